What follows belongs to an exercise in optimizing a design on an open flow for small area and a short achievable clock period; a production flow would make more cautious choices.
Where RTL was checked, it was by simulation tests only, not by an equivalence proof against the original.
The runs stand in the order in which they began. Some may have run side by side, so a run need not build on the results above it, and the first need not be the original design.
The series may have gaps, and a smaller design here may also do less where the tests do not look.
For runs 2 to 4, 7, 8, 15 and 23, only the layout was checked, not whether the RTL still works.
No activity file was given, so power comes from the tool's default toggle rates.

$ cat design/flow/config.mk
export PLATFORM = sky130hd
export DESIGN_NAME = arctos32_top
export DESIGN_NICKNAME = arctos32_top
export VERILOG_FILES = /design/flow/design.v
export SDC_FILE = /design/flow/constraint.sdc
export NUM_CORES = 8
export LEC_CHECK = 0
export CAP_MARGIN = 20
export CORE_MARGIN = 2
export CORE_UTILIZATION = 40
export SLEW_MARGIN = 20
$ cat design/flow/constraint.sdc
create_clock -name core_clock -period 25.0 [get_ports {clock}]
set_input_delay 5.0000 -clock core_clock [delete_from_list [all_inputs] [get_ports {clock}]]
set_output_delay 5.0000 -clock core_clock [all_outputs]
set_load 0.01 [all_outputs]
$ cat design/flow/design.v
module ALU(
    input [3:0] alu_opcode, 
    input [31:0] A_data_in, 
    input [31:0] B_data_in, 
    input alu_src_sel,
    input [31:0] shift_amt,
    input [31:0] alu_immediate_in,
    output reg z_flag, 
    output reg carry_flag,  
    output reg [63:0] data_out 
    );
parameter ADD  =  4'b0000,
          SUB  =  4'b0001,
          MUL  =  4'b0010,
          AND  =  4'b0011,
          OR   =  4'b0100,
          NOT  =  4'b0101,
          NOR  =  4'b0110,
          NAND =  4'b0111,
          XOR  =  4'b1000,
          XNOR =  4'b1001,
          INC  =  4'b1010,
          DEC  =  4'b1011,
          SHL  =  4'b1100,
          SHR  =  4'b1101;
always@(*)   
begin
    case(alu_opcode)
        ADD     :     begin if(alu_src_sel == 1'b0)
                            data_out = A_data_in + B_data_in;
                      else data_out = A_data_in + alu_immediate_in;
                      end
        SUB     :     begin if(alu_src_sel == 1'b0)
                            data_out = (A_data_in - B_data_in);
                      else data_out = A_data_in - alu_immediate_in;
                      end
        MUL     :     begin if(alu_src_sel == 1'b0)
                            data_out = A_data_in * B_data_in;
                      else data_out = A_data_in * alu_immediate_in;
                      end
        AND     :     begin if(alu_src_sel == 1'b0)
                            data_out = A_data_in & B_data_in;
                      else data_out = A_data_in & alu_immediate_in;
                      end
        OR      :     begin if(alu_src_sel == 1'b0)
                            data_out = A_data_in | B_data_in;
                      else data_out = A_data_in | alu_immediate_in;
                      end
        NOT     :        data_out = {32'd0,~A_data_in};
        NOR     :     begin if(alu_src_sel == 1'b0)
                            data_out = {32'd0,~(A_data_in | B_data_in)};
                      else data_out = {32'd0,~(A_data_in | alu_immediate_in)};
                      end
        NAND    :     begin if(alu_src_sel == 1'b0)
                            data_out = {32'd0,~(A_data_in & B_data_in)};
                      else data_out = {32'd0,~(A_data_in & alu_immediate_in)};
                      end
        XOR     :     begin if(alu_src_sel == 1'b0)
                            data_out = (A_data_in ^ B_data_in);
                      else data_out = (A_data_in ^ alu_immediate_in);
                      end
        XNOR    :     begin if(alu_src_sel == 1'b0)
                            data_out = {32'd0,~(A_data_in ^ B_data_in)};
                      else data_out = {32'd0,~(A_data_in ^ alu_immediate_in)};
                      end
        SHL     :     data_out = A_data_in << shift_amt;
        SHR     :     data_out = A_data_in >> shift_amt;
        INC     :     data_out = A_data_in + 1;
        DEC     :     data_out = A_data_in - 1;
                default : data_out = 64'b0;
    endcase
end            
  always@(*) z_flag = (data_out == 64'd0) ? 1'b1 : 1'b0;
  always@(*)
  begin
     carry_flag = 1'b0;
  if(alu_opcode == ADD)
     carry_flag = (data_out[32] == 1'b1) ? 1'b1 : 1'b0;
  else if(alu_opcode == SUB)
     carry_flag = (A_data_in >= B_data_in) ? 1'b1 : 1'b0;
  end
endmodule   
module if_id_reg(
    input reset,
    input [31:0] inst_in,
    output reg [31:0] inst_out
);
always@(*)
begin
    if(!reset)
        inst_out = 32'd0;
    else inst_out = inst_in;
end
endmodule
module flash_memory (
    input [26:0] pc_addr,
    input read,
    input clock,
    input reset,
    input [31:0] imem_rdata,
    output [26:0] imem_addr,
    output imem_en,
    output reg [31:0] inst_out
    );
assign imem_addr = pc_addr;
assign imem_en   = read;
always@(posedge clock or negedge reset)
begin
    if(!reset)
        inst_out <= 32'd0;
    else if(read)
         inst_out <= imem_rdata;
end
endmodule
module instr_decoder(
    input reset,
    input [31:0] instr,
    output [2:0] opcode,
    output reg [31:0] imm_value,
    output reg [4:0] rd_sel,
    output reg [4:0] rs1_sel,
    output reg [4:0] rs2_sel,
    output reg [3:0] alu_func, 
    output reg [31:0] alu_imm,
    output reg mem_rw,
    output reg [22:0] mem_addr,    
    output reg [1:0] branch_type,
    output reg [26:0] inst_addr
);
localparam [2:0] RR = 3'b000;
localparam [2:0] IMM = 3'b001;
localparam [2:0] LOADIMM = 3'b010;
localparam [2:0] MEM = 3'b011;
localparam [2:0] BRANCH = 3'b100;
assign opcode = instr[31:29];
always@(*)
begin
    if(!reset)
    begin
        alu_func    = 4'd0;
        rd_sel      = 5'd0;
        rs1_sel     = 5'd0;
        rs2_sel     = 5'd0;
        alu_imm     = 32'd0;
        mem_rw      = 1'b0;
        mem_addr    = 23'd0;
        branch_type = 2'd0;
        inst_addr   = 27'd0;
        imm_value   = 32'd0;
    end
    else
    begin
        alu_func    = 4'd0;
        rd_sel      = 5'd0;
        rs1_sel     = 5'd0;
        rs2_sel     = 5'd0;
        alu_imm     = 32'd0;
        mem_rw      = 1'b0;
        mem_addr    = 23'd0;
        branch_type = 2'd0;
        inst_addr   = 27'd0;
        imm_value   = 32'd0;
        case (opcode)
        RR           :       begin
                                alu_func = instr[28:25];
                                rd_sel = instr[24:20];
                                rs1_sel = instr[19:15];
                                rs2_sel = instr[14:10];
                             end
        IMM          :       begin
                                alu_func = instr[28:25];
                                rd_sel = instr[24:20];
                                rs1_sel = instr[19:15];
                                alu_imm[14:0] = instr[14:0];
                                    if(instr[14])
                                        alu_imm[31:15] = 17'b11111111111111111;
                                    else alu_imm[31:15] = 17'd0;
                             end
        LOADIMM      :       begin
                                rd_sel = instr[28:24];                                
                                imm_value[23:0] = instr[23:0]; 
                                if(instr[23])
                                    imm_value[31:24] = 8'b11111111;
                                else imm_value[31:24] = 8'd0;           
                             end 
        MEM          :       begin
                                mem_rw = instr[28];
                                if(instr[28])
                                    rs1_sel = instr[27:23];
                                else rd_sel = instr[27:23];
                                mem_addr = instr[22:0];
                             end
        BRANCH       :       begin
                                branch_type = instr[28:27];
                                inst_addr = instr[26:0];
                             end
        endcase
    end
end
endmodule
module control_unit(
    input reset,
    input [2:0] opcode,
    input z_flag, 
    input carry_flag,
    input [1:0] branch_type,
    input mem_rw,
    output reg pc_load,
    output reg pc_inc,
    output reg alu_src_sel,
    output reg reg_write,
    output reg flash_read,
    output reg wr_en_A,
    output reg wr_en_B,
    output reg mem_rw_out,
    output reg [2:0] reg_src_sel
);
    localparam RR       = 3'd0;
    localparam IMM      = 3'd1;
    localparam LOADIMM  = 3'd2;
    localparam MEM      = 3'd3;
    localparam BRANCH   = 3'd4;
    localparam UNB      = 2'd0;
    localparam BIZ      = 2'd1;
    localparam BINZ     = 2'd2;
    localparam BIC      = 2'd3;
always@(*)
begin
    if(!reset)
    begin
            pc_load     = 1'b0;
            pc_inc      = 1'b0;
            alu_src_sel = 1'b0;
            reg_src_sel = 3'd0;
            reg_write   = 1'b0;
            flash_read  = 1'b0;
            wr_en_A     = 1'b0;
            wr_en_B     = 1'b0;
            mem_rw_out  = 1'b0;
    end
    else begin
            pc_load     = 1'b0;
            pc_inc      = 1'b0;
            alu_src_sel = 1'b0;
            reg_src_sel = 3'd0;
            reg_write   = 1'b0;
            flash_read  = 1'b0;
            wr_en_A     = 1'b0;
            wr_en_B     = 1'b0;
            mem_rw_out  = 1'b0;
        case(opcode)
                RR          :       begin
                                        alu_src_sel = 1'b0;
                                        reg_src_sel = 3'd0;
                                        flash_read  = 1'b1;
                                        pc_inc      = 1'b1;
                                        reg_write   = 1'b1;                                        
                                    end
                IMM         :       begin
                                        alu_src_sel = 1'b1;
                                        reg_src_sel = 3'b0;
                                        flash_read  = 1'b1;
                                        pc_inc      = 1'b1;
                                        reg_write   = 1'b1;                    
                                    end 
                LOADIMM     :       begin
                                        reg_write   = 1'b1;
                                        reg_src_sel = 3'd2;
                                        pc_inc      = 1'b1;
                                        flash_read  = 1'b1;                    
                                    end
                MEM         :       begin
                                        mem_rw_out = mem_rw;
                                        if(mem_rw)                                       
                                            reg_write = 1'b0;
                                        else 
                                        begin
                                            reg_src_sel = 3'd1;                                       
                                            reg_write = 1'b1;
                                        end
                                        flash_read  = 1'b1;
                                        pc_inc      = 1'b1;
                                    end
                BRANCH      :       begin
                                        case(branch_type)
                                            UNB     :   pc_load = 1'b1;
                                            BIZ     :   pc_load = z_flag;
                                            BINZ    :   pc_load = ~z_flag;
                                            BIC     :   pc_load = carry_flag;
                                                default : pc_load = 1'b0;
                                        endcase
                                        pc_inc = ~pc_load;
                                        flash_read = 1'b1;
                                    end
        endcase
    end
end
endmodule
module program_counter(
    input clock,
    input reset,
    input pc_load,
    input [26:0] pc_addr_in,
    input pc_inc,
    output reg [26:0] pc_addr_out
    );
always@(posedge clock or negedge reset)
begin
    if(!reset)
        pc_addr_out <= 27'd0;
    else if(pc_load)
        pc_addr_out <= pc_addr_in;
    else if(pc_inc)
        pc_addr_out <= pc_addr_out + 1'b1;
end
endmodule
module control_path(
    input reset,
    input clock,
    input z_flag,
    input carry_flag,
    input [31:0] imem_rdata,
    output [26:0] imem_addr,
    output imem_en,
    output mem_rw,
    output alu_src_sel,
    output reg_write,
    output [31:0] imm_value,
    output [4:0] rd_sel,
    output [4:0] rs1_sel,
    output [4:0] rs2_sel,
    output [3:0] alu_func,
    output [31:0] alu_imm,
    output [22:0] mem_addr,
    output [2:0] reg_src_sel
);
wire [31:0] inst_fm_id_in, inst_ifid_id;
wire [2:0] opcode_w;
wire [1:0] branch_type_w;
wire mem_rw_w, pc_load_w, pc_inc_w, flash_read_w;
wire [26:0] inst_addr_w, pc_addr_out_w;
flash_memory FM (.clock(clock), .pc_addr(pc_addr_out_w), .read(flash_read_w), .reset(reset), .imem_rdata(imem_rdata),
                  .imem_addr(imem_addr), .imem_en(imem_en), .inst_out(inst_fm_id_in));
if_id_reg IFIDreg (.reset(reset), .inst_in(inst_fm_id_in), .inst_out(inst_ifid_id));
instr_decoder ID (.reset(reset), .instr(inst_ifid_id), .opcode(opcode_w), .mem_rw(mem_rw_w),
                  .branch_type(branch_type_w), .inst_addr(inst_addr_w), .imm_value(imm_value),
                  .rs1_sel(rs1_sel), .rs2_sel(rs2_sel), .rd_sel(rd_sel), .mem_addr(mem_addr),
                  .alu_func(alu_func), .alu_imm(alu_imm));
control_unit CU (.reset(reset), .opcode(opcode_w), .mem_rw(mem_rw_w), .branch_type(branch_type_w), .z_flag(z_flag), .carry_flag(carry_flag),
                 .pc_load(pc_load_w), .pc_inc(pc_inc_w), .alu_src_sel(alu_src_sel), .reg_write(reg_write), .flash_read(flash_read_w), .wr_en_A(), .wr_en_B(),
                 .mem_rw_out(mem_rw), .reg_src_sel(reg_src_sel));
program_counter PC (.clock(clock), .reset(reset), .pc_addr_in(inst_addr_w), .pc_inc(pc_inc_w), .pc_load(pc_load_w), .pc_addr_out(pc_addr_out_w));
endmodule
module register_bank(
    input clock, 
    input reset, 
    input reg_write, 
    input [4:0] rd_sel,
    input [4:0] rs1_sel, 
    input [4:0] rs2_sel, 
    input [31:0] write_data, 
    output [31:0] rs1_data,
    output [31:0] rs2_data  
    );
    reg [31:0] buffer [0:31];
    integer i;
    always@(posedge clock or negedge reset)
    begin
        if(!reset)
        begin
            for (i = 0; i < 32; i = i + 1) begin
                buffer[i] <= 32'd0;
            end
        end
   else if(reg_write)
        begin
            if(rd_sel)
                buffer[rd_sel] <= write_data;         
        end
    end
    assign rs1_data = buffer[rs1_sel];
    assign rs2_data = buffer[rs2_sel];  
endmodule
module write_back_mux(
    input [31:0] alu_data_in,
    input [31:0] mem_data_in,
    input [31:0] imm_data_in,
    input [2:0] reg_src_sel,
    output reg [31:0] write_data
    );
    always@(*)
    begin
        case(reg_src_sel)
            3'b000 :  write_data = alu_data_in;
            3'b001 :  write_data = mem_data_in;
            3'b010 :  write_data = imm_data_in;
                default : write_data = 32'd0;    
        endcase
    end
endmodule
module arctos32_top (
    input         clock,
    input         reset,
    output [26:0] imem_addr,
    output        imem_en,
    input  [31:0] imem_rdata,
    output [22:0] dmem_addr,
    output [31:0] dmem_wdata,
    output        dmem_we,
    output        dmem_re,
    input  [31:0] dmem_rdata
);
wire        z_w, carry_w;
reg         z_flag_q, carry_flag_q;
wire        mem_rw_w, alu_src_sel_w, reg_write_w;
wire [31:0] imm_value_w, alu_imm_w;
wire [4:0]  rd_sel_w, rs1_sel_w, rs2_sel_w;
wire [3:0]  alu_func_w;
wire [22:0] mem_addr_w;
wire [2:0]  reg_src_sel_w;
wire [31:0] rs1_data_w, rs2_data_w, write_data_w;
wire [63:0] alu_out_w;
wire [31:0] shift_amt_w;
control_path CP (.reset(reset), .clock(clock), .z_flag(z_flag_q), .carry_flag(carry_flag_q),
                 .imem_rdata(imem_rdata), .imem_addr(imem_addr), .imem_en(imem_en),
                 .mem_rw(mem_rw_w), .alu_src_sel(alu_src_sel_w), .reg_write(reg_write_w),
                 .imm_value(imm_value_w), .rd_sel(rd_sel_w), .rs1_sel(rs1_sel_w), .rs2_sel(rs2_sel_w),
                 .alu_func(alu_func_w), .alu_imm(alu_imm_w), .mem_addr(mem_addr_w), .reg_src_sel(reg_src_sel_w));
register_bank RB (.clock(clock), .reset(reset), .reg_write(reg_write_w), .rd_sel(rd_sel_w),
                  .rs1_sel(rs1_sel_w), .rs2_sel(rs2_sel_w), .write_data(write_data_w),
                  .rs1_data(rs1_data_w), .rs2_data(rs2_data_w));
assign shift_amt_w = alu_src_sel_w ? alu_imm_w : rs2_data_w;
ALU ALU0 (.alu_opcode(alu_func_w), .A_data_in(rs1_data_w), .B_data_in(rs2_data_w), .alu_src_sel(alu_src_sel_w),
          .shift_amt(shift_amt_w), .alu_immediate_in(alu_imm_w), .z_flag(z_w), .carry_flag(carry_w),
          .data_out(alu_out_w));
write_back_mux WB (.alu_data_in(alu_out_w[31:0]), .mem_data_in(dmem_rdata), .imm_data_in(imm_value_w),
                   .reg_src_sel(reg_src_sel_w), .write_data(write_data_w));
always@(posedge clock or negedge reset)
begin
    if(!reset)
    begin
        z_flag_q     <= 1'b0;
        carry_flag_q <= 1'b0;
    end
    else if(reg_write_w && (reg_src_sel_w == 3'd0))
    begin
        z_flag_q     <= z_w;
        carry_flag_q <= carry_w;
    end
end
assign dmem_addr  = mem_addr_w;
assign dmem_wdata = rs1_data_w;
assign dmem_we    = mem_rw_w;
assign dmem_re    = reg_write_w && (reg_src_sel_w == 3'd1);
endmodule
$ cat design/flow/run.sh
#!/bin/bash
# synth_recipe.tcl (not shown) runs the flow's synth.tcl, then flattens the netlist and writes it again
# the make line also repeats each setting of config.mk as NAME=value (left out here)
make -C /OpenROAD-flow-scripts/flow DESIGN_CONFIG=/design/flow/config.mk WORK_HOME=/design/flow/orfs CLKGATE_MAP_FILE= SYNTH_SCRIPT=/design/flow/synth_recipe.tcl finish
==> flow_results.xml, run 1 <==
<?xml version="1.0" encoding="UTF-8"?>
<metrics>
  <group name="outcome">
    <metric name="outcome" unit="">complete, no violations</metric>
  </group>
  <group name="critical_path">
    <metric name="critPathTopFamily" unit="">compound AO/OA/AOI/OAI gates</metric>
    <metric name="crit_path_buf_inv_count" unit="">13</metric>
    <metric name="critical_path.max_stage_delay" unit="ns">0.99</metric>
    <metric name="critPathArrivalTime" unit="ns">22.11</metric>
    <metric name="crit_type" unit="">input pin to flop</metric>
    <metric name="critical_path_required" unit="ns">25.73</metric>
    <metric name="timing.critical_path.fanout_max" unit="">76</metric>
    <metric name="cpMaxStageDelayCell" unit="">sky130_fd_sc_hd__o21ai_1</metric>
    <metric name="timing.critical_path.to_type" unit="">flop</metric>
    <metric name="setup.worst_path.start_class" unit="">input pin</metric>
  </group>
  <group name="drt">
    <metric name="drt-wirelength-per-cell" unit="microns">41.7</metric>
    <metric name="finalWirelength" unit="mm">813</metric>
    <metric name="vias_per_cell" unit="">6.76</metric>
    <metric name="antenna_left" unit="">0</metric>
    <metric name="drc" unit="">0</metric>
    <metric name="drt_first_iter_violations" unit="">18987</metric>
    <metric name="drt_first_pass_iters" unit="">9</metric>
    <metric name="via_count_of_the_routed_design" unit="">131801</metric>
  </group>
  <group name="final_layout">
    <metric name="design.final.nets" unit="">17367</metric>
    <metric name="final_util" unit="%">44.2</metric>
    <metric name="synthToLayoutAreaGrowth" unit="%">9.92</metric>
    <metric name="share_of_post_route_cells_with_drive_strength_above_1" unit="%">8.03</metric>
    <metric name="final_cells" unit="">19497</metric>
    <metric name="commonest_cells_after_routing_fill_and_taps_aside" unit="">sky130_fd_sc_hd__nand2_1, sky130_fd_sc_hd__nor2_1, sky130_fd_sc_hd__inv_1</metric>
    <metric name="layout_commonest_cell" unit="">sky130_fd_sc_hd__nand2_1</metric>
    <metric name="post-route-cell-area" unit="sq mm">0.142</metric>
  </group>
  <group name="timing">
    <metric name="max_clock_freq" unit="GHz">0.0468</metric>
    <metric name="clock_skew" unit="ns">0.0536</metric>
    <metric name="slew_viol_final" unit="">0</metric>
    <metric name="setup_viol" unit="">0</metric>
    <metric name="worstMarginPinSlew" unit="ns">1.37</metric>
    <metric name="period_needed" unit="ns">21.38</metric>
    <metric name="final.setup.tns" unit="ns">0</metric>
    <metric name="slew-limit-headroom" unit="%">8.04</metric>
    <metric name="rsz0062_at_grt" unit="">no</metric>
    <metric name="fin_crit_sh" unit="%">85.5</metric>
    <metric name="report.final.hold_viol_count" unit="">0</metric>
  </group>
  <group name="cts">
    <metric name="ctsRootBufferMaster" unit="">sky130_fd_sc_hd__clkbuf_16</metric>
    <metric name="tritoncts.num_buffers" unit="">112</metric>
    <metric name="clk_pin_slew_worst_paths" unit="ns">0.07</metric>
    <metric name="clock_sink_count" unit="">1085</metric>
    <metric name="tritoncts" unit="">done</metric>
    <metric name="postCtsSetupBuffers" unit="">0</metric>
    <metric name="cts_resized" unit="">0</metric>
    <metric name="ctsHoldBuffers" unit="">0</metric>
    <metric name="clock_latency_of_the_later_clocked_register_in_the_worst_skew_pair" unit="ns">0.83</metric>
    <metric name="htree_levels" unit="">3</metric>
    <metric name="cts_max_path_buffers" unit="">3</metric>
  </group>
  <group name="die">
    <metric name="start_util" unit="%">40.2</metric>
    <metric name="die_height" unit="microns">572</metric>
    <metric name="std_cell_rows" unit="">208</metric>
    <metric name="die_area" unit="sq mm">0.327</metric>
    <metric name="fp.dieW" unit="microns">572</metric>
    <metric name="core_area" unit="sq mm">0.321</metric>
    <metric name="top_level_ports" unit="">151</metric>
  </group>
  <group name="grt">
    <metric name="antenna_found_initial" unit="">114</metric>
    <metric name="global_route_wire_length_before_repair" unit="mm">1100</metric>
    <metric name="grt_pass1_vias" unit="">127194</metric>
    <metric name="grt_usage" unit="%">49.2</metric>
    <metric name="grt_start_max_net_pins" unit="">140</metric>
    <metric name="grt.overflow.total" unit="">0</metric>
  </group>
  <group name="place">
    <metric name="dp_hpwl" unit="mm">587</metric>
    <metric name="dp.cells" unit="">19166</metric>
    <metric name="io_buffers" unit="">150</metric>
    <metric name="dpl-instance-area" unit="sq mm">0.137</metric>
    <metric name="routabilityCongestion" unit="">1.09</metric>
  </group>
  <group name="yosys">
    <metric name="synth.distinct_cells" unit="">110</metric>
    <metric name="postSynthRegisterBits" unit="">1085</metric>
    <metric name="number_of_synthesized_flops_with_an_enable_pin" unit="">0</metric>
    <metric name="synth_flop_cell" unit="">sky130_fd_sc_hd__dfrtp_1</metric>
    <metric name="synth_top_cell_by_area" unit="">sky130_fd_sc_hd__fa_1</metric>
    <metric name="syn-instance-count" unit="">15311</metric>
    <metric name="synth_area" unit="sq mm">0.129</metric>
    <metric name="yosysWarnings" unit="">10</metric>
    <metric name="synth.area.top_cells" unit="">sky130_fd_sc_hd__fa_1, sky130_fd_sc_hd__dfrtp_1, sky130_fd_sc_hd__ha_1</metric>
    <metric name="synth_top_area_share" unit="%">24.2</metric>
    <metric name="synthArstFlopShare" unit="%">100</metric>
    <metric name="syn-mean-instance-area" unit="sq um">8.42</metric>
    <metric name="yosysSeqAreaShare" unit="%">21.1</metric>
  </group>
  <group name="pwr">
    <metric name="total_leakage_power" unit="nW">60.2</metric>
    <metric name="pwr_density_cell" unit="mW/mm^2">116</metric>
    <metric name="worst_ir_drop_vdd" unit="mV">0.127</metric>
  </group>
  <group name="run">
    <metric name="maxCapViolations" unit="">0</metric>
  </group>
  <group name="hold_path">
    <metric name="type_of_the_most_critical_hold_path" unit="">flop to flop</metric>
  </group>
</metrics>
-- registers in the layout, indices dropped and copies added, names as in the netlist --
| register | flops |
|---|---|
| RB.buffer | 1024 |
| carry_flag_q | 1 |
| z_flag_q | 1 |
| CP.PC.pc_addr_out | 27 |
| CP.FM.inst_out | 32 |
-- cell type report --
cell class	count	area, sq um
clock inverters	58	694
flip-flops and latches	1085	27200
well taps	4305	5390
inverters	1636	6140
fillers	32295	179000
multi-input cells	11394	92600
clock buffers	150	3220
repair buffers	750	6220
diodes	119	298
-- per-stage QoR --
step / worst slack [ns] / power [W] / hold WS [ns]
floorplan: 6.78 / 0.00802 / 0.429
global placement: 2.98 / 0.0138 / 0.369
detailed placement: 3.31 / 0.0137 / 0.376
CTS: 4.07 / 0.0156 / 0.392
global route: 3.48 / 0.0165 / 0.407
finish: 3.62 / 0.0164 / 0.396
-- path summary, 6_finish.rpt --
path / start / cells past startpoint / endpoint / slack (ns)
worst max-delay path: reset / 47 / z_flag_q$_DFFE_PN0P_ / 3.62
worst min-delay path: RB.buffer[0][13]$_DFFE_PN0P_ / 0 / RB.buffer[0][13]$_DFFE_PN0P_ / 0.40
min in group asynchronous: reset / 1 / RB.buffer[15][16]$_DFFE_PN0P_ / 4.08
worst min register to register: RB.buffer[0][13]$_DFFE_PN0P_ / 0 / RB.buffer[0][13]$_DFFE_PN0P_ / 0.40
worst max register to register: CP.FM.inst_out[14]$_DFFE_PN0P_ / 45 / z_flag_q$_DFFE_PN0P_ / 7.63
max in group asynchronous: reset / 4 / RB.buffer[6][25]$_DFFE_PN0P_ / 18.29
-- cell families (layout without fill, tap and decap cells) --
logic type | count (synthesis) | in the layout | synth area share, %
simple gates | 4934 | 4934 | 16.7
compound gates | 3557 | 3557 | 17.7
buf+inv | 2832 | 2594 | 8.61
fa+ha+maj | 2324 | 2324 | 31.6
flops | 1085 | 1085 | 21.1
mux | 354 | 354 | 2.82
xor+xnor | 225 | 225 | 1.53
other cells | 0 | 119 | 0
-- per-layer routing --
| metal | global-route usage (%) | routed length [microns] | vias up |
|---|---|---|---|
| met3 | 18.0 | 98900 | 4101 |
| li1 | - | - | 51036 |
| met2 | 70.9 | 337000 | 10947 |
| met4 | 49.5 | 101000 | 54 |
| met5 | 0.926 | 569 | - |
| met1 | 55.1 | 276000 | 65663 |
-- synthesized netlist by cell type, types with 38 or more instances --
library cell,count
sky130_fd_sc_hd__buf_2,172
sky130_fd_sc_hd__mux2_2,67
sky130_fd_sc_hd__o21a_1,41
sky130_fd_sc_hd__nand2_1,1808
sky130_fd_sc_hd__a31oi_1,99
sky130_fd_sc_hd__nor2b_1,45
sky130_fd_sc_hd__o21ai_0,874
sky130_fd_sc_hd__a32oi_1,67
sky130_fd_sc_hd__ha_1,765
sky130_fd_sc_hd__and3_1,133
sky130_fd_sc_hd__o22ai_1,91
sky130_fd_sc_hd__a211oi_1,94
sky130_fd_sc_hd__a21oi_1,1023
sky130_fd_sc_hd__nand3_1,385
sky130_fd_sc_hd__a21o_1,99
sky130_fd_sc_hd__nor4_1,77
sky130_fd_sc_hd__o21ai_1,49
sky130_fd_sc_hd__fa_1,1557
sky130_fd_sc_hd__nand4_1,175
sky130_fd_sc_hd__buf_1,166
sky130_fd_sc_hd__nor2_1,1809
sky130_fd_sc_hd__nand2b_1,48
sky130_fd_sc_hd__clkbuf_1,812
sky130_fd_sc_hd__o21bai_1,38
sky130_fd_sc_hd__inv_1,1595
sky130_fd_sc_hd__xnor2_1,155
sky130_fd_sc_hd__dfrtp_1,1085
sky130_fd_sc_hd__a22oi_1,268
sky130_fd_sc_hd__a2111oi_0,56
sky130_fd_sc_hd__mux2i_1,285
sky130_fd_sc_hd__nor3_1,205
sky130_fd_sc_hd__a221oi_1,89
sky130_fd_sc_hd__a22o_1,151
sky130_fd_sc_hd__xor2_1,70
sky130_fd_sc_hd__o211ai_1,73
-- power by group --
| group | internal (W) | switching, W |
|---|---|---|
| logic | 0.00297 | 0.00902 |
| registers | 0.00207 | 0.000457 |
| clock network | 0.00104 | 0.000843 |
| total | 0.00608 | 0.0103 |
==> run 2, diff against run 1 <==
==> design/flow/design.v (replaced) <==
module mul32lo (input [31:0] a, input [31:0] b, output [31:0] p);
wire neg0, one0, two0, pp0_0, pp0_1, pp0_2, pp0_3, pp0_4, pp0_5, pp0_6, pp0_7, pp0_8, pp0_9, pp0_10, pp0_11, pp0_12;
wire pp0_13, pp0_14, pp0_15, pp0_16, pp0_17, pp0_18, pp0_19, pp0_20, pp0_21, pp0_22, pp0_23, pp0_24, pp0_25, pp0_26, pp0_27, pp0_28;
wire pp0_29, pp0_30, pp0_31, neg1, one1, two1, pp1_0, pp1_1, pp1_2, pp1_3, pp1_4, pp1_5, pp1_6, pp1_7, pp1_8, pp1_9;
wire pp1_10, pp1_11, pp1_12, pp1_13, pp1_14, pp1_15, pp1_16, pp1_17, pp1_18, pp1_19, pp1_20, pp1_21, pp1_22, pp1_23, pp1_24, pp1_25;
wire pp1_26, pp1_27, pp1_28, pp1_29, neg2, one2, two2, pp2_0, pp2_1, pp2_2, pp2_3, pp2_4, pp2_5, pp2_6, pp2_7, pp2_8;
wire pp2_9, pp2_10, pp2_11, pp2_12, pp2_13, pp2_14, pp2_15, pp2_16, pp2_17, pp2_18, pp2_19, pp2_20, pp2_21, pp2_22, pp2_23, pp2_24;
wire pp2_25, pp2_26, pp2_27, neg3, one3, two3, pp3_0, pp3_1, pp3_2, pp3_3, pp3_4, pp3_5, pp3_6, pp3_7, pp3_8, pp3_9;
wire pp3_10, pp3_11, pp3_12, pp3_13, pp3_14, pp3_15, pp3_16, pp3_17, pp3_18, pp3_19, pp3_20, pp3_21, pp3_22, pp3_23, pp3_24, pp3_25;
wire neg4, one4, two4, pp4_0, pp4_1, pp4_2, pp4_3, pp4_4, pp4_5, pp4_6, pp4_7, pp4_8, pp4_9, pp4_10, pp4_11, pp4_12;
wire pp4_13, pp4_14, pp4_15, pp4_16, pp4_17, pp4_18, pp4_19, pp4_20, pp4_21, pp4_22, pp4_23, neg5, one5, two5, pp5_0, pp5_1;
wire pp5_2, pp5_3, pp5_4, pp5_5, pp5_6, pp5_7, pp5_8, pp5_9, pp5_10, pp5_11, pp5_12, pp5_13, pp5_14, pp5_15, pp5_16, pp5_17;
wire pp5_18, pp5_19, pp5_20, pp5_21, neg6, one6, two6, pp6_0, pp6_1, pp6_2, pp6_3, pp6_4, pp6_5, pp6_6, pp6_7, pp6_8;
wire pp6_9, pp6_10, pp6_11, pp6_12, pp6_13, pp6_14, pp6_15, pp6_16, pp6_17, pp6_18, pp6_19, neg7, one7, two7, pp7_0, pp7_1;
wire pp7_2, pp7_3, pp7_4, pp7_5, pp7_6, pp7_7, pp7_8, pp7_9, pp7_10, pp7_11, pp7_12, pp7_13, pp7_14, pp7_15, pp7_16, pp7_17;
wire neg8, one8, two8, pp8_0, pp8_1, pp8_2, pp8_3, pp8_4, pp8_5, pp8_6, pp8_7, pp8_8, pp8_9, pp8_10, pp8_11, pp8_12;
wire pp8_13, pp8_14, pp8_15, neg9, one9, two9, pp9_0, pp9_1, pp9_2, pp9_3, pp9_4, pp9_5, pp9_6, pp9_7, pp9_8, pp9_9;
wire pp9_10, pp9_11, pp9_12, pp9_13, neg10, one10, two10, pp10_0, pp10_1, pp10_2, pp10_3, pp10_4, pp10_5, pp10_6, pp10_7, pp10_8;
wire pp10_9, pp10_10, pp10_11, neg11, one11, two11, pp11_0, pp11_1, pp11_2, pp11_3, pp11_4, pp11_5, pp11_6, pp11_7, pp11_8, pp11_9;
wire neg12, one12, two12, pp12_0, pp12_1, pp12_2, pp12_3, pp12_4, pp12_5, pp12_6, pp12_7, neg13, one13, two13, pp13_0, pp13_1;
wire pp13_2, pp13_3, pp13_4, pp13_5, neg14, one14, two14, pp14_0, pp14_1, pp14_2, pp14_3, neg15, one15, two15, pp15_0, pp15_1;
wire s0, k0, s1, k1, s2, k2, s3, k3, s4, k4, s5, k5, s6, k6, s7, k7;
wire s8, k8, s9, k9, s10, k10, s11, k11, s12, k12, s13, k13, s14, k14, s15, k15;
wire s16, k16, s17, k17, s18, k18, s19, k19, s20, k20, s21, k21, s22, k22, s23, k23;
wire s24, k24, s25, k25, s26, k26, s27, k27, s28, k28, s29, k29, s30, k30, s31, k31;
wire s32, k32, s33, k33, s34, k34, s35, k35, s36, k36, s37, k37, s38, k38, s39, k39;
wire s40, k40, s41, k41, s42, k42, s43, k43, s44, k44, s45, k45, s46, k46, s47, k47;
wire s48, k48, s49, k49, s50, k50, s51, k51, s52, k52, s53, k53, s54, k54, s55, k55;
wire s56, k56, s57, k57, s58, k58, s59, k59, s60, k60, s61, k61, s62, k62, s63, k63;
wire s64, k64, s65, k65, s66, k66, s67, k67, s68, k68, s69, k69, s70, k70, s71, k71;
wire s72, k72, s73, k73, s74, k74, s75, k75, s76, k76, s77, k77, s78, k78, s79, k79;
wire s80, k80, s81, k81, s82, k82, s83, k83, s84, k84, s85, k85, s86, k86, s87, k87;
wire s88, k88, s89, k89, s90, k90, s91, k91, s92, k92, s93, k93, s94, k94, s95, k95;
wire s96, k96, s97, k97, s98, k98, s99, k99, s100, k100, s101, k101, s102, k102, s103, k103;
wire s104, k104, s105, k105, s106, k106, s107, k107, s108, k108, s109, k109, s110, k110, s111, k111;
wire s112, k112, s113, k113, s114, k114, s115, k115, s116, k116, s117, k117, s118, k118, s119, k119;
wire s120, k120, s121, k121, s122, k122, s123, k123, s124, k124, s125, k125, s126, k126, s127, k127;
wire s128, k128, s129, k129, s130, k130, s131, k131, s132, k132, s133, k133, s134, k134, s135, k135;
wire s136, k136, s137, k137, s138, k138, s139, k139, s140, k140, s141, k141, s142, k142, s143, k143;
wire s144, k144, s145, k145, s146, k146, s147, k147, s148, k148, s149, k149, s150, k150, s151, k151;
wire s152, k152, s153, k153, s154, k154, s155, k155, s156, k156, s157, k157, s158, k158, s159, k159;
wire s160, k160, s161, k161, s162, k162, s163, k163, s164, k164, s165, k165, s166, k166, s167, k167;
wire s168, k168, s169, k169, s170, k170, s171, k171, s172, k172, s173, k173, s174, k174, s175, k175;
wire s176, k176, s177, k177, s178, k178, s179, k179, s180, k180, s181, k181, s182, k182, s183, k183;
wire s184, k184, s185, k185, s186, k186, s187, k187, s188, k188, s189, k189, s190, k190, s191, k191;
wire s192, k192, s193, k193, s194, k194, s195, k195, s196, k196, s197, k197, s198, k198, s199, k199;
wire s200, k200, s201, k201, s202, k202, s203, k203, s204, k204, s205, k205, s206, k206, s207, k207;
wire s208, k208, s209, k209, s210, k210, s211, k211, s212, k212, s213, k213, s214, k214, s215, k215;
wire s216, k216, s217, k217, s218, k218, s219, k219, s220, k220, s221, k221, s222, k222, s223, k223;
wire s224, k224, s225, k225, s226, k226, s227, k227, s228, k228, s229, k229, s230, k230, s231, k231;
wire s232, k232, s233, k233, s234, k234, s235, k235, s236, k236, s237, k237, s238, k238, s239, k239;
assign neg0 = b[1];
assign one0 = b[0] ^ 1'b0;
assign two0 = (b[1] & ~b[0] & ~1'b0) | (~b[1] & b[0] & 1'b0);
assign pp0_0 = (one0 & a[0]) ^ neg0;
assign pp0_1 = ((one0 & a[1]) | (two0 & a[0])) ^ neg0;
assign pp0_2 = ((one0 & a[2]) | (two0 & a[1])) ^ neg0;
assign pp0_3 = ((one0 & a[3]) | (two0 & a[2])) ^ neg0;
assign pp0_4 = ((one0 & a[4]) | (two0 & a[3])) ^ neg0;
assign pp0_5 = ((one0 & a[5]) | (two0 & a[4])) ^ neg0;
assign pp0_6 = ((one0 & a[6]) | (two0 & a[5])) ^ neg0;
assign pp0_7 = ((one0 & a[7]) | (two0 & a[6])) ^ neg0;
assign pp0_8 = ((one0 & a[8]) | (two0 & a[7])) ^ neg0;
assign pp0_9 = ((one0 & a[9]) | (two0 & a[8])) ^ neg0;
assign pp0_10 = ((one0 & a[10]) | (two0 & a[9])) ^ neg0;
assign pp0_11 = ((one0 & a[11]) | (two0 & a[10])) ^ neg0;
assign pp0_12 = ((one0 & a[12]) | (two0 & a[11])) ^ neg0;
assign pp0_13 = ((one0 & a[13]) | (two0 & a[12])) ^ neg0;
assign pp0_14 = ((one0 & a[14]) | (two0 & a[13])) ^ neg0;
assign pp0_15 = ((one0 & a[15]) | (two0 & a[14])) ^ neg0;
assign pp0_16 = ((one0 & a[16]) | (two0 & a[15])) ^ neg0;
assign pp0_17 = ((one0 & a[17]) | (two0 & a[16])) ^ neg0;
assign pp0_18 = ((one0 & a[18]) | (two0 & a[17])) ^ neg0;
assign pp0_19 = ((one0 & a[19]) | (two0 & a[18])) ^ neg0;
assign pp0_20 = ((one0 & a[20]) | (two0 & a[19])) ^ neg0;
assign pp0_21 = ((one0 & a[21]) | (two0 & a[20])) ^ neg0;
assign pp0_22 = ((one0 & a[22]) | (two0 & a[21])) ^ neg0;
assign pp0_23 = ((one0 & a[23]) | (two0 & a[22])) ^ neg0;
assign pp0_24 = ((one0 & a[24]) | (two0 & a[23])) ^ neg0;
assign pp0_25 = ((one0 & a[25]) | (two0 & a[24])) ^ neg0;
assign pp0_26 = ((one0 & a[26]) | (two0 & a[25])) ^ neg0;
assign pp0_27 = ((one0 & a[27]) | (two0 & a[26])) ^ neg0;
assign pp0_28 = ((one0 & a[28]) | (two0 & a[27])) ^ neg0;
assign pp0_29 = ((one0 & a[29]) | (two0 & a[28])) ^ neg0;
assign pp0_30 = ((one0 & a[30]) | (two0 & a[29])) ^ neg0;
assign pp0_31 = ((one0 & a[31]) | (two0 & a[30])) ^ neg0;
assign neg1 = b[3];
assign one1 = b[2] ^ b[1];
assign two1 = (b[3] & ~b[2] & ~b[1]) | (~b[3] & b[2] & b[1]);
assign pp1_0 = (one1 & a[0]) ^ neg1;
assign pp1_1 = ((one1 & a[1]) | (two1 & a[0])) ^ neg1;
assign pp1_2 = ((one1 & a[2]) | (two1 & a[1])) ^ neg1;
assign pp1_3 = ((one1 & a[3]) | (two1 & a[2])) ^ neg1;
assign pp1_4 = ((one1 & a[4]) | (two1 & a[3])) ^ neg1;
assign pp1_5 = ((one1 & a[5]) | (two1 & a[4])) ^ neg1;
assign pp1_6 = ((one1 & a[6]) | (two1 & a[5])) ^ neg1;
assign pp1_7 = ((one1 & a[7]) | (two1 & a[6])) ^ neg1;
assign pp1_8 = ((one1 & a[8]) | (two1 & a[7])) ^ neg1;
assign pp1_9 = ((one1 & a[9]) | (two1 & a[8])) ^ neg1;
assign pp1_10 = ((one1 & a[10]) | (two1 & a[9])) ^ neg1;
assign pp1_11 = ((one1 & a[11]) | (two1 & a[10])) ^ neg1;
assign pp1_12 = ((one1 & a[12]) | (two1 & a[11])) ^ neg1;
assign pp1_13 = ((one1 & a[13]) | (two1 & a[12])) ^ neg1;
assign pp1_14 = ((one1 & a[14]) | (two1 & a[13])) ^ neg1;
assign pp1_15 = ((one1 & a[15]) | (two1 & a[14])) ^ neg1;
assign pp1_16 = ((one1 & a[16]) | (two1 & a[15])) ^ neg1;
assign pp1_17 = ((one1 & a[17]) | (two1 & a[16])) ^ neg1;
assign pp1_18 = ((one1 & a[18]) | (two1 & a[17])) ^ neg1;
assign pp1_19 = ((one1 & a[19]) | (two1 & a[18])) ^ neg1;
assign pp1_20 = ((one1 & a[20]) | (two1 & a[19])) ^ neg1;
assign pp1_21 = ((one1 & a[21]) | (two1 & a[20])) ^ neg1;
assign pp1_22 = ((one1 & a[22]) | (two1 & a[21])) ^ neg1;
assign pp1_23 = ((one1 & a[23]) | (two1 & a[22])) ^ neg1;
assign pp1_24 = ((one1 & a[24]) | (two1 & a[23])) ^ neg1;
assign pp1_25 = ((one1 & a[25]) | (two1 & a[24])) ^ neg1;
assign pp1_26 = ((one1 & a[26]) | (two1 & a[25])) ^ neg1;
assign pp1_27 = ((one1 & a[27]) | (two1 & a[26])) ^ neg1;
assign pp1_28 = ((one1 & a[28]) | (two1 & a[27])) ^ neg1;
assign pp1_29 = ((one1 & a[29]) | (two1 & a[28])) ^ neg1;
assign neg2 = b[5];
assign one2 = b[4] ^ b[3];
assign two2 = (b[5] & ~b[4] & ~b[3]) | (~b[5] & b[4] & b[3]);
assign pp2_0 = (one2 & a[0]) ^ neg2;
assign pp2_1 = ((one2 & a[1]) | (two2 & a[0])) ^ neg2;
assign pp2_2 = ((one2 & a[2]) | (two2 & a[1])) ^ neg2;
assign pp2_3 = ((one2 & a[3]) | (two2 & a[2])) ^ neg2;
assign pp2_4 = ((one2 & a[4]) | (two2 & a[3])) ^ neg2;
assign pp2_5 = ((one2 & a[5]) | (two2 & a[4])) ^ neg2;
assign pp2_6 = ((one2 & a[6]) | (two2 & a[5])) ^ neg2;
assign pp2_7 = ((one2 & a[7]) | (two2 & a[6])) ^ neg2;
assign pp2_8 = ((one2 & a[8]) | (two2 & a[7])) ^ neg2;
assign pp2_9 = ((one2 & a[9]) | (two2 & a[8])) ^ neg2;
assign pp2_10 = ((one2 & a[10]) | (two2 & a[9])) ^ neg2;
assign pp2_11 = ((one2 & a[11]) | (two2 & a[10])) ^ neg2;
assign pp2_12 = ((one2 & a[12]) | (two2 & a[11])) ^ neg2;
assign pp2_13 = ((one2 & a[13]) | (two2 & a[12])) ^ neg2;
assign pp2_14 = ((one2 & a[14]) | (two2 & a[13])) ^ neg2;
assign pp2_15 = ((one2 & a[15]) | (two2 & a[14])) ^ neg2;
assign pp2_16 = ((one2 & a[16]) | (two2 & a[15])) ^ neg2;
assign pp2_17 = ((one2 & a[17]) | (two2 & a[16])) ^ neg2;
assign pp2_18 = ((one2 & a[18]) | (two2 & a[17])) ^ neg2;
assign pp2_19 = ((one2 & a[19]) | (two2 & a[18])) ^ neg2;
assign pp2_20 = ((one2 & a[20]) | (two2 & a[19])) ^ neg2;
assign pp2_21 = ((one2 & a[21]) | (two2 & a[20])) ^ neg2;
assign pp2_22 = ((one2 & a[22]) | (two2 & a[21])) ^ neg2;
assign pp2_23 = ((one2 & a[23]) | (two2 & a[22])) ^ neg2;
assign pp2_24 = ((one2 & a[24]) | (two2 & a[23])) ^ neg2;
assign pp2_25 = ((one2 & a[25]) | (two2 & a[24])) ^ neg2;
assign pp2_26 = ((one2 & a[26]) | (two2 & a[25])) ^ neg2;
assign pp2_27 = ((one2 & a[27]) | (two2 & a[26])) ^ neg2;
assign neg3 = b[7];
assign one3 = b[6] ^ b[5];
assign two3 = (b[7] & ~b[6] & ~b[5]) | (~b[7] & b[6] & b[5]);
assign pp3_0 = (one3 & a[0]) ^ neg3;
assign pp3_1 = ((one3 & a[1]) | (two3 & a[0])) ^ neg3;
assign pp3_2 = ((one3 & a[2]) | (two3 & a[1])) ^ neg3;
assign pp3_3 = ((one3 & a[3]) | (two3 & a[2])) ^ neg3;
assign pp3_4 = ((one3 & a[4]) | (two3 & a[3])) ^ neg3;
assign pp3_5 = ((one3 & a[5]) | (two3 & a[4])) ^ neg3;
assign pp3_6 = ((one3 & a[6]) | (two3 & a[5])) ^ neg3;
assign pp3_7 = ((one3 & a[7]) | (two3 & a[6])) ^ neg3;
assign pp3_8 = ((one3 & a[8]) | (two3 & a[7])) ^ neg3;
assign pp3_9 = ((one3 & a[9]) | (two3 & a[8])) ^ neg3;
assign pp3_10 = ((one3 & a[10]) | (two3 & a[9])) ^ neg3;
assign pp3_11 = ((one3 & a[11]) | (two3 & a[10])) ^ neg3;
assign pp3_12 = ((one3 & a[12]) | (two3 & a[11])) ^ neg3;
assign pp3_13 = ((one3 & a[13]) | (two3 & a[12])) ^ neg3;
assign pp3_14 = ((one3 & a[14]) | (two3 & a[13])) ^ neg3;
assign pp3_15 = ((one3 & a[15]) | (two3 & a[14])) ^ neg3;
assign pp3_16 = ((one3 & a[16]) | (two3 & a[15])) ^ neg3;
assign pp3_17 = ((one3 & a[17]) | (two3 & a[16])) ^ neg3;
assign pp3_18 = ((one3 & a[18]) | (two3 & a[17])) ^ neg3;
assign pp3_19 = ((one3 & a[19]) | (two3 & a[18])) ^ neg3;
assign pp3_20 = ((one3 & a[20]) | (two3 & a[19])) ^ neg3;
assign pp3_21 = ((one3 & a[21]) | (two3 & a[20])) ^ neg3;
assign pp3_22 = ((one3 & a[22]) | (two3 & a[21])) ^ neg3;
assign pp3_23 = ((one3 & a[23]) | (two3 & a[22])) ^ neg3;
assign pp3_24 = ((one3 & a[24]) | (two3 & a[23])) ^ neg3;
assign pp3_25 = ((one3 & a[25]) | (two3 & a[24])) ^ neg3;
assign neg4 = b[9];
assign one4 = b[8] ^ b[7];
assign two4 = (b[9] & ~b[8] & ~b[7]) | (~b[9] & b[8] & b[7]);
assign pp4_0 = (one4 & a[0]) ^ neg4;
assign pp4_1 = ((one4 & a[1]) | (two4 & a[0])) ^ neg4;
assign pp4_2 = ((one4 & a[2]) | (two4 & a[1])) ^ neg4;
assign pp4_3 = ((one4 & a[3]) | (two4 & a[2])) ^ neg4;
assign pp4_4 = ((one4 & a[4]) | (two4 & a[3])) ^ neg4;
assign pp4_5 = ((one4 & a[5]) | (two4 & a[4])) ^ neg4;
assign pp4_6 = ((one4 & a[6]) | (two4 & a[5])) ^ neg4;
assign pp4_7 = ((one4 & a[7]) | (two4 & a[6])) ^ neg4;
assign pp4_8 = ((one4 & a[8]) | (two4 & a[7])) ^ neg4;
assign pp4_9 = ((one4 & a[9]) | (two4 & a[8])) ^ neg4;
assign pp4_10 = ((one4 & a[10]) | (two4 & a[9])) ^ neg4;
assign pp4_11 = ((one4 & a[11]) | (two4 & a[10])) ^ neg4;
assign pp4_12 = ((one4 & a[12]) | (two4 & a[11])) ^ neg4;
assign pp4_13 = ((one4 & a[13]) | (two4 & a[12])) ^ neg4;
assign pp4_14 = ((one4 & a[14]) | (two4 & a[13])) ^ neg4;
assign pp4_15 = ((one4 & a[15]) | (two4 & a[14])) ^ neg4;
assign pp4_16 = ((one4 & a[16]) | (two4 & a[15])) ^ neg4;
assign pp4_17 = ((one4 & a[17]) | (two4 & a[16])) ^ neg4;
assign pp4_18 = ((one4 & a[18]) | (two4 & a[17])) ^ neg4;
assign pp4_19 = ((one4 & a[19]) | (two4 & a[18])) ^ neg4;
assign pp4_20 = ((one4 & a[20]) | (two4 & a[19])) ^ neg4;
assign pp4_21 = ((one4 & a[21]) | (two4 & a[20])) ^ neg4;
assign pp4_22 = ((one4 & a[22]) | (two4 & a[21])) ^ neg4;
assign pp4_23 = ((one4 & a[23]) | (two4 & a[22])) ^ neg4;
assign neg5 = b[11];
assign one5 = b[10] ^ b[9];
assign two5 = (b[11] & ~b[10] & ~b[9]) | (~b[11] & b[10] & b[9]);
assign pp5_0 = (one5 & a[0]) ^ neg5;
assign pp5_1 = ((one5 & a[1]) | (two5 & a[0])) ^ neg5;
assign pp5_2 = ((one5 & a[2]) | (two5 & a[1])) ^ neg5;
assign pp5_3 = ((one5 & a[3]) | (two5 & a[2])) ^ neg5;
assign pp5_4 = ((one5 & a[4]) | (two5 & a[3])) ^ neg5;
assign pp5_5 = ((one5 & a[5]) | (two5 & a[4])) ^ neg5;
assign pp5_6 = ((one5 & a[6]) | (two5 & a[5])) ^ neg5;
assign pp5_7 = ((one5 & a[7]) | (two5 & a[6])) ^ neg5;
assign pp5_8 = ((one5 & a[8]) | (two5 & a[7])) ^ neg5;
assign pp5_9 = ((one5 & a[9]) | (two5 & a[8])) ^ neg5;
assign pp5_10 = ((one5 & a[10]) | (two5 & a[9])) ^ neg5;
assign pp5_11 = ((one5 & a[11]) | (two5 & a[10])) ^ neg5;
assign pp5_12 = ((one5 & a[12]) | (two5 & a[11])) ^ neg5;
assign pp5_13 = ((one5 & a[13]) | (two5 & a[12])) ^ neg5;
assign pp5_14 = ((one5 & a[14]) | (two5 & a[13])) ^ neg5;
assign pp5_15 = ((one5 & a[15]) | (two5 & a[14])) ^ neg5;
assign pp5_16 = ((one5 & a[16]) | (two5 & a[15])) ^ neg5;
assign pp5_17 = ((one5 & a[17]) | (two5 & a[16])) ^ neg5;
assign pp5_18 = ((one5 & a[18]) | (two5 & a[17])) ^ neg5;
assign pp5_19 = ((one5 & a[19]) | (two5 & a[18])) ^ neg5;
assign pp5_20 = ((one5 & a[20]) | (two5 & a[19])) ^ neg5;
assign pp5_21 = ((one5 & a[21]) | (two5 & a[20])) ^ neg5;
assign neg6 = b[13];
assign one6 = b[12] ^ b[11];
assign two6 = (b[13] & ~b[12] & ~b[11]) | (~b[13] & b[12] & b[11]);
assign pp6_0 = (one6 & a[0]) ^ neg6;
assign pp6_1 = ((one6 & a[1]) | (two6 & a[0])) ^ neg6;
assign pp6_2 = ((one6 & a[2]) | (two6 & a[1])) ^ neg6;
assign pp6_3 = ((one6 & a[3]) | (two6 & a[2])) ^ neg6;
assign pp6_4 = ((one6 & a[4]) | (two6 & a[3])) ^ neg6;
assign pp6_5 = ((one6 & a[5]) | (two6 & a[4])) ^ neg6;
assign pp6_6 = ((one6 & a[6]) | (two6 & a[5])) ^ neg6;
assign pp6_7 = ((one6 & a[7]) | (two6 & a[6])) ^ neg6;
assign pp6_8 = ((one6 & a[8]) | (two6 & a[7])) ^ neg6;
assign pp6_9 = ((one6 & a[9]) | (two6 & a[8])) ^ neg6;
assign pp6_10 = ((one6 & a[10]) | (two6 & a[9])) ^ neg6;
assign pp6_11 = ((one6 & a[11]) | (two6 & a[10])) ^ neg6;
assign pp6_12 = ((one6 & a[12]) | (two6 & a[11])) ^ neg6;
assign pp6_13 = ((one6 & a[13]) | (two6 & a[12])) ^ neg6;
assign pp6_14 = ((one6 & a[14]) | (two6 & a[13])) ^ neg6;
assign pp6_15 = ((one6 & a[15]) | (two6 & a[14])) ^ neg6;
assign pp6_16 = ((one6 & a[16]) | (two6 & a[15])) ^ neg6;
assign pp6_17 = ((one6 & a[17]) | (two6 & a[16])) ^ neg6;
assign pp6_18 = ((one6 & a[18]) | (two6 & a[17])) ^ neg6;
assign pp6_19 = ((one6 & a[19]) | (two6 & a[18])) ^ neg6;
assign neg7 = b[15];
assign one7 = b[14] ^ b[13];
assign two7 = (b[15] & ~b[14] & ~b[13]) | (~b[15] & b[14] & b[13]);
assign pp7_0 = (one7 & a[0]) ^ neg7;
assign pp7_1 = ((one7 & a[1]) | (two7 & a[0])) ^ neg7;
assign pp7_2 = ((one7 & a[2]) | (two7 & a[1])) ^ neg7;
assign pp7_3 = ((one7 & a[3]) | (two7 & a[2])) ^ neg7;
assign pp7_4 = ((one7 & a[4]) | (two7 & a[3])) ^ neg7;
assign pp7_5 = ((one7 & a[5]) | (two7 & a[4])) ^ neg7;
assign pp7_6 = ((one7 & a[6]) | (two7 & a[5])) ^ neg7;
assign pp7_7 = ((one7 & a[7]) | (two7 & a[6])) ^ neg7;
assign pp7_8 = ((one7 & a[8]) | (two7 & a[7])) ^ neg7;
assign pp7_9 = ((one7 & a[9]) | (two7 & a[8])) ^ neg7;
assign pp7_10 = ((one7 & a[10]) | (two7 & a[9])) ^ neg7;
assign pp7_11 = ((one7 & a[11]) | (two7 & a[10])) ^ neg7;
assign pp7_12 = ((one7 & a[12]) | (two7 & a[11])) ^ neg7;
assign pp7_13 = ((one7 & a[13]) | (two7 & a[12])) ^ neg7;
assign pp7_14 = ((one7 & a[14]) | (two7 & a[13])) ^ neg7;
assign pp7_15 = ((one7 & a[15]) | (two7 & a[14])) ^ neg7;
assign pp7_16 = ((one7 & a[16]) | (two7 & a[15])) ^ neg7;
assign pp7_17 = ((one7 & a[17]) | (two7 & a[16])) ^ neg7;
assign neg8 = b[17];
assign one8 = b[16] ^ b[15];
assign two8 = (b[17] & ~b[16] & ~b[15]) | (~b[17] & b[16] & b[15]);
assign pp8_0 = (one8 & a[0]) ^ neg8;
assign pp8_1 = ((one8 & a[1]) | (two8 & a[0])) ^ neg8;
assign pp8_2 = ((one8 & a[2]) | (two8 & a[1])) ^ neg8;
assign pp8_3 = ((one8 & a[3]) | (two8 & a[2])) ^ neg8;
assign pp8_4 = ((one8 & a[4]) | (two8 & a[3])) ^ neg8;
assign pp8_5 = ((one8 & a[5]) | (two8 & a[4])) ^ neg8;
assign pp8_6 = ((one8 & a[6]) | (two8 & a[5])) ^ neg8;
assign pp8_7 = ((one8 & a[7]) | (two8 & a[6])) ^ neg8;
assign pp8_8 = ((one8 & a[8]) | (two8 & a[7])) ^ neg8;
assign pp8_9 = ((one8 & a[9]) | (two8 & a[8])) ^ neg8;
assign pp8_10 = ((one8 & a[10]) | (two8 & a[9])) ^ neg8;
assign pp8_11 = ((one8 & a[11]) | (two8 & a[10])) ^ neg8;
assign pp8_12 = ((one8 & a[12]) | (two8 & a[11])) ^ neg8;
assign pp8_13 = ((one8 & a[13]) | (two8 & a[12])) ^ neg8;
assign pp8_14 = ((one8 & a[14]) | (two8 & a[13])) ^ neg8;
assign pp8_15 = ((one8 & a[15]) | (two8 & a[14])) ^ neg8;
assign neg9 = b[19];
assign one9 = b[18] ^ b[17];
assign two9 = (b[19] & ~b[18] & ~b[17]) | (~b[19] & b[18] & b[17]);
assign pp9_0 = (one9 & a[0]) ^ neg9;
assign pp9_1 = ((one9 & a[1]) | (two9 & a[0])) ^ neg9;
assign pp9_2 = ((one9 & a[2]) | (two9 & a[1])) ^ neg9;
assign pp9_3 = ((one9 & a[3]) | (two9 & a[2])) ^ neg9;
assign pp9_4 = ((one9 & a[4]) | (two9 & a[3])) ^ neg9;
assign pp9_5 = ((one9 & a[5]) | (two9 & a[4])) ^ neg9;
assign pp9_6 = ((one9 & a[6]) | (two9 & a[5])) ^ neg9;
assign pp9_7 = ((one9 & a[7]) | (two9 & a[6])) ^ neg9;
assign pp9_8 = ((one9 & a[8]) | (two9 & a[7])) ^ neg9;
assign pp9_9 = ((one9 & a[9]) | (two9 & a[8])) ^ neg9;
assign pp9_10 = ((one9 & a[10]) | (two9 & a[9])) ^ neg9;
assign pp9_11 = ((one9 & a[11]) | (two9 & a[10])) ^ neg9;
assign pp9_12 = ((one9 & a[12]) | (two9 & a[11])) ^ neg9;
assign pp9_13 = ((one9 & a[13]) | (two9 & a[12])) ^ neg9;
assign neg10 = b[21];
assign one10 = b[20] ^ b[19];
assign two10 = (b[21] & ~b[20] & ~b[19]) | (~b[21] & b[20] & b[19]);
assign pp10_0 = (one10 & a[0]) ^ neg10;
assign pp10_1 = ((one10 & a[1]) | (two10 & a[0])) ^ neg10;
assign pp10_2 = ((one10 & a[2]) | (two10 & a[1])) ^ neg10;
assign pp10_3 = ((one10 & a[3]) | (two10 & a[2])) ^ neg10;
assign pp10_4 = ((one10 & a[4]) | (two10 & a[3])) ^ neg10;
assign pp10_5 = ((one10 & a[5]) | (two10 & a[4])) ^ neg10;
assign pp10_6 = ((one10 & a[6]) | (two10 & a[5])) ^ neg10;
assign pp10_7 = ((one10 & a[7]) | (two10 & a[6])) ^ neg10;
assign pp10_8 = ((one10 & a[8]) | (two10 & a[7])) ^ neg10;
assign pp10_9 = ((one10 & a[9]) | (two10 & a[8])) ^ neg10;
assign pp10_10 = ((one10 & a[10]) | (two10 & a[9])) ^ neg10;
assign pp10_11 = ((one10 & a[11]) | (two10 & a[10])) ^ neg10;
assign neg11 = b[23];
assign one11 = b[22] ^ b[21];
assign two11 = (b[23] & ~b[22] & ~b[21]) | (~b[23] & b[22] & b[21]);
assign pp11_0 = (one11 & a[0]) ^ neg11;
assign pp11_1 = ((one11 & a[1]) | (two11 & a[0])) ^ neg11;
assign pp11_2 = ((one11 & a[2]) | (two11 & a[1])) ^ neg11;
assign pp11_3 = ((one11 & a[3]) | (two11 & a[2])) ^ neg11;
assign pp11_4 = ((one11 & a[4]) | (two11 & a[3])) ^ neg11;
assign pp11_5 = ((one11 & a[5]) | (two11 & a[4])) ^ neg11;
assign pp11_6 = ((one11 & a[6]) | (two11 & a[5])) ^ neg11;
assign pp11_7 = ((one11 & a[7]) | (two11 & a[6])) ^ neg11;
assign pp11_8 = ((one11 & a[8]) | (two11 & a[7])) ^ neg11;
assign pp11_9 = ((one11 & a[9]) | (two11 & a[8])) ^ neg11;
assign neg12 = b[25];
assign one12 = b[24] ^ b[23];
assign two12 = (b[25] & ~b[24] & ~b[23]) | (~b[25] & b[24] & b[23]);
assign pp12_0 = (one12 & a[0]) ^ neg12;
assign pp12_1 = ((one12 & a[1]) | (two12 & a[0])) ^ neg12;
assign pp12_2 = ((one12 & a[2]) | (two12 & a[1])) ^ neg12;
assign pp12_3 = ((one12 & a[3]) | (two12 & a[2])) ^ neg12;
assign pp12_4 = ((one12 & a[4]) | (two12 & a[3])) ^ neg12;
assign pp12_5 = ((one12 & a[5]) | (two12 & a[4])) ^ neg12;
assign pp12_6 = ((one12 & a[6]) | (two12 & a[5])) ^ neg12;
assign pp12_7 = ((one12 & a[7]) | (two12 & a[6])) ^ neg12;
assign neg13 = b[27];
assign one13 = b[26] ^ b[25];
assign two13 = (b[27] & ~b[26] & ~b[25]) | (~b[27] & b[26] & b[25]);
assign pp13_0 = (one13 & a[0]) ^ neg13;
assign pp13_1 = ((one13 & a[1]) | (two13 & a[0])) ^ neg13;
assign pp13_2 = ((one13 & a[2]) | (two13 & a[1])) ^ neg13;
assign pp13_3 = ((one13 & a[3]) | (two13 & a[2])) ^ neg13;
assign pp13_4 = ((one13 & a[4]) | (two13 & a[3])) ^ neg13;
assign pp13_5 = ((one13 & a[5]) | (two13 & a[4])) ^ neg13;
assign neg14 = b[29];
assign one14 = b[28] ^ b[27];
assign two14 = (b[29] & ~b[28] & ~b[27]) | (~b[29] & b[28] & b[27]);
assign pp14_0 = (one14 & a[0]) ^ neg14;
assign pp14_1 = ((one14 & a[1]) | (two14 & a[0])) ^ neg14;
assign pp14_2 = ((one14 & a[2]) | (two14 & a[1])) ^ neg14;
assign pp14_3 = ((one14 & a[3]) | (two14 & a[2])) ^ neg14;
assign neg15 = b[31];
assign one15 = b[30] ^ b[29];
assign two15 = (b[31] & ~b[30] & ~b[29]) | (~b[31] & b[30] & b[29]);
assign pp15_0 = (one15 & a[0]) ^ neg15;
assign pp15_1 = ((one15 & a[1]) | (two15 & a[0])) ^ neg15;
assign s0 = neg12 ^ pp0_24;
assign k0 = neg12 & pp0_24;
assign s1 = pp0_25 ^ pp10_5;
assign k1 = pp0_25 & pp10_5;
assign s2 = neg13 ^ pp0_26 ^ pp10_6;
assign k2 = (neg13 & pp0_26) | (pp10_6 & (neg13 ^ pp0_26));
assign s3 = pp11_4 ^ pp12_2;
assign k3 = pp11_4 & pp12_2;
assign s4 = pp0_27 ^ pp10_7 ^ pp11_5;
assign k4 = (pp0_27 & pp10_7) | (pp11_5 & (pp0_27 ^ pp10_7));
assign s5 = pp12_3 ^ pp13_1;
assign k5 = pp12_3 & pp13_1;
assign s6 = neg14 ^ pp0_28 ^ pp10_8;
assign k6 = (neg14 & pp0_28) | (pp10_8 & (neg14 ^ pp0_28));
assign s7 = pp11_6 ^ pp12_4 ^ pp13_2;
assign k7 = (pp11_6 & pp12_4) | (pp13_2 & (pp11_6 ^ pp12_4));
assign s8 = pp14_0 ^ pp1_26;
assign k8 = pp14_0 & pp1_26;
assign s9 = pp0_29 ^ pp10_9 ^ pp11_7;
assign k9 = (pp0_29 & pp10_9) | (pp11_7 & (pp0_29 ^ pp10_9));
assign s10 = pp12_5 ^ pp13_3 ^ pp14_1;
assign k10 = (pp12_5 & pp13_3) | (pp14_1 & (pp12_5 ^ pp13_3));
assign s11 = pp1_27 ^ pp2_25;
assign k11 = pp1_27 & pp2_25;
assign s12 = neg15 ^ pp0_30 ^ pp10_10;
assign k12 = (neg15 & pp0_30) | (pp10_10 & (neg15 ^ pp0_30));
assign s13 = pp11_8 ^ pp12_6 ^ pp13_4;
assign k13 = (pp11_8 & pp12_6) | (pp13_4 & (pp11_8 ^ pp12_6));
assign s14 = pp14_2 ^ pp15_0 ^ pp1_28;
assign k14 = (pp14_2 & pp15_0) | (pp1_28 & (pp14_2 ^ pp15_0));
assign s15 = pp2_26 ^ pp3_24;
assign k15 = pp2_26 & pp3_24;
assign s16 = pp0_31 ^ pp10_11 ^ pp11_9;
assign k16 = (pp0_31 & pp10_11) | (pp11_9 & (pp0_31 ^ pp10_11));
assign s17 = pp12_7 ^ pp13_5 ^ pp14_3;
assign k17 = (pp12_7 & pp13_5) | (pp14_3 & (pp12_7 ^ pp13_5));
assign s18 = pp15_1 ^ pp1_29 ^ pp2_27;
assign k18 = (pp15_1 & pp1_29) | (pp2_27 & (pp15_1 ^ pp1_29));
assign s19 = pp3_25 ^ pp4_23;
assign k19 = pp3_25 & pp4_23;
assign s20 = neg8 ^ pp0_16;
assign k20 = neg8 & pp0_16;
assign s21 = pp0_17 ^ pp1_15;
assign k21 = pp0_17 & pp1_15;
assign s22 = neg9 ^ pp0_18 ^ pp1_16;
assign k22 = (neg9 & pp0_18) | (pp1_16 & (neg9 ^ pp0_18));
assign s23 = pp2_14 ^ pp3_12;
assign k23 = pp2_14 & pp3_12;
assign s24 = pp0_19 ^ pp1_17 ^ pp2_15;
assign k24 = (pp0_19 & pp1_17) | (pp2_15 & (pp0_19 ^ pp1_17));
assign s25 = pp3_13 ^ pp4_11;
assign k25 = pp3_13 & pp4_11;
assign s26 = neg10 ^ pp0_20 ^ pp10_0;
assign k26 = (neg10 & pp0_20) | (pp10_0 & (neg10 ^ pp0_20));
assign s27 = pp1_18 ^ pp2_16 ^ pp3_14;
assign k27 = (pp1_18 & pp2_16) | (pp3_14 & (pp1_18 ^ pp2_16));
assign s28 = pp4_12 ^ pp5_10;
assign k28 = pp4_12 & pp5_10;
assign s29 = pp0_21 ^ pp10_1 ^ pp1_19;
assign k29 = (pp0_21 & pp10_1) | (pp1_19 & (pp0_21 ^ pp10_1));
assign s30 = pp2_17 ^ pp3_15 ^ pp4_13;
assign k30 = (pp2_17 & pp3_15) | (pp4_13 & (pp2_17 ^ pp3_15));
assign s31 = pp5_11 ^ pp6_9;
assign k31 = pp5_11 & pp6_9;
assign s32 = neg11 ^ pp0_22 ^ pp10_2;
assign k32 = (neg11 & pp0_22) | (pp10_2 & (neg11 ^ pp0_22));
assign s33 = pp11_0 ^ pp1_20 ^ pp2_18;
assign k33 = (pp11_0 & pp1_20) | (pp2_18 & (pp11_0 ^ pp1_20));
assign s34 = pp3_16 ^ pp4_14 ^ pp5_12;
assign k34 = (pp3_16 & pp4_14) | (pp5_12 & (pp3_16 ^ pp4_14));
assign s35 = pp6_10 ^ pp7_8;
assign k35 = pp6_10 & pp7_8;
assign s36 = pp0_23 ^ pp10_3 ^ pp11_1;
assign k36 = (pp0_23 & pp10_3) | (pp11_1 & (pp0_23 ^ pp10_3));
assign s37 = pp1_21 ^ pp2_19 ^ pp3_17;
assign k37 = (pp1_21 & pp2_19) | (pp3_17 & (pp1_21 ^ pp2_19));
assign s38 = pp4_15 ^ pp5_13 ^ pp6_11;
assign k38 = (pp4_15 & pp5_13) | (pp6_11 & (pp4_15 ^ pp5_13));
assign s39 = pp7_9 ^ pp8_7;
assign k39 = pp7_9 & pp8_7;
assign s40 = pp10_4 ^ pp11_2 ^ pp12_0;
assign k40 = (pp10_4 & pp11_2) | (pp12_0 & (pp10_4 ^ pp11_2));
assign s41 = pp1_22 ^ pp2_20 ^ pp3_18;
assign k41 = (pp1_22 & pp2_20) | (pp3_18 & (pp1_22 ^ pp2_20));
assign s42 = pp4_16 ^ pp5_14 ^ pp6_12;
assign k42 = (pp4_16 & pp5_14) | (pp6_12 & (pp4_16 ^ pp5_14));
assign s43 = pp7_10 ^ pp8_8 ^ pp9_6;
assign k43 = (pp7_10 & pp8_8) | (pp9_6 & (pp7_10 ^ pp8_8));
assign s44 = pp11_3 ^ pp12_1 ^ pp1_23;
assign k44 = (pp11_3 & pp12_1) | (pp1_23 & (pp11_3 ^ pp12_1));
assign s45 = pp2_21 ^ pp3_19 ^ pp4_17;
assign k45 = (pp2_21 & pp3_19) | (pp4_17 & (pp2_21 ^ pp3_19));
assign s46 = pp5_15 ^ pp6_13 ^ pp7_11;
assign k46 = (pp5_15 & pp6_13) | (pp7_11 & (pp5_15 ^ pp6_13));
assign s47 = pp8_9 ^ pp9_7 ^ k0;
assign k47 = (pp8_9 & pp9_7) | (k0 & (pp8_9 ^ pp9_7));
assign s48 = pp13_0 ^ pp1_24 ^ pp2_22;
assign k48 = (pp13_0 & pp1_24) | (pp2_22 & (pp13_0 ^ pp1_24));
assign s49 = pp3_20 ^ pp4_18 ^ pp5_16;
assign k49 = (pp3_20 & pp4_18) | (pp5_16 & (pp3_20 ^ pp4_18));
assign s50 = pp6_14 ^ pp7_12 ^ pp8_10;
assign k50 = (pp6_14 & pp7_12) | (pp8_10 & (pp6_14 ^ pp7_12));
assign s51 = pp9_8 ^ k1 ^ s3;
assign k51 = (pp9_8 & k1) | (s3 & (pp9_8 ^ k1));
assign s52 = pp1_25 ^ pp2_23 ^ pp3_21;
assign k52 = (pp1_25 & pp2_23) | (pp3_21 & (pp1_25 ^ pp2_23));
assign s53 = pp4_19 ^ pp5_17 ^ pp6_15;
assign k53 = (pp4_19 & pp5_17) | (pp6_15 & (pp4_19 ^ pp5_17));
assign s54 = pp7_13 ^ pp8_11 ^ pp9_9;
assign k54 = (pp7_13 & pp8_11) | (pp9_9 & (pp7_13 ^ pp8_11));
assign s55 = k3 ^ s5 ^ k2;
assign k55 = (k3 & s5) | (k2 & (k3 ^ s5));
assign s56 = pp2_24 ^ pp3_22 ^ pp4_20;
assign k56 = (pp2_24 & pp3_22) | (pp4_20 & (pp2_24 ^ pp3_22));
assign s57 = pp5_18 ^ pp6_16 ^ pp7_14;
assign k57 = (pp5_18 & pp6_16) | (pp7_14 & (pp5_18 ^ pp6_16));
assign s58 = pp8_12 ^ pp9_10 ^ k5;
assign k58 = (pp8_12 & pp9_10) | (k5 & (pp8_12 ^ pp9_10));
assign s59 = s8 ^ k4 ^ s6;
assign k59 = (s8 & k4) | (s6 & (s8 ^ k4));
assign s60 = pp3_23 ^ pp4_21 ^ pp5_19;
assign k60 = (pp3_23 & pp4_21) | (pp5_19 & (pp3_23 ^ pp4_21));
assign s61 = pp6_17 ^ pp7_15 ^ pp8_13;
assign k61 = (pp6_17 & pp7_15) | (pp8_13 & (pp6_17 ^ pp7_15));
assign s62 = pp9_11 ^ k8 ^ s11;
assign k62 = (pp9_11 & k8) | (s11 & (pp9_11 ^ k8));
assign s63 = k6 ^ k7 ^ s10;
assign k63 = (k6 & k7) | (s10 & (k6 ^ k7));
assign s64 = pp4_22 ^ pp5_20 ^ pp6_18;
assign k64 = (pp4_22 & pp5_20) | (pp6_18 & (pp4_22 ^ pp5_20));
assign s65 = pp7_16 ^ pp8_14 ^ pp9_12;
assign k65 = (pp7_16 & pp8_14) | (pp9_12 & (pp7_16 ^ pp8_14));
assign s66 = k11 ^ s15 ^ k10;
assign k66 = (k11 & s15) | (k10 & (k11 ^ s15));
assign s67 = k9 ^ s12 ^ s13;
assign k67 = (k9 & s12) | (s13 & (k9 ^ s12));
assign s68 = pp5_21 ^ pp6_19 ^ pp7_17;
assign k68 = (pp5_21 & pp6_19) | (pp7_17 & (pp5_21 ^ pp6_19));
assign s69 = pp8_15 ^ pp9_13 ^ k15;
assign k69 = (pp8_15 & pp9_13) | (k15 & (pp8_15 ^ pp9_13));
assign s70 = s19 ^ k12 ^ k13;
assign k70 = (s19 & k12) | (k13 & (s19 ^ k12));
assign s71 = k14 ^ s16 ^ s17;
assign k71 = (k14 & s16) | (s17 & (k14 ^ s16));
assign s72 = neg5 ^ pp0_10;
assign k72 = neg5 & pp0_10;
assign s73 = pp0_11 ^ pp1_9;
assign k73 = pp0_11 & pp1_9;
assign s74 = neg6 ^ pp0_12 ^ pp1_10;
assign k74 = (neg6 & pp0_12) | (pp1_10 & (neg6 ^ pp0_12));
assign s75 = pp2_8 ^ pp3_6;
assign k75 = pp2_8 & pp3_6;
assign s76 = pp0_13 ^ pp1_11 ^ pp2_9;
assign k76 = (pp0_13 & pp1_11) | (pp2_9 & (pp0_13 ^ pp1_11));
assign s77 = pp3_7 ^ pp4_5;
assign k77 = pp3_7 & pp4_5;
assign s78 = neg7 ^ pp0_14 ^ pp1_12;
assign k78 = (neg7 & pp0_14) | (pp1_12 & (neg7 ^ pp0_14));
assign s79 = pp2_10 ^ pp3_8 ^ pp4_6;
assign k79 = (pp2_10 & pp3_8) | (pp4_6 & (pp2_10 ^ pp3_8));
assign s80 = pp5_4 ^ pp6_2;
assign k80 = pp5_4 & pp6_2;
assign s81 = pp0_15 ^ pp1_13 ^ pp2_11;
assign k81 = (pp0_15 & pp1_13) | (pp2_11 & (pp0_15 ^ pp1_13));
assign s82 = pp3_9 ^ pp4_7 ^ pp5_5;
assign k82 = (pp3_9 & pp4_7) | (pp5_5 & (pp3_9 ^ pp4_7));
assign s83 = pp6_3 ^ pp7_1;
assign k83 = pp6_3 & pp7_1;
assign s84 = pp1_14 ^ pp2_12 ^ pp3_10;
assign k84 = (pp1_14 & pp2_12) | (pp3_10 & (pp1_14 ^ pp2_12));
assign s85 = pp4_8 ^ pp5_6 ^ pp6_4;
assign k85 = (pp4_8 & pp5_6) | (pp6_4 & (pp4_8 ^ pp5_6));
assign s86 = pp7_2 ^ pp8_0 ^ s20;
assign k86 = (pp7_2 & pp8_0) | (s20 & (pp7_2 ^ pp8_0));
assign s87 = pp2_13 ^ pp3_11 ^ pp4_9;
assign k87 = (pp2_13 & pp3_11) | (pp4_9 & (pp2_13 ^ pp3_11));
assign s88 = pp5_7 ^ pp6_5 ^ pp7_3;
assign k88 = (pp5_7 & pp6_5) | (pp7_3 & (pp5_7 ^ pp6_5));
assign s89 = pp8_1 ^ k20 ^ s21;
assign k89 = (pp8_1 & k20) | (s21 & (pp8_1 ^ k20));
assign s90 = pp4_10 ^ pp5_8 ^ pp6_6;
assign k90 = (pp4_10 & pp5_8) | (pp6_6 & (pp4_10 ^ pp5_8));
assign s91 = pp7_4 ^ pp8_2 ^ pp9_0;
assign k91 = (pp7_4 & pp8_2) | (pp9_0 & (pp7_4 ^ pp8_2));
assign s92 = k21 ^ s23 ^ s22;
assign k92 = (k21 & s23) | (s22 & (k21 ^ s23));
assign s93 = pp5_9 ^ pp6_7 ^ pp7_5;
assign k93 = (pp5_9 & pp6_7) | (pp7_5 & (pp5_9 ^ pp6_7));
assign s94 = pp8_3 ^ pp9_1 ^ k23;
assign k94 = (pp8_3 & pp9_1) | (k23 & (pp8_3 ^ pp9_1));
assign s95 = s25 ^ k22 ^ s24;
assign k95 = (s25 & k22) | (s24 & (s25 ^ k22));
assign s96 = pp6_8 ^ pp7_6 ^ pp8_4;
assign k96 = (pp6_8 & pp7_6) | (pp8_4 & (pp6_8 ^ pp7_6));
assign s97 = pp9_2 ^ k25 ^ s28;
assign k97 = (pp9_2 & k25) | (s28 & (pp9_2 ^ k25));
assign s98 = k24 ^ s26 ^ s27;
assign k98 = (k24 & s26) | (s27 & (k24 ^ s26));
assign s99 = pp7_7 ^ pp8_5 ^ pp9_3;
assign k99 = (pp7_7 & pp8_5) | (pp9_3 & (pp7_7 ^ pp8_5));
assign s100 = k28 ^ s31 ^ k26;
assign k100 = (k28 & s31) | (k26 & (k28 ^ s31));
assign s101 = k27 ^ s29 ^ s30;
assign k101 = (k27 & s29) | (s30 & (k27 ^ s29));
assign s102 = pp8_6 ^ pp9_4 ^ k31;
assign k102 = (pp8_6 & pp9_4) | (k31 & (pp8_6 ^ pp9_4));
assign s103 = s35 ^ k29 ^ k30;
assign k103 = (s35 & k29) | (k30 & (s35 ^ k29));
assign s104 = s32 ^ s33 ^ s34;
assign k104 = (s32 & s33) | (s34 & (s32 ^ s33));
assign s105 = pp9_5 ^ k35 ^ s39;
assign k105 = (pp9_5 & k35) | (s39 & (pp9_5 ^ k35));
assign s106 = k32 ^ k33 ^ k34;
assign k106 = (k32 & k33) | (k34 & (k32 ^ k33));
assign s107 = s36 ^ s37 ^ s38;
assign k107 = (s36 & s37) | (s38 & (s36 ^ s37));
assign s108 = k39 ^ s0 ^ k36;
assign k108 = (k39 & s0) | (k36 & (k39 ^ s0));
assign s109 = k37 ^ k38 ^ s40;
assign k109 = (k37 & k38) | (s40 & (k37 ^ k38));
assign s110 = s41 ^ s42 ^ s43;
assign k110 = (s41 & s42) | (s43 & (s41 ^ s42));
assign s111 = s1 ^ k40 ^ k41;
assign k111 = (s1 & k40) | (k41 & (s1 ^ k40));
assign s112 = k42 ^ k43 ^ s44;
assign k112 = (k42 & k43) | (s44 & (k42 ^ k43));
assign s113 = s45 ^ s46 ^ s47;
assign k113 = (s45 & s46) | (s47 & (s45 ^ s46));
assign s114 = k44 ^ k45 ^ k46;
assign k114 = (k44 & k45) | (k46 & (k44 ^ k45));
assign s115 = s2 ^ s48 ^ s49;
assign k115 = (s2 & s48) | (s49 & (s2 ^ s48));
assign s116 = s50 ^ k47 ^ s51;
assign k116 = (s50 & k47) | (s51 & (s50 ^ k47));
assign s117 = k48 ^ k49 ^ k50;
assign k117 = (k48 & k49) | (k50 & (k48 ^ k49));
assign s118 = s4 ^ s52 ^ s53;
assign k118 = (s4 & s52) | (s53 & (s4 ^ s52));
assign s119 = s54 ^ k51 ^ s55;
assign k119 = (s54 & k51) | (s55 & (s54 ^ k51));
assign s120 = k52 ^ k53 ^ k54;
assign k120 = (k52 & k53) | (k54 & (k52 ^ k53));
assign s121 = s56 ^ s57 ^ s7;
assign k121 = (s56 & s57) | (s7 & (s56 ^ s57));
assign s122 = s58 ^ k55 ^ s59;
assign k122 = (s58 & k55) | (s59 & (s58 ^ k55));
assign s123 = k56 ^ k57 ^ s60;
assign k123 = (k56 & k57) | (s60 & (k56 ^ k57));
assign s124 = s61 ^ s9 ^ k58;
assign k124 = (s61 & s9) | (k58 & (s61 ^ s9));
assign s125 = s62 ^ k59 ^ s63;
assign k125 = (s62 & k59) | (s63 & (s62 ^ k59));
assign s126 = k60 ^ k61 ^ s14;
assign k126 = (k60 & k61) | (s14 & (k60 ^ k61));
assign s127 = s64 ^ s65 ^ k62;
assign k127 = (s64 & s65) | (k62 & (s64 ^ s65));
assign s128 = k63 ^ s66 ^ s67;
assign k128 = (k63 & s66) | (s67 & (k63 ^ s66));
assign s129 = k64 ^ k65 ^ s18;
assign k129 = (k64 & k65) | (s18 & (k64 ^ k65));
assign s130 = s68 ^ s69 ^ k66;
assign k130 = (s68 & s69) | (k66 & (s68 ^ s69));
assign s131 = k67 ^ s70 ^ s71;
assign k131 = (k67 & s70) | (s71 & (k67 ^ s70));
assign s132 = neg3 ^ pp0_6;
assign k132 = neg3 & pp0_6;
assign s133 = pp0_7 ^ pp1_5;
assign k133 = pp0_7 & pp1_5;
assign s134 = neg4 ^ pp0_8 ^ pp1_6;
assign k134 = (neg4 & pp0_8) | (pp1_6 & (neg4 ^ pp0_8));
assign s135 = pp2_4 ^ pp3_2;
assign k135 = pp2_4 & pp3_2;
assign s136 = pp0_9 ^ pp1_7 ^ pp2_5;
assign k136 = (pp0_9 & pp1_7) | (pp2_5 & (pp0_9 ^ pp1_7));
assign s137 = pp3_3 ^ pp4_1;
assign k137 = pp3_3 & pp4_1;
assign s138 = pp1_8 ^ pp2_6 ^ pp3_4;
assign k138 = (pp1_8 & pp2_6) | (pp3_4 & (pp1_8 ^ pp2_6));
assign s139 = pp4_2 ^ pp5_0 ^ s72;
assign k139 = (pp4_2 & pp5_0) | (s72 & (pp4_2 ^ pp5_0));
assign s140 = pp2_7 ^ pp3_5 ^ pp4_3;
assign k140 = (pp2_7 & pp3_5) | (pp4_3 & (pp2_7 ^ pp3_5));
assign s141 = pp5_1 ^ k72 ^ s73;
assign k141 = (pp5_1 & k72) | (s73 & (pp5_1 ^ k72));
assign s142 = pp4_4 ^ pp5_2 ^ pp6_0;
assign k142 = (pp4_4 & pp5_2) | (pp6_0 & (pp4_4 ^ pp5_2));
assign s143 = k73 ^ s75 ^ s74;
assign k143 = (k73 & s75) | (s74 & (k73 ^ s75));
assign s144 = pp5_3 ^ pp6_1 ^ k75;
assign k144 = (pp5_3 & pp6_1) | (k75 & (pp5_3 ^ pp6_1));
assign s145 = s77 ^ k74 ^ s76;
assign k145 = (s77 & k74) | (s76 & (s77 ^ k74));
assign s146 = pp7_0 ^ k77 ^ s80;
assign k146 = (pp7_0 & k77) | (s80 & (pp7_0 ^ k77));
assign s147 = k76 ^ s78 ^ s79;
assign k147 = (k76 & s78) | (s79 & (k76 ^ s78));
assign s148 = k80 ^ s83 ^ k78;
assign k148 = (k80 & s83) | (k78 & (k80 ^ s83));
assign s149 = k79 ^ s81 ^ s82;
assign k149 = (k79 & s81) | (s82 & (k79 ^ s81));
assign s150 = k83 ^ k81 ^ k82;
assign k150 = (k83 & k81) | (k82 & (k83 ^ k81));
assign s151 = s84 ^ s85 ^ s86;
assign k151 = (s84 & s85) | (s86 & (s84 ^ s85));
assign s152 = k84 ^ k85 ^ s87;
assign k152 = (k84 & k85) | (s87 & (k84 ^ k85));
assign s153 = s88 ^ k86 ^ s89;
assign k153 = (s88 & k86) | (s89 & (s88 ^ k86));
assign s154 = k87 ^ k88 ^ s90;
assign k154 = (k87 & k88) | (s90 & (k87 ^ k88));
assign s155 = s91 ^ k89 ^ s92;
assign k155 = (s91 & k89) | (s92 & (s91 ^ k89));
assign s156 = k90 ^ k91 ^ s93;
assign k156 = (k90 & k91) | (s93 & (k90 ^ k91));
assign s157 = s94 ^ k92 ^ s95;
assign k157 = (s94 & k92) | (s95 & (s94 ^ k92));
assign s158 = k93 ^ s96 ^ k94;
assign k158 = (k93 & s96) | (k94 & (k93 ^ s96));
assign s159 = s97 ^ k95 ^ s98;
assign k159 = (s97 & k95) | (s98 & (s97 ^ k95));
assign s160 = k96 ^ s99 ^ k97;
assign k160 = (k96 & s99) | (k97 & (k96 ^ s99));
assign s161 = k98 ^ s100 ^ s101;
assign k161 = (k98 & s100) | (s101 & (k98 ^ s100));
assign s162 = k99 ^ s102 ^ k100;
assign k162 = (k99 & s102) | (k100 & (k99 ^ s102));
assign s163 = k101 ^ s103 ^ s104;
assign k163 = (k101 & s103) | (s104 & (k101 ^ s103));
assign s164 = k102 ^ k103 ^ s105;
assign k164 = (k102 & k103) | (s105 & (k102 ^ k103));
assign s165 = k104 ^ s106 ^ s107;
assign k165 = (k104 & s106) | (s107 & (k104 ^ s106));
assign s166 = k105 ^ k106 ^ k107;
assign k166 = (k105 & k106) | (k107 & (k105 ^ k106));
assign s167 = s108 ^ s109 ^ s110;
assign k167 = (s108 & s109) | (s110 & (s108 ^ s109));
assign s168 = k108 ^ k109 ^ k110;
assign k168 = (k108 & k109) | (k110 & (k108 ^ k109));
assign s169 = s111 ^ s112 ^ s113;
assign k169 = (s111 & s112) | (s113 & (s111 ^ s112));
assign s170 = k111 ^ k112 ^ s114;
assign k170 = (k111 & k112) | (s114 & (k111 ^ k112));
assign s171 = s115 ^ k113 ^ s116;
assign k171 = (s115 & k113) | (s116 & (s115 ^ k113));
assign s172 = k114 ^ k115 ^ s117;
assign k172 = (k114 & k115) | (s117 & (k114 ^ k115));
assign s173 = s118 ^ k116 ^ s119;
assign k173 = (s118 & k116) | (s119 & (s118 ^ k116));
assign s174 = k117 ^ k118 ^ s120;
assign k174 = (k117 & k118) | (s120 & (k117 ^ k118));
assign s175 = s121 ^ k119 ^ s122;
assign k175 = (s121 & k119) | (s122 & (s121 ^ k119));
assign s176 = k120 ^ k121 ^ s123;
assign k176 = (k120 & k121) | (s123 & (k120 ^ k121));
assign s177 = s124 ^ k122 ^ s125;
assign k177 = (s124 & k122) | (s125 & (s124 ^ k122));
assign s178 = k123 ^ k124 ^ s126;
assign k178 = (k123 & k124) | (s126 & (k123 ^ k124));
assign s179 = s127 ^ k125 ^ s128;
assign k179 = (s127 & k125) | (s128 & (s127 ^ k125));
assign s180 = k126 ^ s129 ^ k127;
assign k180 = (k126 & s129) | (k127 & (k126 ^ s129));
assign s181 = s130 ^ k128 ^ s131;
assign k181 = (s130 & k128) | (s131 & (s130 ^ k128));
assign s182 = neg2 ^ pp0_4;
assign k182 = neg2 & pp0_4;
assign s183 = pp0_5 ^ pp1_3;
assign k183 = pp0_5 & pp1_3;
assign s184 = pp1_4 ^ pp2_2 ^ pp3_0;
assign k184 = (pp1_4 & pp2_2) | (pp3_0 & (pp1_4 ^ pp2_2));
assign s185 = pp2_3 ^ pp3_1 ^ k132;
assign k185 = (pp2_3 & pp3_1) | (k132 & (pp2_3 ^ pp3_1));
assign s186 = pp4_0 ^ k133 ^ s135;
assign k186 = (pp4_0 & k133) | (s135 & (pp4_0 ^ k133));
assign s187 = k135 ^ s137 ^ k134;
assign k187 = (k135 & s137) | (k134 & (k135 ^ s137));
assign s188 = k137 ^ k136 ^ s138;
assign k188 = (k137 & k136) | (s138 & (k137 ^ k136));
assign s189 = k138 ^ s140 ^ k139;
assign k189 = (k138 & s140) | (k139 & (k138 ^ s140));
assign s190 = k140 ^ s142 ^ k141;
assign k190 = (k140 & s142) | (k141 & (k140 ^ s142));
assign s191 = k142 ^ s144 ^ k143;
assign k191 = (k142 & s144) | (k143 & (k142 ^ s144));
assign s192 = k144 ^ s146 ^ k145;
assign k192 = (k144 & s146) | (k145 & (k144 ^ s146));
assign s193 = k146 ^ k147 ^ s148;
assign k193 = (k146 & k147) | (s148 & (k146 ^ k147));
assign s194 = k148 ^ k149 ^ s150;
assign k194 = (k148 & k149) | (s150 & (k148 ^ k149));
assign s195 = k150 ^ s152 ^ k151;
assign k195 = (k150 & s152) | (k151 & (k150 ^ s152));
assign s196 = k152 ^ s154 ^ k153;
assign k196 = (k152 & s154) | (k153 & (k152 ^ s154));
assign s197 = k154 ^ s156 ^ k155;
assign k197 = (k154 & s156) | (k155 & (k154 ^ s156));
assign s198 = k156 ^ s158 ^ k157;
assign k198 = (k156 & s158) | (k157 & (k156 ^ s158));
assign s199 = k158 ^ s160 ^ k159;
assign k199 = (k158 & s160) | (k159 & (k158 ^ s160));
assign s200 = k160 ^ s162 ^ k161;
assign k200 = (k160 & s162) | (k161 & (k160 ^ s162));
assign s201 = k162 ^ s164 ^ k163;
assign k201 = (k162 & s164) | (k163 & (k162 ^ s164));
assign s202 = k164 ^ k165 ^ s166;
assign k202 = (k164 & k165) | (s166 & (k164 ^ k165));
assign s203 = k166 ^ k167 ^ s168;
assign k203 = (k166 & k167) | (s168 & (k166 ^ k167));
assign s204 = k168 ^ s170 ^ k169;
assign k204 = (k168 & s170) | (k169 & (k168 ^ s170));
assign s205 = k170 ^ s172 ^ k171;
assign k205 = (k170 & s172) | (k171 & (k170 ^ s172));
assign s206 = k172 ^ s174 ^ k173;
assign k206 = (k172 & s174) | (k173 & (k172 ^ s174));
assign s207 = k174 ^ s176 ^ k175;
assign k207 = (k174 & s176) | (k175 & (k174 ^ s176));
assign s208 = k176 ^ s178 ^ k177;
assign k208 = (k176 & s178) | (k177 & (k176 ^ s178));
assign s209 = k178 ^ s180 ^ k179;
assign k209 = (k178 & s180) | (k179 & (k178 ^ s180));
assign s210 = neg1 ^ pp0_2;
assign k210 = neg1 & pp0_2;
assign s211 = pp0_3 ^ pp1_1;
assign k211 = pp0_3 & pp1_1;
assign s212 = pp1_2 ^ pp2_0 ^ s182;
assign k212 = (pp1_2 & pp2_0) | (s182 & (pp1_2 ^ pp2_0));
assign s213 = pp2_1 ^ k182 ^ s183;
assign k213 = (pp2_1 & k182) | (s183 & (pp2_1 ^ k182));
assign s214 = k183 ^ s132 ^ s184;
assign k214 = (k183 & s132) | (s184 & (k183 ^ s132));
assign s215 = s133 ^ k184 ^ s185;
assign k215 = (s133 & k184) | (s185 & (s133 ^ k184));
assign s216 = s134 ^ k185 ^ s186;
assign k216 = (s134 & k185) | (s186 & (s134 ^ k185));
assign s217 = s136 ^ k186 ^ s187;
assign k217 = (s136 & k186) | (s187 & (s136 ^ k186));
assign s218 = k187 ^ s139 ^ s188;
assign k218 = (k187 & s139) | (s188 & (k187 ^ s139));
assign s219 = s141 ^ k188 ^ s189;
assign k219 = (s141 & k188) | (s189 & (s141 ^ k188));
assign s220 = s143 ^ k189 ^ s190;
assign k220 = (s143 & k189) | (s190 & (s143 ^ k189));
assign s221 = s145 ^ k190 ^ s191;
assign k221 = (s145 & k190) | (s191 & (s145 ^ k190));
assign s222 = s147 ^ k191 ^ s192;
assign k222 = (s147 & k191) | (s192 & (s147 ^ k191));
assign s223 = s149 ^ k192 ^ s193;
assign k223 = (s149 & k192) | (s193 & (s149 ^ k192));
assign s224 = k193 ^ s151 ^ s194;
assign k224 = (k193 & s151) | (s194 & (k193 ^ s151));
assign s225 = k194 ^ s153 ^ s195;
assign k225 = (k194 & s153) | (s195 & (k194 ^ s153));
assign s226 = s155 ^ k195 ^ s196;
assign k226 = (s155 & k195) | (s196 & (s155 ^ k195));
assign s227 = s157 ^ k196 ^ s197;
assign k227 = (s157 & k196) | (s197 & (s157 ^ k196));
assign s228 = s159 ^ k197 ^ s198;
assign k228 = (s159 & k197) | (s198 & (s159 ^ k197));
assign s229 = s161 ^ k198 ^ s199;
assign k229 = (s161 & k198) | (s199 & (s161 ^ k198));
assign s230 = s163 ^ k199 ^ s200;
assign k230 = (s163 & k199) | (s200 & (s163 ^ k199));
assign s231 = s165 ^ k200 ^ s201;
assign k231 = (s165 & k200) | (s201 & (s165 ^ k200));
assign s232 = s167 ^ k201 ^ s202;
assign k232 = (s167 & k201) | (s202 & (s167 ^ k201));
assign s233 = s169 ^ k202 ^ s203;
assign k233 = (s169 & k202) | (s203 & (s169 ^ k202));
assign s234 = k203 ^ s171 ^ s204;
assign k234 = (k203 & s171) | (s204 & (k203 ^ s171));
assign s235 = s173 ^ k204 ^ s205;
assign k235 = (s173 & k204) | (s205 & (s173 ^ k204));
assign s236 = s175 ^ k205 ^ s206;
assign k236 = (s175 & k205) | (s206 & (s175 ^ k205));
assign s237 = s177 ^ k206 ^ s207;
assign k237 = (s177 & k206) | (s207 & (s177 ^ k206));
assign s238 = s179 ^ k207 ^ s208;
assign k238 = (s179 & k207) | (s208 & (s179 ^ k207));
assign s239 = s181 ^ k208 ^ s209;
assign k239 = (s181 & k208) | (s209 & (s181 ^ k208));
wire [31:0] rx = {k238, k237, k236, k235, k234, k233, k232, k231, k230, k229, k228, k227, k226, k225, k224, k223, k222, k221, k220, k219, k218, k217, k216, k215, k214, k213, k212, k211, k210, pp1_0, pp0_1, neg0};
wire [31:0] ry = {s239, s238, s237, s236, s235, s234, s233, s232, s231, s230, s229, s228, s227, s226, s225, s224, s223, s222, s221, s220, s219, s218, s217, s216, s215, s214, s213, s212, s211, s210, 1'b0, pp0_0};
assign p = rx + ry;
endmodule
module register_bank (
    input         clock,
    input         reset,
    input         we,        
    input  [4:0]  wa,
    input  [31:0] wd,
    input  [4:0]  ra,
    input  [4:0]  rb,
    input         rb_en,     
    output [31:0] qa,
    output [31:0] qb
);
reg  [31:1] valid;
wire [31:1] wsel;
wire [31:0] ta [0:31];
wire [31:0] tb [0:31];
assign ta[0] = 32'd0;
assign tb[0] = 32'd0;
genvar k;
generate
    for (k = 1; k < 32; k = k + 1) begin : r
        reg [31:0] q;
        assign wsel[k] = we & (wa == k);
        always @(posedge clock)
            if (wsel[k])
                q <= wd;
        wire sa = valid[k] & (ra == k);
        wire sb = valid[k] & rb_en & (rb == k);
        assign ta[k] = ta[k-1] | ({32{sa}} & q);
        assign tb[k] = tb[k-1] | ({32{sb}} & q);
    end
endgenerate
always @(posedge clock or negedge reset)
    if (!reset)
        valid <= 31'd0;
    else
        valid <= valid | wsel;
assign qa = ta[31];
assign qb = tb[31];
endmodule
module arctos32_top (
    input         clock,
    input         reset,
    output [26:0] imem_addr,
    output        imem_en,
    input  [31:0] imem_rdata,
    output [22:0] dmem_addr,
    output [31:0] dmem_wdata,
    output        dmem_we,
    output        dmem_re,
    input  [31:0] dmem_rdata
);
reg  [31:0] ir;         
reg  [4:0]  ra_q;       
reg  [26:0] pc;
reg         zf, cf;
wire [2:0] op     = ir[31:29];
wire       is_rr  = (op == 3'd0);
wire       is_imm = (op == 3'd1);
wire       is_li  = (op == 3'd2);
wire       is_mem = (op == 3'd3);
wire       is_br  = (op == 3'd4);
wire       stop   = ir[31] & (ir[30] | ir[29]);    
wire       is_alu = is_rr | is_imm;
wire [3:0] f      = ir[28:25];
always @(posedge clock or negedge reset)
    if (!reset) begin
        ir   <= 32'd0;
        ra_q <= 5'd0;
    end else begin
        ir   <= {imem_rdata[31:29] | {3{stop}}, imem_rdata[28:0]};
        ra_q <= (imem_rdata[31:29] == 3'd3) ? imem_rdata[27:23] : imem_rdata[19:15];
    end
wire take = is_br & ((ir[28:27] == 2'd0) | ((ir[28:27] == 2'd1) &  zf) |
                     ((ir[28:27] == 2'd2) & ~zf) | ((ir[28:27] == 2'd3) & cf));
always @(posedge clock or negedge reset)
    if (!reset)
        pc <= 27'd0;
    else if (!stop)
        pc <= take ? ir[26:0] : pc + 27'd1;
assign imem_addr = pc;
assign imem_en   = ~stop;
wire [31:0] a, rb_q, wd;
wire        we = is_alu | is_li | (is_mem & ~ir[28]);
wire [4:0]  wa = is_li ? ir[28:24] : (is_mem ? ir[27:23] : ir[24:20]);
register_bank RB (.clock(clock), .reset(reset), .we(we), .wa(wa), .wd(wd),
                  .ra(ra_q), .rb(ir[14:10]), .rb_en(~ir[29]), .qa(a), .qb(rb_q));
wire [31:0] b = rb_q | ({32{ir[29]}} & {{17{ir[14]}}, ir[14:0]});
wire        f_add = (f == 4'd0), f_sub = (f == 4'd1), f_mul = (f == 4'd2);
wire        f_inc = (f == 4'd10), f_dec = (f == 4'd11);
wire        f_shl = (f == 4'd12), f_shr = (f == 4'd13);
wire        use_b = f_add | f_sub;
wire        inv_b = f_sub | f_dec;
wire        cin   = f_sub | f_inc;
wire [31:0] bx    = ({32{use_b}} & b) ^ {32{inv_b}};
wire [33:0] sum34 = {1'b0, a, 1'b1} + {1'b0, bx, cin};
wire [31:0] sum   = sum34[32:1];
wire        cout  = sum34[33];
wire        sh_small = ~|b[31:5];
wire [31:0] shl_raw  = a << b[4:0];
wire [31:0] shr_raw  = a >> b[4:0];
reg  [31:0] fast;
always @* begin
    case (f)
        4'd0, 4'd1, 4'd10, 4'd11: fast = sum;
        4'd3:  fast = a & b;
        4'd4:  fast = a | b;
        4'd5:  fast = ~a;
        4'd6:  fast = ~(a | b);
        4'd7:  fast = ~(a & b);
        4'd8:  fast = a ^ b;
        4'd9:  fast = ~(a ^ b);
        4'd12: fast = sh_small ? shl_raw : 32'd0;
        4'd13: fast = sh_small ? shr_raw : 32'd0;
        default: fast = 32'd0;
    endcase
end
wire [31:0] prod;
mul32lo MUL (.a(a), .b(b), .p(prod));
wire za = ~|a, zb = ~|b;
wire zfast = ~|fast;
wire zshl  = ~sh_small & (|b[31:6] | ~|shl_raw) | (sh_small & za);
wire z_new = f_mul ? (za | zb) :
             f_shl ? zshl :
             (zfast & ~(cout & (f_add | f_inc)));
wire c_new = (f_add & cout) | (f_sub & (cout | ir[29]));
always @(posedge clock or negedge reset)
    if (!reset) begin
        zf <= 1'b0;
        cf <= 1'b0;
    end else if (is_alu) begin
        zf <= z_new;
        cf <= c_new;
    end
wire [31:0] limm  = {{8{ir[23]}}, ir[23:0]};
wire [31:0] other = is_alu ? fast : (is_li ? limm : dmem_rdata);
assign wd = (is_alu & f_mul) ? prod : other;
assign dmem_addr  = ir[22:0];
assign dmem_wdata = a;
assign dmem_we    = is_mem & ir[28];
assign dmem_re    = is_mem & ~ir[28];
endmodule
==> run 2 against run 1 <==
Net effect: combinational power fell by 78%; clock skew fell by 0.0047 ns; critical path depth fell by 11; via count fell by 40%; clock-buffer cell count did not move; register-to-register slack improved by 5.3 ns; setup slack improved by 9.3 ns; flip-flop and latch count rose by 4; total power fell by 61%; critical path type is now flop to flop; largest cell class unchanged.
==> flow_results.xml, run 2 <==
<?xml version="1.0" encoding="UTF-8"?>
<metrics>
  <group name="outcome">
    <metric name="outcome" unit="">complete, no violations</metric>
  </group>
  <group name="drt">
    <metric name="finalWirelength" unit="mm">468</metric>
    <metric name="met2_wirelength" unit="mm">188</metric>
    <metric name="drt-met1-wl" unit="mm">158</metric>
    <metric name="antenna_left" unit="">0</metric>
    <metric name="drt-wirelength-per-cell" unit="microns">44.3</metric>
    <metric name="drt_first_iter_violations" unit="">16119</metric>
    <metric name="highest_layer" unit="">met5</metric>
    <metric name="drc" unit="">0</metric>
    <metric name="drt_first_pass_iters" unit="">9</metric>
    <metric name="via_count_of_the_routed_design" unit="">79535</metric>
    <metric name="vias_per_cell" unit="">7.53</metric>
    <metric name="met3_length" unit="mm">74.2</metric>
  </group>
  <group name="yosys">
    <metric name="syn-mean-instance-area" unit="sq um">9.31</metric>
    <metric name="synth_flop_cell" unit="">sky130_fd_sc_hd__edfxtp_1</metric>
    <metric name="post_synth_xor_xnor_area" unit="%">3.08</metric>
    <metric name="number_of_synthesized_flops_with_an_enable_pin" unit="">992</metric>
    <metric name="synth_most_common_cell" unit="">sky130_fd_sc_hd__edfxtp_1</metric>
    <metric name="synthArstFlopShare" unit="%">8.91</metric>
    <metric name="multiplexer_share_of_the_synthesized_area" unit="%">2.39</metric>
    <metric name="post_synth_and_or_nand_nor_area_fraction" unit="%">21.3</metric>
    <metric name="synth_top_cell_by_area" unit="">sky130_fd_sc_hd__edfxtp_1</metric>
    <metric name="main_combinational_cell_family_by_area_after_synthesis" unit="">simple AND/OR/NAND/NOR gates</metric>
    <metric name="synth.distinct_cells" unit="">108</metric>
    <metric name="syn-instance-count" unit="">8080</metric>
    <metric name="synth_area" unit="sq mm">0.0753</metric>
    <metric name="synth_compound_gate_area_share" unit="%">16.6</metric>
    <metric name="synth.area.top_cells" unit="">sky130_fd_sc_hd__edfxtp_1, sky130_fd_sc_hd__fa_1, sky130_fd_sc_hd__nand2_1</metric>
    <metric name="yosysWarnings" unit="">2</metric>
    <metric name="yosysSeqAreaShare" unit="%">42.8</metric>
    <metric name="postSynthRegisterBits" unit="">1089</metric>
    <metric name="synth_top_area_share" unit="%">39.6</metric>
    <metric name="post_synth_fa_ha_maj_area_fraction" unit="%">7.80</metric>
    <metric name="synth.top_cells.by_count" unit="">sky130_fd_sc_hd__edfxtp_1, sky130_fd_sc_hd__nand2_1, sky130_fd_sc_hd__nor3_1</metric>
  </group>
  <group name="final_layout">
    <metric name="commonest_cells_after_routing_fill_and_taps_aside" unit="">sky130_fd_sc_hd__edfxtp_1, sky130_fd_sc_hd__nand2_1, sky130_fd_sc_hd__nor3_1</metric>
    <metric name="final_cells" unit="">10563</metric>
    <metric name="design.final.nets" unit="">8347</metric>
    <metric name="registers_with_the_most_flip_flops" unit="">RB.r.q x992, ir x32, RB.valid x31</metric>
    <metric name="multi_input_logic_area" unit="sq mm">0.0393</metric>
    <metric name="nFillCells" unit="">17951</metric>
    <metric name="layout_commonest_cell" unit="">sky130_fd_sc_hd__edfxtp_1</metric>
    <metric name="share_of_post_route_cells_with_drive_strength_above_1" unit="%">10.5</metric>
    <metric name="registers.top_by_ff_count" unit="">RB.r.q</metric>
    <metric name="combined_flip_flop_and_latch_cell_area" unit="sq mm">0.0322</metric>
    <metric name="flip_flop_count_of_the_largest_register_all_copies_and_words_added" unit="">992</metric>
    <metric name="synthToLayoutAreaGrowth" unit="%">12.0</metric>
  </group>
  <group name="die">
    <metric name="core_area" unit="sq mm">0.187</metric>
    <metric name="top_level_ports" unit="">151</metric>
    <metric name="std_cell_rows" unit="">159</metric>
    <metric name="die_area" unit="sq mm">0.192</metric>
    <metric name="start_util" unit="%">40.2</metric>
    <metric name="die_height" unit="microns">438</metric>
    <metric name="fp.dieW" unit="microns">438</metric>
  </group>
  <group name="timing">
    <metric name="slew_viol_final" unit="">0</metric>
    <metric name="period_needed" unit="ns">12.10</metric>
    <metric name="worstMarginPinSlew" unit="ns">1.35</metric>
    <metric name="clock_skew" unit="ns">0.0490</metric>
    <metric name="fin_ws" unit="ns">12.90</metric>
    <metric name="report.final.hold_viol_count" unit="">0</metric>
    <metric name="rsz0062_at_grt" unit="">no</metric>
    <metric name="setup_viol" unit="">0</metric>
    <metric name="max_clock_freq" unit="GHz">0.0826</metric>
    <metric name="slew-limit-headroom" unit="%">10.0</metric>
    <metric name="fin_crit_sh" unit="%">48.4</metric>
    <metric name="final.setup.tns" unit="ns">0</metric>
  </group>
  <group name="grt">
    <metric name="grt.overflow.total" unit="">0</metric>
    <metric name="grt_usage" unit="%">47.2</metric>
    <metric name="grt_start_max_net_pins" unit="">142</metric>
    <metric name="grt_pass1_vias" unit="">73032</metric>
    <metric name="antenna_found_initial" unit="">34</metric>
    <metric name="global_route_wire_length_before_repair" unit="mm">626</metric>
  </group>
  <group name="pwr">
    <metric name="pwr_density_cell" unit="mW/mm^2">76.6</metric>
    <metric name="worst_ir_drop_vdd" unit="mV">0.247</metric>
    <metric name="total_leakage_power" unit="nW">27.9</metric>
  </group>
  <group name="place">
    <metric name="dp_worst_setup_slack" unit="ns">13.42</metric>
    <metric name="dp_hpwl" unit="mm">302</metric>
    <metric name="io_buffers" unit="">150</metric>
    <metric name="routabilityCongestion" unit="">1.06</metric>
    <metric name="dp.cells" unit="">10302</metric>
  </group>
  <group name="critical_path">
    <metric name="r2r_setup_slack" unit="ns">12.90</metric>
    <metric name="crit_path_buf_inv_count" unit="">8</metric>
    <metric name="critical_path_required" unit="ns">25.54</metric>
    <metric name="crit_type" unit="">flop to flop</metric>
    <metric name="critical_path.max_stage_delay" unit="ns">0.68</metric>
    <metric name="cpMaxStageDelayCell" unit="">sky130_fd_sc_hd__nor2_1</metric>
    <metric name="timing.critical_path.to_type" unit="">flop</metric>
    <metric name="setup.worst_path.start_class" unit="">flop</metric>
    <metric name="critPathTopFamily" unit="">simple AND/OR/NAND/NOR gates</metric>
    <metric name="timing.critical_path.fanout_max" unit="">36</metric>
    <metric name="critPathArrivalTime" unit="ns">12.64</metric>
    <metric name="timing.critical_path.mode_cell" unit="">sky130_fd_sc_hd__buf_4</metric>
  </group>
  <group name="cts">
    <metric name="clock_latency_of_the_later_clocked_register_in_the_worst_skew_pair" unit="ns">0.84</metric>
    <metric name="clk_pin_slew_worst_paths" unit="ns">0.06</metric>
    <metric name="postCtsSetupBuffers" unit="">0</metric>
    <metric name="cts_max_path_buffers" unit="">3</metric>
    <metric name="tritoncts" unit="">done</metric>
    <metric name="htree_levels" unit="">3</metric>
    <metric name="ctsRootBufferMaster" unit="">sky130_fd_sc_hd__clkbuf_16</metric>
    <metric name="tritoncts.num_buffers" unit="">120</metric>
    <metric name="ctsHoldBuffers" unit="">0</metric>
    <metric name="clock_sink_count" unit="">1089</metric>
    <metric name="cts_resized" unit="">0</metric>
  </group>
  <group name="run">
    <metric name="maxCapViolations" unit="">0</metric>
  </group>
  <group name="hold_path">
    <metric name="type_of_the_most_critical_hold_path" unit="">flop to flop</metric>
  </group>
</metrics>
[run 2: final timing paths]
path | from | endpoint | cells past startpoint
setup / recovery | ir[14]$_DFF_PN0_ | RB.r[20].q[28]$_DFFE_PP_ | 36
hold / removal | cf$_DFFE_PN0N_ | cf$_DFFE_PN0N_ | 1
setup reg to reg | ir[14]$_DFF_PN0_ | RB.r[20].q[28]$_DFFE_PP_ | 36
hold reg to reg | cf$_DFFE_PN0N_ | cf$_DFFE_PN0N_ | 1
max in group asynchronous | reset | ir[22]$_DFF_PN0_ | 3
min in group asynchronous | reset | RB.valid[28]$_DFF_PN0_ | 1
[run 2: cell type report]
cell class,count,share of cell area (%)
antenna,34,0.101
clock buffer,150,3.83
clock inverter,74,0.996
inverter,273,1.23
multi-input combinational,5907,46.6
sequential,1089,38.2
tap,2495,3.70
timing repair buffer,541,5.33
[run 2: report_power, final]
group | internal [W] | switching, W | total [W]
combinational | 0.000842 | 0.00175 | 0.00259
clock | 0.00107 | 0.000801 | 0.00187
sequential | 0.00199 | 0.0000114 | 0.00200
[run 2: stage by stage]
| stage | utilization (%) | cell area (sq um) | hold WS [ns] | power [W] |
|---|---|---|---|---|
| after floorplan | - | 75300 | 0.443 | 0.00347 |
| after global placement | 42.7 | 80100 | 0.455 | 0.00458 |
| after detailed placement | 42.8 | 80100 | 0.464 | 0.00456 |
| after CTS | 44.9 | 84200 | 0.477 | 0.00640 |
| after global routing | 45.0 | 84300 | 0.518 | 0.00664 |
| final | 45.0 | 84300 | 0.482 | 0.00646 |
[run 2: cell families after synthesis]
| family | count (synthesis) |
|---|---|
| buf+inv | 1084 |
| flops | 1089 |
| xor+xnor | 263 |
| simple gates | 3217 |
| fa+ha+maj | 353 |
| compound gates | 1898 |
| mux | 176 |
[run 2: worst register-to-register path: cells and delay by family (launching register included)]
kind	cells	cell delay [ns]
AOI/OAI and AO/OA	12	2.85
buffers and inverters	8	2.25
adders and majority gates	5	2.16
DFF	1	0.47
xor gates and xnor gates	1	0.25
and+or+nand+nor	10	3.81
[run 2: layer usage]
metal | global-route usage (%) | vias up
li1 | - | 30225
met1 | 56.6 | 38357
met2 | 66.2 | 8403
met3 | 19.7 | 2522
met4 | 37.6 | 28
met5 | 0 | -
## Run 3: large edit since run 2, in outline
design/flow/design.v: 997 -> 1422 lines; modules unchanged: 0
  mul32lo: edited, 855 -> 1207 lines, shown in part
  c_a222oi: new, 3 lines
  c_a21oi: new, 3 lines
  c_o21ai: new, 3 lines
  c_o22ai: new, 3 lines
  c_nand2: new, 3 lines
  c_nand3: new, 3 lines
  c_nand4: new, 3 lines
  c_nor2: new, 3 lines
  c_inv: new, 3 lines
  c_xor2: new, 3 lines
  c_xnor2: new, 3 lines
  c_fa: new, 4 lines
  c_ha: new, 4 lines
  register_bank: edited, 40 -> 74 lines
  arctos32_top: edited, 102 -> 100 lines
==> module mul32lo as of run 3, first 15 of 1207 lines <==
module mul32lo (input [31:0] a_n, input [31:0] b, output [31:0] p);
wire sel1, pp3, sel5, pp7, sel9, pp11, sel13, pp15, sel17, pp19, sel21, pp23, sel25, pp27, sel29, pp31;
wire sel33, pp35, sel37, pp39, sel41, pp43, sel45, pp47, sel49, pp51, sel53, pp55, sel57, pp59, sel61, pp63;
wire sel65, pp67, sel69, pp71, sel73, pp75, sel77, pp79, sel81, pp83, sel85, pp87, sel89, pp91, sel93, pp95;
wire sel97, pp99, sel101, pp103, sel105, pp107, sel109, pp111, sel113, pp115, sel117, pp119, sel121, pp123, sel125, pp127;
wire sel129, pp131, sel133, pp135, sel137, pp139, sel141, pp143, sel145, pp147, sel149, pp151, sel153, pp155, sel157, pp159;
wire sel161, pp163, sel165, pp167, sel169, pp171, sel173, pp175, sel177, pp179, sel181, pp183, sel185, pp187, sel189, pp191;
wire sel193, pp195, sel197, pp199, sel201, pp203, sel205, pp207, sel209, pp211, sel213, pp215, sel217, pp219, sel221, pp223;
wire sel225, pp227, sel229, pp231, sel233, pp235, sel237, pp239, sel241, pp243, sel245, pp247, sel249, pp251, sel253, pp255;
wire sel257, pp259, sel261, pp263, sel265, pp267, sel269, pp271, sel273, pp275, sel277, pp279, sel281, pp283, sel285, pp287;
wire sel289, pp291, sel293, pp295, sel297, pp299, sel301, pp303, sel305, pp307, sel309, pp311, sel313, pp315, sel317, pp319;
wire sel321, pp323, sel325, pp327, sel329, pp331, sel333, pp335, sel337, pp339, sel341, pp343, sel345, pp347, sel349, pp351;
wire sel353, pp355, sel357, pp359, sel361, pp363, sel365, pp367, sel369, pp371, sel373, pp375, sel377, pp379, sel381, pp383;
wire sel385, pp387, sel389, pp391, sel393, pp395, sel397, pp399, sel401, pp403, sel405, pp407, sel409, pp411, sel413, pp415;
wire sel417, pp419, sel421, pp423, sel425, pp427, sel429, pp431, sel433, pp435, sel437, pp439, sel441, pp443, sel445, pp447;
==> module c_a222oi as of run 3 <==
module c_a222oi (output Y, input A1, A2, B1, B2, C1, C2);
    assign Y = ~((A1 & A2) | (B1 & B2) | (C1 & C2));
endmodule
==> module c_a21oi as of run 3 <==
module c_a21oi (output Y, input A1, A2, B1);
    assign Y = ~((A1 & A2) | B1);
endmodule
==> module c_o21ai as of run 3 <==
module c_o21ai (output Y, input A1, A2, B1);
    assign Y = ~((A1 | A2) & B1);
endmodule
==> module c_o22ai as of run 3 <==
module c_o22ai (output Y, input A1, A2, B1, B2);
    assign Y = ~((A1 | A2) & (B1 | B2));
endmodule
==> module c_nand2 as of run 3 <==
module c_nand2 (output Y, input A, B);
    assign Y = ~(A & B);
endmodule
==> module c_nand3 as of run 3 <==
module c_nand3 (output Y, input A, B, C);
    assign Y = ~(A & B & C);
endmodule
==> module c_nand4 as of run 3 <==
module c_nand4 (output Y, input A, B, C, D);
    assign Y = ~(A & B & C & D);
endmodule
==> module c_nor2 as of run 3 <==
module c_nor2 (output Y, input A, B);
    assign Y = ~(A | B);
endmodule
==> module c_inv as of run 3 <==
module c_inv (output Y, input A);
    assign Y = ~A;
endmodule
==> module c_xor2 as of run 3 <==
module c_xor2 (output Y, input A, B);
    assign Y = A ^ B;
endmodule
==> module c_xnor2 as of run 3 <==
module c_xnor2 (output Y, input A, B);
    assign Y = ~(A ^ B);
endmodule
==> module c_fa as of run 3 <==
module c_fa (output COUT, SUM, input A, B, CIN);
    assign SUM  = A ^ B ^ CIN;
    assign COUT = (A & B) | (A & CIN) | (B & CIN);
endmodule
==> module c_ha as of run 3 <==
module c_ha (output COUT, SUM, input A, B);
    assign SUM  = A ^ B;
    assign COUT = A & B;
endmodule
==> module register_bank as of run 3 <==
module register_bank (
    input         clock,
    input         reset,
    input         we,        
    input  [4:0]  wa,
    input  [31:0] wd,
    input  [4:0]  ra_nxt,    
    input  [4:0]  rb_nxt,    
    input         rb_en_nxt,
    input  [31:0] b_or,      
    output [31:0] qa,
    output [31:0] qa_n,      
    output [31:0] qb
);
reg  [31:1] valid;
wire [31:1] wsel;
wire [31:1] valid_nxt = valid | wsel;
reg  [31:1] sa, sb;          
wire [31:0] q [0:31];
assign q[0] = 32'd0;
genvar k, j;
generate
    for (k = 1; k < 32; k = k + 1) begin : r
        reg [31:0] d;
        assign wsel[k] = we & (wa == k);
        always @(posedge clock)
            if (wsel[k])
                d <= wd;
        assign q[k] = d;
    end
endgenerate
integer i;
always @(posedge clock or negedge reset)
    if (!reset) begin
        valid <= 31'd0;
        sa    <= 31'd0;
        sb    <= 31'd0;
    end else begin
        valid <= valid_nxt;
        for (i = 1; i < 32; i = i + 1) begin
            sa[i] <= valid_nxt[i] & (ra_nxt == i);
            sb[i] <= valid_nxt[i] & rb_en_nxt & (rb_nxt == i);
        end
    end
wire [31:0] s_a = {sa, 1'b0};
wire [31:0] s_b = {sb, 1'b0};
generate
    for (j = 0; j < 32; j = j + 1) begin : b
        wire [10:0] na, nb;      
        for (k = 0; k < 10; k = k + 1) begin : t
            c_a222oi ua (.Y(na[k]),
                .A1(s_a[3*k+1]), .A2(q[3*k+1][j]), .B1(s_a[3*k+2]), .B2(q[3*k+2][j]),
                .C1(s_a[3*k+3]), .C2(q[3*k+3][j]));
            c_a222oi ub (.Y(nb[k]),
                .A1(s_b[3*k+1]), .A2(q[3*k+1][j]), .B1(s_b[3*k+2]), .B2(q[3*k+2][j]),
                .C1(s_b[3*k+3]), .C2(q[3*k+3][j]));
        end
        c_nand2 la (.Y(na[10]), .A(s_a[31]), .B(q[31][j]));
        c_nand2 lb (.Y(nb[10]), .A(s_b[31]), .B(q[31][j]));
        wire im_n;
        c_inv ib (.Y(im_n), .A(b_or[j]));
        wire [2:0] oa, ob;
        c_nand4 a0 (.Y(oa[0]), .A(na[0]), .B(na[1]), .C(na[2]), .D(na[3]));
        c_nand4 a1 (.Y(oa[1]), .A(na[4]), .B(na[5]), .C(na[6]), .D(na[7]));
        c_nand3 a2 (.Y(oa[2]), .A(na[8]), .B(na[9]), .C(na[10]));
        c_nand4 b0 (.Y(ob[0]), .A(nb[0]), .B(nb[1]), .C(nb[2]), .D(nb[3]));
        c_nand4 b1 (.Y(ob[1]), .A(nb[4]), .B(nb[5]), .C(nb[6]), .D(nb[7]));
        c_nand4 b2 (.Y(ob[2]), .A(nb[8]), .B(nb[9]), .C(nb[10]), .D(im_n));
        assign qa[j]   = |oa;
        assign qa_n[j] = ~|oa;
        assign qb[j]   = |ob;
    end
endgenerate
endmodule
==> module arctos32_top, changes in run 3 <==
@@ -11,7 +11,6 @@
     input  [31:0] dmem_rdata
 );
 reg  [31:0] ir;         
-reg  [4:0]  ra_q;       
 reg  [26:0] pc;
 reg         zf, cf;
 wire [2:0] op     = ir[31:29];
@@ -24,13 +23,10 @@
 wire       is_alu = is_rr | is_imm;
 wire [3:0] f      = ir[28:25];
 always @(posedge clock or negedge reset)
-    if (!reset) begin
-        ir   <= 32'd0;
-        ra_q <= 5'd0;
-    end else begin
-        ir   <= {imem_rdata[31:29] | {3{stop}}, imem_rdata[28:0]};
-        ra_q <= (imem_rdata[31:29] == 3'd3) ? imem_rdata[27:23] : imem_rdata[19:15];
-    end
+    if (!reset)
+        ir <= 32'd0;
+    else
+        ir <= {imem_rdata[31:29] | {3{stop}}, imem_rdata[28:0]};
 wire take = is_br & ((ir[28:27] == 2'd0) | ((ir[28:27] == 2'd1) &  zf) |
                      ((ir[28:27] == 2'd2) & ~zf) | ((ir[28:27] == 2'd3) & cf));
 always @(posedge clock or negedge reset)
@@ -40,12 +36,14 @@
         pc <= take ? ir[26:0] : pc + 27'd1;
 assign imem_addr = pc;
 assign imem_en   = ~stop;
-wire [31:0] a, rb_q, wd;
+wire [31:0] a, a_n, b, wd;
 wire        we = is_alu | is_li | (is_mem & ~ir[28]);
 wire [4:0]  wa = is_li ? ir[28:24] : (is_mem ? ir[27:23] : ir[24:20]);
+wire [4:0]  ra_nxt = (imem_rdata[31:29] == 3'd3) ? imem_rdata[27:23] : imem_rdata[19:15];
 register_bank RB (.clock(clock), .reset(reset), .we(we), .wa(wa), .wd(wd),
-                  .ra(ra_q), .rb(ir[14:10]), .rb_en(~ir[29]), .qa(a), .qb(rb_q));
-wire [31:0] b = rb_q | ({32{ir[29]}} & {{17{ir[14]}}, ir[14:0]});
+                  .ra_nxt(ra_nxt), .rb_nxt(imem_rdata[14:10]), .rb_en_nxt(~imem_rdata[29]),
+                  .b_or({32{ir[29]}} & {{17{ir[14]}}, ir[14:0]}),
+                  .qa(a), .qa_n(a_n), .qb(b));
 wire        f_add = (f == 4'd0), f_sub = (f == 4'd1), f_mul = (f == 4'd2);
 wire        f_inc = (f == 4'd10), f_dec = (f == 4'd11);
 wire        f_shl = (f == 4'd12), f_shr = (f == 4'd13);
@@ -76,7 +74,7 @@
     endcase
 end
 wire [31:0] prod;
-mul32lo MUL (.a(a), .b(b), .p(prod));
+mul32lo MUL (.a_n(a_n), .b(b), .p(prod));
 wire za = ~|a, zb = ~|b;
 wire zfast = ~|fast;
 wire zshl  = ~sh_small & (|b[31:6] | ~|shl_raw) | (sh_small & za);
removed: design/flow/run.sh
==> design/flow/flow/run.sh (new file) <==
#!/bin/bash
# Own flow: the standard layout (standard synthesis included), with
# repair_timing asked to reach a setup margin, so that the layout is optimised
# for a shorter period than the 25 ns constraint. The SDC is unchanged.
set -euo pipefail
MARGIN=$(cat flow/margin.txt)
bash standard.sh SETUP_SLACK_MARGIN=$MARGIN finish > standard_flow.log 2>&1
==> design/flow/flow/margin.txt (new file) <==
16.5
==> design/flow/standard.sh (new file) <==
#!/bin/bash
# synth_recipe.tcl (not shown) runs the flow's synth.tcl, then flattens the netlist and writes it again
# the make line also repeats each setting of config.mk as NAME=value (left out here)
make -C /OpenROAD-flow-scripts/flow DESIGN_CONFIG=/design/flow/config.mk WORK_HOME=/design/flow/orfs CLKGATE_MAP_FILE= SYNTH_SCRIPT=/design/flow/synth_recipe.tcl "${@:-finish}"
--- a/design/flow/config.mk
+++ b/design/flow/config.mk
@@ -9,3 +9,4 @@
 export CORE_MARGIN = 2
 export CORE_UTILIZATION = 40
 export SLEW_MARGIN = 20
+export SYNTH_HIERARCHICAL = 1
==> run 3 against run 2 <==
Net effect: synthesized area down 11%; clock skew down 0.0096 ns; synthesized cell count down 33%; die area down 11%; clock-buffer cell count down 24; utilization up 1.7 points; non-clock buffer count down 102; global-route usage down 13 points; register-to-register slack better by 3.5 ns; worst hold slack worse by 0.018 ns; clock power down 9.6%; critical path depth down 9; highest routed layer unchanged.
==> flow_results.xml, run 3 <==
<?xml version="1.0" encoding="UTF-8"?>
<metrics>
  <group name="drt">
    <metric name="drt_first_pass_iters" unit="">12</metric>
    <metric name="drc" unit="">0</metric>
    <metric name="antenna_left" unit="">0</metric>
    <metric name="drt-wirelength-per-cell" unit="microns">37.0</metric>
    <metric name="via_count_of_the_routed_design" unit="">57587</metric>
    <metric name="vias_per_cell" unit="">7.20</metric>
    <metric name="finalWirelength" unit="mm">296</metric>
    <metric name="drt_first_iter_violations" unit="">11588</metric>
  </group>
  <group name="yosys">
    <metric name="postSynthRegisterBits" unit="">1146</metric>
    <metric name="syn-instance-count" unit="">5395</metric>
    <metric name="synth_top_cell_by_area" unit="">sky130_fd_sc_hd__edfxtp_1</metric>
    <metric name="synth_most_common_cell" unit="">sky130_fd_sc_hd__edfxtp_1</metric>
    <metric name="synth_area" unit="sq mm">0.0667</metric>
    <metric name="synthArstFlopShare" unit="%">13.4</metric>
    <metric name="synth_top_area_share" unit="%">44.6</metric>
    <metric name="synth.area.top_cells" unit="">sky130_fd_sc_hd__edfxtp_1, sky130_fd_sc_hd__a222oi_1, sky130_fd_sc_hd__fa_1</metric>
    <metric name="syn-mean-instance-area" unit="sq um">12.4</metric>
    <metric name="number_of_synthesized_flops_with_an_enable_pin" unit="">992</metric>
    <metric name="yosysSeqAreaShare" unit="%">50.4</metric>
    <metric name="yosysWarnings" unit="">8</metric>
    <metric name="synth_flop_cell" unit="">sky130_fd_sc_hd__edfxtp_1</metric>
    <metric name="synth.top_cells.by_count" unit="">sky130_fd_sc_hd__edfxtp_1, sky130_fd_sc_hd__a222oi_1, sky130_fd_sc_hd__nand2_1</metric>
    <metric name="synth.distinct_cells" unit="">99</metric>
  </group>
  <group name="critical_path">
    <metric name="timing.critical_path.to_type" unit="">flop</metric>
    <metric name="cpMaxStageDelayCell" unit="">sky130_fd_sc_hd__fa_1</metric>
    <metric name="critPathArrivalTime" unit="ns">9.06</metric>
    <metric name="critical_path_required" unit="ns">25.47</metric>
    <metric name="crit_type" unit="">flop to flop</metric>
    <metric name="crit_path_buf_inv_count" unit="">6</metric>
    <metric name="critPathTopFamily" unit="">adder cells</metric>
    <metric name="timing.critical_path.mode_cell" unit="">sky130_fd_sc_hd__fa_1</metric>
    <metric name="setup.worst_path.start_class" unit="">flop</metric>
    <metric name="critical_path.max_stage_delay" unit="ns">0.58</metric>
    <metric name="timing.critical_path.fanout_max" unit="">32</metric>
  </group>
  <group name="cts">
    <metric name="clk_pin_slew_worst_paths" unit="ns">0.06</metric>
    <metric name="tritoncts.num_buffers" unit="">109</metric>
    <metric name="cts_max_path_buffers" unit="">3</metric>
    <metric name="ctsHoldBuffers" unit="">0</metric>
    <metric name="clock_latency_of_the_later_clocked_register_in_the_worst_skew_pair" unit="ns">0.75</metric>
    <metric name="htree_levels" unit="">3</metric>
    <metric name="clock_sink_count" unit="">1146</metric>
    <metric name="tritoncts" unit="">done</metric>
    <metric name="ctsRootBufferMaster" unit="">sky130_fd_sc_hd__clkbuf_16</metric>
  </group>
  <group name="die">
    <metric name="top_level_ports" unit="">151</metric>
    <metric name="core_area" unit="sq mm">0.165</metric>
    <metric name="std_cell_rows" unit="">149</metric>
    <metric name="die_height" unit="microns">412</metric>
    <metric name="start_util" unit="%">40.4</metric>
    <metric name="fp.dieW" unit="microns">412</metric>
    <metric name="die_area" unit="sq mm">0.170</metric>
  </group>
  <group name="hold_path">
    <metric name="type_of_the_most_critical_hold_path" unit="">flop to flop</metric>
  </group>
  <group name="timing">
    <metric name="rsz0062_at_grt" unit="">yes</metric>
    <metric name="max_clock_freq" unit="GHz">0.116</metric>
    <metric name="final.setup.tns" unit="ns">0</metric>
    <metric name="setup_viol" unit="">0</metric>
    <metric name="report.final.hold_viol_count" unit="">0</metric>
    <metric name="clock_skew" unit="ns">0.0394</metric>
    <metric name="slew-limit-headroom" unit="%">18.6</metric>
    <metric name="fin_ws" unit="ns">16.40</metric>
    <metric name="slew_viol_final" unit="">0</metric>
    <metric name="fin_crit_sh" unit="%">34.4</metric>
    <metric name="period_needed" unit="ns">8.60</metric>
    <metric name="worstMarginPinSlew" unit="ns">1.22</metric>
  </group>
  <group name="final_layout">
    <metric name="post-route-cell-area" unit="sq mm">0.0771</metric>
    <metric name="registers.top_by_ff_count" unit="">RB.r.d</metric>
    <metric name="layout_commonest_cell" unit="">sky130_fd_sc_hd__edfxtp_1</metric>
    <metric name="flip_flop_count_of_the_largest_register_all_copies_and_words_added" unit="">992</metric>
    <metric name="final_cells" unit="">8001</metric>
    <metric name="registers_with_the_most_flip_flops" unit="">RB.r.d x992, ir x32</metric>
    <metric name="commonest_cells_after_routing_fill_and_taps_aside" unit="">sky130_fd_sc_hd__edfxtp_1, sky130_fd_sc_hd__a222oi_1, sky130_fd_sc_hd__nand2_1</metric>
    <metric name="synthToLayoutAreaGrowth" unit="%">15.6</metric>
    <metric name="design.final.nets" unit="">6141</metric>
    <metric name="share_of_post_route_cells_with_drive_strength_above_1" unit="%">13.7</metric>
  </group>
  <group name="place">
    <metric name="io_buffers" unit="">150</metric>
    <metric name="dp_worst_setup_slack" unit="ns">15.66</metric>
    <metric name="dp_hpwl" unit="mm">199</metric>
    <metric name="routabilityCongestion" unit="">1.06</metric>
    <metric name="dpl-instance-area" unit="sq mm">0.0720</metric>
    <metric name="dp.cells" unit="">7725</metric>
  </group>
  <group name="grt">
    <metric name="global_route_wire_length_before_repair" unit="mm">414</metric>
    <metric name="grt_usage" unit="%">33.7</metric>
    <metric name="grt.overflow.total" unit="">0</metric>
    <metric name="grt_pass1_vias" unit="">55224</metric>
    <metric name="antenna_found_initial" unit="">37</metric>
    <metric name="grt_start_max_net_pins" unit="">79</metric>
  </group>
  <group name="outcome">
    <metric name="outcome" unit="">complete, no violations</metric>
  </group>
  <group name="pwr">
    <metric name="total_leakage_power" unit="nW">27.1</metric>
    <metric name="pwr_density_cell" unit="mW/mm^2">79.8</metric>
    <metric name="worst_ir_drop_vdd" unit="mV">0.106</metric>
  </group>
  <group name="run">
    <metric name="maxCapViolations" unit="">0</metric>
  </group>
</metrics>
==> run 3: cell count changes in the layout (fill, tap and decap cells not counted), sizes merged, moves of 117 or more <==
cell    previous run  this run
a222oi             4       640
nand2            964       343
nor3             662        83
xor2              40       321
nand3            357        88
xnor2            222        52
o21ai            329       170
nor4             186        37
a22oi            194        72
nor2             352       232
a21oi            409       292
==> run 3: where the power goes <==
group	leakage [nW]	total, W	switching, W	internal (W)
combinational	14.4	0.00237	0.00157	0.000805
sequential	11.0	0.00209	0.00000843	0.00208
clock	1.78	0.00169	0.000747	0.000946
==> run 3: cell families after synthesis <==
logic type	Yosys count	share of synthesized area [%]
adders and majority gates	371	9.33
DFF	1146	50.4
muxes	136	3.00
xor gates and xnor gates	373	4.90
AOI/OAI and AO/OA	1731	20.3
other	1	0.00562
and+or+nand+nor	1207	9.11
buffers and inverters	430	2.91
==> run 3: metal layers <==
layer | share of wire, % | up-vias | wire (microns) | GRT usage (%)
met5 | 0.029 | - | 86 | 0
met4 | 6.2 | 12 | 18300 | 16.6
met3 | 13 | 949 | 37800 | 7.92
met2 | 45 | 4635 | 135000 | 53.7
met1 | 36 | 28846 | 105000 | 43.0
li1 | - | 23145 | - | -
==> run 3: path summary, 6_finish.rpt <==
| check | startpoint | to | slack [ns] | cells after the start |
|---|---|---|---|---|
| max in group asynchronous | reset | RB.sa[19]$_DFF_PN0_ | 19.44 | 2 |
| worst max register to register | RB.sb[1]$_DFF_PN0_ | RB.r[23].d[26]$_DFFE_PP_ | 16.40 | 27 |
| min in group asynchronous | reset | ir[5]$_DFF_PN0_ | 4.31 | 1 |
| worst min register to register | RB.valid[4]$_DFF_PN0_ | RB.valid[4]$_DFF_PN0_ | 0.46 | 2 |
| worst min-delay path | RB.valid[4]$_DFF_PN0_ | RB.valid[4]$_DFF_PN0_ | 0.46 | 2 |
| worst max-delay path | RB.sb[1]$_DFF_PN0_ | RB.r[23].d[26]$_DFFE_PP_ | 16.40 | 27 |
==> run 3: worst min-delay path, delay by kind of cell, from the launching register on <==
family / cells / cell delay (ns)
buffers and inverters: 1 / 0.05
DFF: 1 / 0.34
AOI/OAI and AO/OA: 1 / 0.05
==> run 3: cell type report <==
cell class	count	area (sq um)
timing repair buffer	439	4270
antenna	14	35.0
tap	2189	2740
clock inverter	79	763
clock buffer	126	2850
multi-input combinational	3824	32100
inverter	184	709
sequential	1146	33600
fill	14823	88200
==> run 3: timing repair <==
item / CTS / global route
resized for setup: 99 / 117
setup endpoints to repair: 488 / 478
pin swaps: 57 / 104
gates cloned: 7 / 7
buffers inserted: 20 / 23
==> run 3: through the flow <==
step | hold WS (ns) | total power [W] | utilization, %
final | 0.464 | 0.00615 | 46.7
after global routing | 0.475 | 0.00636 | 46.6
after CTS | 0.467 | 0.00599 | 46.1
after detailed placement | 0.451 | 0.00426 | 43.5
after global placement | 0.447 | 0.00428 | 43.5
after floorplan | 0.425 | 0.00379 | -
==> run 3: modules after synthesis (local to each module, per instance), a selection <==
module | cells inside | flops+latches
arctos32_top | 1890 | 61
c_a21oi | 1 | 0
c_fa | 1 | 0
c_o21ai | 1 | 0
c_nand4 | 1 | 0
c_a222oi | 1 | 0
c_ha | 1 | 0
register_bank | 1410 | 1085
c_xor2 | 1 | 0
c_xnor2 | 1 | 0
mul32lo | 95 | 0
c_nand3 | 1 | 0
c_nand2 | 1 | 0
c_inv | 1 | 0
==> run 4, diff against run 3 <==
==> design/flow/flow/margin.txt (replaced) <==
17.5
==> run 4 against run 3 <==
Net effect: clock skew grew 0.0055 ns; largest cell class is now multi-input gates; sequential power is essentially flat; fmax up 1.5%; largest power group unchanged; sequential share of layout area fell by 3.6 points; register-to-register slack improved by 0.13 ns; critical endpoint is now RB.r[5].d[21]$_DFFE_PP_.
==> flow_results.xml, run 4 <==
<?xml version="1.0" encoding="UTF-8"?>
<metrics>
  <group name="critical_path">
    <metric name="timing.critical_path.fanout_max" unit="">37</metric>
    <metric name="crit_type" unit="">flop to flop</metric>
    <metric name="critical_path_required" unit="ns">25.46</metric>
    <metric name="timing.critical_path.to_type" unit="">flop</metric>
    <metric name="setup.worst_path.start_class" unit="">flop</metric>
    <metric name="critPathArrivalTime" unit="ns">8.93</metric>
  </group>
  <group name="grt">
    <metric name="grt.overflow.total" unit="">0</metric>
    <metric name="global_route_wire_length_before_repair" unit="mm">460</metric>
    <metric name="antenna_found_initial" unit="">35</metric>
    <metric name="grt_start_max_net_pins" unit="">112</metric>
    <metric name="grt_usage" unit="%">38.5</metric>
    <metric name="grt_pass1_vias" unit="">57704</metric>
  </group>
  <group name="timing">
    <metric name="report.final.hold_viol_count" unit="">0</metric>
    <metric name="clock_skew" unit="ns">0.0449</metric>
    <metric name="fin_crit_sh" unit="%">33.9</metric>
    <metric name="setup_viol" unit="">0</metric>
    <metric name="max_clock_freq" unit="GHz">0.118</metric>
    <metric name="slew_viol_final" unit="">0</metric>
    <metric name="period_needed" unit="ns">8.47</metric>
    <metric name="slew-limit-headroom" unit="%">9.58</metric>
    <metric name="fin_ws" unit="ns">16.53</metric>
    <metric name="worstMarginPinSlew" unit="ns">1.35</metric>
    <metric name="final.setup.tns" unit="ns">0</metric>
    <metric name="rsz0062_at_grt" unit="">yes</metric>
  </group>
  <group name="cts">
    <metric name="clock_latency_of_the_later_clocked_register_in_the_worst_skew_pair" unit="ns">0.74</metric>
    <metric name="clock_sink_count" unit="">1146</metric>
    <metric name="ctsRootBufferMaster" unit="">sky130_fd_sc_hd__clkbuf_16</metric>
    <metric name="tritoncts" unit="">done</metric>
    <metric name="clk_pin_slew_worst_paths" unit="ns">0.06</metric>
    <metric name="cts_max_path_buffers" unit="">3</metric>
    <metric name="tritoncts.num_buffers" unit="">109</metric>
    <metric name="ctsHoldBuffers" unit="">0</metric>
    <metric name="htree_levels" unit="">3</metric>
  </group>
  <group name="yosys">
    <metric name="synth_area" unit="sq mm">0.0667</metric>
    <metric name="synth.area.top_cells" unit="">sky130_fd_sc_hd__edfxtp_1, sky130_fd_sc_hd__a222oi_1, sky130_fd_sc_hd__fa_1</metric>
    <metric name="synth_most_common_cell" unit="">sky130_fd_sc_hd__edfxtp_1</metric>
    <metric name="synth.top_cells.by_count" unit="">sky130_fd_sc_hd__edfxtp_1, sky130_fd_sc_hd__a222oi_1, sky130_fd_sc_hd__nand2_1</metric>
    <metric name="syn-mean-instance-area" unit="sq um">12.4</metric>
    <metric name="postSynthRegisterBits" unit="">1146</metric>
    <metric name="synth.distinct_cells" unit="">99</metric>
    <metric name="synth_top_cell_by_area" unit="">sky130_fd_sc_hd__edfxtp_1</metric>
    <metric name="yosysSeqAreaShare" unit="%">50.4</metric>
    <metric name="yosysWarnings" unit="">8</metric>
    <metric name="synth_flop_cell" unit="">sky130_fd_sc_hd__edfxtp_1</metric>
    <metric name="number_of_synthesized_flops_with_an_enable_pin" unit="">992</metric>
    <metric name="syn-instance-count" unit="">5395</metric>
    <metric name="synthArstFlopShare" unit="%">13.4</metric>
    <metric name="synth_top_area_share" unit="%">44.6</metric>
  </group>
  <group name="place">
    <metric name="dp_worst_setup_slack" unit="ns">15.47</metric>
    <metric name="io_buffers" unit="">150</metric>
    <metric name="routabilityCongestion" unit="">1.04</metric>
    <metric name="dp_hpwl" unit="mm">196</metric>
  </group>
  <group name="outcome">
    <metric name="outcome" unit="">complete, no violations</metric>
  </group>
  <group name="final_layout">
    <metric name="flip_flop_count_of_the_largest_register_all_copies_and_words_added" unit="">992</metric>
    <metric name="final_util" unit="%">50.9</metric>
    <metric name="share_of_post_route_cells_with_drive_strength_above_1" unit="%">22.9</metric>
    <metric name="registers_with_the_most_flip_flops" unit="">RB.r.d x992, ir x32</metric>
    <metric name="commonest_cells_after_routing_fill_and_taps_aside" unit="">sky130_fd_sc_hd__edfxtp_1, sky130_fd_sc_hd__a222oi_1, sky130_fd_sc_hd__buf_4</metric>
    <metric name="layout_commonest_cell" unit="">sky130_fd_sc_hd__edfxtp_1</metric>
    <metric name="registers.top_by_ff_count" unit="">RB.r.d</metric>
    <metric name="synthToLayoutAreaGrowth" unit="%">26.1</metric>
    <metric name="design.final.nets" unit="">6461</metric>
  </group>
  <group name="pwr">
    <metric name="net-switching-power" unit="W">0.00276</metric>
    <metric name="seq_power_share" unit="%">28.4</metric>
    <metric name="worst_ir_drop_vdd" unit="mV">0.187</metric>
    <metric name="pwr_density_cell" unit="mW/mm^2">87.5</metric>
    <metric name="total_leakage_power" unit="nW">29.7</metric>
    <metric name="swShare" unit="%">37.5</metric>
    <metric name="p_int" unit="W">0.00460</metric>
    <metric name="pwr-share-clk" unit="%">23.9</metric>
    <metric name="power_frac_comb" unit="%">47.8</metric>
  </group>
  <group name="drt">
    <metric name="drt_first_pass_iters" unit="">14</metric>
    <metric name="drt-wirelength-per-cell" unit="microns">41.4</metric>
    <metric name="vias_per_cell" unit="">7.48</metric>
    <metric name="antenna_left" unit="">0</metric>
    <metric name="drt_first_iter_violations" unit="">14610</metric>
    <metric name="via_count_of_the_routed_design" unit="">62319</metric>
    <metric name="finalWirelength" unit="mm">345</metric>
    <metric name="drc" unit="">0</metric>
  </group>
  <group name="die">
    <metric name="top_level_ports" unit="">151</metric>
    <metric name="die_area" unit="sq mm">0.170</metric>
    <metric name="die_height" unit="microns">412</metric>
    <metric name="core_area" unit="sq mm">0.165</metric>
    <metric name="start_util" unit="%">40.4</metric>
    <metric name="std_cell_rows" unit="">149</metric>
    <metric name="fp.dieW" unit="microns">412</metric>
  </group>
  <group name="run">
    <metric name="maxCapViolations" unit="">0</metric>
  </group>
  <group name="hold_path">
    <metric name="type_of_the_most_critical_hold_path" unit="">flop to flop</metric>
  </group>
</metrics>
==> run 4: power groups by stage <==
stage | sequential [W] | combinational (W) | clock, W
global placement | 0.00213 | 0.00205 | 0
finish | 0.00209 | 0.00351 | 0.00176
CTS | 0.00209 | 0.00274 | 0.00176
detailed placement | 0.00213 | 0.00200 | 0
floorplan | 0.00212 | 0.00167 | 0
global route | 0.00209 | 0.00362 | 0.00183
==> run 4: worst paths after layout <==
path / from / end / slack (ns) / depth (start not counted)
worst min-delay path: RB.valid[2]$_DFF_PN0_ / RB.valid[2]$_DFF_PN0_ / 0.46 / 2
min in group asynchronous: reset / ir[8]$_DFF_PN0_ / 4.43 / 1
worst max-delay path: RB.sb[16]$_DFF_PN0_ / RB.r[5].d[21]$_DFFE_PP_ / 16.53 / 22
worst max register to register: RB.sb[16]$_DFF_PN0_ / RB.r[5].d[21]$_DFFE_PP_ / 16.53 / 22
worst min register to register: RB.valid[2]$_DFF_PN0_ / RB.valid[2]$_DFF_PN0_ / 0.46 / 2
max in group asynchronous: reset / RB.sb[4]$_DFF_PN0_ / 19.26 / 2
==> run 4: area by class of cell <==
cell class | count | area [sq um]
fillers | 14046 | 81200
multi-input cells | 3846 | 34200
flip-flops and latches | 1146 | 33700
repair buffers | 736 | 8950
clock buffers | 139 | 3030
well taps | 2189 | 2740
clock inverters | 66 | 751
inverters | 184 | 751
diodes | 25 | 62.6
repair inverters | 1 | 5.00
==> run 4: cell families (layout without fill, tap and decap cells) <==
family	after synthesis	count (layout)	share of synthesized area, %
XOR/XNOR	373	378	4.90
adder cells (fa/ha/maj)	371	371	9.33
buffers and inverters	430	1126	2.91
AND/OR/NAND/NOR	1207	1216	9.11
flip-flops	1146	1146	50.4
AO/OA/AOI/OAI	1731	1743	20.3
multiplexers	136	136	3.00
other	1	27	0.00562
==> run 4: critical path: stages, from the launching register on <==
cell and delay (ns):
sky130_fd_sc_hd__dfrtp_2 0.42, sky130_fd_sc_hd__buf_12 0.18, sky130_fd_sc_hd__a222oi_1 0.42, sky130_fd_sc_hd__nand4_1 0.80, sky130_fd_sc_hd__or3_4 0.65, sky130_fd_sc_hd__buf_8 0.22
sky130_fd_sc_hd__xnor2_2 0.81, sky130_fd_sc_hd__o22ai_1 0.21, sky130_fd_sc_hd__xor2_1 0.20, sky130_fd_sc_hd__fa_1 0.59, sky130_fd_sc_hd__fa_1 0.43, sky130_fd_sc_hd__fa_1 0.54
sky130_fd_sc_hd__fa_1 0.46, sky130_fd_sc_hd__ha_4 0.35, sky130_fd_sc_hd__nand2_2 0.13, sky130_fd_sc_hd__nor2_4 0.16, sky130_fd_sc_hd__buf_4 0.14, sky130_fd_sc_hd__nand2_4 0.08
sky130_fd_sc_hd__o21ai_4 0.16, sky130_fd_sc_hd__a21oi_4 0.07, sky130_fd_sc_hd__xnor2_4 0.17, sky130_fd_sc_hd__a221o_4 0.59, sky130_fd_sc_hd__buf_16 0.23
==> run 4: per-stage QoR <==
| step | hold slack (ns) | std cells | power [W] | instance area, sq um |
|---|---|---|---|---|
| finish | 0.456 | 8332 | 0.00736 | 84100 |
| global route | 0.478 | 8313 | 0.00754 | 84100 |
| CTS | 0.459 | 8178 | 0.00659 | 81400 |
| detailed placement | 0.444 | 7710 | 0.00413 | 72000 |
| global placement | 0.440 | 7710 | 0.00418 | 72000 |
| floorplan | 0.425 | 5396 | 0.00379 | 67000 |
==> run 4: Yosys stat by module (local to each module, per instance), excerpt <==
module,times used,cells,area (sq um),flip-flops and latches
c_fa,210,1,20.0,0
c_o22ai,256,1,6.26,0
c_ha,61,1,12.5,0
c_a21oi,72,1,8.76,0
c_xnor2,20,1,8.76,0
c_inv,40,1,3.75,0
arctos32_top,1,1890,13800,61
mul32lo,1,95,648,0
c_a222oi,640,1,10.0,0
register_bank,1,1410,33800,1085
c_nor2,58,1,3.75,0
c_o21ai,52,1,5.00,0
c_nand4,160,1,6.26,0
c_nand3,32,1,5.00,0
c_nand2,116,1,3.75,0
==> run 4: per-layer routing <==
metal	track usage, %	share of wire, %	up-vias
met1	46.5	32	30651
met5	0.339	0.095	-
met2	54.8	40	6192
met3	16.2	17	1582
li1	-	-	23866
met4	28.3	10	28
==> run 4: what timing repair did <==
item / 4_1_cts / 5_1_grt
endpoints found under the setup margin: 748 / 746
gates resized for setup: 689 / 279
setup buffers: 208 / 97
cloned: 55 / 27
pin swaps: 257 / 168
==> run 5, diff against run 4 <==
--- a/design/flow/design.v
+++ b/design/flow/design.v
@@ -1,4 +1,4 @@
-module mul32lo (input [31:0] a_n, input [31:0] b, output [31:0] p);
+module mul32lo (input [31:0] a_n, input [31:0] b_n, output [31:0] p);
 wire sel1, pp3, sel5, pp7, sel9, pp11, sel13, pp15, sel17, pp19, sel21, pp23, sel25, pp27, sel29, pp31;
 wire sel33, pp35, sel37, pp39, sel41, pp43, sel45, pp47, sel49, pp51, sel53, pp55, sel57, pp59, sel61, pp63;
 wire sel65, pp67, sel69, pp71, sel73, pp75, sel77, pp79, sel81, pp83, sel85, pp87, sel89, pp91, sel93, pp95;
@@ -63,29 +63,30 @@
 wire s1737, k1738, s1740, k1741, s1743, k1744, s1746, k1747, s1749, k1750, s1752, k1753, s1755, k1756, s1758, k1759;
 wire s1761, k1762, s1764, k1765, s1767, k1768, s1770, k1771, s1773, k1774, s1776, k1777, s1779, k1780, s1782, k1783;
 wire s1785, k1786, s1788, k1789, s1791, k1792, s1794, k1795, s1797, k1798, s1800, k1801, s1803, k1804, s1806, k1807;
-wire p1809, g1810, p1812, g1813, p1815, g1816, p1818, g1819, p1821, g1822, p1824, g1825, p1827, g1828, p1830, g1831;
-wire p1833, g1834, p1836, g1837, p1839, g1840, p1842, g1843, p1845, g1846, p1848, g1849, p1851, g1852, p1854, g1855;
-wire p1857, g1858, p1860, g1861, p1863, g1864, p1866, g1867, p1869, g1870, p1872, g1873, p1875, g1876, p1878, g1879;
-wire p1881, g1882, p1884, g1885, p1887, g1888, p1890, g1891, p1893, g1894, p1896, g1897, p1899, g1900, sum1902, G1904;
-wire sum1906, G1908, P1910, G1912, n1913, sum1916, G1918, P1920, G1922, sum1924, G1926, P1928, G1930, P1932, G1934, sum1936;
-wire G1938, P1940, G1942, P1944, G1946, n1947, sum1950, G1952, P1954, G1956, P1958, G1960, sum1962, G1964, P1966, G1968;
-wire P1970, G1972, sum1974, G1976, P1978, G1980, P1982, G1984, P1986, G1988, sum1990, G1992, P1994, G1996, P1998, G2000;
-wire P2002, G2004, sum2006, G2008, P2010, G2012, P2014, G2016, P2018, G2020, n2021, sum2024, G2026, P2028, G2030, P2032;
-wire G2034, P2036, G2038, n2039, sum2042, G2044, P2046, G2048, P2050, G2052, P2054, G2056, sum2058, G2060, P2062, G2064;
-wire P2066, G2068, P2070, G2072, sum2074, G2076, P2078, G2080, P2082, G2084, P2086, G2088, sum2090, G2092, P2094, G2096;
-wire P2098, G2100, P2102, G2104, sum2106, G2108, P2110, G2112, P2114, G2116, P2118, G2120, P2122, G2124, sum2126, G2128;
-wire P2130, G2132, P2134, G2136, P2138, G2140, P2142, G2144, sum2146, G2148, P2150, G2152, P2154, G2156, P2158, G2160;
-wire P2162, G2164, sum2166, G2168, P2170, G2172, P2174, G2176, P2178, G2180, P2182, G2184, sum2186, G2188, P2190, G2192;
-wire P2194, G2196, P2198, G2200, P2202, G2204, n2205, sum2208, G2210, P2212, G2214, P2216, G2218, P2220, G2222, P2224;
-wire G2226, n2227, sum2230, G2232, P2234, G2236, P2238, G2240, P2242, G2244, P2246, G2248, n2249, sum2252, G2254, P2256;
-wire G2258, P2260, G2262, P2264, G2266, P2268, G2270, n2271, sum2274, G2276, P2278, G2280, P2282, G2284, P2286, G2288;
-wire P2290, G2292, sum2294, G2296, P2298, G2300, P2302, G2304, P2306, G2308, P2310, G2312, sum2314, G2316, P2318, G2320;
-wire P2322, G2324, P2326, G2328, P2330, G2332, sum2334, G2336, P2338, G2340, P2342, G2344, P2346, G2348, P2350, G2352;
-wire sum2354, G2356, P2358, G2360, P2362, G2364, P2366, G2368, P2370, G2372, sum2374, G2376, P2378, G2380, P2382, G2384;
-wire P2386, G2388, P2390, G2392, sum2394, G2396, P2398, G2400, P2402, G2404, P2406, G2408, P2410, G2412, sum2414;
-wire one_n0 = ~(b[0] ^ 1'b0);
-wire two_n0 = ~((b[1] & ~b[0] & ~1'b0) | (~b[1] & b[0] & 1'b0));
-wire neg0 = b[1];
+wire p1809, g1810, p1813, g1814, p1817, g1818, p1821, g1822, p1825, g1826, p1829, g1830, p1833, g1834, p1837, g1838;
+wire p1841, g1842, p1845, g1846, p1849, g1850, p1853, g1854, p1857, g1858, p1861, g1862, p1865, g1866, p1869, g1870;
+wire p1873, g1874, p1877, g1878, p1881, g1882, p1885, g1886, p1889, g1890, p1893, g1894, p1897, g1898, p1901, g1902;
+wire p1905, g1906, p1909, g1910, p1913, g1914, p1917, g1918, p1921, g1922, p1925, g1926, p1929, g1930, n1933, sum1935;
+wire G1937, n1938, sum1941, P1943, G1945, n1946, sum1949, G1951, P1953, G1955, sum1957, G1959, P1961, G1963, n1964, P1967;
+wire G1969, sum1971, G1973, P1975, G1977, P1979, G1981, n1982, sum1985, G1987, P1989, G1991, P1993, G1995, n1996, sum1999;
+wire G2001, P2003, G2005, P2007, G2009, sum2011, G2013, P2015, G2017, P2019, G2021, P2023, G2025, n2026, sum2029, G2031;
+wire P2033, G2035, P2037, G2039, P2041, G2043, sum2045, G2047, P2049, G2051, P2053, G2055, P2057, G2059, sum2061, G2063;
+wire P2065, G2067, P2069, G2071, P2073, G2075, n2076, sum2079, G2081, P2083, G2085, P2087, G2089, P2091, G2093, sum2095;
+wire G2097, P2099, G2101, P2103, G2105, P2107, G2109, sum2111, G2113, P2115, G2117, P2119, G2121, P2123, G2125, sum2127;
+wire G2129, P2131, G2133, P2135, G2137, P2139, G2141, sum2143, G2145, P2147, G2149, P2151, G2153, P2155, G2157, P2159;
+wire G2161, sum2163, G2165, P2167, G2169, P2171, G2173, P2175, G2177, P2179, G2181, sum2183, G2185, P2187, G2189, P2191;
+wire G2193, P2195, G2197, P2199, G2201, sum2203, G2205, P2207, G2209, P2211, G2213, P2215, G2217, P2219, G2221, sum2223;
+wire G2225, P2227, G2229, P2231, G2233, P2235, G2237, P2239, G2241, n2242, sum2245, G2247, P2249, G2251, P2253, G2255;
+wire P2257, G2259, P2261, G2263, n2264, sum2267, G2269, P2271, G2273, P2275, G2277, P2279, G2281, P2283, G2285, n2286;
+wire sum2289, G2291, P2293, G2295, P2297, G2299, P2301, G2303, P2305, G2307, n2308, sum2311, G2313, P2315, G2317, P2319;
+wire G2321, P2323, G2325, P2327, G2329, sum2331, G2333, P2335, G2337, P2339, G2341, P2343, G2345, P2347, G2349, sum2351;
+wire G2353, P2355, G2357, P2359, G2361, P2363, G2365, P2367, G2369, sum2371, G2373, P2375, G2377, P2379, G2381, P2383;
+wire G2385, P2387, G2389, sum2391, G2393, P2395, G2397, P2399, G2401, P2403, G2405, P2407, G2409, sum2411, G2413, P2415;
+wire G2417, P2419, G2421, P2423, G2425, P2427, G2429, sum2431, G2433, P2435, G2437, P2439, G2441, P2443, G2445, P2447;
+wire G2449, sum2451;
+wire one_n0 = ~(~b_n[0] ^ 1'b0);
+wire two_n0 = ~((~b_n[1] & b_n[0] & ~1'b0) | (b_n[1] & ~b_n[0] & 1'b0));
+wire neg0 = ~b_n[1];
 c_nor2 u2 (.Y(sel1), .A(one_n0), .B(a_n[0]));
 c_xor2 u4 (.Y(pp3), .A(sel1), .B(neg0));
 c_o22ai u6 (.Y(sel5), .A1(one_n0), .A2(a_n[1]), .B1(two_n0), .B2(a_n[0]));
@@ -150,9 +151,9 @@
 c_xor2 u124 (.Y(pp123), .A(sel121), .B(neg0));
 c_o22ai u126 (.Y(sel125), .A1(one_n0), .A2(a_n[31]), .B1(two_n0), .B2(a_n[30]));
 c_xor2 u128 (.Y(pp127), .A(sel125), .B(neg0));
-wire one_n1 = ~(b[2] ^ b[1]);
-wire two_n1 = ~((b[3] & ~b[2] & ~b[1]) | (~b[3] & b[2] & b[1]));
-wire neg1 = b[3];
+wire one_n1 = ~(~b_n[2] ^ (~b_n[1]));
+wire two_n1 = ~((~b_n[3] & b_n[2] & ~(~b_n[1])) | (b_n[3] & ~b_n[2] & (~b_n[1])));
+wire neg1 = ~b_n[3];
 c_nor2 u130 (.Y(sel129), .A(one_n1), .B(a_n[0]));
 c_xor2 u132 (.Y(pp131), .A(sel129), .B(neg1));
 c_o22ai u134 (.Y(sel133), .A1(one_n1), .A2(a_n[1]), .B1(two_n1), .B2(a_n[0]));
@@ -213,9 +214,9 @@
 c_xor2 u244 (.Y(pp243), .A(sel241), .B(neg1));
 c_o22ai u246 (.Y(sel245), .A1(one_n1), .A2(a_n[29]), .B1(two_n1), .B2(a_n[28]));
 c_xor2 u248 (.Y(pp247), .A(sel245), .B(neg1));
-wire one_n2 = ~(b[4] ^ b[3]);
-wire two_n2 = ~((b[5] & ~b[4] & ~b[3]) | (~b[5] & b[4] & b[3]));
-wire neg2 = b[5];
+wire one_n2 = ~(~b_n[4] ^ (~b_n[3]));
+wire two_n2 = ~((~b_n[5] & b_n[4] & ~(~b_n[3])) | (b_n[5] & ~b_n[4] & (~b_n[3])));
+wire neg2 = ~b_n[5];
 c_nor2 u250 (.Y(sel249), .A(one_n2), .B(a_n[0]));
 c_xor2 u252 (.Y(pp251), .A(sel249), .B(neg2));
 c_o22ai u254 (.Y(sel253), .A1(one_n2), .A2(a_n[1]), .B1(two_n2), .B2(a_n[0]));
@@ -272,9 +273,9 @@
 c_xor2 u356 (.Y(pp355), .A(sel353), .B(neg2));
 c_o22ai u358 (.Y(sel357), .A1(one_n2), .A2(a_n[27]), .B1(two_n2), .B2(a_n[26]));
 c_xor2 u360 (.Y(pp359), .A(sel357), .B(neg2));
-wire one_n3 = ~(b[6] ^ b[5]);
-wire two_n3 = ~((b[7] & ~b[6] & ~b[5]) | (~b[7] & b[6] & b[5]));
-wire neg3 = b[7];
+wire one_n3 = ~(~b_n[6] ^ (~b_n[5]));
+wire two_n3 = ~((~b_n[7] & b_n[6] & ~(~b_n[5])) | (b_n[7] & ~b_n[6] & (~b_n[5])));
+wire neg3 = ~b_n[7];
 c_nor2 u362 (.Y(sel361), .A(one_n3), .B(a_n[0]));
 c_xor2 u364 (.Y(pp363), .A(sel361), .B(neg3));
 c_o22ai u366 (.Y(sel365), .A1(one_n3), .A2(a_n[1]), .B1(two_n3), .B2(a_n[0]));
@@ -327,9 +328,9 @@
 c_xor2 u460 (.Y(pp459), .A(sel457), .B(neg3));
 c_o22ai u462 (.Y(sel461), .A1(one_n3), .A2(a_n[25]), .B1(two_n3), .B2(a_n[24]));
 c_xor2 u464 (.Y(pp463), .A(sel461), .B(neg3));
-wire one_n4 = ~(b[8] ^ b[7]);
-wire two_n4 = ~((b[9] & ~b[8] & ~b[7]) | (~b[9] & b[8] & b[7]));
-wire neg4 = b[9];
+wire one_n4 = ~(~b_n[8] ^ (~b_n[7]));
+wire two_n4 = ~((~b_n[9] & b_n[8] & ~(~b_n[7])) | (b_n[9] & ~b_n[8] & (~b_n[7])));
+wire neg4 = ~b_n[9];
 c_nor2 u466 (.Y(sel465), .A(one_n4), .B(a_n[0]));
 c_xor2 u468 (.Y(pp467), .A(sel465), .B(neg4));
 c_o22ai u470 (.Y(sel469), .A1(one_n4), .A2(a_n[1]), .B1(two_n4), .B2(a_n[0]));
@@ -378,9 +379,9 @@
 c_xor2 u556 (.Y(pp555), .A(sel553), .B(neg4));
 c_o22ai u558 (.Y(sel557), .A1(one_n4), .A2(a_n[23]), .B1(two_n4), .B2(a_n[22]));
 c_xor2 u560 (.Y(pp559), .A(sel557), .B(neg4));
-wire one_n5 = ~(b[10] ^ b[9]);
-wire two_n5 = ~((b[11] & ~b[10] & ~b[9]) | (~b[11] & b[10] & b[9]));
-wire neg5 = b[11];
+wire one_n5 = ~(~b_n[10] ^ (~b_n[9]));
+wire two_n5 = ~((~b_n[11] & b_n[10] & ~(~b_n[9])) | (b_n[11] & ~b_n[10] & (~b_n[9])));
+wire neg5 = ~b_n[11];
 c_nor2 u562 (.Y(sel561), .A(one_n5), .B(a_n[0]));
 c_xor2 u564 (.Y(pp563), .A(sel561), .B(neg5));
 c_o22ai u566 (.Y(sel565), .A1(one_n5), .A2(a_n[1]), .B1(two_n5), .B2(a_n[0]));
@@ -425,9 +426,9 @@
 c_xor2 u644 (.Y(pp643), .A(sel641), .B(neg5));
 c_o22ai u646 (.Y(sel645), .A1(one_n5), .A2(a_n[21]), .B1(two_n5), .B2(a_n[20]));
 c_xor2 u648 (.Y(pp647), .A(sel645), .B(neg5));
-wire one_n6 = ~(b[12] ^ b[11]);
-wire two_n6 = ~((b[13] & ~b[12] & ~b[11]) | (~b[13] & b[12] & b[11]));
-wire neg6 = b[13];
+wire one_n6 = ~(~b_n[12] ^ (~b_n[11]));
+wire two_n6 = ~((~b_n[13] & b_n[12] & ~(~b_n[11])) | (b_n[13] & ~b_n[12] & (~b_n[11])));
+wire neg6 = ~b_n[13];
 c_nor2 u650 (.Y(sel649), .A(one_n6), .B(a_n[0]));
 c_xor2 u652 (.Y(pp651), .A(sel649), .B(neg6));
 c_o22ai u654 (.Y(sel653), .A1(one_n6), .A2(a_n[1]), .B1(two_n6), .B2(a_n[0]));
@@ -468,9 +469,9 @@
 c_xor2 u724 (.Y(pp723), .A(sel721), .B(neg6));
 c_o22ai u726 (.Y(sel725), .A1(one_n6), .A2(a_n[19]), .B1(two_n6), .B2(a_n[18]));
 c_xor2 u728 (.Y(pp727), .A(sel725), .B(neg6));
-wire one_n7 = ~(b[14] ^ b[13]);
-wire two_n7 = ~((b[15] & ~b[14] & ~b[13]) | (~b[15] & b[14] & b[13]));
-wire neg7 = b[15];
+wire one_n7 = ~(~b_n[14] ^ (~b_n[13]));
+wire two_n7 = ~((~b_n[15] & b_n[14] & ~(~b_n[13])) | (b_n[15] & ~b_n[14] & (~b_n[13])));
+wire neg7 = ~b_n[15];
 c_nor2 u730 (.Y(sel729), .A(one_n7), .B(a_n[0]));
 c_xor2 u732 (.Y(pp731), .A(sel729), .B(neg7));
 c_o22ai u734 (.Y(sel733), .A1(one_n7), .A2(a_n[1]), .B1(two_n7), .B2(a_n[0]));
@@ -507,9 +508,9 @@
 c_xor2 u796 (.Y(pp795), .A(sel793), .B(neg7));
 c_o22ai u798 (.Y(sel797), .A1(one_n7), .A2(a_n[17]), .B1(two_n7), .B2(a_n[16]));
 c_xor2 u800 (.Y(pp799), .A(sel797), .B(neg7));
-wire one_n8 = ~(b[16] ^ b[15]);
-wire two_n8 = ~((b[17] & ~b[16] & ~b[15]) | (~b[17] & b[16] & b[15]));
-wire neg8 = b[17];
+wire one_n8 = ~(~b_n[16] ^ (~b_n[15]));
+wire two_n8 = ~((~b_n[17] & b_n[16] & ~(~b_n[15])) | (b_n[17] & ~b_n[16] & (~b_n[15])));
+wire neg8 = ~b_n[17];
 c_nor2 u802 (.Y(sel801), .A(one_n8), .B(a_n[0]));
 c_xor2 u804 (.Y(pp803), .A(sel801), .B(neg8));
 c_o22ai u806 (.Y(sel805), .A1(one_n8), .A2(a_n[1]), .B1(two_n8), .B2(a_n[0]));
@@ -542,9 +543,9 @@
 c_xor2 u860 (.Y(pp859), .A(sel857), .B(neg8));
 c_o22ai u862 (.Y(sel861), .A1(one_n8), .A2(a_n[15]), .B1(two_n8), .B2(a_n[14]));
 c_xor2 u864 (.Y(pp863), .A(sel861), .B(neg8));
-wire one_n9 = ~(b[18] ^ b[17]);
-wire two_n9 = ~((b[19] & ~b[18] & ~b[17]) | (~b[19] & b[18] & b[17]));
-wire neg9 = b[19];
+wire one_n9 = ~(~b_n[18] ^ (~b_n[17]));
+wire two_n9 = ~((~b_n[19] & b_n[18] & ~(~b_n[17])) | (b_n[19] & ~b_n[18] & (~b_n[17])));
+wire neg9 = ~b_n[19];
 c_nor2 u866 (.Y(sel865), .A(one_n9), .B(a_n[0]));
 c_xor2 u868 (.Y(pp867), .A(sel865), .B(neg9));
 c_o22ai u870 (.Y(sel869), .A1(one_n9), .A2(a_n[1]), .B1(two_n9), .B2(a_n[0]));
@@ -573,9 +574,9 @@
 c_xor2 u916 (.Y(pp915), .A(sel913), .B(neg9));
 c_o22ai u918 (.Y(sel917), .A1(one_n9), .A2(a_n[13]), .B1(two_n9), .B2(a_n[12]));
 c_xor2 u920 (.Y(pp919), .A(sel917), .B(neg9));
-wire one_n10 = ~(b[20] ^ b[19]);
-wire two_n10 = ~((b[21] & ~b[20] & ~b[19]) | (~b[21] & b[20] & b[19]));
-wire neg10 = b[21];
+wire one_n10 = ~(~b_n[20] ^ (~b_n[19]));
+wire two_n10 = ~((~b_n[21] & b_n[20] & ~(~b_n[19])) | (b_n[21] & ~b_n[20] & (~b_n[19])));
+wire neg10 = ~b_n[21];
 c_nor2 u922 (.Y(sel921), .A(one_n10), .B(a_n[0]));
 c_xor2 u924 (.Y(pp923), .A(sel921), .B(neg10));
 c_o22ai u926 (.Y(sel925), .A1(one_n10), .A2(a_n[1]), .B1(two_n10), .B2(a_n[0]));
@@ -600,9 +601,9 @@
 c_xor2 u964 (.Y(pp963), .A(sel961), .B(neg10));
 c_o22ai u966 (.Y(sel965), .A1(one_n10), .A2(a_n[11]), .B1(two_n10), .B2(a_n[10]));
 c_xor2 u968 (.Y(pp967), .A(sel965), .B(neg10));
-wire one_n11 = ~(b[22] ^ b[21]);
-wire two_n11 = ~((b[23] & ~b[22] & ~b[21]) | (~b[23] & b[22] & b[21]));
-wire neg11 = b[23];
+wire one_n11 = ~(~b_n[22] ^ (~b_n[21]));
+wire two_n11 = ~((~b_n[23] & b_n[22] & ~(~b_n[21])) | (b_n[23] & ~b_n[22] & (~b_n[21])));
+wire neg11 = ~b_n[23];
 c_nor2 u970 (.Y(sel969), .A(one_n11), .B(a_n[0]));
 c_xor2 u972 (.Y(pp971), .A(sel969), .B(neg11));
 c_o22ai u974 (.Y(sel973), .A1(one_n11), .A2(a_n[1]), .B1(two_n11), .B2(a_n[0]));
@@ -623,9 +624,9 @@
 c_xor2 u1004 (.Y(pp1003), .A(sel1001), .B(neg11));
 c_o22ai u1006 (.Y(sel1005), .A1(one_n11), .A2(a_n[9]), .B1(two_n11), .B2(a_n[8]));
 c_xor2 u1008 (.Y(pp1007), .A(sel1005), .B(neg11));
-wire one_n12 = ~(b[24] ^ b[23]);
-wire two_n12 = ~((b[25] & ~b[24] & ~b[23]) | (~b[25] & b[24] & b[23]));
-wire neg12 = b[25];
+wire one_n12 = ~(~b_n[24] ^ (~b_n[23]));
+wire two_n12 = ~((~b_n[25] & b_n[24] & ~(~b_n[23])) | (b_n[25] & ~b_n[24] & (~b_n[23])));
+wire neg12 = ~b_n[25];
 c_nor2 u1010 (.Y(sel1009), .A(one_n12), .B(a_n[0]));
 c_xor2 u1012 (.Y(pp1011), .A(sel1009), .B(neg12));
 c_o22ai u1014 (.Y(sel1013), .A1(one_n12), .A2(a_n[1]), .B1(two_n12), .B2(a_n[0]));
@@ -642,9 +643,9 @@
 c_xor2 u1036 (.Y(pp1035), .A(sel1033), .B(neg12));
 c_o22ai u1038 (.Y(sel1037), .A1(one_n12), .A2(a_n[7]), .B1(two_n12), .B2(a_n[6]));
 c_xor2 u1040 (.Y(pp1039), .A(sel1037), .B(neg12));
-wire one_n13 = ~(b[26] ^ b[25]);
-wire two_n13 = ~((b[27] & ~b[26] & ~b[25]) | (~b[27] & b[26] & b[25]));
-wire neg13 = b[27];
+wire one_n13 = ~(~b_n[26] ^ (~b_n[25]));
+wire two_n13 = ~((~b_n[27] & b_n[26] & ~(~b_n[25])) | (b_n[27] & ~b_n[26] & (~b_n[25])));
+wire neg13 = ~b_n[27];
 c_nor2 u1042 (.Y(sel1041), .A(one_n13), .B(a_n[0]));
 c_xor2 u1044 (.Y(pp1043), .A(sel1041), .B(neg13));
 c_o22ai u1046 (.Y(sel1045), .A1(one_n13), .A2(a_n[1]), .B1(two_n13), .B2(a_n[0]));
@@ -657,9 +658,9 @@
 c_xor2 u1060 (.Y(pp1059), .A(sel1057), .B(neg13));
 c_o22ai u1062 (.Y(sel1061), .A1(one_n13), .A2(a_n[5]), .B1(two_n13), .B2(a_n[4]));
 c_xor2 u1064 (.Y(pp1063), .A(sel1061), .B(neg13));
-wire one_n14 = ~(b[28] ^ b[27]);
-wire two_n14 = ~((b[29] & ~b[28] & ~b[27]) | (~b[29] & b[28] & b[27]));
-wire neg14 = b[29];
+wire one_n14 = ~(~b_n[28] ^ (~b_n[27]));
+wire two_n14 = ~((~b_n[29] & b_n[28] & ~(~b_n[27])) | (b_n[29] & ~b_n[28] & (~b_n[27])));
+wire neg14 = ~b_n[29];
 c_nor2 u1066 (.Y(sel1065), .A(one_n14), .B(a_n[0]));
 c_xor2 u1068 (.Y(pp1067), .A(sel1065), .B(neg14));
 c_o22ai u1070 (.Y(sel1069), .A1(one_n14), .A2(a_n[1]), .B1(two_n14), .B2(a_n[0]));
@@ -668,9 +669,9 @@
 c_xor2 u1076 (.Y(pp1075), .A(sel1073), .B(neg14));
 c_o22ai u1078 (.Y(sel1077), .A1(one_n14), .A2(a_n[3]), .B1(two_n14), .B2(a_n[2]));
 c_xor2 u1080 (.Y(pp1079), .A(sel1077), .B(neg14));
-wire one_n15 = ~(b[30] ^ b[29]);
-wire two_n15 = ~((b[31] & ~b[30] & ~b[29]) | (~b[31] & b[30] & b[29]));
-wire neg15 = b[31];
+wire one_n15 = ~(~b_n[30] ^ (~b_n[29]));
+wire two_n15 = ~((~b_n[31] & b_n[30] & ~(~b_n[29])) | (b_n[31] & ~b_n[30] & (~b_n[29])));
+wire neg15 = ~b_n[31];
 c_nor2 u1082 (.Y(sel1081), .A(one_n15), .B(a_n[0]));
 c_xor2 u1084 (.Y(pp1083), .A(sel1081), .B(neg15));
 c_o22ai u1086 (.Y(sel1085), .A1(one_n15), .A2(a_n[1]), .B1(two_n15), .B2(a_n[0]));
@@ -915,295 +916,329 @@
 c_fa u1802 (.SUM(s1800), .COUT(k1801), .A(s1620), .B(k1708), .CIN(s1710));
 c_fa u1805 (.SUM(s1803), .COUT(k1804), .A(s1626), .B(k1711), .CIN(s1713));
 c_fa u1808 (.SUM(s1806), .COUT(k1807), .A(s1632), .B(k1714), .CIN(s1716));
-c_ha u1811 (.SUM(p1809), .COUT(g1810), .A(neg0), .B(pp3));
-c_ha u1814 (.SUM(p1812), .COUT(g1813), .A(pp131), .B(s1719));
-c_ha u1817 (.SUM(p1815), .COUT(g1816), .A(k1720), .B(s1722));
-c_ha u1820 (.SUM(p1818), .COUT(g1819), .A(k1723), .B(s1725));
-c_ha u1823 (.SUM(p1821), .COUT(g1822), .A(k1726), .B(s1728));
-c_ha u1826 (.SUM(p1824), .COUT(g1825), .A(k1729), .B(s1731));
-c_ha u1829 (.SUM(p1827), .COUT(g1828), .A(k1732), .B(s1734));
-c_ha u1832 (.SUM(p1830), .COUT(g1831), .A(k1735), .B(s1737));
-c_ha u1835 (.SUM(p1833), .COUT(g1834), .A(k1738), .B(s1740));
-c_ha u1838 (.SUM(p1836), .COUT(g1837), .A(k1741), .B(s1743));
-c_ha u1841 (.SUM(p1839), .COUT(g1840), .A(k1744), .B(s1746));
-c_ha u1844 (.SUM(p1842), .COUT(g1843), .A(k1747), .B(s1749));
-c_ha u1847 (.SUM(p1845), .COUT(g1846), .A(k1750), .B(s1752));
-c_ha u1850 (.SUM(p1848), .COUT(g1849), .A(k1753), .B(s1755));
-c_ha u1853 (.SUM(p1851), .COUT(g1852), .A(k1756), .B(s1758));
-c_ha u1856 (.SUM(p1854), .COUT(g1855), .A(k1759), .B(s1761));
-c_ha u1859 (.SUM(p1857), .COUT(g1858), .A(k1762), .B(s1764));
-c_ha u1862 (.SUM(p1860), .COUT(g1861), .A(k1765), .B(s1767));
-c_ha u1865 (.SUM(p1863), .COUT(g1864), .A(k1768), .B(s1770));
-c_ha u1868 (.SUM(p1866), .COUT(g1867), .A(k1771), .B(s1773));
-c_ha u1871 (.SUM(p1869), .COUT(g1870), .A(k1774), .B(s1776));
-c_ha u1874 (.SUM(p1872), .COUT(g1873), .A(k1777), .B(s1779));
-c_ha u1877 (.SUM(p1875), .COUT(g1876), .A(k1780), .B(s1782));
-c_ha u1880 (.SUM(p1878), .COUT(g1879), .A(k1783), .B(s1785));
-c_ha u1883 (.SUM(p1881), .COUT(g1882), .A(k1786), .B(s1788));
-c_ha u1886 (.SUM(p1884), .COUT(g1885), .A(k1789), .B(s1791));
-c_ha u1889 (.SUM(p1887), .COUT(g1888), .A(k1792), .B(s1794));
-c_ha u1892 (.SUM(p1890), .COUT(g1891), .A(k1795), .B(s1797));
-c_ha u1895 (.SUM(p1893), .COUT(g1894), .A(k1798), .B(s1800));
-c_ha u1898 (.SUM(p1896), .COUT(g1897), .A(k1801), .B(s1803));
-c_ha u1901 (.SUM(p1899), .COUT(g1900), .A(k1804), .B(s1806));
-c_xor2 u1903 (.Y(sum1902), .A(pp7), .B(g1810));
-c_a21oi u1905 (.Y(G1904), .A1(pp7), .A2(g1810), .B1(1'b0));
-c_xnor2 u1907 (.Y(sum1906), .A(p1812), .B(G1904));
-c_a21oi u1909 (.Y(G1908), .A1(p1812), .A2(1'b0), .B1(g1813));
-c_nand2 u1911 (.Y(P1910), .A(p1812), .B(pp7));
-c_inv u1914 (.Y(n1913), .A(g1810));
-c_o21ai u1915 (.Y(G1912), .A1(P1910), .A2(n1913), .B1(G1908));
-c_xor2 u1917 (.Y(sum1916), .A(p1815), .B(G1912));
-c_a21oi u1919 (.Y(G1918), .A1(p1815), .A2(g1813), .B1(g1816));
-c_nand2 u1921 (.Y(P1920), .A(p1815), .B(p1812));
-c_o21ai u1923 (.Y(G1922), .A1(P1920), .A2(G1904), .B1(G1918));
-c_xor2 u1925 (.Y(sum1924), .A(p1818), .B(G1922));
-c_a21oi u1927 (.Y(G1926), .A1(p1818), .A2(g1816), .B1(g1819));
-c_nand2 u1929 (.Y(P1928), .A(p1818), .B(p1815));
-c_o21ai u1931 (.Y(G1930), .A1(P1928), .A2(G1908), .B1(G1926));
-c_nor2 u1933 (.Y(P1932), .A(P1928), .B(P1910));
-c_a21oi u1935 (.Y(G1934), .A1(P1932), .A2(g1810), .B1(G1930));
-c_xnor2 u1937 (.Y(sum1936), .A(p1821), .B(G1934));
-c_a21oi u1939 (.Y(G1938), .A1(p1821), .A2(g1819), .B1(g1822));
-c_nand2 u1941 (.Y(P1940), .A(p1821), .B(p1818));
-c_o21ai u1943 (.Y(G1942), .A1(P1940), .A2(G1918), .B1(G1938));
-c_nor2 u1945 (.Y(P1944), .A(P1940), .B(P1920));
-c_inv u1948 (.Y(n1947), .A(G1904));
-c_a21oi u1949 (.Y(G1946), .A1(P1944), .A2(n1947), .B1(G1942));
-c_xnor2 u1951 (.Y(sum1950), .A(p1824), .B(G1946));
-c_a21oi u1953 (.Y(G1952), .A1(p1824), .A2(g1822), .B1(g1825));
-c_nand2 u1955 (.Y(P1954), .A(p1824), .B(p1821));
-c_o21ai u1957 (.Y(G1956), .A1(P1954), .A2(G1926), .B1(G1952));
-c_nor2 u1959 (.Y(P1958), .A(P1954), .B(P1928));
-c_a21oi u1961 (.Y(G1960), .A1(P1958), .A2(G1912), .B1(G1956));
-c_xnor2 u1963 (.Y(sum1962), .A(p1827), .B(G1960));
-c_a21oi u1965 (.Y(G1964), .A1(p1827), .A2(g1825), .B1(g1828));
-c_nand2 u1967 (.Y(P1966), .A(p1827), .B(p1824));
-c_o21ai u1969 (.Y(G1968), .A1(P1966), .A2(G1938), .B1(G1964));
-c_nor2 u1971 (.Y(P1970), .A(P1966), .B(P1940));
-c_a21oi u1973 (.Y(G1972), .A1(P1970), .A2(G1922), .B1(G1968));
-c_xnor2 u1975 (.Y(sum1974), .A(p1830), .B(G1972));
-c_a21oi u1977 (.Y(G1976), .A1(p1830), .A2(g1828), .B1(g1831));
-c_nand2 u1979 (.Y(P1978), .A(p1830), .B(p1827));
-c_o21ai u1981 (.Y(G1980), .A1(P1978), .A2(G1952), .B1(G1976));
-c_nor2 u1983 (.Y(P1982), .A(P1978), .B(P1954));
-c_a21oi u1985 (.Y(G1984), .A1(P1982), .A2(G1930), .B1(G1980));
-c_nand2 u1987 (.Y(P1986), .A(P1982), .B(P1932));
-c_o21ai u1989 (.Y(G1988), .A1(P1986), .A2(n1913), .B1(G1984));
-c_xor2 u1991 (.Y(sum1990), .A(p1833), .B(G1988));
-c_a21oi u1993 (.Y(G1992), .A1(p1833), .A2(g1831), .B1(g1834));
-c_nand2 u1995 (.Y(P1994), .A(p1833), .B(p1830));
-c_o21ai u1997 (.Y(G1996), .A1(P1994), .A2(G1964), .B1(G1992));
-c_nor2 u1999 (.Y(P1998), .A(P1994), .B(P1966));
-c_a21oi u2001 (.Y(G2000), .A1(P1998), .A2(G1942), .B1(G1996));
-c_nand2 u2003 (.Y(P2002), .A(P1998), .B(P1944));
-c_o21ai u2005 (.Y(G2004), .A1(P2002), .A2(G1904), .B1(G2000));
-c_xor2 u2007 (.Y(sum2006), .A(p1836), .B(G2004));
-c_a21oi u2009 (.Y(G2008), .A1(p1836), .A2(g1834), .B1(g1837));
-c_nand2 u2011 (.Y(P2010), .A(p1836), .B(p1833));
-c_o21ai u2013 (.Y(G2012), .A1(P2010), .A2(G1976), .B1(G2008));
-c_nor2 u2015 (.Y(P2014), .A(P2010), .B(P1978));
-c_a21oi u2017 (.Y(G2016), .A1(P2014), .A2(G1956), .B1(G2012));
-c_nand2 u2019 (.Y(P2018), .A(P2014), .B(P1958));
-c_inv u2022 (.Y(n2021), .A(G1912));
-c_o21ai u2023 (.Y(G2020), .A1(P2018), .A2(n2021), .B1(G2016));
-c_xor2 u2025 (.Y(sum2024), .A(p1839), .B(G2020));
-c_a21oi u2027 (.Y(G2026), .A1(p1839), .A2(g1837), .B1(g1840));
-c_nand2 u2029 (.Y(P2028), .A(p1839), .B(p1836));
-c_o21ai u2031 (.Y(G2030), .A1(P2028), .A2(G1992), .B1(G2026));
-c_nor2 u2033 (.Y(P2032), .A(P2028), .B(P1994));
-c_a21oi u2035 (.Y(G2034), .A1(P2032), .A2(G1968), .B1(G2030));
-c_nand2 u2037 (.Y(P2036), .A(P2032), .B(P1970));
-c_inv u2040 (.Y(n2039), .A(G1922));
-c_o21ai u2041 (.Y(G2038), .A1(P2036), .A2(n2039), .B1(G2034));
-c_xor2 u2043 (.Y(sum2042), .A(p1842), .B(G2038));
-c_a21oi u2045 (.Y(G2044), .A1(p1842), .A2(g1840), .B1(g1843));
-c_nand2 u2047 (.Y(P2046), .A(p1842), .B(p1839));
-c_o21ai u2049 (.Y(G2048), .A1(P2046), .A2(G2008), .B1(G2044));
-c_nor2 u2051 (.Y(P2050), .A(P2046), .B(P2010));
-c_a21oi u2053 (.Y(G2052), .A1(P2050), .A2(G1980), .B1(G2048));
-c_nand2 u2055 (.Y(P2054), .A(P2050), .B(P1982));
-c_o21ai u2057 (.Y(G2056), .A1(P2054), .A2(G1934), .B1(G2052));
-c_xor2 u2059 (.Y(sum2058), .A(p1845), .B(G2056));
-c_a21oi u2061 (.Y(G2060), .A1(p1845), .A2(g1843), .B1(g1846));
-c_nand2 u2063 (.Y(P2062), .A(p1845), .B(p1842));
-c_o21ai u2065 (.Y(G2064), .A1(P2062), .A2(G2026), .B1(G2060));
-c_nor2 u2067 (.Y(P2066), .A(P2062), .B(P2028));
-c_a21oi u2069 (.Y(G2068), .A1(P2066), .A2(G1996), .B1(G2064));
-c_nand2 u2071 (.Y(P2070), .A(P2066), .B(P1998));
-c_o21ai u2073 (.Y(G2072), .A1(P2070), .A2(G1946), .B1(G2068));
-c_xor2 u2075 (.Y(sum2074), .A(p1848), .B(G2072));
-c_a21oi u2077 (.Y(G2076), .A1(p1848), .A2(g1846), .B1(g1849));
-c_nand2 u2079 (.Y(P2078), .A(p1848), .B(p1845));
-c_o21ai u2081 (.Y(G2080), .A1(P2078), .A2(G2044), .B1(G2076));
-c_nor2 u2083 (.Y(P2082), .A(P2078), .B(P2046));
-c_a21oi u2085 (.Y(G2084), .A1(P2082), .A2(G2012), .B1(G2080));
-c_nand2 u2087 (.Y(P2086), .A(P2082), .B(P2014));
-c_o21ai u2089 (.Y(G2088), .A1(P2086), .A2(G1960), .B1(G2084));
-c_xor2 u2091 (.Y(sum2090), .A(p1851), .B(G2088));
-c_a21oi u2093 (.Y(G2092), .A1(p1851), .A2(g1849), .B1(g1852));
-c_nand2 u2095 (.Y(P2094), .A(p1851), .B(p1848));
-c_o21ai u2097 (.Y(G2096), .A1(P2094), .A2(G2060), .B1(G2092));
-c_nor2 u2099 (.Y(P2098), .A(P2094), .B(P2062));
-c_a21oi u2101 (.Y(G2100), .A1(P2098), .A2(G2030), .B1(G2096));
-c_nand2 u2103 (.Y(P2102), .A(P2098), .B(P2032));
-c_o21ai u2105 (.Y(G2104), .A1(P2102), .A2(G1972), .B1(G2100));
-c_xor2 u2107 (.Y(sum2106), .A(p1854), .B(G2104));
-c_a21oi u2109 (.Y(G2108), .A1(p1854), .A2(g1852), .B1(g1855));
-c_nand2 u2111 (.Y(P2110), .A(p1854), .B(p1851));
-c_o21ai u2113 (.Y(G2112), .A1(P2110), .A2(G2076), .B1(G2108));
-c_nor2 u2115 (.Y(P2114), .A(P2110), .B(P2078));
-c_a21oi u2117 (.Y(G2116), .A1(P2114), .A2(G2048), .B1(G2112));
-c_nand2 u2119 (.Y(P2118), .A(P2114), .B(P2050));
-c_o21ai u2121 (.Y(G2120), .A1(P2118), .A2(G1984), .B1(G2116));
-c_nor2 u2123 (.Y(P2122), .A(P2118), .B(P1986));
-c_a21oi u2125 (.Y(G2124), .A1(P2122), .A2(g1810), .B1(G2120));
-c_xnor2 u2127 (.Y(sum2126), .A(p1857), .B(G2124));
-c_a21oi u2129 (.Y(G2128), .A1(p1857), .A2(g1855), .B1(g1858));
-c_nand2 u2131 (.Y(P2130), .A(p1857), .B(p1854));
-c_o21ai u2133 (.Y(G2132), .A1(P2130), .A2(G2092), .B1(G2128));
-c_nor2 u2135 (.Y(P2134), .A(P2130), .B(P2094));
-c_a21oi u2137 (.Y(G2136), .A1(P2134), .A2(G2064), .B1(G2132));
-c_nand2 u2139 (.Y(P2138), .A(P2134), .B(P2066));
-c_o21ai u2141 (.Y(G2140), .A1(P2138), .A2(G2000), .B1(G2136));
-c_nor2 u2143 (.Y(P2142), .A(P2138), .B(P2002));
-c_a21oi u2145 (.Y(G2144), .A1(P2142), .A2(n1947), .B1(G2140));
-c_xnor2 u2147 (.Y(sum2146), .A(p1860), .B(G2144));
-c_a21oi u2149 (.Y(G2148), .A1(p1860), .A2(g1858), .B1(g1861));
-c_nand2 u2151 (.Y(P2150), .A(p1860), .B(p1857));
-c_o21ai u2153 (.Y(G2152), .A1(P2150), .A2(G2108), .B1(G2148));
-c_nor2 u2155 (.Y(P2154), .A(P2150), .B(P2110));
-c_a21oi u2157 (.Y(G2156), .A1(P2154), .A2(G2080), .B1(G2152));
-c_nand2 u2159 (.Y(P2158), .A(P2154), .B(P2082));
-c_o21ai u2161 (.Y(G2160), .A1(P2158), .A2(G2016), .B1(G2156));
-c_nor2 u2163 (.Y(P2162), .A(P2158), .B(P2018));
-c_a21oi u2165 (.Y(G2164), .A1(P2162), .A2(G1912), .B1(G2160));
-c_xnor2 u2167 (.Y(sum2166), .A(p1863), .B(G2164));
-c_a21oi u2169 (.Y(G2168), .A1(p1863), .A2(g1861), .B1(g1864));
-c_nand2 u2171 (.Y(P2170), .A(p1863), .B(p1860));
-c_o21ai u2173 (.Y(G2172), .A1(P2170), .A2(G2128), .B1(G2168));
-c_nor2 u2175 (.Y(P2174), .A(P2170), .B(P2130));
-c_a21oi u2177 (.Y(G2176), .A1(P2174), .A2(G2096), .B1(G2172));
-c_nand2 u2179 (.Y(P2178), .A(P2174), .B(P2098));
-c_o21ai u2181 (.Y(G2180), .A1(P2178), .A2(G2034), .B1(G2176));
-c_nor2 u2183 (.Y(P2182), .A(P2178), .B(P2036));
-c_a21oi u2185 (.Y(G2184), .A1(P2182), .A2(G1922), .B1(G2180));
-c_xnor2 u2187 (.Y(sum2186), .A(p1866), .B(G2184));
-c_a21oi u2189 (.Y(G2188), .A1(p1866), .A2(g1864), .B1(g1867));
-c_nand2 u2191 (.Y(P2190), .A(p1866), .B(p1863));
-c_o21ai u2193 (.Y(G2192), .A1(P2190), .A2(G2148), .B1(G2188));
-c_nor2 u2195 (.Y(P2194), .A(P2190), .B(P2150));
-c_a21oi u2197 (.Y(G2196), .A1(P2194), .A2(G2112), .B1(G2192));
-c_nand2 u2199 (.Y(P2198), .A(P2194), .B(P2114));
-c_o21ai u2201 (.Y(G2200), .A1(P2198), .A2(G2052), .B1(G2196));
-c_nor2 u2203 (.Y(P2202), .A(P2198), .B(P2054));
-c_inv u2206 (.Y(n2205), .A(G1934));
-c_a21oi u2207 (.Y(G2204), .A1(P2202), .A2(n2205), .B1(G2200));
-c_xnor2 u2209 (.Y(sum2208), .A(p1869), .B(G2204));
-c_a21oi u2211 (.Y(G2210), .A1(p1869), .A2(g1867), .B1(g1870));
-c_nand2 u2213 (.Y(P2212), .A(p1869), .B(p1866));
-c_o21ai u2215 (.Y(G2214), .A1(P2212), .A2(G2168), .B1(G2210));
-c_nor2 u2217 (.Y(P2216), .A(P2212), .B(P2170));
-c_a21oi u2219 (.Y(G2218), .A1(P2216), .A2(G2132), .B1(G2214));
-c_nand2 u2221 (.Y(P2220), .A(P2216), .B(P2134));
-c_o21ai u2223 (.Y(G2222), .A1(P2220), .A2(G2068), .B1(G2218));
-c_nor2 u2225 (.Y(P2224), .A(P2220), .B(P2070));
-c_inv u2228 (.Y(n2227), .A(G1946));
-c_a21oi u2229 (.Y(G2226), .A1(P2224), .A2(n2227), .B1(G2222));
-c_xnor2 u2231 (.Y(sum2230), .A(p1872), .B(G2226));
-c_a21oi u2233 (.Y(G2232), .A1(p1872), .A2(g1870), .B1(g1873));
-c_nand2 u2235 (.Y(P2234), .A(p1872), .B(p1869));
-c_o21ai u2237 (.Y(G2236), .A1(P2234), .A2(G2188), .B1(G2232));
-c_nor2 u2239 (.Y(P2238), .A(P2234), .B(P2190));
-c_a21oi u2241 (.Y(G2240), .A1(P2238), .A2(G2152), .B1(G2236));
-c_nand2 u2243 (.Y(P2242), .A(P2238), .B(P2154));
-c_o21ai u2245 (.Y(G2244), .A1(P2242), .A2(G2084), .B1(G2240));
-c_nor2 u2247 (.Y(P2246), .A(P2242), .B(P2086));
-c_inv u2250 (.Y(n2249), .A(G1960));
-c_a21oi u2251 (.Y(G2248), .A1(P2246), .A2(n2249), .B1(G2244));
-c_xnor2 u2253 (.Y(sum2252), .A(p1875), .B(G2248));
-c_a21oi u2255 (.Y(G2254), .A1(p1875), .A2(g1873), .B1(g1876));
-c_nand2 u2257 (.Y(P2256), .A(p1875), .B(p1872));
-c_o21ai u2259 (.Y(G2258), .A1(P2256), .A2(G2210), .B1(G2254));
-c_nor2 u2261 (.Y(P2260), .A(P2256), .B(P2212));
-c_a21oi u2263 (.Y(G2262), .A1(P2260), .A2(G2172), .B1(G2258));
-c_nand2 u2265 (.Y(P2264), .A(P2260), .B(P2174));
-c_o21ai u2267 (.Y(G2266), .A1(P2264), .A2(G2100), .B1(G2262));
-c_nor2 u2269 (.Y(P2268), .A(P2264), .B(P2102));
-c_inv u2272 (.Y(n2271), .A(G1972));
-c_a21oi u2273 (.Y(G2270), .A1(P2268), .A2(n2271), .B1(G2266));
-c_xnor2 u2275 (.Y(sum2274), .A(p1878), .B(G2270));
-c_a21oi u2277 (.Y(G2276), .A1(p1878), .A2(g1876), .B1(g1879));
-c_nand2 u2279 (.Y(P2278), .A(p1878), .B(p1875));
-c_o21ai u2281 (.Y(G2280), .A1(P2278), .A2(G2232), .B1(G2276));
-c_nor2 u2283 (.Y(P2282), .A(P2278), .B(P2234));
-c_a21oi u2285 (.Y(G2284), .A1(P2282), .A2(G2192), .B1(G2280));
-c_nand2 u2287 (.Y(P2286), .A(P2282), .B(P2194));
-c_o21ai u2289 (.Y(G2288), .A1(P2286), .A2(G2116), .B1(G2284));
-c_nor2 u2291 (.Y(P2290), .A(P2286), .B(P2118));
-c_a21oi u2293 (.Y(G2292), .A1(P2290), .A2(G1988), .B1(G2288));
-c_xnor2 u2295 (.Y(sum2294), .A(p1881), .B(G2292));
-c_a21oi u2297 (.Y(G2296), .A1(p1881), .A2(g1879), .B1(g1882));
-c_nand2 u2299 (.Y(P2298), .A(p1881), .B(p1878));
-c_o21ai u2301 (.Y(G2300), .A1(P2298), .A2(G2254), .B1(G2296));
-c_nor2 u2303 (.Y(P2302), .A(P2298), .B(P2256));
-c_a21oi u2305 (.Y(G2304), .A1(P2302), .A2(G2214), .B1(G2300));
-c_nand2 u2307 (.Y(P2306), .A(P2302), .B(P2216));
-c_o21ai u2309 (.Y(G2308), .A1(P2306), .A2(G2136), .B1(G2304));
-c_nor2 u2311 (.Y(P2310), .A(P2306), .B(P2138));
-c_a21oi u2313 (.Y(G2312), .A1(P2310), .A2(G2004), .B1(G2308));
-c_xnor2 u2315 (.Y(sum2314), .A(p1884), .B(G2312));
-c_a21oi u2317 (.Y(G2316), .A1(p1884), .A2(g1882), .B1(g1885));
-c_nand2 u2319 (.Y(P2318), .A(p1884), .B(p1881));
-c_o21ai u2321 (.Y(G2320), .A1(P2318), .A2(G2276), .B1(G2316));
-c_nor2 u2323 (.Y(P2322), .A(P2318), .B(P2278));
-c_a21oi u2325 (.Y(G2324), .A1(P2322), .A2(G2236), .B1(G2320));
-c_nand2 u2327 (.Y(P2326), .A(P2322), .B(P2238));
-c_o21ai u2329 (.Y(G2328), .A1(P2326), .A2(G2156), .B1(G2324));
-c_nor2 u2331 (.Y(P2330), .A(P2326), .B(P2158));
-c_a21oi u2333 (.Y(G2332), .A1(P2330), .A2(G2020), .B1(G2328));
-c_xnor2 u2335 (.Y(sum2334), .A(p1887), .B(G2332));
-c_a21oi u2337 (.Y(G2336), .A1(p1887), .A2(g1885), .B1(g1888));
-c_nand2 u2339 (.Y(P2338), .A(p1887), .B(p1884));
-c_o21ai u2341 (.Y(G2340), .A1(P2338), .A2(G2296), .B1(G2336));
-c_nor2 u2343 (.Y(P2342), .A(P2338), .B(P2298));
-c_a21oi u2345 (.Y(G2344), .A1(P2342), .A2(G2258), .B1(G2340));
-c_nand2 u2347 (.Y(P2346), .A(P2342), .B(P2260));
-c_o21ai u2349 (.Y(G2348), .A1(P2346), .A2(G2176), .B1(G2344));
-c_nor2 u2351 (.Y(P2350), .A(P2346), .B(P2178));
-c_a21oi u2353 (.Y(G2352), .A1(P2350), .A2(G2038), .B1(G2348));
-c_xnor2 u2355 (.Y(sum2354), .A(p1890), .B(G2352));
-c_a21oi u2357 (.Y(G2356), .A1(p1890), .A2(g1888), .B1(g1891));
-c_nand2 u2359 (.Y(P2358), .A(p1890), .B(p1887));
-c_o21ai u2361 (.Y(G2360), .A1(P2358), .A2(G2316), .B1(G2356));
-c_nor2 u2363 (.Y(P2362), .A(P2358), .B(P2318));
-c_a21oi u2365 (.Y(G2364), .A1(P2362), .A2(G2280), .B1(G2360));
-c_nand2 u2367 (.Y(P2366), .A(P2362), .B(P2282));
-c_o21ai u2369 (.Y(G2368), .A1(P2366), .A2(G2196), .B1(G2364));
-c_nor2 u2371 (.Y(P2370), .A(P2366), .B(P2198));
-c_a21oi u2373 (.Y(G2372), .A1(P2370), .A2(G2056), .B1(G2368));
-c_xnor2 u2375 (.Y(sum2374), .A(p1893), .B(G2372));
-c_a21oi u2377 (.Y(G2376), .A1(p1893), .A2(g1891), .B1(g1894));
-c_nand2 u2379 (.Y(P2378), .A(p1893), .B(p1890));
-c_o21ai u2381 (.Y(G2380), .A1(P2378), .A2(G2336), .B1(G2376));
-c_nor2 u2383 (.Y(P2382), .A(P2378), .B(P2338));
-c_a21oi u2385 (.Y(G2384), .A1(P2382), .A2(G2300), .B1(G2380));
-c_nand2 u2387 (.Y(P2386), .A(P2382), .B(P2302));
-c_o21ai u2389 (.Y(G2388), .A1(P2386), .A2(G2218), .B1(G2384));
-c_nor2 u2391 (.Y(P2390), .A(P2386), .B(P2220));
-c_a21oi u2393 (.Y(G2392), .A1(P2390), .A2(G2072), .B1(G2388));
-c_xnor2 u2395 (.Y(sum2394), .A(p1896), .B(G2392));
-c_a21oi u2397 (.Y(G2396), .A1(p1896), .A2(g1894), .B1(g1897));
-c_nand2 u2399 (.Y(P2398), .A(p1896), .B(p1893));
-c_o21ai u2401 (.Y(G2400), .A1(P2398), .A2(G2356), .B1(G2396));
-c_nor2 u2403 (.Y(P2402), .A(P2398), .B(P2358));
-c_a21oi u2405 (.Y(G2404), .A1(P2402), .A2(G2320), .B1(G2400));
-c_nand2 u2407 (.Y(P2406), .A(P2402), .B(P2322));
-c_o21ai u2409 (.Y(G2408), .A1(P2406), .A2(G2240), .B1(G2404));
-c_nor2 u2411 (.Y(P2410), .A(P2406), .B(P2242));
-c_a21oi u2413 (.Y(G2412), .A1(P2410), .A2(G2088), .B1(G2408));
-c_xnor2 u2415 (.Y(sum2414), .A(p1899), .B(G2412));
-assign p = {sum2414, sum2394, sum2374, sum2354, sum2334, sum2314, sum2294, sum2274, sum2252, sum2230, sum2208, sum2186, sum2166, sum2146, sum2126, sum2106, sum2090, sum2074, sum2058, sum2042, sum2024, sum2006, sum1990, sum1974, sum1962, sum1950, sum1936, sum1924, sum1916, sum1906, sum1902, p1809};
+c_xnor2 u1811 (.Y(p1809), .A(neg0), .B(pp3));
+c_nand2 u1812 (.Y(g1810), .A(neg0), .B(pp3));
+c_xnor2 u1815 (.Y(p1813), .A(pp131), .B(s1719));
+c_nand2 u1816 (.Y(g1814), .A(pp131), .B(s1719));
+c_xnor2 u1819 (.Y(p1817), .A(k1720), .B(s1722));
+c_nand2 u1820 (.Y(g1818), .A(k1720), .B(s1722));
+c_xnor2 u1823 (.Y(p1821), .A(k1723), .B(s1725));
+c_nand2 u1824 (.Y(g1822), .A(k1723), .B(s1725));
+c_xnor2 u1827 (.Y(p1825), .A(k1726), .B(s1728));
+c_nand2 u1828 (.Y(g1826), .A(k1726), .B(s1728));
+c_xnor2 u1831 (.Y(p1829), .A(k1729), .B(s1731));
+c_nand2 u1832 (.Y(g1830), .A(k1729), .B(s1731));
+c_xnor2 u1835 (.Y(p1833), .A(k1732), .B(s1734));
+c_nand2 u1836 (.Y(g1834), .A(k1732), .B(s1734));
+c_xnor2 u1839 (.Y(p1837), .A(k1735), .B(s1737));
+c_nand2 u1840 (.Y(g1838), .A(k1735), .B(s1737));
+c_xnor2 u1843 (.Y(p1841), .A(k1738), .B(s1740));
+c_nand2 u1844 (.Y(g1842), .A(k1738), .B(s1740));
+c_xnor2 u1847 (.Y(p1845), .A(k1741), .B(s1743));
+c_nand2 u1848 (.Y(g1846), .A(k1741), .B(s1743));
+c_xnor2 u1851 (.Y(p1849), .A(k1744), .B(s1746));
+c_nand2 u1852 (.Y(g1850), .A(k1744), .B(s1746));
+c_xnor2 u1855 (.Y(p1853), .A(k1747), .B(s1749));
+c_nand2 u1856 (.Y(g1854), .A(k1747), .B(s1749));
+c_xnor2 u1859 (.Y(p1857), .A(k1750), .B(s1752));
+c_nand2 u1860 (.Y(g1858), .A(k1750), .B(s1752));
+c_xnor2 u1863 (.Y(p1861), .A(k1753), .B(s1755));
+c_nand2 u1864 (.Y(g1862), .A(k1753), .B(s1755));
+c_xnor2 u1867 (.Y(p1865), .A(k1756), .B(s1758));
+c_nand2 u1868 (.Y(g1866), .A(k1756), .B(s1758));
+c_xnor2 u1871 (.Y(p1869), .A(k1759), .B(s1761));
+c_nand2 u1872 (.Y(g1870), .A(k1759), .B(s1761));
+c_xnor2 u1875 (.Y(p1873), .A(k1762), .B(s1764));
+c_nand2 u1876 (.Y(g1874), .A(k1762), .B(s1764));
+c_xnor2 u1879 (.Y(p1877), .A(k1765), .B(s1767));
+c_nand2 u1880 (.Y(g1878), .A(k1765), .B(s1767));
+c_xnor2 u1883 (.Y(p1881), .A(k1768), .B(s1770));
+c_nand2 u1884 (.Y(g1882), .A(k1768), .B(s1770));
+c_xnor2 u1887 (.Y(p1885), .A(k1771), .B(s1773));
+c_nand2 u1888 (.Y(g1886), .A(k1771), .B(s1773));
+c_xnor2 u1891 (.Y(p1889), .A(k1774), .B(s1776));
+c_nand2 u1892 (.Y(g1890), .A(k1774), .B(s1776));
+c_xnor2 u1895 (.Y(p1893), .A(k1777), .B(s1779));
+c_nand2 u1896 (.Y(g1894), .A(k1777), .B(s1779));
+c_xnor2 u1899 (.Y(p1897), .A(k1780), .B(s1782));
+c_nand2 u1900 (.Y(g1898), .A(k1780), .B(s1782));
+c_xnor2 u1903 (.Y(p1901), .A(k1783), .B(s1785));
+c_nand2 u1904 (.Y(g1902), .A(k1783), .B(s1785));
+c_xnor2 u1907 (.Y(p1905), .A(k1786), .B(s1788));
+c_nand2 u1908 (.Y(g1906), .A(k1786), .B(s1788));
+c_xnor2 u1911 (.Y(p1909), .A(k1789), .B(s1791));
+c_nand2 u1912 (.Y(g1910), .A(k1789), .B(s1791));
+c_xnor2 u1915 (.Y(p1913), .A(k1792), .B(s1794));
+c_nand2 u1916 (.Y(g1914), .A(k1792), .B(s1794));
+c_xnor2 u1919 (.Y(p1917), .A(k1795), .B(s1797));
+c_nand2 u1920 (.Y(g1918), .A(k1795), .B(s1797));
+c_xnor2 u1923 (.Y(p1921), .A(k1798), .B(s1800));
+c_nand2 u1924 (.Y(g1922), .A(k1798), .B(s1800));
+c_xnor2 u1927 (.Y(p1925), .A(k1801), .B(s1803));
+c_nand2 u1928 (.Y(g1926), .A(k1801), .B(s1803));
+c_xnor2 u1931 (.Y(p1929), .A(k1804), .B(s1806));
+c_nand2 u1932 (.Y(g1930), .A(k1804), .B(s1806));
+c_inv u1934 (.Y(n1933), .A(p1809));
+c_xnor2 u1936 (.Y(sum1935), .A(pp7), .B(g1810));
+c_inv u1939 (.Y(n1938), .A(pp7));
+c_nor2 u1940 (.Y(G1937), .A(n1938), .B(g1810));
+c_xnor2 u1942 (.Y(sum1941), .A(p1813), .B(G1937));
+c_nor2 u1944 (.Y(P1943), .A(p1813), .B(n1938));
+c_inv u1947 (.Y(n1946), .A(P1943));
+c_o21ai u1948 (.Y(G1945), .A1(n1946), .A2(g1810), .B1(g1814));
+c_xnor2 u1950 (.Y(sum1949), .A(p1817), .B(G1945));
+c_o21ai u1952 (.Y(G1951), .A1(p1817), .A2(g1814), .B1(g1818));
+c_nor2 u1954 (.Y(P1953), .A(p1817), .B(p1813));
+c_a21oi u1956 (.Y(G1955), .A1(P1953), .A2(G1937), .B1(G1951));
+c_xor2 u1958 (.Y(sum1957), .A(p1821), .B(G1955));
+c_o21ai u1960 (.Y(G1959), .A1(p1821), .A2(g1818), .B1(g1822));
+c_nor2 u1962 (.Y(P1961), .A(p1821), .B(p1817));
+c_inv u1965 (.Y(n1964), .A(g1814));
+c_a21oi u1966 (.Y(G1963), .A1(P1961), .A2(n1964), .B1(G1959));
+c_nand2 u1968 (.Y(P1967), .A(P1961), .B(P1943));
+c_o21ai u1970 (.Y(G1969), .A1(P1967), .A2(g1810), .B1(G1963));
+c_xnor2 u1972 (.Y(sum1971), .A(p1825), .B(G1969));
+c_o21ai u1974 (.Y(G1973), .A1(p1825), .A2(g1822), .B1(g1826));
+c_nor2 u1976 (.Y(P1975), .A(p1825), .B(p1821));
+c_a21oi u1978 (.Y(G1977), .A1(P1975), .A2(G1951), .B1(G1973));
+c_nand2 u1980 (.Y(P1979), .A(P1975), .B(P1953));
+c_inv u1983 (.Y(n1982), .A(G1937));
+c_o21ai u1984 (.Y(G1981), .A1(P1979), .A2(n1982), .B1(G1977));
+c_xnor2 u1986 (.Y(sum1985), .A(p1829), .B(G1981));
+c_o21ai u1988 (.Y(G1987), .A1(p1829), .A2(g1826), .B1(g1830));
+c_nor2 u1990 (.Y(P1989), .A(p1829), .B(p1825));
+c_a21oi u1992 (.Y(G1991), .A1(P1989), .A2(G1959), .B1(G1987));
+c_nand2 u1994 (.Y(P1993), .A(P1989), .B(P1961));
+c_inv u1997 (.Y(n1996), .A(G1945));
+c_o21ai u1998 (.Y(G1995), .A1(P1993), .A2(n1996), .B1(G1991));
+c_xnor2 u2000 (.Y(sum1999), .A(p1833), .B(G1995));
+c_o21ai u2002 (.Y(G2001), .A1(p1833), .A2(g1830), .B1(g1834));
+c_nor2 u2004 (.Y(P2003), .A(p1833), .B(p1829));
+c_a21oi u2006 (.Y(G2005), .A1(P2003), .A2(G1973), .B1(G2001));
+c_nand2 u2008 (.Y(P2007), .A(P2003), .B(P1975));
+c_o21ai u2010 (.Y(G2009), .A1(P2007), .A2(G1955), .B1(G2005));
+c_xnor2 u2012 (.Y(sum2011), .A(p1837), .B(G2009));
+c_o21ai u2014 (.Y(G2013), .A1(p1837), .A2(g1834), .B1(g1838));
+c_nor2 u2016 (.Y(P2015), .A(p1837), .B(p1833));
+c_a21oi u2018 (.Y(G2017), .A1(P2015), .A2(G1987), .B1(G2013));
+c_nand2 u2020 (.Y(P2019), .A(P2015), .B(P1989));
+c_o21ai u2022 (.Y(G2021), .A1(P2019), .A2(G1963), .B1(G2017));
+c_nor2 u2024 (.Y(P2023), .A(P2019), .B(P1967));
+c_inv u2027 (.Y(n2026), .A(g1810));
+c_a21oi u2028 (.Y(G2025), .A1(P2023), .A2(n2026), .B1(G2021));
+c_xor2 u2030 (.Y(sum2029), .A(p1841), .B(G2025));
+c_o21ai u2032 (.Y(G2031), .A1(p1841), .A2(g1838), .B1(g1842));
+c_nor2 u2034 (.Y(P2033), .A(p1841), .B(p1837));
+c_a21oi u2036 (.Y(G2035), .A1(P2033), .A2(G2001), .B1(G2031));
+c_nand2 u2038 (.Y(P2037), .A(P2033), .B(P2003));
+c_o21ai u2040 (.Y(G2039), .A1(P2037), .A2(G1977), .B1(G2035));
+c_nor2 u2042 (.Y(P2041), .A(P2037), .B(P1979));
+c_a21oi u2044 (.Y(G2043), .A1(P2041), .A2(G1937), .B1(G2039));
+c_xor2 u2046 (.Y(sum2045), .A(p1845), .B(G2043));
+c_o21ai u2048 (.Y(G2047), .A1(p1845), .A2(g1842), .B1(g1846));
+c_nor2 u2050 (.Y(P2049), .A(p1845), .B(p1841));
+c_a21oi u2052 (.Y(G2051), .A1(P2049), .A2(G2013), .B1(G2047));
+c_nand2 u2054 (.Y(P2053), .A(P2049), .B(P2015));
+c_o21ai u2056 (.Y(G2055), .A1(P2053), .A2(G1991), .B1(G2051));
+c_nor2 u2058 (.Y(P2057), .A(P2053), .B(P1993));
+c_a21oi u2060 (.Y(G2059), .A1(P2057), .A2(G1945), .B1(G2055));
+c_xor2 u2062 (.Y(sum2061), .A(p1849), .B(G2059));
+c_o21ai u2064 (.Y(G2063), .A1(p1849), .A2(g1846), .B1(g1850));
+c_nor2 u2066 (.Y(P2065), .A(p1849), .B(p1845));
+c_a21oi u2068 (.Y(G2067), .A1(P2065), .A2(G2031), .B1(G2063));
+c_nand2 u2070 (.Y(P2069), .A(P2065), .B(P2033));
+c_o21ai u2072 (.Y(G2071), .A1(P2069), .A2(G2005), .B1(G2067));
+c_nor2 u2074 (.Y(P2073), .A(P2069), .B(P2007));
+c_inv u2077 (.Y(n2076), .A(G1955));
+c_a21oi u2078 (.Y(G2075), .A1(P2073), .A2(n2076), .B1(G2071));
+c_xor2 u2080 (.Y(sum2079), .A(p1853), .B(G2075));
+c_o21ai u2082 (.Y(G2081), .A1(p1853), .A2(g1850), .B1(g1854));
+c_nor2 u2084 (.Y(P2083), .A(p1853), .B(p1849));
+c_a21oi u2086 (.Y(G2085), .A1(P2083), .A2(G2047), .B1(G2081));
+c_nand2 u2088 (.Y(P2087), .A(P2083), .B(P2049));
+c_o21ai u2090 (.Y(G2089), .A1(P2087), .A2(G2017), .B1(G2085));
+c_nor2 u2092 (.Y(P2091), .A(P2087), .B(P2019));
+c_a21oi u2094 (.Y(G2093), .A1(P2091), .A2(G1969), .B1(G2089));
+c_xor2 u2096 (.Y(sum2095), .A(p1857), .B(G2093));
+c_o21ai u2098 (.Y(G2097), .A1(p1857), .A2(g1854), .B1(g1858));
+c_nor2 u2100 (.Y(P2099), .A(p1857), .B(p1853));
+c_a21oi u2102 (.Y(G2101), .A1(P2099), .A2(G2063), .B1(G2097));
+c_nand2 u2104 (.Y(P2103), .A(P2099), .B(P2065));
+c_o21ai u2106 (.Y(G2105), .A1(P2103), .A2(G2035), .B1(G2101));
+c_nor2 u2108 (.Y(P2107), .A(P2103), .B(P2037));
+c_a21oi u2110 (.Y(G2109), .A1(P2107), .A2(G1981), .B1(G2105));
+c_xor2 u2112 (.Y(sum2111), .A(p1861), .B(G2109));
+c_o21ai u2114 (.Y(G2113), .A1(p1861), .A2(g1858), .B1(g1862));
+c_nor2 u2116 (.Y(P2115), .A(p1861), .B(p1857));
+c_a21oi u2118 (.Y(G2117), .A1(P2115), .A2(G2081), .B1(G2113));
+c_nand2 u2120 (.Y(P2119), .A(P2115), .B(P2083));
+c_o21ai u2122 (.Y(G2121), .A1(P2119), .A2(G2051), .B1(G2117));
+c_nor2 u2124 (.Y(P2123), .A(P2119), .B(P2053));
+c_a21oi u2126 (.Y(G2125), .A1(P2123), .A2(G1995), .B1(G2121));
+c_xor2 u2128 (.Y(sum2127), .A(p1865), .B(G2125));
+c_o21ai u2130 (.Y(G2129), .A1(p1865), .A2(g1862), .B1(g1866));
+c_nor2 u2132 (.Y(P2131), .A(p1865), .B(p1861));
+c_a21oi u2134 (.Y(G2133), .A1(P2131), .A2(G2097), .B1(G2129));
+c_nand2 u2136 (.Y(P2135), .A(P2131), .B(P2099));
+c_o21ai u2138 (.Y(G2137), .A1(P2135), .A2(G2067), .B1(G2133));
+c_nor2 u2140 (.Y(P2139), .A(P2135), .B(P2069));
+c_a21oi u2142 (.Y(G2141), .A1(P2139), .A2(G2009), .B1(G2137));
+c_xor2 u2144 (.Y(sum2143), .A(p1869), .B(G2141));
+c_o21ai u2146 (.Y(G2145), .A1(p1869), .A2(g1866), .B1(g1870));
+c_nor2 u2148 (.Y(P2147), .A(p1869), .B(p1865));
+c_a21oi u2150 (.Y(G2149), .A1(P2147), .A2(G2113), .B1(G2145));
+c_nand2 u2152 (.Y(P2151), .A(P2147), .B(P2115));
+c_o21ai u2154 (.Y(G2153), .A1(P2151), .A2(G2085), .B1(G2149));
+c_nor2 u2156 (.Y(P2155), .A(P2151), .B(P2087));
+c_a21oi u2158 (.Y(G2157), .A1(P2155), .A2(G2021), .B1(G2153));
+c_nand2 u2160 (.Y(P2159), .A(P2155), .B(P2023));
+c_o21ai u2162 (.Y(G2161), .A1(P2159), .A2(g1810), .B1(G2157));
+c_xnor2 u2164 (.Y(sum2163), .A(p1873), .B(G2161));
+c_o21ai u2166 (.Y(G2165), .A1(p1873), .A2(g1870), .B1(g1874));
+c_nor2 u2168 (.Y(P2167), .A(p1873), .B(p1869));
+c_a21oi u2170 (.Y(G2169), .A1(P2167), .A2(G2129), .B1(G2165));
+c_nand2 u2172 (.Y(P2171), .A(P2167), .B(P2131));
+c_o21ai u2174 (.Y(G2173), .A1(P2171), .A2(G2101), .B1(G2169));
+c_nor2 u2176 (.Y(P2175), .A(P2171), .B(P2103));
+c_a21oi u2178 (.Y(G2177), .A1(P2175), .A2(G2039), .B1(G2173));
+c_nand2 u2180 (.Y(P2179), .A(P2175), .B(P2041));
+c_o21ai u2182 (.Y(G2181), .A1(P2179), .A2(n1982), .B1(G2177));
+c_xnor2 u2184 (.Y(sum2183), .A(p1877), .B(G2181));
+c_o21ai u2186 (.Y(G2185), .A1(p1877), .A2(g1874), .B1(g1878));
+c_nor2 u2188 (.Y(P2187), .A(p1877), .B(p1873));
+c_a21oi u2190 (.Y(G2189), .A1(P2187), .A2(G2145), .B1(G2185));
+c_nand2 u2192 (.Y(P2191), .A(P2187), .B(P2147));
+c_o21ai u2194 (.Y(G2193), .A1(P2191), .A2(G2117), .B1(G2189));
+c_nor2 u2196 (.Y(P2195), .A(P2191), .B(P2119));
+c_a21oi u2198 (.Y(G2197), .A1(P2195), .A2(G2055), .B1(G2193));
+c_nand2 u2200 (.Y(P2199), .A(P2195), .B(P2057));
+c_o21ai u2202 (.Y(G2201), .A1(P2199), .A2(n1996), .B1(G2197));
+c_xnor2 u2204 (.Y(sum2203), .A(p1881), .B(G2201));
+c_o21ai u2206 (.Y(G2205), .A1(p1881), .A2(g1878), .B1(g1882));
+c_nor2 u2208 (.Y(P2207), .A(p1881), .B(p1877));
+c_a21oi u2210 (.Y(G2209), .A1(P2207), .A2(G2165), .B1(G2205));
+c_nand2 u2212 (.Y(P2211), .A(P2207), .B(P2167));
+c_o21ai u2214 (.Y(G2213), .A1(P2211), .A2(G2133), .B1(G2209));
+c_nor2 u2216 (.Y(P2215), .A(P2211), .B(P2135));
+c_a21oi u2218 (.Y(G2217), .A1(P2215), .A2(G2071), .B1(G2213));
+c_nand2 u2220 (.Y(P2219), .A(P2215), .B(P2073));
+c_o21ai u2222 (.Y(G2221), .A1(P2219), .A2(G1955), .B1(G2217));
+c_xnor2 u2224 (.Y(sum2223), .A(p1885), .B(G2221));
+c_o21ai u2226 (.Y(G2225), .A1(p1885), .A2(g1882), .B1(g1886));
+c_nor2 u2228 (.Y(P2227), .A(p1885), .B(p1881));
+c_a21oi u2230 (.Y(G2229), .A1(P2227), .A2(G2185), .B1(G2225));
+c_nand2 u2232 (.Y(P2231), .A(P2227), .B(P2187));
+c_o21ai u2234 (.Y(G2233), .A1(P2231), .A2(G2149), .B1(G2229));
+c_nor2 u2236 (.Y(P2235), .A(P2231), .B(P2151));
+c_a21oi u2238 (.Y(G2237), .A1(P2235), .A2(G2089), .B1(G2233));
+c_nand2 u2240 (.Y(P2239), .A(P2235), .B(P2091));
+c_inv u2243 (.Y(n2242), .A(G1969));
+c_o21ai u2244 (.Y(G2241), .A1(P2239), .A2(n2242), .B1(G2237));
+c_xnor2 u2246 (.Y(sum2245), .A(p1889), .B(G2241));
+c_o21ai u2248 (.Y(G2247), .A1(p1889), .A2(g1886), .B1(g1890));
+c_nor2 u2250 (.Y(P2249), .A(p1889), .B(p1885));
+c_a21oi u2252 (.Y(G2251), .A1(P2249), .A2(G2205), .B1(G2247));
+c_nand2 u2254 (.Y(P2253), .A(P2249), .B(P2207));
+c_o21ai u2256 (.Y(G2255), .A1(P2253), .A2(G2169), .B1(G2251));
+c_nor2 u2258 (.Y(P2257), .A(P2253), .B(P2171));
+c_a21oi u2260 (.Y(G2259), .A1(P2257), .A2(G2105), .B1(G2255));
+c_nand2 u2262 (.Y(P2261), .A(P2257), .B(P2107));
+c_inv u2265 (.Y(n2264), .A(G1981));
+c_o21ai u2266 (.Y(G2263), .A1(P2261), .A2(n2264), .B1(G2259));
+c_xnor2 u2268 (.Y(sum2267), .A(p1893), .B(G2263));
+c_o21ai u2270 (.Y(G2269), .A1(p1893), .A2(g1890), .B1(g1894));
+c_nor2 u2272 (.Y(P2271), .A(p1893), .B(p1889));
+c_a21oi u2274 (.Y(G2273), .A1(P2271), .A2(G2225), .B1(G2269));
+c_nand2 u2276 (.Y(P2275), .A(P2271), .B(P2227));
+c_o21ai u2278 (.Y(G2277), .A1(P2275), .A2(G2189), .B1(G2273));
+c_nor2 u2280 (.Y(P2279), .A(P2275), .B(P2191));
+c_a21oi u2282 (.Y(G2281), .A1(P2279), .A2(G2121), .B1(G2277));
+c_nand2 u2284 (.Y(P2283), .A(P2279), .B(P2123));
+c_inv u2287 (.Y(n2286), .A(G1995));
+c_o21ai u2288 (.Y(G2285), .A1(P2283), .A2(n2286), .B1(G2281));
+c_xnor2 u2290 (.Y(sum2289), .A(p1897), .B(G2285));
+c_o21ai u2292 (.Y(G2291), .A1(p1897), .A2(g1894), .B1(g1898));
+c_nor2 u2294 (.Y(P2293), .A(p1897), .B(p1893));
+c_a21oi u2296 (.Y(G2295), .A1(P2293), .A2(G2247), .B1(G2291));
+c_nand2 u2298 (.Y(P2297), .A(P2293), .B(P2249));
+c_o21ai u2300 (.Y(G2299), .A1(P2297), .A2(G2209), .B1(G2295));
+c_nor2 u2302 (.Y(P2301), .A(P2297), .B(P2211));
+c_a21oi u2304 (.Y(G2303), .A1(P2301), .A2(G2137), .B1(G2299));
+c_nand2 u2306 (.Y(P2305), .A(P2301), .B(P2139));
+c_inv u2309 (.Y(n2308), .A(G2009));
+c_o21ai u2310 (.Y(G2307), .A1(P2305), .A2(n2308), .B1(G2303));
+c_xnor2 u2312 (.Y(sum2311), .A(p1901), .B(G2307));
+c_o21ai u2314 (.Y(G2313), .A1(p1901), .A2(g1898), .B1(g1902));
+c_nor2 u2316 (.Y(P2315), .A(p1901), .B(p1897));
+c_a21oi u2318 (.Y(G2317), .A1(P2315), .A2(G2269), .B1(G2313));
+c_nand2 u2320 (.Y(P2319), .A(P2315), .B(P2271));
+c_o21ai u2322 (.Y(G2321), .A1(P2319), .A2(G2229), .B1(G2317));
+c_nor2 u2324 (.Y(P2323), .A(P2319), .B(P2231));
+c_a21oi u2326 (.Y(G2325), .A1(P2323), .A2(G2153), .B1(G2321));
+c_nand2 u2328 (.Y(P2327), .A(P2323), .B(P2155));
+c_o21ai u2330 (.Y(G2329), .A1(P2327), .A2(G2025), .B1(G2325));
+c_xnor2 u2332 (.Y(sum2331), .A(p1905), .B(G2329));
+c_o21ai u2334 (.Y(G2333), .A1(p1905), .A2(g1902), .B1(g1906));
+c_nor2 u2336 (.Y(P2335), .A(p1905), .B(p1901));
+c_a21oi u2338 (.Y(G2337), .A1(P2335), .A2(G2291), .B1(G2333));
+c_nand2 u2340 (.Y(P2339), .A(P2335), .B(P2293));
+c_o21ai u2342 (.Y(G2341), .A1(P2339), .A2(G2251), .B1(G2337));
+c_nor2 u2344 (.Y(P2343), .A(P2339), .B(P2253));
+c_a21oi u2346 (.Y(G2345), .A1(P2343), .A2(G2173), .B1(G2341));
+c_nand2 u2348 (.Y(P2347), .A(P2343), .B(P2175));
+c_o21ai u2350 (.Y(G2349), .A1(P2347), .A2(G2043), .B1(G2345));
+c_xnor2 u2352 (.Y(sum2351), .A(p1909), .B(G2349));
+c_o21ai u2354 (.Y(G2353), .A1(p1909), .A2(g1906), .B1(g1910));
+c_nor2 u2356 (.Y(P2355), .A(p1909), .B(p1905));
+c_a21oi u2358 (.Y(G2357), .A1(P2355), .A2(G2313), .B1(G2353));
+c_nand2 u2360 (.Y(P2359), .A(P2355), .B(P2315));
+c_o21ai u2362 (.Y(G2361), .A1(P2359), .A2(G2273), .B1(G2357));
+c_nor2 u2364 (.Y(P2363), .A(P2359), .B(P2275));
+c_a21oi u2366 (.Y(G2365), .A1(P2363), .A2(G2193), .B1(G2361));
+c_nand2 u2368 (.Y(P2367), .A(P2363), .B(P2195));
+c_o21ai u2370 (.Y(G2369), .A1(P2367), .A2(G2059), .B1(G2365));
+c_xnor2 u2372 (.Y(sum2371), .A(p1913), .B(G2369));
+c_o21ai u2374 (.Y(G2373), .A1(p1913), .A2(g1910), .B1(g1914));
+c_nor2 u2376 (.Y(P2375), .A(p1913), .B(p1909));
+c_a21oi u2378 (.Y(G2377), .A1(P2375), .A2(G2333), .B1(G2373));
+c_nand2 u2380 (.Y(P2379), .A(P2375), .B(P2335));
+c_o21ai u2382 (.Y(G2381), .A1(P2379), .A2(G2295), .B1(G2377));
+c_nor2 u2384 (.Y(P2383), .A(P2379), .B(P2297));
+c_a21oi u2386 (.Y(G2385), .A1(P2383), .A2(G2213), .B1(G2381));
+c_nand2 u2388 (.Y(P2387), .A(P2383), .B(P2215));
+c_o21ai u2390 (.Y(G2389), .A1(P2387), .A2(G2075), .B1(G2385));
+c_xnor2 u2392 (.Y(sum2391), .A(p1917), .B(G2389));
+c_o21ai u2394 (.Y(G2393), .A1(p1917), .A2(g1914), .B1(g1918));
+c_nor2 u2396 (.Y(P2395), .A(p1917), .B(p1913));
+c_a21oi u2398 (.Y(G2397), .A1(P2395), .A2(G2353), .B1(G2393));
+c_nand2 u2400 (.Y(P2399), .A(P2395), .B(P2355));
+c_o21ai u2402 (.Y(G2401), .A1(P2399), .A2(G2317), .B1(G2397));
+c_nor2 u2404 (.Y(P2403), .A(P2399), .B(P2319));
+c_a21oi u2406 (.Y(G2405), .A1(P2403), .A2(G2233), .B1(G2401));
+c_nand2 u2408 (.Y(P2407), .A(P2403), .B(P2235));
+c_o21ai u2410 (.Y(G2409), .A1(P2407), .A2(G2093), .B1(G2405));
+c_xnor2 u2412 (.Y(sum2411), .A(p1921), .B(G2409));
+c_o21ai u2414 (.Y(G2413), .A1(p1921), .A2(g1918), .B1(g1922));
+c_nor2 u2416 (.Y(P2415), .A(p1921), .B(p1917));
+c_a21oi u2418 (.Y(G2417), .A1(P2415), .A2(G2373), .B1(G2413));
+c_nand2 u2420 (.Y(P2419), .A(P2415), .B(P2375));
+c_o21ai u2422 (.Y(G2421), .A1(P2419), .A2(G2337), .B1(G2417));
+c_nor2 u2424 (.Y(P2423), .A(P2419), .B(P2339));
+c_a21oi u2426 (.Y(G2425), .A1(P2423), .A2(G2255), .B1(G2421));
+c_nand2 u2428 (.Y(P2427), .A(P2423), .B(P2257));
+c_o21ai u2430 (.Y(G2429), .A1(P2427), .A2(G2109), .B1(G2425));
+c_xnor2 u2432 (.Y(sum2431), .A(p1925), .B(G2429));
+c_o21ai u2434 (.Y(G2433), .A1(p1925), .A2(g1922), .B1(g1926));
+c_nor2 u2436 (.Y(P2435), .A(p1925), .B(p1921));
+c_a21oi u2438 (.Y(G2437), .A1(P2435), .A2(G2393), .B1(G2433));
+c_nand2 u2440 (.Y(P2439), .A(P2435), .B(P2395));
+c_o21ai u2442 (.Y(G2441), .A1(P2439), .A2(G2357), .B1(G2437));
+c_nor2 u2444 (.Y(P2443), .A(P2439), .B(P2359));
+c_a21oi u2446 (.Y(G2445), .A1(P2443), .A2(G2277), .B1(G2441));
+c_nand2 u2448 (.Y(P2447), .A(P2443), .B(P2279));
+c_o21ai u2450 (.Y(G2449), .A1(P2447), .A2(G2125), .B1(G2445));
+c_xnor2 u2452 (.Y(sum2451), .A(p1929), .B(G2449));
+assign p = {sum2451, sum2431, sum2411, sum2391, sum2371, sum2351, sum2331, sum2311, sum2289, sum2267, sum2245, sum2223, sum2203, sum2183, sum2163, sum2143, sum2127, sum2111, sum2095, sum2079, sum2061, sum2045, sum2029, sum2011, sum1999, sum1985, sum1971, sum1957, sum1949, sum1941, sum1935, n1933};
 endmodule
 module c_a222oi (output Y, input A1, A2, B1, B2, C1, C2);
     assign Y = ~((A1 & A2) | (B1 & B2) | (C1 & C2));
@@ -1246,6 +1281,12 @@
     assign SUM  = A ^ B;
     assign COUT = A & B;
 endmodule
+module c_or3 (output X, input A, B, C);
+    assign X = A | B | C;
+endmodule
+module c_nor3 (output Y, input A, B, C);
+    assign Y = ~(A | B | C);
+endmodule
 module register_bank (
     input         clock,
     input         reset,
@@ -1257,8 +1298,10 @@
     input         rb_en_nxt,
     input  [31:0] b_or,      
     output [31:0] qa,
+    output [31:0] qa_w,      
     output [31:0] qa_n,      
-    output [31:0] qb
+    output [31:0] qb,
+    output [31:0] qb_n       
 );
 reg  [31:1] valid;
 wire [31:1] wsel;
@@ -1314,9 +1357,11 @@
         c_nand4 b0 (.Y(ob[0]), .A(nb[0]), .B(nb[1]), .C(nb[2]), .D(nb[3]));
         c_nand4 b1 (.Y(ob[1]), .A(nb[4]), .B(nb[5]), .C(nb[6]), .D(nb[7]));
         c_nand4 b2 (.Y(ob[2]), .A(nb[8]), .B(nb[9]), .C(nb[10]), .D(im_n));
-        assign qa[j]   = |oa;
-        assign qa_n[j] = ~|oa;
-        assign qb[j]   = |ob;
+        c_or3  oqa  (.X(qa[j]),   .A(oa[0]), .B(oa[1]), .C(oa[2]));
+        c_or3  oqaw (.X(qa_w[j]), .A(oa[0]), .B(oa[1]), .C(oa[2]));
+        c_nor3 oqan (.Y(qa_n[j]), .A(oa[0]), .B(oa[1]), .C(oa[2]));
+        c_or3  oqb  (.X(qb[j]),   .A(ob[0]), .B(ob[1]), .C(ob[2]));
+        c_nor3 oqbn (.Y(qb_n[j]), .A(ob[0]), .B(ob[1]), .C(ob[2]));
     end
 endgenerate
 endmodule
@@ -1358,14 +1403,14 @@
         pc <= take ? ir[26:0] : pc + 27'd1;
 assign imem_addr = pc;
 assign imem_en   = ~stop;
-wire [31:0] a, a_n, b, wd;
+wire [31:0] a, a_w, a_n, b, b_n, wd;
 wire        we = is_alu | is_li | (is_mem & ~ir[28]);
 wire [4:0]  wa = is_li ? ir[28:24] : (is_mem ? ir[27:23] : ir[24:20]);
 wire [4:0]  ra_nxt = (imem_rdata[31:29] == 3'd3) ? imem_rdata[27:23] : imem_rdata[19:15];
 register_bank RB (.clock(clock), .reset(reset), .we(we), .wa(wa), .wd(wd),
                   .ra_nxt(ra_nxt), .rb_nxt(imem_rdata[14:10]), .rb_en_nxt(~imem_rdata[29]),
                   .b_or({32{ir[29]}} & {{17{ir[14]}}, ir[14:0]}),
-                  .qa(a), .qa_n(a_n), .qb(b));
+                  .qa(a), .qa_w(a_w), .qa_n(a_n), .qb(b), .qb_n(b_n));
 wire        f_add = (f == 4'd0), f_sub = (f == 4'd1), f_mul = (f == 4'd2);
 wire        f_inc = (f == 4'd10), f_dec = (f == 4'd11);
 wire        f_shl = (f == 4'd12), f_shr = (f == 4'd13);
@@ -1396,7 +1441,7 @@
     endcase
 end
 wire [31:0] prod;
-mul32lo MUL (.a_n(a_n), .b(b), .p(prod));
+mul32lo MUL (.a_n(a_n), .b_n(b_n), .p(prod));
 wire za = ~|a, zb = ~|b;
 wire zfast = ~|fast;
 wire zshl  = ~sh_small & (|b[31:6] | ~|shl_raw) | (sh_small & za);
@@ -1413,10 +1458,18 @@
         cf <= c_new;
     end
 wire [31:0] limm  = {{8{ir[23]}}, ir[23:0]};
-wire [31:0] other = is_alu ? fast : (is_li ? limm : dmem_rdata);
-assign wd = (is_alu & f_mul) ? prod : other;
+wire        msel  = is_alu & f_mul;
+wire [31:0] other_n = ~(msel ? 32'd0 : (is_alu ? fast : (is_li ? limm : dmem_rdata)));
+genvar j;
+generate
+    for (j = 0; j < 32; j = j + 1) begin : w
+        wire t;
+        c_nand2 m0 (.Y(t), .A(prod[j]), .B(msel));
+        c_nand2 m1 (.Y(wd[j]), .A(t), .B(other_n[j]));
+    end
+endgenerate
 assign dmem_addr  = ir[22:0];
-assign dmem_wdata = a;
+assign dmem_wdata = a_w;
 assign dmem_we    = is_mem & ir[28];
 assign dmem_re    = is_mem & ~ir[28];
 endmodule
==> design/flow/flow/run.sh (replaced) <==
#!/bin/bash
# Own flow: the standard layout (standard synthesis included, unchanged),
# with repair_timing asked for a setup margin so that the layout is optimised
# for a shorter clock period than the 25 ns constraint. The SDC is unchanged;
# the margin only steers repair_timing. make's output goes to standard_flow.log
# and each ORFS step writes its own log under orfs/logs.
set -euo pipefail
bash standard.sh SETUP_SLACK_MARGIN=17.5 finish > standard_flow.log 2>&1
--- a/design/flow/config.mk
+++ b/design/flow/config.mk
@@ -7,6 +7,6 @@
 export LEC_CHECK = 0
 export CAP_MARGIN = 20
 export CORE_MARGIN = 2
-export CORE_UTILIZATION = 40
+export CORE_UTILIZATION = 60
 export SLEW_MARGIN = 20
 export SYNTH_HIERARCHICAL = 1
removed: design/flow/flow/margin.txt
==> run 5 against run 4 <==
Net effect: now fails the layout checks on capacitance limit, slew limit; non-clock buffer count shrank 114; final cell count shrank 9.2%; die area shrank 32%; total power shrank 15%; setup slack gained 0.60 ns.
==> flow_results.xml, run 5 <==
<?xml version="1.0" encoding="UTF-8"?>
<metrics>
  <group name="cts">
    <metric name="htree_levels" unit="">3</metric>
    <metric name="ctsRootBufferMaster" unit="">sky130_fd_sc_hd__clkbuf_16</metric>
    <metric name="clock_latency_of_the_later_clocked_register_in_the_worst_skew_pair" unit="ns">0.71</metric>
    <metric name="cts_max_path_buffers" unit="">3</metric>
    <metric name="tritoncts.num_buffers" unit="">105</metric>
    <metric name="tritoncts" unit="">done</metric>
    <metric name="clock_sink_count" unit="">1146</metric>
    <metric name="clk_pin_slew_worst_paths" unit="ns">0.07</metric>
  </group>
  <group name="yosys">
    <metric name="synth.distinct_cells" unit="">102</metric>
    <metric name="synth_top_cell_by_area" unit="">sky130_fd_sc_hd__edfxtp_1</metric>
    <metric name="yosysSeqAreaShare" unit="%">49.8</metric>
    <metric name="synth.top_cells.by_count" unit="">sky130_fd_sc_hd__edfxtp_1, sky130_fd_sc_hd__a222oi_1, sky130_fd_sc_hd__nand2_1</metric>
    <metric name="synth.area.top_cells" unit="">sky130_fd_sc_hd__edfxtp_1, sky130_fd_sc_hd__a222oi_1, sky130_fd_sc_hd__fa_1</metric>
    <metric name="synth_top_area_share" unit="%">44.1</metric>
    <metric name="synthArstFlopShare" unit="%">13.4</metric>
    <metric name="yosysWarnings" unit="">8</metric>
    <metric name="synth_area" unit="sq mm">0.0675</metric>
    <metric name="number_of_synthesized_flops_with_an_enable_pin" unit="">992</metric>
    <metric name="postSynthRegisterBits" unit="">1146</metric>
    <metric name="synth_most_common_cell" unit="">sky130_fd_sc_hd__edfxtp_1</metric>
    <metric name="syn-instance-count" unit="">5476</metric>
    <metric name="synth_flop_cell" unit="">sky130_fd_sc_hd__edfxtp_1</metric>
    <metric name="syn-mean-instance-area" unit="sq um">12.3</metric>
  </group>
  <group name="pwr">
    <metric name="total_leakage_power" unit="nW">28.5</metric>
    <metric name="p_int" unit="W">0.00404</metric>
    <metric name="pwr-share-clk" unit="%">25.9</metric>
    <metric name="net-switching-power" unit="W">0.00225</metric>
    <metric name="power_frac_comb" unit="%">40.9</metric>
    <metric name="worst_ir_drop_vdd" unit="mV">0.137</metric>
    <metric name="pwr_density_cell" unit="mW/mm^2">78.8</metric>
    <metric name="p_total" unit="W">0.00629</metric>
    <metric name="swShare" unit="%">35.8</metric>
    <metric name="seq_power_share" unit="%">33.2</metric>
  </group>
  <group name="critical_path">
    <metric name="timing.critical_path.fanout_max" unit="">8</metric>
    <metric name="critical_path.reg2reg.startpoint" unit="">ir[26]$_DFF_PN0_</metric>
    <metric name="critPathArrivalTime" unit="ns">2.87</metric>
    <metric name="worstPathCellList" unit="">buf_12, clkbuf_16, a222oi_1, nand4_1, buf_4, or3_4, buf_6</metric>
    <metric name="crit_type" unit="">flop to output port</metric>
    <metric name="critical_path.startpoint" unit="">RB.sa[19]$_DFF_PN0_</metric>
    <metric name="worst_r2r_path_depth" unit="">19</metric>
    <metric name="cpMaxStageDelayCell" unit="">sky130_fd_sc_hd__dfrtp_2</metric>
    <metric name="setup.worst_path.start_class" unit="">flop</metric>
    <metric name="critPathTopFamily" unit="">buffers and inverters</metric>
    <metric name="crit_path_buf_inv_count" unit="">4</metric>
    <metric name="timing.critical_path.to_type" unit="">output port</metric>
    <metric name="critical_path.max_stage_delay" unit="ns">0.45</metric>
    <metric name="critical_path_cell_count" unit="">7</metric>
    <metric name="critical_path_required" unit="ns">20.00</metric>
  </group>
  <group name="hold_path">
    <metric name="hold_path.startpoint" unit="">RB.valid[12]$_DFF_PN0_</metric>
    <metric name="type_of_the_most_critical_hold_path" unit="">flop to flop</metric>
    <metric name="hold_depth" unit="">2</metric>
  </group>
  <group name="drt">
    <metric name="drc" unit="">0</metric>
    <metric name="vias_per_cell" unit="">8.11</metric>
    <metric name="drt-wirelength-per-cell" unit="microns">40.1</metric>
    <metric name="drt_first_iter_violations" unit="">14228</metric>
    <metric name="finalWirelength" unit="mm">303</metric>
    <metric name="antenna_left" unit="">0</metric>
    <metric name="via_count_of_the_routed_design" unit="">61375</metric>
    <metric name="drt_first_pass_iters" unit="">15</metric>
  </group>
  <group name="timing">
    <metric name="slew-limit-headroom" unit="%">-8.12</metric>
    <metric name="fin_crit_sh" unit="%">31.5</metric>
    <metric name="setup_viol" unit="">0</metric>
    <metric name="final.setup.tns" unit="ns">0</metric>
    <metric name="report.final.hold_viol_count" unit="">0</metric>
    <metric name="slew_viol_final" unit="">10</metric>
    <metric name="period_needed" unit="ns">7.87</metric>
    <metric name="clock_skew" unit="ns">0.0442</metric>
    <metric name="max_clock_freq" unit="GHz">0.127</metric>
    <metric name="worstMarginPinSlew" unit="ns">1.62</metric>
    <metric name="rsz0062_at_grt" unit="">yes</metric>
  </group>
  <group name="die">
    <metric name="std_cell_rows" unit="">123</metric>
    <metric name="fp.dieW" unit="microns">339</metric>
    <metric name="top_level_ports" unit="">151</metric>
    <metric name="die_area" unit="sq mm">0.115</metric>
    <metric name="die_height" unit="microns">339</metric>
    <metric name="start_util" unit="%">60.3</metric>
    <metric name="core_area" unit="sq mm">0.112</metric>
  </group>
  <group name="final_layout">
    <metric name="design.final.nets" unit="">6383</metric>
    <metric name="layout_commonest_cell" unit="">sky130_fd_sc_hd__edfxtp_1</metric>
    <metric name="registers_with_the_most_flip_flops" unit="">RB.r.d x992, ir x32</metric>
    <metric name="flip_flop_count_of_the_largest_register_all_copies_and_words_added" unit="">992</metric>
    <metric name="commonest_cells_after_routing_fill_and_taps_aside" unit="">sky130_fd_sc_hd__edfxtp_1, sky130_fd_sc_hd__a222oi_1, sky130_fd_sc_hd__nand2_1</metric>
    <metric name="share_of_post_route_cells_with_drive_strength_above_1" unit="%">18.8</metric>
    <metric name="registers.top_by_ff_count" unit="">RB.r.d</metric>
    <metric name="synthToLayoutAreaGrowth" unit="%">18.2</metric>
  </group>
  <group name="run">
    <metric name="maxCapViolations" unit="">1</metric>
  </group>
  <group name="outcome">
    <metric name="outcome" unit="">complete, but fails checks</metric>
    <metric name="so.violations" unit="">capacitance limit, slew limit</metric>
  </group>
  <group name="grt">
    <metric name="antenna_found_initial" unit="">4</metric>
    <metric name="grt_pass1_vias" unit="">57940</metric>
    <metric name="global_route_wire_length_before_repair" unit="mm">411</metric>
    <metric name="grt_usage" unit="%">49.1</metric>
    <metric name="grt.overflow.total" unit="">0</metric>
    <metric name="grt_start_max_net_pins" unit="">82</metric>
  </group>
  <group name="place">
    <metric name="routabilityCongestion" unit="">1.02</metric>
    <metric name="io_buffers" unit="">150</metric>
    <metric name="dp_hpwl" unit="mm">184</metric>
  </group>
</metrics>
## run 5: final timing paths
path | slack [ns] | to
hold reg to reg | 0.46 | RB.valid[12]$_DFF_PN0_
setup reg to reg | 17.43 | zf$_DFFE_PN0N_
max in group asynchronous | 19.14 | ir[26]$_DFF_PN0_
min in group asynchronous | 4.33 | RB.sa[9]$_DFF_PN0_
hold / removal | 0.46 | RB.valid[12]$_DFF_PN0_
setup / recovery | 17.13 | dmem_wdata[4]
## run 5: per-module statistics from Yosys (local to each module, per instance), excerpt
module,area [sq um],cells inside
c_a21oi,8.76,1
c_or3,6.26,1
arctos32_top,13600,1796
c_fa,20.0,1
c_nor2,3.75,1
mul32lo,716,109
c_o22ai,6.26,1
c_a222oi,10.0,1
c_nand4,6.26,1
register_bank,33300,1314
c_inv,3.75,1
c_xor2,8.76,1
c_xnor2,8.76,1
## run 5: layer usage
metal,vias to the layer above,wire [microns],GRT usage (%),part of all wire [%]
li1,23798,-,-,-
met1,29471,96000,63.4,32
met2,6558,127000,71.8,42
met3,1544,52900,17.4,17
met4,4,27200,29.2,9.0
met5,-,212,0,0.070
## run 5: power by group through the flow
stage | Sequential (W) | Clock [W] | Combinational [W]
after floorplan | 0.00212 | 0 | 0.00167
after global placement | 0.00213 | 0 | 0.00185
after detailed placement | 0.00213 | 0 | 0.00184
after CTS | 0.00209 | 0.00161 | 0.00190
after global routing | 0.00208 | 0.00169 | 0.00273
final | 0.00209 | 0.00163 | 0.00257
## run 5: stage by stage
| stage | area, sq um | setup slack [ns] | hold slack, ns | cells | util (%) |
|---|---|---|---|---|---|
| after floorplan | 67500 | 17.50 | 0.425 | 5476 | - |
| after global placement | 71800 | 16.53 | 0.439 | 7103 | 64.1 |
| after detailed placement | 71800 | 16.34 | 0.440 | 7103 | 64.1 |
| after CTS | 77200 | 17.17 | 0.456 | 7438 | 68.9 |
| after global routing | 79800 | 17.09 | 0.477 | 7562 | 71.2 |
| final | 79800 | 17.13 | 0.458 | 7566 | 71.2 |
## run 5: layout make-up
| type | instances | area, sq um |
|---|---|---|
| inverter | 182 | 687 |
| clock buffer | 137 | 2840 |
| timing repair buffer | 622 | 6260 |
| antenna | 4 | 10.0 |
| fill | 7748 | 32200 |
| sequential | 1146 | 33700 |
| clock inverter | 55 | 618 |
| multi-input combinational | 3920 | 33900 |
| tap | 1500 | 1880 |
## run 5: logic make-up (layout without fill, tap and decap cells)
| group | Yosys count | after routing | share of synthesized area [%] |
|---|---|---|---|
| buffers and inverters | 421 | 996 | 2.85 |
| and+or+nand+nor | 1333 | 1343 | 10.4 |
| AOI/OAI and AO/OA | 1680 | 1681 | 19.4 |
| xor gates and xnor gates | 398 | 398 | 5.16 |
| adders and majority gates | 340 | 340 | 8.65 |
| other | 0 | 4 | 0 |
| DFF | 1146 | 1146 | 49.8 |
| muxes | 158 | 158 | 3.66 |
## run 5: tightest hold or removal path, cell delays in order (launching register included)
cell and delay [ns]:
sky130_fd_sc_hd__dfrtp_1 0.34, sky130_fd_sc_hd__a21oi_2 0.05, sky130_fd_sc_hd__inv_1 0.04
## run 5: timing repair
action	4_1_cts	5_1_grt
pin swaps	177	193
hold buffers	0	0
buffers inserted	136	92
cloned	7	30
gates resized for setup	298	256
setup endpoints to repair	717	687
==> run 6, diff against run 5 <==
--- a/design/flow/design.v
+++ b/design/flow/design.v
@@ -1,4 +1,7 @@
-module mul32lo (input [31:0] a_n, input [31:0] b_n, output [31:0] p);
+module mul32lo (input [31:0] a, input [31:0] b, output [31:0] p);
+wire [31:0] a_n;
+genvar j;
+generate for (j = 0; j < 32; j = j + 1) begin : ia c_inv u (.Y(a_n[j]), .A(a[j])); end endgenerate
 wire sel1, pp3, sel5, pp7, sel9, pp11, sel13, pp15, sel17, pp19, sel21, pp23, sel25, pp27, sel29, pp31;
 wire sel33, pp35, sel37, pp39, sel41, pp43, sel45, pp47, sel49, pp51, sel53, pp55, sel57, pp59, sel61, pp63;
 wire sel65, pp67, sel69, pp71, sel73, pp75, sel77, pp79, sel81, pp83, sel85, pp87, sel89, pp91, sel93, pp95;
@@ -84,9 +87,9 @@
 wire G2385, P2387, G2389, sum2391, G2393, P2395, G2397, P2399, G2401, P2403, G2405, P2407, G2409, sum2411, G2413, P2415;
 wire G2417, P2419, G2421, P2423, G2425, P2427, G2429, sum2431, G2433, P2435, G2437, P2439, G2441, P2443, G2445, P2447;
 wire G2449, sum2451;
-wire one_n0 = ~(~b_n[0] ^ 1'b0);
-wire two_n0 = ~((~b_n[1] & b_n[0] & ~1'b0) | (b_n[1] & ~b_n[0] & 1'b0));
-wire neg0 = ~b_n[1];
+wire one_n0 = ~(b[0] ^ 1'b0);
+wire two_n0 = ~((b[1] & ~b[0] & ~1'b0) | (~b[1] & b[0] & 1'b0));
+wire neg0 = b[1];
 c_nor2 u2 (.Y(sel1), .A(one_n0), .B(a_n[0]));
 c_xor2 u4 (.Y(pp3), .A(sel1), .B(neg0));
 c_o22ai u6 (.Y(sel5), .A1(one_n0), .A2(a_n[1]), .B1(two_n0), .B2(a_n[0]));
@@ -151,9 +154,9 @@
 c_xor2 u124 (.Y(pp123), .A(sel121), .B(neg0));
 c_o22ai u126 (.Y(sel125), .A1(one_n0), .A2(a_n[31]), .B1(two_n0), .B2(a_n[30]));
 c_xor2 u128 (.Y(pp127), .A(sel125), .B(neg0));
-wire one_n1 = ~(~b_n[2] ^ (~b_n[1]));
-wire two_n1 = ~((~b_n[3] & b_n[2] & ~(~b_n[1])) | (b_n[3] & ~b_n[2] & (~b_n[1])));
-wire neg1 = ~b_n[3];
+wire one_n1 = ~(b[2] ^ b[1]);
+wire two_n1 = ~((b[3] & ~b[2] & ~b[1]) | (~b[3] & b[2] & b[1]));
+wire neg1 = b[3];
 c_nor2 u130 (.Y(sel129), .A(one_n1), .B(a_n[0]));
 c_xor2 u132 (.Y(pp131), .A(sel129), .B(neg1));
 c_o22ai u134 (.Y(sel133), .A1(one_n1), .A2(a_n[1]), .B1(two_n1), .B2(a_n[0]));
@@ -214,9 +217,9 @@
 c_xor2 u244 (.Y(pp243), .A(sel241), .B(neg1));
 c_o22ai u246 (.Y(sel245), .A1(one_n1), .A2(a_n[29]), .B1(two_n1), .B2(a_n[28]));
 c_xor2 u248 (.Y(pp247), .A(sel245), .B(neg1));
-wire one_n2 = ~(~b_n[4] ^ (~b_n[3]));
-wire two_n2 = ~((~b_n[5] & b_n[4] & ~(~b_n[3])) | (b_n[5] & ~b_n[4] & (~b_n[3])));
-wire neg2 = ~b_n[5];
+wire one_n2 = ~(b[4] ^ b[3]);
+wire two_n2 = ~((b[5] & ~b[4] & ~b[3]) | (~b[5] & b[4] & b[3]));
+wire neg2 = b[5];
 c_nor2 u250 (.Y(sel249), .A(one_n2), .B(a_n[0]));
 c_xor2 u252 (.Y(pp251), .A(sel249), .B(neg2));
 c_o22ai u254 (.Y(sel253), .A1(one_n2), .A2(a_n[1]), .B1(two_n2), .B2(a_n[0]));
@@ -273,9 +276,9 @@
 c_xor2 u356 (.Y(pp355), .A(sel353), .B(neg2));
 c_o22ai u358 (.Y(sel357), .A1(one_n2), .A2(a_n[27]), .B1(two_n2), .B2(a_n[26]));
 c_xor2 u360 (.Y(pp359), .A(sel357), .B(neg2));
-wire one_n3 = ~(~b_n[6] ^ (~b_n[5]));
-wire two_n3 = ~((~b_n[7] & b_n[6] & ~(~b_n[5])) | (b_n[7] & ~b_n[6] & (~b_n[5])));
-wire neg3 = ~b_n[7];
+wire one_n3 = ~(b[6] ^ b[5]);
+wire two_n3 = ~((b[7] & ~b[6] & ~b[5]) | (~b[7] & b[6] & b[5]));
+wire neg3 = b[7];
 c_nor2 u362 (.Y(sel361), .A(one_n3), .B(a_n[0]));
 c_xor2 u364 (.Y(pp363), .A(sel361), .B(neg3));
 c_o22ai u366 (.Y(sel365), .A1(one_n3), .A2(a_n[1]), .B1(two_n3), .B2(a_n[0]));
@@ -328,9 +331,9 @@
 c_xor2 u460 (.Y(pp459), .A(sel457), .B(neg3));
 c_o22ai u462 (.Y(sel461), .A1(one_n3), .A2(a_n[25]), .B1(two_n3), .B2(a_n[24]));
 c_xor2 u464 (.Y(pp463), .A(sel461), .B(neg3));
-wire one_n4 = ~(~b_n[8] ^ (~b_n[7]));
-wire two_n4 = ~((~b_n[9] & b_n[8] & ~(~b_n[7])) | (b_n[9] & ~b_n[8] & (~b_n[7])));
-wire neg4 = ~b_n[9];
+wire one_n4 = ~(b[8] ^ b[7]);
+wire two_n4 = ~((b[9] & ~b[8] & ~b[7]) | (~b[9] & b[8] & b[7]));
+wire neg4 = b[9];
 c_nor2 u466 (.Y(sel465), .A(one_n4), .B(a_n[0]));
 c_xor2 u468 (.Y(pp467), .A(sel465), .B(neg4));
 c_o22ai u470 (.Y(sel469), .A1(one_n4), .A2(a_n[1]), .B1(two_n4), .B2(a_n[0]));
@@ -379,9 +382,9 @@
 c_xor2 u556 (.Y(pp555), .A(sel553), .B(neg4));
 c_o22ai u558 (.Y(sel557), .A1(one_n4), .A2(a_n[23]), .B1(two_n4), .B2(a_n[22]));
 c_xor2 u560 (.Y(pp559), .A(sel557), .B(neg4));
-wire one_n5 = ~(~b_n[10] ^ (~b_n[9]));
-wire two_n5 = ~((~b_n[11] & b_n[10] & ~(~b_n[9])) | (b_n[11] & ~b_n[10] & (~b_n[9])));
-wire neg5 = ~b_n[11];
+wire one_n5 = ~(b[10] ^ b[9]);
+wire two_n5 = ~((b[11] & ~b[10] & ~b[9]) | (~b[11] & b[10] & b[9]));
+wire neg5 = b[11];
 c_nor2 u562 (.Y(sel561), .A(one_n5), .B(a_n[0]));
 c_xor2 u564 (.Y(pp563), .A(sel561), .B(neg5));
 c_o22ai u566 (.Y(sel565), .A1(one_n5), .A2(a_n[1]), .B1(two_n5), .B2(a_n[0]));
@@ -426,9 +429,9 @@
 c_xor2 u644 (.Y(pp643), .A(sel641), .B(neg5));
 c_o22ai u646 (.Y(sel645), .A1(one_n5), .A2(a_n[21]), .B1(two_n5), .B2(a_n[20]));
 c_xor2 u648 (.Y(pp647), .A(sel645), .B(neg5));
-wire one_n6 = ~(~b_n[12] ^ (~b_n[11]));
-wire two_n6 = ~((~b_n[13] & b_n[12] & ~(~b_n[11])) | (b_n[13] & ~b_n[12] & (~b_n[11])));
-wire neg6 = ~b_n[13];
+wire one_n6 = ~(b[12] ^ b[11]);
+wire two_n6 = ~((b[13] & ~b[12] & ~b[11]) | (~b[13] & b[12] & b[11]));
+wire neg6 = b[13];
 c_nor2 u650 (.Y(sel649), .A(one_n6), .B(a_n[0]));
 c_xor2 u652 (.Y(pp651), .A(sel649), .B(neg6));
 c_o22ai u654 (.Y(sel653), .A1(one_n6), .A2(a_n[1]), .B1(two_n6), .B2(a_n[0]));
@@ -469,9 +472,9 @@
 c_xor2 u724 (.Y(pp723), .A(sel721), .B(neg6));
 c_o22ai u726 (.Y(sel725), .A1(one_n6), .A2(a_n[19]), .B1(two_n6), .B2(a_n[18]));
 c_xor2 u728 (.Y(pp727), .A(sel725), .B(neg6));
-wire one_n7 = ~(~b_n[14] ^ (~b_n[13]));
-wire two_n7 = ~((~b_n[15] & b_n[14] & ~(~b_n[13])) | (b_n[15] & ~b_n[14] & (~b_n[13])));
-wire neg7 = ~b_n[15];
+wire one_n7 = ~(b[14] ^ b[13]);
+wire two_n7 = ~((b[15] & ~b[14] & ~b[13]) | (~b[15] & b[14] & b[13]));
+wire neg7 = b[15];
 c_nor2 u730 (.Y(sel729), .A(one_n7), .B(a_n[0]));
 c_xor2 u732 (.Y(pp731), .A(sel729), .B(neg7));
 c_o22ai u734 (.Y(sel733), .A1(one_n7), .A2(a_n[1]), .B1(two_n7), .B2(a_n[0]));
@@ -508,9 +511,9 @@
 c_xor2 u796 (.Y(pp795), .A(sel793), .B(neg7));
 c_o22ai u798 (.Y(sel797), .A1(one_n7), .A2(a_n[17]), .B1(two_n7), .B2(a_n[16]));
 c_xor2 u800 (.Y(pp799), .A(sel797), .B(neg7));
-wire one_n8 = ~(~b_n[16] ^ (~b_n[15]));
-wire two_n8 = ~((~b_n[17] & b_n[16] & ~(~b_n[15])) | (b_n[17] & ~b_n[16] & (~b_n[15])));
-wire neg8 = ~b_n[17];
+wire one_n8 = ~(b[16] ^ b[15]);
+wire two_n8 = ~((b[17] & ~b[16] & ~b[15]) | (~b[17] & b[16] & b[15]));
+wire neg8 = b[17];
 c_nor2 u802 (.Y(sel801), .A(one_n8), .B(a_n[0]));
 c_xor2 u804 (.Y(pp803), .A(sel801), .B(neg8));
 c_o22ai u806 (.Y(sel805), .A1(one_n8), .A2(a_n[1]), .B1(two_n8), .B2(a_n[0]));
@@ -543,9 +546,9 @@
 c_xor2 u860 (.Y(pp859), .A(sel857), .B(neg8));
 c_o22ai u862 (.Y(sel861), .A1(one_n8), .A2(a_n[15]), .B1(two_n8), .B2(a_n[14]));
 c_xor2 u864 (.Y(pp863), .A(sel861), .B(neg8));
-wire one_n9 = ~(~b_n[18] ^ (~b_n[17]));
-wire two_n9 = ~((~b_n[19] & b_n[18] & ~(~b_n[17])) | (b_n[19] & ~b_n[18] & (~b_n[17])));
-wire neg9 = ~b_n[19];
+wire one_n9 = ~(b[18] ^ b[17]);
+wire two_n9 = ~((b[19] & ~b[18] & ~b[17]) | (~b[19] & b[18] & b[17]));
+wire neg9 = b[19];
 c_nor2 u866 (.Y(sel865), .A(one_n9), .B(a_n[0]));
 c_xor2 u868 (.Y(pp867), .A(sel865), .B(neg9));
 c_o22ai u870 (.Y(sel869), .A1(one_n9), .A2(a_n[1]), .B1(two_n9), .B2(a_n[0]));
@@ -574,9 +577,9 @@
 c_xor2 u916 (.Y(pp915), .A(sel913), .B(neg9));
 c_o22ai u918 (.Y(sel917), .A1(one_n9), .A2(a_n[13]), .B1(two_n9), .B2(a_n[12]));
 c_xor2 u920 (.Y(pp919), .A(sel917), .B(neg9));
-wire one_n10 = ~(~b_n[20] ^ (~b_n[19]));
-wire two_n10 = ~((~b_n[21] & b_n[20] & ~(~b_n[19])) | (b_n[21] & ~b_n[20] & (~b_n[19])));
-wire neg10 = ~b_n[21];
+wire one_n10 = ~(b[20] ^ b[19]);
+wire two_n10 = ~((b[21] & ~b[20] & ~b[19]) | (~b[21] & b[20] & b[19]));
+wire neg10 = b[21];
 c_nor2 u922 (.Y(sel921), .A(one_n10), .B(a_n[0]));
 c_xor2 u924 (.Y(pp923), .A(sel921), .B(neg10));
 c_o22ai u926 (.Y(sel925), .A1(one_n10), .A2(a_n[1]), .B1(two_n10), .B2(a_n[0]));
@@ -601,9 +604,9 @@
 c_xor2 u964 (.Y(pp963), .A(sel961), .B(neg10));
 c_o22ai u966 (.Y(sel965), .A1(one_n10), .A2(a_n[11]), .B1(two_n10), .B2(a_n[10]));
 c_xor2 u968 (.Y(pp967), .A(sel965), .B(neg10));
-wire one_n11 = ~(~b_n[22] ^ (~b_n[21]));
-wire two_n11 = ~((~b_n[23] & b_n[22] & ~(~b_n[21])) | (b_n[23] & ~b_n[22] & (~b_n[21])));
-wire neg11 = ~b_n[23];
+wire one_n11 = ~(b[22] ^ b[21]);
+wire two_n11 = ~((b[23] & ~b[22] & ~b[21]) | (~b[23] & b[22] & b[21]));
+wire neg11 = b[23];
 c_nor2 u970 (.Y(sel969), .A(one_n11), .B(a_n[0]));
 c_xor2 u972 (.Y(pp971), .A(sel969), .B(neg11));
 c_o22ai u974 (.Y(sel973), .A1(one_n11), .A2(a_n[1]), .B1(two_n11), .B2(a_n[0]));
@@ -624,9 +627,9 @@
 c_xor2 u1004 (.Y(pp1003), .A(sel1001), .B(neg11));
 c_o22ai u1006 (.Y(sel1005), .A1(one_n11), .A2(a_n[9]), .B1(two_n11), .B2(a_n[8]));
 c_xor2 u1008 (.Y(pp1007), .A(sel1005), .B(neg11));
-wire one_n12 = ~(~b_n[24] ^ (~b_n[23]));
-wire two_n12 = ~((~b_n[25] & b_n[24] & ~(~b_n[23])) | (b_n[25] & ~b_n[24] & (~b_n[23])));
-wire neg12 = ~b_n[25];
+wire one_n12 = ~(b[24] ^ b[23]);
+wire two_n12 = ~((b[25] & ~b[24] & ~b[23]) | (~b[25] & b[24] & b[23]));
+wire neg12 = b[25];
 c_nor2 u1010 (.Y(sel1009), .A(one_n12), .B(a_n[0]));
 c_xor2 u1012 (.Y(pp1011), .A(sel1009), .B(neg12));
 c_o22ai u1014 (.Y(sel1013), .A1(one_n12), .A2(a_n[1]), .B1(two_n12), .B2(a_n[0]));
@@ -643,9 +646,9 @@
 c_xor2 u1036 (.Y(pp1035), .A(sel1033), .B(neg12));
 c_o22ai u1038 (.Y(sel1037), .A1(one_n12), .A2(a_n[7]), .B1(two_n12), .B2(a_n[6]));
 c_xor2 u1040 (.Y(pp1039), .A(sel1037), .B(neg12));
-wire one_n13 = ~(~b_n[26] ^ (~b_n[25]));
-wire two_n13 = ~((~b_n[27] & b_n[26] & ~(~b_n[25])) | (b_n[27] & ~b_n[26] & (~b_n[25])));
-wire neg13 = ~b_n[27];
+wire one_n13 = ~(b[26] ^ b[25]);
+wire two_n13 = ~((b[27] & ~b[26] & ~b[25]) | (~b[27] & b[26] & b[25]));
+wire neg13 = b[27];
 c_nor2 u1042 (.Y(sel1041), .A(one_n13), .B(a_n[0]));
 c_xor2 u1044 (.Y(pp1043), .A(sel1041), .B(neg13));
 c_o22ai u1046 (.Y(sel1045), .A1(one_n13), .A2(a_n[1]), .B1(two_n13), .B2(a_n[0]));
@@ -658,9 +661,9 @@
 c_xor2 u1060 (.Y(pp1059), .A(sel1057), .B(neg13));
 c_o22ai u1062 (.Y(sel1061), .A1(one_n13), .A2(a_n[5]), .B1(two_n13), .B2(a_n[4]));
 c_xor2 u1064 (.Y(pp1063), .A(sel1061), .B(neg13));
-wire one_n14 = ~(~b_n[28] ^ (~b_n[27]));
-wire two_n14 = ~((~b_n[29] & b_n[28] & ~(~b_n[27])) | (b_n[29] & ~b_n[28] & (~b_n[27])));
-wire neg14 = ~b_n[29];
+wire one_n14 = ~(b[28] ^ b[27]);
+wire two_n14 = ~((b[29] & ~b[28] & ~b[27]) | (~b[29] & b[28] & b[27]));
+wire neg14 = b[29];
 c_nor2 u1066 (.Y(sel1065), .A(one_n14), .B(a_n[0]));
 c_xor2 u1068 (.Y(pp1067), .A(sel1065), .B(neg14));
 c_o22ai u1070 (.Y(sel1069), .A1(one_n14), .A2(a_n[1]), .B1(two_n14), .B2(a_n[0]));
@@ -669,9 +672,9 @@
 c_xor2 u1076 (.Y(pp1075), .A(sel1073), .B(neg14));
 c_o22ai u1078 (.Y(sel1077), .A1(one_n14), .A2(a_n[3]), .B1(two_n14), .B2(a_n[2]));
 c_xor2 u1080 (.Y(pp1079), .A(sel1077), .B(neg14));
-wire one_n15 = ~(~b_n[30] ^ (~b_n[29]));
-wire two_n15 = ~((~b_n[31] & b_n[30] & ~(~b_n[29])) | (b_n[31] & ~b_n[30] & (~b_n[29])));
-wire neg15 = ~b_n[31];
+wire one_n15 = ~(b[30] ^ b[29]);
+wire two_n15 = ~((b[31] & ~b[30] & ~b[29]) | (~b[31] & b[30] & b[29]));
+wire neg15 = b[31];
 c_nor2 u1082 (.Y(sel1081), .A(one_n15), .B(a_n[0]));
 c_xor2 u1084 (.Y(pp1083), .A(sel1081), .B(neg15));
 c_o22ai u1086 (.Y(sel1085), .A1(one_n15), .A2(a_n[1]), .B1(two_n15), .B2(a_n[0]));
@@ -1287,26 +1290,28 @@
 module c_nor3 (output Y, input A, B, C);
     assign Y = ~(A | B | C);
 endmodule
+module c_o31ai (output Y, input A1, A2, A3, B1);
+    assign Y = ~((A1 | A2 | A3) & B1);
+endmodule
+module c_mux2 (output X, input S, A0, A1);
+    assign X = S ? A1 : A0;
+endmodule
 module register_bank (
     input         clock,
     input         reset,
     input         we,        
     input  [4:0]  wa,
     input  [31:0] wd,
-    input  [4:0]  ra_nxt,    
-    input  [4:0]  rb_nxt,    
-    input         rb_en_nxt,
-    input  [31:0] b_or,      
-    output [31:0] qa,
-    output [31:0] qa_w,      
+    input         ra_sel,    
+    input  [4:0]  ra0,
+    input  [4:0]  ra1,
+    input  [4:0]  rb,        
+    input         rb_en,     
     output [31:0] qa_n,      
-    output [31:0] qb,
     output [31:0] qb_n       
 );
 reg  [31:1] valid;
 wire [31:1] wsel;
-wire [31:1] valid_nxt = valid | wsel;
-reg  [31:1] sa, sb;          
 wire [31:0] q [0:31];
 assign q[0] = 32'd0;
 genvar k, j;
@@ -1320,21 +1325,42 @@
         assign q[k] = d;
     end
 endgenerate
-integer i;
 always @(posedge clock or negedge reset)
-    if (!reset) begin
+    if (!reset)
         valid <= 31'd0;
-        sa    <= 31'd0;
-        sb    <= 31'd0;
-    end else begin
-        valid <= valid_nxt;
-        for (i = 1; i < 32; i = i + 1) begin
-            sa[i] <= valid_nxt[i] & (ra_nxt == i);
-            sb[i] <= valid_nxt[i] & rb_en_nxt & (rb_nxt == i);
-        end
+    else
+        valid <= valid | wsel;
+wire [31:0] s_a, s_b;
+wire [4:0]  ra0_n, ra1_n, rb_n;
+wire        ra_sel_n;
+wire [7:0]  pa0_n, pa1_n, pb_n;      
+wire [31:1] rd_ok = valid & ~wsel;
+c_inv isel (.Y(ra_sel_n), .A(ra_sel));
+generate
+    for (k = 0; k < 5; k = k + 1) begin : li
+        c_inv ia0 (.Y(ra0_n[k]), .A(ra0[k]));
+        c_inv ia1 (.Y(ra1_n[k]), .A(ra1[k]));
+        c_inv ib  (.Y(rb_n[k]),  .A(rb[k]));
+    end
+    for (k = 0; k < 8; k = k + 1) begin : p
+        c_nand4 pa0 (.Y(pa0_n[k]), .A(k & 1 ? ra0[0] : ra0_n[0]), .B(k & 2 ? ra0[1] : ra0_n[1]),
+                     .C(k & 4 ? ra0[2] : ra0_n[2]), .D(ra_sel_n));
+        c_nand4 pa1 (.Y(pa1_n[k]), .A(k & 1 ? ra1[0] : ra1_n[0]), .B(k & 2 ? ra1[1] : ra1_n[1]),
+                     .C(k & 4 ? ra1[2] : ra1_n[2]), .D(ra_sel));
+        c_nand3 pb  (.Y(pb_n[k]),  .A(k & 1 ? rb[0] : rb_n[0]),   .B(k & 2 ? rb[1] : rb_n[1]),
+                     .C(k & 4 ? rb[2] : rb_n[2]));
+    end
+    for (k = 1; k < 32; k = k + 1) begin : s
+        wire ha0_n, ha1_n, hb_n;
+        c_nand3 ha0 (.Y(ha0_n), .A(rd_ok[k]), .B(k & 8 ? ra0[3] : ra0_n[3]), .C(k & 16 ? ra0[4] : ra0_n[4]));
+        c_nand3 ha1 (.Y(ha1_n), .A(rd_ok[k]), .B(k & 8 ? ra1[3] : ra1_n[3]), .C(k & 16 ? ra1[4] : ra1_n[4]));
+        c_nand3 hb  (.Y(hb_n),  .A(rd_ok[k]), .B(k & 8 ? rb[3] : rb_n[3]),   .C(k & 16 ? rb[4] : rb_n[4]));
+        c_o22ai sa (.Y(s_a[k]), .A1(pa0_n[k % 8]), .A2(ha0_n), .B1(pa1_n[k % 8]), .B2(ha1_n));
+        c_nor2  sb (.Y(s_b[k]), .A(pb_n[k % 8]), .B(hb_n));
     end
-wire [31:0] s_a = {sa, 1'b0};
-wire [31:0] s_b = {sb, 1'b0};
+endgenerate
+assign s_a[0] = 1'b0;
+assign s_b[0] = 1'b0;
 generate
     for (j = 0; j < 32; j = j + 1) begin : b
         wire [10:0] na, nb;      
@@ -1348,20 +1374,15 @@
         end
         c_nand2 la (.Y(na[10]), .A(s_a[31]), .B(q[31][j]));
         c_nand2 lb (.Y(nb[10]), .A(s_b[31]), .B(q[31][j]));
-        wire im_n;
-        c_inv ib (.Y(im_n), .A(b_or[j]));
         wire [2:0] oa, ob;
         c_nand4 a0 (.Y(oa[0]), .A(na[0]), .B(na[1]), .C(na[2]), .D(na[3]));
         c_nand4 a1 (.Y(oa[1]), .A(na[4]), .B(na[5]), .C(na[6]), .D(na[7]));
         c_nand3 a2 (.Y(oa[2]), .A(na[8]), .B(na[9]), .C(na[10]));
         c_nand4 b0 (.Y(ob[0]), .A(nb[0]), .B(nb[1]), .C(nb[2]), .D(nb[3]));
         c_nand4 b1 (.Y(ob[1]), .A(nb[4]), .B(nb[5]), .C(nb[6]), .D(nb[7]));
-        c_nand4 b2 (.Y(ob[2]), .A(nb[8]), .B(nb[9]), .C(nb[10]), .D(im_n));
-        c_or3  oqa  (.X(qa[j]),   .A(oa[0]), .B(oa[1]), .C(oa[2]));
-        c_or3  oqaw (.X(qa_w[j]), .A(oa[0]), .B(oa[1]), .C(oa[2]));
-        c_nor3 oqan (.Y(qa_n[j]), .A(oa[0]), .B(oa[1]), .C(oa[2]));
-        c_or3  oqb  (.X(qb[j]),   .A(ob[0]), .B(ob[1]), .C(ob[2]));
-        c_nor3 oqbn (.Y(qb_n[j]), .A(ob[0]), .B(ob[1]), .C(ob[2]));
+        c_nand3 b2 (.Y(ob[2]), .A(nb[8]), .B(nb[9]), .C(nb[10]));
+        c_nor3  oqa (.Y(qa_n[j]), .A(oa[0]), .B(oa[1]), .C(oa[2]));
+        c_o31ai oqb (.Y(qb_n[j]), .A1(ob[0]), .A2(ob[1]), .A3(ob[2]), .B1(rb_en));
     end
 endgenerate
 endmodule
@@ -1377,7 +1398,9 @@
     output        dmem_re,
     input  [31:0] dmem_rdata
 );
+genvar j;
 reg  [31:0] ir;         
+reg  [31:0] a, b;       
 reg  [26:0] pc;
 reg         zf, cf;
 wire [2:0] op     = ir[31:29];
@@ -1391,9 +1414,11 @@
 wire [3:0] f      = ir[28:25];
 always @(posedge clock or negedge reset)
     if (!reset)
-        ir <= 32'd0;
+        ir[31:24] <= 8'b010_00000;
     else
-        ir <= {imem_rdata[31:29] | {3{stop}}, imem_rdata[28:0]};
+        ir[31:24] <= {imem_rdata[31:29] | {3{stop}}, imem_rdata[28:24]};
+always @(posedge clock)
+    ir[23:0] <= imem_rdata[23:0];
 wire take = is_br & ((ir[28:27] == 2'd0) | ((ir[28:27] == 2'd1) &  zf) |
                      ((ir[28:27] == 2'd2) & ~zf) | ((ir[28:27] == 2'd3) & cf));
 always @(posedge clock or negedge reset)
@@ -1401,16 +1426,47 @@
         pc <= 27'd0;
     else if (!stop)
         pc <= take ? ir[26:0] : pc + 27'd1;
+wire [2:0] op_nxt = imem_rdata[31:29] | {3{stop}};
+reg        en_q, we_q, re_q;
+always @(posedge clock or negedge reset)
+    if (!reset) begin
+        en_q <= 1'b1;
+        we_q <= 1'b0;
+        re_q <= 1'b0;
+    end else begin
+        en_q <= ~(op_nxt[2] & (op_nxt[1] | op_nxt[0]));
+        we_q <= (op_nxt == 3'd3) &  imem_rdata[28];
+        re_q <= (op_nxt == 3'd3) & ~imem_rdata[28];
+    end
 assign imem_addr = pc;
-assign imem_en   = ~stop;
-wire [31:0] a, a_w, a_n, b, b_n, wd;
+assign imem_en   = en_q;
+wire [31:0] wd, wd_f;    
 wire        we = is_alu | is_li | (is_mem & ~ir[28]);
 wire [4:0]  wa = is_li ? ir[28:24] : (is_mem ? ir[27:23] : ir[24:20]);
-wire [4:0]  ra_nxt = (imem_rdata[31:29] == 3'd3) ? imem_rdata[27:23] : imem_rdata[19:15];
+wire [31:0] nx     = imem_rdata;
+wire [4:0]  ra_nxt = nx[30] ? nx[27:23] : nx[19:15];
+wire [4:0]  rb_nxt = nx[14:10];
+wire [31:0] qa_n, qb_n;
 register_bank RB (.clock(clock), .reset(reset), .we(we), .wa(wa), .wd(wd),
-                  .ra_nxt(ra_nxt), .rb_nxt(imem_rdata[14:10]), .rb_en_nxt(~imem_rdata[29]),
-                  .b_or({32{ir[29]}} & {{17{ir[14]}}, ir[14:0]}),
-                  .qa(a), .qa_w(a_w), .qa_n(a_n), .qb(b), .qb_n(b_n));
+                  .ra_sel(nx[30]), .ra0(nx[19:15]), .ra1(nx[27:23]), .rb(rb_nxt), .rb_en(~nx[29]),
+                  .qa_n(qa_n), .qb_n(qb_n));
+wire        fwd_a = we & (wa == ra_nxt) & (|ra_nxt);
+wire        fwd_b = we & ~nx[29] & (wa == rb_nxt) & (|rb_nxt);
+wire [31:0] a_d, b_d;
+wire [31:0] imm_n = ~({32{nx[29]}} & {{17{nx[14]}}, nx[14:0]});    
+generate
+    for (j = 0; j < 32; j = j + 1) begin : fw
+        wire ta, tb;
+        c_nand2 a0 (.Y(ta), .A(wd_f[j]), .B(fwd_a));
+        c_nand2 a2 (.Y(a_d[j]), .A(ta), .B(qa_n[j]));
+        c_nand2 b0 (.Y(tb), .A(wd_f[j]), .B(fwd_b));
+        c_nand3 b2 (.Y(b_d[j]), .A(tb), .B(qb_n[j]), .C(imm_n[j]));
+    end
+endgenerate
+always @(posedge clock) begin
+    a  <= a_d;
+    b  <= b_d;
+end
 wire        f_add = (f == 4'd0), f_sub = (f == 4'd1), f_mul = (f == 4'd2);
 wire        f_inc = (f == 4'd10), f_dec = (f == 4'd11);
 wire        f_shl = (f == 4'd12), f_shr = (f == 4'd13);
@@ -1422,8 +1478,14 @@
 wire [31:0] sum   = sum34[32:1];
 wire        cout  = sum34[33];
 wire        sh_small = ~|b[31:5];
-wire [31:0] shl_raw  = a << b[4:0];
-wire [31:0] shr_raw  = a >> b[4:0];
+function [31:0] rev32(input [31:0] x);
+    integer i;
+    for (i = 0; i < 32; i = i + 1)
+        rev32[i] = x[31-i];
+endfunction
+wire [31:0] sh_in    = f[0] ? rev32(a) : a;      
+wire [31:0] shl_raw  = sh_in << b[4:0];
+wire [31:0] shr_raw  = rev32(shl_raw);
 reg  [31:0] fast;
 always @* begin
     case (f)
@@ -1441,7 +1503,7 @@
     endcase
 end
 wire [31:0] prod;
-mul32lo MUL (.a_n(a_n), .b_n(b_n), .p(prod));
+mul32lo MUL (.a(a), .b(b), .p(prod));
 wire za = ~|a, zb = ~|b;
 wire zfast = ~|fast;
 wire zshl  = ~sh_small & (|b[31:6] | ~|shl_raw) | (sh_small & za);
@@ -1451,25 +1513,24 @@
 wire c_new = (f_add & cout) | (f_sub & (cout | ir[29]));
 always @(posedge clock or negedge reset)
     if (!reset) begin
-        zf <= 1'b0;
+        zf <= 1'b1;
         cf <= 1'b0;
     end else if (is_alu) begin
         zf <= z_new;
         cf <= c_new;
     end
-wire [31:0] limm  = {{8{ir[23]}}, ir[23:0]};
-wire        msel  = is_alu & f_mul;
-wire [31:0] other_n = ~(msel ? 32'd0 : (is_alu ? fast : (is_li ? limm : dmem_rdata)));
-genvar j;
+wire        msel    = is_alu & f_mul;
+wire [31:0] other_n = ~(msel ? 32'd0 : (is_alu ? fast : (is_li ? {{8{ir[23]}}, ir[23:0]} : dmem_rdata)));
 generate
     for (j = 0; j < 32; j = j + 1) begin : w
         wire t;
         c_nand2 m0 (.Y(t), .A(prod[j]), .B(msel));
         c_nand2 m1 (.Y(wd[j]), .A(t), .B(other_n[j]));
+        c_nand2 m2 (.Y(wd_f[j]), .A(t), .B(other_n[j]));
     end
 endgenerate
 assign dmem_addr  = ir[22:0];
-assign dmem_wdata = a_w;
-assign dmem_we    = is_mem & ir[28];
-assign dmem_re    = is_mem & ~ir[28];
+assign dmem_wdata = a;
+assign dmem_we    = we_q;     
+assign dmem_re    = re_q;     
 endmodule
==> design/flow/flow/run.sh (replaced) <==
#!/bin/bash
set -euo pipefail
MARGIN=$(cat flow/margin.txt)
bash standard.sh SETUP_SLACK_MARGIN=$MARGIN POST_GLOBAL_ROUTE_TCL=$PWD/flow/post_grt.tcl finish > standard_flow.log 2>&1
==> design/flow/flow/margin.txt (new file) <==
18.5
==> design/flow/flow/post_grt.tcl (new file) <==
# Sourced by ORFS's global_route.tcl (POST_GLOBAL_ROUTE_TCL) after its
# repair_timing: repair max slew and capacitance once more, with a wider
# margin, then legalise and re-route the changed nets incrementally.
puts "post_grt: repair_design after repair_timing"
estimate_parasitics -global_routing
repair_design -slew_margin 35 -cap_margin 35 -verbose
global_route -start_incremental
detailed_placement
global_route -end_incremental
estimate_parasitics -global_routing
report_check_types -max_slew -max_cap -violators
--- a/design/flow/config.mk
+++ b/design/flow/config.mk
@@ -7,6 +7,6 @@
 export LEC_CHECK = 0
 export CAP_MARGIN = 20
 export CORE_MARGIN = 2
-export CORE_UTILIZATION = 60
+export CORE_UTILIZATION = 50
 export SLEW_MARGIN = 20
 export SYNTH_HIERARCHICAL = 1
==> run 6 against run 5 <==
Net effect: now clean on timing, DRC and antenna; die area is 18% higher; flip-flop and latch count up 5; register-to-register slack gained 1.2 ns; synthesized area down 1.4%; critical path type is now input pin to flop; critical endpoint is now b[8]$_DFF_P_.
==> flow_results.xml, run 6 <==
<?xml version="1.0" encoding="UTF-8"?>
<metrics>
  <group name="outcome">
    <metric name="outcome" unit="">complete, no violations</metric>
  </group>
  <group name="pwr">
    <metric name="p_int" unit="W">0.00363</metric>
    <metric name="pwr_density_cell" unit="mW/mm^2">68.0</metric>
    <metric name="pwr-share-clk" unit="%">30.1</metric>
    <metric name="seq_power_share" unit="%">38.6</metric>
    <metric name="worst_ir_drop_vdd" unit="mV">0.0858</metric>
    <metric name="p_total" unit="W">0.00546</metric>
    <metric name="swShare" unit="%">33.5</metric>
    <metric name="total_leakage_power" unit="nW">28.7</metric>
    <metric name="net-switching-power" unit="W">0.00183</metric>
    <metric name="power_frac_comb" unit="%">31.4</metric>
  </group>
  <group name="grt">
    <metric name="grt.overflow.total" unit="">0</metric>
    <metric name="global_route_wire_length_before_repair" unit="mm">434</metric>
    <metric name="grt_start_max_net_pins" unit="">72</metric>
    <metric name="grt_pass1_vias" unit="">56806</metric>
    <metric name="antenna_found_initial" unit="">21</metric>
    <metric name="grt_usage" unit="%">45.1</metric>
  </group>
  <group name="cts">
    <metric name="ctsHoldBuffers" unit="">0</metric>
    <metric name="clock_sink_count" unit="">1151</metric>
    <metric name="clock_latency_of_the_later_clocked_register_in_the_worst_skew_pair" unit="ns">0.73</metric>
    <metric name="ctsRootBufferMaster" unit="">sky130_fd_sc_hd__clkbuf_16</metric>
    <metric name="clk_pin_slew_worst_paths" unit="ns">0.06</metric>
    <metric name="tritoncts.num_buffers" unit="">107</metric>
    <metric name="postCtsSetupBuffers" unit="">99</metric>
    <metric name="cts_max_path_buffers" unit="">3</metric>
    <metric name="tritoncts" unit="">done</metric>
    <metric name="cts_resized" unit="">584</metric>
    <metric name="htree_levels" unit="">3</metric>
  </group>
  <group name="timing">
    <metric name="worstMarginPinSlew" unit="ns">1.04</metric>
    <metric name="clock_skew" unit="ns">0.0233</metric>
    <metric name="setup_viol" unit="">0</metric>
    <metric name="period_needed" unit="ns">6.64</metric>
    <metric name="fin_crit_sh" unit="%">26.6</metric>
    <metric name="fin_ws" unit="ns">18.36</metric>
    <metric name="final.setup.tns" unit="ns">0</metric>
    <metric name="slew-limit-headroom" unit="%">30.5</metric>
    <metric name="slew_viol_final" unit="">0</metric>
    <metric name="max_clock_freq" unit="GHz">0.151</metric>
    <metric name="report.final.hold_viol_count" unit="">0</metric>
  </group>
  <group name="critical_path">
    <metric name="critical_path.startpoint" unit="">imem_rdata[13]</metric>
    <metric name="setup.worst_path.start_class" unit="">input pin</metric>
    <metric name="worstPathCellList" unit="">buf_8, buf_12, clkinvlp_4, buf_12, nand3_4, nor2_4, buf_12, buf_16, a222oi_1, nand4_1, o31ai_2, nand3_1</metric>
    <metric name="crit_type" unit="">input pin to flop</metric>
    <metric name="critPathArrivalTime" unit="ns">7.24</metric>
    <metric name="timing.critical_path.mode_cell" unit="">sky130_fd_sc_hd__buf_12</metric>
    <metric name="critical_path.reg2reg.startpoint" unit="">a[14]$_DFF_P_</metric>
    <metric name="timing.critical_path.to_type" unit="">flop</metric>
    <metric name="cpMaxStageDelayCell" unit="">sky130_fd_sc_hd__a222oi_1</metric>
    <metric name="critical_path_required" unit="ns">25.60</metric>
    <metric name="critical_path_cell_count" unit="">12</metric>
    <metric name="critPathTopFamily" unit="">buffers and inverters</metric>
    <metric name="critical_path.max_stage_delay" unit="ns">0.43</metric>
    <metric name="timing.critical_path.fanout_max" unit="">8</metric>
    <metric name="worst_r2r_path_depth" unit="">21</metric>
    <metric name="crit_path_buf_inv_count" unit="">6</metric>
  </group>
  <group name="yosys">
    <metric name="synth_top_area_share" unit="%">44.8</metric>
    <metric name="yosysSeqAreaShare" unit="%">50.1</metric>
    <metric name="postSynthRegisterBits" unit="">1151</metric>
    <metric name="synth.top_cells.by_count" unit="">sky130_fd_sc_hd__edfxtp_1, sky130_fd_sc_hd__a222oi_1, sky130_fd_sc_hd__nand2_1</metric>
    <metric name="synth.area.top_cells" unit="">sky130_fd_sc_hd__edfxtp_1, sky130_fd_sc_hd__a222oi_1, sky130_fd_sc_hd__fa_1</metric>
    <metric name="syn-mean-instance-area" unit="sq um">12.1</metric>
    <metric name="synth_flop_cell" unit="">sky130_fd_sc_hd__edfxtp_1</metric>
    <metric name="synth_top_cell_by_area" unit="">sky130_fd_sc_hd__edfxtp_1</metric>
    <metric name="synth.distinct_cells" unit="">91</metric>
    <metric name="yosysWarnings" unit="">8</metric>
    <metric name="synth_area" unit="sq mm">0.0666</metric>
    <metric name="synthArstFlopShare" unit="%">6.17</metric>
    <metric name="synth_most_common_cell" unit="">sky130_fd_sc_hd__edfxtp_1</metric>
    <metric name="syn-instance-count" unit="">5523</metric>
    <metric name="number_of_synthesized_flops_with_an_enable_pin" unit="">992</metric>
  </group>
  <group name="drt">
    <metric name="via_count_of_the_routed_design" unit="">62021</metric>
    <metric name="drt-wirelength-per-cell" unit="microns">41.3</metric>
    <metric name="drc" unit="">0</metric>
    <metric name="vias_per_cell" unit="">7.86</metric>
    <metric name="antenna_left" unit="">0</metric>
    <metric name="finalWirelength" unit="mm">326</metric>
    <metric name="drt_first_iter_violations" unit="">14847</metric>
    <metric name="drt_first_pass_iters" unit="">14</metric>
  </group>
  <group name="final_layout">
    <metric name="nFillCells" unit="">10536</metric>
    <metric name="commonest_cells_after_routing_fill_and_taps_aside" unit="">sky130_fd_sc_hd__edfxtp_1, sky130_fd_sc_hd__a222oi_1, sky130_fd_sc_hd__nand2_1</metric>
    <metric name="layout_commonest_cell" unit="">sky130_fd_sc_hd__edfxtp_1</metric>
    <metric name="share_of_post_route_cells_with_drive_strength_above_1" unit="%">19.0</metric>
    <metric name="final_util" unit="%">61.0</metric>
    <metric name="synthToLayoutAreaGrowth" unit="%">20.8</metric>
    <metric name="design.final.nets" unit="">6437</metric>
    <metric name="registers.top_by_ff_count" unit="">RB.r.d</metric>
    <metric name="flip_flop_count_of_the_largest_register_all_copies_and_words_added" unit="">992</metric>
  </group>
  <group name="die">
    <metric name="start_util" unit="%">50.5</metric>
    <metric name="core_area" unit="sq mm">0.132</metric>
    <metric name="std_cell_rows" unit="">133</metric>
    <metric name="top_level_ports" unit="">151</metric>
    <metric name="fp.dieW" unit="microns">369</metric>
    <metric name="die_area" unit="sq mm">0.136</metric>
    <metric name="die_height" unit="microns">369</metric>
  </group>
  <group name="run">
    <metric name="maxCapViolations" unit="">0</metric>
  </group>
  <group name="place">
    <metric name="io_buffers" unit="">150</metric>
    <metric name="dp_worst_setup_slack" unit="ns">16.37</metric>
    <metric name="dp_hpwl" unit="mm">184</metric>
    <metric name="routabilityCongestion" unit="">0.993</metric>
  </group>
  <group name="hold_path">
    <metric name="hold_depth" unit="">2</metric>
    <metric name="type_of_the_most_critical_hold_path" unit="">flop to flop</metric>
    <metric name="hold_path.startpoint" unit="">cf$_DFFE_PN0N_</metric>
  </group>
</metrics>
## run 6: logic make-up (layout without fill, tap and decap cells)
family / Yosys count / in the layout / synth area share (%)
flops: 1151 / 1151 / 50.1
xor+xnor: 414 / 414 / 5.45
other cells: 0 / 13 / 0
simple gates: 1427 / 1434 / 10.2
compound gates: 1710 / 1710 / 20.4
buf+inv: 358 / 951 / 2.43
mux: 124 / 124 / 2.71
fa+ha+maj: 339 / 339 / 8.75
## run 6: layer usage
layer  track usage (%)  wire length (microns)  up-vias
li1                  -                      -    23948
met1              60.0                 114000    30342
met2              61.3                 129000     6395
met3              19.8                  59900     1298
met4              24.4                  22800       38
met5              1.92                    530        -
## run 6: power groups by stage
stage	registers, W	clock network (W)	logic (W)
after detailed placement	0.00215	0	0.00148
final	0.00211	0.00164	0.00171
after global placement	0.00215	0	0.00148
after CTS	0.00211	0.00164	0.00158
after floorplan	0.00215	0	0.00126
## run 6: final timing paths
kind	to	slack [ns]
worst max-delay path	b[8]$_DFF_P_	18.36
worst min-delay path	cf$_DFFE_PN0N_	0.46
worst max register to register	b[21]$_DFF_P_	18.59
worst min register to register	cf$_DFFE_PN0N_	0.46
max in group asynchronous	ir[25]$_DFF_PN0_	20.16
min in group asynchronous	pc[22]$_DFFE_PN0N_	4.30
## run 6: through the flow
step | hold slack [ns] | cell area (sq um) | cells
after floorplan | 0.432 | 67300 | 5523
after global placement | 0.447 | 71900 | 7443
after detailed placement | 0.452 | 72000 | 7445
after CTS | 0.466 | 78200 | 7767
final | 0.461 | 80400 | 7891
## run 6: layout make-up
cell class | count | area, sq um | share of cell area, %
multi-input cells | 4021 | 33500 | 41.7
flip-flops and latches | 1151 | 33400 | 41.6
repair buffers | 602 | 7140 | 8.88
clock buffers | 127 | 2790 | 3.48
well taps | 1755 | 2200 | 2.73
clock inverters | 73 | 637 | 0.792
inverters | 148 | 612 | 0.761
diodes | 13 | 32.5 | 0.0405
repair inverters | 1 | 7.51 | 0.00934
## run 6: Yosys stat by module, one instance, submodules excluded, a selection
module         flip-flops and latches  copies in the design
c_fa                                0                   210
arctos32_top                      128                     1
c_nor3                              0                    32
c_a21oi                             0                    51
c_o31ai                             0                    32
c_a222oi                            0                   640
register_bank                    1023                     1
c_xnor2                             0                    53
c_o22ai                             0                   287
c_inv                               0                    60
c_o21ai                             0                    71
c_ha                                0                    30
## run 6: tightest hold or removal path, stage by stage (launching register included)
cell	delay [ns]
sky130_fd_sc_hd__dfrtp_1	0.34
sky130_fd_sc_hd__nand2_1	0.05
sky130_fd_sc_hd__nand2_1	0.05
==> run 7, diff against run 6 <==
--- a/design/flow/design.v
+++ b/design/flow/design.v
@@ -1296,6 +1296,9 @@
 module c_mux2 (output X, input S, A0, A1);
     assign X = S ? A1 : A0;
 endmodule
+module c_nand4b (output Y, input A_N, B, C, D);
+    assign Y = ~(~A_N & B & C & D);
+endmodule
 module register_bank (
     input         clock,
     input         reset,
@@ -1306,7 +1309,7 @@
     input  [4:0]  ra0,
     input  [4:0]  ra1,
     input  [4:0]  rb,        
-    input         rb_en,     
+    input         rb_off,    
     output [31:0] qa_n,      
     output [31:0] qb_n       
 );
@@ -1347,8 +1350,8 @@
                      .C(k & 4 ? ra0[2] : ra0_n[2]), .D(ra_sel_n));
         c_nand4 pa1 (.Y(pa1_n[k]), .A(k & 1 ? ra1[0] : ra1_n[0]), .B(k & 2 ? ra1[1] : ra1_n[1]),
                      .C(k & 4 ? ra1[2] : ra1_n[2]), .D(ra_sel));
-        c_nand3 pb  (.Y(pb_n[k]),  .A(k & 1 ? rb[0] : rb_n[0]),   .B(k & 2 ? rb[1] : rb_n[1]),
-                     .C(k & 4 ? rb[2] : rb_n[2]));
+        c_nand4b pb (.Y(pb_n[k]),  .A_N(rb_off), .B(k & 1 ? rb[0] : rb_n[0]),
+                     .C(k & 2 ? rb[1] : rb_n[1]), .D(k & 4 ? rb[2] : rb_n[2]));
     end
     for (k = 1; k < 32; k = k + 1) begin : s
         wire ha0_n, ha1_n, hb_n;
@@ -1382,7 +1385,7 @@
         c_nand4 b1 (.Y(ob[1]), .A(nb[4]), .B(nb[5]), .C(nb[6]), .D(nb[7]));
         c_nand3 b2 (.Y(ob[2]), .A(nb[8]), .B(nb[9]), .C(nb[10]));
         c_nor3  oqa (.Y(qa_n[j]), .A(oa[0]), .B(oa[1]), .C(oa[2]));
-        c_o31ai oqb (.Y(qb_n[j]), .A1(ob[0]), .A2(ob[1]), .A3(ob[2]), .B1(rb_en));
+        c_nor3  oqb (.Y(qb_n[j]), .A(ob[0]), .B(ob[1]), .C(ob[2]));
     end
 endgenerate
 endmodule
@@ -1401,6 +1404,7 @@
 genvar j;
 reg  [31:0] ir;         
 reg  [31:0] a, b;       
+reg  [31:0] wdata_n;    
 reg  [26:0] pc;
 reg         zf, cf;
 wire [2:0] op     = ir[31:29];
@@ -1448,7 +1452,7 @@
 wire [4:0]  rb_nxt = nx[14:10];
 wire [31:0] qa_n, qb_n;
 register_bank RB (.clock(clock), .reset(reset), .we(we), .wa(wa), .wd(wd),
-                  .ra_sel(nx[30]), .ra0(nx[19:15]), .ra1(nx[27:23]), .rb(rb_nxt), .rb_en(~nx[29]),
+                  .ra_sel(nx[30]), .ra0(nx[19:15]), .ra1(nx[27:23]), .rb(rb_nxt), .rb_off(nx[29]),
                   .qa_n(qa_n), .qb_n(qb_n));
 wire        fwd_a = we & (wa == ra_nxt) & (|ra_nxt);
 wire        fwd_b = we & ~nx[29] & (wa == rb_nxt) & (|rb_nxt);
@@ -1464,8 +1468,9 @@
     end
 endgenerate
 always @(posedge clock) begin
-    a  <= a_d;
-    b  <= b_d;
+    a       <= a_d;
+    b       <= b_d;
+    wdata_n <= ~a_d;
 end
 wire        f_add = (f == 4'd0), f_sub = (f == 4'd1), f_mul = (f == 4'd2);
 wire        f_inc = (f == 4'd10), f_dec = (f == 4'd11);
@@ -1530,7 +1535,7 @@
     end
 endgenerate
 assign dmem_addr  = ir[22:0];
-assign dmem_wdata = a;
+assign dmem_wdata = ~wdata_n;
 assign dmem_we    = we_q;     
 assign dmem_re    = re_q;     
 endmodule
==> design/flow/flow/run.sh (replaced) <==
#!/bin/bash
# Own flow: the standard layout (standard synthesis included, unchanged)
# with changes that only steer optimisation; the SDC is unchanged:
#  - repair_timing is asked for a setup margin (flow/margin.txt), so the
#    layout is optimised for a shorter period than the 25 ns constraint;
#  - the port buffers are buf_4 (buffer_ports would otherwise pick a slow
#    delay cell);
set -euo pipefail
MARGIN=$(cat flow/margin.txt)
bash standard.sh synth > standard_synth.log 2>&1
bash standard.sh SETUP_SLACK_MARGIN=$MARGIN POST_GLOBAL_ROUTE_TCL=$PWD/flow/post_grt.tcl \
    "BUFFER_PORTS_ARGS=-buffer_cell sky130_fd_sc_hd__buf_4" finish > standard_flow.log 2>&1
==> run 7 against run 6 <==
Net effect: final cell count is 0.19% higher; combinational power down 3%; largest power group unchanged; still clean; setup slack worse by 0.17 ns; clock power grew 16%; flip-flop and latch count up 32; critical endpoint is now a[16]$_DFF_P_; global-route usage is 0.47 points lower; highest routed layer unchanged.
==> flow_results.xml, run 7 <==
<?xml version="1.0" encoding="UTF-8"?>
<metrics>
  <group name="outcome">
    <metric name="outcome" unit="">complete, no violations</metric>
  </group>
  <group name="cts">
    <metric name="cts_max_path_buffers" unit="">3</metric>
    <metric name="ctsRootBufferMaster" unit="">sky130_fd_sc_hd__clkbuf_16</metric>
    <metric name="clock_latency_of_the_later_clocked_register_in_the_worst_skew_pair" unit="ns">0.76</metric>
    <metric name="tritoncts.num_buffers" unit="">119</metric>
    <metric name="clk_pin_slew_worst_paths" unit="ns">0.06</metric>
    <metric name="tritoncts" unit="">done</metric>
    <metric name="cts_resized" unit="">243</metric>
    <metric name="htree_levels" unit="">3</metric>
    <metric name="postCtsSetupBuffers" unit="">80</metric>
    <metric name="ctsHoldBuffers" unit="">0</metric>
    <metric name="clock_sink_count" unit="">1183</metric>
  </group>
  <group name="final_layout">
    <metric name="registers.top_by_ff_count" unit="">RB.r.d</metric>
    <metric name="nFillCells" unit="">10559</metric>
    <metric name="commonest_cells_after_routing_fill_and_taps_aside" unit="">sky130_fd_sc_hd__edfxtp_1, sky130_fd_sc_hd__a222oi_1, sky130_fd_sc_hd__nand2_1</metric>
    <metric name="design.final.nets" unit="">6438</metric>
    <metric name="flip_flop_count_of_the_largest_register_all_copies_and_words_added" unit="">992</metric>
    <metric name="synthToLayoutAreaGrowth" unit="%">20.7</metric>
    <metric name="layout_commonest_cell" unit="">sky130_fd_sc_hd__edfxtp_1</metric>
    <metric name="post-route-cell-area" unit="sq mm">0.0811</metric>
    <metric name="share_of_post_route_cells_with_drive_strength_above_1" unit="%">20.2</metric>
  </group>
  <group name="drt">
    <metric name="drt_first_pass_iters" unit="">14</metric>
    <metric name="drc" unit="">0</metric>
    <metric name="drt_first_iter_violations" unit="">14256</metric>
    <metric name="antenna_left" unit="">0</metric>
    <metric name="finalWirelength" unit="mm">328</metric>
    <metric name="via_count_of_the_routed_design" unit="">62071</metric>
    <metric name="vias_per_cell" unit="">7.85</metric>
    <metric name="drt-wirelength-per-cell" unit="microns">41.4</metric>
  </group>
  <group name="critical_path">
    <metric name="crit_type" unit="">input pin to flop</metric>
    <metric name="setup.worst_path.start_class" unit="">input pin</metric>
    <metric name="timing.critical_path.fanout_max" unit="">9</metric>
    <metric name="worst_r2r_path_depth" unit="">18</metric>
    <metric name="critPathArrivalTime" unit="ns">7.43</metric>
    <metric name="r2r_setup_slack" unit="ns">18.50</metric>
    <metric name="reg2reg_to" unit="">RB.r[2].d[17]$_DFFE_PP_</metric>
    <metric name="timing.critical_path.to_type" unit="">flop</metric>
    <metric name="critical_path_required" unit="ns">25.62</metric>
    <metric name="critical_path.reg2reg.startpoint" unit="">ir[28]$_DFF_PN0_</metric>
  </group>
  <group name="yosys">
    <metric name="synthArstFlopShare" unit="%">6.00</metric>
    <metric name="number_of_synthesized_flops_with_an_enable_pin" unit="">992</metric>
    <metric name="postSynthRegisterBits" unit="">1183</metric>
    <metric name="synth_most_common_cell" unit="">sky130_fd_sc_hd__edfxtp_1</metric>
    <metric name="synth_top_cell_by_area" unit="">sky130_fd_sc_hd__edfxtp_1</metric>
    <metric name="synth_area" unit="sq mm">0.0672</metric>
    <metric name="syn-mean-instance-area" unit="sq um">12.1</metric>
    <metric name="yosysSeqAreaShare" unit="%">50.5</metric>
    <metric name="synth_top_area_share" unit="%">44.3</metric>
    <metric name="synth.area.top_cells" unit="">sky130_fd_sc_hd__edfxtp_1, sky130_fd_sc_hd__a222oi_1, sky130_fd_sc_hd__fa_1</metric>
    <metric name="synth_flop_cell" unit="">sky130_fd_sc_hd__edfxtp_1</metric>
    <metric name="yosysWarnings" unit="">8</metric>
    <metric name="synth.top_cells.by_count" unit="">sky130_fd_sc_hd__edfxtp_1, sky130_fd_sc_hd__a222oi_1, sky130_fd_sc_hd__nand2_1</metric>
    <metric name="syn-instance-count" unit="">5533</metric>
    <metric name="synth.distinct_cells" unit="">95</metric>
  </group>
  <group name="die">
    <metric name="top_level_ports" unit="">151</metric>
    <metric name="die_height" unit="microns">371</metric>
    <metric name="std_cell_rows" unit="">134</metric>
    <metric name="die_area" unit="sq mm">0.137</metric>
    <metric name="core_area" unit="sq mm">0.133</metric>
    <metric name="fp.dieW" unit="microns">371</metric>
    <metric name="start_util" unit="%">50.4</metric>
  </group>
  <group name="timing">
    <metric name="report.final.hold_viol_count" unit="">0</metric>
    <metric name="period_needed" unit="ns">6.81</metric>
    <metric name="slew-limit-headroom" unit="%">27.6</metric>
    <metric name="final.setup.tns" unit="ns">0</metric>
    <metric name="max_clock_freq" unit="GHz">0.147</metric>
    <metric name="worstMarginPinSlew" unit="ns">1.09</metric>
    <metric name="slew_viol_final" unit="">0</metric>
    <metric name="clock_skew" unit="ns">0.0355</metric>
    <metric name="fin_crit_sh" unit="%">27.2</metric>
    <metric name="setup_viol" unit="">0</metric>
  </group>
  <group name="pwr">
    <metric name="worst_ir_drop_vdd" unit="mV">0.0997</metric>
    <metric name="p_int" unit="W">0.00385</metric>
    <metric name="pwr-share-clk" unit="%">33.2</metric>
    <metric name="pwr_density_cell" unit="mW/mm^2">70.6</metric>
    <metric name="seq_power_share" unit="%">37.7</metric>
    <metric name="total_leakage_power" unit="nW">29.2</metric>
    <metric name="swShare" unit="%">32.8</metric>
    <metric name="net-switching-power" unit="W">0.00188</metric>
    <metric name="power_frac_comb" unit="%">29.1</metric>
  </group>
  <group name="grt">
    <metric name="global_route_wire_length_before_repair" unit="mm">432</metric>
    <metric name="grt.overflow.total" unit="">0</metric>
    <metric name="grt_usage" unit="%">44.7</metric>
    <metric name="grt_start_max_net_pins" unit="">72</metric>
    <metric name="grt_pass1_vias" unit="">56517</metric>
    <metric name="antenna_found_initial" unit="">10</metric>
  </group>
  <group name="place">
    <metric name="routabilityCongestion" unit="">1.08</metric>
    <metric name="dp_hpwl" unit="mm">192</metric>
    <metric name="io_buffers" unit="">150</metric>
    <metric name="dpl-instance-area" unit="sq mm">0.0721</metric>
  </group>
  <group name="hold_path">
    <metric name="hold_depth" unit="">1</metric>
    <metric name="type_of_the_most_critical_hold_path" unit="">flop to flop</metric>
    <metric name="hold_path.startpoint" unit="">RB.valid[7]$_DFF_PN0_</metric>
    <metric name="hold_path_end" unit="">RB.valid[7]$_DFF_PN0_</metric>
  </group>
  <group name="run">
    <metric name="maxCapViolations" unit="">0</metric>
  </group>
</metrics>
## run 7: cell types whose count changed in the layout (fill, tap and decap cells not counted), sizes merged, moves of 35 or more
| cell | before | now |
|---|---|---|
| nor3 | 69 | 114 |
| o31ai | 42 | 7 |
| dlygate4sd2 | 50 | 0 |
| a21oi | 221 | 178 |
| nor2 | 273 | 238 |
| inv | 135 | 203 |
| buf | 442 | 534 |
| nand2 | 551 | 483 |
| clkdlybuf4s50 | 48 | 0 |
## run 7: worst max path at each step
stage,start,to,slack (ns),cells past startpoint
2_1_floorplan,imem_rdata[11],b[14]$_DFF_P_,18.08,7
3_3_place_gp,b[1]$_DFF_P_,RB.r[4].d[29]$_DFFE_PP_,16.86,19
3_5_place_dp,imem_rdata[30],a[18]$_DFF_P_,17.17,9
4_1_cts,imem_rdata[17],a[29]$_DFF_P_,18.47,11
6_report,imem_rdata[26],a[16]$_DFF_P_,18.19,11
## run 7: modules after synthesis (local to each module, per instance), a selection
module	cells	area [sq um]	copies in the design	flops+latches
mul32lo	94	644	1	0
c_a222oi	1	10.0	640	0
c_nor2	1	3.75	100	0
c_nand3	1	5.00	189	0
c_nand4	1	6.26	144	0
c_fa	1	20.0	210	0
c_nand4b	1	8.76	8	0
c_inv	1	3.75	60	0
c_o21ai	1	5.00	71	0
c_ha	1	12.5	30	0
register_bank	1146	31300	1	1023
c_o22ai	1	6.26	287	0
c_a21oi	1	8.76	51	0
c_xor2	1	8.76	281	0
c_nand2	1	3.75	328	0
## run 7: per-layer routing
| metal | share of wire (%) | wire, microns | up-vias | GRT usage [%] |
|---|---|---|---|---|
| met2 | 40 | 129000 | 6448 | 60.6 |
| met3 | 18 | 58800 | 1305 | 16.8 |
| met4 | 8.1 | 26500 | 6 | 28.4 |
| met5 | 0.014 | 46 | - | 0 |
| li1 | - | - | 23914 | - |
| met1 | 34 | 113000 | 30398 | 59.9 |
## run 7: per-stage QoR
stage          util (%)  power (W)  cells  worst slack [ns]  hold slack, ns
2_1_floorplan         -    0.00346   5533             18.08           0.444
3_3_place_gp       54.0    0.00370   7458             16.86           0.458
3_5_place_dp       54.1    0.00369   7458             17.17           0.462
4_1_cts            59.0    0.00562   7781             18.47           0.479
6_report           60.8    0.00572   7906             18.19           0.478
## run 7: critical path, cell delays in order
cell and delay, ns:
sky130_fd_sc_hd__buf_16 0.09, sky130_fd_sc_hd__clkinvlp_4 0.22, sky130_fd_sc_hd__buf_4 0.22, sky130_fd_sc_hd__nand3_2 0.07, sky130_fd_sc_hd__o22ai_4 0.15, sky130_fd_sc_hd__buf_12 0.20
sky130_fd_sc_hd__buf_8 0.17, sky130_fd_sc_hd__a222oi_1 0.45, sky130_fd_sc_hd__nand4_1 0.34, sky130_fd_sc_hd__nor3_4 0.38, sky130_fd_sc_hd__nand2_1 0.13
## run 7: kinds of logic (layout without fill, tap and decap cells)
| family | after synthesis | count (layout) | share of synthesized area [%] |
|---|---|---|---|
| mux | 117 | 117 | 2.53 |
| fa+ha+maj | 339 | 339 | 8.67 |
| xor+xnor | 416 | 417 | 5.42 |
| flops | 1183 | 1183 | 50.5 |
| simple gates | 1389 | 1390 | 10.3 |
| buf+inv | 408 | 1006 | 2.72 |
| other cells | 0 | 5 | 0 |
| compound gates | 1681 | 1681 | 19.8 |
## run 7: power by group through the flow
stage          clock network [W]  registers [W]  logic, W
3_3_place_gp                   0        0.00220   0.00150
2_1_floorplan                  0        0.00220   0.00126
6_report                 0.00190        0.00216   0.00166
3_5_place_dp                   0        0.00220   0.00149
4_1_cts                  0.00189        0.00216   0.00157
## run 7: final cells by class
cell class	instances	area, sq um	share of cell area, %
Tap cell	1768	2210	2.73
Timing Repair Buffer	565	6500	8.02
Antenna cell	5	12.5	0.0154
Clock inverter	66	838	1.03
Sequential cell	1183	34000	42.0
Multi-Input combinational cell	3944	33300	41.1
Inverter	216	857	1.06
Timing Repair inverter	4	30.0	0.0370
Clock buffer	155	3290	4.06
==> run 8, diff against run 7 <==
--- a/design/flow/design.v
+++ b/design/flow/design.v
@@ -1404,7 +1404,6 @@
 genvar j;
 reg  [31:0] ir;         
 reg  [31:0] a, b;       
-reg  [31:0] wdata_n;    
 reg  [26:0] pc;
 reg         zf, cf;
 wire [2:0] op     = ir[31:29];
@@ -1468,9 +1467,8 @@
     end
 endgenerate
 always @(posedge clock) begin
-    a       <= a_d;
-    b       <= b_d;
-    wdata_n <= ~a_d;
+    a <= a_d;
+    b <= b_d;
 end
 wire        f_add = (f == 4'd0), f_sub = (f == 4'd1), f_mul = (f == 4'd2);
 wire        f_inc = (f == 4'd10), f_dec = (f == 4'd11);
@@ -1479,34 +1477,38 @@
 wire        inv_b = f_sub | f_dec;
 wire        cin   = f_sub | f_inc;
 wire [31:0] bx    = ({32{use_b}} & b) ^ {32{inv_b}};
-wire [33:0] sum34 = {1'b0, a, 1'b1} + {1'b0, bx, cin};
-wire [31:0] sum   = sum34[32:1];
-wire        cout  = sum34[33];
-wire        sh_small = ~|b[31:5];
+wire [31:0] sum;
+wire        cout;
+alu_add ADD (.a(a), .b(bx), .cin(cin), .sum(sum), .cout(cout));
 function [31:0] rev32(input [31:0] x);
     integer i;
     for (i = 0; i < 32; i = i + 1)
         rev32[i] = x[31-i];
 endfunction
+wire        sh_small = ~|b[31:5];
 wire [31:0] sh_in    = f[0] ? rev32(a) : a;      
-wire [31:0] shl_raw  = sh_in << b[4:0];
+wire [31:0] shl_raw;
+alu_shl SHL (.x(sh_in), .s(b[4:0]), .y(shl_raw));
 wire [31:0] shr_raw  = rev32(shl_raw);
-reg  [31:0] fast;
+reg  [3:0]  tt;
 always @* begin
     case (f)
-        4'd0, 4'd1, 4'd10, 4'd11: fast = sum;
-        4'd3:  fast = a & b;
-        4'd4:  fast = a | b;
-        4'd5:  fast = ~a;
-        4'd6:  fast = ~(a | b);
-        4'd7:  fast = ~(a & b);
-        4'd8:  fast = a ^ b;
-        4'd9:  fast = ~(a ^ b);
-        4'd12: fast = sh_small ? shl_raw : 32'd0;
-        4'd13: fast = sh_small ? shr_raw : 32'd0;
-        default: fast = 32'd0;
+        4'd3:    tt = 4'b1000;    
+        4'd4:    tt = 4'b1110;    
+        4'd5:    tt = 4'b0011;    
+        4'd6:    tt = 4'b0001;    
+        4'd7:    tt = 4'b0111;    
+        4'd8:    tt = 4'b0110;    
+        4'd9:    tt = 4'b1001;    
+        default: tt = 4'b0000;
     endcase
 end
+wire [31:0] lgc;
+alu_logic LGC (.a(a), .b(b), .t(tt), .y(lgc));
+wire        s_sum = f_add | f_sub | f_inc | f_dec;
+wire        s_shl = f_shl & sh_small;
+wire        s_shr = f_shr & sh_small;
+wire [31:0] fast  = ({32{s_sum}} & sum) | lgc | ({32{s_shl}} & shl_raw) | ({32{s_shr}} & shr_raw);
 wire [31:0] prod;
 mul32lo MUL (.a(a), .b(b), .p(prod));
 wire za = ~|a, zb = ~|b;
@@ -1535,7 +1537,21 @@
     end
 endgenerate
 assign dmem_addr  = ir[22:0];
-assign dmem_wdata = ~wdata_n;
+assign dmem_wdata = a;
 assign dmem_we    = we_q;     
 assign dmem_re    = re_q;     
 endmodule
+module alu_add (input [31:0] a, input [31:0] b, input cin, output [31:0] sum, output cout);
+    assign {cout, sum} = a + b + cin;
+endmodule
+module alu_shl (input [31:0] x, input [4:0] s, output [31:0] y);
+    assign y = x << s;
+endmodule
+module alu_logic (input [31:0] a, input [31:0] b, input [3:0] t, output [31:0] y);
+    genvar j;
+    generate
+        for (j = 0; j < 32; j = j + 1) begin : g
+            assign y[j] = t[{a[j], b[j]}];
+        end
+    endgenerate
+endmodule
==> run 8 against run 7 <==
Net effect: still clean on timing, DRC and antenna; die area fell by 4.4%; final cell count fell by 6.1%; synthesized area fell by 4.5%; critical path type unchanged; critical endpoint is now a[0]$_DFF_P_; highest routed layer unchanged.
==> flow_results.xml, run 8 <==
<?xml version="1.0" encoding="UTF-8"?>
<metrics>
  <group name="yosys">
    <metric name="postSynthRegisterBits" unit="">1151</metric>
    <metric name="synth.top_cells.by_count" unit="">sky130_fd_sc_hd__edfxtp_1, sky130_fd_sc_hd__a222oi_1, sky130_fd_sc_hd__nand2_1</metric>
    <metric name="number_of_synthesized_flops_with_an_enable_pin" unit="">992</metric>
    <metric name="synth_most_common_cell" unit="">sky130_fd_sc_hd__edfxtp_1</metric>
    <metric name="synth_area" unit="sq mm">0.0642</metric>
    <metric name="synth_flop_cell" unit="">sky130_fd_sc_hd__edfxtp_1</metric>
    <metric name="synth_top_area_share" unit="%">46.4</metric>
    <metric name="synth_top_cell_by_area" unit="">sky130_fd_sc_hd__edfxtp_1</metric>
    <metric name="synthArstFlopShare" unit="%">6.17</metric>
    <metric name="syn-instance-count" unit="">5065</metric>
    <metric name="synth.distinct_cells" unit="">105</metric>
    <metric name="yosysWarnings" unit="">8</metric>
    <metric name="syn-mean-instance-area" unit="sq um">12.7</metric>
    <metric name="synth.area.top_cells" unit="">sky130_fd_sc_hd__edfxtp_1, sky130_fd_sc_hd__a222oi_1, sky130_fd_sc_hd__fa_1</metric>
    <metric name="yosysSeqAreaShare" unit="%">51.9</metric>
  </group>
  <group name="hold_path">
    <metric name="hold_path.startpoint" unit="">cf$_DFFE_PN0N_</metric>
    <metric name="type_of_the_most_critical_hold_path" unit="">flop to flop</metric>
    <metric name="hold_path_end" unit="">cf$_DFFE_PN0N_</metric>
    <metric name="hold_depth" unit="">2</metric>
  </group>
  <group name="final_layout">
    <metric name="layout_commonest_cell" unit="">sky130_fd_sc_hd__edfxtp_1</metric>
    <metric name="final_util" unit="%">61.5</metric>
    <metric name="commonest_cells_after_routing_fill_and_taps_aside" unit="">sky130_fd_sc_hd__edfxtp_1, sky130_fd_sc_hd__a222oi_1, sky130_fd_sc_hd__nand2_1</metric>
    <metric name="design.final.nets" unit="">5986</metric>
    <metric name="flip_flop_count_of_the_largest_register_all_copies_and_words_added" unit="">992</metric>
    <metric name="nFillCells" unit="">9864</metric>
    <metric name="registers.top_by_ff_count" unit="">RB.r.d</metric>
    <metric name="share_of_post_route_cells_with_drive_strength_above_1" unit="%">22.9</metric>
    <metric name="synthToLayoutAreaGrowth" unit="%">22.3</metric>
  </group>
  <group name="die">
    <metric name="core_area" unit="sq mm">0.128</metric>
    <metric name="start_util" unit="%">50.3</metric>
    <metric name="top_level_ports" unit="">151</metric>
    <metric name="die_area" unit="sq mm">0.131</metric>
    <metric name="fp.dieW" unit="microns">362</metric>
    <metric name="die_height" unit="microns">362</metric>
    <metric name="std_cell_rows" unit="">131</metric>
  </group>
  <group name="critical_path">
    <metric name="crit_type" unit="">input pin to flop</metric>
    <metric name="worstPathCellList" unit="">buf_12, clkinvlp_4, buf_4, nand3_1, o22ai_4, buf_8, a222oi_1, nand4_1, nor3_4, nand2_1</metric>
    <metric name="critical_path_required" unit="ns">25.60</metric>
    <metric name="critical_path.reg2reg.startpoint" unit="">a[7]$_DFF_P_</metric>
    <metric name="timing.critical_path.to_type" unit="">flop</metric>
    <metric name="r2r_setup_slack" unit="ns">18.59</metric>
    <metric name="cpMaxStageDelayCell" unit="">sky130_fd_sc_hd__nand4_1</metric>
    <metric name="critPathTopFamily" unit="">simple AND/OR/NAND/NOR gates</metric>
    <metric name="critPathArrivalTime" unit="ns">7.29</metric>
    <metric name="timing.critical_path.fanout_max" unit="">32</metric>
    <metric name="reg2reg_to" unit="">RB.r[25].d[15]$_DFFE_PP_</metric>
    <metric name="setup.worst_path.start_class" unit="">input pin</metric>
    <metric name="crit_path_buf_inv_count" unit="">4</metric>
    <metric name="critical_path.max_stage_delay" unit="ns">0.45</metric>
    <metric name="worst_r2r_path_depth" unit="">16</metric>
  </group>
  <group name="run">
    <metric name="maxCapViolations" unit="">0</metric>
  </group>
  <group name="timing">
    <metric name="slew-limit-headroom" unit="%">27.3</metric>
    <metric name="max_clock_freq" unit="GHz">0.149</metric>
    <metric name="clock_skew" unit="ns">0.0949</metric>
    <metric name="setup_viol" unit="">0</metric>
    <metric name="fin_crit_sh" unit="%">26.8</metric>
    <metric name="report.final.hold_viol_count" unit="">0</metric>
    <metric name="worstMarginPinSlew" unit="ns">1.08</metric>
    <metric name="final.setup.tns" unit="ns">0</metric>
    <metric name="slew_viol_final" unit="">0</metric>
    <metric name="period_needed" unit="ns">6.70</metric>
  </group>
  <group name="cts">
    <metric name="tritoncts.num_buffers" unit="">117</metric>
    <metric name="clock_sink_count" unit="">1151</metric>
    <metric name="clock_latency_of_the_later_clocked_register_in_the_worst_skew_pair" unit="ns">0.81</metric>
    <metric name="cts_resized" unit="">264</metric>
    <metric name="ctsHoldBuffers" unit="">0</metric>
    <metric name="htree_levels" unit="">3</metric>
    <metric name="postCtsSetupBuffers" unit="">127</metric>
    <metric name="ctsRootBufferMaster" unit="">sky130_fd_sc_hd__clkbuf_16</metric>
    <metric name="clk_pin_slew_worst_paths" unit="ns">0.06</metric>
    <metric name="tritoncts" unit="">done</metric>
    <metric name="cts_max_path_buffers" unit="">3</metric>
  </group>
  <group name="place">
    <metric name="io_buffers" unit="">150</metric>
    <metric name="routabilityCongestion" unit="">1.01</metric>
    <metric name="dp_hpwl" unit="mm">180</metric>
  </group>
  <group name="grt">
    <metric name="grt.overflow.total" unit="">0</metric>
    <metric name="grt_usage" unit="%">44.3</metric>
    <metric name="grt_start_max_net_pins" unit="">68</metric>
    <metric name="antenna_found_initial" unit="">7</metric>
    <metric name="grt_pass1_vias" unit="">53016</metric>
    <metric name="global_route_wire_length_before_repair" unit="mm">410</metric>
  </group>
  <group name="pwr">
    <metric name="worst_ir_drop_vdd" unit="mV">0.0984</metric>
    <metric name="p_total" unit="W">0.00559</metric>
    <metric name="total_leakage_power" unit="nW">28.1</metric>
    <metric name="pwr_density_cell" unit="mW/mm^2">71.3</metric>
  </group>
  <group name="drt">
    <metric name="drt_first_pass_iters" unit="">14</metric>
    <metric name="drc" unit="">0</metric>
    <metric name="vias_per_cell" unit="">7.87</metric>
    <metric name="drt-wirelength-per-cell" unit="microns">42.6</metric>
    <metric name="drt_first_iter_violations" unit="">13403</metric>
    <metric name="antenna_left" unit="">0</metric>
    <metric name="finalWirelength" unit="mm">316</metric>
    <metric name="via_count_of_the_routed_design" unit="">58383</metric>
  </group>
  <group name="outcome">
    <metric name="outcome" unit="">complete, no violations</metric>
  </group>
</metrics>
==> run 8: how the worst max path moves through the flow <==
stage	startpoint	to	slack (ns)	depth (start not counted)
after global placement	imem_rdata[30]	a[16]$_DFF_P_	17.13	9
after CTS	a[28]$_DFF_P_	dmem_wdata[28]	18.50	2
after detailed placement	imem_rdata[30]	a[16]$_DFF_P_	17.11	9
final	imem_rdata[26]	a[0]$_DFF_P_	18.30	10
after floorplan	imem_rdata[30]	a[10]$_DFF_P_	18.39	8
==> run 8: cell families (layout without fill, tap and decap cells) <==
logic type | count (synthesis) | after routing | share of synthesized area (%)
AO/OA/AOI/OAI | 1540 | 1540 | 19.1
XOR/XNOR | 389 | 389 | 5.31
other | 0 | 10 | 0
buffers and inverters | 252 | 936 | 1.96
AND/OR/NAND/NOR | 1325 | 1327 | 10.4
multiplexers | 134 | 134 | 3.50
flip-flops | 1151 | 1151 | 51.9
adder cells (fa/ha/maj) | 274 | 274 | 7.82
==> run 8: cell type report <==
cell class / instances / area (sq um) / share of cell area [%]
multi-input cells: 3664 / 31300 / 39.9
repair inverters: 4 / 27.5 / 0.0351
well taps: 1662 / 2080 / 2.65
repair buffers: 628 / 7200 / 9.17
clock inverters: 69 / 887 / 1.13
diodes: 10 / 25.0 / 0.0319
inverters: 80 / 340 / 0.434
clock buffers: 155 / 3240 / 4.13
flip-flops and latches: 1151 / 33400 / 42.6
==> run 8: worst reg2reg max path, cell delays in order, from the launching register on <==
cell                         delay (ns)
sky130_fd_sc_hd__dfxtp_1           0.33
sky130_fd_sc_hd__buf_6             0.27
sky130_fd_sc_hd__clkinvlp_2        0.83
sky130_fd_sc_hd__o22ai_1           0.39
sky130_fd_sc_hd__xor2_1            0.21
sky130_fd_sc_hd__fa_1              0.46
sky130_fd_sc_hd__fa_1              0.42
sky130_fd_sc_hd__fa_1              0.52
sky130_fd_sc_hd__fa_1              0.45
sky130_fd_sc_hd__xnor2_1           0.51
sky130_fd_sc_hd__nor2_1            0.18
sky130_fd_sc_hd__a21oi_2           0.21
sky130_fd_sc_hd__o21ai_1           0.15
sky130_fd_sc_hd__a21oi_2           0.20
sky130_fd_sc_hd__xor2_1            0.20
sky130_fd_sc_hd__nand2_1           0.18
sky130_fd_sc_hd__nand2_2           0.60
==> run 8: per-stage QoR <==
step | instances | instance area [sq um] | setup WS (ns) | hold WS (ns)
floorplan | 5065 | 64900 | 18.39 | 0.432
global placement | 6914 | 69100 | 17.13 | 0.453
detailed placement | 6914 | 69100 | 17.11 | 0.462
CTS | 7274 | 75800 | 18.50 | 0.475
finish | 7423 | 78500 | 18.30 | 0.477
==> run 8: modules after synthesis, one instance, submodules excluded, a selection <==
module        times used  flip-flops and latches  area [sq um]  cells inside
alu_add                1                       0          1790           250
arctos32_top           1                     128          7000           832
c_ha                  30                       0          12.5             1
c_nand3              189                       0          5.00             1
c_nand4b               8                       0          8.76             1
c_xor2               281                       0          8.76             1
==> run 8: per-layer routing <==
layer / vias up / GRT usage (%) / routed length, microns
met5: - / 0.777 / 322
met4: 8 / 28.8 / 29800
met1: 28699 / 56.5 / 105000
li1: 22571 / - / -
met3: 1382 / 16.2 / 51800
met2: 5723 / 63.5 / 130000
==> run 8: power breakdown <==
part           switching [W]  internal, W
clock network       0.000800      0.00108
registers          0.0000194      0.00209
logic                0.00101     0.000592
total                0.00183      0.00376
==> run 9, diff against run 8 <==
--- a/design/flow/design.v
+++ b/design/flow/design.v
@@ -1333,7 +1333,8 @@
         valid <= 31'd0;
     else
         valid <= valid | wsel;
-wire [31:0] s_a, s_b;
+wire [31:0] s_a, s_b;        
+wire [31:0] s_a2, s_b2;      
 wire [4:0]  ra0_n, ra1_n, rb_n;
 wire        ra_sel_n;
 wire [7:0]  pa0_n, pa1_n, pb_n;      
@@ -1358,25 +1359,31 @@
         c_nand3 ha0 (.Y(ha0_n), .A(rd_ok[k]), .B(k & 8 ? ra0[3] : ra0_n[3]), .C(k & 16 ? ra0[4] : ra0_n[4]));
         c_nand3 ha1 (.Y(ha1_n), .A(rd_ok[k]), .B(k & 8 ? ra1[3] : ra1_n[3]), .C(k & 16 ? ra1[4] : ra1_n[4]));
         c_nand3 hb  (.Y(hb_n),  .A(rd_ok[k]), .B(k & 8 ? rb[3] : rb_n[3]),   .C(k & 16 ? rb[4] : rb_n[4]));
-        c_o22ai sa (.Y(s_a[k]), .A1(pa0_n[k % 8]), .A2(ha0_n), .B1(pa1_n[k % 8]), .B2(ha1_n));
-        c_nor2  sb (.Y(s_b[k]), .A(pb_n[k % 8]), .B(hb_n));
+        c_o22ai sa  (.Y(s_a[k]),  .A1(pa0_n[k % 8]), .A2(ha0_n), .B1(pa1_n[k % 8]), .B2(ha1_n));
+        c_o22ai sa2 (.Y(s_a2[k]), .A1(pa0_n[k % 8]), .A2(ha0_n), .B1(pa1_n[k % 8]), .B2(ha1_n));
+        c_nor2  sb  (.Y(s_b[k]),  .A(pb_n[k % 8]), .B(hb_n));
+        c_nor2  sb2 (.Y(s_b2[k]), .A(pb_n[k % 8]), .B(hb_n));
     end
 endgenerate
-assign s_a[0] = 1'b0;
-assign s_b[0] = 1'b0;
+assign s_a[0]  = 1'b0;
+assign s_b[0]  = 1'b0;
+assign s_a2[0] = 1'b0;
+assign s_b2[0] = 1'b0;
 generate
     for (j = 0; j < 32; j = j + 1) begin : b
+        wire [31:0] sa = j < 16 ? s_a : s_a2;
+        wire [31:0] sb = j < 16 ? s_b : s_b2;
         wire [10:0] na, nb;      
         for (k = 0; k < 10; k = k + 1) begin : t
             c_a222oi ua (.Y(na[k]),
-                .A1(s_a[3*k+1]), .A2(q[3*k+1][j]), .B1(s_a[3*k+2]), .B2(q[3*k+2][j]),
-                .C1(s_a[3*k+3]), .C2(q[3*k+3][j]));
+                .A1(sa[3*k+1]), .A2(q[3*k+1][j]), .B1(sa[3*k+2]), .B2(q[3*k+2][j]),
+                .C1(sa[3*k+3]), .C2(q[3*k+3][j]));
             c_a222oi ub (.Y(nb[k]),
-                .A1(s_b[3*k+1]), .A2(q[3*k+1][j]), .B1(s_b[3*k+2]), .B2(q[3*k+2][j]),
-                .C1(s_b[3*k+3]), .C2(q[3*k+3][j]));
+                .A1(sb[3*k+1]), .A2(q[3*k+1][j]), .B1(sb[3*k+2]), .B2(q[3*k+2][j]),
+                .C1(sb[3*k+3]), .C2(q[3*k+3][j]));
         end
-        c_nand2 la (.Y(na[10]), .A(s_a[31]), .B(q[31][j]));
-        c_nand2 lb (.Y(nb[10]), .A(s_b[31]), .B(q[31][j]));
+        c_nand2 la (.Y(na[10]), .A(sa[31]), .B(q[31][j]));
+        c_nand2 lb (.Y(nb[10]), .A(sb[31]), .B(q[31][j]));
         wire [2:0] oa, ob;
         c_nand4 a0 (.Y(oa[0]), .A(na[0]), .B(na[1]), .C(na[2]), .D(na[3]));
         c_nand4 a1 (.Y(oa[1]), .A(na[4]), .B(na[5]), .C(na[6]), .D(na[7]));
==> run 9 against run 8 <==
Net effect: still clean; setup slack got worse by 0.051 ns; synthesized area increased by 0.48%; total power increased by 2.1%; design area decreased by 0.80%; worst hold slack got worse by 0.0038 ns; combinational power increased by about 10%; register-to-register slack got worse by 0.13 ns; non-clock buffer count increased by 54; clock skew increased by 0.00058 ns; sequential share of layout area increased by 0.35 points; utilization decreased by 0.65 points; die area increased by 0.48%; critical path type unchanged; critical endpoint is now a[20]$_DFF_P_; largest cell class unchanged.
==> flow_results.xml, run 9 <==
<?xml version="1.0" encoding="UTF-8"?>
<metrics>
  <group name="outcome">
    <metric name="outcome" unit="">complete, no violations</metric>
  </group>
  <group name="place">
    <metric name="dp_hpwl" unit="mm">196</metric>
    <metric name="dp.cells" unit="">7033</metric>
    <metric name="io_buffers" unit="">150</metric>
    <metric name="dpl-instance-area" unit="sq mm">0.0694</metric>
    <metric name="routabilityCongestion" unit="">1.05</metric>
  </group>
  <group name="pwr">
    <metric name="worst_ir_drop_vdd" unit="mV">0.0975</metric>
    <metric name="pwr-share-clk" unit="%">32.3</metric>
    <metric name="power_frac_comb" unit="%">30.8</metric>
    <metric name="p_total" unit="W">0.00571</metric>
    <metric name="p_int" unit="W">0.00378</metric>
    <metric name="seq_power_share" unit="%">36.9</metric>
    <metric name="net-switching-power" unit="W">0.00193</metric>
    <metric name="swShare" unit="%">33.8</metric>
    <metric name="total_leakage_power" unit="nW">27.9</metric>
    <metric name="pwr_density_cell" unit="mW/mm^2">73.3</metric>
  </group>
  <group name="grt">
    <metric name="grt_pass1_vias" unit="">54089</metric>
    <metric name="global_route_wire_length_before_repair" unit="mm">415</metric>
    <metric name="grt_usage" unit="%">44.8</metric>
    <metric name="grt_start_max_net_pins" unit="">64</metric>
    <metric name="grt.overflow.total" unit="">0</metric>
    <metric name="antenna_found_initial" unit="">12</metric>
  </group>
  <group name="cts">
    <metric name="clock_sink_count" unit="">1151</metric>
    <metric name="ctsHoldBuffers" unit="">0</metric>
    <metric name="clock_latency_of_the_later_clocked_register_in_the_worst_skew_pair" unit="ns">0.81</metric>
    <metric name="ctsRootBufferMaster" unit="">sky130_fd_sc_hd__clkbuf_16</metric>
    <metric name="htree_levels" unit="">3</metric>
    <metric name="clk_pin_slew_worst_paths" unit="ns">0.06</metric>
    <metric name="tritoncts" unit="">done</metric>
    <metric name="cts_resized" unit="">183</metric>
    <metric name="cts_max_path_buffers" unit="">3</metric>
    <metric name="tritoncts.num_buffers" unit="">115</metric>
    <metric name="postCtsSetupBuffers" unit="">99</metric>
  </group>
  <group name="timing">
    <metric name="setup_viol" unit="">0</metric>
    <metric name="report.final.hold_viol_count" unit="">0</metric>
    <metric name="slew-limit-headroom" unit="%">26.2</metric>
    <metric name="period_needed" unit="ns">6.75</metric>
    <metric name="final.setup.tns" unit="ns">0</metric>
    <metric name="worstMarginPinSlew" unit="ns">1.10</metric>
    <metric name="fin_crit_sh" unit="%">27.0</metric>
    <metric name="max_clock_freq" unit="GHz">0.148</metric>
    <metric name="clock_skew" unit="ns">0.0955</metric>
    <metric name="slew_viol_final" unit="">0</metric>
  </group>
  <group name="final_layout">
    <metric name="post-route-cell-area" unit="sq mm">0.0779</metric>
    <metric name="final_util" unit="%">60.9</metric>
    <metric name="share_of_post_route_cells_with_drive_strength_above_1" unit="%">23.4</metric>
    <metric name="commonest_cells_after_routing_fill_and_taps_aside" unit="">sky130_fd_sc_hd__edfxtp_1, sky130_fd_sc_hd__a222oi_1, sky130_fd_sc_hd__buf_4</metric>
    <metric name="flip_flop_count_of_the_largest_register_all_copies_and_words_added" unit="">992</metric>
    <metric name="registers.top_by_ff_count" unit="">RB.r.d</metric>
    <metric name="layout_commonest_cell" unit="">sky130_fd_sc_hd__edfxtp_1</metric>
    <metric name="design.final.nets" unit="">6097</metric>
    <metric name="synthToLayoutAreaGrowth" unit="%">20.7</metric>
    <metric name="final_cells" unit="">7521</metric>
    <metric name="nFillCells" unit="">10131</metric>
  </group>
  <group name="critical_path">
    <metric name="crit_type" unit="">input pin to flop</metric>
    <metric name="timing.critical_path.fanout_max" unit="">16</metric>
    <metric name="setup.worst_path.start_class" unit="">input pin</metric>
    <metric name="critPathArrivalTime" unit="ns">7.39</metric>
    <metric name="r2r_setup_slack" unit="ns">18.46</metric>
    <metric name="critical_path_required" unit="ns">25.64</metric>
    <metric name="timing.critical_path.to_type" unit="">flop</metric>
  </group>
  <group name="yosys">
    <metric name="synth.area.top_cells" unit="">sky130_fd_sc_hd__edfxtp_1, sky130_fd_sc_hd__a222oi_1, sky130_fd_sc_hd__fa_1</metric>
    <metric name="postSynthRegisterBits" unit="">1151</metric>
    <metric name="yosysSeqAreaShare" unit="%">51.7</metric>
    <metric name="synth.distinct_cells" unit="">105</metric>
    <metric name="synth.top_cells.by_count" unit="">sky130_fd_sc_hd__edfxtp_1, sky130_fd_sc_hd__a222oi_1, sky130_fd_sc_hd__nand2_1</metric>
    <metric name="synth_area" unit="sq mm">0.0645</metric>
    <metric name="synth_flop_cell" unit="">sky130_fd_sc_hd__edfxtp_1</metric>
    <metric name="syn-instance-count" unit="">5127</metric>
    <metric name="synth_top_area_share" unit="%">46.2</metric>
    <metric name="number_of_synthesized_flops_with_an_enable_pin" unit="">992</metric>
    <metric name="yosysWarnings" unit="">8</metric>
    <metric name="synthArstFlopShare" unit="%">6.17</metric>
    <metric name="syn-mean-instance-area" unit="sq um">12.6</metric>
    <metric name="synth_top_cell_by_area" unit="">sky130_fd_sc_hd__edfxtp_1</metric>
    <metric name="synth_most_common_cell" unit="">sky130_fd_sc_hd__edfxtp_1</metric>
  </group>
  <group name="die">
    <metric name="top_level_ports" unit="">151</metric>
    <metric name="die_height" unit="microns">363</metric>
    <metric name="die_area" unit="sq mm">0.132</metric>
    <metric name="std_cell_rows" unit="">131</metric>
    <metric name="core_area" unit="sq mm">0.128</metric>
    <metric name="fp.dieW" unit="microns">363</metric>
    <metric name="start_util" unit="%">50.5</metric>
  </group>
  <group name="drt">
    <metric name="vias_per_cell" unit="">7.83</metric>
    <metric name="drt-wirelength-per-cell" unit="microns">41.4</metric>
    <metric name="drc" unit="">0</metric>
    <metric name="antenna_left" unit="">0</metric>
    <metric name="via_count_of_the_routed_design" unit="">58878</metric>
    <metric name="finalWirelength" unit="mm">311</metric>
    <metric name="drt_first_iter_violations" unit="">13624</metric>
    <metric name="drt_first_pass_iters" unit="">14</metric>
  </group>
  <group name="run">
    <metric name="maxCapViolations" unit="">0</metric>
  </group>
  <group name="hold_path">
    <metric name="type_of_the_most_critical_hold_path" unit="">flop to flop</metric>
  </group>
</metrics>
-- run 9: cell count changes after synthesis, sizes merged --
cell   delta
nor2     +31
o22ai    +31
-- run 9: path summary, 6_finish.rpt --
| check | start | endpoint | depth (start not counted) |
|---|---|---|---|
| max in group asynchronous | reset | re_q$_DFF_PN0_ | 2 |
| max reg2reg | a[12]$_DFF_P_ | RB.r[1].d[19]$_DFFE_PP_ | 18 |
| min in group asynchronous | reset | RB.valid[9]$_DFF_PN0_ | 1 |
| min reg2reg | cf$_DFFE_PN0N_ | cf$_DFFE_PN0N_ | 2 |
| min | cf$_DFFE_PN0N_ | cf$_DFFE_PN0N_ | 2 |
| max | imem_rdata[30] | a[20]$_DFF_P_ | 10 |
-- run 9: layout make-up --
| cell class | count | area (sq um) | share of cell area [%] |
|---|---|---|---|
| clock buffer | 156 | 3080 | 3.96 |
| antenna | 3 | 7.51 | 0.00964 |
| inverter | 80 | 362 | 0.464 |
| tap | 1662 | 2080 | 2.67 |
| clock inverter | 60 | 923 | 1.19 |
| multi-input combinational | 3725 | 31500 | 40.4 |
| sequential | 1151 | 33400 | 42.9 |
| timing repair buffer | 682 | 6530 | 8.39 |
| timing repair inverter | 2 | 12.5 | 0.0161 |
-- run 9: logic make-up (layout without fill, tap and decap cells) --
kind of cell    count (synthesis)  after routing  synth area share (%)
simple gates                 1356           1356                  10.5
fa+ha+maj                     274            274                  7.78
compound gates               1571           1572                  19.3
mux                           134            134                  3.49
other cells                     0              3                     0
xor+xnor                      389            389                  5.28
flops                        1151           1151                  51.7
buf+inv                       252            980                  1.95
-- run 9: per-module statistics from Yosys, one instance, submodules excluded, a selection --
module        cells  cell area (sq um)  copies in the design  flops+latches
alu_add         250               1790                     1              0
alu_shl         183               1770                     1              0
arctos32_top    832               7000                     1            128
c_a21oi           1               8.76                    51              0
c_a222oi          1               10.0                   640              0
c_fa              1               20.0                   210              0
c_ha              1               12.5                    30              0
c_inv             1               3.75                    60              0
c_nand2           1               3.75                   328              0
c_nand4           1               6.26                   144              0
c_nand4b          1               8.76                     8              0
c_o21ai           1               5.00                    71              0
c_o22ai           1               6.26                   318              0
c_xnor2           1               8.76                    53              0
c_xor2            1               8.76                   281              0
mul32lo          94                644                     1              0
-- run 9: worst max-delay path: stages --
cell	delay [ns]
sky130_fd_sc_hd__buf_16	0.10
sky130_fd_sc_hd__clkinvlp_4	0.16
sky130_fd_sc_hd__nand4_1	0.20
sky130_fd_sc_hd__buf_4	0.17
sky130_fd_sc_hd__o22ai_1	0.12
sky130_fd_sc_hd__buf_4	0.26
sky130_fd_sc_hd__a222oi_1	0.39
sky130_fd_sc_hd__nand4_1	0.56
sky130_fd_sc_hd__nor3_2	0.33
sky130_fd_sc_hd__nand2_1	0.07
-- run 9: power by group through the flow --
stage | logic [W] | registers (W) | clock network, W
floorplan | 0.00124 | 0.00215 | 0
global placement | 0.00153 | 0.00215 | 0
detailed placement | 0.00151 | 0.00215 | 0
CTS | 0.00159 | 0.00211 | 0.00185
finish | 0.00176 | 0.00211 | 0.00184
-- run 9: stage by stage --
stage / setup WS, ns / hold WS, ns
2_1_floorplan: 18.39 / 0.432
3_3_place_gp: 17.04 / 0.446
3_5_place_dp: 17.13 / 0.454
6_report: 18.25 / 0.473
4_1_cts: 18.40 / 0.468
-- run 9: layer usage --
layer | vias to the layer above | global-route usage (%) | part of all wire, %
met5 | - | 0 | 0.041
met4 | 14 | 26.7 | 7.9
met3 | 1369 | 17.9 | 18
met2 | 5831 | 63.6 | 41
met1 | 28763 | 57.6 | 34
li1 | 22901 | - | -
==> run 10, diff against run 9 <==
--- a/design/flow/flow/run.sh
+++ b/design/flow/flow/run.sh
@@ -5,8 +5,13 @@
 #    layout is optimised for a shorter period than the 25 ns constraint;
 #  - the port buffers are buf_4 (buffer_ports would otherwise pick a slow
 #    delay cell);
+#  - clock tree synthesis clusters the sinks more coarsely and adds no dummy
+#    loads (a smaller clock tree; every register still gets the clock
+#    through the same balanced tree);
 set -euo pipefail
 MARGIN=$(cat flow/margin.txt)
 bash standard.sh synth > standard_synth.log 2>&1
 bash standard.sh SETUP_SLACK_MARGIN=$MARGIN POST_GLOBAL_ROUTE_TCL=$PWD/flow/post_grt.tcl \
-    "BUFFER_PORTS_ARGS=-buffer_cell sky130_fd_sc_hd__buf_4" finish > standard_flow.log 2>&1
+    "BUFFER_PORTS_ARGS=-buffer_cell sky130_fd_sc_hd__buf_4" \
+    "CTS_ARGS=-sink_clustering_enable -repair_clock_nets -dont_use_dummy_load -sink_clustering_size 24 -sink_clustering_max_diameter 70" \
+    finish > standard_flow.log 2>&1
==> run 10 against run 9 <==
Net effect: still clean; global-route usage shrank 0.64 points; routed wire length shrank 1.1%; synthesized area is the same; critical path depth is the same; combinational power is essentially flat; non-clock buffer count shrank 7; setup slack lost 0.0092 ns; final cell count shrank 1.8%; largest cell class unchanged; largest power group unchanged; highest routed layer unchanged.
==> flow_results.xml, run 10 <==
<?xml version="1.0" encoding="UTF-8"?>
<metrics>
  <group name="timing">
    <metric name="final.setup.tns" unit="ns">0</metric>
    <metric name="slew_viol_final" unit="">0</metric>
    <metric name="worst_hold_slack" unit="ns">0.478</metric>
    <metric name="worstMarginPinSlew" unit="ns">1.18</metric>
    <metric name="fin_ws" unit="ns">18.24</metric>
    <metric name="fin_crit_sh" unit="%">27.0</metric>
    <metric name="period_needed" unit="ns">6.76</metric>
    <metric name="report.final.hold_viol_count" unit="">0</metric>
    <metric name="slew-limit-headroom" unit="%">20.3</metric>
    <metric name="clock_skew" unit="ns">0.141</metric>
    <metric name="setup_viol" unit="">0</metric>
    <metric name="max_clock_freq" unit="GHz">0.148</metric>
  </group>
  <group name="yosys">
    <metric name="syn-instance-count" unit="">5127</metric>
    <metric name="synth.distinct_cells" unit="">105</metric>
    <metric name="synth_flop_cell" unit="">sky130_fd_sc_hd__edfxtp_1</metric>
    <metric name="synthArstFlopShare" unit="%">6.17</metric>
    <metric name="yosysWarnings" unit="">8</metric>
    <metric name="synth_top_area_share" unit="%">46.2</metric>
    <metric name="synth_top_cell_by_area" unit="">sky130_fd_sc_hd__edfxtp_1</metric>
    <metric name="synth.area.top_cells" unit="">sky130_fd_sc_hd__edfxtp_1, sky130_fd_sc_hd__a222oi_1, sky130_fd_sc_hd__fa_1</metric>
    <metric name="synth.top_cells.by_count" unit="">sky130_fd_sc_hd__edfxtp_1, sky130_fd_sc_hd__a222oi_1, sky130_fd_sc_hd__nand2_1</metric>
    <metric name="synth_most_common_cell" unit="">sky130_fd_sc_hd__edfxtp_1</metric>
    <metric name="postSynthRegisterBits" unit="">1151</metric>
    <metric name="yosysSeqAreaShare" unit="%">51.7</metric>
    <metric name="synth_area" unit="sq mm">0.0645</metric>
    <metric name="syn-mean-instance-area" unit="sq um">12.6</metric>
    <metric name="number_of_synthesized_flops_with_an_enable_pin" unit="">992</metric>
  </group>
  <group name="cts">
    <metric name="tritoncts" unit="">done</metric>
    <metric name="ctsRootBufferMaster" unit="">sky130_fd_sc_hd__clkbuf_16</metric>
    <metric name="htree_levels" unit="">3</metric>
    <metric name="postCtsSetupBuffers" unit="">93</metric>
    <metric name="cts_max_path_buffers" unit="">3</metric>
    <metric name="cts_resized" unit="">154</metric>
    <metric name="clock_latency_of_the_later_clocked_register_in_the_worst_skew_pair" unit="ns">0.78</metric>
    <metric name="clk_pin_slew_worst_paths" unit="ns">0.08</metric>
    <metric name="ctsHoldBuffers" unit="">0</metric>
    <metric name="clock_sink_count" unit="">1151</metric>
    <metric name="tritoncts.num_buffers" unit="">77</metric>
  </group>
  <group name="hold_path">
    <metric name="type_of_the_most_critical_hold_path" unit="">flop to flop</metric>
  </group>
  <group name="place">
    <metric name="dp_worst_setup_slack" unit="ns">17.13</metric>
    <metric name="dp_hpwl" unit="mm">196</metric>
    <metric name="routabilityCongestion" unit="">1.05</metric>
    <metric name="dp.cells" unit="">7033</metric>
    <metric name="io_buffers" unit="">150</metric>
  </group>
  <group name="die">
    <metric name="start_util" unit="%">50.5</metric>
    <metric name="core_area" unit="sq mm">0.128</metric>
    <metric name="die_height" unit="microns">363</metric>
    <metric name="fp.dieW" unit="microns">363</metric>
    <metric name="std_cell_rows" unit="">131</metric>
    <metric name="top_level_ports" unit="">151</metric>
    <metric name="die_area" unit="sq mm">0.132</metric>
  </group>
  <group name="drt">
    <metric name="vias_per_cell" unit="">7.93</metric>
    <metric name="drt_first_pass_iters" unit="">12</metric>
    <metric name="drt-wirelength-per-cell" unit="microns">41.7</metric>
    <metric name="via_count_of_the_routed_design" unit="">58565</metric>
    <metric name="antenna_left" unit="">0</metric>
    <metric name="drt_first_iter_violations" unit="">14056</metric>
    <metric name="finalWirelength" unit="mm">308</metric>
    <metric name="drc" unit="">0</metric>
  </group>
  <group name="critical_path">
    <metric name="timing.critical_path.to_type" unit="">flop</metric>
    <metric name="critPathArrivalTime" unit="ns">7.32</metric>
    <metric name="critical_path_required" unit="ns">25.57</metric>
    <metric name="setup.worst_path.start_class" unit="">input pin</metric>
    <metric name="r2r_setup_slack" unit="ns">18.36</metric>
    <metric name="crit_type" unit="">input pin to flop</metric>
    <metric name="timing.critical_path.fanout_max" unit="">8</metric>
  </group>
  <group name="run">
    <metric name="maxCapViolations" unit="">0</metric>
  </group>
  <group name="final_layout">
    <metric name="share_of_post_route_cells_with_drive_strength_above_1" unit="%">22.3</metric>
    <metric name="final_cells" unit="">7385</metric>
    <metric name="registers.top_by_ff_count" unit="">RB.r.d</metric>
    <metric name="flip_flop_count_of_the_largest_register_all_copies_and_words_added" unit="">992</metric>
    <metric name="design.final.nets" unit="">6053</metric>
    <metric name="commonest_cells_after_routing_fill_and_taps_aside" unit="">sky130_fd_sc_hd__edfxtp_1, sky130_fd_sc_hd__a222oi_1, sky130_fd_sc_hd__buf_4</metric>
    <metric name="layout_commonest_cell" unit="">sky130_fd_sc_hd__edfxtp_1</metric>
    <metric name="synthToLayoutAreaGrowth" unit="%">17.7</metric>
  </group>
  <group name="grt">
    <metric name="global_route_wire_length_before_repair" unit="mm">410</metric>
    <metric name="grt_start_max_net_pins" unit="">64</metric>
    <metric name="grt_usage" unit="%">44.1</metric>
    <metric name="grt_pass1_vias" unit="">53498</metric>
    <metric name="antenna_found_initial" unit="">20</metric>
    <metric name="grt.overflow.total" unit="">0</metric>
  </group>
  <group name="pwr">
    <metric name="p_total" unit="W">0.00507</metric>
    <metric name="worst_ir_drop_vdd" unit="mV">0.100</metric>
    <metric name="pwr_density_cell" unit="mW/mm^2">66.8</metric>
    <metric name="total_leakage_power" unit="nW">27.0</metric>
  </group>
  <group name="outcome">
    <metric name="outcome" unit="">complete, no violations</metric>
  </group>
</metrics>
[run 10: area by class of cell]
cell class | instances | area, sq um
well taps | 1662 | 2080
fillers | 10228 | 51900
repair buffers | 675 | 6490
diodes | 12 | 30.0
repair inverters | 3 | 22.5
flip-flops and latches | 1151 | 33400
inverters | 80 | 340
clock buffers | 77 | 1930
multi-input cells | 3725 | 31700
[run 10: logic make-up (layout without fill, tap and decap cells)]
group | count (synthesis) | count (layout) | synth area share [%]
AND/OR/NAND/NOR | 1356 | 1356 | 10.5
XOR/XNOR | 389 | 389 | 5.28
adder cells (fa/ha/maj) | 274 | 274 | 7.78
flip-flops | 1151 | 1151 | 51.7
buffers and inverters | 252 | 835 | 1.95
multiplexers | 134 | 134 | 3.49
other | 0 | 12 | 0
AO/OA/AOI/OAI | 1571 | 1572 | 19.3
[run 10: metal layers]
layer	global-route usage, %	part of all wire, %
met5	0	0.14
met3	17.8	17
met1	56.9	34
met2	63.4	41
met4	24.3	7.6
[run 10: power by group]
part,leakage [nW],switching (W),internal (W),total (W)
Sequential,10.6,0.0000180,0.00209,0.00211
Clock,0.949,0.000633,0.000545,0.00118
Combinational,15.4,0.00114,0.000654,0.00179
Total,27.0,0.00179,0.00329,0.00507
[run 10: critical path, cell delays in order]
cell and delay [ns]:
sky130_fd_sc_hd__buf_16 0.10, sky130_fd_sc_hd__clkinvlp_4 0.15, sky130_fd_sc_hd__nand4_1 0.16, sky130_fd_sc_hd__buf_6 0.16, sky130_fd_sc_hd__o22ai_4 0.09, sky130_fd_sc_hd__buf_6 0.16
sky130_fd_sc_hd__a222oi_1 0.52, sky130_fd_sc_hd__nand4_1 0.57, sky130_fd_sc_hd__nor3_2 0.33, sky130_fd_sc_hd__nand2_1 0.08
[run 10: modules after synthesis (local to each module, per instance), excerpt]
module	area, sq um	flip-flops and latches	copies in the design	cells
c_fa	20.0	0	210	1
arctos32_top	7000	128	1	832
c_o22ai	6.26	0	318	1
c_nor2	3.75	0	131	1
c_a21oi	8.76	0	51	1
mul32lo	644	0	1	94
c_xnor2	8.76	0	53	1
c_nand3	5.00	0	189	1
c_ha	12.5	0	30	1
alu_shl	1770	0	1	183
[run 10: worst paths after layout]
check                                     from                      end  depth (start not counted)
worst min register to register  cf$_DFFE_PN0N_           cf$_DFFE_PN0N_                          2
worst max register to register   a[10]$_DFF_P_  RB.r[4].d[24]$_DFFE_PP_                         18
worst min-delay path            cf$_DFFE_PN0N_           cf$_DFFE_PN0N_                          2
min in group asynchronous                reset   RB.valid[14]$_DFF_PN0_                          1
worst max-delay path            imem_rdata[30]             a[8]$_DFF_P_                         10
max in group asynchronous                reset       pc[18]$_DFFE_PN0N_                          2
[run 10: through the flow]
stage               instance area, sq um  util, %
CTS                                72900     57.0
floorplan                          64600        -
global placement                   69300     54.2
detailed placement                 69400     54.3
finish                             75900     59.4
--- run 11: outline of the changes from run 10 ---
design/flow/design.v: 1564 -> 1569 lines; modules unchanged: 23
  mul32lo: edited, 1245 -> 1250 lines, shown in part
==> module mul32lo, changes in run 11, first 32 of 882 lines <==
@@ -1,7 +1,12 @@
 module mul32lo (input [31:0] a, input [31:0] b, output [31:0] p);
-wire [31:0] a_n;
+wire [31:0] a_n0, a_n1, a_n2, a_n3;
 genvar j;
-generate for (j = 0; j < 32; j = j + 1) begin : ia c_inv u (.Y(a_n[j]), .A(a[j])); end endgenerate
+generate for (j = 0; j < 32; j = j + 1) begin : ia
+    c_inv u0 (.Y(a_n0[j]), .A(a[j]));
+    c_inv u1 (.Y(a_n1[j]), .A(a[j]));
+    c_inv u2 (.Y(a_n2[j]), .A(a[j]));
+    c_inv u3 (.Y(a_n3[j]), .A(a[j]));
+end endgenerate
 wire sel1, pp3, sel5, pp7, sel9, pp11, sel13, pp15, sel17, pp19, sel21, pp23, sel25, pp27, sel29, pp31;
 wire sel33, pp35, sel37, pp39, sel41, pp43, sel45, pp47, sel49, pp51, sel53, pp55, sel57, pp59, sel61, pp63;
 wire sel65, pp67, sel69, pp71, sel73, pp75, sel77, pp79, sel81, pp83, sel85, pp87, sel89, pp91, sel93, pp95;
@@ -90,594 +95,594 @@
 wire one_n0 = ~(b[0] ^ 1'b0);
 wire two_n0 = ~((b[1] & ~b[0] & ~1'b0) | (~b[1] & b[0] & 1'b0));
 wire neg0 = b[1];
-c_nor2 u2 (.Y(sel1), .A(one_n0), .B(a_n[0]));
+c_nor2 u2 (.Y(sel1), .A(one_n0), .B(a_n0[0]));
 c_xor2 u4 (.Y(pp3), .A(sel1), .B(neg0));
-c_o22ai u6 (.Y(sel5), .A1(one_n0), .A2(a_n[1]), .B1(two_n0), .B2(a_n[0]));
+c_o22ai u6 (.Y(sel5), .A1(one_n0), .A2(a_n0[1]), .B1(two_n0), .B2(a_n0[0]));
 c_xor2 u8 (.Y(pp7), .A(sel5), .B(neg0));
-c_o22ai u10 (.Y(sel9), .A1(one_n0), .A2(a_n[2]), .B1(two_n0), .B2(a_n[1]));
+c_o22ai u10 (.Y(sel9), .A1(one_n0), .A2(a_n0[2]), .B1(two_n0), .B2(a_n0[1]));
 c_xor2 u12 (.Y(pp11), .A(sel9), .B(neg0));
-c_o22ai u14 (.Y(sel13), .A1(one_n0), .A2(a_n[3]), .B1(two_n0), .B2(a_n[2]));
+c_o22ai u14 (.Y(sel13), .A1(one_n0), .A2(a_n0[3]), .B1(two_n0), .B2(a_n0[2]));
 c_xor2 u16 (.Y(pp15), .A(sel13), .B(neg0));
-c_o22ai u18 (.Y(sel17), .A1(one_n0), .A2(a_n[4]), .B1(two_n0), .B2(a_n[3]));
==> design/flow/flow/run.sh (replaced) <==
#!/bin/bash
# Own flow: the standard layout (standard synthesis included, unchanged)
# with changes that only steer optimisation; the SDC is unchanged:
#  - repair_timing is asked for a setup margin, so the layout is optimised
#    for a shorter period than the 25 ns constraint: flow/margin.txt after
#    clock tree synthesis, flow/margin_grt.txt after global routing (a little
#    more, since detailed routing loses some of what it gains);
#  - the port buffers are buf_4 (buffer_ports would otherwise pick a slow
#    delay cell);
#  - clock tree synthesis clusters the sinks more coarsely and adds no dummy
#    loads (a smaller clock tree; every register still gets the clock
#    through the same balanced tree);
set -euo pipefail
MARGIN=$(cat flow/margin.txt)
MARGIN_GRT=$(cat flow/margin_grt.txt)
COMMON=("BUFFER_PORTS_ARGS=-buffer_cell sky130_fd_sc_hd__buf_4"
        "CTS_ARGS=-sink_clustering_enable -repair_clock_nets -dont_use_dummy_load -sink_clustering_size 24 -sink_clustering_max_diameter 70"
        "POST_GLOBAL_ROUTE_TCL=$PWD/flow/post_grt.tcl")
bash standard.sh synth > standard_synth.log 2>&1
bash standard.sh SETUP_SLACK_MARGIN=$MARGIN "${COMMON[@]}" cts > standard_cts.log 2>&1
bash standard.sh SETUP_SLACK_MARGIN=$MARGIN_GRT "${COMMON[@]}" finish > standard_flow.log 2>&1
==> design/flow/flow/margin_grt.txt (new file) <==
18.8
==> run 11 against run 10 <==
Net effect: clock skew is 0.038 ns lower; combinational power is 26% higher; largest cell class unchanged; still clean; register-to-register slack better by 0.43 ns; setup slack worse by 0.0039 ns; global-route usage is 3.8 points lower; via count is 0.55% lower; synthesized area is 0.28% higher; synthesized cell count is 0.94% higher; total power is 9.8% higher.
==> flow_results.xml, run 11 <==
<?xml version="1.0" encoding="UTF-8"?>
<metrics>
  <group name="yosys">
    <metric name="synth_top_cell_by_area" unit="">sky130_fd_sc_hd__edfxtp_1</metric>
    <metric name="synth_area" unit="sq mm">0.0647</metric>
    <metric name="synthArstFlopShare" unit="%">6.17</metric>
    <metric name="synth.area.top_cells" unit="">sky130_fd_sc_hd__edfxtp_1, sky130_fd_sc_hd__a222oi_1, sky130_fd_sc_hd__fa_1</metric>
    <metric name="yosysWarnings" unit="">8</metric>
    <metric name="synth.top_cells.by_count" unit="">sky130_fd_sc_hd__edfxtp_1, sky130_fd_sc_hd__a222oi_1, sky130_fd_sc_hd__nand2_1</metric>
    <metric name="yosysSeqAreaShare" unit="%">51.5</metric>
    <metric name="postSynthRegisterBits" unit="">1151</metric>
    <metric name="synth_top_area_share" unit="%">46.0</metric>
    <metric name="synth.distinct_cells" unit="">105</metric>
    <metric name="syn-instance-count" unit="">5175</metric>
    <metric name="number_of_synthesized_flops_with_an_enable_pin" unit="">992</metric>
    <metric name="syn-mean-instance-area" unit="sq um">12.5</metric>
    <metric name="synth_flop_cell" unit="">sky130_fd_sc_hd__edfxtp_1</metric>
    <metric name="synth_most_common_cell" unit="">sky130_fd_sc_hd__edfxtp_1</metric>
  </group>
  <group name="die">
    <metric name="die_area" unit="sq mm">0.132</metric>
    <metric name="start_util" unit="%">50.5</metric>
    <metric name="top_level_ports" unit="">151</metric>
    <metric name="core_area" unit="sq mm">0.128</metric>
    <metric name="std_cell_rows" unit="">131</metric>
    <metric name="fp.dieW" unit="microns">364</metric>
    <metric name="die_height" unit="microns">364</metric>
  </group>
  <group name="critical_path">
    <metric name="crit_path_end" unit="">a[5]$_DFF_P_</metric>
    <metric name="worst_r2r_path_depth" unit="">22</metric>
    <metric name="critical_path.reg2reg.startpoint" unit="">a[2]$_DFF_P_</metric>
    <metric name="timing.critical_path.fanout_max" unit="">7</metric>
    <metric name="timing.critical_path.to_type" unit="">flop</metric>
    <metric name="critical_path.max_stage_delay" unit="ns">0.55</metric>
    <metric name="critical_path.startpoint" unit="">imem_rdata[18]</metric>
    <metric name="critical_path_required" unit="ns">25.60</metric>
    <metric name="reg2reg_to" unit="">a[30]$_DFF_P_</metric>
    <metric name="timing.critical_path.mode_cell" unit="">sky130_fd_sc_hd__buf_12</metric>
    <metric name="r2r_setup_slack" unit="ns">18.79</metric>
    <metric name="critPathArrivalTime" unit="ns">7.35</metric>
    <metric name="crit_type" unit="">input pin to flop</metric>
    <metric name="cpMaxStageDelayCell" unit="">sky130_fd_sc_hd__nand4_1</metric>
    <metric name="worstPathCellList" unit="">buf_16, clkinvlp_4, buf_6, buf_12, nand3_4, o22ai_4, buf_12, a222oi_1, nand4_1, nor3_2, nand2_1</metric>
    <metric name="setup.worst_path.start_class" unit="">input pin</metric>
  </group>
  <group name="timing">
    <metric name="slew_viol_final" unit="">0</metric>
    <metric name="period_needed" unit="ns">6.76</metric>
    <metric name="clock_skew" unit="ns">0.103</metric>
    <metric name="worstMarginPinSlew" unit="ns">1.04</metric>
    <metric name="final.setup.tns" unit="ns">0</metric>
    <metric name="max_clock_freq" unit="GHz">0.148</metric>
    <metric name="fin_crit_sh" unit="%">27.0</metric>
    <metric name="slew-limit-headroom" unit="%">30.1</metric>
    <metric name="setup_viol" unit="">0</metric>
    <metric name="report.final.hold_viol_count" unit="">0</metric>
    <metric name="worst_hold_slack" unit="ns">0.476</metric>
  </group>
  <group name="pwr">
    <metric name="p_total" unit="W">0.00557</metric>
    <metric name="worst_ir_drop_vdd" unit="mV">0.116</metric>
    <metric name="pwr_density_cell" unit="mW/mm^2">69.9</metric>
    <metric name="total_leakage_power" unit="nW">28.4</metric>
  </group>
  <group name="grt">
    <metric name="grt_start_max_net_pins" unit="">67</metric>
    <metric name="grt_usage" unit="%">40.4</metric>
    <metric name="antenna_found_initial" unit="">11</metric>
    <metric name="global_route_wire_length_before_repair" unit="mm">383</metric>
    <metric name="grt.overflow.total" unit="">0</metric>
    <metric name="grt_pass1_vias" unit="">51963</metric>
  </group>
  <group name="drt">
    <metric name="vias_per_cell" unit="">7.61</metric>
    <metric name="drt_first_pass_iters" unit="">13</metric>
    <metric name="antenna_left" unit="">0</metric>
    <metric name="via_count_of_the_routed_design" unit="">58240</metric>
    <metric name="drt-wirelength-per-cell" unit="microns">38.7</metric>
    <metric name="finalWirelength" unit="mm">296</metric>
    <metric name="drt_first_iter_violations" unit="">12522</metric>
    <metric name="drc" unit="">0</metric>
  </group>
  <group name="final_layout">
    <metric name="registers.top_by_ff_count" unit="">RB.r.d</metric>
    <metric name="multi_input_logic_area" unit="sq mm">0.0327</metric>
    <metric name="design.final.nets" unit="">6264</metric>
    <metric name="commonest_cells_after_routing_fill_and_taps_aside" unit="">sky130_fd_sc_hd__edfxtp_1, sky130_fd_sc_hd__a222oi_1, sky130_fd_sc_hd__buf_4</metric>
    <metric name="synthToLayoutAreaGrowth" unit="%">23.2</metric>
    <metric name="share_of_post_route_cells_with_drive_strength_above_1" unit="%">26.7</metric>
    <metric name="combined_flip_flop_and_latch_cell_area" unit="sq mm">0.0335</metric>
    <metric name="nFillCells" unit="">9934</metric>
    <metric name="layout_commonest_cell" unit="">sky130_fd_sc_hd__edfxtp_1</metric>
    <metric name="flip_flop_count_of_the_largest_register_all_copies_and_words_added" unit="">992</metric>
    <metric name="final_util" unit="%">62.2</metric>
  </group>
  <group name="cts">
    <metric name="htree_levels" unit="">3</metric>
    <metric name="cts_resized" unit="">191</metric>
    <metric name="postCtsSetupBuffers" unit="">68</metric>
    <metric name="clock_sink_count" unit="">1151</metric>
    <metric name="ctsRootBufferMaster" unit="">sky130_fd_sc_hd__clkbuf_16</metric>
    <metric name="clock_latency_of_the_later_clocked_register_in_the_worst_skew_pair" unit="ns">0.74</metric>
    <metric name="ctsHoldBuffers" unit="">0</metric>
    <metric name="tritoncts" unit="">done</metric>
    <metric name="cts_max_path_buffers" unit="">3</metric>
    <metric name="clk_pin_slew_worst_paths" unit="ns">0.06</metric>
    <metric name="tritoncts.num_buffers" unit="">81</metric>
  </group>
  <group name="outcome">
    <metric name="outcome" unit="">complete, no violations</metric>
  </group>
  <group name="place">
    <metric name="io_buffers" unit="">150</metric>
    <metric name="routabilityCongestion" unit="">1.01</metric>
    <metric name="dp_hpwl" unit="mm">189</metric>
  </group>
  <group name="hold_path">
    <metric name="type_of_the_most_critical_hold_path" unit="">flop to flop</metric>
  </group>
  <group name="run">
    <metric name="maxCapViolations" unit="">0</metric>
  </group>
</metrics>
-- run 11: cell count changes in the layout (fill, tap and decap cells not counted), moves of 12 or more --
cell	previous run	this run
sky130_fd_sc_hd__clkbuf_16	86	99
sky130_fd_sc_hd__dfrtp_2	3	15
sky130_fd_sc_hd__nand2_1	439	427
sky130_fd_sc_hd__xnor2_1	72	60
sky130_fd_sc_hd__buf_12	42	94
sky130_fd_sc_hd__dfxtp_1	64	15
sky130_fd_sc_hd__dfrtp_1	65	52
sky130_fd_sc_hd__inv_1	64	110
sky130_fd_sc_hd__nand2_4	9	21
sky130_fd_sc_hd__nor2_1	208	193
sky130_fd_sc_hd__buf_6	101	186
sky130_fd_sc_hd__dfxtp_2	17	35
sky130_fd_sc_hd__o22ai_4	20	41
sky130_fd_sc_hd__dfxtp_4	7	38
-- run 11: per-layer routing --
| metal | part of all wire (%) | vias up | global-route usage (%) |
|---|---|---|---|
| li1 | - | 23146 | - |
| met5 | 0.020 | - | 0 |
| met3 | 16 | 1136 | 12.3 |
| met4 | 7.2 | 8 | 17.6 |
| met2 | 42 | 5416 | 60.1 |
| met1 | 35 | 28534 | 54.7 |
-- run 11: through the flow --
stage,instance area (sq um),std cells,worst slack [ns]
CTS,73000,7278,18.50
floorplan,64800,5175,18.39
finish,79700,7657,18.24
global placement,69400,7121,17.23
detailed placement,69400,7124,17.24
-- run 11: cell type report --
| cell class | instances | area share [%] |
|---|---|---|
| antenna | 6 | 0.0188 |
| clock buffer | 81 | 2.54 |
| inverter | 128 | 0.674 |
| multi-input combinational | 3737 | 41.0 |
| sequential | 1151 | 42.1 |
| tap | 1729 | 2.72 |
| timing repair buffer | 822 | 10.9 |
| timing repair inverter | 3 | 0.0251 |
-- run 11: power by group --
| part | internal [W] | total (W) | switching [W] |
|---|---|---|---|
| registers | 0.00208 | 0.00210 | 0.0000139 |
| clock network | 0.000571 | 0.00121 | 0.000635 |
| logic | 0.000877 | 0.00226 | 0.00139 |
| total | 0.00353 | 0.00557 | 0.00204 |
-- run 11: cell families (layout without fill, tap and decap cells) --
group | count (synthesis) | in the layout | synth area share, %
AO/OA/AOI/OAI | 1571 | 1578 | 19.2
AND/OR/NAND/NOR | 1356 | 1362 | 10.5
flip-flops | 1151 | 1151 | 51.5
XOR/XNOR | 389 | 389 | 5.27
buffers and inverters | 300 | 1034 | 2.23
adder cells (fa/ha/maj) | 274 | 274 | 7.76
multiplexers | 134 | 134 | 3.48
other | 0 | 6 | 0
-- run 11: worst min path at each step --
stage               slack, ns                      to  cells past startpoint                   start
floorplan                0.43          cf$_DFFE_PN0N_                      2          cf$_DFFE_PN0N_
global placement         0.46          cf$_DFFE_PN0N_                      2          cf$_DFFE_PN0N_
detailed placement       0.46  RB.valid[11]$_DFF_PN0_                      1  RB.valid[11]$_DFF_PN0_
CTS                      0.47  RB.valid[26]$_DFF_PN0_                      1  RB.valid[26]$_DFF_PN0_
finish                   0.48   RB.valid[1]$_DFF_PN0_                      1   RB.valid[1]$_DFF_PN0_
-- run 11: Yosys stat by module, one instance, submodules excluded, excerpt --
module / area (sq um) / flip-flops and latches
alu_shl: 1770 / 0
c_nor2: 3.75 / 0
c_nand4: 6.26 / 0
c_nor3: 10.0 / 0
c_nand3: 5.00 / 0
c_o22ai: 6.26 / 0
c_nand2: 3.75 / 0
c_ha: 12.5 / 0
c_inv: 3.75 / 0
c_o21ai: 5.00 / 0
-- run 11: critical path, delay by kind of cell --
kind	cells	cell delay, ns
and+or+nand+nor	4	1.06
buffers and inverters	5	0.77
AOI/OAI and AO/OA	2	0.51
==> run 12, diff against run 11 <==
==> design/flow/flow/run.sh (replaced) <==
#!/bin/bash
# Own flow: the standard layout (standard synthesis included, unchanged)
# with changes that only steer optimisation; the SDC is unchanged:
#  - repair_timing is asked for a setup margin (flow/margin.txt), so the
#    layout is optimised for a shorter period than the 25 ns constraint;
#  - the port buffers are buf_4 (buffer_ports would otherwise pick a slow
#    delay cell);
#  - clock tree synthesis clusters the sinks more coarsely and adds no dummy
#    loads (a smaller clock tree; every register still gets the clock
#    through the same balanced tree);
set -euo pipefail
MARGIN=$(cat flow/margin.txt)
bash standard.sh synth > standard_synth.log 2>&1
bash standard.sh SETUP_SLACK_MARGIN=$MARGIN POST_GLOBAL_ROUTE_TCL=$PWD/flow/post_grt.tcl \
    "BUFFER_PORTS_ARGS=-buffer_cell sky130_fd_sc_hd__buf_4" \
    "CTS_ARGS=-sink_clustering_enable -repair_clock_nets -dont_use_dummy_load -sink_clustering_size 24 -sink_clustering_max_diameter 70" \
    finish > standard_flow.log 2>&1
removed: design/flow/flow/margin_grt.txt
==> run 12 against run 11 <==
Net effect: critical path depth fell by 2; fmax is 2.2% higher; die area is the same; synthesized area is the same; sequential power barely moved; first-iteration DRC count down 6.1%; global-route usage did not move; setup slack gained 0.14 ns.
==> flow_results.xml, run 12 <==
<?xml version="1.0" encoding="UTF-8"?>
<metrics>
  <group name="cts">
    <metric name="clk_pin_slew_worst_paths" unit="ns">0.06</metric>
    <metric name="postCtsSetupBuffers" unit="">68</metric>
    <metric name="htree_levels" unit="">3</metric>
    <metric name="clock_sink_count" unit="">1151</metric>
    <metric name="ctsHoldBuffers" unit="">0</metric>
    <metric name="tritoncts.num_buffers" unit="">81</metric>
    <metric name="cts_resized" unit="">191</metric>
    <metric name="tritoncts" unit="">done</metric>
    <metric name="clock_latency_of_the_later_clocked_register_in_the_worst_skew_pair" unit="ns">0.74</metric>
    <metric name="ctsRootBufferMaster" unit="">sky130_fd_sc_hd__clkbuf_16</metric>
    <metric name="cts_max_path_buffers" unit="">3</metric>
  </group>
  <group name="yosys">
    <metric name="synth_area" unit="sq mm">0.0647</metric>
    <metric name="synth.distinct_cells" unit="">105</metric>
    <metric name="synthArstFlopShare" unit="%">6.17</metric>
    <metric name="synth_flop_cell" unit="">sky130_fd_sc_hd__edfxtp_1</metric>
    <metric name="synth.area.top_cells" unit="">sky130_fd_sc_hd__edfxtp_1, sky130_fd_sc_hd__a222oi_1, sky130_fd_sc_hd__fa_1</metric>
    <metric name="yosysWarnings" unit="">8</metric>
    <metric name="synth.top_cells.by_count" unit="">sky130_fd_sc_hd__edfxtp_1, sky130_fd_sc_hd__a222oi_1, sky130_fd_sc_hd__nand2_1</metric>
    <metric name="syn-instance-count" unit="">5175</metric>
    <metric name="number_of_synthesized_flops_with_an_enable_pin" unit="">992</metric>
    <metric name="synth_top_area_share" unit="%">46.0</metric>
    <metric name="syn-mean-instance-area" unit="sq um">12.5</metric>
    <metric name="synth_top_cell_by_area" unit="">sky130_fd_sc_hd__edfxtp_1</metric>
    <metric name="yosysSeqAreaShare" unit="%">51.5</metric>
    <metric name="postSynthRegisterBits" unit="">1151</metric>
    <metric name="synth_most_common_cell" unit="">sky130_fd_sc_hd__edfxtp_1</metric>
  </group>
  <group name="timing">
    <metric name="max_clock_freq" unit="GHz">0.151</metric>
    <metric name="setup_viol" unit="">0</metric>
    <metric name="slew_viol_final" unit="">0</metric>
    <metric name="worstMarginPinSlew" unit="ns">1.07</metric>
    <metric name="fin_crit_sh" unit="%">26.5</metric>
    <metric name="final.setup.tns" unit="ns">0</metric>
    <metric name="report.final.hold_viol_count" unit="">0</metric>
    <metric name="fin_ws" unit="ns">18.38</metric>
    <metric name="period_needed" unit="ns">6.62</metric>
    <metric name="clock_skew" unit="ns">0.103</metric>
    <metric name="slew-limit-headroom" unit="%">28.2</metric>
  </group>
  <group name="drt">
    <metric name="drt_first_iter_violations" unit="">11763</metric>
    <metric name="vias_per_cell" unit="">7.59</metric>
    <metric name="drc" unit="">0</metric>
    <metric name="drt_first_pass_iters" unit="">14</metric>
    <metric name="drt-wirelength-per-cell" unit="microns">38.0</metric>
    <metric name="finalWirelength" unit="mm">282</metric>
    <metric name="antenna_left" unit="">0</metric>
    <metric name="via_count_of_the_routed_design" unit="">56342</metric>
  </group>
  <group name="hold_path">
    <metric name="type_of_the_most_critical_hold_path" unit="">flop to flop</metric>
  </group>
  <group name="critical_path">
    <metric name="crit_type" unit="">input pin to flop</metric>
    <metric name="timing.critical_path.to_type" unit="">flop</metric>
    <metric name="critPathArrivalTime" unit="ns">7.21</metric>
    <metric name="setup.worst_path.start_class" unit="">input pin</metric>
    <metric name="timing.critical_path.fanout_max" unit="">10</metric>
    <metric name="critical_path_required" unit="ns">25.59</metric>
  </group>
  <group name="final_layout">
    <metric name="combined_flip_flop_and_latch_cell_area" unit="sq mm">0.0334</metric>
    <metric name="layout_commonest_cell" unit="">sky130_fd_sc_hd__edfxtp_1</metric>
    <metric name="design.final.nets" unit="">6031</metric>
    <metric name="synthToLayoutAreaGrowth" unit="%">17.0</metric>
    <metric name="nFillCells" unit="">10345</metric>
    <metric name="post-route-cell-area" unit="sq mm">0.0757</metric>
    <metric name="flip_flop_count_of_the_largest_register_all_copies_and_words_added" unit="">992</metric>
    <metric name="registers.top_by_ff_count" unit="">RB.r.d</metric>
    <metric name="share_of_post_route_cells_with_drive_strength_above_1" unit="%">21.0</metric>
    <metric name="multi_input_logic_area" unit="sq mm">0.0317</metric>
    <metric name="commonest_cells_after_routing_fill_and_taps_aside" unit="">sky130_fd_sc_hd__edfxtp_1, sky130_fd_sc_hd__a222oi_1, sky130_fd_sc_hd__nand2_1</metric>
  </group>
  <group name="pwr">
    <metric name="pwr_density_cell" unit="mW/mm^2">68.1</metric>
    <metric name="total_leakage_power" unit="nW">26.7</metric>
    <metric name="worst_ir_drop_vdd" unit="mV">0.0862</metric>
  </group>
  <group name="die">
    <metric name="start_util" unit="%">50.5</metric>
    <metric name="die_height" unit="microns">364</metric>
    <metric name="core_area" unit="sq mm">0.128</metric>
    <metric name="top_level_ports" unit="">151</metric>
    <metric name="std_cell_rows" unit="">131</metric>
    <metric name="fp.dieW" unit="microns">364</metric>
    <metric name="die_area" unit="sq mm">0.132</metric>
  </group>
  <group name="grt">
    <metric name="global_route_wire_length_before_repair" unit="mm">383</metric>
    <metric name="grt_usage" unit="%">40.4</metric>
    <metric name="grt_pass1_vias" unit="">51963</metric>
    <metric name="grt_start_max_net_pins" unit="">67</metric>
    <metric name="grt.overflow.total" unit="">0</metric>
    <metric name="antenna_found_initial" unit="">10</metric>
  </group>
  <group name="run">
    <metric name="maxCapViolations" unit="">0</metric>
  </group>
  <group name="place">
    <metric name="dp_hpwl" unit="mm">189</metric>
    <metric name="routabilityCongestion" unit="">1.01</metric>
    <metric name="io_buffers" unit="">150</metric>
    <metric name="dpl-instance-area" unit="sq mm">0.0694</metric>
    <metric name="dp_worst_setup_slack" unit="ns">17.24</metric>
  </group>
  <group name="outcome">
    <metric name="outcome" unit="">complete, no violations</metric>
  </group>
</metrics>
run 12: path summary, 6_finish.rpt:
path	from	slack, ns	end	cells after the start
worst max-delay path	imem_rdata[19]	18.38	a[5]$_DFF_P_	9
max in group asynchronous	reset	19.42	pc[1]$_DFFE_PN0N_	2
worst max register to register	b[0]$_DFF_P_	18.63	b[30]$_DFF_P_	23
worst min register to register	RB.valid[13]$_DFF_PN0_	0.47	RB.valid[13]$_DFF_PN0_	1
min in group asynchronous	reset	4.30	RB.valid[16]$_DFF_PN0_	1
worst min-delay path	RB.valid[13]$_DFF_PN0_	0.47	RB.valid[13]$_DFF_PN0_	1
run 12: final cells by class:
class / count / share of cell area [%]
multi-input cells: 3728 / 41.9
well taps: 1729 / 2.86
repair inverters: 3 / 0.0265
clock buffers: 81 / 2.68
repair buffers: 598 / 7.67
inverters: 128 / 0.685
flip-flops and latches: 1151 / 44.1
diodes: 5 / 0.0165
run 12: logic make-up after synthesis:
family                   synth area share, %
AO/OA/AOI/OAI                           19.2
AND/OR/NAND/NOR                         10.5
flip-flops                              51.5
XOR/XNOR                                5.27
buffers and inverters                   2.23
adder cells (fa/ha/maj)                 7.76
multiplexers                            3.48
run 12: through the flow:
stage          total power, W  hold WS [ns]  cells  util, %
2_1_floorplan         0.00339         0.432   5175        -
3_3_place_gp          0.00377         0.456   7121     54.2
3_5_place_dp          0.00373         0.462   7124     54.2
4_1_cts               0.00502         0.475   7278     57.1
6_report              0.00515         0.475   7423     59.1
run 12: layer usage:
metal	track usage [%]	up-vias	part of all wire, %
met5	0	-	0.019
met4	17.6	12	6.0
met3	12.3	916	16
met2	60.1	4958	43
met1	54.7	27785	36
li1	-	22671	-
run 12: Yosys stat by module, one instance, submodules excluded, a selection:
module,cells,flip-flops and latches,cell area (sq um),times used
c_o22ai,1,0,6.26,318
arctos32_top,832,128,7000,1
c_o21ai,1,0,5.00,71
c_inv,1,0,3.75,108
register_bank,1146,1023,31300,1
c_nand2,1,0,3.75,328
c_ha,1,0,12.5,30
alu_shl,183,0,1770,1
c_nand4,1,0,6.26,144
alu_add,250,0,1790,1
c_nand4b,1,0,8.76,8
run 12: power breakdown:
group	internal (W)	total, W	switching (W)
clock	0.000571	0.00120	0.000632
sequential	0.00209	0.00210	0.0000164
combinational	0.000650	0.00185	0.00120
run 12: worst max-delay path: stages:
cell and delay [ns]:
sky130_fd_sc_hd__buf_16 0.15, sky130_fd_sc_hd__clkinvlp_4 0.19, sky130_fd_sc_hd__buf_4 0.19, sky130_fd_sc_hd__nand3_4 0.15
sky130_fd_sc_hd__o22ai_2 0.24, sky130_fd_sc_hd__a222oi_1 0.40, sky130_fd_sc_hd__nand4_1 0.49, sky130_fd_sc_hd__nor3_2 0.29
sky130_fd_sc_hd__nand2_1 0.07
==> run 13, diff against run 12 <==
==> design/flow/flow/margin.txt (replaced) <==
18.25
==> run 13 against run 12 <==
Net effect: synthesized area unchanged; routed wire length up 0.31%; fmax decreased by 2.8%; synthesized cell count is the same; die area is the same; critical path type unchanged; sequential power barely moved; sequential share of layout area rose by 1.1 points; clock-buffer cell count is the same; register-to-register slack worse by 0.28 ns; clock skew is 0.029 ns higher; still clean on timing, DRC and antenna.
==> flow_results.xml, run 13 <==
<?xml version="1.0" encoding="UTF-8"?>
<metrics>
  <group name="critical_path">
    <metric name="critPathArrivalTime" unit="ns">7.39</metric>
    <metric name="setup.worst_path.start_class" unit="">input pin</metric>
    <metric name="cpMaxStageDelayCell" unit="">sky130_fd_sc_hd__a222oi_1</metric>
    <metric name="worst_r2r_path_depth" unit="">17</metric>
    <metric name="worstPathCellList" unit="">buf_6, clkinvlp_4, nand4_1, buf_4, buf_6, o22ai_4, a222oi_1, nand4_1, nor3_2, nand2_1</metric>
    <metric name="crit_type" unit="">input pin to flop</metric>
    <metric name="timing.critical_path.fanout_max" unit="">17</metric>
    <metric name="critical_path_cell_count" unit="">10</metric>
    <metric name="timing.critical_path.to_type" unit="">flop</metric>
    <metric name="crit_path_buf_inv_count" unit="">4</metric>
    <metric name="critical_path_required" unit="ns">25.59</metric>
    <metric name="critical_path.max_stage_delay" unit="ns">0.54</metric>
    <metric name="critPathTopFamily" unit="">simple AND/OR/NAND/NOR gates</metric>
  </group>
  <group name="grt">
    <metric name="grt_start_max_net_pins" unit="">54</metric>
    <metric name="grt_usage" unit="%">41.3</metric>
    <metric name="grt.overflow.total" unit="">0</metric>
    <metric name="grt_pass1_vias" unit="">52056</metric>
    <metric name="global_route_wire_length_before_repair" unit="mm">389</metric>
    <metric name="antenna_found_initial" unit="">6</metric>
  </group>
  <group name="yosys">
    <metric name="synthArstFlopShare" unit="%">6.17</metric>
    <metric name="synth.area.top_cells" unit="">sky130_fd_sc_hd__edfxtp_1, sky130_fd_sc_hd__a222oi_1, sky130_fd_sc_hd__fa_1</metric>
    <metric name="yosysSeqAreaShare" unit="%">51.5</metric>
    <metric name="synth_top_area_share" unit="%">46.0</metric>
    <metric name="postSynthRegisterBits" unit="">1151</metric>
    <metric name="number_of_synthesized_flops_with_an_enable_pin" unit="">992</metric>
    <metric name="synth_flop_cell" unit="">sky130_fd_sc_hd__edfxtp_1</metric>
    <metric name="syn-mean-instance-area" unit="sq um">12.5</metric>
    <metric name="synth_area" unit="sq mm">0.0647</metric>
    <metric name="synth_top_cell_by_area" unit="">sky130_fd_sc_hd__edfxtp_1</metric>
    <metric name="synth_most_common_cell" unit="">sky130_fd_sc_hd__edfxtp_1</metric>
    <metric name="synth.distinct_cells" unit="">105</metric>
    <metric name="yosysWarnings" unit="">8</metric>
    <metric name="syn-instance-count" unit="">5175</metric>
    <metric name="synth.top_cells.by_count" unit="">sky130_fd_sc_hd__edfxtp_1, sky130_fd_sc_hd__a222oi_1, sky130_fd_sc_hd__nand2_1</metric>
  </group>
  <group name="final_layout">
    <metric name="design.final.nets" unit="">5929</metric>
    <metric name="commonest_cells_after_routing_fill_and_taps_aside" unit="">sky130_fd_sc_hd__edfxtp_1, sky130_fd_sc_hd__a222oi_1, sky130_fd_sc_hd__nand2_1</metric>
    <metric name="flip_flop_count_of_the_largest_register_all_copies_and_words_added" unit="">992</metric>
    <metric name="registers.top_by_ff_count" unit="">RB.r.d</metric>
    <metric name="layout_commonest_cell" unit="">sky130_fd_sc_hd__edfxtp_1</metric>
    <metric name="share_of_post_route_cells_with_drive_strength_above_1" unit="%">18.5</metric>
    <metric name="synthToLayoutAreaGrowth" unit="%">14.1</metric>
    <metric name="nFillCells" unit="">10606</metric>
    <metric name="final_util" unit="%">57.7</metric>
  </group>
  <group name="drt">
    <metric name="vias_per_cell" unit="">7.60</metric>
    <metric name="drt-wirelength-per-cell" unit="microns">38.7</metric>
    <metric name="drt_first_iter_violations" unit="">11579</metric>
    <metric name="antenna_left" unit="">0</metric>
    <metric name="via_count_of_the_routed_design" unit="">55648</metric>
    <metric name="finalWirelength" unit="mm">283</metric>
    <metric name="drt_first_pass_iters" unit="">14</metric>
    <metric name="drc" unit="">0</metric>
  </group>
  <group name="timing">
    <metric name="fin_crit_sh" unit="%">27.2</metric>
    <metric name="final.setup.tns" unit="ns">0</metric>
    <metric name="period_needed" unit="ns">6.81</metric>
    <metric name="slew_viol_final" unit="">0</metric>
    <metric name="report.final.hold_viol_count" unit="">0</metric>
    <metric name="max_clock_freq" unit="GHz">0.147</metric>
    <metric name="slew-limit-headroom" unit="%">19.9</metric>
    <metric name="clock_skew" unit="ns">0.132</metric>
    <metric name="worstMarginPinSlew" unit="ns">1.19</metric>
    <metric name="setup_viol" unit="">0</metric>
    <metric name="worst_hold_slack" unit="ns">0.466</metric>
  </group>
  <group name="pwr">
    <metric name="seq_power_share" unit="%">40.9</metric>
    <metric name="p_int" unit="W">0.00330</metric>
    <metric name="pwr_density_cell" unit="mW/mm^2">69.9</metric>
    <metric name="net-switching-power" unit="W">0.00186</metric>
    <metric name="pwr-share-clk" unit="%">23.3</metric>
    <metric name="power_frac_comb" unit="%">35.8</metric>
    <metric name="total_leakage_power" unit="nW">25.9</metric>
    <metric name="worst_ir_drop_vdd" unit="mV">0.0912</metric>
    <metric name="p_total" unit="W">0.00516</metric>
    <metric name="swShare" unit="%">36.0</metric>
  </group>
  <group name="cts">
    <metric name="cts_resized" unit="">111</metric>
    <metric name="tritoncts" unit="">done</metric>
    <metric name="postCtsSetupBuffers" unit="">73</metric>
    <metric name="htree_levels" unit="">3</metric>
    <metric name="clk_pin_slew_worst_paths" unit="ns">0.07</metric>
    <metric name="ctsRootBufferMaster" unit="">sky130_fd_sc_hd__clkbuf_16</metric>
    <metric name="cts_max_path_buffers" unit="">3</metric>
    <metric name="clock_sink_count" unit="">1151</metric>
    <metric name="tritoncts.num_buffers" unit="">81</metric>
    <metric name="clock_latency_of_the_later_clocked_register_in_the_worst_skew_pair" unit="ns">0.73</metric>
    <metric name="ctsHoldBuffers" unit="">0</metric>
  </group>
  <group name="die">
    <metric name="top_level_ports" unit="">151</metric>
    <metric name="fp.dieW" unit="microns">364</metric>
    <metric name="std_cell_rows" unit="">131</metric>
    <metric name="core_area" unit="sq mm">0.128</metric>
    <metric name="die_area" unit="sq mm">0.132</metric>
    <metric name="start_util" unit="%">50.5</metric>
    <metric name="die_height" unit="microns">364</metric>
  </group>
  <group name="place">
    <metric name="io_buffers" unit="">150</metric>
    <metric name="dp_hpwl" unit="mm">191</metric>
    <metric name="routabilityCongestion" unit="">0.994</metric>
  </group>
  <group name="outcome">
    <metric name="outcome" unit="">complete, no violations</metric>
  </group>
  <group name="hold_path">
    <metric name="type_of_the_most_critical_hold_path" unit="">flop to flop</metric>
    <metric name="hold_depth" unit="">2</metric>
  </group>
  <group name="run">
    <metric name="maxCapViolations" unit="">0</metric>
  </group>
</metrics>
-- run 13: cell counts after synthesis --
No cell type changed its count.
-- run 13: worst min-delay path: cells and delay by family, from the launching register on --
kind / cells / cell delay (ns)
simple gates: 2 / 0.11
flops: 1 / 0.33
-- run 13: per-module statistics from Yosys (local to each module, per instance), a selection --
module / cells inside / flops+latches / copies in the design
c_nand2: 1 / 0 / 328
c_nand4: 1 / 0 / 144
c_nor2: 1 / 0 / 131
c_o21ai: 1 / 0 / 71
c_fa: 1 / 0 / 210
c_xnor2: 1 / 0 / 53
c_o22ai: 1 / 0 / 318
c_a222oi: 1 / 0 / 640
c_nand4b: 1 / 0 / 8
mul32lo: 94 / 0 / 1
-- run 13: routing by layer --
layer | GRT usage [%] | share of wire (%) | wire length, microns
met4 | 20.0 | 6.4 | 18100
met1 | 55.2 | 36 | 103000
met2 | 61.8 | 43 | 122000
met3 | 12.0 | 14 | 40200
met5 | 0.145 | 0.0035 | 10
-- run 13: kinds of logic after synthesis --
kind of cell,Yosys count,share of synthesized area [%]
AOI/OAI and AO/OA,1571,19.2
xor gates and xnor gates,389,5.27
adders and majority gates,274,7.76
buffers and inverters,300,2.23
DFF,1151,51.5
muxes,134,3.48
and+or+nand+nor,1356,10.5
-- run 13: worst paths after layout --
| path | startpoint | to | slack [ns] |
|---|---|---|---|
| setup reg to reg | ir[25]$_DFF_PN0_ | RB.r[25].d[14]$_DFFE_PP_ | 18.35 |
| max in group asynchronous | reset | ir[28]$_DFF_PN0_ | 19.70 |
| hold / removal | cf$_DFFE_PN0N_ | cf$_DFFE_PN0N_ | 0.47 |
| hold reg to reg | cf$_DFFE_PN0N_ | cf$_DFFE_PN0N_ | 0.47 |
| setup / recovery | imem_rdata[30] | a[26]$_DFF_P_ | 18.19 |
| min in group asynchronous | reset | RB.valid[11]$_DFF_PN0_ | 4.17 |
-- run 13: through the flow --
stage | cell area, sq um | std cells | worst slack [ns]
2_1_floorplan | 64700 | 5175 | 18.28
3_3_place_gp | 69400 | 7114 | 16.94
3_5_place_dp | 69500 | 7119 | 17.21
4_1_cts | 72800 | 7274 | 18.25
6_report | 73800 | 7319 | 18.19
-- run 13: power groups by stage --
stage | Combinational [W] | Clock, W | Sequential, W
3_3_place_gp | 0.00164 | 0 | 0.00215
4_1_cts | 0.00171 | 0.00121 | 0.00211
3_5_place_dp | 0.00163 | 0 | 0.00215
6_report | 0.00185 | 0.00120 | 0.00211
2_1_floorplan | 0.00124 | 0 | 0.00215
-- run 13: cell type report --
class                   count  area (sq um)  share of cell area, %
diodes                      3          7.51                 0.0102
clock buffers              81          2030                   2.75
inverters                 128           507                  0.686
multi-input cells        3730         31400                   42.5
flip-flops and latches   1151         33400                   45.2
well taps                1729          2160                   2.93
repair buffers            496          4340                   5.88
repair inverters            1          7.51                 0.0102
==> run 14, diff against run 13 <==
==> design/flow/flow/margin.txt (replaced) <==
18.75
==> run 14 against run 13 <==
Net effect: still clean; register-to-register slack improved by 0.28 ns; via count increased by 5.6%; clock skew decreased by 0.021 ns; final cell count increased by 3.9%; first-iteration DRC count increased by 8.5%; routed wire length increased by 11%; non-clock buffer count increased by 257; total power increased by 9.7%; design area increased by 7.3%.
==> flow_results.xml, run 14 <==
<?xml version="1.0" encoding="UTF-8"?>
<metrics>
  <group name="drt">
    <metric name="drt_first_pass_iters" unit="">11</metric>
    <metric name="finalWirelength" unit="mm">313</metric>
    <metric name="met3_length" unit="mm">52.6</metric>
    <metric name="highest_layer" unit="">met5</metric>
    <metric name="drt-met1-wl" unit="mm">102</metric>
    <metric name="vias_per_cell" unit="">7.72</metric>
    <metric name="drt_first_iter_violations" unit="">12565</metric>
    <metric name="met2_wirelength" unit="mm">131</metric>
    <metric name="drc" unit="">0</metric>
    <metric name="antenna_left" unit="">0</metric>
    <metric name="drt-wirelength-per-cell" unit="microns">41.2</metric>
    <metric name="via_count_of_the_routed_design" unit="">58738</metric>
  </group>
  <group name="critical_path">
    <metric name="cpMaxStageDelayCell" unit="">sky130_fd_sc_hd__a222oi_1</metric>
    <metric name="critPathArrivalTime" unit="ns">7.27</metric>
    <metric name="crit_type" unit="">input pin to flop</metric>
    <metric name="crit_path_buf_inv_count" unit="">4</metric>
    <metric name="timing.critical_path.fanout_max" unit="">16</metric>
    <metric name="timing.critical_path.to_type" unit="">flop</metric>
    <metric name="critPathTopFamily" unit="">simple AND/OR/NAND/NOR gates</metric>
    <metric name="critical_path_required" unit="ns">25.55</metric>
    <metric name="setup.worst_path.start_class" unit="">input pin</metric>
    <metric name="worstPathCellList" unit="">buf_16, buf_4, nand4_1, buf_12, o22ai_1, buf_4, a222oi_1, nand4_1, nor3_2, nand2_1</metric>
    <metric name="critical_path.max_stage_delay" unit="ns">0.52</metric>
  </group>
  <group name="final_layout">
    <metric name="combined_flip_flop_and_latch_cell_area" unit="sq mm">0.0336</metric>
    <metric name="registers.top_by_ff_count" unit="">RB.r.d</metric>
    <metric name="flip_flop_count_of_the_largest_register_all_copies_and_words_added" unit="">992</metric>
    <metric name="share_of_post_route_cells_with_drive_strength_above_1" unit="%">26.5</metric>
    <metric name="synthToLayoutAreaGrowth" unit="%">22.5</metric>
    <metric name="multi_input_logic_area" unit="sq mm">0.0328</metric>
    <metric name="design.final.nets" unit="">6202</metric>
    <metric name="nFillCells" unit="">9914</metric>
    <metric name="commonest_cells_after_routing_fill_and_taps_aside" unit="">sky130_fd_sc_hd__edfxtp_1, sky130_fd_sc_hd__a222oi_1, sky130_fd_sc_hd__buf_4</metric>
    <metric name="layout_commonest_cell" unit="">sky130_fd_sc_hd__edfxtp_1</metric>
  </group>
  <group name="yosys">
    <metric name="synth_area" unit="sq mm">0.0647</metric>
    <metric name="synth_flop_cell" unit="">sky130_fd_sc_hd__edfxtp_1</metric>
    <metric name="synth.top_cells.by_count" unit="">sky130_fd_sc_hd__edfxtp_1, sky130_fd_sc_hd__a222oi_1, sky130_fd_sc_hd__nand2_1</metric>
    <metric name="synth_top_area_share" unit="%">46.0</metric>
    <metric name="syn-instance-count" unit="">5175</metric>
    <metric name="postSynthRegisterBits" unit="">1151</metric>
    <metric name="syn-mean-instance-area" unit="sq um">12.5</metric>
    <metric name="synth_top_cell_by_area" unit="">sky130_fd_sc_hd__edfxtp_1</metric>
    <metric name="yosysWarnings" unit="">8</metric>
    <metric name="synth.distinct_cells" unit="">105</metric>
    <metric name="number_of_synthesized_flops_with_an_enable_pin" unit="">992</metric>
    <metric name="synth.area.top_cells" unit="">sky130_fd_sc_hd__edfxtp_1, sky130_fd_sc_hd__a222oi_1, sky130_fd_sc_hd__fa_1</metric>
    <metric name="yosysSeqAreaShare" unit="%">51.5</metric>
    <metric name="synth_most_common_cell" unit="">sky130_fd_sc_hd__edfxtp_1</metric>
    <metric name="synthArstFlopShare" unit="%">6.17</metric>
  </group>
  <group name="run">
    <metric name="maxCapViolations" unit="">0</metric>
  </group>
  <group name="timing">
    <metric name="final.setup.tns" unit="ns">0</metric>
    <metric name="worstMarginPinSlew" unit="ns">1.02</metric>
    <metric name="period_needed" unit="ns">6.72</metric>
    <metric name="slew-limit-headroom" unit="%">32.2</metric>
    <metric name="max_clock_freq" unit="GHz">0.149</metric>
    <metric name="fin_ws" unit="ns">18.28</metric>
    <metric name="slew_viol_final" unit="">0</metric>
    <metric name="setup_viol" unit="">0</metric>
    <metric name="fin_crit_sh" unit="%">26.9</metric>
    <metric name="report.final.hold_viol_count" unit="">0</metric>
    <metric name="clock_skew" unit="ns">0.111</metric>
  </group>
  <group name="place">
    <metric name="dp_hpwl" unit="mm">193</metric>
    <metric name="routabilityCongestion" unit="">1.08</metric>
    <metric name="dp_worst_setup_slack" unit="ns">16.80</metric>
    <metric name="io_buffers" unit="">150</metric>
  </group>
  <group name="grt">
    <metric name="grt_start_max_net_pins" unit="">49</metric>
    <metric name="grt.overflow.total" unit="">0</metric>
    <metric name="antenna_found_initial" unit="">19</metric>
    <metric name="global_route_wire_length_before_repair" unit="mm">422</metric>
    <metric name="grt_usage" unit="%">45.5</metric>
    <metric name="grt_pass1_vias" unit="">54604</metric>
  </group>
  <group name="die">
    <metric name="top_level_ports" unit="">151</metric>
    <metric name="die_height" unit="microns">364</metric>
    <metric name="start_util" unit="%">50.5</metric>
    <metric name="die_area" unit="sq mm">0.132</metric>
    <metric name="core_area" unit="sq mm">0.128</metric>
    <metric name="std_cell_rows" unit="">131</metric>
    <metric name="fp.dieW" unit="microns">364</metric>
  </group>
  <group name="pwr">
    <metric name="pwr_density_cell" unit="mW/mm^2">71.5</metric>
    <metric name="worst_ir_drop_vdd" unit="mV">0.197</metric>
    <metric name="total_leakage_power" unit="nW">28.0</metric>
    <metric name="p_total" unit="W">0.00566</metric>
  </group>
  <group name="cts">
    <metric name="ctsRootBufferMaster" unit="">sky130_fd_sc_hd__clkbuf_16</metric>
    <metric name="cts_max_path_buffers" unit="">3</metric>
    <metric name="clock_sink_count" unit="">1151</metric>
    <metric name="tritoncts.num_buffers" unit="">84</metric>
    <metric name="htree_levels" unit="">3</metric>
    <metric name="ctsHoldBuffers" unit="">0</metric>
    <metric name="tritoncts" unit="">done</metric>
    <metric name="postCtsSetupBuffers" unit="">275</metric>
    <metric name="cts_resized" unit="">648</metric>
    <metric name="clk_pin_slew_worst_paths" unit="ns">0.05</metric>
    <metric name="clock_latency_of_the_later_clocked_register_in_the_worst_skew_pair" unit="ns">0.75</metric>
  </group>
  <group name="hold_path">
    <metric name="type_of_the_most_critical_hold_path" unit="">flop to flop</metric>
  </group>
  <group name="outcome">
    <metric name="outcome" unit="">complete, no violations</metric>
  </group>
</metrics>
-- run 14: area by class of cell --
| class | instances | area share [%] |
|---|---|---|
| Tap cell | 1729 | 2.73 |
| Sequential cell | 1151 | 42.4 |
| Inverter | 128 | 0.670 |
| Timing Repair Buffer | 753 | 10.1 |
| Clock buffer | 84 | 2.65 |
| Multi-Input combinational cell | 3744 | 41.5 |
| Antenna cell | 15 | 0.0474 |
-- run 14: power by group --
group / total [W] / switching [W] / leakage [nW] / internal, W
combinational: 0.00232 / 0.00145 / 16.4 / 0.000873
sequential: 0.00210 / 0.0000174 / 10.6 / 0.00209
clock: 0.00124 / 0.000648 / 1.04 / 0.000591
total: 0.00566 / 0.00211 / 28.0 / 0.00355
-- run 14: per-layer routing --
layer | GRT usage [%] | up-vias
met5 | 0.654 | -
met4 | 29.4 | 14
met3 | 17.8 | 1378
met2 | 66.9 | 5540
met1 | 55.9 | 28753
li1 | - | 23053
-- run 14: cell families after synthesis --
kind of cell               share of synthesized area (%)
DFF                                                 51.5
AOI/OAI and AO/OA                                   19.2
buffers and inverters                               2.23
muxes                                               3.48
xor gates and xnor gates                            5.27
adders and majority gates                           7.76
and+or+nand+nor                                     10.5
-- run 14: path summary, 6_finish.rpt --
kind	start	endpoint	slack, ns	depth (start not counted)
hold reg to reg	RB.valid[6]$_DFF_PN0_	RB.valid[6]$_DFF_PN0_	0.48	1
hold / removal	RB.valid[6]$_DFF_PN0_	RB.valid[6]$_DFF_PN0_	0.48	1
setup reg to reg	b[7]$_DFF_P_	b[30]$_DFF_P_	18.63	24
min in group asynchronous	reset	RB.valid[24]$_DFF_PN0_	4.22	1
setup / recovery	imem_rdata[30]	a[27]$_DFF_P_	18.28	10
max in group asynchronous	reset	ir[25]$_DFF_PN0_	19.44	2
-- run 14: stage by stage --
| stage | hold WS [ns] | utilization, % | std cells | cell area [sq um] |
|---|---|---|---|---|
| 2_1_floorplan | 0.432 | - | 5175 | 65000 |
| 3_3_place_gp | 0.455 | 54.1 | 7071 | 69200 |
| 3_5_place_dp | 0.462 | 54.1 | 7073 | 69300 |
| 4_1_cts | 0.475 | 60.3 | 7462 | 77200 |
| 6_report | 0.477 | 61.9 | 7604 | 79200 |
-- run 14: modules after synthesis (local to each module, per instance), a selection --
module	flip-flops and latches	cells
mul32lo	0	94
arctos32_top	128	832
c_fa	0	1
c_nand4b	0	1
c_xor2	0	1
alu_logic	0	44
==> run 15, diff against run 14 <==
--- a/design/flow/design.v
+++ b/design/flow/design.v
@@ -1343,6 +1343,7 @@
 wire [4:0]  ra0_n, ra1_n, rb_n;
 wire        ra_sel_n;
 wire [7:0]  pa0_n, pa1_n, pb_n;      
+wire [3:0]  ph0, ph1, phb;           
 wire [31:1] rd_ok = valid & ~wsel;
 c_inv isel (.Y(ra_sel_n), .A(ra_sel));
 generate
@@ -1359,11 +1360,16 @@
         c_nand4b pb (.Y(pb_n[k]),  .A_N(rb_off), .B(k & 1 ? rb[0] : rb_n[0]),
                      .C(k & 2 ? rb[1] : rb_n[1]), .D(k & 4 ? rb[2] : rb_n[2]));
     end
+    for (k = 0; k < 4; k = k + 1) begin : h
+        c_nor2 h0 (.Y(ph0[k]), .A(k & 1 ? ra0_n[3] : ra0[3]), .B(k & 2 ? ra0_n[4] : ra0[4]));
+        c_nor2 h1 (.Y(ph1[k]), .A(k & 1 ? ra1_n[3] : ra1[3]), .B(k & 2 ? ra1_n[4] : ra1[4]));
+        c_nor2 hb (.Y(phb[k]), .A(k & 1 ? rb_n[3] : rb[3]),   .B(k & 2 ? rb_n[4] : rb[4]));
+    end
     for (k = 1; k < 32; k = k + 1) begin : s
         wire ha0_n, ha1_n, hb_n;
-        c_nand3 ha0 (.Y(ha0_n), .A(rd_ok[k]), .B(k & 8 ? ra0[3] : ra0_n[3]), .C(k & 16 ? ra0[4] : ra0_n[4]));
-        c_nand3 ha1 (.Y(ha1_n), .A(rd_ok[k]), .B(k & 8 ? ra1[3] : ra1_n[3]), .C(k & 16 ? ra1[4] : ra1_n[4]));
-        c_nand3 hb  (.Y(hb_n),  .A(rd_ok[k]), .B(k & 8 ? rb[3] : rb_n[3]),   .C(k & 16 ? rb[4] : rb_n[4]));
+        c_nand2 ha0 (.Y(ha0_n), .A(rd_ok[k]), .B(ph0[k / 8]));
+        c_nand2 ha1 (.Y(ha1_n), .A(rd_ok[k]), .B(ph1[k / 8]));
+        c_nand2 hb  (.Y(hb_n),  .A(rd_ok[k]), .B(phb[k / 8]));
         c_o22ai sa  (.Y(s_a[k]),  .A1(pa0_n[k % 8]), .A2(ha0_n), .B1(pa1_n[k % 8]), .B2(ha1_n));
         c_o22ai sa2 (.Y(s_a2[k]), .A1(pa0_n[k % 8]), .A2(ha0_n), .B1(pa1_n[k % 8]), .B2(ha1_n));
         c_nor2  sb  (.Y(s_b[k]),  .A(pb_n[k % 8]), .B(hb_n));
==> design/flow/flow/margin.txt (replaced) <==
18.5
==> run 15 against run 14 <==
Net effect: clock power decreased by 4%; sequential share of layout area increased by 2.3 points; register-to-register slack got worse by 0.07 ns; die area decreased by 0.11%; flip-flop and latch count unchanged; total power decreased by 10%; synthesized cell count increased by 0.23%; sequential power about the same; clock-buffer cell count decreased by 5; combinational power decreased by 23%; largest power group is now sequential cells.
==> flow_results.xml, run 15 <==
<?xml version="1.0" encoding="UTF-8"?>
<metrics>
  <group name="die">
    <metric name="top_level_ports" unit="">151</metric>
    <metric name="start_util" unit="%">50.5</metric>
    <metric name="die_height" unit="microns">363</metric>
    <metric name="die_area" unit="sq mm">0.132</metric>
    <metric name="fp.dieW" unit="microns">363</metric>
    <metric name="core_area" unit="sq mm">0.128</metric>
    <metric name="std_cell_rows" unit="">131</metric>
  </group>
  <group name="yosys">
    <metric name="postSynthRegisterBits" unit="">1151</metric>
    <metric name="synth_top_area_share" unit="%">46.1</metric>
    <metric name="synth_area" unit="sq mm">0.0646</metric>
    <metric name="yosysSeqAreaShare" unit="%">51.6</metric>
    <metric name="number_of_synthesized_flops_with_an_enable_pin" unit="">992</metric>
    <metric name="syn-instance-count" unit="">5187</metric>
    <metric name="synth.top_cells.by_count" unit="">sky130_fd_sc_hd__edfxtp_1, sky130_fd_sc_hd__a222oi_1, sky130_fd_sc_hd__nand2_1</metric>
    <metric name="synthArstFlopShare" unit="%">6.17</metric>
    <metric name="synth_flop_cell" unit="">sky130_fd_sc_hd__edfxtp_1</metric>
    <metric name="synth_most_common_cell" unit="">sky130_fd_sc_hd__edfxtp_1</metric>
    <metric name="synth_top_cell_by_area" unit="">sky130_fd_sc_hd__edfxtp_1</metric>
    <metric name="synth.distinct_cells" unit="">105</metric>
    <metric name="syn-mean-instance-area" unit="sq um">12.5</metric>
    <metric name="synth.area.top_cells" unit="">sky130_fd_sc_hd__edfxtp_1, sky130_fd_sc_hd__a222oi_1, sky130_fd_sc_hd__fa_1</metric>
    <metric name="yosysWarnings" unit="">8</metric>
  </group>
  <group name="critical_path">
    <metric name="critical_path.reg2reg.startpoint" unit="">b[7]$_DFF_P_</metric>
    <metric name="critical_path.startpoint" unit="">imem_rdata[23]</metric>
    <metric name="cpMaxStageDelayCell" unit="">sky130_fd_sc_hd__nand4_1</metric>
    <metric name="critical_path.max_stage_delay" unit="ns">0.49</metric>
    <metric name="reg2reg_to" unit="">RB.r[28].d[27]$_DFFE_PP_</metric>
    <metric name="crit_type" unit="">input pin to flop</metric>
    <metric name="setup.worst_path.start_class" unit="">input pin</metric>
    <metric name="crit_path_end" unit="">a[22]$_DFF_P_</metric>
    <metric name="critPathArrivalTime" unit="ns">7.23</metric>
    <metric name="crit_path_buf_inv_count" unit="">4</metric>
    <metric name="critical_path_cell_count" unit="">10</metric>
    <metric name="worstPathCellList" unit="">buf_4, inv_1, nand4_1, buf_12, o22ai_4, buf_12, a222oi_1, nand4_1, nor3_2, nand2_1</metric>
    <metric name="timing.critical_path.to_type" unit="">flop</metric>
    <metric name="r2r_setup_slack" unit="ns">18.56</metric>
    <metric name="timing.critical_path.fanout_max" unit="">8</metric>
    <metric name="critical_path_required" unit="ns">25.51</metric>
    <metric name="worst_r2r_path_depth" unit="">19</metric>
    <metric name="critPathTopFamily" unit="">simple AND/OR/NAND/NOR gates</metric>
  </group>
  <group name="drt">
    <metric name="drt-wirelength-per-cell" unit="microns">36.0</metric>
    <metric name="drt_first_iter_violations" unit="">10846</metric>
    <metric name="vias_per_cell" unit="">7.49</metric>
    <metric name="drt_first_pass_iters" unit="">13</metric>
    <metric name="finalWirelength" unit="mm">263</metric>
    <metric name="via_count_of_the_routed_design" unit="">54739</metric>
    <metric name="antenna_left" unit="">0</metric>
    <metric name="drc" unit="">0</metric>
  </group>
  <group name="final_layout">
    <metric name="share_of_post_route_cells_with_drive_strength_above_1" unit="%">20.1</metric>
    <metric name="synthToLayoutAreaGrowth" unit="%">15.7</metric>
    <metric name="post-route-cell-area" unit="sq mm">0.0747</metric>
    <metric name="registers.top_by_ff_count" unit="">RB.r.d</metric>
    <metric name="final_util" unit="%">58.5</metric>
    <metric name="layout_commonest_cell" unit="">sky130_fd_sc_hd__edfxtp_1</metric>
    <metric name="flip_flop_count_of_the_largest_register_all_copies_and_words_added" unit="">992</metric>
    <metric name="final_cells" unit="">7311</metric>
    <metric name="design.final.nets" unit="">5988</metric>
    <metric name="commonest_cells_after_routing_fill_and_taps_aside" unit="">sky130_fd_sc_hd__edfxtp_1, sky130_fd_sc_hd__a222oi_1, sky130_fd_sc_hd__nand2_1</metric>
  </group>
  <group name="grt">
    <metric name="grt.overflow.total" unit="">0</metric>
    <metric name="grt_usage" unit="%">38.2</metric>
    <metric name="antenna_found_initial" unit="">3</metric>
    <metric name="grt_start_max_net_pins" unit="">59</metric>
    <metric name="grt_pass1_vias" unit="">51918</metric>
    <metric name="global_route_wire_length_before_repair" unit="mm">365</metric>
  </group>
  <group name="timing">
    <metric name="slew_viol_final" unit="">0</metric>
    <metric name="clock_skew" unit="ns">0.134</metric>
    <metric name="fin_crit_sh" unit="%">26.9</metric>
    <metric name="period_needed" unit="ns">6.71</metric>
    <metric name="setup_viol" unit="">0</metric>
    <metric name="report.final.hold_viol_count" unit="">0</metric>
    <metric name="max_clock_freq" unit="GHz">0.149</metric>
    <metric name="slew-limit-headroom" unit="%">36.3</metric>
    <metric name="final.setup.tns" unit="ns">0</metric>
    <metric name="worstMarginPinSlew" unit="ns">0.955</metric>
  </group>
  <group name="place">
    <metric name="routabilityCongestion" unit="">1.04</metric>
    <metric name="dp_hpwl" unit="mm">177</metric>
    <metric name="dp.cells" unit="">7044</metric>
    <metric name="io_buffers" unit="">150</metric>
    <metric name="dpl-instance-area" unit="sq mm">0.0692</metric>
  </group>
  <group name="hold_path">
    <metric name="type_of_the_most_critical_hold_path" unit="">flop to flop</metric>
  </group>
  <group name="cts">
    <metric name="clock_latency_of_the_later_clocked_register_in_the_worst_skew_pair" unit="ns">0.73</metric>
    <metric name="cts_max_path_buffers" unit="">3</metric>
    <metric name="tritoncts" unit="">done</metric>
    <metric name="tritoncts.num_buffers" unit="">79</metric>
    <metric name="ctsRootBufferMaster" unit="">sky130_fd_sc_hd__clkbuf_16</metric>
    <metric name="ctsHoldBuffers" unit="">0</metric>
    <metric name="clk_pin_slew_worst_paths" unit="ns">0.06</metric>
    <metric name="postCtsSetupBuffers" unit="">65</metric>
    <metric name="clock_sink_count" unit="">1151</metric>
    <metric name="htree_levels" unit="">3</metric>
    <metric name="cts_resized" unit="">205</metric>
  </group>
  <group name="outcome">
    <metric name="outcome" unit="">complete, no violations</metric>
  </group>
  <group name="run">
    <metric name="maxCapViolations" unit="">0</metric>
  </group>
  <group name="pwr">
    <metric name="total_leakage_power" unit="nW">26.5</metric>
    <metric name="pwr_density_cell" unit="mW/mm^2">67.9</metric>
    <metric name="worst_ir_drop_vdd" unit="mV">0.127</metric>
  </group>
</metrics>
-- run 15: cell count changes in the layout (fill, tap and decap cells not counted), moves of 18 or more --
cell | previous run | this run
sky130_fd_sc_hd__nand3_1 | 175 | 127
sky130_fd_sc_hd__buf_6 | 123 | 54
sky130_fd_sc_hd__nand3_4 | 18 | 0
sky130_fd_sc_hd__nor2_4 | 98 | 49
sky130_fd_sc_hd__dfxtp_1 | 9 | 56
sky130_fd_sc_hd__nand3_2 | 30 | 3
sky130_fd_sc_hd__buf_12 | 93 | 50
sky130_fd_sc_hd__nand2_1 | 423 | 518
sky130_fd_sc_hd__nor2_1 | 144 | 213
sky130_fd_sc_hd__dfxtp_4 | 46 | 11
sky130_fd_sc_hd__buf_4 | 487 | 407
-- run 15: final cells by class --
class                      count  area (sq um)
antenna                        3          7.51
clock buffer                  79          1980
fill                       10381         53100
inverter                     128           509
multi-input combinational   3738         31600
sequential                  1151         33400
tap                         1662          2080
timing repair buffer         550          5190
-- run 15: worst min path at each step --
stage,from,endpoint,cells past startpoint
detailed placement,cf$_DFFE_PN0N_,cf$_DFFE_PN0N_,2
global placement,cf$_DFFE_PN0N_,cf$_DFFE_PN0N_,2
floorplan,cf$_DFFE_PN0N_,cf$_DFFE_PN0N_,2
CTS,cf$_DFFE_PN0N_,cf$_DFFE_PN0N_,2
finish,cf$_DFFE_PN0N_,cf$_DFFE_PN0N_,2
-- run 15: stage by stage --
stage                     power (W)  setup WS (ns)  hold WS, ns
after CTS                   0.00499          18.47        0.458
after floorplan             0.00339          18.39        0.432
after detailed placement    0.00369          16.66        0.451
final                       0.00508          18.29        0.455
after global placement      0.00371          16.68        0.449
-- run 15: cells by family (layout without fill, tap and decap cells) --
| logic type | count (synthesis) | in the layout | synth area share [%] |
|---|---|---|---|
| compound gates | 1571 | 1573 | 19.3 |
| xor+xnor | 389 | 389 | 5.27 |
| fa+ha+maj | 274 | 274 | 7.77 |
| buf+inv | 300 | 757 | 2.23 |
| flops | 1151 | 1151 | 51.6 |
| mux | 134 | 134 | 3.48 |
| other cells | 0 | 3 | 0 |
| simple gates | 1368 | 1368 | 10.4 |
-- run 15: per-layer routing --
| layer | vias to the layer above | part of all wire (%) | global-route usage [%] |
|---|---|---|---|
| met4 | 2 | 6.3 | 18.5 |
| met2 | 4315 | 45 | 58.9 |
| met3 | 829 | 14 | 11.4 |
| met1 | 27153 | 35 | 49.4 |
| li1 | 22440 | - | - |
| met5 | - | 0.0042 | 0 |
-- run 15: where the power goes --
part | switching (W) | leakage [nW] | internal [W]
clock | 0.000629 | 0.974 | 0.000558
sequential | 0.0000161 | 10.6 | 0.00209
combinational | 0.00116 | 14.9 | 0.000630
-- run 15: per-module statistics from Yosys (local to each module, per instance), excerpt --
module   flip-flops and latches  cells
alu_shl                       0    183
c_ha                          0      1
c_nor3                        0      1
c_a21oi                       0      1
c_o22ai                       0      1
c_nand3                       0      1
c_nand2                       0      1
c_inv                         0      1
-- run 15: worst min-delay path, delay by kind of cell (launching register included) --
kind / cells / cell delay, ns
flops: 1 / 0.33
simple gates: 2 / 0.10
==> run 16, diff against run 15 <==
--- a/design/flow/design.v
+++ b/design/flow/design.v
@@ -1343,7 +1343,6 @@
 wire [4:0]  ra0_n, ra1_n, rb_n;
 wire        ra_sel_n;
 wire [7:0]  pa0_n, pa1_n, pb_n;      
-wire [3:0]  ph0, ph1, phb;           
 wire [31:1] rd_ok = valid & ~wsel;
 c_inv isel (.Y(ra_sel_n), .A(ra_sel));
 generate
@@ -1360,16 +1359,11 @@
         c_nand4b pb (.Y(pb_n[k]),  .A_N(rb_off), .B(k & 1 ? rb[0] : rb_n[0]),
                      .C(k & 2 ? rb[1] : rb_n[1]), .D(k & 4 ? rb[2] : rb_n[2]));
     end
-    for (k = 0; k < 4; k = k + 1) begin : h
-        c_nor2 h0 (.Y(ph0[k]), .A(k & 1 ? ra0_n[3] : ra0[3]), .B(k & 2 ? ra0_n[4] : ra0[4]));
-        c_nor2 h1 (.Y(ph1[k]), .A(k & 1 ? ra1_n[3] : ra1[3]), .B(k & 2 ? ra1_n[4] : ra1[4]));
-        c_nor2 hb (.Y(phb[k]), .A(k & 1 ? rb_n[3] : rb[3]),   .B(k & 2 ? rb_n[4] : rb[4]));
-    end
     for (k = 1; k < 32; k = k + 1) begin : s
         wire ha0_n, ha1_n, hb_n;
-        c_nand2 ha0 (.Y(ha0_n), .A(rd_ok[k]), .B(ph0[k / 8]));
-        c_nand2 ha1 (.Y(ha1_n), .A(rd_ok[k]), .B(ph1[k / 8]));
-        c_nand2 hb  (.Y(hb_n),  .A(rd_ok[k]), .B(phb[k / 8]));
+        c_nand3 ha0 (.Y(ha0_n), .A(rd_ok[k]), .B(k & 8 ? ra0[3] : ra0_n[3]), .C(k & 16 ? ra0[4] : ra0_n[4]));
+        c_nand3 ha1 (.Y(ha1_n), .A(rd_ok[k]), .B(k & 8 ? ra1[3] : ra1_n[3]), .C(k & 16 ? ra1[4] : ra1_n[4]));
+        c_nand3 hb  (.Y(hb_n),  .A(rd_ok[k]), .B(k & 8 ? rb[3] : rb_n[3]),   .C(k & 16 ? rb[4] : rb_n[4]));
         c_o22ai sa  (.Y(s_a[k]),  .A1(pa0_n[k % 8]), .A2(ha0_n), .B1(pa1_n[k % 8]), .B2(ha1_n));
         c_o22ai sa2 (.Y(s_a2[k]), .A1(pa0_n[k % 8]), .A2(ha0_n), .B1(pa1_n[k % 8]), .B2(ha1_n));
         c_nor2  sb  (.Y(s_b[k]),  .A(pb_n[k % 8]), .B(hb_n));
--- a/design/flow/flow/run.sh
+++ b/design/flow/flow/run.sh
@@ -8,10 +8,13 @@
 #  - clock tree synthesis clusters the sinks more coarsely and adds no dummy
 #    loads (a smaller clock tree; every register still gets the clock
 #    through the same balanced tree);
+#  - after floorplanning, flow/post_fp.tcl upsizes the gates that drive the
+#    long wires from the register-bank read trees to the operand registers;
 set -euo pipefail
 MARGIN=$(cat flow/margin.txt)
 bash standard.sh synth > standard_synth.log 2>&1
 bash standard.sh SETUP_SLACK_MARGIN=$MARGIN POST_GLOBAL_ROUTE_TCL=$PWD/flow/post_grt.tcl \
+    POST_FLOORPLAN_TCL=$PWD/flow/post_fp.tcl \
     "BUFFER_PORTS_ARGS=-buffer_cell sky130_fd_sc_hd__buf_4" \
     "CTS_ARGS=-sink_clustering_enable -repair_clock_nets -dont_use_dummy_load -sink_clustering_size 24 -sink_clustering_max_diameter 70" \
     finish > standard_flow.log 2>&1
==> design/flow/flow/post_fp.tcl (new file) <==
# Sourced by ORFS's floorplan.tcl (POST_FLOORPLAN_TCL): upsize the nand gates
# that drive the last stage (nor3) of each register-bank read tree. Those
# nets run from the register bank to the operand registers, a long wire the
# minimum-size nand drives slowly.
set block [ord::get_db_block]
set n 0
foreach inst [$block getInsts] {
  if {![string match "sky130_fd_sc_hd__nor3_*" [[$inst getMaster] getName]]} { continue }
  foreach it [$inst getITerms] {
    if {![$it isInputSignal]} { continue }
    set net [$it getNet]
    if {$net eq "NULL"} { continue }
    foreach d [$net getITerms] {
      if {![$d isOutputSignal]} { continue }
      set di [$d getInst]
      set dm [[$di getMaster] getName]
      if {$dm eq "sky130_fd_sc_hd__nand4_1"} {
        replace_cell $di sky130_fd_sc_hd__nand4_2
        incr n
      } elseif {$dm eq "sky130_fd_sc_hd__nand3_1"} {
        replace_cell $di sky130_fd_sc_hd__nand3_2
        incr n
      }
    }
  }
}
puts "post_fp: upsized $n read-tree nand gates"
==> run 16 against run 15 <==
Net effect: the run now fails in floorplan; synthesized cell count shrank 0.23%; synthesized area increased by 0.11%.
==> flow_results.xml, run 16 <==
<?xml version="1.0" encoding="UTF-8"?>
<metrics>
  <group name="yosys">
    <metric name="multiplexer_share_of_the_synthesized_area" unit="%">3.48</metric>
    <metric name="number_of_synthesized_flops_with_an_enable_pin" unit="">992</metric>
    <metric name="yosysWarnings" unit="">8</metric>
    <metric name="synth.distinct_cells" unit="">105</metric>
    <metric name="synth_top_cell_by_area" unit="">sky130_fd_sc_hd__edfxtp_1</metric>
    <metric name="synth.top_cells.by_count" unit="">sky130_fd_sc_hd__edfxtp_1, sky130_fd_sc_hd__a222oi_1, sky130_fd_sc_hd__nand2_1</metric>
    <metric name="main_combinational_cell_family_by_area_after_synthesis" unit="">compound AO/OA/AOI/OAI gates</metric>
    <metric name="syn-instance-count" unit="">5175</metric>
    <metric name="synth_top_area_share" unit="%">46.0</metric>
    <metric name="post_synth_xor_xnor_area" unit="%">5.27</metric>
    <metric name="syn-mean-instance-area" unit="sq um">12.5</metric>
    <metric name="post_synth_and_or_nand_nor_area_fraction" unit="%">10.5</metric>
    <metric name="synthArstFlopShare" unit="%">6.17</metric>
    <metric name="synth_compound_gate_area_share" unit="%">19.2</metric>
    <metric name="postSynthRegisterBits" unit="">1151</metric>
    <metric name="synth_most_common_cell" unit="">sky130_fd_sc_hd__edfxtp_1</metric>
    <metric name="synth.area.top_cells" unit="">sky130_fd_sc_hd__edfxtp_1, sky130_fd_sc_hd__a222oi_1, sky130_fd_sc_hd__fa_1</metric>
    <metric name="yosysSeqAreaShare" unit="%">51.5</metric>
    <metric name="post_synth_fa_ha_maj_area_fraction" unit="%">7.76</metric>
    <metric name="synth_flop_cell" unit="">sky130_fd_sc_hd__edfxtp_1</metric>
    <metric name="synth_area" unit="sq mm">0.0647</metric>
  </group>
  <group name="die">
    <metric name="die_height" unit="microns">364</metric>
    <metric name="std_cell_rows" unit="">131</metric>
    <metric name="start_util" unit="%">50.5</metric>
    <metric name="fp.dieW" unit="microns">364</metric>
  </group>
  <group name="outcome">
    <metric name="run.stop_error" unit="">[ERROR STA-0124] instance type &#x27;odb__dbInst&#x27; is not an instance.</metric>
    <metric name="outcome" unit="">stopped before the end</metric>
    <metric name="stop_stage" unit="">floorplan</metric>
  </group>
</metrics>
[run 16: cell types whose count changed after synthesis]
cell	previous run	this run
sky130_fd_sc_hd__nand2_1	563	470
sky130_fd_sc_hd__nand3_1	129	222
sky130_fd_sc_hd__nor2_1	273	261
[run 16: Yosys stat by module, one instance, submodules excluded, excerpt]
module	area [sq um]	times used
c_nor2	3.75	131
c_nand3	5.00	189
c_o21ai	5.00	71
c_fa	20.0	210
alu_shl	1770	1
c_nand4b	8.76	8
c_o22ai	6.26	318
arctos32_top	7000	1
c_nand4	6.26	144
mul32lo	644	1
c_ha	12.5	30
[run 16: kinds of logic after synthesis]
kind of cell / count (synthesis)
compound gates: 1571
buf+inv: 300
simple gates: 1356
fa+ha+maj: 274
flops: 1151
mux: 134
xor+xnor: 389
==> run 17, diff against run 16 <==
--- a/design/flow/flow/post_fp.tcl
+++ b/design/flow/flow/post_fp.tcl
@@ -3,6 +3,9 @@
 # nets run from the register bank to the operand registers, a long wire the
 # minimum-size nand drives slowly.
 set block [ord::get_db_block]
+set db [ord::get_db]
+set nand4_2 [$db findMaster sky130_fd_sc_hd__nand4_2]
+set nand3_2 [$db findMaster sky130_fd_sc_hd__nand3_2]
 set n 0
 foreach inst [$block getInsts] {
   if {![string match "sky130_fd_sc_hd__nor3_*" [[$inst getMaster] getName]]} { continue }
@@ -15,10 +18,10 @@
       set di [$d getInst]
       set dm [[$di getMaster] getName]
       if {$dm eq "sky130_fd_sc_hd__nand4_1"} {
-        replace_cell $di sky130_fd_sc_hd__nand4_2
+        $di swapMaster $nand4_2
         incr n
       } elseif {$dm eq "sky130_fd_sc_hd__nand3_1"} {
-        replace_cell $di sky130_fd_sc_hd__nand3_2
+        $di swapMaster $nand3_2
         incr n
       }
     }
==> run 17 against run 16 <==
Net effect: synthesized cell count stayed put; the run now finishes clean; synthesized area stayed put.
==> flow_results.xml, run 17 <==
<?xml version="1.0" encoding="UTF-8"?>
<metrics>
  <group name="outcome">
    <metric name="outcome" unit="">complete, no violations</metric>
  </group>
  <group name="timing">
    <metric name="period_needed" unit="ns">6.64</metric>
    <metric name="max_clock_freq" unit="GHz">0.151</metric>
    <metric name="setup_viol" unit="">0</metric>
    <metric name="clock_skew" unit="ns">0.124</metric>
    <metric name="final.setup.tns" unit="ns">0</metric>
    <metric name="fin_crit_sh" unit="%">26.6</metric>
    <metric name="report.final.hold_viol_count" unit="">0</metric>
    <metric name="slew_viol_final" unit="">0</metric>
    <metric name="worstMarginPinSlew" unit="ns">0.947</metric>
    <metric name="fin_ws" unit="ns">18.36</metric>
    <metric name="slew-limit-headroom" unit="%">36.2</metric>
  </group>
  <group name="cts">
    <metric name="htree_levels" unit="">3</metric>
    <metric name="tritoncts" unit="">done</metric>
    <metric name="ctsHoldBuffers" unit="">0</metric>
    <metric name="postCtsSetupBuffers" unit="">85</metric>
    <metric name="clock_sink_count" unit="">1151</metric>
    <metric name="clock_latency_of_the_later_clocked_register_in_the_worst_skew_pair" unit="ns">0.76</metric>
    <metric name="tritoncts.num_buffers" unit="">85</metric>
    <metric name="cts_resized" unit="">191</metric>
    <metric name="clk_pin_slew_worst_paths" unit="ns">0.05</metric>
    <metric name="ctsRootBufferMaster" unit="">sky130_fd_sc_hd__clkbuf_16</metric>
    <metric name="cts_max_path_buffers" unit="">3</metric>
  </group>
  <group name="yosys">
    <metric name="synthArstFlopShare" unit="%">6.17</metric>
    <metric name="main_combinational_cell_family_by_area_after_synthesis" unit="">compound AO/OA/AOI/OAI gates</metric>
    <metric name="synth.area.top_cells" unit="">sky130_fd_sc_hd__edfxtp_1, sky130_fd_sc_hd__a222oi_1, sky130_fd_sc_hd__fa_1</metric>
    <metric name="synth_top_area_share" unit="%">46.0</metric>
    <metric name="post_synth_and_or_nand_nor_area_fraction" unit="%">10.5</metric>
    <metric name="yosysWarnings" unit="">8</metric>
    <metric name="multiplexer_share_of_the_synthesized_area" unit="%">3.48</metric>
    <metric name="synth_most_common_cell" unit="">sky130_fd_sc_hd__edfxtp_1</metric>
    <metric name="post_synth_fa_ha_maj_area_fraction" unit="%">7.76</metric>
    <metric name="syn-instance-count" unit="">5175</metric>
    <metric name="post_synth_xor_xnor_area" unit="%">5.27</metric>
    <metric name="synth_flop_cell" unit="">sky130_fd_sc_hd__edfxtp_1</metric>
    <metric name="yosysSeqAreaShare" unit="%">51.5</metric>
    <metric name="synth.distinct_cells" unit="">105</metric>
    <metric name="synth_area" unit="sq mm">0.0647</metric>
    <metric name="syn-mean-instance-area" unit="sq um">12.5</metric>
    <metric name="number_of_synthesized_flops_with_an_enable_pin" unit="">992</metric>
    <metric name="synth.top_cells.by_count" unit="">sky130_fd_sc_hd__edfxtp_1, sky130_fd_sc_hd__a222oi_1, sky130_fd_sc_hd__nand2_1</metric>
    <metric name="synth_top_cell_by_area" unit="">sky130_fd_sc_hd__edfxtp_1</metric>
    <metric name="postSynthRegisterBits" unit="">1151</metric>
    <metric name="synth_compound_gate_area_share" unit="%">19.2</metric>
  </group>
  <group name="critical_path">
    <metric name="critical_path.startpoint" unit="">imem_rdata[18]</metric>
    <metric name="crit_type" unit="">input pin to flop</metric>
    <metric name="critical_path_cell_count" unit="">10</metric>
    <metric name="critical_path.max_stage_delay" unit="ns">0.33</metric>
    <metric name="timing.critical_path.to_type" unit="">flop</metric>
    <metric name="reg2reg_to" unit="">RB.r[31].d[27]$_DFFE_PP_</metric>
    <metric name="worst_r2r_path_depth" unit="">20</metric>
    <metric name="crit_path_buf_inv_count" unit="">4</metric>
    <metric name="worstPathCellList" unit="">buf_16, clkinvlp_4, nand3_2, o22ai_2, buf_6, buf_6, a222oi_1, nand4_2, nor3_4, nand2_1</metric>
    <metric name="critPathArrivalTime" unit="ns">7.18</metric>
    <metric name="critPathTopFamily" unit="">simple AND/OR/NAND/NOR gates</metric>
    <metric name="timing.critical_path.fanout_max" unit="">10</metric>
    <metric name="timing.critical_path.mode_cell" unit="">sky130_fd_sc_hd__buf_6</metric>
    <metric name="critical_path.reg2reg.startpoint" unit="">b[19]$_DFF_P_</metric>
    <metric name="cpMaxStageDelayCell" unit="">sky130_fd_sc_hd__a222oi_1</metric>
    <metric name="r2r_setup_slack" unit="ns">18.53</metric>
    <metric name="critical_path_required" unit="ns">25.53</metric>
    <metric name="crit_path_end" unit="">a[14]$_DFF_P_</metric>
    <metric name="setup.worst_path.start_class" unit="">input pin</metric>
  </group>
  <group name="drt">
    <metric name="drc" unit="">0</metric>
    <metric name="finalWirelength" unit="mm">292</metric>
    <metric name="drt-wirelength-per-cell" unit="microns">39.1</metric>
    <metric name="drt_first_iter_violations" unit="">11396</metric>
    <metric name="antenna_left" unit="">0</metric>
    <metric name="via_count_of_the_routed_design" unit="">56757</metric>
    <metric name="drt_first_pass_iters" unit="">13</metric>
    <metric name="vias_per_cell" unit="">7.61</metric>
  </group>
  <group name="pwr">
    <metric name="total_leakage_power" unit="nW">27.3</metric>
    <metric name="pwr_density_cell" unit="mW/mm^2">68.5</metric>
    <metric name="worst_ir_drop_vdd" unit="mV">0.0995</metric>
    <metric name="p_total" unit="W">0.00527</metric>
  </group>
  <group name="die">
    <metric name="top_level_ports" unit="">151</metric>
    <metric name="start_util" unit="%">50.5</metric>
    <metric name="fp.dieW" unit="microns">364</metric>
    <metric name="die_height" unit="microns">364</metric>
    <metric name="core_area" unit="sq mm">0.128</metric>
    <metric name="std_cell_rows" unit="">131</metric>
    <metric name="die_area" unit="sq mm">0.132</metric>
  </group>
  <group name="final_layout">
    <metric name="share_of_post_route_cells_with_drive_strength_above_1" unit="%">24.5</metric>
    <metric name="final_cells" unit="">7457</metric>
    <metric name="registers.top_by_ff_count" unit="">RB.r.d</metric>
    <metric name="flip_flop_count_of_the_largest_register_all_copies_and_words_added" unit="">992</metric>
    <metric name="synthToLayoutAreaGrowth" unit="%">18.9</metric>
    <metric name="post-route-cell-area" unit="sq mm">0.0769</metric>
    <metric name="layout_commonest_cell" unit="">sky130_fd_sc_hd__edfxtp_1</metric>
    <metric name="commonest_cells_after_routing_fill_and_taps_aside" unit="">sky130_fd_sc_hd__edfxtp_1, sky130_fd_sc_hd__a222oi_1, sky130_fd_sc_hd__buf_4</metric>
    <metric name="design.final.nets" unit="">6060</metric>
    <metric name="nFillCells" unit="">10344</metric>
  </group>
  <group name="place">
    <metric name="dp_worst_setup_slack" unit="ns">17.01</metric>
    <metric name="dp_hpwl" unit="mm">195</metric>
    <metric name="dp.cells" unit="">7137</metric>
    <metric name="routabilityCongestion" unit="">1.06</metric>
    <metric name="dpl-instance-area" unit="sq mm">0.0707</metric>
    <metric name="io_buffers" unit="">150</metric>
  </group>
  <group name="grt">
    <metric name="grt_pass1_vias" unit="">53128</metric>
    <metric name="global_route_wire_length_before_repair" unit="mm">391</metric>
    <metric name="grt_start_max_net_pins" unit="">80</metric>
    <metric name="grt.overflow.total" unit="">0</metric>
    <metric name="grt_usage" unit="%">41.7</metric>
    <metric name="antenna_found_initial" unit="">11</metric>
  </group>
  <group name="hold_path">
    <metric name="type_of_the_most_critical_hold_path" unit="">flop to flop</metric>
    <metric name="hold_path.startpoint" unit="">RB.valid[31]$_DFF_PN0_</metric>
  </group>
  <group name="run">
    <metric name="maxCapViolations" unit="">0</metric>
  </group>
</metrics>
[run 17: cell counts after synthesis]
Identical to the previous run, type by type.
[run 17: worst reg2reg max path: cells and delay by family (launching register included)]
kind	cells	cell delay [ns]
fa+ha+maj	5	2.46
simple gates	7	1.51
compound gates	3	0.52
xor+xnor	3	0.70
flops	1	0.31
buf+inv	2	0.64
[run 17: area by class of cell]
cell class / instances / area (sq um) / area share (%)
inverter: 128 / 517 / 0.672
sequential: 1151 / 33400 / 43.4
timing repair buffer: 623 / 5860 / 7.61
clock buffer: 85 / 2130 / 2.77
timing repair inverter: 3 / 22.5 / 0.0293
antenna: 10 / 25.0 / 0.0325
tap: 1729 / 2160 / 2.81
multi-input combinational: 3728 / 32800 / 42.7
[run 17: routing by layer]
metal	track usage [%]	vias to the layer above	wire length (microns)
li1	-	22679	-
met1	53.6	28330	102000
met2	64.2	4781	129000
met3	12.4	961	42300
met4	21.1	6	19200
met5	0	-	186
[run 17: worst min-delay path by stage]
stage          slack (ns)                      to  cells past startpoint
2_1_floorplan        0.43          cf$_DFFE_PN0N_                      2
3_3_place_gp         0.45          cf$_DFFE_PN0N_                      2
3_5_place_dp         0.46   RB.valid[6]$_DFF_PN0_                      1
4_1_cts              0.47   RB.valid[7]$_DFF_PN0_                      1
6_report             0.48  RB.valid[31]$_DFF_PN0_                      1
[run 17: modules after synthesis (local to each module, per instance), excerpt]
module	copies in the design	flops+latches	cell area, sq um
alu_shl	1	0	1770
c_nand4b	8	0	8.76
c_xor2	281	0	8.76
register_bank	1	1023	31300
c_o22ai	318	0	6.26
c_nor2	131	0	3.75
c_a222oi	640	0	10.0
alu_add	1	0	1790
c_nor3	64	0	10.0
[run 17: power by group]
part	switching (W)	leakage, nW	internal (W)
sequential	0.0000159	10.6	0.00209
combinational	0.00124	15.7	0.000675
clock	0.000649	1.05	0.000598
[run 17: stage by stage]
| step | utilization (%) | hold slack (ns) |
|---|---|---|
| floorplan | - | 0.432 |
| global placement | 55.2 | 0.450 |
| detailed placement | 55.2 | 0.463 |
| CTS | 58.2 | 0.475 |
| finish | 60.1 | 0.476 |
[run 17: kinds of logic (layout without fill, tap and decap cells)]
| family | Yosys count | count (layout) |
|---|---|---|
| flops | 1151 | 1151 |
| other cells | 0 | 10 |
| compound gates | 1571 | 1573 |
| mux | 134 | 134 |
| xor+xnor | 389 | 389 |
| simple gates | 1356 | 1358 |
| fa+ha+maj | 274 | 274 |
| buf+inv | 300 | 839 |
==> run 18, diff against run 17 <==
==> design/flow/flow/run.sh (replaced) <==
#!/bin/bash
# Own flow: the standard layout (standard synthesis included, unchanged)
# with changes that only steer optimisation; the SDC is unchanged:
#  - repair_timing is asked for a setup margin (flow/margin.txt), so the
#    layout is optimised for a shorter period than the 25 ns constraint;
#  - the port buffers are buf_2 (buffer_ports would otherwise pick a slow
#    delay cell);
#  - clock tree synthesis clusters the sinks more coarsely and adds no dummy
#    loads (a smaller clock tree; every register still gets the clock
#    through the same balanced tree);
set -euo pipefail
MARGIN=$(cat flow/margin.txt)
bash standard.sh synth > standard_synth.log 2>&1
bash standard.sh SETUP_SLACK_MARGIN=$MARGIN POST_GLOBAL_ROUTE_TCL=$PWD/flow/post_grt.tcl \
    "BUFFER_PORTS_ARGS=-buffer_cell sky130_fd_sc_hd__buf_2" \
    "CTS_ARGS=-sink_clustering_enable -repair_clock_nets -dont_use_dummy_load -sink_clustering_size 24 -sink_clustering_max_diameter 70" \
    finish > standard_flow.log 2>&1
removed: design/flow/flow/post_fp.tcl
==> run 18 against run 17 <==
Net effect: critical endpoint is now a[15]$_DFF_P_; sequential power hardly changed; sequential share of layout area is 0.82 points higher; highest routed layer unchanged; critical path type unchanged; register-to-register slack better by 0.05 ns; flip-flop and latch count stayed put; largest cell class unchanged.
==> flow_results.xml, run 18 <==
<?xml version="1.0" encoding="UTF-8"?>
<metrics>
  <group name="grt">
    <metric name="grt.overflow.total" unit="">0</metric>
    <metric name="grt_usage" unit="%">41.0</metric>
    <metric name="global_route_wire_length_before_repair" unit="mm">386</metric>
    <metric name="grt_pass1_vias" unit="">52087</metric>
    <metric name="antenna_found_initial" unit="">12</metric>
    <metric name="grt_start_max_net_pins" unit="">52</metric>
  </group>
  <group name="die">
    <metric name="top_level_ports" unit="">151</metric>
    <metric name="fp.dieW" unit="microns">364</metric>
    <metric name="std_cell_rows" unit="">131</metric>
    <metric name="die_area" unit="sq mm">0.132</metric>
    <metric name="start_util" unit="%">50.5</metric>
    <metric name="die_height" unit="microns">364</metric>
    <metric name="core_area" unit="sq mm">0.128</metric>
  </group>
  <group name="final_layout">
    <metric name="nFillCells" unit="">10302</metric>
    <metric name="commonest_cells_after_routing_fill_and_taps_aside" unit="">sky130_fd_sc_hd__edfxtp_1, sky130_fd_sc_hd__a222oi_1, sky130_fd_sc_hd__nand2_1</metric>
    <metric name="synthToLayoutAreaGrowth" unit="%">16.8</metric>
    <metric name="registers.top_by_ff_count" unit="">RB.r.d</metric>
    <metric name="flip_flop_count_of_the_largest_register_all_copies_and_words_added" unit="">992</metric>
    <metric name="post-route-cell-area" unit="sq mm">0.0756</metric>
    <metric name="share_of_post_route_cells_with_drive_strength_above_1" unit="%">21.4</metric>
    <metric name="design.final.nets" unit="">6039</metric>
    <metric name="layout_commonest_cell" unit="">sky130_fd_sc_hd__edfxtp_1</metric>
  </group>
  <group name="place">
    <metric name="dp_hpwl" unit="mm">188</metric>
    <metric name="io_buffers" unit="">150</metric>
    <metric name="routabilityCongestion" unit="">1.07</metric>
    <metric name="dpl-instance-area" unit="sq mm">0.0690</metric>
  </group>
  <group name="yosys">
    <metric name="synth_most_common_cell" unit="">sky130_fd_sc_hd__edfxtp_1</metric>
    <metric name="syn-instance-count" unit="">5175</metric>
    <metric name="yosysWarnings" unit="">8</metric>
    <metric name="syn-mean-instance-area" unit="sq um">12.5</metric>
    <metric name="synth.area.top_cells" unit="">sky130_fd_sc_hd__edfxtp_1, sky130_fd_sc_hd__a222oi_1, sky130_fd_sc_hd__fa_1</metric>
    <metric name="postSynthRegisterBits" unit="">1151</metric>
    <metric name="synth_top_cell_by_area" unit="">sky130_fd_sc_hd__edfxtp_1</metric>
    <metric name="number_of_synthesized_flops_with_an_enable_pin" unit="">992</metric>
    <metric name="synth_top_area_share" unit="%">46.0</metric>
    <metric name="synth.top_cells.by_count" unit="">sky130_fd_sc_hd__edfxtp_1, sky130_fd_sc_hd__a222oi_1, sky130_fd_sc_hd__nand2_1</metric>
    <metric name="synth_area" unit="sq mm">0.0647</metric>
    <metric name="synth.distinct_cells" unit="">105</metric>
    <metric name="yosysSeqAreaShare" unit="%">51.5</metric>
    <metric name="synthArstFlopShare" unit="%">6.17</metric>
    <metric name="synth_flop_cell" unit="">sky130_fd_sc_hd__edfxtp_1</metric>
  </group>
  <group name="cts">
    <metric name="htree_levels" unit="">3</metric>
    <metric name="clock_sink_count" unit="">1151</metric>
    <metric name="cts_resized" unit="">215</metric>
    <metric name="postCtsSetupBuffers" unit="">97</metric>
    <metric name="clock_latency_of_the_later_clocked_register_in_the_worst_skew_pair" unit="ns">0.73</metric>
    <metric name="tritoncts" unit="">done</metric>
    <metric name="ctsRootBufferMaster" unit="">sky130_fd_sc_hd__clkbuf_16</metric>
    <metric name="tritoncts.num_buffers" unit="">79</metric>
    <metric name="clk_pin_slew_worst_paths" unit="ns">0.06</metric>
    <metric name="ctsHoldBuffers" unit="">0</metric>
    <metric name="cts_max_path_buffers" unit="">3</metric>
  </group>
  <group name="timing">
    <metric name="clock_skew" unit="ns">0.126</metric>
    <metric name="slew_viol_final" unit="">0</metric>
    <metric name="worstMarginPinSlew" unit="ns">1.08</metric>
    <metric name="setup_viol" unit="">0</metric>
    <metric name="report.final.hold_viol_count" unit="">0</metric>
    <metric name="period_needed" unit="ns">6.70</metric>
    <metric name="slew-limit-headroom" unit="%">27.2</metric>
    <metric name="final.setup.tns" unit="ns">0</metric>
    <metric name="fin_crit_sh" unit="%">26.8</metric>
    <metric name="max_clock_freq" unit="GHz">0.149</metric>
  </group>
  <group name="critical_path">
    <metric name="timing.critical_path.to_type" unit="">flop</metric>
    <metric name="critPathArrivalTime" unit="ns">7.22</metric>
    <metric name="setup.worst_path.start_class" unit="">input pin</metric>
    <metric name="timing.critical_path.fanout_max" unit="">8</metric>
    <metric name="critical_path_required" unit="ns">25.52</metric>
    <metric name="crit_type" unit="">input pin to flop</metric>
  </group>
  <group name="run">
    <metric name="maxCapViolations" unit="">0</metric>
  </group>
  <group name="drt">
    <metric name="via_count_of_the_routed_design" unit="">56547</metric>
    <metric name="drt_first_pass_iters" unit="">17</metric>
    <metric name="vias_per_cell" unit="">7.61</metric>
    <metric name="drt-wirelength-per-cell" unit="microns">38.6</metric>
    <metric name="drc" unit="">0</metric>
    <metric name="antenna_left" unit="">0</metric>
    <metric name="finalWirelength" unit="mm">287</metric>
    <metric name="drt_first_iter_violations" unit="">12533</metric>
  </group>
  <group name="pwr">
    <metric name="pwr_density_cell" unit="mW/mm^2">66.9</metric>
    <metric name="total_leakage_power" unit="nW">26.7</metric>
    <metric name="worst_ir_drop_vdd" unit="mV">0.0915</metric>
  </group>
  <group name="hold_path">
    <metric name="type_of_the_most_critical_hold_path" unit="">flop to flop</metric>
  </group>
  <group name="outcome">
    <metric name="outcome" unit="">complete, no violations</metric>
  </group>
</metrics>
[run 18: cell count changes in the layout (fill, tap and decap cells not counted), moves of 9 or more]
cell / before / now
sky130_fd_sc_hd__nand4_2: 131 / 1
sky130_fd_sc_hd__dfxtp_1: 73 / 59
sky130_fd_sc_hd__o22ai_4: 22 / 31
sky130_fd_sc_hd__xnor2_2: 13 / 22
sky130_fd_sc_hd__buf_2: 16 / 145
sky130_fd_sc_hd__nor3_2: 50 / 61
sky130_fd_sc_hd__nor2_1: 202 / 212
sky130_fd_sc_hd__nor3_4: 18 / 7
sky130_fd_sc_hd__buf_12: 31 / 58
sky130_fd_sc_hd__buf_4: 452 / 281
sky130_fd_sc_hd__nand3_2: 90 / 37
sky130_fd_sc_hd__nand4_1: 31 / 161
sky130_fd_sc_hd__nand3_1: 125 / 181
[run 18: layer usage]
| layer | vias to the layer above | global-route usage [%] | part of all wire (%) |
|---|---|---|---|
| met1 | 27957 | 55.1 | 35 |
| met4 | 18 | 21.4 | 7.3 |
| met3 | 963 | 11.7 | 15 |
| met5 | - | 0.182 | 0.036 |
| met2 | 4923 | 60.5 | 42 |
| li1 | 22686 | - | - |
[run 18: final cells by class]
cell class | instances | area [sq um] | area share (%)
Sequential cell | 1151 | 33400 | 44.2
Antenna cell | 4 | 10.0 | 0.0132
Timing Repair Buffer | 606 | 5680 | 7.52
Tap cell | 1729 | 2160 | 2.86
Clock buffer | 79 | 1980 | 2.62
Inverter | 128 | 514 | 0.680
Multi-Input combinational cell | 3733 | 31800 | 42.1
[run 18: cells by family after synthesis]
group                      share of synthesized area, %
DFF                                                51.5
buffers and inverters                              2.23
adders and majority gates                          7.76
xor gates and xnor gates                           5.27
and+or+nand+nor                                    10.5
AOI/OAI and AO/OA                                  19.2
muxes                                              3.48
[run 18: report_power, final]
part           internal (W)  total (W)  switching (W)
clock network      0.000558    0.00118       0.000627
logic              0.000634    0.00177        0.00113
registers           0.00209    0.00211      0.0000209
total               0.00328    0.00506        0.00178
[run 18: path summary, 6_finish.rpt]
path	from	to	slack (ns)	cells past startpoint
setup / recovery	imem_rdata[30]	a[15]$_DFF_P_	18.30	10
setup reg to reg	b[2]$_DFF_P_	RB.r[4].d[22]$_DFFE_PP_	18.58	20
hold reg to reg	RB.valid[6]$_DFF_PN0_	RB.valid[6]$_DFF_PN0_	0.48	1
max in group asynchronous	reset	we_q$_DFF_PN0_	19.66	2
min in group asynchronous	reset	RB.valid[2]$_DFF_PN0_	4.22	1
hold / removal	RB.valid[6]$_DFF_PN0_	RB.valid[6]$_DFF_PN0_	0.48	1
[run 18: metrics by stage]
stage / utilization (%) / worst slack, ns / instances / total power (W) / hold WS, ns
floorplan: - / 18.39 / 5175 / 0.00339 / 0.432
global placement: 53.9 / 16.83 / 7116 / 0.00367 / 0.447
detailed placement: 53.9 / 16.85 / 7117 / 0.00365 / 0.458
CTS: 56.9 / 18.44 / 7296 / 0.00487 / 0.466
finish: 59.0 / 18.30 / 7430 / 0.00506 / 0.477
[run 18: worst max-delay path, cell delays in order]
cell,delay [ns]
sky130_fd_sc_hd__buf_16,0.09
sky130_fd_sc_hd__clkinvlp_4,0.14
sky130_fd_sc_hd__nand4_1,0.30
sky130_fd_sc_hd__buf_6,0.20
sky130_fd_sc_hd__buf_6,0.11
sky130_fd_sc_hd__o22ai_4,0.16
sky130_fd_sc_hd__a222oi_1,0.35
sky130_fd_sc_hd__nand4_1,0.39
sky130_fd_sc_hd__nor3_4,0.34
sky130_fd_sc_hd__nand2_1,0.12
[run 18: modules after synthesis, one instance, submodules excluded, excerpt]
module,area (sq um),flip-flops and latches
c_a21oi,8.76,0
arctos32_top,7000,128
mul32lo,644,0
c_nand4,6.26,0
c_ha,12.5,0
c_nand4b,8.76,0
c_a222oi,10.0,0
c_inv,3.75,0
c_nor2,3.75,0
alu_shl,1770,0
c_xor2,8.76,0
alu_add,1790,0
==> run 19, diff against run 18 <==
==> design/flow/flow/run.sh (replaced) <==
#!/bin/bash
# Own flow: the standard layout (standard synthesis included, unchanged)
# with changes that only steer optimisation; the SDC is unchanged:
#  - repair_timing is asked for a setup margin (flow/margin.txt), so the
#    layout is optimised for a shorter period than the 25 ns constraint;
#  - the port buffers are buf_4 (buffer_ports would otherwise pick a slow
#    delay cell);
#  - clock tree synthesis clusters the sinks more coarsely and adds no dummy
#    loads (a smaller clock tree; every register still gets the clock
#    through the same balanced tree);
set -euo pipefail
MARGIN=$(cat flow/margin.txt)
bash standard.sh synth > standard_synth.log 2>&1
bash standard.sh SETUP_SLACK_MARGIN=$MARGIN POST_GLOBAL_ROUTE_TCL=$PWD/flow/post_grt.tcl \
    "BUFFER_PORTS_ARGS=-buffer_cell sky130_fd_sc_hd__buf_4" \
    "CTS_ARGS=-sink_clustering_enable -repair_clock_nets -dont_use_dummy_load -sink_clustering_size 24 -sink_clustering_max_diameter 70" \
    finish > standard_flow.log 2>&1
--- a/design/flow/config.mk
+++ b/design/flow/config.mk
@@ -8,5 +8,6 @@
 export CAP_MARGIN = 20
 export CORE_MARGIN = 2
 export CORE_UTILIZATION = 50
+export PLACE_DENSITY = 0.72
 export SLEW_MARGIN = 20
 export SYNTH_HIERARCHICAL = 1
==> run 19 against run 18 <==
Net effect: flip-flop and latch count did not move; register-to-register slack got worse by 0.14 ns; non-clock buffer count shrank 72; worst hold slack got worse by 0.0018 ns; total power shrank 4.3%; clock-buffer cell count shrank 9; sequential power about the same; final cell count decreased by 1.0%; clock skew rose by 0.0088 ns; routed wire length fell by 0.32%; critical path type unchanged.
==> flow_results.xml, run 19 <==
<?xml version="1.0" encoding="UTF-8"?>
<metrics>
  <group name="timing">
    <metric name="slew_viol_final" unit="">0</metric>
    <metric name="report.final.hold_viol_count" unit="">0</metric>
    <metric name="max_clock_freq" unit="GHz">0.147</metric>
    <metric name="slew-limit-headroom" unit="%">24.2</metric>
    <metric name="fin_crit_sh" unit="%">27.3</metric>
    <metric name="worstMarginPinSlew" unit="ns">1.13</metric>
    <metric name="clock_skew" unit="ns">0.135</metric>
    <metric name="fin_ws" unit="ns">18.19</metric>
    <metric name="final.setup.tns" unit="ns">0</metric>
    <metric name="period_needed" unit="ns">6.82</metric>
    <metric name="setup_viol" unit="">0</metric>
  </group>
  <group name="grt">
    <metric name="global_route.peak_usage_layer" unit="">met2</metric>
    <metric name="antenna_found_initial" unit="">17</metric>
    <metric name="grt.overflow.total" unit="">0</metric>
    <metric name="grt_usage" unit="%">40.7</metric>
    <metric name="met1_usage" unit="%">51.4</metric>
    <metric name="global_route_wire_length_before_repair" unit="mm">386</metric>
    <metric name="grt_start_max_net_pins" unit="">52</metric>
    <metric name="grt.met2_usage" unit="%">59.9</metric>
    <metric name="met3_usage" unit="%">15.4</metric>
    <metric name="grt_pass1_vias" unit="">53200</metric>
  </group>
  <group name="yosys">
    <metric name="syn-instance-count" unit="">5175</metric>
    <metric name="synth_top_cell_by_area" unit="">sky130_fd_sc_hd__edfxtp_1</metric>
    <metric name="synthArstFlopShare" unit="%">6.17</metric>
    <metric name="synth_top_area_share" unit="%">46.0</metric>
    <metric name="postSynthRegisterBits" unit="">1151</metric>
    <metric name="synth.distinct_cells" unit="">105</metric>
    <metric name="synth_most_common_cell" unit="">sky130_fd_sc_hd__edfxtp_1</metric>
    <metric name="number_of_synthesized_flops_with_an_enable_pin" unit="">992</metric>
    <metric name="synth_flop_cell" unit="">sky130_fd_sc_hd__edfxtp_1</metric>
    <metric name="synth.top_cells.by_count" unit="">sky130_fd_sc_hd__edfxtp_1, sky130_fd_sc_hd__a222oi_1, sky130_fd_sc_hd__nand2_1</metric>
    <metric name="synth.area.top_cells" unit="">sky130_fd_sc_hd__edfxtp_1, sky130_fd_sc_hd__a222oi_1, sky130_fd_sc_hd__fa_1</metric>
    <metric name="syn-mean-instance-area" unit="sq um">12.5</metric>
    <metric name="yosysSeqAreaShare" unit="%">51.5</metric>
    <metric name="yosysWarnings" unit="">8</metric>
    <metric name="synth_area" unit="sq mm">0.0647</metric>
  </group>
  <group name="die">
    <metric name="start_util" unit="%">50.5</metric>
    <metric name="fp.dieW" unit="microns">364</metric>
    <metric name="die_area" unit="sq mm">0.132</metric>
    <metric name="top_level_ports" unit="">151</metric>
    <metric name="core_area" unit="sq mm">0.128</metric>
    <metric name="die_height" unit="microns">364</metric>
    <metric name="std_cell_rows" unit="">131</metric>
  </group>
  <group name="final_layout">
    <metric name="combined_flip_flop_and_latch_cell_area" unit="sq mm">0.0334</metric>
    <metric name="share_of_post_route_cells_with_drive_strength_above_1" unit="%">20.0</metric>
    <metric name="commonest_cells_after_routing_fill_and_taps_aside" unit="">sky130_fd_sc_hd__edfxtp_1, sky130_fd_sc_hd__a222oi_1, sky130_fd_sc_hd__nand2_1</metric>
    <metric name="multi_input_logic_area" unit="sq mm">0.0317</metric>
    <metric name="design.final.nets" unit="">5956</metric>
    <metric name="synthToLayoutAreaGrowth" unit="%">15.5</metric>
    <metric name="registers.top_by_ff_count" unit="">RB.r.d</metric>
    <metric name="layout_commonest_cell" unit="">sky130_fd_sc_hd__edfxtp_1</metric>
    <metric name="nFillCells" unit="">10095</metric>
    <metric name="flip_flop_count_of_the_largest_register_all_copies_and_words_added" unit="">992</metric>
  </group>
  <group name="cts">
    <metric name="ctsHoldBuffers" unit="">0</metric>
    <metric name="tritoncts.num_buffers" unit="">70</metric>
    <metric name="tritoncts" unit="">done</metric>
    <metric name="htree_levels" unit="">3</metric>
    <metric name="clock_latency_of_the_later_clocked_register_in_the_worst_skew_pair" unit="ns">0.76</metric>
    <metric name="clk_pin_slew_worst_paths" unit="ns">0.04</metric>
    <metric name="cts_max_path_buffers" unit="">3</metric>
    <metric name="cts_resized" unit="">153</metric>
    <metric name="postCtsSetupBuffers" unit="">53</metric>
    <metric name="ctsRootBufferMaster" unit="">sky130_fd_sc_hd__clkbuf_16</metric>
    <metric name="clock_sink_count" unit="">1151</metric>
  </group>
  <group name="place">
    <metric name="dp_hpwl" unit="mm">187</metric>
    <metric name="dp_worst_setup_slack" unit="ns">17.13</metric>
    <metric name="io_buffers" unit="">150</metric>
    <metric name="routabilityCongestion" unit="">1.04</metric>
  </group>
  <group name="drt">
    <metric name="drt_first_pass_iters" unit="">15</metric>
    <metric name="finalWirelength" unit="mm">286</metric>
    <metric name="drc" unit="">0</metric>
    <metric name="drt_first_iter_violations" unit="">14579</metric>
    <metric name="vias_per_cell" unit="">7.87</metric>
    <metric name="via_count_of_the_routed_design" unit="">57844</metric>
    <metric name="antenna_left" unit="">0</metric>
    <metric name="drt-wirelength-per-cell" unit="microns">38.9</metric>
  </group>
  <group name="critical_path">
    <metric name="critPathArrivalTime" unit="ns">7.33</metric>
    <metric name="worst_r2r_path_depth" unit="">15</metric>
    <metric name="timing.critical_path.fanout_max" unit="">5</metric>
    <metric name="setup.worst_path.start_class" unit="">input pin</metric>
    <metric name="critical_path_required" unit="ns">25.51</metric>
    <metric name="crit_type" unit="">input pin to flop</metric>
    <metric name="r2r_setup_slack" unit="ns">18.44</metric>
    <metric name="timing.critical_path.to_type" unit="">flop</metric>
  </group>
  <group name="hold_path">
    <metric name="hold_depth" unit="">2</metric>
    <metric name="type_of_the_most_critical_hold_path" unit="">flop to flop</metric>
  </group>
  <group name="run">
    <metric name="maxCapViolations" unit="">0</metric>
  </group>
  <group name="pwr">
    <metric name="total_leakage_power" unit="nW">26.1</metric>
    <metric name="pwr_density_cell" unit="mW/mm^2">64.8</metric>
    <metric name="worst_ir_drop_vdd" unit="mV">0.0929</metric>
  </group>
  <group name="outcome">
    <metric name="outcome" unit="">complete, no violations</metric>
  </group>
</metrics>
run 19: cell counts after synthesis:
No cell type changed its count.
run 19: final timing paths:
| check | from | endpoint |
|---|---|---|
| min in group asynchronous | reset | RB.valid[17]$_DFF_PN0_ |
| max in group asynchronous | reset | re_q$_DFF_PN0_ |
| setup / recovery | imem_rdata[30] | a[10]$_DFF_P_ |
| hold reg to reg | cf$_DFFE_PN0N_ | cf$_DFFE_PN0N_ |
| hold / removal | cf$_DFFE_PN0N_ | cf$_DFFE_PN0N_ |
| setup reg to reg | ir[28]$_DFF_PN0_ | RB.r[3].d[17]$_DFFE_PP_ |
run 19: final cells by class:
cell class | instances | share of cell area, %
Inverter | 128 | 0.678
Timing Repair Buffer | 534 | 6.92
Timing Repair inverter | 4 | 0.0402
Antenna cell | 10 | 0.0335
Tap cell | 1729 | 2.89
Sequential cell | 1151 | 44.7
Clock buffer | 70 | 2.34
Multi-Input combinational cell | 3727 | 42.4
run 19: kinds of logic after synthesis:
group,after synthesis,synth area share [%]
simple gates,1356,10.5
xor+xnor,389,5.27
flops,1151,51.5
compound gates,1571,19.2
fa+ha+maj,274,7.76
buf+inv,300,2.23
mux,134,3.48
run 19: critical path, stage by stage:
cell	delay, ns
sky130_fd_sc_hd__buf_16	0.12
sky130_fd_sc_hd__buf_4	0.15
sky130_fd_sc_hd__nand4_1	0.23
sky130_fd_sc_hd__o22ai_2	0.18
sky130_fd_sc_hd__buf_6	0.19
sky130_fd_sc_hd__a222oi_1	0.46
sky130_fd_sc_hd__nand4_1	0.58
sky130_fd_sc_hd__nor3_2	0.33
sky130_fd_sc_hd__nand2_1	0.07
run 19: modules after synthesis, one instance, submodules excluded, excerpt:
module,flops+latches,times used,cell area (sq um),cells
register_bank,1023,1,31300,1146
arctos32_top,128,1,7000,832
alu_add,0,1,1790,250
alu_shl,0,1,1770,183
alu_logic,0,1,781,44
mul32lo,0,1,644,94
c_ha,0,30,12.5,1
c_nor3,0,64,10.0,1
c_xor2,0,281,8.76,1
c_nand4b,0,8,8.76,1
c_a21oi,0,51,8.76,1
c_o22ai,0,318,6.26,1
c_nand4,0,144,6.26,1
c_nor2,0,131,3.75,1
c_inv,0,108,3.75,1
c_nand2,0,328,3.75,1
run 19: power by group:
part           leakage, nW  internal [W]  total, W  switching, W
Sequential            10.6       0.00209   0.00211     0.0000190
Combinational         14.7      0.000584   0.00163       0.00104
Clock                0.863      0.000497   0.00111      0.000610
Total                 26.1       0.00317   0.00484       0.00167
run 19: metal layers:
| layer | vias up | wire [microns] |
|---|---|---|
| met2 | 5952 | 120000 |
| met4 | 22 | 23300 |
| li1 | 22505 | - |
| met1 | 27916 | 93500 |
| met3 | 1449 | 49200 |
| met5 | - | 146 |
run 19: metrics by stage:
stage               area [sq um]  total power (W)  hold WS (ns)  utilization (%)  cells
CTS                        72200          0.00471         0.467             56.4   7222
detailed placement         69200          0.00361         0.460             54.1   7094
finish                     74700          0.00484         0.475             58.4   7353
floorplan                  64800          0.00339         0.432                -   5175
global placement           69200          0.00362         0.447             54.0   7091
==> run 20, diff against run 19 <==
--- a/design/flow/flow/run.sh
+++ b/design/flow/flow/run.sh
@@ -8,10 +8,16 @@
 #  - clock tree synthesis clusters the sinks more coarsely and adds no dummy
 #    loads (a smaller clock tree; every register still gets the clock
 #    through the same balanced tree);
+#  - timing is repaired once, after clock tree synthesis; global routing
+#    skips its own incremental repair (SKIP_INCREMENTAL_REPAIR), and
+#    flow/post_grt.tcl repairs max slew and capacitance after it instead.
+# make's output goes to standard_synth.log and standard_flow.log; each ORFS
+# step writes its own log under orfs/logs.
 set -euo pipefail
 MARGIN=$(cat flow/margin.txt)
 bash standard.sh synth > standard_synth.log 2>&1
 bash standard.sh SETUP_SLACK_MARGIN=$MARGIN POST_GLOBAL_ROUTE_TCL=$PWD/flow/post_grt.tcl \
+    SKIP_INCREMENTAL_REPAIR=1 \
     "BUFFER_PORTS_ARGS=-buffer_cell sky130_fd_sc_hd__buf_4" \
     "CTS_ARGS=-sink_clustering_enable -repair_clock_nets -dont_use_dummy_load -sink_clustering_size 24 -sink_clustering_max_diameter 70" \
     finish > standard_flow.log 2>&1
==> design/flow/flow/post_grt.tcl (replaced) <==
# Sourced by ORFS's global_route.tcl (POST_GLOBAL_ROUTE_TCL) after global
# routing: repair max slew and capacitance once more, with a wider
# margin, then legalise and re-route the changed nets incrementally.
puts "post_grt: repair_design after repair_timing"
estimate_parasitics -global_routing
repair_design -slew_margin 35 -cap_margin 35 -verbose
global_route -start_incremental
detailed_placement
global_route -end_incremental
estimate_parasitics -global_routing
report_check_types -max_slew -max_cap -violators
--- a/design/flow/config.mk
+++ b/design/flow/config.mk
@@ -8,6 +8,5 @@
 export CAP_MARGIN = 20
 export CORE_MARGIN = 2
 export CORE_UTILIZATION = 50
-export PLACE_DENSITY = 0.72
 export SLEW_MARGIN = 20
 export SYNTH_HIERARCHICAL = 1
==> run 20 against run 19 <==
Net effect: first-iteration DRC count down 24%; global-route usage down 0.39 points; largest cell class unchanged; routed wire length down 4.9%; via count down 4.6%; synthesized cell count unchanged; non-clock buffer count down 66; synthesized area unchanged; critical path depth unchanged; die area unchanged.
==> flow_results.xml, run 20 <==
<?xml version="1.0" encoding="UTF-8"?>
<metrics>
  <group name="final_layout">
    <metric name="commonest_cells_after_routing_fill_and_taps_aside" unit="">sky130_fd_sc_hd__edfxtp_1, sky130_fd_sc_hd__a222oi_1, sky130_fd_sc_hd__nand2_1</metric>
    <metric name="share_of_post_route_cells_with_drive_strength_above_1" unit="%">17.6</metric>
    <metric name="post-route-cell-area" unit="sq mm">0.0731</metric>
    <metric name="layout_commonest_cell" unit="">sky130_fd_sc_hd__edfxtp_1</metric>
    <metric name="flip_flop_count_of_the_largest_register_all_copies_and_words_added" unit="">992</metric>
    <metric name="final_util" unit="%">57.1</metric>
    <metric name="nFillCells" unit="">10605</metric>
    <metric name="design.final.nets" unit="">5899</metric>
    <metric name="registers.top_by_ff_count" unit="">RB.r.d</metric>
    <metric name="synthToLayoutAreaGrowth" unit="%">13.1</metric>
  </group>
  <group name="critical_path">
    <metric name="critical_path.startpoint" unit="">imem_rdata[27]</metric>
    <metric name="r2r_setup_slack" unit="ns">18.23</metric>
    <metric name="crit_type" unit="">input pin to flop</metric>
    <metric name="timing.critical_path.fanout_max" unit="">20</metric>
    <metric name="setup.worst_path.start_class" unit="">input pin</metric>
    <metric name="timing.critical_path.to_type" unit="">flop</metric>
    <metric name="worst_r2r_path_depth" unit="">17</metric>
    <metric name="critical_path.reg2reg.startpoint" unit="">ir[25]$_DFF_PN0_</metric>
    <metric name="reg2reg_to" unit="">RB.r[7].d[8]$_DFFE_PP_</metric>
    <metric name="critPathArrivalTime" unit="ns">7.37</metric>
    <metric name="critical_path_required" unit="ns">25.59</metric>
  </group>
  <group name="hold_path">
    <metric name="hold_path_end" unit="">RB.valid[1]$_DFF_PN0_</metric>
    <metric name="hold_path.startpoint" unit="">RB.valid[1]$_DFF_PN0_</metric>
    <metric name="type_of_the_most_critical_hold_path" unit="">flop to flop</metric>
    <metric name="hold_depth" unit="">1</metric>
  </group>
  <group name="grt">
    <metric name="global_route.peak_usage_layer" unit="">met2</metric>
    <metric name="met3_usage" unit="%">12.3</metric>
    <metric name="met1_usage" unit="%">54.7</metric>
    <metric name="grt_pass1_vias" unit="">51963</metric>
    <metric name="grt.met2_usage" unit="%">60.1</metric>
    <metric name="grt_usage" unit="%">40.4</metric>
    <metric name="antenna_found_initial" unit="">8</metric>
    <metric name="grt.overflow.total" unit="">0</metric>
    <metric name="global_route_wire_length_before_repair" unit="mm">383</metric>
    <metric name="grt_start_max_net_pins" unit="">67</metric>
  </group>
  <group name="cts">
    <metric name="ctsHoldBuffers" unit="">0</metric>
    <metric name="tritoncts" unit="">done</metric>
    <metric name="clock_sink_count" unit="">1151</metric>
    <metric name="postCtsSetupBuffers" unit="">68</metric>
    <metric name="tritoncts.num_buffers" unit="">81</metric>
    <metric name="cts_resized" unit="">191</metric>
    <metric name="cts_max_path_buffers" unit="">3</metric>
    <metric name="ctsRootBufferMaster" unit="">sky130_fd_sc_hd__clkbuf_16</metric>
    <metric name="clk_pin_slew_worst_paths" unit="ns">0.06</metric>
    <metric name="clock_latency_of_the_later_clocked_register_in_the_worst_skew_pair" unit="ns">0.74</metric>
    <metric name="htree_levels" unit="">3</metric>
  </group>
  <group name="die">
    <metric name="core_area" unit="sq mm">0.128</metric>
    <metric name="die_height" unit="microns">364</metric>
    <metric name="fp.dieW" unit="microns">364</metric>
    <metric name="std_cell_rows" unit="">131</metric>
    <metric name="die_area" unit="sq mm">0.132</metric>
    <metric name="top_level_ports" unit="">151</metric>
    <metric name="start_util" unit="%">50.5</metric>
  </group>
  <group name="drt">
    <metric name="via_count_of_the_routed_design" unit="">55163</metric>
    <metric name="vias_per_cell" unit="">7.56</metric>
    <metric name="drt_first_pass_iters" unit="">13</metric>
    <metric name="finalWirelength" unit="mm">272</metric>
    <metric name="drt_first_iter_violations" unit="">11024</metric>
    <metric name="drt-wirelength-per-cell" unit="microns">37.3</metric>
    <metric name="antenna_left" unit="">0</metric>
    <metric name="drc" unit="">0</metric>
  </group>
  <group name="yosys">
    <metric name="postSynthRegisterBits" unit="">1151</metric>
    <metric name="yosysWarnings" unit="">8</metric>
    <metric name="synth.top_cells.by_count" unit="">sky130_fd_sc_hd__edfxtp_1, sky130_fd_sc_hd__a222oi_1, sky130_fd_sc_hd__nand2_1</metric>
    <metric name="synth_flop_cell" unit="">sky130_fd_sc_hd__edfxtp_1</metric>
    <metric name="synth_top_area_share" unit="%">46.0</metric>
    <metric name="syn-mean-instance-area" unit="sq um">12.5</metric>
    <metric name="synth.area.top_cells" unit="">sky130_fd_sc_hd__edfxtp_1, sky130_fd_sc_hd__a222oi_1, sky130_fd_sc_hd__fa_1</metric>
    <metric name="synth.distinct_cells" unit="">105</metric>
    <metric name="synth_top_cell_by_area" unit="">sky130_fd_sc_hd__edfxtp_1</metric>
    <metric name="yosysSeqAreaShare" unit="%">51.5</metric>
    <metric name="syn-instance-count" unit="">5175</metric>
    <metric name="number_of_synthesized_flops_with_an_enable_pin" unit="">992</metric>
    <metric name="synthArstFlopShare" unit="%">6.17</metric>
    <metric name="synth_most_common_cell" unit="">sky130_fd_sc_hd__edfxtp_1</metric>
    <metric name="synth_area" unit="sq mm">0.0647</metric>
  </group>
  <group name="place">
    <metric name="dp_hpwl" unit="mm">189</metric>
    <metric name="dp_worst_setup_slack" unit="ns">17.24</metric>
    <metric name="routabilityCongestion" unit="">1.01</metric>
    <metric name="io_buffers" unit="">150</metric>
    <metric name="dpl-instance-area" unit="sq mm">0.0694</metric>
  </group>
  <group name="timing">
    <metric name="worstMarginPinSlew" unit="ns">1.08</metric>
    <metric name="slew_viol_final" unit="">0</metric>
    <metric name="fin_ws" unit="ns">18.23</metric>
    <metric name="report.final.hold_viol_count" unit="">0</metric>
    <metric name="slew-limit-headroom" unit="%">27.5</metric>
    <metric name="period_needed" unit="ns">6.77</metric>
    <metric name="clock_skew" unit="ns">0.106</metric>
    <metric name="setup_viol" unit="">0</metric>
    <metric name="final.setup.tns" unit="ns">0</metric>
    <metric name="max_clock_freq" unit="GHz">0.148</metric>
    <metric name="fin_crit_sh" unit="%">27.1</metric>
  </group>
  <group name="pwr">
    <metric name="worst_ir_drop_vdd" unit="mV">0.0798</metric>
    <metric name="pwr_density_cell" unit="mW/mm^2">68.9</metric>
    <metric name="total_leakage_power" unit="nW">25.6</metric>
  </group>
  <group name="outcome">
    <metric name="outcome" unit="">complete, no violations</metric>
  </group>
  <group name="run">
    <metric name="maxCapViolations" unit="">0</metric>
  </group>
</metrics>
[run 20: cell counts after synthesis]
No cell type changed its count.
[run 20: report_power, final]
group          total (W)  internal (W)  switching (W)
clock            0.00120      0.000571       0.000632
sequential       0.00210       0.00209      0.0000157
combinational    0.00173      0.000592        0.00114
[run 20: final cells by class]
class	instances	area, sq um	area share [%]
Antenna cell	6	15.0	0.0205
Clock buffer	81	2030	2.77
Inverter	128	503	0.688
Multi-Input combinational cell	3726	31000	42.4
Sequential cell	1151	33400	45.7
Tap cell	1729	2160	2.96
Timing Repair Buffer	468	4000	5.47
Timing Repair inverter	3	17.5	0.0240
[run 20: cells by family (layout without fill, tap and decap cells)]
kind of cell	Yosys count	count (layout)	synth area share [%]
buffers and inverters	300	680	2.23
xor gates and xnor gates	389	389	5.27
other	0	6	0
DFF	1151	1151	51.5
and+or+nand+nor	1356	1356	10.5
AOI/OAI and AO/OA	1571	1573	19.2
adders and majority gates	274	274	7.76
muxes	134	134	3.48
[run 20: worst max path at each step]
stage | to | slack, ns | depth (start not counted)
2_1_floorplan | a[10]$_DFF_P_ | 18.39 | 8
3_3_place_gp | RB.r[23].d[30]$_DFFE_PP_ | 17.23 | 18
3_5_place_dp | RB.r[20].d[30]$_DFFE_PP_ | 17.24 | 18
4_1_cts | a[23]$_DFF_P_ | 18.50 | 9
6_report | a[6]$_DFF_P_ | 18.23 | 9
[run 20: critical path: stages]
cell and delay [ns]:
sky130_fd_sc_hd__buf_8 0.20, sky130_fd_sc_hd__clkinvlp_4 0.22, sky130_fd_sc_hd__nand3_1 0.21, sky130_fd_sc_hd__o22ai_1 0.12, sky130_fd_sc_hd__buf_4 0.24, sky130_fd_sc_hd__a222oi_1 0.38
sky130_fd_sc_hd__nand4_1 0.56, sky130_fd_sc_hd__nor3_2 0.33, sky130_fd_sc_hd__nand2_1 0.07
[run 20: stage by stage]
stage	power, W	hold slack, ns	std cells
3_5_place_dp	0.00373	0.462	7124
4_1_cts	0.00502	0.475	7278
6_report	0.00504	0.474	7292
2_1_floorplan	0.00339	0.432	5175
3_3_place_gp	0.00377	0.456	7121
[run 20: per-layer routing]
layer / up-vias / wire (microns)
met2: 4603 / 117000
met4: 14 / 14000
met1: 27410 / 101000
li1: 22372 / -
met3: 764 / 40100
met5: - / 79
[run 20: Yosys stat by module (local to each module, per instance), excerpt]
| module | times used | cell area [sq um] | flops+latches |
|---|---|---|---|
| alu_shl | 1 | 1770 | 0 |
| c_fa | 210 | 20.0 | 0 |
| c_nand4b | 8 | 8.76 | 0 |
| c_xnor2 | 53 | 8.76 | 0 |
| c_o21ai | 71 | 5.00 | 0 |
| c_nand3 | 189 | 5.00 | 0 |
| c_nor2 | 131 | 3.75 | 0 |
| c_inv | 108 | 3.75 | 0 |
==> run 21, diff against run 20 <==
==> design/flow/flow/margin.txt (replaced) <==
18.75
==> run 21 against run 20 <==
Net effect: the run now fails in global routing; synthesized area stayed put; synthesized cell count stayed put.
==> flow_results.xml, run 21 <==
<?xml version="1.0" encoding="UTF-8"?>
<metrics>
  <group name="place">
    <metric name="io_buffers" unit="">150</metric>
    <metric name="routabilityCongestion" unit="">1.08</metric>
    <metric name="dp_hpwl" unit="mm">193</metric>
  </group>
  <group name="cts">
    <metric name="htree_levels" unit="">3</metric>
    <metric name="cts_max_path_buffers" unit="">3</metric>
    <metric name="ctsRootBufferMaster" unit="">sky130_fd_sc_hd__clkbuf_16</metric>
    <metric name="tritoncts.num_buffers" unit="">84</metric>
    <metric name="clock_sink_count" unit="">1151</metric>
  </group>
  <group name="grt">
    <metric name="antenna_found_initial" unit="">22</metric>
    <metric name="grt_start_max_net_pins" unit="">49</metric>
  </group>
  <group name="yosys">
    <metric name="postSynthRegisterBits" unit="">1151</metric>
    <metric name="yosysSeqAreaShare" unit="%">51.5</metric>
    <metric name="syn-instance-count" unit="">5175</metric>
    <metric name="synth.distinct_cells" unit="">105</metric>
    <metric name="synthArstFlopShare" unit="%">6.17</metric>
    <metric name="synth_most_common_cell" unit="">sky130_fd_sc_hd__edfxtp_1</metric>
    <metric name="synth.area.top_cells" unit="">sky130_fd_sc_hd__edfxtp_1, sky130_fd_sc_hd__a222oi_1, sky130_fd_sc_hd__fa_1</metric>
    <metric name="synth_flop_cell" unit="">sky130_fd_sc_hd__edfxtp_1</metric>
    <metric name="synth.top_cells.by_count" unit="">sky130_fd_sc_hd__edfxtp_1, sky130_fd_sc_hd__a222oi_1, sky130_fd_sc_hd__nand2_1</metric>
    <metric name="synth_area" unit="sq mm">0.0647</metric>
    <metric name="number_of_synthesized_flops_with_an_enable_pin" unit="">992</metric>
    <metric name="yosysWarnings" unit="">8</metric>
    <metric name="synth_top_area_share" unit="%">46.0</metric>
    <metric name="synth_top_cell_by_area" unit="">sky130_fd_sc_hd__edfxtp_1</metric>
    <metric name="syn-mean-instance-area" unit="sq um">12.5</metric>
  </group>
  <group name="outcome">
    <metric name="stop_stage" unit="">global routing</metric>
    <metric name="run.stop_error" unit="">[ERROR EST-0104] inconsistent parasitics state</metric>
    <metric name="outcome" unit="">stopped before the end</metric>
  </group>
  <group name="die">
    <metric name="top_level_ports" unit="">151</metric>
    <metric name="fp.dieW" unit="microns">364</metric>
    <metric name="die_height" unit="microns">364</metric>
    <metric name="start_util" unit="%">50.5</metric>
    <metric name="std_cell_rows" unit="">131</metric>
  </group>
</metrics>
[run 21: what timing repair did]
action,in CTS
cloned,30
setup buffers,275
setup endpoints to repair,953
hold buffers,0
pin swaps,252
resized for setup,648
endpoints found under the hold margin,0
[run 21: worst min path at each step]
stage / endpoint / cells past startpoint
2_1_floorplan: cf$_DFFE_PN0N_ / 2
3_3_place_gp: cf$_DFFE_PN0N_ / 2
3_5_place_dp: RB.valid[27]$_DFF_PN0_ / 1
4_1_cts: RB.valid[27]$_DFF_PN0_ / 1
[run 21: kinds of logic after synthesis]
family	synth area share (%)
flops	51.5
mux	3.48
simple gates	10.5
compound gates	19.2
fa+ha+maj	7.76
buf+inv	2.23
xor+xnor	5.27
[run 21: power by group through the flow]
stage | Clock, W | Combinational, W | Sequential [W]
4_1_cts | 0.00124 | 0.00186 | 0.00210
2_1_floorplan | 0 | 0.00125 | 0.00215
3_3_place_gp | 0 | 0.00158 | 0.00215
3_5_place_dp | 0 | 0.00157 | 0.00215
[run 21: per-module statistics from Yosys, one instance, submodules excluded, a selection]
module	times used	cell area [sq um]	flops+latches
c_nor3	64	10.0	0
c_nand4	144	6.26	0
c_xor2	281	8.76	0
c_xnor2	53	8.76	0
alu_logic	1	781	0
c_o21ai	71	5.00	0
c_fa	210	20.0	0
c_nand2	328	3.75	0
c_ha	30	12.5	0
c_nor2	131	3.75	0
c_o22ai	318	6.26	0
c_a222oi	640	10.0	0
register_bank	1	31300	1023
arctos32_top	1	7000	128
[run 21: metrics by stage]
| stage | worst slack [ns] | instance area (sq um) | instances | util (%) | total power [W] |
|---|---|---|---|---|---|
| after global placement | 16.80 | 69200 | 7071 | 54.1 | 0.00373 |
| after CTS | 18.48 | 77200 | 7462 | 60.3 | 0.00520 |
| after detailed placement | 16.80 | 69300 | 7073 | 54.1 | 0.00372 |
| after floorplan | 18.39 | 65000 | 5175 | - | 0.00339 |
==> run 22, diff against run 21 <==
==> design/flow/flow/run.sh (replaced) <==
#!/bin/bash
# Own flow: the standard layout (standard synthesis included, unchanged)
# with changes that only steer optimisation; the SDC is unchanged:
#  - repair_timing is asked for a setup margin (flow/margin.txt), so the
#    layout is optimised for a shorter period than the 25 ns constraint;
#  - the port buffers are buf_4 (buffer_ports would otherwise pick a slow
#    delay cell);
#  - clock tree synthesis clusters the sinks more coarsely and adds no dummy
#    loads (a smaller clock tree; every register still gets the clock
#    through the same balanced tree);
set -euo pipefail
MARGIN=$(cat flow/margin.txt)
bash standard.sh synth > standard_synth.log 2>&1
bash standard.sh SETUP_SLACK_MARGIN=$MARGIN POST_GLOBAL_ROUTE_TCL=$PWD/flow/post_grt.tcl \
    "BUFFER_PORTS_ARGS=-buffer_cell sky130_fd_sc_hd__buf_4" \
    "CTS_ARGS=-sink_clustering_enable -repair_clock_nets -dont_use_dummy_load -sink_clustering_size 24 -sink_clustering_max_diameter 70" \
    finish > standard_flow.log 2>&1
==> design/flow/flow/margin.txt (replaced) <==
18.5
==> design/flow/flow/post_grt.tcl (replaced) <==
# Sourced by ORFS's global_route.tcl (POST_GLOBAL_ROUTE_TCL) after its
# repair_timing: repair max slew and capacitance once more, with a wider
# margin, then legalise and re-route the changed nets incrementally.
puts "post_grt: repair_design after repair_timing"
estimate_parasitics -global_routing
repair_design -slew_margin 35 -cap_margin 35 -verbose
global_route -start_incremental
detailed_placement
global_route -end_incremental
estimate_parasitics -global_routing
report_check_types -max_slew -max_cap -violators
--- a/design/flow/config.mk
+++ b/design/flow/config.mk
@@ -7,6 +7,6 @@
 export LEC_CHECK = 0
 export CAP_MARGIN = 20
 export CORE_MARGIN = 2
-export CORE_UTILIZATION = 50
+export CORE_UTILIZATION = 58
 export SLEW_MARGIN = 20
 export SYNTH_HIERARCHICAL = 1
==> run 22 against run 21 <==
Net effect: synthesized area did not move; synthesized cell count did not move; the run now finishes clean.
==> flow_results.xml, run 22 <==
<?xml version="1.0" encoding="UTF-8"?>
<metrics>
  <group name="final_layout">
    <metric name="design.final.nets" unit="">6078</metric>
    <metric name="share_of_post_route_cells_with_drive_strength_above_1" unit="%">21.2</metric>
    <metric name="multi_input_logic_area" unit="sq mm">0.0317</metric>
    <metric name="commonest_cells_after_routing_fill_and_taps_aside" unit="">sky130_fd_sc_hd__edfxtp_1, sky130_fd_sc_hd__a222oi_1, sky130_fd_sc_hd__buf_4</metric>
    <metric name="final_util" unit="%">68.2</metric>
    <metric name="registers.top_by_ff_count" unit="">RB.r.d</metric>
    <metric name="flip_flop_count_of_the_largest_register_all_copies_and_words_added" unit="">992</metric>
    <metric name="combined_flip_flop_and_latch_cell_area" unit="sq mm">0.0334</metric>
    <metric name="synthToLayoutAreaGrowth" unit="%">16.7</metric>
    <metric name="post-route-cell-area" unit="sq mm">0.0755</metric>
    <metric name="layout_commonest_cell" unit="">sky130_fd_sc_hd__edfxtp_1</metric>
    <metric name="nFillCells" unit="">7949</metric>
  </group>
  <group name="place">
    <metric name="dpl-instance-area" unit="sq mm">0.0690</metric>
    <metric name="dp_worst_setup_slack" unit="ns">17.23</metric>
    <metric name="dp_hpwl" unit="mm">178</metric>
    <metric name="routabilityCongestion" unit="">1.08</metric>
    <metric name="io_buffers" unit="">150</metric>
  </group>
  <group name="yosys">
    <metric name="yosysSeqAreaShare" unit="%">51.5</metric>
    <metric name="synth.distinct_cells" unit="">105</metric>
    <metric name="synth_top_cell_by_area" unit="">sky130_fd_sc_hd__edfxtp_1</metric>
    <metric name="yosysWarnings" unit="">8</metric>
    <metric name="synth.area.top_cells" unit="">sky130_fd_sc_hd__edfxtp_1, sky130_fd_sc_hd__a222oi_1, sky130_fd_sc_hd__fa_1</metric>
    <metric name="syn-instance-count" unit="">5175</metric>
    <metric name="post_synth_xor_xnor_area" unit="%">5.27</metric>
    <metric name="synth_flop_cell" unit="">sky130_fd_sc_hd__edfxtp_1</metric>
    <metric name="multiplexer_share_of_the_synthesized_area" unit="%">3.48</metric>
    <metric name="synth_most_common_cell" unit="">sky130_fd_sc_hd__edfxtp_1</metric>
    <metric name="number_of_synthesized_flops_with_an_enable_pin" unit="">992</metric>
    <metric name="post_synth_fa_ha_maj_area_fraction" unit="%">7.76</metric>
    <metric name="main_combinational_cell_family_by_area_after_synthesis" unit="">compound AO/OA/AOI/OAI gates</metric>
    <metric name="post_synth_and_or_nand_nor_area_fraction" unit="%">10.5</metric>
    <metric name="synth_compound_gate_area_share" unit="%">19.2</metric>
    <metric name="synth.top_cells.by_count" unit="">sky130_fd_sc_hd__edfxtp_1, sky130_fd_sc_hd__a222oi_1, sky130_fd_sc_hd__nand2_1</metric>
    <metric name="postSynthRegisterBits" unit="">1151</metric>
    <metric name="synthArstFlopShare" unit="%">6.17</metric>
    <metric name="synth_area" unit="sq mm">0.0647</metric>
    <metric name="synth_top_area_share" unit="%">46.0</metric>
    <metric name="syn-mean-instance-area" unit="sq um">12.5</metric>
  </group>
  <group name="run">
    <metric name="maxCapViolations" unit="">0</metric>
  </group>
  <group name="die">
    <metric name="std_cell_rows" unit="">122</metric>
    <metric name="die_area" unit="sq mm">0.114</metric>
    <metric name="core_area" unit="sq mm">0.111</metric>
    <metric name="start_util" unit="%">58.5</metric>
    <metric name="die_height" unit="microns">338</metric>
    <metric name="fp.dieW" unit="microns">338</metric>
    <metric name="top_level_ports" unit="">151</metric>
  </group>
  <group name="critical_path">
    <metric name="setup.worst_path.start_class" unit="">input pin</metric>
    <metric name="critPathArrivalTime" unit="ns">7.30</metric>
    <metric name="timing.critical_path.fanout_max" unit="">7</metric>
    <metric name="timing.critical_path.to_type" unit="">flop</metric>
    <metric name="crit_type" unit="">input pin to flop</metric>
    <metric name="critical_path_required" unit="ns">25.55</metric>
  </group>
  <group name="cts">
    <metric name="postCtsSetupBuffers" unit="">83</metric>
    <metric name="ctsHoldBuffers" unit="">0</metric>
    <metric name="htree_levels" unit="">3</metric>
    <metric name="cts_resized" unit="">179</metric>
    <metric name="tritoncts.num_buffers" unit="">72</metric>
    <metric name="tritoncts" unit="">done</metric>
    <metric name="clock_sink_count" unit="">1151</metric>
    <metric name="clk_pin_slew_worst_paths" unit="ns">0.09</metric>
    <metric name="cts_max_path_buffers" unit="">3</metric>
    <metric name="ctsRootBufferMaster" unit="">sky130_fd_sc_hd__clkbuf_16</metric>
    <metric name="clock_latency_of_the_later_clocked_register_in_the_worst_skew_pair" unit="ns">0.71</metric>
  </group>
  <group name="pwr">
    <metric name="pwr-share-clk" unit="%">23.1</metric>
    <metric name="p_total" unit="W">0.00485</metric>
    <metric name="net-switching-power" unit="W">0.00167</metric>
    <metric name="total_leakage_power" unit="nW">26.8</metric>
    <metric name="p_int" unit="W">0.00319</metric>
    <metric name="swShare" unit="%">34.3</metric>
    <metric name="worst_ir_drop_vdd" unit="mV">0.0933</metric>
    <metric name="seq_power_share" unit="%">43.4</metric>
    <metric name="pwr_density_cell" unit="mW/mm^2">64.2</metric>
    <metric name="power_frac_comb" unit="%">33.5</metric>
  </group>
  <group name="drt">
    <metric name="via_count_of_the_routed_design" unit="">57357</metric>
    <metric name="antenna_left" unit="">0</metric>
    <metric name="vias_per_cell" unit="">7.93</metric>
    <metric name="finalWirelength" unit="mm">277</metric>
    <metric name="drt_first_pass_iters" unit="">13</metric>
    <metric name="drt-wirelength-per-cell" unit="microns">38.3</metric>
    <metric name="drc" unit="">0</metric>
    <metric name="drt_first_iter_violations" unit="">12874</metric>
  </group>
  <group name="grt">
    <metric name="grt.overflow.total" unit="">0</metric>
    <metric name="global_route_wire_length_before_repair" unit="mm">368</metric>
    <metric name="grt_usage" unit="%">45.1</metric>
    <metric name="antenna_found_initial" unit="">9</metric>
    <metric name="grt_start_max_net_pins" unit="">51</metric>
    <metric name="grt_pass1_vias" unit="">51577</metric>
  </group>
  <group name="timing">
    <metric name="fin_ws" unit="ns">18.25</metric>
    <metric name="clock_skew" unit="ns">0.143</metric>
    <metric name="setup_viol" unit="">0</metric>
    <metric name="period_needed" unit="ns">6.75</metric>
    <metric name="final.setup.tns" unit="ns">0</metric>
    <metric name="worstMarginPinSlew" unit="ns">1.08</metric>
    <metric name="report.final.hold_viol_count" unit="">0</metric>
    <metric name="max_clock_freq" unit="GHz">0.148</metric>
    <metric name="slew_viol_final" unit="">0</metric>
    <metric name="slew-limit-headroom" unit="%">28.2</metric>
    <metric name="fin_crit_sh" unit="%">27.0</metric>
  </group>
  <group name="hold_path">
    <metric name="type_of_the_most_critical_hold_path" unit="">flop to flop</metric>
  </group>
  <group name="outcome">
    <metric name="outcome" unit="">complete, no violations</metric>
  </group>
</metrics>
-- run 22: cell counts after synthesis --
No cell type changed its count.
-- run 22: metal layers --
metal	wire [microns]	up-vias	track usage [%]	share of wire [%]
met5	51	-	0	0.018
met4	22700	8	25.4	8.2
met3	45300	1204	15.2	16
met2	117000	5614	66.4	42
met1	92000	27802	58.9	33
li1	-	22729	-	-
-- run 22: path summary, 6_finish.rpt --
| path | cells past startpoint | end | startpoint | slack, ns |
|---|---|---|---|---|
| setup / recovery | 11 | a[13]$_DFF_P_ | imem_rdata[17] | 18.25 |
| hold / removal | 2 | cf$_DFFE_PN0N_ | cf$_DFFE_PN0N_ | 0.46 |
| setup reg to reg | 19 | RB.r[28].d[27]$_DFFE_PP_ | b[19]$_DFF_P_ | 18.59 |
| hold reg to reg | 2 | cf$_DFFE_PN0N_ | cf$_DFFE_PN0N_ | 0.46 |
| max in group asynchronous | 3 | zf$_DFFE_PN1N_ | reset | 19.65 |
| min in group asynchronous | 1 | RB.valid[14]$_DFF_PN0_ | reset | 4.22 |
-- run 22: cell type report --
class | count | share of cell area, %
Sequential cell | 1151 | 44.2
Multi-Input combinational cell | 3732 | 42.0
Timing Repair Buffer | 651 | 8.21
Tap cell | 1488 | 2.47
Clock buffer | 72 | 2.39
Inverter | 128 | 0.684
Antenna cell | 7 | 0.0232
Timing Repair inverter | 2 | 0.0199
-- run 22: cell families (layout without fill, tap and decap cells) --
logic type,Yosys count,after routing
compound gates,1571,1579
simple gates,1356,1356
flops,1151,1151
xor+xnor,389,389
buf+inv,300,853
fa+ha+maj,274,274
mux,134,134
other cells,0,7
-- run 22: power by group through the flow --
stage | clock network [W] | registers [W] | logic (W)
after detailed placement | 0 | 0.00215 | 0.00144
final | 0.00112 | 0.00210 | 0.00163
after global placement | 0 | 0.00215 | 0.00147
after CTS | 0.00111 | 0.00210 | 0.00152
after floorplan | 0 | 0.00215 | 0.00124
-- run 22: critical path: stages --
cell and delay (ns):
sky130_fd_sc_hd__buf_4 0.20, sky130_fd_sc_hd__inv_1 0.12, sky130_fd_sc_hd__nand4_1 0.15, sky130_fd_sc_hd__buf_6 0.16, sky130_fd_sc_hd__o22ai_4 0.13, sky130_fd_sc_hd__buf_6 0.19
sky130_fd_sc_hd__buf_4 0.15, sky130_fd_sc_hd__a222oi_1 0.48, sky130_fd_sc_hd__nand4_1 0.38, sky130_fd_sc_hd__nor3_2 0.27, sky130_fd_sc_hd__nand2_1 0.06
-- run 22: through the flow --
stage / std cells / hold slack (ns)
finish: 7231 / 0.462
CTS: 7031 / 0.463
detailed placement: 6869 / 0.449
global placement: 6868 / 0.444
floorplan: 5175 / 0.432
-- run 22: modules after synthesis (local to each module, per instance), a selection --
module / area (sq um) / cells inside
c_nor2: 3.75 / 1
alu_shl: 1770 / 183
c_a21oi: 8.76 / 1
c_o22ai: 6.26 / 1
c_o21ai: 5.00 / 1
c_nor3: 10.0 / 1
c_nand2: 3.75 / 1
c_nand4: 6.26 / 1
mul32lo: 644 / 94
c_xor2: 8.76 / 1
alu_logic: 781 / 44
arctos32_top: 7000 / 832
c_inv: 3.75 / 1
alu_add: 1790 / 250
==> run 23, diff against run 22 <==
--- a/design/flow/design.v
+++ b/design/flow/design.v
@@ -1304,6 +1304,9 @@
 module c_nand4b (output Y, input A_N, B, C, D);
     assign Y = ~(~A_N & B & C & D);
 endmodule
+module c_nor4 (output Y, input A, B, C, D);
+    assign Y = ~(A | B | C | D);
+endmodule
 module register_bank (
     input         clock,
     input         reset,
@@ -1316,7 +1319,9 @@
     input  [4:0]  rb,        
     input         rb_off,    
     output [31:0] qa_n,      
-    output [31:0] qb_n       
+    output [31:0] qa_n2,
+    output [31:0] qb_n,      
+    output [31:0] qb_n2
 );
 reg  [31:1] valid;
 wire [31:1] wsel;
@@ -1378,26 +1383,24 @@
     for (j = 0; j < 32; j = j + 1) begin : b
         wire [31:0] sa = j < 16 ? s_a : s_a2;
         wire [31:0] sb = j < 16 ? s_b : s_b2;
-        wire [10:0] na, nb;      
-        for (k = 0; k < 10; k = k + 1) begin : t
-            c_a222oi ua (.Y(na[k]),
-                .A1(sa[3*k+1]), .A2(q[3*k+1][j]), .B1(sa[3*k+2]), .B2(q[3*k+2][j]),
-                .C1(sa[3*k+3]), .C2(q[3*k+3][j]));
-            c_a222oi ub (.Y(nb[k]),
-                .A1(sb[3*k+1]), .A2(q[3*k+1][j]), .B1(sb[3*k+2]), .B2(q[3*k+2][j]),
-                .C1(sb[3*k+3]), .C2(q[3*k+3][j]));
+        wire [31:0] ta, tb;              
+        assign ta[0] = 1'b1;
+        assign tb[0] = 1'b1;
+        for (k = 1; k < 32; k = k + 1) begin : t
+            c_nand2 ua (.Y(ta[k]), .A(sa[k]), .B(q[k][j]));
+            c_nand2 ub (.Y(tb[k]), .A(sb[k]), .B(q[k][j]));
+        end
+        wire [7:0] pa, pb;               
+        c_nand3 a0 (.Y(pa[0]), .A(ta[1]), .B(ta[2]), .C(ta[3]));
+        c_nand3 b0 (.Y(pb[0]), .A(tb[1]), .B(tb[2]), .C(tb[3]));
+        for (k = 1; k < 8; k = k + 1) begin : g
+            c_nand4 a (.Y(pa[k]), .A(ta[4*k]), .B(ta[4*k+1]), .C(ta[4*k+2]), .D(ta[4*k+3]));
+            c_nand4 b (.Y(pb[k]), .A(tb[4*k]), .B(tb[4*k+1]), .C(tb[4*k+2]), .D(tb[4*k+3]));
         end
-        c_nand2 la (.Y(na[10]), .A(sa[31]), .B(q[31][j]));
-        c_nand2 lb (.Y(nb[10]), .A(sb[31]), .B(q[31][j]));
-        wire [2:0] oa, ob;
-        c_nand4 a0 (.Y(oa[0]), .A(na[0]), .B(na[1]), .C(na[2]), .D(na[3]));
-        c_nand4 a1 (.Y(oa[1]), .A(na[4]), .B(na[5]), .C(na[6]), .D(na[7]));
-        c_nand3 a2 (.Y(oa[2]), .A(na[8]), .B(na[9]), .C(na[10]));
-        c_nand4 b0 (.Y(ob[0]), .A(nb[0]), .B(nb[1]), .C(nb[2]), .D(nb[3]));
-        c_nand4 b1 (.Y(ob[1]), .A(nb[4]), .B(nb[5]), .C(nb[6]), .D(nb[7]));
-        c_nand3 b2 (.Y(ob[2]), .A(nb[8]), .B(nb[9]), .C(nb[10]));
-        c_nor3  oqa (.Y(qa_n[j]), .A(oa[0]), .B(oa[1]), .C(oa[2]));
-        c_nor3  oqb (.Y(qb_n[j]), .A(ob[0]), .B(ob[1]), .C(ob[2]));
+        c_nor4 na0 (.Y(qa_n[j]),  .A(pa[0]), .B(pa[1]), .C(pa[2]), .D(pa[3]));
+        c_nor4 na1 (.Y(qa_n2[j]), .A(pa[4]), .B(pa[5]), .C(pa[6]), .D(pa[7]));
+        c_nor4 nb0 (.Y(qb_n[j]),  .A(pb[0]), .B(pb[1]), .C(pb[2]), .D(pb[3]));
+        c_nor4 nb1 (.Y(qb_n2[j]), .A(pb[4]), .B(pb[5]), .C(pb[6]), .D(pb[7]));
     end
 endgenerate
 endmodule
@@ -1461,10 +1464,10 @@
 wire [31:0] nx     = imem_rdata;
 wire [4:0]  ra_nxt = nx[30] ? nx[27:23] : nx[19:15];
 wire [4:0]  rb_nxt = nx[14:10];
-wire [31:0] qa_n, qb_n;
+wire [31:0] qa_n, qa_n2, qb_n, qb_n2;
 register_bank RB (.clock(clock), .reset(reset), .we(we), .wa(wa), .wd(wd),
                   .ra_sel(nx[30]), .ra0(nx[19:15]), .ra1(nx[27:23]), .rb(rb_nxt), .rb_off(nx[29]),
-                  .qa_n(qa_n), .qb_n(qb_n));
+                  .qa_n(qa_n), .qa_n2(qa_n2), .qb_n(qb_n), .qb_n2(qb_n2));
 wire        fwd_a = we & (wa == ra_nxt) & (|ra_nxt);
 wire        fwd_b = we & ~nx[29] & (wa == rb_nxt) & (|rb_nxt);
 wire [31:0] a_d, b_d;
@@ -1473,9 +1476,9 @@
     for (j = 0; j < 32; j = j + 1) begin : fw
         wire ta, tb;
         c_nand2 a0 (.Y(ta), .A(wd_f[j]), .B(fwd_a));
-        c_nand2 a2 (.Y(a_d[j]), .A(ta), .B(qa_n[j]));
+        c_nand3 a2 (.Y(a_d[j]), .A(ta), .B(qa_n[j]), .C(qa_n2[j]));
         c_nand2 b0 (.Y(tb), .A(wd_f[j]), .B(fwd_b));
-        c_nand3 b2 (.Y(b_d[j]), .A(tb), .B(qb_n[j]), .C(imm_n[j]));
+        c_nand4 b2 (.Y(b_d[j]), .A(tb), .B(qb_n[j]), .C(qb_n2[j]), .D(imm_n[j]));
     end
 endgenerate
 always @(posedge clock) begin
--- a/design/flow/config.mk
+++ b/design/flow/config.mk
@@ -7,6 +7,6 @@
 export LEC_CHECK = 0
 export CAP_MARGIN = 20
 export CORE_MARGIN = 2
-export CORE_UTILIZATION = 58
+export CORE_UTILIZATION = 50
 export SLEW_MARGIN = 20
 export SYNTH_HIERARCHICAL = 1
==> run 23 against run 22 <==
Net effect: register-to-register slack barely moved; combinational power up 6%; worst hold slack got worse by 0.0032 ns; synthesized cell count increased by 32%; total power is 4.9% higher; utilization down 9.7 points; via count increased by 7.7%; global-route usage down 3.6 points; non-clock buffer count down 68; sequential power barely moved; clock power is 12% higher; highest routed layer unchanged.
==> flow_results.xml, run 23 <==
<?xml version="1.0" encoding="UTF-8"?>
<metrics>
  <group name="grt">
    <metric name="global_route_wire_length_before_repair" unit="mm">415</metric>
    <metric name="grt.overflow.total" unit="">0</metric>
    <metric name="grt_usage" unit="%">41.5</metric>
    <metric name="grt_start_max_net_pins" unit="">50</metric>
    <metric name="antenna_found_initial" unit="">11</metric>
    <metric name="grt_pass1_vias" unit="">57092</metric>
  </group>
  <group name="critical_path">
    <metric name="critical_path.reg2reg.startpoint" unit="">ir[27]$_DFF_PN0_</metric>
    <metric name="worst_r2r_path_depth" unit="">14</metric>
    <metric name="critPathArrivalTime" unit="ns">7.49</metric>
    <metric name="timing.critical_path.to_type" unit="">flop</metric>
    <metric name="critical_path_required" unit="ns">25.18</metric>
    <metric name="crit_type" unit="">input pin to flop</metric>
    <metric name="reg2reg_to" unit="">RB.r[22].d[10]$_DFFE_PP_</metric>
    <metric name="setup.worst_path.start_class" unit="">input pin</metric>
    <metric name="r2r_setup_slack" unit="ns">18.59</metric>
    <metric name="timing.critical_path.fanout_max" unit="">6</metric>
  </group>
  <group name="drt">
    <metric name="vias_per_cell" unit="">6.76</metric>
    <metric name="antenna_left" unit="">0</metric>
    <metric name="drt-wirelength-per-cell" unit="microns">33.0</metric>
    <metric name="drt_first_iter_violations" unit="">9480</metric>
    <metric name="finalWirelength" unit="mm">301</metric>
    <metric name="drc" unit="">0</metric>
    <metric name="drt_first_pass_iters" unit="">8</metric>
    <metric name="via_count_of_the_routed_design" unit="">61750</metric>
  </group>
  <group name="yosys">
    <metric name="synth.area.top_cells" unit="">sky130_fd_sc_hd__edfxtp_1, sky130_fd_sc_hd__nand2_1, sky130_fd_sc_hd__fa_1</metric>
    <metric name="synth_top_area_share" unit="%">43.5</metric>
    <metric name="synth_top_cell_by_area" unit="">sky130_fd_sc_hd__edfxtp_1</metric>
    <metric name="synth_flop_cell" unit="">sky130_fd_sc_hd__edfxtp_1</metric>
    <metric name="synthArstFlopShare" unit="%">6.17</metric>
    <metric name="synth.top_cells.by_count" unit="">sky130_fd_sc_hd__nand2_1, sky130_fd_sc_hd__edfxtp_1, sky130_fd_sc_hd__nand4_1</metric>
    <metric name="postSynthRegisterBits" unit="">1151</metric>
    <metric name="synth_area" unit="sq mm">0.0685</metric>
    <metric name="syn-instance-count" unit="">6839</metric>
    <metric name="synth_most_common_cell" unit="">sky130_fd_sc_hd__nand2_1</metric>
    <metric name="syn-mean-instance-area" unit="sq um">10.0</metric>
    <metric name="yosysSeqAreaShare" unit="%">48.6</metric>
    <metric name="synth.distinct_cells" unit="">104</metric>
    <metric name="yosysWarnings" unit="">8</metric>
    <metric name="number_of_synthesized_flops_with_an_enable_pin" unit="">992</metric>
  </group>
  <group name="timing">
    <metric name="slew_viol_final" unit="">0</metric>
    <metric name="report.final.hold_viol_count" unit="">0</metric>
    <metric name="worst_hold_slack" unit="ns">0.459</metric>
    <metric name="worstMarginPinSlew" unit="ns">1.10</metric>
    <metric name="setup_viol" unit="">0</metric>
    <metric name="slew-limit-headroom" unit="%">26.4</metric>
    <metric name="fin_crit_sh" unit="%">29.2</metric>
    <metric name="max_clock_freq" unit="GHz">0.137</metric>
    <metric name="clock_skew" unit="ns">0.135</metric>
    <metric name="period_needed" unit="ns">7.31</metric>
    <metric name="final.setup.tns" unit="ns">0</metric>
  </group>
  <group name="pwr">
    <metric name="worst_ir_drop_vdd" unit="mV">0.0803</metric>
    <metric name="pwr_density_cell" unit="mW/mm^2">64.0</metric>
    <metric name="total_leakage_power" unit="nW">28.8</metric>
    <metric name="p_total" unit="W">0.00509</metric>
  </group>
  <group name="final_layout">
    <metric name="synthToLayoutAreaGrowth" unit="%">16.0</metric>
    <metric name="combined_flip_flop_and_latch_cell_area" unit="sq mm">0.0334</metric>
    <metric name="flip_flop_count_of_the_largest_register_all_copies_and_words_added" unit="">992</metric>
    <metric name="share_of_post_route_cells_with_drive_strength_above_1" unit="%">16.8</metric>
    <metric name="design.final.nets" unit="">7679</metric>
    <metric name="multi_input_logic_area" unit="sq mm">0.0354</metric>
    <metric name="registers.top_by_ff_count" unit="">RB.r.d</metric>
    <metric name="commonest_cells_after_routing_fill_and_taps_aside" unit="">sky130_fd_sc_hd__nand2_1, sky130_fd_sc_hd__edfxtp_1, sky130_fd_sc_hd__nand4_1</metric>
    <metric name="final_cells" unit="">9128</metric>
    <metric name="layout_commonest_cell" unit="">sky130_fd_sc_hd__nand2_1</metric>
    <metric name="nFillCells" unit="">11394</metric>
  </group>
  <group name="place">
    <metric name="routabilityCongestion" unit="">1.04</metric>
    <metric name="dp.cells" unit="">8851</metric>
    <metric name="dp_hpwl" unit="mm">204</metric>
    <metric name="io_buffers" unit="">150</metric>
  </group>
  <group name="die">
    <metric name="fp.dieW" unit="microns">374</metric>
    <metric name="top_level_ports" unit="">151</metric>
    <metric name="die_area" unit="sq mm">0.140</metric>
    <metric name="die_height" unit="microns">374</metric>
    <metric name="std_cell_rows" unit="">135</metric>
    <metric name="start_util" unit="%">50.5</metric>
    <metric name="core_area" unit="sq mm">0.136</metric>
  </group>
  <group name="cts">
    <metric name="clock_latency_of_the_later_clocked_register_in_the_worst_skew_pair" unit="ns">0.77</metric>
    <metric name="clk_pin_slew_worst_paths" unit="ns">0.03</metric>
    <metric name="htree_levels" unit="">3</metric>
    <metric name="postCtsSetupBuffers" unit="">82</metric>
    <metric name="clock_sink_count" unit="">1151</metric>
    <metric name="cts_resized" unit="">225</metric>
    <metric name="ctsHoldBuffers" unit="">0</metric>
    <metric name="tritoncts.num_buffers" unit="">85</metric>
    <metric name="ctsRootBufferMaster" unit="">sky130_fd_sc_hd__clkbuf_16</metric>
    <metric name="cts_max_path_buffers" unit="">3</metric>
    <metric name="tritoncts" unit="">done</metric>
  </group>
  <group name="hold_path">
    <metric name="hold_path.startpoint" unit="">cf$_DFFE_PN0N_</metric>
    <metric name="hold_depth" unit="">2</metric>
    <metric name="type_of_the_most_critical_hold_path" unit="">flop to flop</metric>
    <metric name="hold_path_end" unit="">cf$_DFFE_PN0N_</metric>
  </group>
  <group name="outcome">
    <metric name="outcome" unit="">complete, no violations</metric>
  </group>
  <group name="run">
    <metric name="maxCapViolations" unit="">0</metric>
  </group>
</metrics>
==> run 23: cell count changes in the layout (fill, tap and decap cells not counted), moves of 26 or more <==
cell / change
sky130_fd_sc_hd__nand2_1: +1884
sky130_fd_sc_hd__a222oi_1: -640
sky130_fd_sc_hd__nand4_1: +352
sky130_fd_sc_hd__nor4_2: +84
sky130_fd_sc_hd__nor3_2: -61
sky130_fd_sc_hd__nor4_4: +44
sky130_fd_sc_hd__nor2_1: -36
sky130_fd_sc_hd__buf_4: -34
sky130_fd_sc_hd__buf_6: -32
sky130_fd_sc_hd__nor2_2: +31
sky130_fd_sc_hd__o22ai_4: -31
sky130_fd_sc_hd__nand3_1: +26
==> run 23: report_power, final <==
group	switching [W]	internal, W	leakage [nW]
logic	0.00110	0.000630	17.2
registers	0.0000217	0.00209	10.6
clock network	0.000651	0.000597	1.05
==> run 23: worst max-delay path by stage <==
| stage | startpoint | to | slack (ns) | cells after the start |
|---|---|---|---|---|
| 3_5_place_dp | imem_rdata[29] | b[3]$_DFF_P_ | 16.40 | 8 |
| 4_1_cts | imem_rdata[12] | b[3]$_DFF_P_ | 17.85 | 10 |
| 6_report | imem_rdata[10] | b[3]$_DFF_P_ | 17.69 | 10 |
| 3_3_place_gp | imem_rdata[29] | b[3]$_DFF_P_ | 16.45 | 8 |
| 2_1_floorplan | imem_rdata[30] | a[10]$_DFF_P_ | 18.37 | 8 |
==> run 23: critical path, stage by stage <==
cell	delay [ns]
sky130_fd_sc_hd__buf_12	0.13
sky130_fd_sc_hd__inv_8	0.04
sky130_fd_sc_hd__nand4b_1	0.22
sky130_fd_sc_hd__buf_4	0.19
sky130_fd_sc_hd__nor2_4	0.04
sky130_fd_sc_hd__buf_12	0.13
sky130_fd_sc_hd__nand2_2	0.05
sky130_fd_sc_hd__nand4_1	0.17
sky130_fd_sc_hd__nor4_4	0.62
sky130_fd_sc_hd__nand4_1	0.85
==> run 23: per-layer routing <==
| metal | track usage (%) | part of all wire (%) | wire length, microns | vias to the layer above |
|---|---|---|---|---|
| met3 | 11.9 | 14 | 41800 | 1108 |
| met2 | 61.0 | 42 | 128000 | 4776 |
| met1 | 54.7 | 36 | 109000 | 29919 |
| li1 | - | - | - | 25941 |
| met5 | 0 | 0.012 | 35 | - |
| met4 | 24.7 | 7.5 | 22500 | 6 |
==> run 23: cells by family after synthesis <==
logic type	Yosys count	share of synthesized area (%)
simple gates	3660	24.9
compound gates	931	8.82
buf+inv	300	2.10
mux	134	3.28
xor+xnor	389	4.97
flops	1151	48.6
fa+ha+maj	274	7.32
==> run 23: per-stage QoR <==
step                      worst slack [ns]  util, %  instance area, sq um
after floorplan                      18.37        -                 68600
after global placement               16.45     54.0                 73300
after detailed placement             16.40     54.1                 73500
after CTS                            17.85     57.0                 77400
final                                17.69     58.5                 79500
==> run 23: cell type report <==
class,instances,share of cell area [%]
antenna,10,0.0315
clock buffer,85,2.68
inverter,128,0.653
multi-input combinational,5389,44.6
sequential,1151,42.0
tap,1781,2.80
timing repair buffer,583,7.22
timing repair inverter,1,0.00944
==> run 23: modules after synthesis (local to each module, per instance), a selection <==
| module | cells inside | flip-flops and latches |
|---|---|---|
| c_o21ai | 1 | 0 |
| alu_add | 250 | 0 |
| c_fa | 1 | 0 |
| c_nand4b | 1 | 0 |
| c_xnor2 | 1 | 0 |
| c_a21oi | 1 | 0 |
| c_nand2 | 1 | 0 |
| c_inv | 1 | 0 |
| c_nor4 | 1 | 0 |
| c_xor2 | 1 | 0 |
| alu_shl | 183 | 0 |
| mul32lo | 94 | 0 |
| c_nand4 | 1 | 0 |
| arctos32_top | 832 | 128 |
| c_nor2 | 1 | 0 |

[port drivers added, routing unchanged]
No port has a modelled driver above. Below, the same layouts with a new extraction and two added sets of constraints.
Step 1 sets driving cells, clkbuf_16 on the clock port and buf_2 on the other inputs (assumed; they add their load-dependent delay and slew).
Step 2 also shifts input and output timing later by t, the mid clock arrival at the registers, as if the neighbouring blocks saw the same clock.
Slacks: ideal ports / drivers / drivers and shift; pairs: ideal ports / drivers.
run	t (ns)	setup WS [ns]	clock arrival spread, ns	slew at the worst register clock pin (ns)	pins driven straight from the clock port
run 1	0.863	3.616 / 3.614 / 2.751	0.053 / 0.053	0.08 / 0.08	1
run 2	0.913	12.899 / 12.899 / 12.899	0.049 / 0.049	0.07 / 0.07	1
run 3	0.814	16.404 / 16.348 / 16.404	0.040 / 0.039	0.07 / 0.07	1
run 4	0.792	16.532 / 16.510 / 16.532	0.045 / 0.045	0.07 / 0.07	1
run 5	0.759	17.134 / 17.065 / 17.434	0.045 / 0.044	0.08 / 0.08	1
run 6	0.802	18.359 / 18.347 / 17.545	0.024 / 0.025	0.08 / 0.08	1
run 7	0.827	18.189 / 18.101 / 17.275	0.036 / 0.037	0.08 / 0.08	1
run 8	0.833	18.304 / 18.256 / 17.424	0.095 / 0.095	0.10 / 0.10	1
run 9	0.851	18.253 / 18.101 / 17.250	0.096 / 0.096	0.08 / 0.08	1
run 10	0.793	18.244 / 18.070 / 17.277	0.142 / 0.142	0.10 / 0.10	1
run 11	0.769	18.240 / 18.169 / 17.399	0.113 / 0.113	0.09 / 0.09	1
run 12	0.767	18.384 / 18.212 / 17.444	0.115 / 0.115	0.10 / 0.10	1
run 13	0.739	18.194 / 18.134 / 17.395	0.132 / 0.132	0.10 / 0.10	1
run 14	0.784	18.276 / 18.186 / 17.401	0.111 / 0.111	0.10 / 0.10	1
run 15	0.742	18.285 / 18.231 / 17.489	0.134 / 0.134	0.10 / 0.10	1
run 17	0.768	18.356 / 18.157 / 17.389	0.126 / 0.126	0.10 / 0.10	1
run 18	0.744	18.297 / 18.185 / 17.441	0.127 / 0.126	0.09 / 0.09	1
run 19	0.765	18.185 / 18.084 / 17.318	0.135 / 0.135	0.10 / 0.10	1
run 20	0.763	18.228 / 18.155 / 17.392	0.112 / 0.112	0.09 / 0.09	1
run 22	0.720	18.247 / 18.120 / 17.401	0.143 / 0.143	0.10 / 0.10	1
run 23	0.778	17.692 / 17.488 / 16.710	0.135 / 0.135	0.10 / 0.10	1
The setup slack of run 9, which loses most, moves by -0.152 ns with the drivers and by -1.003 ns with both steps.
